Background: an optimization exercise with open tools, aiming at small area. Do not read the settings as production practice.
At most, simulation tests tie the RTL to the original design; equivalence was not proved.
Order is by start time. A run may have started before the one above it ended, and the first run may already hold edits.
The series may have gaps, and a smaller design here may also do less where the tests do not look.
The RTL of runs 2 to 12, 25, 26 and 28 was laid out without a check of its function.

--- flow/design.v ---
module xor_module (
    input   x_share0,
    input   x_share1,
    input   y_share0,
    input   y_share1,
    output  z_share0,
    output  z_share1
);
    assign z_share0 = x_share0 ^ y_share0;
    assign z_share1 = x_share1 ^ y_share1;
endmodule
module reg_module (
    input   clk,
    input   input_share0,
    input   input_share1,
    output reg  output_share0,
    output reg  output_share1
);
    always @(posedge clk) begin
        output_share0 <= input_share0;
        output_share1 <= input_share1;
    end
endmodule
module reg_26bits (
    input clk,
    input  [25:0] input_share0,
    output [25:0] output_share0
);
    reg [25:0] reg_share0;
    always @(posedge clk) begin
        reg_share0 <= input_share0;
    end
    assign output_share0 = reg_share0;
endmodule
module hpc3_and_module (
    input   clk,
    input   x_share0,
    input   x_share1,
    input   y_share0,
    input   y_share1,
    input   randa,
    input   randb,
    output  z_share0,
    output  z_share1
);
    reg t0,t1,t2,t3,t4,t5,t6,t7;
    always @(posedge clk) begin
        t0 <= x_share0 & y_share0;
        t1 <= (~x_share0 & randa) ^ randb;
        t2 <= x_share0;
        t3 <= y_share1 ^ randa;
        t4 <= x_share1 & y_share1;
        t5 <= (~x_share1 & randa) ^ randb;
        t6 <= x_share1;
        t7 <= y_share0 ^ randa;
    end
    assign z_share0 = t0 ^ t1 ^ (t2 & t3);
    assign z_share1 = t4 ^ t5 ^ (t6 & t7);
endmodule
`timescale 1ns / 1ps
module aes_bp_graph_coloring (
  input           clk,
  input  [7:0] share0_in,
  input  [7:0] share1_in,
  input  [51:0] rand_bit_share0,
  input  [51:0] rand_bit_share1,
  output [7:0] o_share0,
  output [7:0] o_share1
);
  wire   [25:0] stage2a_share0, stage3a_share0, stage4a_share0;
  wire   [25:0] stage2b_share0, stage3b_share0, stage4b_share0;
  reg_26bits rand_stage1a (.clk(clk), .input_share0(rand_bit_share0[25:0]), .output_share0(stage2a_share0));
  reg_26bits rand_stage2a (.clk(clk), .input_share0(stage2a_share0), .output_share0(stage3a_share0));
  reg_26bits rand_stage3a (.clk(clk), .input_share0(stage3a_share0), .output_share0(stage4a_share0));
  reg_26bits rand_stage1b (.clk(clk), .input_share0(rand_bit_share0[51:26]), .output_share0(stage2b_share0));
  reg_26bits rand_stage2b (.clk(clk), .input_share0(stage2b_share0), .output_share0(stage3b_share0));
  reg_26bits rand_stage3b (.clk(clk), .input_share0(stage3b_share0), .output_share0(stage4b_share0));
  xor_module u_xor_t1_d0 (.x_share0(share0_in[7]), .x_share1(share1_in[7]), .y_share0(share0_in[4]), .y_share1(share1_in[4]), .z_share0(d0_t1_s0), .z_share1(d0_t1_s1));
  xor_module u_xor_t2_d0 (.x_share0(share0_in[7]), .x_share1(share1_in[7]), .y_share0(share0_in[2]), .y_share1(share1_in[2]), .z_share0(d0_t2_s0), .z_share1(d0_t2_s1));
  xor_module u_xor_t3_d0 (.x_share0(share0_in[7]), .x_share1(share1_in[7]), .y_share0(share0_in[1]), .y_share1(share1_in[1]), .z_share0(d0_t3_s0), .z_share1(d0_t3_s1));
  xor_module u_xor_t4_d0 (.x_share0(share0_in[4]), .x_share1(share1_in[4]), .y_share0(share0_in[2]), .y_share1(share1_in[2]), .z_share0(d0_t4_s0), .z_share1(d0_t4_s1));
  xor_module u_xor_t5_d0 (.x_share0(share0_in[3]), .x_share1(share1_in[3]), .y_share0(share0_in[1]), .y_share1(share1_in[1]), .z_share0(d0_t5_s0), .z_share1(d0_t5_s1));
  xor_module u_xor_t6_d0 (.x_share0(d0_t1_s0), .x_share1(d0_t1_s1), .y_share0(d0_t5_s0), .y_share1(d0_t5_s1), .z_share0(d0_t6_s0), .z_share1(d0_t6_s1));
  xor_module u_xor_t7_d0 (.x_share0(share0_in[6]), .x_share1(share1_in[6]), .y_share0(share0_in[5]), .y_share1(share1_in[5]), .z_share0(d0_t7_s0), .z_share1(d0_t7_s1));
  xor_module u_xor_t8_d0 (.x_share0(share0_in[0]), .x_share1(share1_in[0]), .y_share0(d0_t6_s0), .y_share1(d0_t6_s1), .z_share0(d0_t8_s0), .z_share1(d0_t8_s1));
  xor_module u_xor_t9_d0 (.x_share0(share0_in[0]), .x_share1(share1_in[0]), .y_share0(d0_t7_s0), .y_share1(d0_t7_s1), .z_share0(d0_t9_s0), .z_share1(d0_t9_s1));
  xor_module u_xor_t10_d0 (.x_share0(d0_t6_s0), .x_share1(d0_t6_s1), .y_share0(d0_t7_s0), .y_share1(d0_t7_s1), .z_share0(d0_t10_s0), .z_share1(d0_t10_s1));
  xor_module u_xor_t11_d0 (.x_share0(share0_in[6]), .x_share1(share1_in[6]), .y_share0(share0_in[2]), .y_share1(share1_in[2]), .z_share0(d0_t11_s0), .z_share1(d0_t11_s1));
  xor_module u_xor_t12_d0 (.x_share0(share0_in[5]), .x_share1(share1_in[5]), .y_share0(share0_in[2]), .y_share1(share1_in[2]), .z_share0(d0_t12_s0), .z_share1(d0_t12_s1));
  xor_module u_xor_t13_d0 (.x_share0(d0_t3_s0), .x_share1(d0_t3_s1), .y_share0(d0_t4_s0), .y_share1(d0_t4_s1), .z_share0(d0_t13_s0), .z_share1(d0_t13_s1));
  xor_module u_xor_t14_d0 (.x_share0(d0_t6_s0), .x_share1(d0_t6_s1), .y_share0(d0_t11_s0), .y_share1(d0_t11_s1), .z_share0(d0_t14_s0), .z_share1(d0_t14_s1));
  xor_module u_xor_t15_d0 (.x_share0(d0_t5_s0), .x_share1(d0_t5_s1), .y_share0(d0_t11_s0), .y_share1(d0_t11_s1), .z_share0(d0_t15_s0), .z_share1(d0_t15_s1));
  xor_module u_xor_t16_d0 (.x_share0(d0_t5_s0), .x_share1(d0_t5_s1), .y_share0(d0_t12_s0), .y_share1(d0_t12_s1), .z_share0(d0_t16_s0), .z_share1(d0_t16_s1));
  xor_module u_xor_t17_d0 (.x_share0(d0_t9_s0), .x_share1(d0_t9_s1), .y_share0(d0_t16_s0), .y_share1(d0_t16_s1), .z_share0(d0_t17_s0), .z_share1(d0_t17_s1));
  xor_module u_xor_t18_d0 (.x_share0(share0_in[4]), .x_share1(share1_in[4]), .y_share0(share0_in[0]), .y_share1(share1_in[0]), .z_share0(d0_t18_s0), .z_share1(d0_t18_s1));
  xor_module u_xor_t19_d0 (.x_share0(d0_t7_s0), .x_share1(d0_t7_s1), .y_share0(d0_t18_s0), .y_share1(d0_t18_s1), .z_share0(d0_t19_s0), .z_share1(d0_t19_s1));
  xor_module u_xor_t20_d0 (.x_share0(d0_t1_s0), .x_share1(d0_t1_s1), .y_share0(d0_t19_s0), .y_share1(d0_t19_s1), .z_share0(d0_t20_s0), .z_share1(d0_t20_s1));
  xor_module u_xor_t21_d0 (.x_share0(share0_in[1]), .x_share1(share1_in[1]), .y_share0(share0_in[0]), .y_share1(share1_in[0]), .z_share0(d0_t21_s0), .z_share1(d0_t21_s1));
  xor_module u_xor_t22_d0 (.x_share0(d0_t7_s0), .x_share1(d0_t7_s1), .y_share0(d0_t21_s0), .y_share1(d0_t21_s1), .z_share0(d0_t22_s0), .z_share1(d0_t22_s1));
  xor_module u_xor_t23_d0 (.x_share0(d0_t2_s0), .x_share1(d0_t2_s1), .y_share0(d0_t22_s0), .y_share1(d0_t22_s1), .z_share0(d0_t23_s0), .z_share1(d0_t23_s1));
  xor_module u_xor_t24_d0 (.x_share0(d0_t2_s0), .x_share1(d0_t2_s1), .y_share0(d0_t10_s0), .y_share1(d0_t10_s1), .z_share0(d0_t24_s0), .z_share1(d0_t24_s1));
  xor_module u_xor_t25_d0 (.x_share0(d0_t20_s0), .x_share1(d0_t20_s1), .y_share0(d0_t17_s0), .y_share1(d0_t17_s1), .z_share0(d0_t25_s0), .z_share1(d0_t25_s1));
  xor_module u_xor_t26_d0 (.x_share0(d0_t3_s0), .x_share1(d0_t3_s1), .y_share0(d0_t16_s0), .y_share1(d0_t16_s1), .z_share0(d0_t26_s0), .z_share1(d0_t26_s1));
  xor_module u_xor_t27_d0 (.x_share0(d0_t1_s0), .x_share1(d0_t1_s1), .y_share0(d0_t12_s0), .y_share1(d0_t12_s1), .z_share0(d0_t27_s0), .z_share1(d0_t27_s1));
  reg_module u_reg_t14_d1 (.clk(clk), .input_share0(d0_t14_s0), .input_share1(d0_t14_s1), .output_share0(d1_t14_s0), .output_share1(d1_t14_s1));
  reg_module u_reg_t26_d1 (.clk(clk), .input_share0(d0_t26_s0), .input_share1(d0_t26_s1), .output_share0(d1_t26_s0), .output_share1(d1_t26_s1));
  reg_module u_reg_t24_d1 (.clk(clk), .input_share0(d0_t24_s0), .input_share1(d0_t24_s1), .output_share0(d1_t24_s0), .output_share1(d1_t24_s1));
  reg_module u_reg_t25_d1 (.clk(clk), .input_share0(d0_t25_s0), .input_share1(d0_t25_s1), .output_share0(d1_t25_s0), .output_share1(d1_t25_s1));
  reg_module u_reg_t6_d1 (.clk(clk), .input_share0(d0_t6_s0), .input_share1(d0_t6_s1), .output_share0(d1_t6_s0), .output_share1(d1_t6_s1));
  reg_module u_reg_t8_d1 (.clk(clk), .input_share0(d0_t8_s0), .input_share1(d0_t8_s1), .output_share0(d1_t8_s0), .output_share1(d1_t8_s1));
  reg_module u_reg_i0_d1 (.clk(clk), .input_share0(share0_in[0]), .input_share1(share1_in[0]), .output_share0(d1_i0_s0), .output_share1(d1_i0_s1));
  reg_module u_reg_t16_d1 (.clk(clk), .input_share0(d0_t16_s0), .input_share1(d0_t16_s1), .output_share0(d1_t16_s0), .output_share1(d1_t16_s1));
  reg_module u_reg_t9_d1 (.clk(clk), .input_share0(d0_t9_s0), .input_share1(d0_t9_s1), .output_share0(d1_t9_s0), .output_share1(d1_t9_s1));
  reg_module u_reg_t17_d1 (.clk(clk), .input_share0(d0_t17_s0), .input_share1(d0_t17_s1), .output_share0(d1_t17_s0), .output_share1(d1_t17_s1));
  reg_module u_reg_t15_d1 (.clk(clk), .input_share0(d0_t15_s0), .input_share1(d0_t15_s1), .output_share0(d1_t15_s0), .output_share1(d1_t15_s1));
  reg_module u_reg_t27_d1 (.clk(clk), .input_share0(d0_t27_s0), .input_share1(d0_t27_s1), .output_share0(d1_t27_s0), .output_share1(d1_t27_s1));
  reg_module u_reg_t10_d1 (.clk(clk), .input_share0(d0_t10_s0), .input_share1(d0_t10_s1), .output_share0(d1_t10_s0), .output_share1(d1_t10_s1));
  reg_module u_reg_t13_d1 (.clk(clk), .input_share0(d0_t13_s0), .input_share1(d0_t13_s1), .output_share0(d1_t13_s0), .output_share1(d1_t13_s1));
  reg_module u_reg_t23_d1 (.clk(clk), .input_share0(d0_t23_s0), .input_share1(d0_t23_s1), .output_share0(d1_t23_s0), .output_share1(d1_t23_s1));
  reg_module u_reg_t19_d1 (.clk(clk), .input_share0(d0_t19_s0), .input_share1(d0_t19_s1), .output_share0(d1_t19_s0), .output_share1(d1_t19_s1));
  reg_module u_reg_t3_d1 (.clk(clk), .input_share0(d0_t3_s0), .input_share1(d0_t3_s1), .output_share0(d1_t3_s0), .output_share1(d1_t3_s1));
  reg_module u_reg_t22_d1 (.clk(clk), .input_share0(d0_t22_s0), .input_share1(d0_t22_s1), .output_share0(d1_t22_s0), .output_share1(d1_t22_s1));
  reg_module u_reg_t20_d1 (.clk(clk), .input_share0(d0_t20_s0), .input_share1(d0_t20_s1), .output_share0(d1_t20_s0), .output_share1(d1_t20_s1));
  reg_module u_reg_t1_d1 (.clk(clk), .input_share0(d0_t1_s0), .input_share1(d0_t1_s1), .output_share0(d1_t1_s0), .output_share1(d1_t1_s1));
  reg_module u_reg_t4_d1 (.clk(clk), .input_share0(d0_t4_s0), .input_share1(d0_t4_s1), .output_share0(d1_t4_s0), .output_share1(d1_t4_s1));
  reg_module u_reg_t2_d1 (.clk(clk), .input_share0(d0_t2_s0), .input_share1(d0_t2_s1), .output_share0(d1_t2_s0), .output_share1(d1_t2_s1));
  hpc3_and_module u_and_m1_d1 (.clk(clk), .x_share0(d0_t13_s0), .x_share1(d0_t13_s1), .y_share0(d0_t6_s0), .y_share1(d0_t6_s1),         .randa(ra_m1),  .randb(rb_m1), .z_share0(d1_m1_s0), .z_share1(d1_m1_s1));
  hpc3_and_module u_and_m2_d1 (.clk(clk), .x_share0(d0_t23_s0), .x_share1(d0_t23_s1), .y_share0(d0_t8_s0), .y_share1(d0_t8_s1),         .randa(ra_m2),  .randb(rb_m2), .z_share0(d1_m2_s0), .z_share1(d1_m2_s1));
  hpc3_and_module u_and_m4_d1 (.clk(clk), .x_share0(d0_t19_s0), .x_share1(d0_t19_s1), .y_share0(share0_in[0]), .y_share1(share1_in[0]), .randa(ra_m4),  .randb(rb_m4), .z_share0(d1_m4_s0), .z_share1(d1_m4_s1));
  hpc3_and_module u_and_m6_d1 (.clk(clk), .x_share0(d0_t3_s0), .x_share1(d0_t3_s1), .y_share0(d0_t16_s0), .y_share1(d0_t16_s1),         .randa(ra_m6),  .randb(rb_m6), .z_share0(d1_m6_s0), .z_share1(d1_m6_s1));
  hpc3_and_module u_and_m7_d1 (.clk(clk), .x_share0(d0_t22_s0), .x_share1(d0_t22_s1), .y_share0(d0_t9_s0), .y_share1(d0_t9_s1),         .randa(ra_m7),  .randb(rb_m7), .z_share0(d1_m7_s0), .z_share1(d1_m7_s1));
  hpc3_and_module u_and_m9_d1 (.clk(clk), .x_share0(d0_t20_s0), .x_share1(d0_t20_s1), .y_share0(d0_t17_s0), .y_share1(d0_t17_s1),       .randa(ra_m9),  .randb(rb_m9), .z_share0(d1_m9_s0), .z_share1(d1_m9_s1));
  hpc3_and_module u_and_m11_d1 (.clk(clk), .x_share0(d0_t1_s0), .x_share1(d0_t1_s1), .y_share0(d0_t15_s0), .y_share1(d0_t15_s1),        .randa(ra_m11), .randb(rb_m11), .z_share0(d1_m11_s0), .z_share1(d1_m11_s1));
  hpc3_and_module u_and_m12_d1 (.clk(clk), .x_share0(d0_t4_s0), .x_share1(d0_t4_s1), .y_share0(d0_t27_s0), .y_share1(d0_t27_s1),        .randa(ra_m12), .randb(rb_m12), .z_share0(d1_m12_s0), .z_share1(d1_m12_s1));
  hpc3_and_module u_and_m14_d1 (.clk(clk), .x_share0(d0_t2_s0), .x_share1(d0_t2_s1), .y_share0(d0_t10_s0), .y_share1(d0_t10_s1),        .randa(ra_m14), .randb(rb_m14), .z_share0(d1_m14_s0), .z_share1(d1_m14_s1));
  assign ra_m1 = rand_bit_share0[0];
  assign ra_m2 = rand_bit_share0[1];
  assign ra_m4 = rand_bit_share0[2];
  assign ra_m6 = rand_bit_share0[3];
  assign ra_m7 = rand_bit_share0[4];
  assign ra_m9 = rand_bit_share0[5];
  assign ra_m11 = rand_bit_share0[6];
  assign ra_m12 = rand_bit_share0[7];
  assign ra_m14 = rand_bit_share0[8];
  assign rb_m1 =  rand_bit_share0[26+0];
  assign rb_m2 =  rand_bit_share0[26+1];
  assign rb_m4 =  rand_bit_share0[26+2];
  assign rb_m6 =  rand_bit_share0[26+3];
  assign rb_m7 =  rand_bit_share0[26+4];
  assign rb_m9 =  rand_bit_share0[26+5];
  assign rb_m11 = rand_bit_share0[26+6];
  assign rb_m12 = rand_bit_share0[26+7];
  assign rb_m14 = rand_bit_share0[26+8];
  xor_module u_xor_m3_d1 (.x_share0(d1_t14_s0), .x_share1(d1_t14_s1), .y_share0(d1_m1_s0), .y_share1(d1_m1_s1), .z_share0(d1_m3_s0), .z_share1(d1_m3_s1));
  xor_module u_xor_m5_d1 (.x_share0(d1_m4_s0), .x_share1(d1_m4_s1), .y_share0(d1_m1_s0), .y_share1(d1_m1_s1), .z_share0(d1_m5_s0), .z_share1(d1_m5_s1));
  xor_module u_xor_m8_d1 (.x_share0(d1_t26_s0), .x_share1(d1_t26_s1), .y_share0(d1_m6_s0), .y_share1(d1_m6_s1), .z_share0(d1_m8_s0), .z_share1(d1_m8_s1));
  xor_module u_xor_m10_d1 (.x_share0(d1_m9_s0), .x_share1(d1_m9_s1), .y_share0(d1_m6_s0), .y_share1(d1_m6_s1), .z_share0(d1_m10_s0), .z_share1(d1_m10_s1));
  xor_module u_xor_m13_d1 (.x_share0(d1_m12_s0), .x_share1(d1_m12_s1), .y_share0(d1_m11_s0), .y_share1(d1_m11_s1), .z_share0(d1_m13_s0), .z_share1(d1_m13_s1));
  xor_module u_xor_m15_d1 (.x_share0(d1_m14_s0), .x_share1(d1_m14_s1), .y_share0(d1_m11_s0), .y_share1(d1_m11_s1), .z_share0(d1_m15_s0), .z_share1(d1_m15_s1));
  xor_module u_xor_m16_d1 (.x_share0(d1_m3_s0), .x_share1(d1_m3_s1), .y_share0(d1_m2_s0), .y_share1(d1_m2_s1), .z_share0(d1_m16_s0), .z_share1(d1_m16_s1));
  xor_module u_xor_m17_d1 (.x_share0(d1_m5_s0), .x_share1(d1_m5_s1), .y_share0(d1_t24_s0), .y_share1(d1_t24_s1), .z_share0(d1_m17_s0), .z_share1(d1_m17_s1));
  xor_module u_xor_m18_d1 (.x_share0(d1_m8_s0), .x_share1(d1_m8_s1), .y_share0(d1_m7_s0), .y_share1(d1_m7_s1), .z_share0(d1_m18_s0), .z_share1(d1_m18_s1));
  xor_module u_xor_m19_d1 (.x_share0(d1_m10_s0), .x_share1(d1_m10_s1), .y_share0(d1_m15_s0), .y_share1(d1_m15_s1), .z_share0(d1_m19_s0), .z_share1(d1_m19_s1));
  xor_module u_xor_m20_d1 (.x_share0(d1_m16_s0), .x_share1(d1_m16_s1), .y_share0(d1_m13_s0), .y_share1(d1_m13_s1), .z_share0(d1_m20_s0), .z_share1(d1_m20_s1));
  xor_module u_xor_m21_d1 (.x_share0(d1_m17_s0), .x_share1(d1_m17_s1), .y_share0(d1_m15_s0), .y_share1(d1_m15_s1), .z_share0(d1_m21_s0), .z_share1(d1_m21_s1));
  xor_module u_xor_m22_d1 (.x_share0(d1_m18_s0), .x_share1(d1_m18_s1), .y_share0(d1_m13_s0), .y_share1(d1_m13_s1), .z_share0(d1_m22_s0), .z_share1(d1_m22_s1));
  xor_module u_xor_m23_d1 (.x_share0(d1_m19_s0), .x_share1(d1_m19_s1), .y_share0(d1_t25_s0), .y_share1(d1_t25_s1), .z_share0(d1_m23_s0), .z_share1(d1_m23_s1));
  xor_module u_xor_m24_d1 (.x_share0(d1_m22_s0), .x_share1(d1_m22_s1), .y_share0(d1_m23_s0), .y_share1(d1_m23_s1), .z_share0(d1_m24_s0), .z_share1(d1_m24_s1));
  xor_module u_xor_m27_d1 (.x_share0(d1_m20_s0), .x_share1(d1_m20_s1), .y_share0(d1_m21_s0), .y_share1(d1_m21_s1), .z_share0(d1_m27_s0), .z_share1(d1_m27_s1));
  reg_module u_reg_m21_d2 (.clk(clk), .input_share0(d1_m21_s0), .input_share1(d1_m21_s1), .output_share0(d2_m21_s0), .output_share1(d2_m21_s1));
  reg_module u_reg_m23_d2 (.clk(clk), .input_share0(d1_m23_s0), .input_share1(d1_m23_s1), .output_share0(d2_m23_s0), .output_share1(d2_m23_s1));
  reg_module u_reg_m27_d2 (.clk(clk), .input_share0(d1_m27_s0), .input_share1(d1_m27_s1), .output_share0(d2_m27_s0), .output_share1(d2_m27_s1));
  reg_module u_reg_m24_d2 (.clk(clk), .input_share0(d1_m24_s0), .input_share1(d1_m24_s1), .output_share0(d2_m24_s0), .output_share1(d2_m24_s1));
  reg_module u_reg_t6_d2 (.clk(clk), .input_share0(d1_t6_s0), .input_share1(d1_t6_s1), .output_share0(d2_t6_s0), .output_share1(d2_t6_s1));
  reg_module u_reg_t8_d2 (.clk(clk), .input_share0(d1_t8_s0), .input_share1(d1_t8_s1), .output_share0(d2_t8_s0), .output_share1(d2_t8_s1));
  reg_module u_reg_i0_d2 (.clk(clk), .input_share0(d1_i0_s0), .input_share1(d1_i0_s1), .output_share0(d2_i0_s0), .output_share1(d2_i0_s1));
  reg_module u_reg_t16_d2 (.clk(clk), .input_share0(d1_t16_s0), .input_share1(d1_t16_s1), .output_share0(d2_t16_s0), .output_share1(d2_t16_s1));
  reg_module u_reg_t9_d2 (.clk(clk), .input_share0(d1_t9_s0), .input_share1(d1_t9_s1), .output_share0(d2_t9_s0), .output_share1(d2_t9_s1));
  reg_module u_reg_t17_d2 (.clk(clk), .input_share0(d1_t17_s0), .input_share1(d1_t17_s1), .output_share0(d2_t17_s0), .output_share1(d2_t17_s1));
  reg_module u_reg_t15_d2 (.clk(clk), .input_share0(d1_t15_s0), .input_share1(d1_t15_s1), .output_share0(d2_t15_s0), .output_share1(d2_t15_s1));
  reg_module u_reg_t27_d2 (.clk(clk), .input_share0(d1_t27_s0), .input_share1(d1_t27_s1), .output_share0(d2_t27_s0), .output_share1(d2_t27_s1));
  reg_module u_reg_t10_d2 (.clk(clk), .input_share0(d1_t10_s0), .input_share1(d1_t10_s1), .output_share0(d2_t10_s0), .output_share1(d2_t10_s1));
  reg_module u_reg_t13_d2 (.clk(clk), .input_share0(d1_t13_s0), .input_share1(d1_t13_s1), .output_share0(d2_t13_s0), .output_share1(d2_t13_s1));
  reg_module u_reg_t23_d2 (.clk(clk), .input_share0(d1_t23_s0), .input_share1(d1_t23_s1), .output_share0(d2_t23_s0), .output_share1(d2_t23_s1));
  reg_module u_reg_t19_d2 (.clk(clk), .input_share0(d1_t19_s0), .input_share1(d1_t19_s1), .output_share0(d2_t19_s0), .output_share1(d2_t19_s1));
  reg_module u_reg_t3_d2 (.clk(clk), .input_share0(d1_t3_s0), .input_share1(d1_t3_s1), .output_share0(d2_t3_s0), .output_share1(d2_t3_s1));
  reg_module u_reg_t22_d2 (.clk(clk), .input_share0(d1_t22_s0), .input_share1(d1_t22_s1), .output_share0(d2_t22_s0), .output_share1(d2_t22_s1));
  reg_module u_reg_t20_d2 (.clk(clk), .input_share0(d1_t20_s0), .input_share1(d1_t20_s1), .output_share0(d2_t20_s0), .output_share1(d2_t20_s1));
  reg_module u_reg_t1_d2 (.clk(clk), .input_share0(d1_t1_s0), .input_share1(d1_t1_s1), .output_share0(d2_t1_s0), .output_share1(d2_t1_s1));
  reg_module u_reg_t4_d2 (.clk(clk), .input_share0(d1_t4_s0), .input_share1(d1_t4_s1), .output_share0(d2_t4_s0), .output_share1(d2_t4_s1));
  reg_module u_reg_t2_d2 (.clk(clk), .input_share0(d1_t2_s0), .input_share1(d1_t2_s1), .output_share0(d2_t2_s0), .output_share1(d2_t2_s1));
  hpc3_and_module u_and_m25_d2 (.clk(clk), .x_share0(d1_m22_s0), .x_share1(d1_m22_s1), .y_share0(d1_m20_s0), .y_share1(d1_m20_s1), .randa(ra_m25), .randb(rb_m25), .z_share0(d2_m25_s0), .z_share1(d2_m25_s1));
  hpc3_and_module u_and_m31_d2 (.clk(clk), .x_share0(d1_m20_s0), .x_share1(d1_m20_s1), .y_share0(d1_m23_s0), .y_share1(d1_m23_s1), .randa(ra_m31), .randb(rb_m31), .z_share0(d2_m31_s0), .z_share1(d2_m31_s1));
  hpc3_and_module u_and_m34_d2 (.clk(clk), .x_share0(d1_m21_s0), .x_share1(d1_m21_s1), .y_share0(d1_m22_s0), .y_share1(d1_m22_s1), .randa(ra_m34), .randb(rb_m34), .z_share0(d2_m34_s0), .z_share1(d2_m34_s1));
  assign ra_m25 = stage2a_share0[9];
  assign ra_m31 = stage2a_share0[14];
  assign ra_m34 = stage2a_share0[17];
  assign rb_m25 = stage2b_share0[9];
  assign rb_m31 = stage2b_share0[14];
  assign rb_m34 = stage2b_share0[17];
  xor_module u_xor_m26_d2 (.x_share0(d2_m21_s0), .x_share1(d2_m21_s1), .y_share0(d2_m25_s0), .y_share1(d2_m25_s1), .z_share0(d2_m26_s0), .z_share1(d2_m26_s1));
  xor_module u_xor_m28_d2 (.x_share0(d2_m23_s0), .x_share1(d2_m23_s1), .y_share0(d2_m25_s0), .y_share1(d2_m25_s1), .z_share0(d2_m28_s0), .z_share1(d2_m28_s1));
  xor_module u_xor_m33_d2 (.x_share0(d2_m27_s0), .x_share1(d2_m27_s1), .y_share0(d2_m25_s0), .y_share1(d2_m25_s1), .z_share0(d2_m33_s0), .z_share1(d2_m33_s1));
  xor_module u_xor_m36_d2 (.x_share0(d2_m24_s0), .x_share1(d2_m24_s1), .y_share0(d2_m25_s0), .y_share1(d2_m25_s1), .z_share0(d2_m36_s0), .z_share1(d2_m36_s1));
  reg_module u_reg_m21_d3 (.clk(clk), .input_share0(d2_m21_s0), .input_share1(d2_m21_s1), .output_share0(d3_m21_s0), .output_share1(d3_m21_s1));
  reg_module u_reg_m33_d3 (.clk(clk), .input_share0(d2_m33_s0), .input_share1(d2_m33_s1), .output_share0(d3_m33_s0), .output_share1(d3_m33_s1));
  reg_module u_reg_m23_d3 (.clk(clk), .input_share0(d2_m23_s0), .input_share1(d2_m23_s1), .output_share0(d3_m23_s0), .output_share1(d3_m23_s1));
  reg_module u_reg_m36_d3 (.clk(clk), .input_share0(d2_m36_s0), .input_share1(d2_m36_s1), .output_share0(d3_m36_s0), .output_share1(d3_m36_s1));
  reg_module u_reg_t6_d3 (.clk(clk), .input_share0(d2_t6_s0), .input_share1(d2_t6_s1), .output_share0(d3_t6_s0), .output_share1(d3_t6_s1));
  reg_module u_reg_t8_d3 (.clk(clk), .input_share0(d2_t8_s0), .input_share1(d2_t8_s1), .output_share0(d3_t8_s0), .output_share1(d3_t8_s1));
  reg_module u_reg_i0_d3 (.clk(clk), .input_share0(d2_i0_s0), .input_share1(d2_i0_s1), .output_share0(d3_i0_s0), .output_share1(d3_i0_s1));
  reg_module u_reg_t16_d3 (.clk(clk), .input_share0(d2_t16_s0), .input_share1(d2_t16_s1), .output_share0(d3_t16_s0), .output_share1(d3_t16_s1));
  reg_module u_reg_t9_d3 (.clk(clk), .input_share0(d2_t9_s0), .input_share1(d2_t9_s1), .output_share0(d3_t9_s0), .output_share1(d3_t9_s1));
  reg_module u_reg_t17_d3 (.clk(clk), .input_share0(d2_t17_s0), .input_share1(d2_t17_s1), .output_share0(d3_t17_s0), .output_share1(d3_t17_s1));
  reg_module u_reg_t15_d3 (.clk(clk), .input_share0(d2_t15_s0), .input_share1(d2_t15_s1), .output_share0(d3_t15_s0), .output_share1(d3_t15_s1));
  reg_module u_reg_t27_d3 (.clk(clk), .input_share0(d2_t27_s0), .input_share1(d2_t27_s1), .output_share0(d3_t27_s0), .output_share1(d3_t27_s1));
  reg_module u_reg_t10_d3 (.clk(clk), .input_share0(d2_t10_s0), .input_share1(d2_t10_s1), .output_share0(d3_t10_s0), .output_share1(d3_t10_s1));
  reg_module u_reg_t13_d3 (.clk(clk), .input_share0(d2_t13_s0), .input_share1(d2_t13_s1), .output_share0(d3_t13_s0), .output_share1(d3_t13_s1));
  reg_module u_reg_t23_d3 (.clk(clk), .input_share0(d2_t23_s0), .input_share1(d2_t23_s1), .output_share0(d3_t23_s0), .output_share1(d3_t23_s1));
  reg_module u_reg_t19_d3 (.clk(clk), .input_share0(d2_t19_s0), .input_share1(d2_t19_s1), .output_share0(d3_t19_s0), .output_share1(d3_t19_s1));
  reg_module u_reg_t3_d3 (.clk(clk), .input_share0(d2_t3_s0), .input_share1(d2_t3_s1), .output_share0(d3_t3_s0), .output_share1(d3_t3_s1));
  reg_module u_reg_t22_d3 (.clk(clk), .input_share0(d2_t22_s0), .input_share1(d2_t22_s1), .output_share0(d3_t22_s0), .output_share1(d3_t22_s1));
  reg_module u_reg_t20_d3 (.clk(clk), .input_share0(d2_t20_s0), .input_share1(d2_t20_s1), .output_share0(d3_t20_s0), .output_share1(d3_t20_s1));
  reg_module u_reg_t1_d3 (.clk(clk), .input_share0(d2_t1_s0), .input_share1(d2_t1_s1), .output_share0(d3_t1_s0), .output_share1(d3_t1_s1));
  reg_module u_reg_t4_d3 (.clk(clk), .input_share0(d2_t4_s0), .input_share1(d2_t4_s1), .output_share0(d3_t4_s0), .output_share1(d3_t4_s1));
  reg_module u_reg_t2_d3 (.clk(clk), .input_share0(d2_t2_s0), .input_share1(d2_t2_s1), .output_share0(d3_t2_s0), .output_share1(d3_t2_s1));
  hpc3_and_module u_and_m29_d3 (.clk(clk), .x_share0(d2_m28_s0), .x_share1(d2_m28_s1), .y_share0(d2_m27_s0), .y_share1(d2_m27_s1), .randa(ra_m29), .randb(rb_m29), .z_share0(d3_m29_s0), .z_share1(d3_m29_s1));
  hpc3_and_module u_and_m30_d3 (.clk(clk), .x_share0(d2_m26_s0), .x_share1(d2_m26_s1), .y_share0(d2_m24_s0), .y_share1(d2_m24_s1), .randa(ra_m30), .randb(rb_m30), .z_share0(d3_m30_s0), .z_share1(d3_m30_s1));
  hpc3_and_module u_and_m32_d3 (.clk(clk), .x_share0(d2_m27_s0), .x_share1(d2_m27_s1), .y_share0(d2_m31_s0), .y_share1(d2_m31_s1), .randa(ra_m32), .randb(rb_m32), .z_share0(d3_m32_s0), .z_share1(d3_m32_s1));
  hpc3_and_module u_and_m35_d3 (.clk(clk), .x_share0(d2_m24_s0), .x_share1(d2_m24_s1), .y_share0(d2_m34_s0), .y_share1(d2_m34_s1), .randa(ra_m35), .randb(rb_m35), .z_share0(d3_m35_s0), .z_share1(d3_m35_s1));
  assign ra_m29 = stage3a_share0[10];
  assign ra_m30 = stage3a_share0[11];
  assign ra_m32 = stage3a_share0[12];
  assign ra_m35 = stage3a_share0[13];
  assign rb_m29 = stage3b_share0[10];
  assign rb_m30 = stage3b_share0[11];
  assign rb_m32 = stage3b_share0[12];
  assign rb_m35 = stage3b_share0[13];
  xor_module u_xor_m37_d3 (.x_share0(d3_m21_s0), .x_share1(d3_m21_s1), .y_share0(d3_m29_s0), .y_share1(d3_m29_s1), .z_share0(d3_m37_s0), .z_share1(d3_m37_s1));
  xor_module u_xor_m38_d3 (.x_share0(d3_m32_s0), .x_share1(d3_m32_s1), .y_share0(d3_m33_s0), .y_share1(d3_m33_s1), .z_share0(d3_m38_s0), .z_share1(d3_m38_s1));
  xor_module u_xor_m39_d3 (.x_share0(d3_m23_s0), .x_share1(d3_m23_s1), .y_share0(d3_m30_s0), .y_share1(d3_m30_s1), .z_share0(d3_m39_s0), .z_share1(d3_m39_s1));
  xor_module u_xor_m40_d3 (.x_share0(d3_m35_s0), .x_share1(d3_m35_s1), .y_share0(d3_m36_s0), .y_share1(d3_m36_s1), .z_share0(d3_m40_s0), .z_share1(d3_m40_s1));
  xor_module u_xor_m41_d3 (.x_share0(d3_m38_s0), .x_share1(d3_m38_s1), .y_share0(d3_m40_s0), .y_share1(d3_m40_s1), .z_share0(d3_m41_s0), .z_share1(d3_m41_s1));
  xor_module u_xor_m42_d3 (.x_share0(d3_m37_s0), .x_share1(d3_m37_s1), .y_share0(d3_m39_s0), .y_share1(d3_m39_s1), .z_share0(d3_m42_s0), .z_share1(d3_m42_s1));
  xor_module u_xor_m43_d3 (.x_share0(d3_m37_s0), .x_share1(d3_m37_s1), .y_share0(d3_m38_s0), .y_share1(d3_m38_s1), .z_share0(d3_m43_s0), .z_share1(d3_m43_s1));
  xor_module u_xor_m44_d3 (.x_share0(d3_m39_s0), .x_share1(d3_m39_s1), .y_share0(d3_m40_s0), .y_share1(d3_m40_s1), .z_share0(d3_m44_s0), .z_share1(d3_m44_s1));
  xor_module u_xor_m45_d3 (.x_share0(d3_m42_s0), .x_share1(d3_m42_s1), .y_share0(d3_m41_s0), .y_share1(d3_m41_s1), .z_share0(d3_m45_s0), .z_share1(d3_m45_s1));
  hpc3_and_module u_and_m46_d4 (.clk(clk), .x_share0(d3_m44_s0), .x_share1(d3_m44_s1), .y_share0(d3_t6_s0), .y_share1(d3_t6_s1),   .randa(ra_m46), .randb(rb_m46), .z_share0(d4_m46_s0), .z_share1(d4_m46_s1));
  hpc3_and_module u_and_m47_d4 (.clk(clk), .x_share0(d3_m40_s0), .x_share1(d3_m40_s1), .y_share0(d3_t8_s0), .y_share1(d3_t8_s1),   .randa(ra_m47), .randb(rb_m47), .z_share0(d4_m47_s0), .z_share1(d4_m47_s1));
  hpc3_and_module u_and_m48_d4 (.clk(clk), .x_share0(d3_m39_s0), .x_share1(d3_m39_s1), .y_share0(d3_i0_s0), .y_share1(d3_i0_s1),   .randa(ra_m48), .randb(rb_m48), .z_share0(d4_m48_s0), .z_share1(d4_m48_s1));
  hpc3_and_module u_and_m49_d4 (.clk(clk), .x_share0(d3_m43_s0), .x_share1(d3_m43_s1), .y_share0(d3_t16_s0), .y_share1(d3_t16_s1), .randa(ra_m49), .randb(rb_m49), .z_share0(d4_m49_s0), .z_share1(d4_m49_s1));
  hpc3_and_module u_and_m50_d4 (.clk(clk), .x_share0(d3_m38_s0), .x_share1(d3_m38_s1), .y_share0(d3_t9_s0), .y_share1(d3_t9_s1),   .randa(ra_m50), .randb(rb_m50), .z_share0(d4_m50_s0), .z_share1(d4_m50_s1));
  hpc3_and_module u_and_m51_d4 (.clk(clk), .x_share0(d3_m37_s0), .x_share1(d3_m37_s1), .y_share0(d3_t17_s0), .y_share1(d3_t17_s1), .randa(ra_m51), .randb(rb_m51), .z_share0(d4_m51_s0), .z_share1(d4_m51_s1));
  hpc3_and_module u_and_m52_d4 (.clk(clk), .x_share0(d3_m42_s0), .x_share1(d3_m42_s1), .y_share0(d3_t15_s0), .y_share1(d3_t15_s1), .randa(ra_m52), .randb(rb_m52), .z_share0(d4_m52_s0), .z_share1(d4_m52_s1));
  hpc3_and_module u_and_m53_d4 (.clk(clk), .x_share0(d3_m45_s0), .x_share1(d3_m45_s1), .y_share0(d3_t27_s0), .y_share1(d3_t27_s1), .randa(ra_m53), .randb(rb_m53), .z_share0(d4_m53_s0), .z_share1(d4_m53_s1));
  hpc3_and_module u_and_m54_d4 (.clk(clk), .x_share0(d3_m41_s0), .x_share1(d3_m41_s1), .y_share0(d3_t10_s0), .y_share1(d3_t10_s1), .randa(ra_m54), .randb(rb_m54), .z_share0(d4_m54_s0), .z_share1(d4_m54_s1));
  hpc3_and_module u_and_m55_d4 (.clk(clk), .x_share0(d3_m44_s0), .x_share1(d3_m44_s1), .y_share0(d3_t13_s0), .y_share1(d3_t13_s1), .randa(ra_m55), .randb(rb_m55), .z_share0(d4_m55_s0), .z_share1(d4_m55_s1));
  hpc3_and_module u_and_m56_d4 (.clk(clk), .x_share0(d3_m40_s0), .x_share1(d3_m40_s1), .y_share0(d3_t23_s0), .y_share1(d3_t23_s1), .randa(ra_m56), .randb(rb_m56), .z_share0(d4_m56_s0), .z_share1(d4_m56_s1));
  hpc3_and_module u_and_m57_d4 (.clk(clk), .x_share0(d3_m39_s0), .x_share1(d3_m39_s1), .y_share0(d3_t19_s0), .y_share1(d3_t19_s1), .randa(ra_m57), .randb(rb_m57), .z_share0(d4_m57_s0), .z_share1(d4_m57_s1));
  hpc3_and_module u_and_m58_d4 (.clk(clk), .x_share0(d3_m43_s0), .x_share1(d3_m43_s1), .y_share0(d3_t3_s0), .y_share1(d3_t3_s1),   .randa(ra_m58), .randb(rb_m58), .z_share0(d4_m58_s0), .z_share1(d4_m58_s1));
  hpc3_and_module u_and_m59_d4 (.clk(clk), .x_share0(d3_m38_s0), .x_share1(d3_m38_s1), .y_share0(d3_t22_s0), .y_share1(d3_t22_s1), .randa(ra_m59), .randb(rb_m59), .z_share0(d4_m59_s0), .z_share1(d4_m59_s1));
  hpc3_and_module u_and_m60_d4 (.clk(clk), .x_share0(d3_m37_s0), .x_share1(d3_m37_s1), .y_share0(d3_t20_s0), .y_share1(d3_t20_s1), .randa(ra_m60), .randb(rb_m60), .z_share0(d4_m60_s0), .z_share1(d4_m60_s1));
  hpc3_and_module u_and_m61_d4 (.clk(clk), .x_share0(d3_m42_s0), .x_share1(d3_m42_s1), .y_share0(d3_t1_s0), .y_share1(d3_t1_s1),   .randa(ra_m61), .randb(rb_m61), .z_share0(d4_m61_s0), .z_share1(d4_m61_s1));
  hpc3_and_module u_and_m62_d4 (.clk(clk), .x_share0(d3_m45_s0), .x_share1(d3_m45_s1), .y_share0(d3_t4_s0), .y_share1(d3_t4_s1),   .randa(ra_m62), .randb(rb_m62), .z_share0(d4_m62_s0), .z_share1(d4_m62_s1));
  hpc3_and_module u_and_m63_d4 (.clk(clk), .x_share0(d3_m41_s0), .x_share1(d3_m41_s1), .y_share0(d3_t2_s0), .y_share1(d3_t2_s1),   .randa(ra_m63), .randb(rb_m63), .z_share0(d4_m63_s0), .z_share1(d4_m63_s1));
  assign ra_m46 = stage4a_share0[14];
  assign ra_m47 = stage4a_share0[20];
  assign ra_m48 = stage4a_share0[17];
  assign ra_m49 = stage4a_share0[18];
  assign ra_m50 = stage4a_share0[19];
  assign ra_m51 = stage4a_share0[24];
  assign ra_m52 = stage4a_share0[24];
  assign ra_m53 = stage4a_share0[15];
  assign ra_m54 = stage4a_share0[20];
  assign ra_m55 = stage4a_share0[23];
  assign ra_m56 = stage4a_share0[22];
  assign ra_m57 = stage4a_share0[24];
  assign ra_m58 = stage4a_share0[23];
  assign ra_m59 = stage4a_share0[22];
  assign ra_m60 = stage4a_share0[25];
  assign ra_m61 = stage4a_share0[21];
  assign ra_m62 = stage4a_share0[16];
  assign ra_m63 = stage4a_share0[15];
  assign rb_m46 = stage4b_share0[14];
  assign rb_m47 = stage4b_share0[20];
  assign rb_m48 = stage4b_share0[17];
  assign rb_m49 = stage4b_share0[18];
  assign rb_m50 = stage4b_share0[19];
  assign rb_m51 = stage4b_share0[24];
  assign rb_m52 = stage4b_share0[24];
  assign rb_m53 = stage4b_share0[15];
  assign rb_m54 = stage4b_share0[20];
  assign rb_m55 = stage4b_share0[23];
  assign rb_m56 = stage4b_share0[22];
  assign rb_m57 = stage4b_share0[24];
  assign rb_m58 = stage4b_share0[23];
  assign rb_m59 = stage4b_share0[22];
  assign rb_m60 = stage4b_share0[25];
  assign rb_m61 = stage4b_share0[21];
  assign rb_m62 = stage4b_share0[16];
  assign rb_m63 = stage4b_share0[15];
  xor_module u_xor_l0_d4 (.x_share0(d4_m61_s0), .x_share1(d4_m61_s1), .y_share0(d4_m62_s0), .y_share1(d4_m62_s1), .z_share0(d4_l0_s0), .z_share1(d4_l0_s1));
  xor_module u_xor_l1_d4 (.x_share0(d4_m50_s0), .x_share1(d4_m50_s1), .y_share0(d4_m56_s0), .y_share1(d4_m56_s1), .z_share0(d4_l1_s0), .z_share1(d4_l1_s1));
  xor_module u_xor_l2_d4 (.x_share0(d4_m46_s0), .x_share1(d4_m46_s1), .y_share0(d4_m48_s0), .y_share1(d4_m48_s1), .z_share0(d4_l2_s0), .z_share1(d4_l2_s1));
  xor_module u_xor_l3_d4 (.x_share0(d4_m47_s0), .x_share1(d4_m47_s1), .y_share0(d4_m55_s0), .y_share1(d4_m55_s1), .z_share0(d4_l3_s0), .z_share1(d4_l3_s1));
  xor_module u_xor_l4_d4 (.x_share0(d4_m54_s0), .x_share1(d4_m54_s1), .y_share0(d4_m58_s0), .y_share1(d4_m58_s1), .z_share0(d4_l4_s0), .z_share1(d4_l4_s1));
  xor_module u_xor_l5_d4 (.x_share0(d4_m49_s0), .x_share1(d4_m49_s1), .y_share0(d4_m61_s0), .y_share1(d4_m61_s1), .z_share0(d4_l5_s0), .z_share1(d4_l5_s1));
  xor_module u_xor_l6_d4 (.x_share0(d4_m62_s0), .x_share1(d4_m62_s1), .y_share0(d4_l5_s0), .y_share1(d4_l5_s1), .z_share0(d4_l6_s0), .z_share1(d4_l6_s1));
  xor_module u_xor_l7_d4 (.x_share0(d4_m46_s0), .x_share1(d4_m46_s1), .y_share0(d4_l3_s0), .y_share1(d4_l3_s1), .z_share0(d4_l7_s0), .z_share1(d4_l7_s1));
  xor_module u_xor_l8_d4 (.x_share0(d4_m51_s0), .x_share1(d4_m51_s1), .y_share0(d4_m59_s0), .y_share1(d4_m59_s1), .z_share0(d4_l8_s0), .z_share1(d4_l8_s1));
  xor_module u_xor_l9_d4 (.x_share0(d4_m52_s0), .x_share1(d4_m52_s1), .y_share0(d4_m53_s0), .y_share1(d4_m53_s1), .z_share0(d4_l9_s0), .z_share1(d4_l9_s1));
  xor_module u_xor_l10_d4 (.x_share0(d4_m53_s0), .x_share1(d4_m53_s1), .y_share0(d4_l4_s0), .y_share1(d4_l4_s1), .z_share0(d4_l10_s0), .z_share1(d4_l10_s1));
  xor_module u_xor_l11_d4 (.x_share0(d4_m60_s0), .x_share1(d4_m60_s1), .y_share0(d4_l2_s0), .y_share1(d4_l2_s1), .z_share0(d4_l11_s0), .z_share1(d4_l11_s1));
  xor_module u_xor_l12_d4 (.x_share0(d4_m48_s0), .x_share1(d4_m48_s1), .y_share0(d4_m51_s0), .y_share1(d4_m51_s1), .z_share0(d4_l12_s0), .z_share1(d4_l12_s1));
  xor_module u_xor_l13_d4 (.x_share0(d4_m50_s0), .x_share1(d4_m50_s1), .y_share0(d4_l0_s0), .y_share1(d4_l0_s1), .z_share0(d4_l13_s0), .z_share1(d4_l13_s1));
  xor_module u_xor_l14_d4 (.x_share0(d4_m52_s0), .x_share1(d4_m52_s1), .y_share0(d4_m61_s0), .y_share1(d4_m61_s1), .z_share0(d4_l14_s0), .z_share1(d4_l14_s1));
  xor_module u_xor_l15_d4 (.x_share0(d4_m55_s0), .x_share1(d4_m55_s1), .y_share0(d4_l1_s0), .y_share1(d4_l1_s1), .z_share0(d4_l15_s0), .z_share1(d4_l15_s1));
  xor_module u_xor_l16_d4 (.x_share0(d4_m56_s0), .x_share1(d4_m56_s1), .y_share0(d4_l0_s0), .y_share1(d4_l0_s1), .z_share0(d4_l16_s0), .z_share1(d4_l16_s1));
  xor_module u_xor_l17_d4 (.x_share0(d4_m57_s0), .x_share1(d4_m57_s1), .y_share0(d4_l1_s0), .y_share1(d4_l1_s1), .z_share0(d4_l17_s0), .z_share1(d4_l17_s1));
  xor_module u_xor_l18_d4 (.x_share0(d4_m58_s0), .x_share1(d4_m58_s1), .y_share0(d4_l8_s0), .y_share1(d4_l8_s1), .z_share0(d4_l18_s0), .z_share1(d4_l18_s1));
  xor_module u_xor_l19_d4 (.x_share0(d4_m63_s0), .x_share1(d4_m63_s1), .y_share0(d4_l4_s0), .y_share1(d4_l4_s1), .z_share0(d4_l19_s0), .z_share1(d4_l19_s1));
  xor_module u_xor_l20_d4 (.x_share0(d4_l0_s0), .x_share1(d4_l0_s1), .y_share0(d4_l1_s0), .y_share1(d4_l1_s1), .z_share0(d4_l20_s0), .z_share1(d4_l20_s1));
  xor_module u_xor_l21_d4 (.x_share0(d4_l1_s0), .x_share1(d4_l1_s1), .y_share0(d4_l7_s0), .y_share1(d4_l7_s1), .z_share0(d4_l21_s0), .z_share1(d4_l21_s1));
  xor_module u_xor_l22_d4 (.x_share0(d4_l3_s0), .x_share1(d4_l3_s1), .y_share0(d4_l12_s0), .y_share1(d4_l12_s1), .z_share0(d4_l22_s0), .z_share1(d4_l22_s1));
  xor_module u_xor_l23_d4 (.x_share0(d4_l18_s0), .x_share1(d4_l18_s1), .y_share0(d4_l2_s0), .y_share1(d4_l2_s1), .z_share0(d4_l23_s0), .z_share1(d4_l23_s1));
  xor_module u_xor_l24_d4 (.x_share0(d4_l15_s0), .x_share1(d4_l15_s1), .y_share0(d4_l9_s0), .y_share1(d4_l9_s1), .z_share0(d4_l24_s0), .z_share1(d4_l24_s1));
  xor_module u_xor_l25_d4 (.x_share0(d4_l6_s0), .x_share1(d4_l6_s1), .y_share0(d4_l10_s0), .y_share1(d4_l10_s1), .z_share0(d4_l25_s0), .z_share1(d4_l25_s1));
  xor_module u_xor_l26_d4 (.x_share0(d4_l7_s0), .x_share1(d4_l7_s1), .y_share0(d4_l9_s0), .y_share1(d4_l9_s1), .z_share0(d4_l26_s0), .z_share1(d4_l26_s1));
  xor_module u_xor_l27_d4 (.x_share0(d4_l8_s0), .x_share1(d4_l8_s1), .y_share0(d4_l10_s0), .y_share1(d4_l10_s1), .z_share0(d4_l27_s0), .z_share1(d4_l27_s1));
  xor_module u_xor_l28_d4 (.x_share0(d4_l11_s0), .x_share1(d4_l11_s1), .y_share0(d4_l14_s0), .y_share1(d4_l14_s1), .z_share0(d4_l28_s0), .z_share1(d4_l28_s1));
  xor_module u_xor_l29_d4 (.x_share0(d4_l11_s0), .x_share1(d4_l11_s1), .y_share0(d4_l17_s0), .y_share1(d4_l17_s1), .z_share0(d4_l29_s0), .z_share1(d4_l29_s1));
  xor_module u_xor_o7_d4 (.x_share0(d4_l6_s0), .x_share1(d4_l6_s1), .y_share0(d4_l24_s0), .y_share1(d4_l24_s1), .z_share0(d4_o7_s0), .z_share1(d4_o7_s1));
  xor_module u_xor_o6_d4 (.x_share0(d4_l16_s0), .x_share1(d4_l16_s1), .y_share0(d4_l26_s0), .y_share1(d4_l26_s1), .z_share0(d4_o6_s0), .z_share1(d4_o6_s1));
  xor_module u_xor_o5_d4 (.x_share0(d4_l19_s0), .x_share1(d4_l19_s1), .y_share0(d4_l28_s0), .y_share1(d4_l28_s1), .z_share0(d4_o5_s0), .z_share1(d4_o5_s1));
  xor_module u_xor_o4_d4 (.x_share0(d4_l6_s0), .x_share1(d4_l6_s1), .y_share0(d4_l21_s0), .y_share1(d4_l21_s1), .z_share0(d4_o4_s0), .z_share1(d4_o4_s1));
  xor_module u_xor_o3_d4 (.x_share0(d4_l20_s0), .x_share1(d4_l20_s1), .y_share0(d4_l22_s0), .y_share1(d4_l22_s1), .z_share0(d4_o3_s0), .z_share1(d4_o3_s1));
  xor_module u_xor_o2_d4 (.x_share0(d4_l25_s0), .x_share1(d4_l25_s1), .y_share0(d4_l29_s0), .y_share1(d4_l29_s1), .z_share0(d4_o2_s0), .z_share1(d4_o2_s1));
  xor_module u_xor_o1_d4 (.x_share0(d4_l13_s0), .x_share1(d4_l13_s1), .y_share0(d4_l27_s0), .y_share1(d4_l27_s1), .z_share0(d4_o1_s0), .z_share1(d4_o1_s1));
  xor_module u_xor_o0_d4 (.x_share0(d4_l6_s0), .x_share1(d4_l6_s1), .y_share0(d4_l23_s0), .y_share1(d4_l23_s1), .z_share0(d4_o0_s0), .z_share1(d4_o0_s1));
  assign o_share0[0] = d4_o0_s0 ^ 1'b1;
  assign o_share1[0] = d4_o0_s1;
  assign o_share0[1] = d4_o1_s0 ^ 1'b1;
  assign o_share1[1] = d4_o1_s1;
  assign o_share0[2] = d4_o2_s0;
  assign o_share1[2] = d4_o2_s1;
  assign o_share0[3] = d4_o3_s0;
  assign o_share1[3] = d4_o3_s1;
  assign o_share0[4] = d4_o4_s0;
  assign o_share1[4] = d4_o4_s1;
  assign o_share0[5] = d4_o5_s0 ^ 1'b1;
  assign o_share1[5] = d4_o5_s1;
  assign o_share0[6] = d4_o6_s0 ^ 1'b1;
  assign o_share1[6] = d4_o6_s1;
  assign o_share0[7] = d4_o7_s0;
  assign o_share1[7] = d4_o7_s1;
endmodule
--- flow/run.sh ---
#!/bin/bash
# synth_recipe.tcl (not shown) runs the flow's synth.tcl, then flattens the netlist and writes it again
# the make line also repeats each setting of config.mk as NAME=value (left out here)
make -C /OpenROAD-flow-scripts/flow DESIGN_CONFIG=/design/flow/config.mk WORK_HOME=/design/flow/orfs CLKGATE_MAP_FILE= SYNTH_SCRIPT=/design/flow/synth_recipe.tcl finish
--- flow/config.mk ---
export PLATFORM = sky130hd
export DESIGN_NAME = aes_bp_graph_coloring
export DESIGN_NICKNAME = aes_bp_graph_coloring
export VERILOG_FILES = /design/flow/design.v
export SDC_FILE = /design/flow/constraint.sdc
export NUM_CORES = 4
export LEC_CHECK = 0
export CAP_MARGIN = 20
export CORE_MARGIN = 2
export CORE_UTILIZATION = 40
export SLEW_MARGIN = 20
--- flow/constraint.sdc ---
create_clock -name core_clock -period 5.0 [get_ports {clk}]
set_input_delay 1.0000 -clock core_clock [delete_from_list [all_inputs] [get_ports {clk}]]
set_output_delay 1.0000 -clock core_clock [all_outputs]
set_load 0.01 [all_outputs]
==> results of run 1 <==
==> through the flow <==
step	util, %	worst slack [ns]	std cells
after floorplan	-	2.08	1170
after detailed placement	44.3	1.46	1690
final	48.6	0.937	1773
after global routing	48.6	0.769	1773
after CTS	48.6	0.862	1773
after global placement	44.3	1.47	1690
==> cell usage in the layout (no fill, tap or decap), types with 2 or more instances in the layout <==
master,netlist,layout
dfxtp_1,456,456
xnor2_1,290,290
nand2_1,126,126
xor2_1,114,114
clkdlybuf4s50_1,0,84
inv_1,55,55
clkbuf_16,0,46
and2_1,44,44
nor2_1,22,22
xnor3_1,15,15
clkbuf_8,0,12
clkinv_2,0,10
xnor2_2,8,8
clkbuf_1,6,8
ha_1,6,6
nand2b_1,4,4
bufinv_16,0,3
nor2b_1,2,2
==> logic make-up (layout without fill, tap and decap cells) <==
group | Yosys count | after routing | synth area share [%]
XOR/XNOR | 429 | 429 | 28.0
buffers and inverters | 81 | 223 | 2.43
adder cells (fa/ha/maj) | 6 | 6 | 0.518
AND/OR/NAND/NOR | 198 | 198 | 6.00
flip-flops | 456 | 456 | 63.0
==> flip-flops by register name (all words and copies together) (netlist names), 12 cells and up <==
| name | count |
|---|---|
| rand_stage1a.reg_share0 | 17 |
| rand_stage1b.reg_share0 | 17 |
| rand_stage2a.reg_share0 | 16 |
| rand_stage2b.reg_share0 | 16 |
| rand_stage3a.reg_share0 | 12 |
| rand_stage3b.reg_share0 | 12 |
==> worst min-delay path by stage <==
stage / start / to / cells after the start
global route: u_reg_t16_d2.output_share0 / u_reg_t16_d3.output_share0 / 0
global placement: u_reg_t6_d2.output_share0 / u_reg_t6_d3.output_share0 / 0
floorplan: rand_stage1a.reg_share0[10] / rand_stage2a.reg_share0[10] / 0
detailed placement: rand_stage2a.reg_share0[22] / rand_stage3a.reg_share0[22] / 0
CTS: u_reg_t16_d2.output_share0 / u_reg_t16_d3.output_share0 / 0
finish: rand_stage2b.reg_share0[16] / rand_stage3b.reg_share0[16] / 0
==> layout make-up <==
| class | count | area share [%] |
|---|---|---|
| multi-input combinational | 633 | 28.9 |
| timing repair buffer | 85 | 4.90 |
| sequential | 456 | 52.8 |
| tap | 461 | 3.33 |
| clock inverter | 17 | 1.12 |
| clock buffer | 66 | 7.78 |
| inverter | 55 | 1.19 |
==> per-layer routing <==
metal	GRT usage (%)	share of wire, %	routed length, um
met2	21.4	45	11100
met5	0	0	0
met4	5.33	2.5	611
met1	17.5	49	12000
met3	2.49	3.7	920
==> critical path, delay by kind of cell (launching register included) <==
kind / cells / cell delay (ns)
xor gates and xnor gates: 6 / 1.66
buffers and inverters: 1 / 0.55
DFF: 1 / 0.31
==> results.sh, run 1 <==
export IMPL_cp_required_ns=4.00
export IMPL_worst_pin_slew_ns=0.766
export IMPL_area_growth_pct=19.5
export IMPL_synth_top_flop_cell="dfxtp_1"
export IMPL_yosys_warnings=459
export IMPL_h_tree_depth=2
export IMPL_crit_chain="xor2_1 > xnor2_1 > xnor2_2 > xnor3_2 > xnor2_4 > xnor2_1 > clkdlybuf4s50_1"
export IMPL_grt_usage_pct=13.2
export IMPL_drive_above_1_share_pct=6.55
export IMPL_dr_total_vias=7101
export IMPL_syn_nets=1297
export IMPL_min_period_ns=4.06
export IMPL_viasPerCell=4.01
export IMPL_slowest_stage="xnor3_2"
export IMPL_insertedDiodeCount=0
export IMPL_cp_max_fo=3
export IMPL_synth_seq_area_share_pct=63.0
export IMPL_clk_latency_ns=0.56
export IMPL_worstPathArrival_ns=3.06
export IMPL_start_util_pct=40.7
export IMPL_synth_top_area_share_pct=63.0
export IMPL_placed_area_um2=15800
export IMPL_cp_common_cell="xnor2_1"
export IMPL_dp_final_hpwl_um=18700
export IMPL_fp_dieW_um=194
export IMPL_synth_edf_count=0
export IMPL_critPathLaunch="u_and_m61_d4.t1"
export IMPL_endpoint="o_share0[2]"
export IMPL_dieArea_um2=37700
export IMPL_fill_cells=3311
export IMPL_fp_dieH_um=194
export IMPL_overflow=0
export IMPL_final_hold_viol_count=0
export IMPL_cts_buffers=45
export IMPL_status="finished clean"
export IMPL_wl_per_cell_um=13.9
export IMPL_skew_ns=0.0135
export IMPL_pin_count=137
export IMPL_finalCritPeriodShare_pct=81.3
export IMPL_rows=69
export IMPL_fin_nets=1403
export IMPL_core_um2=35600
export IMPL_async_reset_ff_share_pct=0
export IMPL_ys_ff_latch=456
export IMPL_drv_slew=0
export IMPL_slowest_delay_ns=0.55
export IMPL_synth_commonest_cells="dfxtp_1 (456), xnor2_1 (290), nand2_1 (126), xor2_1 (114), inv_1 (55)"
export IMPL_max_cap_viol_count=0
export IMPL_gp_congestion=0.801
export IMPL_syn_inst=1170
export IMPL_synth_distinct_cells=18
export IMPL_avgSynthCellArea_um2=12.4
export IMPL_setup_violations=0
export IMPL_clkSinkCount=456
export IMPL_clockBufferDepth=3
export IMPL_cts_resized=0
export IMPL_slew_headroom_pct=48.6
export IMPL_holdWs_ns=0.324
export IMPL_reg2reg_setup_slack_ns=2.87
export IMPL_synth_area_um2=14500
export IMPL_multi_input_area_um2=5000
export IMPL_dr_pass1_iters=4
export IMPL_antenna_found_initial=0
export IMPL_r2r_end="u_and_m25_d2.t5"
export IMPL_hold_path_class="reg2reg"
export IMPL_setup_tns_ns=0
export IMPL_yosysMostFrequentCell="dfxtp_1"
export IMPL_drcViolationCount=0
export IMPL_holdBufCountCts=0
export IMPL_cp_start_kind="flop"
export IMPL_end_kind="primary output"
export IMPL_grt_max_degree=15
export IMPL_critPathKind="reg2out"
export IMPL_rsz0062_at_grt="no"
export IMPL_grt_pass1_vias=7226
export IMPL_ys_top_cells_by_area="dfxtp_1 (63%), xnor2_1 (18%), xor2_1 (6.9%)"
export IMPL_yosysTopAreaCell="dfxtp_1"
export IMPL_ff_latch_area_um2=9130
export IMPL_max_freq_ghz=0.246
export IMPL_cts_root_buf="clkbuf_16"
export IMPL_io_buffer_count=84
export IMPL_crit_reg2reg_launch="u_and_m12_d1.t5"
export IMPL_ant_nets=0
export IMPL_drt_iter0_drc=165
export IMPL_grt_pass1_wl_um=38500
export IMPL_finalInstanceArea_um2=17300
export IMPL_cts_setup_buffers=0
export IMPL_r2r_cells=6
export IMPL_tritoncts="yes"
export IMPL_clk_pin_slew_ns=0.06
export IMPL_wl_um=24600
Power of run 1 is left out: the tool's default activity adds up to more than one toggle a clock period on the data nets, which glitch-free logic cannot reach.
==> inputs of run 2 (changes only) <==
==> flow/design.v (replaced) <==
module xor_module (
    input   x_share0,
    input   x_share1,
    input   y_share0,
    input   y_share1,
    output  z_share0,
    output  z_share1
);
    assign z_share0 = x_share0 ^ y_share0;
    assign z_share1 = x_share1 ^ y_share1;
endmodule
module reg_module (
    input   clk,
    input   input_share0,
    input   input_share1,
    output reg  output_share0,
    output reg  output_share1
);
    always @(posedge clk) begin
        output_share0 <= input_share0;
        output_share1 <= input_share1;
    end
endmodule
module reg_26bits (
    input clk,
    input  [25:0] input_share0,
    output [25:0] output_share0
);
    reg [25:0] reg_share0;
    always @(posedge clk) begin
        reg_share0 <= input_share0;
    end
    assign output_share0 = reg_share0;
endmodule
module hpc3_and_module (
    input   clk,
    input   x_share0,
    input   x_share1,
    input   y_share0,
    input   y_share1,
    input   randa,
    input   randb,
    output  z_share0,
    output  z_share1
);
    reg t0,t1,t2,t3,t4,t5,t6,t7;
    always @(posedge clk) begin
        t0 <= x_share0 & y_share0;
        t1 <= (~x_share0 & randa) ^ randb;
        t2 <= x_share0;
        t3 <= y_share1 ^ randa;
        t4 <= x_share1 & y_share1;
        t5 <= (~x_share1 & randa) ^ randb;
        t6 <= x_share1;
        t7 <= y_share0 ^ randa;
    end
    assign z_share0 = t0 ^ t1 ^ (t2 & t3);
    assign z_share1 = t4 ^ t5 ^ (t6 & t7);
endmodule
`timescale 1ns / 1ps
module aes_bp_graph_coloring (
  input           clk,
  input  [7:0] share0_in,
  input  [7:0] share1_in,
  input  [51:0] rand_bit_share0,
  input  [51:0] rand_bit_share1,
  output [7:0] o_share0,
  output [7:0] o_share1
);
  reg ra1_9;
  reg ra1_10;
  reg ra2_10;
  reg ra1_11;
  reg ra2_11;
  reg ra1_12;
  reg ra2_12;
  reg ra1_13;
  reg ra2_13;
  reg ra1_14;
  reg ra2_14;
  reg ra3_14;
  reg ra1_15;
  reg ra2_15;
  reg ra3_15;
  reg ra1_16;
  reg ra2_16;
  reg ra3_16;
  reg ra1_17;
  reg ra2_17;
  reg ra3_17;
  reg ra1_18;
  reg ra2_18;
  reg ra3_18;
  reg ra1_19;
  reg ra2_19;
  reg ra3_19;
  reg ra1_20;
  reg ra2_20;
  reg ra3_20;
  reg ra1_21;
  reg ra2_21;
  reg ra3_21;
  reg ra1_22;
  reg ra2_22;
  reg ra3_22;
  reg ra1_23;
  reg ra2_23;
  reg ra3_23;
  reg ra1_24;
  reg ra2_24;
  reg ra3_24;
  reg ra1_25;
  reg ra2_25;
  reg ra3_25;
  reg rb1_9;
  reg rb1_10;
  reg rb2_10;
  reg rb1_11;
  reg rb2_11;
  reg rb1_12;
  reg rb2_12;
  reg rb1_13;
  reg rb2_13;
  reg rb1_14;
  reg rb1_17;
  wire rc_0_0;
  reg rc_0_1;
  reg rc_0_2;
  reg rc_0_3;
  wire rc_1_0;
  reg rc_1_1;
  reg rc_1_2;
  reg rc_1_3;
  wire rc_2_0;
  reg rc_2_1;
  reg rc_2_2;
  reg rc_2_3;
  wire rc_3_0;
  reg rc_3_1;
  reg rc_3_2;
  reg rc_3_3;
  wire rc_4_0;
  reg rc_4_1;
  reg rc_4_2;
  reg rc_4_3;
  wire rc_5_0;
  reg rc_5_1;
  reg rc_5_2;
  reg rc_5_3;
  wire rc_6_0;
  reg rc_6_1;
  reg rc_6_2;
  reg rc_6_3;
  wire R_0;
  wire R_1;
  wire R_2;
  wire R_3;
  wire R_4;
  wire R_5;
  wire R_6;
  wire R_7;
  reg in1_0_0;
  reg in1_0_1;
  reg in1_0_2;
  reg in1_0_3;
  reg in1_0_4;
  reg in1_0_5;
  reg in1_0_6;
  reg in1_0_7;
  reg in2_0_0;
  reg in2_0_1;
  reg in2_0_2;
  reg in2_0_3;
  reg in2_0_4;
  reg in2_0_5;
  reg in2_0_6;
  reg in2_0_7;
  reg in3_0_0;
  reg in3_0_1;
  reg in3_0_2;
  reg in3_0_3;
  reg in3_0_4;
  reg in3_0_5;
  reg in3_0_6;
  reg in3_0_7;
  wire m1_x0_p;
  wire m1_mx0;
  reg m1_t3_0;
  wire m2_x0_p;
  wire m2_mx0;
  reg m2_t3_0;
  wire m4_x0_p;
  wire m4_mx0;
  reg m4_t3_0;
  wire m6_x0_p;
  wire m6_mx0;
  reg m6_t3_0;
  wire m7_x0_p;
  wire m7_mx0;
  reg m7_t3_0;
  wire m9_x0_p;
  wire m9_mx0;
  reg m9_t3_0;
  wire m11_x0_p;
  wire m11_mx0;
  reg m11_t3_0;
  wire m12_x0_p;
  wire m12_mx0;
  reg m12_t3_0;
  wire m14_x0_p;
  wire m14_mx0;
  reg m14_t3_0;
  reg Tm20_0;
  reg Tm21_0;
  reg Tm22_0;
  reg Tm23_0;
  wire m1_p0;
  wire m2_p0;
  wire m4_p0;
  wire m6_p0;
  wire m7_p0;
  wire m9_p0;
  wire m11_p0;
  wire m12_p0;
  wire m14_p0;
  wire m20_0;
  wire m21_0;
  wire m22_0;
  wire m23_0;
  wire m25_x0_p;
  wire m25_mx0;
  reg m25_t3_0;
  reg m25_t01_0;
  wire m31_x0_p;
  wire m31_mx0;
  reg m31_t3_0;
  reg m31_t01_0;
  wire m34_x0_p;
  wire m34_mx0;
  reg m34_t3_0;
  reg m34_t01_0;
  reg m20_r2_0;
  reg m21_r2_0;
  reg m22_r2_0;
  reg m23_r2_0;
  wire m25_0;
  wire m31_0;
  wire m34_0;
  wire m29_x0_p;
  wire m29_mx0;
  reg m29_t3_0;
  reg m29_xc_0;
  wire m30_x0_p;
  wire m30_mx0;
  reg m30_t3_0;
  reg m30_xc_0;
  wire m32_x0_p;
  wire m32_mx0;
  reg m32_t3_0;
  reg m32_xc_0;
  wire m35_x0_p;
  wire m35_mx0;
  reg m35_t3_0;
  reg m35_xc_0;
  reg Tm37_0;
  reg Tm38_0;
  reg Tm39_0;
  reg Tm40_0;
  wire m37_0;
  wire m38_0;
  wire m39_0;
  wire m40_0;
  wire m41_0;
  wire m42_0;
  wire m43_0;
  wire m44_0;
  wire m45_0;
  wire m46_mx0;
  reg m46_t3_0;
  wire m47_mx0;
  reg m47_t3_0;
  wire m48_mx0;
  reg m48_t3_0;
  wire m49_mx0;
  reg m49_t3_0;
  wire m50_mx0;
  reg m50_t3_0;
  wire m51_mx0;
  reg m51_t3_0;
  wire m52_mx0;
  reg m52_t3_0;
  wire m53_mx0;
  reg m53_t3_0;
  wire m54_mx0;
  reg m54_t3_0;
  wire m55_mx0;
  reg m55_t3_0;
  wire m56_mx0;
  reg m56_t3_0;
  wire m57_mx0;
  reg m57_t3_0;
  wire m58_mx0;
  reg m58_t3_0;
  wire m59_mx0;
  reg m59_t3_0;
  wire m60_mx0;
  reg m60_t3_0;
  wire m61_mx0;
  reg m61_t3_0;
  wire m62_mx0;
  reg m62_t3_0;
  wire m63_mx0;
  reg m63_t3_0;
  reg m37_r4_0;
  reg m38_r4_0;
  reg m39_r4_0;
  reg m40_r4_0;
  reg T0_0;
  reg T1_0;
  reg T2_0;
  reg T3_0;
  reg T4_0;
  reg T5_0;
  reg T6_0;
  reg T7_0;
  wire m37_q0;
  wire m38_q0;
  wire m39_q0;
  wire m40_q0;
  wire m41_q0;
  wire m42_q0;
  wire m43_q0;
  wire m44_q0;
  wire m45_q0;
  reg in1_1_0;
  reg in1_1_1;
  reg in1_1_2;
  reg in1_1_3;
  reg in1_1_4;
  reg in1_1_5;
  reg in1_1_6;
  reg in1_1_7;
  reg in2_1_0;
  reg in2_1_1;
  reg in2_1_2;
  reg in2_1_3;
  reg in2_1_4;
  reg in2_1_5;
  reg in2_1_6;
  reg in2_1_7;
  reg in3_1_0;
  reg in3_1_1;
  reg in3_1_2;
  reg in3_1_3;
  reg in3_1_4;
  reg in3_1_5;
  reg in3_1_6;
  reg in3_1_7;
  wire m1_x1_p;
  wire m1_mx1;
  reg m1_t3_1;
  wire m2_x1_p;
  wire m2_mx1;
  reg m2_t3_1;
  wire m4_x1_p;
  wire m4_mx1;
  reg m4_t3_1;
  wire m6_x1_p;
  wire m6_mx1;
  reg m6_t3_1;
  wire m7_x1_p;
  wire m7_mx1;
  reg m7_t3_1;
  wire m9_x1_p;
  wire m9_mx1;
  reg m9_t3_1;
  wire m11_x1_p;
  wire m11_mx1;
  reg m11_t3_1;
  wire m12_x1_p;
  wire m12_mx1;
  reg m12_t3_1;
  wire m14_x1_p;
  wire m14_mx1;
  reg m14_t3_1;
  reg Tm20_1;
  reg Tm21_1;
  reg Tm22_1;
  reg Tm23_1;
  wire m1_p1;
  wire m2_p1;
  wire m4_p1;
  wire m6_p1;
  wire m7_p1;
  wire m9_p1;
  wire m11_p1;
  wire m12_p1;
  wire m14_p1;
  wire m20_1;
  wire m21_1;
  wire m22_1;
  wire m23_1;
  wire m25_x1_p;
  wire m25_mx1;
  reg m25_t3_1;
  reg m25_t01_1;
  wire m31_x1_p;
  wire m31_mx1;
  reg m31_t3_1;
  reg m31_t01_1;
  wire m34_x1_p;
  wire m34_mx1;
  reg m34_t3_1;
  reg m34_t01_1;
  reg m20_r2_1;
  reg m21_r2_1;
  reg m22_r2_1;
  reg m23_r2_1;
  wire m25_1;
  wire m31_1;
  wire m34_1;
  wire m29_x1_p;
  wire m29_mx1;
  reg m29_t3_1;
  reg m29_xc_1;
  wire m30_x1_p;
  wire m30_mx1;
  reg m30_t3_1;
  reg m30_xc_1;
  wire m32_x1_p;
  wire m32_mx1;
  reg m32_t3_1;
  reg m32_xc_1;
  wire m35_x1_p;
  wire m35_mx1;
  reg m35_t3_1;
  reg m35_xc_1;
  reg Tm37_1;
  reg Tm38_1;
  reg Tm39_1;
  reg Tm40_1;
  wire m37_1;
  wire m38_1;
  wire m39_1;
  wire m40_1;
  wire m41_1;
  wire m42_1;
  wire m43_1;
  wire m44_1;
  wire m45_1;
  wire m46_mx1;
  reg m46_t3_1;
  wire m47_mx1;
  reg m47_t3_1;
  wire m48_mx1;
  reg m48_t3_1;
  wire m49_mx1;
  reg m49_t3_1;
  wire m50_mx1;
  reg m50_t3_1;
  wire m51_mx1;
  reg m51_t3_1;
  wire m52_mx1;
  reg m52_t3_1;
  wire m53_mx1;
  reg m53_t3_1;
  wire m54_mx1;
  reg m54_t3_1;
  wire m55_mx1;
  reg m55_t3_1;
  wire m56_mx1;
  reg m56_t3_1;
  wire m57_mx1;
  reg m57_t3_1;
  wire m58_mx1;
  reg m58_t3_1;
  wire m59_mx1;
  reg m59_t3_1;
  wire m60_mx1;
  reg m60_t3_1;
  wire m61_mx1;
  reg m61_t3_1;
  wire m62_mx1;
  reg m62_t3_1;
  wire m63_mx1;
  reg m63_t3_1;
  reg m37_r4_1;
  reg m38_r4_1;
  reg m39_r4_1;
  reg m40_r4_1;
  reg T0_1;
  reg T1_1;
  reg T2_1;
  reg T3_1;
  reg T4_1;
  reg T5_1;
  reg T6_1;
  reg T7_1;
  wire m37_q1;
  wire m38_q1;
  wire m39_q1;
  wire m40_q1;
  wire m41_q1;
  wire m42_q1;
  wire m43_q1;
  wire m44_q1;
  wire m45_q1;
  assign rc_0_0 = rand_bit_share0[40] ^ rand_bit_share0[42] ^ rand_bit_share0[43] ^ rand_bit_share0[44] ^ rand_bit_share0[47] ^ rand_bit_share0[48] ^ rand_bit_share0[49] ^ rand_bit_share0[50];
  assign rc_1_0 = rand_bit_share0[41] ^ rand_bit_share0[42] ^ rand_bit_share0[45] ^ rand_bit_share0[46] ^ rand_bit_share0[47] ^ rand_bit_share0[48] ^ rand_bit_share0[49] ^ rand_bit_share0[50];
  assign rc_2_0 = rand_bit_share0[40] ^ rand_bit_share0[41] ^ rand_bit_share0[42] ^ rand_bit_share0[43] ^ rand_bit_share0[44] ^ rand_bit_share0[45] ^ rand_bit_share0[46] ^ rand_bit_share0[47] ^ rand_bit_share0[48] ^ rand_bit_share0[49] ^ rand_bit_share0[50] ^ rand_bit_share0[51];
  assign rc_3_0 = rand_bit_share0[42] ^ rand_bit_share0[43] ^ rand_bit_share0[45] ^ rand_bit_share0[46] ^ rand_bit_share0[47] ^ rand_bit_share0[48] ^ rand_bit_share0[49] ^ rand_bit_share0[50];
  assign rc_4_0 = rand_bit_share0[40] ^ rand_bit_share0[42] ^ rand_bit_share0[44] ^ rand_bit_share0[45] ^ rand_bit_share0[46] ^ rand_bit_share0[47] ^ rand_bit_share0[48] ^ rand_bit_share0[49];
  assign rc_5_0 = rand_bit_share0[40] ^ rand_bit_share0[41] ^ rand_bit_share0[43] ^ rand_bit_share0[46] ^ rand_bit_share0[47] ^ rand_bit_share0[49] ^ rand_bit_share0[50] ^ rand_bit_share0[51];
  assign rc_6_0 = rand_bit_share0[40] ^ rand_bit_share0[41] ^ rand_bit_share0[42] ^ rand_bit_share0[46] ^ rand_bit_share0[47] ^ rand_bit_share0[48] ^ rand_bit_share0[49] ^ rand_bit_share0[50];
  assign R_0 = rc_0_3;
  assign R_1 = rc_1_3;
  assign R_2 = rc_2_3;
  assign R_3 = rc_3_3;
  assign R_4 = rc_4_3;
  assign R_5 = rc_5_3;
  assign R_6 = rc_6_3;
  assign R_7 = rc_0_3 ^ rc_3_3 ^ rc_6_3;
  assign m1_x0_p = share0_in[1] ^ share0_in[2] ^ share0_in[4] ^ share0_in[7];
  assign m1_mx0 = (m1_x0_p & (share0_in[1] ^ share0_in[3] ^ share0_in[4] ^ share0_in[7])) | (~m1_x0_p & rand_bit_share0[0]);
  assign m2_x0_p = share0_in[0] ^ share0_in[1] ^ share0_in[2] ^ share0_in[5] ^ share0_in[6] ^ share0_in[7];
  assign m2_mx0 = (m2_x0_p & (share0_in[0] ^ share0_in[1] ^ share0_in[3] ^ share0_in[4] ^ share0_in[7])) | (~m2_x0_p & rand_bit_share0[1]);
  assign m4_x0_p = share0_in[0] ^ share0_in[4] ^ share0_in[5] ^ share0_in[6];
  assign m4_mx0 = (m4_x0_p & (share0_in[0])) | (~m4_x0_p & rand_bit_share0[2]);
  assign m6_x0_p = share0_in[1] ^ share0_in[7];
  assign m6_mx0 = (m6_x0_p & (share0_in[1] ^ share0_in[2] ^ share0_in[3] ^ share0_in[5])) | (~m6_x0_p & rand_bit_share0[3]);
  assign m7_x0_p = share0_in[0] ^ share0_in[1] ^ share0_in[5] ^ share0_in[6];
  assign m7_mx0 = (m7_x0_p & (share0_in[0] ^ share0_in[5] ^ share0_in[6])) | (~m7_x0_p & rand_bit_share0[4]);
  assign m9_x0_p = share0_in[0] ^ share0_in[5] ^ share0_in[6] ^ share0_in[7];
  assign m9_mx0 = (m9_x0_p & (share0_in[0] ^ share0_in[1] ^ share0_in[2] ^ share0_in[3] ^ share0_in[6])) | (~m9_x0_p & rand_bit_share0[5]);
  assign m11_x0_p = share0_in[4] ^ share0_in[7];
  assign m11_mx0 = (m11_x0_p & (share0_in[1] ^ share0_in[2] ^ share0_in[3] ^ share0_in[6])) | (~m11_x0_p & rand_bit_share0[6]);
  assign m12_x0_p = share0_in[2] ^ share0_in[4];
  assign m12_mx0 = (m12_x0_p & (share0_in[2] ^ share0_in[4] ^ share0_in[5] ^ share0_in[7])) | (~m12_x0_p & rand_bit_share0[7]);
  assign m14_x0_p = share0_in[2] ^ share0_in[7];
  assign m14_mx0 = (m14_x0_p & (share0_in[1] ^ share0_in[3] ^ share0_in[4] ^ share0_in[5] ^ share0_in[6] ^ share0_in[7])) | (~m14_x0_p & rand_bit_share0[8]);
  assign m1_p0 = (in1_0_1 ^ in1_0_2 ^ in1_0_4 ^ in1_0_7) & m1_t3_0;
  assign m2_p0 = (in1_0_0 ^ in1_0_1 ^ in1_0_2 ^ in1_0_5 ^ in1_0_6 ^ in1_0_7) & m2_t3_0;
  assign m4_p0 = (in1_0_0 ^ in1_0_4 ^ in1_0_5 ^ in1_0_6) & m4_t3_0;
  assign m6_p0 = (in1_0_1 ^ in1_0_7) & m6_t3_0;
  assign m7_p0 = (in1_0_0 ^ in1_0_1 ^ in1_0_5 ^ in1_0_6) & m7_t3_0;
  assign m9_p0 = (in1_0_0 ^ in1_0_5 ^ in1_0_6 ^ in1_0_7) & m9_t3_0;
  assign m11_p0 = (in1_0_4 ^ in1_0_7) & m11_t3_0;
  assign m12_p0 = (in1_0_2 ^ in1_0_4) & m12_t3_0;
  assign m14_p0 = (in1_0_2 ^ in1_0_7) & m14_t3_0;
  assign m20_0 = Tm20_0 ^ m1_p0 ^ m2_p0 ^ m11_p0 ^ m12_p0;
  assign m21_0 = Tm21_0 ^ m1_p0 ^ m4_p0 ^ m11_p0 ^ m14_p0;
  assign m22_0 = Tm22_0 ^ m6_p0 ^ m7_p0 ^ m11_p0 ^ m12_p0;
  assign m23_0 = Tm23_0 ^ m6_p0 ^ m9_p0 ^ m11_p0 ^ m14_p0;
  assign m25_x0_p = m22_0;
  assign m25_mx0 = (m25_x0_p & (m20_0)) | (~m25_x0_p & ra1_9);
  assign m31_x0_p = m20_0;
  assign m31_mx0 = (m31_x0_p & (m23_0)) | (~m31_x0_p & ra1_14);
  assign m34_x0_p = m21_0;
  assign m34_mx0 = (m34_x0_p & (m22_0)) | (~m34_x0_p & ra1_17);
  assign m25_0 = m25_t01_0 ^ ((m22_r2_0) & m25_t3_0);
  assign m31_0 = m31_t01_0 ^ ((m20_r2_0) & m31_t3_0);
  assign m34_0 = m34_t01_0 ^ ((m21_r2_0) & m34_t3_0);
  assign m29_x0_p = m23_r2_0 ^ m25_0;
  assign m29_mx0 = (m29_x0_p & (m20_r2_0 ^ m21_r2_0)) | (~m29_x0_p & ra2_10);
  assign m30_x0_p = m21_r2_0 ^ m25_0;
  assign m30_mx0 = (m30_x0_p & (m22_r2_0 ^ m23_r2_0)) | (~m30_x0_p & ra2_11);
  assign m32_x0_p = m20_r2_0 ^ m21_r2_0;
  assign m32_mx0 = (m32_x0_p & (m31_0)) | (~m32_x0_p & ra2_12);
  assign m35_x0_p = m22_r2_0 ^ m23_r2_0;
  assign m35_mx0 = (m35_x0_p & (m34_0)) | (~m35_x0_p & ra2_13);
  assign m37_0 = Tm37_0 ^ (m29_xc_0 & m29_t3_0);
  assign m38_0 = Tm38_0 ^ (m32_xc_0 & m32_t3_0);
  assign m39_0 = Tm39_0 ^ (m30_xc_0 & m30_t3_0);
  assign m40_0 = Tm40_0 ^ (m35_xc_0 & m35_t3_0);
  assign m41_0 = m38_0 ^ m40_0;
  assign m42_0 = m37_0 ^ m39_0;
  assign m43_0 = m37_0 ^ m38_0;
  assign m44_0 = m39_0 ^ m40_0;
  assign m45_0 = m37_0 ^ m38_0 ^ m39_0 ^ m40_0;
  assign m46_mx0 = (m44_0 & (in3_0_1 ^ in3_0_3 ^ in3_0_4 ^ in3_0_7)) | (~m44_0 & ra3_14);
  assign m47_mx0 = (m40_0 & (in3_0_0 ^ in3_0_1 ^ in3_0_3 ^ in3_0_4 ^ in3_0_7)) | (~m40_0 & ra3_20);
  assign m48_mx0 = (m39_0 & (in3_0_0)) | (~m39_0 & ra3_17);
  assign m49_mx0 = (m43_0 & (in3_0_1 ^ in3_0_2 ^ in3_0_3 ^ in3_0_5)) | (~m43_0 & ra3_18);
  assign m50_mx0 = (m38_0 & (in3_0_0 ^ in3_0_5 ^ in3_0_6)) | (~m38_0 & ra3_19);
  assign m51_mx0 = (m37_0 & (in3_0_0 ^ in3_0_1 ^ in3_0_2 ^ in3_0_3 ^ in3_0_6)) | (~m37_0 & ra3_24);
  assign m52_mx0 = (m42_0 & (in3_0_1 ^ in3_0_2 ^ in3_0_3 ^ in3_0_6)) | (~m42_0 & ra3_24);
  assign m53_mx0 = (m45_0 & (in3_0_2 ^ in3_0_4 ^ in3_0_5 ^ in3_0_7)) | (~m45_0 & ra3_15);
  assign m54_mx0 = (m41_0 & (in3_0_1 ^ in3_0_3 ^ in3_0_4 ^ in3_0_5 ^ in3_0_6 ^ in3_0_7)) | (~m41_0 & ra3_20);
  assign m55_mx0 = (m44_0 & (in3_0_1 ^ in3_0_2 ^ in3_0_4 ^ in3_0_7)) | (~m44_0 & ra3_23);
  assign m56_mx0 = (m40_0 & (in3_0_0 ^ in3_0_1 ^ in3_0_2 ^ in3_0_5 ^ in3_0_6 ^ in3_0_7)) | (~m40_0 & ra3_22);
  assign m57_mx0 = (m39_0 & (in3_0_0 ^ in3_0_4 ^ in3_0_5 ^ in3_0_6)) | (~m39_0 & ra3_24);
  assign m58_mx0 = (m43_0 & (in3_0_1 ^ in3_0_7)) | (~m43_0 & ra3_23);
  assign m59_mx0 = (m38_0 & (in3_0_0 ^ in3_0_1 ^ in3_0_5 ^ in3_0_6)) | (~m38_0 & ra3_22);
  assign m60_mx0 = (m37_0 & (in3_0_0 ^ in3_0_5 ^ in3_0_6 ^ in3_0_7)) | (~m37_0 & ra3_25);
  assign m61_mx0 = (m42_0 & (in3_0_4 ^ in3_0_7)) | (~m42_0 & ra3_21);
  assign m62_mx0 = (m45_0 & (in3_0_2 ^ in3_0_4)) | (~m45_0 & ra3_16);
  assign m63_mx0 = (m41_0 & (in3_0_2 ^ in3_0_7)) | (~m41_0 & ra3_15);
  assign m37_q0 = m37_r4_0;
  assign m38_q0 = m38_r4_0;
  assign m39_q0 = m39_r4_0;
  assign m40_q0 = m40_r4_0;
  assign m41_q0 = m38_r4_0 ^ m40_r4_0;
  assign m42_q0 = m37_r4_0 ^ m39_r4_0;
  assign m43_q0 = m37_r4_0 ^ m38_r4_0;
  assign m44_q0 = m39_r4_0 ^ m40_r4_0;
  assign m45_q0 = m37_r4_0 ^ m38_r4_0 ^ m39_r4_0 ^ m40_r4_0;
  assign m1_x1_p = share1_in[1] ^ share1_in[2] ^ share1_in[4] ^ share1_in[7];
  assign m1_mx1 = (m1_x1_p & (share1_in[1] ^ share1_in[3] ^ share1_in[4] ^ share1_in[7])) | (~m1_x1_p & rand_bit_share0[0]);
  assign m2_x1_p = share1_in[0] ^ share1_in[1] ^ share1_in[2] ^ share1_in[5] ^ share1_in[6] ^ share1_in[7];
  assign m2_mx1 = (m2_x1_p & (share1_in[0] ^ share1_in[1] ^ share1_in[3] ^ share1_in[4] ^ share1_in[7])) | (~m2_x1_p & rand_bit_share0[1]);
  assign m4_x1_p = share1_in[0] ^ share1_in[4] ^ share1_in[5] ^ share1_in[6];
  assign m4_mx1 = (m4_x1_p & (share1_in[0])) | (~m4_x1_p & rand_bit_share0[2]);
  assign m6_x1_p = share1_in[1] ^ share1_in[7];
  assign m6_mx1 = (m6_x1_p & (share1_in[1] ^ share1_in[2] ^ share1_in[3] ^ share1_in[5])) | (~m6_x1_p & rand_bit_share0[3]);
  assign m7_x1_p = share1_in[0] ^ share1_in[1] ^ share1_in[5] ^ share1_in[6];
  assign m7_mx1 = (m7_x1_p & (share1_in[0] ^ share1_in[5] ^ share1_in[6])) | (~m7_x1_p & rand_bit_share0[4]);
  assign m9_x1_p = share1_in[0] ^ share1_in[5] ^ share1_in[6] ^ share1_in[7];
  assign m9_mx1 = (m9_x1_p & (share1_in[0] ^ share1_in[1] ^ share1_in[2] ^ share1_in[3] ^ share1_in[6])) | (~m9_x1_p & rand_bit_share0[5]);
  assign m11_x1_p = share1_in[4] ^ share1_in[7];
  assign m11_mx1 = (m11_x1_p & (share1_in[1] ^ share1_in[2] ^ share1_in[3] ^ share1_in[6])) | (~m11_x1_p & rand_bit_share0[6]);
  assign m12_x1_p = share1_in[2] ^ share1_in[4];
  assign m12_mx1 = (m12_x1_p & (share1_in[2] ^ share1_in[4] ^ share1_in[5] ^ share1_in[7])) | (~m12_x1_p & rand_bit_share0[7]);
  assign m14_x1_p = share1_in[2] ^ share1_in[7];
  assign m14_mx1 = (m14_x1_p & (share1_in[1] ^ share1_in[3] ^ share1_in[4] ^ share1_in[5] ^ share1_in[6] ^ share1_in[7])) | (~m14_x1_p & rand_bit_share0[8]);
  assign m1_p1 = (in1_1_1 ^ in1_1_2 ^ in1_1_4 ^ in1_1_7) & m1_t3_1;
  assign m2_p1 = (in1_1_0 ^ in1_1_1 ^ in1_1_2 ^ in1_1_5 ^ in1_1_6 ^ in1_1_7) & m2_t3_1;
  assign m4_p1 = (in1_1_0 ^ in1_1_4 ^ in1_1_5 ^ in1_1_6) & m4_t3_1;
  assign m6_p1 = (in1_1_1 ^ in1_1_7) & m6_t3_1;
  assign m7_p1 = (in1_1_0 ^ in1_1_1 ^ in1_1_5 ^ in1_1_6) & m7_t3_1;
  assign m9_p1 = (in1_1_0 ^ in1_1_5 ^ in1_1_6 ^ in1_1_7) & m9_t3_1;
  assign m11_p1 = (in1_1_4 ^ in1_1_7) & m11_t3_1;
  assign m12_p1 = (in1_1_2 ^ in1_1_4) & m12_t3_1;
  assign m14_p1 = (in1_1_2 ^ in1_1_7) & m14_t3_1;
  assign m20_1 = Tm20_1 ^ m1_p1 ^ m2_p1 ^ m11_p1 ^ m12_p1;
  assign m21_1 = Tm21_1 ^ m1_p1 ^ m4_p1 ^ m11_p1 ^ m14_p1;
  assign m22_1 = Tm22_1 ^ m6_p1 ^ m7_p1 ^ m11_p1 ^ m12_p1;
  assign m23_1 = Tm23_1 ^ m6_p1 ^ m9_p1 ^ m11_p1 ^ m14_p1;
  assign m25_x1_p = m22_1;
  assign m25_mx1 = (m25_x1_p & (m20_1)) | (~m25_x1_p & ra1_9);
  assign m31_x1_p = m20_1;
  assign m31_mx1 = (m31_x1_p & (m23_1)) | (~m31_x1_p & ra1_14);
  assign m34_x1_p = m21_1;
  assign m34_mx1 = (m34_x1_p & (m22_1)) | (~m34_x1_p & ra1_17);
  assign m25_1 = m25_t01_1 ^ ((m22_r2_1) & m25_t3_1);
  assign m31_1 = m31_t01_1 ^ ((m20_r2_1) & m31_t3_1);
  assign m34_1 = m34_t01_1 ^ ((m21_r2_1) & m34_t3_1);
  assign m29_x1_p = m23_r2_1 ^ m25_1;
  assign m29_mx1 = (m29_x1_p & (m20_r2_1 ^ m21_r2_1)) | (~m29_x1_p & ra2_10);
  assign m30_x1_p = m21_r2_1 ^ m25_1;
  assign m30_mx1 = (m30_x1_p & (m22_r2_1 ^ m23_r2_1)) | (~m30_x1_p & ra2_11);
  assign m32_x1_p = m20_r2_1 ^ m21_r2_1;
  assign m32_mx1 = (m32_x1_p & (m31_1)) | (~m32_x1_p & ra2_12);
  assign m35_x1_p = m22_r2_1 ^ m23_r2_1;
  assign m35_mx1 = (m35_x1_p & (m34_1)) | (~m35_x1_p & ra2_13);
  assign m37_1 = Tm37_1 ^ (m29_xc_1 & m29_t3_1);
  assign m38_1 = Tm38_1 ^ (m32_xc_1 & m32_t3_1);
  assign m39_1 = Tm39_1 ^ (m30_xc_1 & m30_t3_1);
  assign m40_1 = Tm40_1 ^ (m35_xc_1 & m35_t3_1);
  assign m41_1 = m38_1 ^ m40_1;
  assign m42_1 = m37_1 ^ m39_1;
  assign m43_1 = m37_1 ^ m38_1;
  assign m44_1 = m39_1 ^ m40_1;
  assign m45_1 = m37_1 ^ m38_1 ^ m39_1 ^ m40_1;
  assign m46_mx1 = (m44_1 & (in3_1_1 ^ in3_1_3 ^ in3_1_4 ^ in3_1_7)) | (~m44_1 & ra3_14);
  assign m47_mx1 = (m40_1 & (in3_1_0 ^ in3_1_1 ^ in3_1_3 ^ in3_1_4 ^ in3_1_7)) | (~m40_1 & ra3_20);
  assign m48_mx1 = (m39_1 & (in3_1_0)) | (~m39_1 & ra3_17);
  assign m49_mx1 = (m43_1 & (in3_1_1 ^ in3_1_2 ^ in3_1_3 ^ in3_1_5)) | (~m43_1 & ra3_18);
  assign m50_mx1 = (m38_1 & (in3_1_0 ^ in3_1_5 ^ in3_1_6)) | (~m38_1 & ra3_19);
  assign m51_mx1 = (m37_1 & (in3_1_0 ^ in3_1_1 ^ in3_1_2 ^ in3_1_3 ^ in3_1_6)) | (~m37_1 & ra3_24);
  assign m52_mx1 = (m42_1 & (in3_1_1 ^ in3_1_2 ^ in3_1_3 ^ in3_1_6)) | (~m42_1 & ra3_24);
  assign m53_mx1 = (m45_1 & (in3_1_2 ^ in3_1_4 ^ in3_1_5 ^ in3_1_7)) | (~m45_1 & ra3_15);
  assign m54_mx1 = (m41_1 & (in3_1_1 ^ in3_1_3 ^ in3_1_4 ^ in3_1_5 ^ in3_1_6 ^ in3_1_7)) | (~m41_1 & ra3_20);
  assign m55_mx1 = (m44_1 & (in3_1_1 ^ in3_1_2 ^ in3_1_4 ^ in3_1_7)) | (~m44_1 & ra3_23);
  assign m56_mx1 = (m40_1 & (in3_1_0 ^ in3_1_1 ^ in3_1_2 ^ in3_1_5 ^ in3_1_6 ^ in3_1_7)) | (~m40_1 & ra3_22);
  assign m57_mx1 = (m39_1 & (in3_1_0 ^ in3_1_4 ^ in3_1_5 ^ in3_1_6)) | (~m39_1 & ra3_24);
  assign m58_mx1 = (m43_1 & (in3_1_1 ^ in3_1_7)) | (~m43_1 & ra3_23);
  assign m59_mx1 = (m38_1 & (in3_1_0 ^ in3_1_1 ^ in3_1_5 ^ in3_1_6)) | (~m38_1 & ra3_22);
  assign m60_mx1 = (m37_1 & (in3_1_0 ^ in3_1_5 ^ in3_1_6 ^ in3_1_7)) | (~m37_1 & ra3_25);
  assign m61_mx1 = (m42_1 & (in3_1_4 ^ in3_1_7)) | (~m42_1 & ra3_21);
  assign m62_mx1 = (m45_1 & (in3_1_2 ^ in3_1_4)) | (~m45_1 & ra3_16);
  assign m63_mx1 = (m41_1 & (in3_1_2 ^ in3_1_7)) | (~m41_1 & ra3_15);
  assign m37_q1 = m37_r4_1;
  assign m38_q1 = m38_r4_1;
  assign m39_q1 = m39_r4_1;
  assign m40_q1 = m40_r4_1;
  assign m41_q1 = m38_r4_1 ^ m40_r4_1;
  assign m42_q1 = m37_r4_1 ^ m39_r4_1;
  assign m43_q1 = m37_r4_1 ^ m38_r4_1;
  assign m44_q1 = m39_r4_1 ^ m40_r4_1;
  assign m45_q1 = m37_r4_1 ^ m38_r4_1 ^ m39_r4_1 ^ m40_r4_1;
  assign o_share0[0] = T0_0 ^ (m44_q0 & (m46_t3_0)) ^ (m39_q0 & (m48_t3_0)) ^ (m43_q0 & (m49_t3_0 ^ m58_t3_0)) ^ (m37_q0 & (m51_t3_0)) ^ (m38_q0 & (m59_t3_0)) ^ (m42_q0 & (m61_t3_0)) ^ (m45_q0 & (m62_t3_0)) ^ 1'b1;
  assign o_share0[1] = T1_0 ^ (m38_q0 & (m50_t3_0 ^ m59_t3_0)) ^ (m37_q0 & (m51_t3_0)) ^ (m45_q0 & (m53_t3_0 ^ m62_t3_0)) ^ (m41_q0 & (m54_t3_0)) ^ (m43_q0 & (m58_t3_0)) ^ (m42_q0 & (m61_t3_0)) ^ 1'b1;
  assign o_share0[2] = T2_0 ^ (m44_q0 & (m46_t3_0)) ^ (m39_q0 & (m48_t3_0 ^ m57_t3_0)) ^ (m43_q0 & (m49_t3_0 ^ m58_t3_0)) ^ (m38_q0 & (m50_t3_0)) ^ (m45_q0 & (m53_t3_0 ^ m62_t3_0)) ^ (m41_q0 & (m54_t3_0)) ^ (m40_q0 & (m56_t3_0)) ^ (m37_q0 & (m60_t3_0)) ^ (m42_q0 & (m61_t3_0));
  assign o_share0[3] = T3_0 ^ (m40_q0 & (m47_t3_0 ^ m56_t3_0)) ^ (m39_q0 & (m48_t3_0)) ^ (m38_q0 & (m50_t3_0)) ^ (m37_q0 & (m51_t3_0)) ^ (m44_q0 & (m55_t3_0)) ^ (m42_q0 & (m61_t3_0)) ^ (m45_q0 & (m62_t3_0));
  assign o_share0[4] = T4_0 ^ (m44_q0 & (m46_t3_0 ^ m55_t3_0)) ^ (m40_q0 & (m47_t3_0 ^ m56_t3_0)) ^ (m43_q0 & (m49_t3_0)) ^ (m38_q0 & (m50_t3_0)) ^ (m42_q0 & (m61_t3_0)) ^ (m45_q0 & (m62_t3_0));
  assign o_share0[5] = T5_0 ^ (m44_q0 & (m46_t3_0)) ^ (m39_q0 & (m48_t3_0)) ^ (m42_q0 & (m52_t3_0 ^ m61_t3_0)) ^ (m41_q0 & (m54_t3_0 ^ m63_t3_0)) ^ (m43_q0 & (m58_t3_0)) ^ (m37_q0 & (m60_t3_0)) ^ 1'b1;
  assign o_share0[6] = T6_0 ^ (m44_q0 & (m46_t3_0 ^ m55_t3_0)) ^ (m40_q0 & (m47_t3_0 ^ m56_t3_0)) ^ (m42_q0 & (m52_t3_0 ^ m61_t3_0)) ^ (m45_q0 & (m53_t3_0 ^ m62_t3_0)) ^ 1'b1;
  assign o_share0[7] = T7_0 ^ (m43_q0 & (m49_t3_0)) ^ (m38_q0 & (m50_t3_0)) ^ (m42_q0 & (m52_t3_0 ^ m61_t3_0)) ^ (m45_q0 & (m53_t3_0 ^ m62_t3_0)) ^ (m44_q0 & (m55_t3_0)) ^ (m40_q0 & (m56_t3_0));
  assign o_share1[0] = T0_1 ^ (m44_q1 & (m46_t3_1)) ^ (m39_q1 & (m48_t3_1)) ^ (m43_q1 & (m49_t3_1 ^ m58_t3_1)) ^ (m37_q1 & (m51_t3_1)) ^ (m38_q1 & (m59_t3_1)) ^ (m42_q1 & (m61_t3_1)) ^ (m45_q1 & (m62_t3_1));
  assign o_share1[1] = T1_1 ^ (m38_q1 & (m50_t3_1 ^ m59_t3_1)) ^ (m37_q1 & (m51_t3_1)) ^ (m45_q1 & (m53_t3_1 ^ m62_t3_1)) ^ (m41_q1 & (m54_t3_1)) ^ (m43_q1 & (m58_t3_1)) ^ (m42_q1 & (m61_t3_1));
  assign o_share1[2] = T2_1 ^ (m44_q1 & (m46_t3_1)) ^ (m39_q1 & (m48_t3_1 ^ m57_t3_1)) ^ (m43_q1 & (m49_t3_1 ^ m58_t3_1)) ^ (m38_q1 & (m50_t3_1)) ^ (m45_q1 & (m53_t3_1 ^ m62_t3_1)) ^ (m41_q1 & (m54_t3_1)) ^ (m40_q1 & (m56_t3_1)) ^ (m37_q1 & (m60_t3_1)) ^ (m42_q1 & (m61_t3_1));
  assign o_share1[3] = T3_1 ^ (m40_q1 & (m47_t3_1 ^ m56_t3_1)) ^ (m39_q1 & (m48_t3_1)) ^ (m38_q1 & (m50_t3_1)) ^ (m37_q1 & (m51_t3_1)) ^ (m44_q1 & (m55_t3_1)) ^ (m42_q1 & (m61_t3_1)) ^ (m45_q1 & (m62_t3_1));
  assign o_share1[4] = T4_1 ^ (m44_q1 & (m46_t3_1 ^ m55_t3_1)) ^ (m40_q1 & (m47_t3_1 ^ m56_t3_1)) ^ (m43_q1 & (m49_t3_1)) ^ (m38_q1 & (m50_t3_1)) ^ (m42_q1 & (m61_t3_1)) ^ (m45_q1 & (m62_t3_1));
  assign o_share1[5] = T5_1 ^ (m44_q1 & (m46_t3_1)) ^ (m39_q1 & (m48_t3_1)) ^ (m42_q1 & (m52_t3_1 ^ m61_t3_1)) ^ (m41_q1 & (m54_t3_1 ^ m63_t3_1)) ^ (m43_q1 & (m58_t3_1)) ^ (m37_q1 & (m60_t3_1));
  assign o_share1[6] = T6_1 ^ (m44_q1 & (m46_t3_1 ^ m55_t3_1)) ^ (m40_q1 & (m47_t3_1 ^ m56_t3_1)) ^ (m42_q1 & (m52_t3_1 ^ m61_t3_1)) ^ (m45_q1 & (m53_t3_1 ^ m62_t3_1));
  assign o_share1[7] = T7_1 ^ (m43_q1 & (m49_t3_1)) ^ (m38_q1 & (m50_t3_1)) ^ (m42_q1 & (m52_t3_1 ^ m61_t3_1)) ^ (m45_q1 & (m53_t3_1 ^ m62_t3_1)) ^ (m44_q1 & (m55_t3_1)) ^ (m40_q1 & (m56_t3_1));
  always @(posedge clk) begin
    ra1_9 <= rand_bit_share0[9];
    ra1_10 <= rand_bit_share0[10];
    ra2_10 <= ra1_10;
    ra1_11 <= rand_bit_share0[11];
    ra2_11 <= ra1_11;
    ra1_12 <= rand_bit_share0[12];
    ra2_12 <= ra1_12;
    ra1_13 <= rand_bit_share0[13];
    ra2_13 <= ra1_13;
    ra1_14 <= rand_bit_share0[14];
    ra2_14 <= ra1_14;
    ra3_14 <= ra2_14;
    ra1_15 <= rand_bit_share0[15];
    ra2_15 <= ra1_15;
    ra3_15 <= ra2_15;
    ra1_16 <= rand_bit_share0[16];
    ra2_16 <= ra1_16;
    ra3_16 <= ra2_16;
    ra1_17 <= rand_bit_share0[17];
    ra2_17 <= ra1_17;
    ra3_17 <= ra2_17;
    ra1_18 <= rand_bit_share0[18];
    ra2_18 <= ra1_18;
    ra3_18 <= ra2_18;
    ra1_19 <= rand_bit_share0[19];
    ra2_19 <= ra1_19;
    ra3_19 <= ra2_19;
    ra1_20 <= rand_bit_share0[20];
    ra2_20 <= ra1_20;
    ra3_20 <= ra2_20;
    ra1_21 <= rand_bit_share0[21];
    ra2_21 <= ra1_21;
    ra3_21 <= ra2_21;
    ra1_22 <= rand_bit_share0[22];
    ra2_22 <= ra1_22;
    ra3_22 <= ra2_22;
    ra1_23 <= rand_bit_share0[23];
    ra2_23 <= ra1_23;
    ra3_23 <= ra2_23;
    ra1_24 <= rand_bit_share0[24];
    ra2_24 <= ra1_24;
    ra3_24 <= ra2_24;
    ra1_25 <= rand_bit_share0[25];
    ra2_25 <= ra1_25;
    ra3_25 <= ra2_25;
    rb1_9 <= rand_bit_share0[35];
    rb1_10 <= rand_bit_share0[36];
    rb2_10 <= rb1_10;
    rb1_11 <= rand_bit_share0[37];
    rb2_11 <= rb1_11;
    rb1_12 <= rand_bit_share0[38];
    rb2_12 <= rb1_12;
    rb1_13 <= rand_bit_share0[39];
    rb2_13 <= rb1_13;
    rb1_14 <= rand_bit_share0[40];
    rb1_17 <= rand_bit_share0[43];
    rc_0_1 <= rc_0_0;
    rc_0_2 <= rc_0_1;
    rc_0_3 <= rc_0_2;
    rc_1_1 <= rc_1_0;
    rc_1_2 <= rc_1_1;
    rc_1_3 <= rc_1_2;
    rc_2_1 <= rc_2_0;
    rc_2_2 <= rc_2_1;
    rc_2_3 <= rc_2_2;
    rc_3_1 <= rc_3_0;
    rc_3_2 <= rc_3_1;
    rc_3_3 <= rc_3_2;
    rc_4_1 <= rc_4_0;
    rc_4_2 <= rc_4_1;
    rc_4_3 <= rc_4_2;
    rc_5_1 <= rc_5_0;
    rc_5_2 <= rc_5_1;
    rc_5_3 <= rc_5_2;
    rc_6_1 <= rc_6_0;
    rc_6_2 <= rc_6_1;
    rc_6_3 <= rc_6_2;
    in1_0_0 <= share0_in[0];
    in1_0_1 <= share0_in[1];
    in1_0_2 <= share0_in[2];
    in1_0_3 <= share0_in[3];
    in1_0_4 <= share0_in[4];
    in1_0_5 <= share0_in[5];
    in1_0_6 <= share0_in[6];
    in1_0_7 <= share0_in[7];
    in2_0_0 <= in1_0_0;
    in2_0_1 <= in1_0_1;
    in2_0_2 <= in1_0_2;
    in2_0_3 <= in1_0_3;
    in2_0_4 <= in1_0_4;
    in2_0_5 <= in1_0_5;
    in2_0_6 <= in1_0_6;
    in2_0_7 <= in1_0_7;
    in3_0_0 <= in2_0_0;
    in3_0_1 <= in2_0_1;
    in3_0_2 <= in2_0_2;
    in3_0_3 <= in2_0_3;
    in3_0_4 <= in2_0_4;
    in3_0_5 <= in2_0_5;
    in3_0_6 <= in2_0_6;
    in3_0_7 <= in2_0_7;
    m1_t3_0 <= share1_in[1] ^ share1_in[3] ^ share1_in[4] ^ share1_in[7] ^ rand_bit_share0[0];
    m2_t3_0 <= share1_in[0] ^ share1_in[1] ^ share1_in[3] ^ share1_in[4] ^ share1_in[7] ^ rand_bit_share0[1];
    m4_t3_0 <= share1_in[0] ^ rand_bit_share0[2];
    m6_t3_0 <= share1_in[1] ^ share1_in[2] ^ share1_in[3] ^ share1_in[5] ^ rand_bit_share0[3];
    m7_t3_0 <= share1_in[0] ^ share1_in[5] ^ share1_in[6] ^ rand_bit_share0[4];
    m9_t3_0 <= share1_in[0] ^ share1_in[1] ^ share1_in[2] ^ share1_in[3] ^ share1_in[6] ^ rand_bit_share0[5];
    m11_t3_0 <= share1_in[1] ^ share1_in[2] ^ share1_in[3] ^ share1_in[6] ^ rand_bit_share0[6];
    m12_t3_0 <= share1_in[2] ^ share1_in[4] ^ share1_in[5] ^ share1_in[7] ^ rand_bit_share0[7];
    m14_t3_0 <= share1_in[1] ^ share1_in[3] ^ share1_in[4] ^ share1_in[5] ^ share1_in[6] ^ share1_in[7] ^ rand_bit_share0[8];
    Tm20_0 <= share0_in[1] ^ share0_in[2] ^ share0_in[3] ^ share0_in[4] ^ share0_in[6] ^ share0_in[7] ^ m1_mx0 ^ rand_bit_share0[26] ^ m2_mx0 ^ rand_bit_share0[27] ^ m11_mx0 ^ rand_bit_share0[32] ^ m12_mx0 ^ rand_bit_share0[33];
    Tm21_0 <= share0_in[1] ^ share0_in[2] ^ share0_in[3] ^ share0_in[4] ^ share0_in[5] ^ share0_in[6] ^ m1_mx0 ^ rand_bit_share0[26] ^ m4_mx0 ^ rand_bit_share0[28] ^ m11_mx0 ^ rand_bit_share0[32] ^ m14_mx0 ^ rand_bit_share0[34];
    Tm22_0 <= share0_in[2] ^ share0_in[3] ^ share0_in[5] ^ share0_in[7] ^ m6_mx0 ^ rand_bit_share0[29] ^ m7_mx0 ^ rand_bit_share0[30] ^ m11_mx0 ^ rand_bit_share0[32] ^ m12_mx0 ^ rand_bit_share0[33];
    Tm23_0 <= share0_in[1] ^ share0_in[2] ^ share0_in[3] ^ share0_in[5] ^ share0_in[7] ^ m6_mx0 ^ rand_bit_share0[29] ^ m9_mx0 ^ rand_bit_share0[31] ^ m11_mx0 ^ rand_bit_share0[32] ^ m14_mx0 ^ rand_bit_share0[34];
    m25_t3_0 <= m20_1 ^ ra1_9;
    m25_t01_0 <= m25_mx0 ^ rb1_9;
    m31_t3_0 <= m23_1 ^ ra1_14;
    m31_t01_0 <= m31_mx0 ^ rb1_14;
    m34_t3_0 <= m22_1 ^ ra1_17;
    m34_t01_0 <= m34_mx0 ^ rb1_17;
    m20_r2_0 <= m20_0;
    m21_r2_0 <= m21_0;
    m22_r2_0 <= m22_0;
    m23_r2_0 <= m23_0;
    m29_t3_0 <= m20_r2_1 ^ m21_r2_1 ^ ra2_10;
    m29_xc_0 <= m23_r2_0 ^ m25_0;
    m30_t3_0 <= m22_r2_1 ^ m23_r2_1 ^ ra2_11;
    m30_xc_0 <= m21_r2_0 ^ m25_0;
    m32_t3_0 <= m31_1 ^ ra2_12;
    m32_xc_0 <= m20_r2_0 ^ m21_r2_0;
    m35_t3_0 <= m34_1 ^ ra2_13;
    m35_xc_0 <= m22_r2_0 ^ m23_r2_0;
    Tm37_0 <= m21_r2_0 ^ m29_mx0 ^ rb2_10;
    Tm38_0 <= m20_r2_0 ^ m21_r2_0 ^ m25_0 ^ m32_mx0 ^ rb2_12;
    Tm39_0 <= m23_r2_0 ^ m30_mx0 ^ rb2_11;
    Tm40_0 <= m22_r2_0 ^ m23_r2_0 ^ m25_0 ^ m35_mx0 ^ rb2_13;
    m46_t3_0 <= in3_1_1 ^ in3_1_3 ^ in3_1_4 ^ in3_1_7 ^ ra3_14;
    m47_t3_0 <= in3_1_0 ^ in3_1_1 ^ in3_1_3 ^ in3_1_4 ^ in3_1_7 ^ ra3_20;
    m48_t3_0 <= in3_1_0 ^ ra3_17;
    m49_t3_0 <= in3_1_1 ^ in3_1_2 ^ in3_1_3 ^ in3_1_5 ^ ra3_18;
    m50_t3_0 <= in3_1_0 ^ in3_1_5 ^ in3_1_6 ^ ra3_19;
    m51_t3_0 <= in3_1_0 ^ in3_1_1 ^ in3_1_2 ^ in3_1_3 ^ in3_1_6 ^ ra3_24;
    m52_t3_0 <= in3_1_1 ^ in3_1_2 ^ in3_1_3 ^ in3_1_6 ^ ra3_24;
    m53_t3_0 <= in3_1_2 ^ in3_1_4 ^ in3_1_5 ^ in3_1_7 ^ ra3_15;
    m54_t3_0 <= in3_1_1 ^ in3_1_3 ^ in3_1_4 ^ in3_1_5 ^ in3_1_6 ^ in3_1_7 ^ ra3_20;
    m55_t3_0 <= in3_1_1 ^ in3_1_2 ^ in3_1_4 ^ in3_1_7 ^ ra3_23;
    m56_t3_0 <= in3_1_0 ^ in3_1_1 ^ in3_1_2 ^ in3_1_5 ^ in3_1_6 ^ in3_1_7 ^ ra3_22;
    m57_t3_0 <= in3_1_0 ^ in3_1_4 ^ in3_1_5 ^ in3_1_6 ^ ra3_24;
    m58_t3_0 <= in3_1_1 ^ in3_1_7 ^ ra3_23;
    m59_t3_0 <= in3_1_0 ^ in3_1_1 ^ in3_1_5 ^ in3_1_6 ^ ra3_22;
    m60_t3_0 <= in3_1_0 ^ in3_1_5 ^ in3_1_6 ^ in3_1_7 ^ ra3_25;
    m61_t3_0 <= in3_1_4 ^ in3_1_7 ^ ra3_21;
    m62_t3_0 <= in3_1_2 ^ in3_1_4 ^ ra3_16;
    m63_t3_0 <= in3_1_2 ^ in3_1_7 ^ ra3_15;
    m37_r4_0 <= m37_0;
    m38_r4_0 <= m38_0;
    m39_r4_0 <= m39_0;
    m40_r4_0 <= m40_0;
    T0_0 <= m46_mx0 ^ m48_mx0 ^ ((m43_0 & ((in3_0_1 ^ in3_0_2 ^ in3_0_3 ^ in3_0_5) ^ (in3_0_1 ^ in3_0_7))) | (~m43_0 & (ra3_18 ^ ra3_23))) ^ m51_mx0 ^ m59_mx0 ^ m61_mx0 ^ m62_mx0 ^ R_0;
    T1_0 <= ((m38_0 & ((in3_0_0 ^ in3_0_5 ^ in3_0_6) ^ (in3_0_0 ^ in3_0_1 ^ in3_0_5 ^ in3_0_6))) | (~m38_0 & (ra3_19 ^ ra3_22))) ^ m51_mx0 ^ ((m45_0 & ((in3_0_2 ^ in3_0_4 ^ in3_0_5 ^ in3_0_7) ^ (in3_0_2 ^ in3_0_4))) | (~m45_0 & (ra3_15 ^ ra3_16))) ^ m54_mx0 ^ m58_mx0 ^ m61_mx0 ^ R_1;
    T2_0 <= m46_mx0 ^ ((m39_0 & ((in3_0_0) ^ (in3_0_0 ^ in3_0_4 ^ in3_0_5 ^ in3_0_6))) | (~m39_0 & (ra3_17 ^ ra3_24))) ^ ((m43_0 & ((in3_0_1 ^ in3_0_2 ^ in3_0_3 ^ in3_0_5) ^ (in3_0_1 ^ in3_0_7))) | (~m43_0 & (ra3_18 ^ ra3_23))) ^ m50_mx0 ^ ((m45_0 & ((in3_0_2 ^ in3_0_4 ^ in3_0_5 ^ in3_0_7) ^ (in3_0_2 ^ in3_0_4))) | (~m45_0 & (ra3_15 ^ ra3_16))) ^ m54_mx0 ^ m56_mx0 ^ m60_mx0 ^ m61_mx0 ^ R_2;
    T3_0 <= ((m40_0 & ((in3_0_0 ^ in3_0_1 ^ in3_0_3 ^ in3_0_4 ^ in3_0_7) ^ (in3_0_0 ^ in3_0_1 ^ in3_0_2 ^ in3_0_5 ^ in3_0_6 ^ in3_0_7))) | (~m40_0 & (ra3_20 ^ ra3_22))) ^ m48_mx0 ^ m50_mx0 ^ m51_mx0 ^ m55_mx0 ^ m61_mx0 ^ m62_mx0 ^ R_3;
    T4_0 <= ((m44_0 & ((in3_0_1 ^ in3_0_3 ^ in3_0_4 ^ in3_0_7) ^ (in3_0_1 ^ in3_0_2 ^ in3_0_4 ^ in3_0_7))) | (~m44_0 & (ra3_14 ^ ra3_23))) ^ ((m40_0 & ((in3_0_0 ^ in3_0_1 ^ in3_0_3 ^ in3_0_4 ^ in3_0_7) ^ (in3_0_0 ^ in3_0_1 ^ in3_0_2 ^ in3_0_5 ^ in3_0_6 ^ in3_0_7))) | (~m40_0 & (ra3_20 ^ ra3_22))) ^ m49_mx0 ^ m50_mx0 ^ m61_mx0 ^ m62_mx0 ^ R_4;
    T5_0 <= m46_mx0 ^ m48_mx0 ^ ((m42_0 & ((in3_0_1 ^ in3_0_2 ^ in3_0_3 ^ in3_0_6) ^ (in3_0_4 ^ in3_0_7))) | (~m42_0 & (ra3_24 ^ ra3_21))) ^ ((m41_0 & ((in3_0_1 ^ in3_0_3 ^ in3_0_4 ^ in3_0_5 ^ in3_0_6 ^ in3_0_7) ^ (in3_0_2 ^ in3_0_7))) | (~m41_0 & (ra3_20 ^ ra3_15))) ^ m58_mx0 ^ m60_mx0 ^ R_5;
    T6_0 <= ((m44_0 & ((in3_0_1 ^ in3_0_3 ^ in3_0_4 ^ in3_0_7) ^ (in3_0_1 ^ in3_0_2 ^ in3_0_4 ^ in3_0_7))) | (~m44_0 & (ra3_14 ^ ra3_23))) ^ ((m40_0 & ((in3_0_0 ^ in3_0_1 ^ in3_0_3 ^ in3_0_4 ^ in3_0_7) ^ (in3_0_0 ^ in3_0_1 ^ in3_0_2 ^ in3_0_5 ^ in3_0_6 ^ in3_0_7))) | (~m40_0 & (ra3_20 ^ ra3_22))) ^ ((m42_0 & ((in3_0_1 ^ in3_0_2 ^ in3_0_3 ^ in3_0_6) ^ (in3_0_4 ^ in3_0_7))) | (~m42_0 & (ra3_24 ^ ra3_21))) ^ ((m45_0 & ((in3_0_2 ^ in3_0_4 ^ in3_0_5 ^ in3_0_7) ^ (in3_0_2 ^ in3_0_4))) | (~m45_0 & (ra3_15 ^ ra3_16))) ^ R_6;
    T7_0 <= m49_mx0 ^ m50_mx0 ^ ((m42_0 & ((in3_0_1 ^ in3_0_2 ^ in3_0_3 ^ in3_0_6) ^ (in3_0_4 ^ in3_0_7))) | (~m42_0 & (ra3_24 ^ ra3_21))) ^ ((m45_0 & ((in3_0_2 ^ in3_0_4 ^ in3_0_5 ^ in3_0_7) ^ (in3_0_2 ^ in3_0_4))) | (~m45_0 & (ra3_15 ^ ra3_16))) ^ m55_mx0 ^ m56_mx0 ^ R_7;
    in1_1_0 <= share1_in[0];
    in1_1_1 <= share1_in[1];
    in1_1_2 <= share1_in[2];
    in1_1_3 <= share1_in[3];
    in1_1_4 <= share1_in[4];
    in1_1_5 <= share1_in[5];
    in1_1_6 <= share1_in[6];
    in1_1_7 <= share1_in[7];
    in2_1_0 <= in1_1_0;
    in2_1_1 <= in1_1_1;
    in2_1_2 <= in1_1_2;
    in2_1_3 <= in1_1_3;
    in2_1_4 <= in1_1_4;
    in2_1_5 <= in1_1_5;
    in2_1_6 <= in1_1_6;
    in2_1_7 <= in1_1_7;
    in3_1_0 <= in2_1_0;
    in3_1_1 <= in2_1_1;
    in3_1_2 <= in2_1_2;
    in3_1_3 <= in2_1_3;
    in3_1_4 <= in2_1_4;
    in3_1_5 <= in2_1_5;
    in3_1_6 <= in2_1_6;
    in3_1_7 <= in2_1_7;
    m1_t3_1 <= share0_in[1] ^ share0_in[3] ^ share0_in[4] ^ share0_in[7] ^ rand_bit_share0[0];
    m2_t3_1 <= share0_in[0] ^ share0_in[1] ^ share0_in[3] ^ share0_in[4] ^ share0_in[7] ^ rand_bit_share0[1];
    m4_t3_1 <= share0_in[0] ^ rand_bit_share0[2];
    m6_t3_1 <= share0_in[1] ^ share0_in[2] ^ share0_in[3] ^ share0_in[5] ^ rand_bit_share0[3];
    m7_t3_1 <= share0_in[0] ^ share0_in[5] ^ share0_in[6] ^ rand_bit_share0[4];
    m9_t3_1 <= share0_in[0] ^ share0_in[1] ^ share0_in[2] ^ share0_in[3] ^ share0_in[6] ^ rand_bit_share0[5];
    m11_t3_1 <= share0_in[1] ^ share0_in[2] ^ share0_in[3] ^ share0_in[6] ^ rand_bit_share0[6];
    m12_t3_1 <= share0_in[2] ^ share0_in[4] ^ share0_in[5] ^ share0_in[7] ^ rand_bit_share0[7];
    m14_t3_1 <= share0_in[1] ^ share0_in[3] ^ share0_in[4] ^ share0_in[5] ^ share0_in[6] ^ share0_in[7] ^ rand_bit_share0[8];
    Tm20_1 <= share1_in[1] ^ share1_in[2] ^ share1_in[3] ^ share1_in[4] ^ share1_in[6] ^ share1_in[7] ^ m1_mx1 ^ rand_bit_share0[26] ^ m2_mx1 ^ rand_bit_share0[27] ^ m11_mx1 ^ rand_bit_share0[32] ^ m12_mx1 ^ rand_bit_share0[33];
    Tm21_1 <= share1_in[1] ^ share1_in[2] ^ share1_in[3] ^ share1_in[4] ^ share1_in[5] ^ share1_in[6] ^ m1_mx1 ^ rand_bit_share0[26] ^ m4_mx1 ^ rand_bit_share0[28] ^ m11_mx1 ^ rand_bit_share0[32] ^ m14_mx1 ^ rand_bit_share0[34];
    Tm22_1 <= share1_in[2] ^ share1_in[3] ^ share1_in[5] ^ share1_in[7] ^ m6_mx1 ^ rand_bit_share0[29] ^ m7_mx1 ^ rand_bit_share0[30] ^ m11_mx1 ^ rand_bit_share0[32] ^ m12_mx1 ^ rand_bit_share0[33];
    Tm23_1 <= share1_in[1] ^ share1_in[2] ^ share1_in[3] ^ share1_in[5] ^ share1_in[7] ^ m6_mx1 ^ rand_bit_share0[29] ^ m9_mx1 ^ rand_bit_share0[31] ^ m11_mx1 ^ rand_bit_share0[32] ^ m14_mx1 ^ rand_bit_share0[34];
    m25_t3_1 <= m20_0 ^ ra1_9;
    m25_t01_1 <= m25_mx1 ^ rb1_9;
    m31_t3_1 <= m23_0 ^ ra1_14;
    m31_t01_1 <= m31_mx1 ^ rb1_14;
    m34_t3_1 <= m22_0 ^ ra1_17;
    m34_t01_1 <= m34_mx1 ^ rb1_17;
    m20_r2_1 <= m20_1;
    m21_r2_1 <= m21_1;
    m22_r2_1 <= m22_1;
    m23_r2_1 <= m23_1;
    m29_t3_1 <= m20_r2_0 ^ m21_r2_0 ^ ra2_10;
    m29_xc_1 <= m23_r2_1 ^ m25_1;
    m30_t3_1 <= m22_r2_0 ^ m23_r2_0 ^ ra2_11;
    m30_xc_1 <= m21_r2_1 ^ m25_1;
    m32_t3_1 <= m31_0 ^ ra2_12;
    m32_xc_1 <= m20_r2_1 ^ m21_r2_1;
    m35_t3_1 <= m34_0 ^ ra2_13;
    m35_xc_1 <= m22_r2_1 ^ m23_r2_1;
    Tm37_1 <= m21_r2_1 ^ m29_mx1 ^ rb2_10;
    Tm38_1 <= m20_r2_1 ^ m21_r2_1 ^ m25_1 ^ m32_mx1 ^ rb2_12;
    Tm39_1 <= m23_r2_1 ^ m30_mx1 ^ rb2_11;
    Tm40_1 <= m22_r2_1 ^ m23_r2_1 ^ m25_1 ^ m35_mx1 ^ rb2_13;
    m46_t3_1 <= in3_0_1 ^ in3_0_3 ^ in3_0_4 ^ in3_0_7 ^ ra3_14;
    m47_t3_1 <= in3_0_0 ^ in3_0_1 ^ in3_0_3 ^ in3_0_4 ^ in3_0_7 ^ ra3_20;
    m48_t3_1 <= in3_0_0 ^ ra3_17;
    m49_t3_1 <= in3_0_1 ^ in3_0_2 ^ in3_0_3 ^ in3_0_5 ^ ra3_18;
    m50_t3_1 <= in3_0_0 ^ in3_0_5 ^ in3_0_6 ^ ra3_19;
    m51_t3_1 <= in3_0_0 ^ in3_0_1 ^ in3_0_2 ^ in3_0_3 ^ in3_0_6 ^ ra3_24;
    m52_t3_1 <= in3_0_1 ^ in3_0_2 ^ in3_0_3 ^ in3_0_6 ^ ra3_24;
    m53_t3_1 <= in3_0_2 ^ in3_0_4 ^ in3_0_5 ^ in3_0_7 ^ ra3_15;
    m54_t3_1 <= in3_0_1 ^ in3_0_3 ^ in3_0_4 ^ in3_0_5 ^ in3_0_6 ^ in3_0_7 ^ ra3_20;
    m55_t3_1 <= in3_0_1 ^ in3_0_2 ^ in3_0_4 ^ in3_0_7 ^ ra3_23;
    m56_t3_1 <= in3_0_0 ^ in3_0_1 ^ in3_0_2 ^ in3_0_5 ^ in3_0_6 ^ in3_0_7 ^ ra3_22;
    m57_t3_1 <= in3_0_0 ^ in3_0_4 ^ in3_0_5 ^ in3_0_6 ^ ra3_24;
    m58_t3_1 <= in3_0_1 ^ in3_0_7 ^ ra3_23;
    m59_t3_1 <= in3_0_0 ^ in3_0_1 ^ in3_0_5 ^ in3_0_6 ^ ra3_22;
    m60_t3_1 <= in3_0_0 ^ in3_0_5 ^ in3_0_6 ^ in3_0_7 ^ ra3_25;
    m61_t3_1 <= in3_0_4 ^ in3_0_7 ^ ra3_21;
    m62_t3_1 <= in3_0_2 ^ in3_0_4 ^ ra3_16;
    m63_t3_1 <= in3_0_2 ^ in3_0_7 ^ ra3_15;
    m37_r4_1 <= m37_1;
    m38_r4_1 <= m38_1;
    m39_r4_1 <= m39_1;
    m40_r4_1 <= m40_1;
    T0_1 <= m46_mx1 ^ m48_mx1 ^ ((m43_1 & ((in3_1_1 ^ in3_1_2 ^ in3_1_3 ^ in3_1_5) ^ (in3_1_1 ^ in3_1_7))) | (~m43_1 & (ra3_18 ^ ra3_23))) ^ m51_mx1 ^ m59_mx1 ^ m61_mx1 ^ m62_mx1 ^ R_0;
    T1_1 <= ((m38_1 & ((in3_1_0 ^ in3_1_5 ^ in3_1_6) ^ (in3_1_0 ^ in3_1_1 ^ in3_1_5 ^ in3_1_6))) | (~m38_1 & (ra3_19 ^ ra3_22))) ^ m51_mx1 ^ ((m45_1 & ((in3_1_2 ^ in3_1_4 ^ in3_1_5 ^ in3_1_7) ^ (in3_1_2 ^ in3_1_4))) | (~m45_1 & (ra3_15 ^ ra3_16))) ^ m54_mx1 ^ m58_mx1 ^ m61_mx1 ^ R_1;
    T2_1 <= m46_mx1 ^ ((m39_1 & ((in3_1_0) ^ (in3_1_0 ^ in3_1_4 ^ in3_1_5 ^ in3_1_6))) | (~m39_1 & (ra3_17 ^ ra3_24))) ^ ((m43_1 & ((in3_1_1 ^ in3_1_2 ^ in3_1_3 ^ in3_1_5) ^ (in3_1_1 ^ in3_1_7))) | (~m43_1 & (ra3_18 ^ ra3_23))) ^ m50_mx1 ^ ((m45_1 & ((in3_1_2 ^ in3_1_4 ^ in3_1_5 ^ in3_1_7) ^ (in3_1_2 ^ in3_1_4))) | (~m45_1 & (ra3_15 ^ ra3_16))) ^ m54_mx1 ^ m56_mx1 ^ m60_mx1 ^ m61_mx1 ^ R_2;
    T3_1 <= ((m40_1 & ((in3_1_0 ^ in3_1_1 ^ in3_1_3 ^ in3_1_4 ^ in3_1_7) ^ (in3_1_0 ^ in3_1_1 ^ in3_1_2 ^ in3_1_5 ^ in3_1_6 ^ in3_1_7))) | (~m40_1 & (ra3_20 ^ ra3_22))) ^ m48_mx1 ^ m50_mx1 ^ m51_mx1 ^ m55_mx1 ^ m61_mx1 ^ m62_mx1 ^ R_3;
    T4_1 <= ((m44_1 & ((in3_1_1 ^ in3_1_3 ^ in3_1_4 ^ in3_1_7) ^ (in3_1_1 ^ in3_1_2 ^ in3_1_4 ^ in3_1_7))) | (~m44_1 & (ra3_14 ^ ra3_23))) ^ ((m40_1 & ((in3_1_0 ^ in3_1_1 ^ in3_1_3 ^ in3_1_4 ^ in3_1_7) ^ (in3_1_0 ^ in3_1_1 ^ in3_1_2 ^ in3_1_5 ^ in3_1_6 ^ in3_1_7))) | (~m40_1 & (ra3_20 ^ ra3_22))) ^ m49_mx1 ^ m50_mx1 ^ m61_mx1 ^ m62_mx1 ^ R_4;
    T5_1 <= m46_mx1 ^ m48_mx1 ^ ((m42_1 & ((in3_1_1 ^ in3_1_2 ^ in3_1_3 ^ in3_1_6) ^ (in3_1_4 ^ in3_1_7))) | (~m42_1 & (ra3_24 ^ ra3_21))) ^ ((m41_1 & ((in3_1_1 ^ in3_1_3 ^ in3_1_4 ^ in3_1_5 ^ in3_1_6 ^ in3_1_7) ^ (in3_1_2 ^ in3_1_7))) | (~m41_1 & (ra3_20 ^ ra3_15))) ^ m58_mx1 ^ m60_mx1 ^ R_5;
    T6_1 <= ((m44_1 & ((in3_1_1 ^ in3_1_3 ^ in3_1_4 ^ in3_1_7) ^ (in3_1_1 ^ in3_1_2 ^ in3_1_4 ^ in3_1_7))) | (~m44_1 & (ra3_14 ^ ra3_23))) ^ ((m40_1 & ((in3_1_0 ^ in3_1_1 ^ in3_1_3 ^ in3_1_4 ^ in3_1_7) ^ (in3_1_0 ^ in3_1_1 ^ in3_1_2 ^ in3_1_5 ^ in3_1_6 ^ in3_1_7))) | (~m40_1 & (ra3_20 ^ ra3_22))) ^ ((m42_1 & ((in3_1_1 ^ in3_1_2 ^ in3_1_3 ^ in3_1_6) ^ (in3_1_4 ^ in3_1_7))) | (~m42_1 & (ra3_24 ^ ra3_21))) ^ ((m45_1 & ((in3_1_2 ^ in3_1_4 ^ in3_1_5 ^ in3_1_7) ^ (in3_1_2 ^ in3_1_4))) | (~m45_1 & (ra3_15 ^ ra3_16))) ^ R_6;
    T7_1 <= m49_mx1 ^ m50_mx1 ^ ((m42_1 & ((in3_1_1 ^ in3_1_2 ^ in3_1_3 ^ in3_1_6) ^ (in3_1_4 ^ in3_1_7))) | (~m42_1 & (ra3_24 ^ ra3_21))) ^ ((m45_1 & ((in3_1_2 ^ in3_1_4 ^ in3_1_5 ^ in3_1_7) ^ (in3_1_2 ^ in3_1_4))) | (~m45_1 & (ra3_15 ^ ra3_16))) ^ m55_mx1 ^ m56_mx1 ^ R_7;
  end
endmodule
==> results.sh, run 2 <==
export IMPL_status="finished clean"
export IMPL_avgSynthCellArea_um2=11.0
export IMPL_yosys_warnings=1
export IMPL_syn_inst=1120
export IMPL_cp_max_fo=14
export IMPL_worstPathArrival_ns=3.02
export IMPL_cp_required_ns=4.00
export IMPL_reg2reg_setup_slack_ns=2.10
export IMPL_syn_nets=1241
export IMPL_setup_slack_ns=0.982
export IMPL_cts_root_buf="clkbuf_16"
export IMPL_slew_headroom_pct=46.5
export IMPL_area_growth_pct=17.2
export IMPL_synth_top_area_share_pct=41.4
export IMPL_dr_pass1_iters=4
export IMPL_antenna_found_initial=0
export IMPL_max_freq_ghz=0.249
export IMPL_synth_seq_area_share_pct=41.4
export IMPL_dp_final_hpwl_um=20500
export IMPL_mostFrequentLayoutCell="xnor2_1"
export IMPL_grt_usage_pct=15.6
export IMPL_ys_ff_latch=255
export IMPL_yosysTopAreaCell="dfxtp_1"
export IMPL_hold_path_class="reg2reg"
export IMPL_cts_resized=0
export IMPL_grt_max_degree=16
export IMPL_final_hold_viol_count=0
export IMPL_clk_latency_ns=0.54
export IMPL_grt_pass1_wl_um=40000
export IMPL_worst_pin_slew_ns=0.799
export IMPL_io_buffer_count=84
export IMPL_max_cap_viol_count=0
export IMPL_critPathLaunch="m38_r4_1"
export IMPL_place_inst=1560
export IMPL_wl_per_cell_um=15.6
export IMPL_synth_area_um2=12300
export IMPL_drive_above_1_share_pct=7.91
export IMPL_fp_dieH_um=180
export IMPL_rsz0062_at_grt="no"
export IMPL_ant_nets=0
export IMPL_clk_pin_slew_ns=0.06
export IMPL_grt_pass1_vias=7310
export IMPL_setup_violations=0
export IMPL_pin_count=137
export IMPL_dr_total_vias=7071
export IMPL_yosysMostFrequentCell="xnor2_1"
export IMPL_pre_cts_slack_ns=1.25
export IMPL_end_kind="primary output"
export IMPL_min_period_ns=4.02
export IMPL_cp_common_cell="xnor2_1"
export IMPL_fin_nets=1314
export IMPL_layout_common_cells="xnor2_1 (324), dfxtp_1 (255), xor2_1 (159)"
export IMPL_drcViolationCount=0
export IMPL_synth_commonest_cells="xnor2_1 (324), dfxtp_1 (255), xor2_1 (159), nand2_1 (70), mux2i_1 (47)"
export IMPL_tritoncts="yes"
export IMPL_layout_cells_non_filler=1610
export IMPL_slowest_delay_ns=0.61
export IMPL_start_util_pct=40.5
export IMPL_wl_um=25200
export IMPL_rows=64
export IMPL_insertedDiodeCount=0
export IMPL_critical_path_top_delay_family="XOR/XNOR gates"
export IMPL_gp_congestion=0.906
export IMPL_holdBufCountCts=0
export IMPL_cp_start_kind="flop"
export IMPL_cts_setup_buffers=0
export IMPL_crit_reg2reg_launch="m29_t3_1"
export IMPL_drv_slew=0
export IMPL_ys_top_cells_by_area="dfxtp_1 (41%), xnor2_1 (23%), xor2_1 (11%)"
export IMPL_synth_top_flop_cell="dfxtp_1"
export IMPL_drt_iter0_drc=251
export IMPL_skew_ns=0.0236
export IMPL_overflow=0
export IMPL_core_um2=30400
export IMPL_crit_cells=7
export IMPL_setup_tns_ns=0
export IMPL_endpoint="o_share1[2]"
export IMPL_fp_dieW_um=180
export IMPL_r2r_end="T7_1"
export IMPL_synth_edf_count=0
export IMPL_path_buf_inv=1
export IMPL_slowest_stage="dfxtp_1"
export IMPL_synth_distinct_cells=48
export IMPL_finalCritPeriodShare_pct=80.4
export IMPL_holdWs_ns=0.311
export IMPL_dieArea_um2=32200
export IMPL_critPathKind="reg2out"
export IMPL_h_tree_depth=1
export IMPL_clockBufferDepth=3
export IMPL_clkSinkCount=255
export IMPL_viasPerCell=4.39
export IMPL_cts_buffers=27
export IMPL_r2r_cells=7
export IMPL_async_reset_ff_share_pct=0
export IMPL_crit_chain="xor2_1 > xnor2_1 > and2_1 > xor2_1 > xnor2_1 > xnor2_1 > clkdlybuf4s50_1"
run 2: changes by cell type after synthesis, moves of 34 or more:
| cell | delta |
|---|---|
| mux2i_1 | +47 |
| xor2_1 | +45 |
| xnor2_1 | +34 |
| dfxtp_1 | -201 |
| nand2_1 | -56 |
| and2_1 | -39 |
run 2: per-layer routing:
metal	global-route usage, %	vias to the layer above	wire length (um)	share of wire [%]
met2	28.5	125	12800	51
met4	3.71	0	462	1.8
met5	0	-	0	0
met1	19.4	3233	10900	43
met3	2.31	35	1000	4.0
li1	-	3678	-	-
run 2: cell type report:
| class | count | area, um2 |
|---|---|---|
| inverter | 28 | 105 |
| timing repair buffer | 84 | 841 |
| tap | 396 | 495 |
| multi-input combinational | 797 | 6920 |
| sequential | 255 | 5100 |
| fill | 2860 | 16000 |
| clock buffer | 31 | 721 |
| clock inverter | 19 | 255 |
run 2: per-stage QoR:
stage	area [um2]	util [%]
after floorplan	12300	-
after global placement	13500	44.3
after detailed placement	13500	44.3
after CTS	14400	47.5
after global routing	14400	47.5
final	14400	47.5
run 2: kinds of logic after synthesis:
| logic type | Yosys count | synth area share [%] |
|---|---|---|
| XOR/XNOR | 529 | 42.3 |
| AO/OA/AOI/OAI | 68 | 3.52 |
| adder cells (fa/ha/maj) | 1 | 0.0812 |
| AND/OR/NAND/NOR | 137 | 4.66 |
| multiplexers | 62 | 5.59 |
| buffers and inverters | 68 | 2.43 |
| flip-flops | 255 | 41.4 |
run 2: worst reg2reg max path: stages, from the launching register on:
cell     delay [ns]
dfxtp_1        0.31
nand2_1        0.06
xor2_1         0.64
xnor2_2        0.25
xnor2_2        0.29
mux2i_2        0.43
xor2_1         0.31
xnor3_1        0.47
run 2: worst min-delay path by stage:
stage / start / endpoint / slack, ns / cells after the start
detailed placement: in1_0_3 / in2_0_3 / 0.31 / 0
finish: in2_0_3 / in3_0_3 / 0.31 / 0
global placement: in2_1_7 / in3_1_7 / 0.31 / 0
global route: rc_3_2 / rc_3_3 / 0.33 / 0
CTS: in2_0_3 / in3_0_3 / 0.31 / 0
floorplan: in1_0_3 / in2_0_3 / 0.31 / 0
Power of run 2 is not shown: the default activity estimate is doubtful for this run.
==> run 3: too many edits to list; what changed since run 2 <==
flow/design.v: 964 -> 1842 lines; modules unchanged: 4
  aes_bp_graph_coloring: edited, 904 -> 1782 lines, shown in part
==> module aes_bp_graph_coloring as of run 3, first 118 of 1782 lines <==
module aes_bp_graph_coloring (
  input           clk,
  input  [7:0] share0_in,
  input  [7:0] share1_in,
  input  [51:0] rand_bit_share0,
  input  [51:0] rand_bit_share1,
  output [7:0] o_share0,
  output [7:0] o_share1
);
  reg ra9_d1;
  reg ra10_d1;
  reg ra10_d2;
  reg ra11_d1;
  reg ra11_d2;
  reg ra12_d1;
  reg ra12_d2;
  reg ra13_d1;
  reg ra13_d2;
  reg ra14_d1;
  reg ra14_d2;
  reg ra14_d3;
  reg ra15_d1;
  reg ra15_d2;
  reg ra15_d3;
  reg ra16_d1;
  reg ra16_d2;
  reg ra16_d3;
  reg ra17_d1;
  reg ra17_d2;
  reg ra17_d3;
  reg ra18_d1;
  reg ra18_d2;
  reg ra18_d3;
  reg ra19_d1;
  reg ra19_d2;
  reg ra19_d3;
  reg ra20_d1;
  reg ra20_d2;
  reg ra20_d3;
  reg ra21_d1;
  reg ra21_d2;
  reg ra21_d3;
  reg ra22_d1;
  reg ra22_d2;
  reg ra22_d3;
  reg ra23_d1;
  reg ra23_d2;
  reg ra23_d3;
  reg ra24_d1;
  reg ra24_d2;
  reg ra24_d3;
  reg ra25_d1;
  reg ra25_d2;
  reg ra25_d3;
  wire c0_9;
  reg c9_d1;
  wire c0_14;
  reg c14_d1;
  wire c0_17;
  reg c17_d1;
  wire c0_10;
  reg c10_d1;
  reg c10_d2;
  wire c0_11;
  reg c11_d1;
  reg c11_d2;
  wire c0_12;
  reg c12_d1;
  reg c12_d2;
  wire c0_13;
  reg c13_d1;
  reg c13_d2;
  wire c0_0;
  wire c0_1;
  wire c0_6;
  wire c0_7;
  wire rr1_m20;
  wire c0_2;
  wire c0_8;
  wire rr1_m21;
  wire c0_3;
  wire c0_4;
  wire rr1_m22;
  wire c0_5;
  wire rr1_m23;
  wire c0_16;
  wire c0_18;
  wire c0_21;
  wire c0_22;
  wire c0_23;
  wire c0_24;
  wire rc0_d0;
  reg rc0_d1;
  reg rc0_d2;
  reg rc0_d3;
  wire c0_15;
  wire c0_19;
  wire c0_20;
  wire rc1_d0;
  reg rc1_d1;
  reg rc1_d2;
  reg rc1_d3;
  wire c0_25;
  wire rc2_d0;
  reg rc2_d1;
  reg rc2_d2;
  reg rc2_d3;
  wire rc3_d0;
  reg rc3_d1;
  reg rc3_d2;
  reg rc3_d3;
  wire rc4_d0;
  reg rc4_d1;
  reg rc4_d2;
  reg rc4_d3;
  wire rc5_d0;
  reg rc5_d1;
  reg rc5_d2;
==> results.sh, run 3 <==
export IMPL_status="finished clean"
export IMPL_cp_required_ns=4.00
export IMPL_worstPathArrival_ns=3.36
export IMPL_holdBufCountCts=0
export IMPL_fin_nets=1375
export IMPL_place_inst=1622
export IMPL_hold_path_class="reg2reg"
export IMPL_final_hold_viol_count=0
export IMPL_max_cap_viol_count=0
export IMPL_cts_root_buf="clkbuf_16"
export IMPL_fp_dieW_um=181
export IMPL_cts_setup_buffers=0
export IMPL_clockBufferDepth=3
export IMPL_layout_cells_non_filler=1669
export IMPL_crit_chain="xnor2_1 > nor2_1 > o21bai_1 > a32o_1 > xor2_1 > xnor2_1 > xor2_1 > clkdlybuf4s50_1"
export IMPL_cp_max_fo=10
export IMPL_syn_inst=1173
export IMPL_syn_nets=1294
export IMPL_dieArea_um2=32700
export IMPL_dp_final_hpwl_um=21400
export IMPL_synth_distinct_cells=73
export IMPL_slew_headroom_pct=48.7
export IMPL_worst_pin_slew_ns=0.764
export IMPL_io_buffer_count=84
export IMPL_tritoncts="yes"
export IMPL_setup_tns_ns=0
export IMPL_fp_dieH_um=181
export IMPL_core_um2=30700
export IMPL_cts_resized=0
export IMPL_dr_total_vias=7719
export IMPL_ys_top_cells_by_area="dfxtp_1 (41%), xnor2_1 (19%), xor2_1 (8.9%)"
export IMPL_clk_latency_ns=0.52
export IMPL_wl_um=26200
export IMPL_skew_ns=0.00825
export IMPL_clkSinkCount=255
export IMPL_rsz0062_at_grt="no"
export IMPL_viasPerCell=4.62
export IMPL_ys_ff_latch=255
export IMPL_path_buf_inv=1
export IMPL_gp_congestion=0.874
export IMPL_yosys_warnings=1
export IMPL_avgSynthCellArea_um2=10.7
export IMPL_area_growth_pct=16.4
export IMPL_synth_commonest_cells="xnor2_1 (277), dfxtp_1 (255), xor2_1 (127), nand2_1 (96), nor2_1 (44)"
export IMPL_grt_pass1_vias=7500
export IMPL_drv_slew=0
export IMPL_slowest_delay_ns=0.55
export IMPL_synth_top_area_share_pct=40.8
export IMPL_yosysMostFrequentCell="xnor2_1"
export IMPL_grt_max_degree=16
export IMPL_h_tree_depth=1
export IMPL_drive_above_1_share_pct=5.73
export IMPL_setup_slack_ns=0.640
export IMPL_cts_buffers=26
export IMPL_overflow=0
export IMPL_ant_nets=0
export IMPL_max_freq_ghz=0.229
export IMPL_critPathKind="reg2out"
export IMPL_synth_edf_count=0
export IMPL_slowest_stage="clkdlybuf4s50_1"
export IMPL_pin_count=137
export IMPL_end_kind="primary output"
export IMPL_critical_path_top_delay_family="XOR/XNOR gates"
export IMPL_dr_pass1_iters=4
export IMPL_layout_common_cells="xnor2_1 (277), dfxtp_1 (255), xor2_1 (127)"
export IMPL_drcViolationCount=0
export IMPL_wl_per_cell_um=15.7
export IMPL_grt_usage_pct=15.9
export IMPL_clk_pin_slew_ns=0.07
export IMPL_async_reset_ff_share_pct=0
export IMPL_drt_iter0_drc=340
export IMPL_yosysTopAreaCell="dfxtp_1"
export IMPL_synth_top_flop_cell="dfxtp_1"
export IMPL_start_util_pct=40.8
export IMPL_rows=64
export IMPL_min_period_ns=4.36
export IMPL_antenna_found_initial=0
export IMPL_pre_cts_slack_ns=1.07
export IMPL_grt_pass1_wl_um=40800
export IMPL_synth_seq_area_share_pct=40.8
export IMPL_setup_violations=0
export IMPL_synth_area_um2=12500
export IMPL_mostFrequentLayoutCell="xnor2_1"
export IMPL_cp_start_kind="flop"
export IMPL_finalCritPeriodShare_pct=87.2
export IMPL_insertedDiodeCount=0
## run 3: routing by layer
| layer | vias up | GRT usage, % | part of all wire, % | wire length [um] |
|---|---|---|---|---|
| li1 | 3988 | - | - | - |
| met1 | 3572 | 19.4 | 44 | 11500 |
| met4 | 0 | 3.77 | 1.7 | 439 |
| met2 | 128 | 29.5 | 51 | 13500 |
| met5 | - | 0 | 0 | 0 |
| met3 | 31 | 2.10 | 3.0 | 794 |
## run 3: cells by family after synthesis
family	after synthesis	synth area share, %
AO/OA/AOI/OAI	134	7.39
multiplexers	16	1.30
buffers and inverters	76	2.58
adder cells (fa/ha/maj)	3	0.240
XOR/XNOR	464	39.2
AND/OR/NAND/NOR	225	8.49
flip-flops	255	40.8
## run 3: layout make-up
class | count | area (um2)
timing repair buffer | 85 | 848
multi-input combinational | 842 | 7070
inverter | 44 | 165
fill | 2828 | 16100
tap | 396 | 495
sequential | 255 | 5100
clock inverter | 14 | 136
clock buffer | 33 | 728
## run 3: metrics by stage
stage | cell area (um2) | hold WS (ns) | utilization, %
after floorplan | 12500 | 0.310 | -
after global placement | 13700 | 0.310 | 44.6
after detailed placement | 13700 | 0.312 | 44.6
after CTS | 14600 | 0.324 | 47.5
after global routing | 14600 | 0.329 | 47.5
final | 14600 | 0.324 | 47.5
## run 3: path summary, 6_finish.rpt
kind	slack, ns	startpoint	endpoint	cells past startpoint
worst min-delay path	0.32	in0_d2_4	in0_d3_4	0
worst min register to register	0.32	in0_d2_4	in0_d3_4	0
worst max-delay path	0.64	m40_r4_1	o_share1[2]	8
worst max register to register	1.74	m35_t3_0	T2_0	8
## run 3: worst register-to-register path, stage by stage, from the launching register on
cell,delay [ns]
dfxtp_1,0.31
a21boi_0,0.20
nor2_1,0.51
clkinv_1,0.41
xnor2_1,0.25
o21ai_0,0.31
xnor3_2,0.52
xnor3_1,0.40
xor3_1,0.21
Power of run 3 is not shown: the default activity estimate is doubtful for this run.
==> inputs of run 4 (changes only) <==
--- a/flow/config.mk
+++ b/flow/config.mk
@@ -9,3 +9,4 @@
 export CORE_MARGIN = 2
 export CORE_UTILIZATION = 40
+export CTS_BUF_LIST = sky130_fd_sc_hd__clkbuf_2
 export SLEW_MARGIN = 20
==> results.sh, run 4 <==
export IMPL_slowest_delay_ns=0.55
export IMPL_synth_area_um2=12500
export IMPL_wl_per_cell_um=15.2
export IMPL_top_usage_layer="met2"
export IMPL_yosysTopAreaCell="dfxtp_1"
export IMPL_synth_seq_area_share_pct=40.8
export IMPL_fp_dieH_um=181
export IMPL_overflow=0
export IMPL_r2r_cells=8
export IMPL_wl_um=26400
export IMPL_syn_nets=1294
export IMPL_pre_cts_slack_ns=1.07
export IMPL_clk_latency_ns=0.81
export IMPL_drive_above_1_share_pct=9.91
export IMPL_dr_pass1_iters=5
export IMPL_antenna_found_initial=1
export IMPL_viasPerCell=4.58
export IMPL_async_reset_ff_share_pct=0
export IMPL_mostFrequentLayoutCell="xnor2_1"
export IMPL_grt_pass1_vias=7878
export IMPL_holdBufCountCts=0
export IMPL_drt_iter0_drc=308
export IMPL_worstHoldStart="in0_d2_1"
export IMPL_skew_ns=0.0570
export IMPL_r2r_end="T2_0"
export IMPL_gp_congestion=0.874
export IMPL_grt_usage_pct=16.3
export IMPL_synth_edf_count=0
export IMPL_final_hold_viol_count=0
export IMPL_clk_pin_slew_ns=0.09
export IMPL_crit_chain="xnor2_1 > nor2_1 > o21bai_1 > a32o_1 > xor2_1 > xnor2_1 > xor2_1 > clkdlybuf4s50_1"
export IMPL_hold_end="in0_d3_1"
export IMPL_synth_top_area_share_pct=40.8
export IMPL_io_buffer_count=84
export IMPL_synth_top_flop_cell="dfxtp_1"
export IMPL_fp_dieW_um=181
export IMPL_yosysMostFrequentCell="xnor2_1"
export IMPL_clkSinkCount=255
export IMPL_avgSynthCellArea_um2=10.7
export IMPL_max_cap_viol_count=0
export IMPL_path_buf_inv=1
export IMPL_status="finished clean"
export IMPL_cp_max_fo=10
export IMPL_pin_count=137
export IMPL_setup_slack_ns=0.347
export IMPL_critPathKind="reg2out"
export IMPL_critical_path_top_delay_family="XOR/XNOR gates"
export IMPL_tritoncts="yes"
export IMPL_slew_headroom_pct=51.3
export IMPL_grt_use_met2_pct=29.2
export IMPL_end_kind="primary output"
export IMPL_rsz0062_at_grt="no"
export IMPL_start_util_pct=40.8
export IMPL_syn_inst=1173
export IMPL_gr_usage_met3_pct=3.18
export IMPL_cp_start_kind="flop"
export IMPL_drcViolationCount=0
export IMPL_cts_buffers=66
export IMPL_area_growth_pct=14.1
export IMPL_fin_nets=1415
export IMPL_cts_resized=0
export IMPL_synth_distinct_cells=73
export IMPL_ant_nets=0
export IMPL_synth_commonest_cells="xnor2_1 (277), dfxtp_1 (255), xor2_1 (127), nand2_1 (96), nor2_1 (44)"
export IMPL_crit_reg2reg_launch="m35_xc_0"
export IMPL_worst_pin_slew_ns=0.725
export IMPL_rows=64
export IMPL_finalCritPeriodShare_pct=93.1
export IMPL_cp_required_ns=4.00
export IMPL_reg2reg_setup_slack_ns=1.74
export IMPL_grt_max_degree=16
export IMPL_ys_ff_latch=255
export IMPL_h_tree_depth=3
export IMPL_cts_root_buf="clkbuf_2"
export IMPL_core_um2=30700
export IMPL_grt_use_met1_pct=19.0
export IMPL_max_freq_ghz=0.215
export IMPL_hold_path_class="reg2reg"
export IMPL_setup_violations=0
export IMPL_drv_slew=0
export IMPL_slowest_stage="clkdlybuf4s50_1"
export IMPL_setup_tns_ns=0
export IMPL_dieArea_um2=32700
export IMPL_grt_pass1_wl_um=41400
export IMPL_clockBufferDepth=3
export IMPL_layout_common_cells="xnor2_1 (277), dfxtp_1 (255), xor2_1 (127)"
export IMPL_min_period_ns=4.65
export IMPL_worstPathArrival_ns=3.65
export IMPL_cts_setup_buffers=0
export IMPL_dr_total_vias=7968
export IMPL_dp_final_hpwl_um=21400
export IMPL_worstHoldPathCells=0
export IMPL_ys_top_cells_by_area="dfxtp_1 (41%), xnor2_1 (19%), xor2_1 (8.9%)"
export IMPL_yosys_warnings=1
export IMPL_crit_cells=8
run 4: cell types whose count changed in the layout (fill, tap and decap cells not counted), sizes merged:
cell / before / now
clkinv: 12 / 19
inv: 42 / 43
clkbuf: 33 / 96
diode: 0 / 1
bufinv: 2 / 0
run 4: area by class of cell:
class                           count  area [um2]
Sequential cell                   255        5100
Timing Repair Buffer               85         848
Antenna cell                        1        2.50
Clock inverter                     20        87.6
Fill cell                        2904       16400
Inverter                           44         165
Multi-Input combinational cell    842        7070
Tap cell                          396         495
Clock buffer                       96         480
run 4: kinds of logic after synthesis:
kind of cell	share of synthesized area, %
xor gates and xnor gates	39.2
DFF	40.8
and+or+nand+nor	8.49
AOI/OAI and AO/OA	7.39
buffers and inverters	2.58
muxes	1.30
adders and majority gates	0.240
run 4: per-layer routing:
| metal | part of all wire, % | vias up | wire (um) |
|---|---|---|---|
| met5 | 0 | - | 0 |
| met4 | 2.3 | 0 | 599 |
| met3 | 4.4 | 36 | 1160 |
| met2 | 51 | 170 | 13500 |
| met1 | 42 | 3656 | 11200 |
| li1 | - | 4106 | - |
run 4: how the worst max path moves through the flow:
stage                 start           to
6_report           m40_r4_1  o_share1[2]
5_1_grt            m39_r4_1  o_share1[2]
4_1_cts            m40_r4_1  o_share1[2]
3_5_place_dp   share0_in[7]       Tm21_0
3_3_place_gp   share0_in[7]       Tm23_0
2_1_floorplan      m39_r4_1  o_share1[2]
run 4: worst reg2reg max path, delay by kind of cell, from the launching register on:
kind / cells / cell delay, ns
compound gates: 2 / 0.51
xor+xnor: 4 / 1.37
buf+inv: 1 / 0.40
flops: 1 / 0.33
simple gates: 1 / 0.50
run 4: metrics by stage:
step	instance area (um2)	hold WS (ns)	std cells	util [%]
after global placement	13700	0.310	1622	44.6
final	14300	0.319	1739	46.5
after floorplan	12500	0.310	1173	-
after detailed placement	13700	0.312	1622	44.6
after CTS	14300	0.322	1738	46.5
after global routing	14300	0.334	1739	46.5
Power of run 4 is not shown: the default activity estimate is doubtful for this run.
==> inputs of run 5 (changes only) <==
--- a/flow/config.mk
+++ b/flow/config.mk
@@ -8,5 +8,5 @@
 export CAP_MARGIN = 20
 export CORE_MARGIN = 2
-export CORE_UTILIZATION = 40
-export CTS_BUF_LIST = sky130_fd_sc_hd__clkbuf_2
+export CORE_UTILIZATION = 60
+export CTS_BUF_LIST = sky130_fd_sc_hd__clkbuf_1 sky130_fd_sc_hd__clkbuf_2 sky130_fd_sc_hd__clkbuf_4
 export SLEW_MARGIN = 20
==> results.sh, run 5 <==
export IMPL_critPathKind="reg2out"
export IMPL_clk_pin_slew_ns=0.07
export IMPL_grt_max_degree=19
export IMPL_end_kind="primary output"
export IMPL_drive_above_1_share_pct=7.50
export IMPL_finalCritPeriodShare_pct=89.4
export IMPL_final_hold_viol_count=0
export IMPL_dr_total_vias=7985
export IMPL_rows=52
export IMPL_core_um2=20400
export IMPL_drt_iter0_drc=439
export IMPL_clockBufferDepth=3
export IMPL_hold_path_class="reg2reg"
export IMPL_wl_per_cell_um=16.1
export IMPL_synth_distinct_cells=73
export IMPL_min_period_ns=4.47
export IMPL_yosysMostFrequentCell="xnor2_1"
export IMPL_slowest_delay_ns=0.55
export IMPL_wl_um=25800
export IMPL_pin_count=137
export IMPL_worstHoldStart="ra23_d2"
export IMPL_synth_edf_count=0
export IMPL_start_util_pct=61.4
export IMPL_grt_pass1_vias=8020
export IMPL_synth_seq_area_share_pct=40.8
export IMPL_layout_common_cells="xnor2_1 (277), dfxtp_1 (255), xor2_1 (127)"
export IMPL_io_buffer_count=84
export IMPL_dp_final_hpwl_um=20600
export IMPL_cp_start_kind="flop"
export IMPL_pre_cts_slack_ns=1.04
export IMPL_gr_usage_met3_pct=3.99
export IMPL_worstHoldPathCells=0
export IMPL_yosysTopAreaCell="dfxtp_1"
export IMPL_grt_use_met2_pct=45.5
export IMPL_setup_slack_ns=0.529
export IMPL_fin_nets=1411
export IMPL_fp_dieH_um=148
export IMPL_setup_tns_ns=0
export IMPL_avgSynthCellArea_um2=10.7
export IMPL_ys_top_cells_by_area="dfxtp_1 (41%), xnor2_1 (19%), xor2_1 (8.9%)"
export IMPL_cp_common_cell="xor2_1"
export IMPL_area_growth_pct=13.7
export IMPL_crit_chain="xor2_1 > nor2_1 > o21bai_1 > a32o_1 > xor2_1 > xnor2_1 > xor2_1 > clkdlybuf4s50_1"
export IMPL_synth_area_um2=12500
export IMPL_worst_pin_slew_ns=0.885
export IMPL_top_usage_layer="met2"
export IMPL_h_tree_depth=2
export IMPL_mostFrequentLayoutCell="xnor2_1"
export IMPL_holdBufCountCts=0
export IMPL_skew_ns=0.0601
export IMPL_max_cap_viol_count=0
export IMPL_slew_headroom_pct=40.6
export IMPL_clkSinkCount=255
export IMPL_synth_top_flop_cell="dfxtp_1"
export IMPL_cts_resized=0
export IMPL_dr_pass1_iters=5
export IMPL_ys_ff_latch=255
export IMPL_critical_path_top_delay_family="XOR/XNOR gates"
export IMPL_overflow=0
export IMPL_r2r_cells=8
export IMPL_fp_dieW_um=148
export IMPL_crit_reg2reg_launch="Tm40_0"
export IMPL_fill_cells=1613
export IMPL_rsz0062_at_grt="no"
export IMPL_yosys_warnings=1
export IMPL_hold_end="ra23_d3"
export IMPL_ff_latch_area_um2=5100
export IMPL_cp_required_ns=4.00
export IMPL_reg2reg_setup_slack_ns=1.88
export IMPL_cts_root_buf="clkbuf_4"
export IMPL_r2r_end="T2_0"
export IMPL_gp_congestion=0.934
export IMPL_clk_latency_ns=0.69
export IMPL_tritoncts="yes"
export IMPL_dieArea_um2=22000
export IMPL_cts_buffers=61
export IMPL_slowest_stage="dfxtp_1"
export IMPL_multi_input_area_um2=7070
export IMPL_cp_max_fo=9
export IMPL_viasPerCell=4.98
export IMPL_grt_usage_pct=24.3
export IMPL_synth_top_area_share_pct=40.8
export IMPL_syn_nets=1294
export IMPL_drcViolationCount=0
export IMPL_synth_commonest_cells="xnor2_1 (277), dfxtp_1 (255), xor2_1 (127), nand2_1 (96), nor2_1 (44)"
export IMPL_setup_violations=0
export IMPL_antenna_found_initial=2
export IMPL_grt_use_met1_pct=27.4
export IMPL_cts_setup_buffers=0
export IMPL_ant_nets=0
export IMPL_async_reset_ff_share_pct=0
export IMPL_drv_slew=0
export IMPL_grt_pass1_wl_um=41100
export IMPL_path_buf_inv=1
export IMPL_syn_inst=1173
export IMPL_status="finished clean"
export IMPL_worstPathArrival_ns=3.47
export IMPL_max_freq_ghz=0.224
run 5: how the worst max path moves through the flow:
stage | startpoint | endpoint | slack [ns] | cells past startpoint
finish | m39_r4_1 | o_share1[2] | 0.53 | 8
global route | m39_r4_1 | o_share1[2] | 0.26 | 8
CTS | m39_r4_1 | o_share1[2] | 0.45 | 8
detailed placement | share1_in[7] | Tm23_1 | 1.04 | 8
global placement | share0_in[7] | Tm23_0 | 1.10 | 8
floorplan | m39_r4_1 | o_share1[2] | 1.87 | 8
run 5: metrics by stage:
| stage | utilization (%) | hold WS [ns] | instances | instance area, um2 |
|---|---|---|---|---|
| finish | 69.8 | 0.282 | 1604 | 14200 |
| global route | 69.8 | 0.314 | 1604 | 14200 |
| CTS | 69.8 | 0.277 | 1603 | 14200 |
| detailed placement | 66.5 | 0.312 | 1497 | 13500 |
| global placement | 66.5 | 0.310 | 1497 | 13500 |
| floorplan | - | 0.310 | 1173 | 12500 |
run 5: final cells by class:
cell class                      instances  area share, %
Antenna cell                            1         0.0176
Clock buffer                           85           3.86
Clock inverter                         21          0.863
Inverter                               44           1.16
Multi-Input combinational cell        842           49.8
Sequential cell                       255           35.9
Tap cell                              270           2.38
Timing Repair Buffer                   86           6.02
run 5: worst reg2reg max path, cell delays in order (launching register included):
cell and delay [ns]:
dfxtp_1 0.31, a21boi_0 0.58, nor2_1 0.11, buf_4 0.20
or3_1 0.39, a31oi_2 0.32, xnor3_2 0.43, xnor3_1 0.38
xor3_1 0.23
run 5: metal layers:
layer	vias to the layer above	part of all wire (%)
li1	4120	-
met1	3644	41
met2	181	52
met3	40	3.6
met4	0	3.2
met5	-	0
run 5: cell families (layout without fill, tap and decap cells):
logic type      Yosys count  after routing  share of synthesized area, %
compound gates          134            134                          7.39
xor+xnor                464            464                          39.2
fa+ha+maj                 3              3                         0.240
buf+inv                  76            236                          2.58
flops                   255            255                          40.8
mux                      16             16                          1.30
other cells               0              1                             0
simple gates            225            225                          8.49
Power of run 5 is not shown: the default activity estimate is doubtful for this run.
==> run 6: too many edits to list; what changed since run 5 <==
flow/design.v: 1842 -> 1728 lines; modules unchanged: 4
  aes_bp_graph_coloring: edited, 1782 -> 1668 lines, shown in part
==> module aes_bp_graph_coloring, changes in run 6, first 114 of 1422 lines <==
@@ -73,116 +73,213 @@
   wire c0_0;
   wire c0_1;
-  wire c0_6;
-  wire c0_7;
-  wire rr1_m20;
   wire c0_2;
-  wire c0_8;
-  wire rr1_m21;
   wire c0_3;
   wire c0_4;
-  wire rr1_m22;
   wire c0_5;
-  wire rr1_m23;
+  wire c0_6;
+  wire c0_7;
+  wire c0_8;
+  wire rr1_x0;
+  wire rr1_x1;
+  wire rr1_x2;
+  wire rr1_x3;
+  wire rr1_x4;
+  wire rr1_x5;
+  wire rr1_x6;
+  wire rr1_x7;
+  wire rr1_x8;
+  wire rr1_x9;
+  wire c0_15;
   wire c0_16;
   wire c0_18;
+  wire c0_19;
+  wire c0_20;
   wire c0_21;
   wire c0_22;
   wire c0_23;
   wire c0_24;
-  wire rc0_d0;
+  wire c0_25;
+  wire rc_x0;
+  wire rc_x1;
+  wire rc_x2;
+  wire rc_x3;
+  wire rc_x4;
+  wire rc_x5;
+  wire rc_x6;
+  wire rc_x7;
+  wire rc_x8;
+  wire rc_x9;
+  wire rc_x10;
+  wire rc_x11;
+  wire rc_x12;
+  wire rc_x13;
+  wire rc_x14;
+  wire rc_x15;
+  wire rc_x16;
+  wire rc_x17;
+  wire rc_x18;
+  wire rc_x19;
+  wire rc_x20;
   reg rc0_d1;
   reg rc0_d2;
   reg rc0_d3;
-  wire c0_15;
-  wire c0_19;
-  wire c0_20;
-  wire rc1_d0;
   reg rc1_d1;
   reg rc1_d2;
   reg rc1_d3;
-  wire c0_25;
-  wire rc2_d0;
   reg rc2_d1;
   reg rc2_d2;
   reg rc2_d3;
-  wire rc3_d0;
   reg rc3_d1;
   reg rc3_d2;
   reg rc3_d3;
-  wire rc4_d0;
   reg rc4_d1;
   reg rc4_d2;
   reg rc4_d3;
-  wire rc5_d0;
   reg rc5_d1;
   reg rc5_d2;
   reg rc5_d3;
-  wire rc6_d0;
   reg rc6_d1;
   reg rc6_d2;
   reg rc6_d3;
-  wire r4_7;
-  reg in0_d1_0;
-  reg in0_d1_1;
-  reg in0_d1_2;
-  reg in0_d1_3;
-  reg in0_d1_4;
-  reg in0_d1_5;
-  reg in0_d1_6;
-  reg in0_d1_7;
-  reg in0_d2_0;
-  reg in0_d2_1;
-  reg in0_d2_2;
-  reg in0_d2_3;
-  reg in0_d2_4;
-  reg in0_d2_5;
-  reg in0_d2_6;
-  reg in0_d2_7;
-  reg in0_d3_0;
-  reg in0_d3_1;
-  reg in0_d3_2;
-  reg in0_d3_3;
-  reg in0_d3_4;
-  reg in0_d3_5;
-  reg in0_d3_6;
--- a/flow/config.mk
+++ b/flow/config.mk
@@ -8,5 +8,4 @@
 export CAP_MARGIN = 20
 export CORE_MARGIN = 2
-export CORE_UTILIZATION = 60
-export CTS_BUF_LIST = sky130_fd_sc_hd__clkbuf_1 sky130_fd_sc_hd__clkbuf_2 sky130_fd_sc_hd__clkbuf_4
+export CORE_UTILIZATION = 40
 export SLEW_MARGIN = 20
==> results.sh, run 6 <==
export IMPL_insertedDiodeCount=0
export IMPL_drv_slew=0
export IMPL_end_kind="primary output"
export IMPL_clockBufferDepth=3
export IMPL_start_util_pct=40.5
export IMPL_antenna_found_initial=0
export IMPL_drt_iter0_drc=282
export IMPL_rows=63
export IMPL_wl_um=25200
export IMPL_finalInstanceArea_um2=14000
export IMPL_ys_ff_latch=255
export IMPL_fp_dieW_um=177
export IMPL_grt_pass1_wl_um=39800
export IMPL_viasPerCell=4.60
export IMPL_mostFrequentLayoutCell="xnor2_1"
export IMPL_syn_nets=1298
export IMPL_critPathKind="reg2out"
export IMPL_setup_tns_ns=0
export IMPL_max_freq_ghz=0.231
export IMPL_synth_top_area_share_pct=42.7
export IMPL_ys_top_cells_by_area="dfxtp_1 (43%), xnor2_1 (21%), xor2_1 (11%)"
export IMPL_cp_required_ns=4.00
export IMPL_rsz0062_at_grt="no"
export IMPL_cts_root_buf="clkbuf_16"
export IMPL_layout_common_cells="xnor2_1 (292), dfxtp_1 (255), xor2_1 (144)"
export IMPL_placed_area_um2=13100
export IMPL_yosysTopAreaCell="dfxtp_1"
export IMPL_slew_headroom_pct=48.5
export IMPL_gp_congestion=0.872
export IMPL_grt_max_degree=17
export IMPL_grt_pass1_vias=7444
export IMPL_dieArea_um2=31300
export IMPL_cts_buffers=24
export IMPL_synth_top_flop_cell="dfxtp_1"
export IMPL_worstPathArrival_ns=3.32
export IMPL_yosys_warnings=1
export IMPL_cts_setup_buffers=0
export IMPL_cp_start_kind="flop"
export IMPL_h_tree_depth=1
export IMPL_skew_ns=0.0149
export IMPL_clk_latency_ns=0.51
export IMPL_max_cap_viol_count=0
export IMPL_yosysMostFrequentCell="xnor2_1"
export IMPL_worstHoldStart="ra18_d2"
export IMPL_core_um2=29600
export IMPL_finalCritPeriodShare_pct=86.4
export IMPL_syn_inst=1177
export IMPL_fill_cells=2790
export IMPL_worst_pin_slew_ns=0.767
export IMPL_dp_final_hpwl_um=20600
export IMPL_clkSinkCount=255
export IMPL_area_growth_pct=16.8
export IMPL_async_reset_ff_share_pct=0
export IMPL_overflow=0
export IMPL_hold_path_class="reg2reg"
export IMPL_tritoncts="yes"
export IMPL_synth_area_um2=12000
export IMPL_place_inst=1615
export IMPL_final_hold_viol_count=0
export IMPL_synth_commonest_cells="xnor2_1 (292), dfxtp_1 (255), xor2_1 (144), nand2_1 (108), inv_1 (47)"
export IMPL_synth_edf_count=0
export IMPL_holdBufCountCts=0
export IMPL_drive_above_1_share_pct=5.36
export IMPL_ff_latch_area_um2=5100
export IMPL_ant_nets=0
export IMPL_avgSynthCellArea_um2=10.2
export IMPL_dr_pass1_iters=4
export IMPL_layout_cells_non_filler=1659
export IMPL_grt_usage_pct=16.4
export IMPL_critPathLaunch="m39_r4_0"
export IMPL_wl_per_cell_um=15.2
export IMPL_fp_dieH_um=177
export IMPL_multi_input_area_um2=6480
export IMPL_setup_violations=0
export IMPL_drcViolationCount=0
export IMPL_min_period_ns=4.32
export IMPL_synth_seq_area_share_pct=42.7
export IMPL_dr_total_vias=7628
export IMPL_pin_count=137
export IMPL_fin_nets=1372
export IMPL_cp_max_fo=9
export IMPL_status="finished clean"
export IMPL_crit_reg2reg_launch="Tm38_1"
export IMPL_synth_distinct_cells=63
export IMPL_cts_resized=0
export IMPL_clk_pin_slew_ns=0.07
export IMPL_io_buffer_count=84
==> run 6: cell count changes in the layout (fill, tap and decap cells not counted), sizes merged, moves of 12 or more <==
cell / before / now
clkinv: 21 / 6
nand2: 96 / 108
xnor2: 279 / 299
xnor3: 46 / 14
xor2: 128 / 145
clkbuf: 85 / 33
==> run 6: area by class of cell <==
type | count | area share (%)
clock inverter | 11 | 1.31
sequential | 255 | 36.5
tap | 390 | 3.49
clock buffer | 33 | 4.84
timing repair buffer | 86 | 6.13
inverter | 48 | 1.29
multi-input combinational | 836 | 46.4
==> run 6: final timing paths <==
check / end / slack (ns) / depth (start not counted)
hold reg to reg: ra18_d3 / 0.32 / 0
setup / recovery: o_share0[4] / 0.68 / 8
setup reg to reg: T4_1 / 2.14 / 7
hold / removal: ra18_d3 / 0.32 / 0
==> run 6: metrics by stage <==
stage / hold WS (ns) / utilization, % / setup slack [ns]
floorplan: 0.310 / - / 1.94
global placement: 0.310 / 44.4 / 1.10
detailed placement: 0.312 / 44.4 / 1.07
CTS: 0.318 / 47.3 / 0.629
global route: 0.324 / 47.3 / 0.383
finish: 0.315 / 47.3 / 0.679
==> run 6: kinds of logic (layout without fill, tap and decap cells) <==
logic type / count (synthesis) / count (layout) / synth area share (%)
xor+xnor: 460 / 460 / 36.2
flops: 255 / 255 / 42.7
simple gates: 219 / 219 / 8.26
compound gates: 139 / 139 / 8.25
buf+inv: 86 / 178 / 3.10
mux: 17 / 17 / 1.45
fa+ha+maj: 1 / 1 / 0.0837
==> run 6: worst max-delay path: stages (launching register included) <==
cell	delay [ns]
dfxtp_1	0.54
xor2_1	0.39
nor2_1	0.11
o21bai_1	0.17
a32o_1	0.27
xor2_1	0.21
xnor2_1	0.39
xnor2_1	0.17
clkdlybuf4s50_1	0.55
==> run 6: per-layer routing <==
| layer | part of all wire, % | GRT usage, % | vias up |
|---|---|---|---|
| li1 | - | - | 3960 |
| met1 | 43 | 19.8 | 3482 |
| met2 | 51 | 30.3 | 150 |
| met3 | 3.5 | 2.13 | 36 |
| met4 | 2.1 | 4.34 | 0 |
| met5 | 0 | 0 | - |
Power of run 6 is not shown: the default activity estimate is doubtful for this run.
==> inputs of run 7 (changes only) <==
--- a/flow/config.mk
+++ b/flow/config.mk
@@ -9,3 +9,5 @@
 export CORE_MARGIN = 2
 export CORE_UTILIZATION = 40
+export CTS_BUF_LIST = sky130_fd_sc_hd__clkbuf_4
+export CTS_CLUSTER_SIZE = 12
 export SLEW_MARGIN = 20
==> results.sh, run 7 <==
export IMPL_status="finished clean"
export IMPL_yosysMostFrequentCell="xnor2_1"
export IMPL_syn_inst=1177
export IMPL_clockBufferDepth=3
export IMPL_min_period_ns=4.54
export IMPL_dp_final_hpwl_um=20600
export IMPL_ys_top_cells_by_area="dfxtp_1 (43%), xnor2_1 (21%), xor2_1 (11%)"
export IMPL_area_growth_pct=16.6
export IMPL_drv_slew=0
export IMPL_end_kind="primary output"
export IMPL_h_tree_depth=2
export IMPL_yosysTopAreaCell="dfxtp_1"
export IMPL_hold_path_class="reg2reg"
export IMPL_rsz0062_at_grt="no"
export IMPL_fp_dieH_um=177
export IMPL_critical_path_top_delay_family="XOR/XNOR gates"
export IMPL_syn_nets=1298
export IMPL_drive_above_1_share_pct=9.52
export IMPL_core_um2=29600
export IMPL_critPathKind="reg2out"
export IMPL_dieArea_um2=31300
export IMPL_ys_ff_latch=255
export IMPL_clk_pin_slew_ns=0.07
export IMPL_cp_start_kind="flop"
export IMPL_setup_tns_ns=0
export IMPL_mostFrequentLayoutCell="xnor2_1"
export IMPL_grt_usage_pct=16.6
export IMPL_cp_required_ns=4.00
export IMPL_synth_commonest_cells="xnor2_1 (292), dfxtp_1 (255), xor2_1 (144), nand2_1 (108), inv_1 (47)"
export IMPL_antenna_found_initial=1
export IMPL_synth_edf_count=0
export IMPL_overflow=0
export IMPL_wl_um=25300
export IMPL_grt_pass1_vias=7739
export IMPL_synth_area_um2=12000
export IMPL_clkSinkCount=255
export IMPL_cts_resized=0
export IMPL_max_freq_ghz=0.220
export IMPL_slew_headroom_pct=48.9
export IMPL_max_cap_viol_count=0
export IMPL_grt_max_degree=20
export IMPL_synth_top_area_share_pct=42.7
export IMPL_crit_chain="xor2_1 > nor2_1 > o21bai_1 > a32o_1 > xor2_1 > xnor2_1 > xnor2_1 > clkdlybuf4s50_1"
export IMPL_holdBufCountCts=0
export IMPL_dr_pass1_iters=5
export IMPL_viasPerCell=4.55
export IMPL_worstPathArrival_ns=3.54
export IMPL_skew_ns=0.0723
export IMPL_fin_nets=1407
export IMPL_wl_per_cell_um=14.7
export IMPL_finalCritPeriodShare_pct=90.7
export IMPL_pin_count=137
export IMPL_tritoncts="yes"
export IMPL_cts_setup_buffers=0
export IMPL_worst_pin_slew_ns=0.760
export IMPL_cts_buffers=59
export IMPL_io_buffer_count=84
export IMPL_rows=63
export IMPL_slowest_stage="clkdlybuf4s50_1"
export IMPL_yosys_warnings=1
export IMPL_drcViolationCount=0
export IMPL_cp_max_fo=9
export IMPL_drt_iter0_drc=322
export IMPL_fp_dieW_um=177
export IMPL_gp_congestion=0.872
export IMPL_layout_common_cells="xnor2_1 (292), dfxtp_1 (255), xor2_1 (144)"
export IMPL_dr_total_vias=7848
export IMPL_cts_root_buf="clkbuf_4"
export IMPL_synth_distinct_cells=63
export IMPL_ant_nets=0
export IMPL_synth_seq_area_share_pct=42.7
export IMPL_async_reset_ff_share_pct=0
export IMPL_start_util_pct=40.5
export IMPL_path_buf_inv=1
export IMPL_clk_latency_ns=0.73
export IMPL_avgSynthCellArea_um2=10.2
export IMPL_grt_pass1_wl_um=40100
export IMPL_fill_cells=2831
export IMPL_final_hold_viol_count=0
export IMPL_setup_violations=0
export IMPL_synth_top_flop_cell="dfxtp_1"
export IMPL_slowest_delay_ns=0.55
[run 7: cell counts after synthesis]
No cell type changed its count.
[run 7: cell type report]
cell class | count | area (um2) | share of cell area [%]
diodes | 1 | 2.50 | 0.0180
flip-flops and latches | 255 | 5100 | 36.6
repair buffers | 86 | 856 | 6.14
clock inverters | 19 | 149 | 1.07
multi-input cells | 836 | 6480 | 46.5
well taps | 390 | 488 | 3.50
clock buffers | 90 | 676 | 4.85
inverters | 48 | 180 | 1.29
[run 7: routing by layer]
metal	share of wire, %	track usage [%]	wire [um]	up-vias
li1	-	-	-	4080
met4	1.9	5.30	472	0
met2	51	30.4	13000	162
met5	0	0	0	-
met1	43	19.3	10800	3573
met3	4.1	3.29	1020	33
[run 7: worst paths after layout]
path	startpoint	to	slack [ns]	cells after the start
hold / removal	ra16_d2	ra16_d3	0.29	0
setup reg to reg	Tm38_1	T4_1	2.21	7
setup / recovery	m39_r4_0	o_share0[4]	0.46	8
hold reg to reg	ra16_d2	ra16_d3	0.29	0
[run 7: kinds of logic (layout without fill, tap and decap cells)]
family / after synthesis / in the layout / share of synthesized area (%)
muxes: 17 / 17 / 1.45
other: 0 / 1 / 0
and+or+nand+nor: 219 / 219 / 8.26
buffers and inverters: 86 / 243 / 3.10
xor gates and xnor gates: 460 / 460 / 36.2
DFF: 255 / 255 / 42.7
adders and majority gates: 1 / 1 / 0.0837
AOI/OAI and AO/OA: 139 / 139 / 8.25
[run 7: through the flow]
| stage | hold slack [ns] | utilization, % | area, um2 | std cells | setup slack (ns) |
|---|---|---|---|---|---|
| 2_1_floorplan | 0.310 | - | 12000 | 1177 | 1.94 |
| 3_5_place_dp | 0.312 | 44.4 | 13100 | 1615 | 1.07 |
| 5_1_grt | 0.321 | 47.2 | 13900 | 1725 | 0.149 |
| 4_1_cts | 0.307 | 47.1 | 13900 | 1724 | 0.418 |
| 3_3_place_gp | 0.310 | 44.4 | 13100 | 1615 | 1.10 |
| 6_report | 0.286 | 47.2 | 13900 | 1725 | 0.463 |
[run 7: worst reg2reg max path: stages (launching register included)]
cell and delay [ns]:
dfxtp_1 0.32, a21boi_0 0.54, o211ai_1 0.34, and2_0 0.36, o32ai_2 0.42, xnor2_1 0.25
xor2_1 0.33, xnor2_1 0.20
Power of run 7 is not shown: the default activity estimate is doubtful for this run.
==> inputs of run 8 (changes only) <==
--- a/flow/config.mk
+++ b/flow/config.mk
@@ -9,5 +9,5 @@
 export CORE_MARGIN = 2
 export CORE_UTILIZATION = 40
-export CTS_BUF_LIST = sky130_fd_sc_hd__clkbuf_4
-export CTS_CLUSTER_SIZE = 12
+export CTS_BUF_LIST = sky130_fd_sc_hd__clkbuf_8
+export CTS_CLUSTER_SIZE = 24
 export SLEW_MARGIN = 20
==> results.sh, run 8 <==
export IMPL_status="finished clean"
export IMPL_grt_pass1_vias=7596
export IMPL_async_reset_ff_share_pct=0
export IMPL_yosys_warnings=1
export IMPL_final_hold_viol_count=0
export IMPL_synthSimpleGateAreaFrac_pct=8.26
export IMPL_grt_pass1_wl_um=39800
export IMPL_setup_violations=0
export IMPL_io_buffer_count=84
export IMPL_dr_total_vias=7695
export IMPL_mostFrequentLayoutCell="xnor2_1"
export IMPL_core_um2=29600
export IMPL_h_tree_depth=2
export IMPL_synth_area_um2=12000
export IMPL_min_period_ns=4.35
export IMPL_gp_congestion=0.872
export IMPL_wl_per_cell_um=15.0
export IMPL_pin_count=137
export IMPL_setup_tns_ns=0
export IMPL_syn_nets=1298
export IMPL_tritoncts="yes"
export IMPL_clkSinkCount=255
export IMPL_worst_pin_slew_ns=0.766
export IMPL_yosysMostFrequentCell="xnor2_1"
export IMPL_wl_um=25300
export IMPL_clockBufferDepth=3
export IMPL_synth_seq_area_share_pct=42.7
export IMPL_skew_ns=0.0356
export IMPL_cts_buffers=38
export IMPL_fp_dieH_um=177
export IMPL_hold_path_class="reg2reg"
export IMPL_clk_latency_ns=0.54
export IMPL_synth_top_area_share_pct=42.7
export IMPL_rsz0062_at_grt="no"
export IMPL_slowest_stage="dfxtp_1"
export IMPL_drive_above_1_share_pct=6.52
export IMPL_cts_setup_buffers=0
export IMPL_drv_slew=0
export IMPL_cp_start_kind="flop"
export IMPL_finalCritPeriodShare_pct=87.0
export IMPL_max_cap_viol_count=0
export IMPL_ant_nets=0
export IMPL_slew_headroom_pct=48.6
export IMPL_synth_top_flop_cell="dfxtp_1"
export IMPL_synth_fa_ha_area_share_pct=0.0837
export IMPL_yosysTopAreaCell="dfxtp_1"
export IMPL_avgSynthCellArea_um2=10.2
export IMPL_end_kind="primary output"
export IMPL_max_freq_ghz=0.230
export IMPL_synth_edf_count=0
export IMPL_crit_chain="xor2_1 > nor2_1 > o21bai_1 > a32o_1 > xor2_1 > xnor2_1 > xnor2_1 > clkdlybuf4s50_1"
export IMPL_synth_distinct_cells=63
export IMPL_yosys_area_share_xor_xnor_pct=36.2
export IMPL_rows=63
export IMPL_holdBufCountCts=0
export IMPL_fin_nets=1386
export IMPL_muxShareOfSynthArea_pct=1.45
export IMPL_drt_iter0_drc=334
export IMPL_cts_root_buf="clkbuf_8"
export IMPL_syn_inst=1177
export IMPL_worstPathArrival_ns=3.35
export IMPL_layout_common_cells="xnor2_1 (292), dfxtp_1 (255), xor2_1 (144)"
export IMPL_critPathKind="reg2out"
export IMPL_insertedDiodeCount=0
export IMPL_drcViolationCount=0
export IMPL_ys_top_cells_by_area="dfxtp_1 (43%), xnor2_1 (21%), xor2_1 (11%)"
export IMPL_cp_max_fo=9
export IMPL_viasPerCell=4.58
export IMPL_antenna_found_initial=0
export IMPL_grt_usage_pct=16.5
export IMPL_area_growth_pct=16.3
export IMPL_slowest_delay_ns=0.55
export IMPL_holdWs_ns=0.312
export IMPL_synth_top_family_by_area="XOR/XNOR gates"
export IMPL_synth_compound_area_share_pct=8.25
export IMPL_clk_pin_slew_ns=0.07
export IMPL_ys_ff_latch=255
export IMPL_fp_dieW_um=177
export IMPL_start_util_pct=40.5
export IMPL_cp_required_ns=4.00
export IMPL_synth_commonest_cells="xnor2_1 (292), dfxtp_1 (255), xor2_1 (144), nand2_1 (108), inv_1 (47)"
export IMPL_dr_pass1_iters=4
export IMPL_cts_resized=0
export IMPL_grt_max_degree=17
export IMPL_overflow=0
export IMPL_dp_final_hpwl_um=20600
export IMPL_dieArea_um2=31300
## run 8: cell counts after synthesis
No cell type changed its count.
## run 8: worst paths after layout
| path | cells past startpoint | slack [ns] | startpoint | end |
|---|---|---|---|---|
| min reg2reg | 0 | 0.31 | rc0_d2 | rc0_d3 |
| max | 8 | 0.65 | m39_r4_0 | o_share0[4] |
| max reg2reg | 7 | 2.16 | Tm38_1 | T4_1 |
| min | 0 | 0.31 | rc0_d2 | rc0_d3 |
## run 8: cells by family after synthesis
kind of cell | after synthesis
AOI/OAI and AO/OA | 139
xor gates and xnor gates | 460
adders and majority gates | 1
buffers and inverters | 86
DFF | 255
muxes | 17
and+or+nand+nor | 219
## run 8: stage by stage
step / cell area [um2] / worst slack [ns] / utilization (%) / cells
after floorplan: 12000 / 1.94 / - / 1177
after global routing: 13900 / 0.362 / 47.1 / 1679
after global placement: 13100 / 1.10 / 44.4 / 1615
after detailed placement: 13100 / 1.07 / 44.4 / 1615
final: 13900 / 0.649 / 47.1 / 1679
after CTS: 13900 / 0.600 / 47.1 / 1679
## run 8: routing by layer
layer | wire, um | global-route usage [%]
met2 | 12800 | 30.2
met1 | 10600 | 19.4
met3 | 1080 | 2.58
met5 | 0 | 0
met4 | 698 | 6.13
## run 8: final cells by class
class | instances | area (um2)
multi-input cells | 836 | 6480
clock buffers | 49 | 674
fillers | 2800 | 15700
well taps | 390 | 488
inverters | 48 | 180
flip-flops and latches | 255 | 5100
clock inverters | 15 | 124
repair buffers | 86 | 856
## run 8: worst max-delay path, delay by kind of cell (launching register included)
kind | cells | cell delay [ns]
AND/OR/NAND/NOR | 1 | 0.11
flip-flops | 1 | 0.55
buffers and inverters | 1 | 0.55
XOR/XNOR | 4 | 1.16
AO/OA/AOI/OAI | 2 | 0.45
Power of run 8 is not shown: the default activity estimate is doubtful for this run.
==> inputs of run 9 (changes only) <==
==> flow/flow/run.sh (new file) <==
#!/bin/bash
set -euo pipefail
bash standard.sh "BUFFER_PORTS_ARGS=-buffer_cell sky130_fd_sc_hd__buf_1" finish > standard_flow.log 2>&1
==> flow/standard.sh (new file) <==
#!/bin/bash
# synth_recipe.tcl (not shown) runs the flow's synth.tcl, then flattens the netlist and writes it again
# the make line also repeats each setting of config.mk as NAME=value (left out here)
make -C /OpenROAD-flow-scripts/flow DESIGN_CONFIG=/design/flow/config.mk WORK_HOME=/design/flow/orfs CLKGATE_MAP_FILE= SYNTH_SCRIPT=/design/flow/synth_recipe.tcl "${@:-finish}"
--- a/flow/config.mk
+++ b/flow/config.mk
@@ -9,5 +9,3 @@
 export CORE_MARGIN = 2
 export CORE_UTILIZATION = 40
-export CTS_BUF_LIST = sky130_fd_sc_hd__clkbuf_8
-export CTS_CLUSTER_SIZE = 24
 export SLEW_MARGIN = 20
removed: flow/run.sh
==> results.sh, run 9 <==
export IMPL_overflow=0
export IMPL_finalCritPeriodShare_pct=78.3
export IMPL_max_cap_viol_count=0
export IMPL_cp_required_ns=4.00
export IMPL_fill_cells=2869
export IMPL_muxShareOfSynthArea_pct=1.45
export IMPL_h_tree_depth=1
export IMPL_fp_dieW_um=177
export IMPL_critPathKind="reg2out"
export IMPL_cts_buffers=23
export IMPL_drive_above_1_share_pct=5.38
export IMPL_fp_dieH_um=177
export IMPL_viasPerCell=4.56
export IMPL_dp_final_hpwl_um=20000
export IMPL_end_kind="primary output"
export IMPL_synthSimpleGateAreaFrac_pct=8.26
export IMPL_worst_pin_slew_ns=0.851
export IMPL_synth_distinct_cells=63
export IMPL_grt_max_degree=17
export IMPL_grt_pass1_wl_um=38700
export IMPL_start_util_pct=40.5
export IMPL_tritoncts="yes"
export IMPL_grt_pass1_vias=7361
export IMPL_dr_pass1_iters=4
export IMPL_synth_compound_area_share_pct=8.25
export IMPL_worstPathArrival_ns=2.92
export IMPL_maxUsedRoutingLayer="met4"
export IMPL_grt_usage_pct=15.8
export IMPL_ys_top_cells_by_area="dfxtp_1 (43%), xnor2_1 (21%), xor2_1 (11%)"
export IMPL_ys_ff_latch=255
export IMPL_insertedDiodeCount=0
export IMPL_status="finished clean"
export IMPL_rows=63
export IMPL_wl_per_cell_um=14.8
export IMPL_synth_top_area_share_pct=42.7
export IMPL_io_buffer_count=84
export IMPL_synth_edf_count=0
export IMPL_hold_path_class="reg2reg"
export IMPL_wl_um=24600
export IMPL_mostFrequentLayoutCell="xnor2_1"
export IMPL_cp_max_fo=9
export IMPL_async_reset_ff_share_pct=0
export IMPL_max_freq_ghz=0.255
export IMPL_yosysMostFrequentCell="xnor2_1"
export IMPL_yosys_area_share_xor_xnor_pct=36.2
export IMPL_drcViolationCount=0
export IMPL_dieArea_um2=31300
export IMPL_syn_nets=1298
export IMPL_area_growth_pct=11.6
export IMPL_core_um2=29600
export IMPL_holdBufCountCts=0
export IMPL_cp_start_kind="flop"
export IMPL_layout_common_cells="xnor2_1 (292), dfxtp_1 (255), xor2_1 (144)"
export IMPL_drv_slew=0
export IMPL_cts_root_buf="clkbuf_16"
export IMPL_setup_violations=0
export IMPL_synth_fa_ha_area_share_pct=0.0837
export IMPL_routed_wl_met2_um=12300
export IMPL_pin_count=137
export IMPL_setup_tns_ns=0
export IMPL_rsz0062_at_grt="no"
export IMPL_dr_total_vias=7555
export IMPL_cts_resized=0
export IMPL_clockBufferDepth=3
export IMPL_yosys_warnings=1
export IMPL_avgSynthCellArea_um2=10.2
export IMPL_antenna_found_initial=0
export IMPL_wl_met1_um=10900
export IMPL_skew_ns=0.0129
export IMPL_clk_latency_ns=0.51
export IMPL_synth_area_um2=12000
export IMPL_ant_nets=0
export IMPL_clk_pin_slew_ns=0.07
export IMPL_fin_nets=1371
export IMPL_cts_setup_buffers=0
export IMPL_clkSinkCount=255
export IMPL_min_period_ns=3.92
export IMPL_drt_iter0_drc=298
export IMPL_yosysTopAreaCell="dfxtp_1"
export IMPL_synth_top_flop_cell="dfxtp_1"
export IMPL_synth_seq_area_share_pct=42.7
export IMPL_syn_inst=1177
export IMPL_final_hold_viol_count=0
export IMPL_synth_commonest_cells="xnor2_1 (292), dfxtp_1 (255), xor2_1 (144), nand2_1 (108), inv_1 (47)"
export IMPL_gp_congestion=0.890
export IMPL_slew_headroom_pct=43.3
export IMPL_synth_top_family_by_area="XOR/XNOR gates"
export IMPL_wl_met3_um=845
==> run 9: changes by cell type in the layout (fill, tap and decap cells not counted), sizes merged <==
cell	delta
clkdlybuf4s50	-84
clkinv	+6
clkinvlp	-1
buf	+84
inv	-11
clkbuf	-18
==> run 9: metal layers <==
layer  up-vias  global-route usage, %
li1       3946                      -
met1      3446                   19.1
met2       131                   29.4
met3        32                   1.80
met4         0                   4.34
met5         -                      0
==> run 9: cell type report <==
| type | instances | area [um2] | area share [%] |
|---|---|---|---|
| Clock buffer | 31 | 666 | 4.99 |
| Sequential cell | 255 | 5100 | 38.2 |
| Inverter | 48 | 180 | 1.35 |
| Tap cell | 390 | 488 | 3.66 |
| Clock inverter | 9 | 97.6 | 0.731 |
| Timing Repair Buffer | 86 | 330 | 2.47 |
| Multi-Input combinational cell | 836 | 6480 | 48.6 |
==> run 9: cells by family after synthesis <==
logic type	Yosys count
xor gates and xnor gates	460
DFF	255
and+or+nand+nor	219
AOI/OAI and AO/OA	139
buffers and inverters	86
muxes	17
adders and majority gates	1
==> run 9: final timing paths <==
kind / from / end / slack (ns) / cells after the start
max: m39_r4_0 / o_share0[4] / 1.08 / 8
min: ra19_d2 / ra19_d3 / 0.32 / 0
max reg2reg: Tm38_1 / T4_1 / 2.19 / 7
min reg2reg: ra19_d2 / ra19_d3 / 0.32 / 0
==> run 9: worst max-delay path, cell delays in order, from the launching register on <==
cell	delay, ns
dfxtp_1	0.53
xor2_1	0.38
nor2_1	0.12
o21bai_1	0.18
a32o_1	0.27
xor2_1	0.21
xnor2_1	0.40
xnor2_1	0.16
buf_1	0.17
==> run 9: through the flow <==
| stage | setup slack [ns] | util [%] | hold slack, ns | instances | cell area (um2) |
|---|---|---|---|---|---|
| global route | 0.809 | 45.2 | 0.321 | 1655 | 13300 |
| global placement | 1.43 | 42.6 | 0.310 | 1615 | 12600 |
| floorplan | 1.94 | - | 0.310 | 1177 | 12000 |
| detailed placement | 1.40 | 42.6 | 0.312 | 1615 | 12600 |
| CTS | 1.03 | 45.2 | 0.314 | 1655 | 13300 |
| finish | 1.08 | 45.2 | 0.318 | 1655 | 13300 |
Power of run 9 is not shown: the default activity estimate is doubtful for this run.
==> inputs of run 10 (changes only) <==
==> flow/run.sh (new file) <==
#!/bin/bash
# synth_recipe.tcl (not shown) runs the flow's synth.tcl, then flattens the netlist and writes it again
# the make line also repeats each setting of config.mk as NAME=value (left out here)
make -C /OpenROAD-flow-scripts/flow DESIGN_CONFIG=/design/flow/config.mk WORK_HOME=/design/flow/orfs CLKGATE_MAP_FILE= SYNTH_SCRIPT=/design/flow/synth_recipe.tcl finish
--- a/flow/config.mk
+++ b/flow/config.mk
@@ -6,4 +6,5 @@
 export NUM_CORES = 4
 export LEC_CHECK = 0
+export ABC_AREA = 1
 export CAP_MARGIN = 20
 export CORE_MARGIN = 2
removed: flow/flow/run.sh
removed: flow/standard.sh
==> results.sh, run 10 <==
export IMPL_endpoint="o_share0[6]"
export IMPL_io_buffer_count=84
export IMPL_cts_buffers=27
export IMPL_critPathKind="reg2out"
export IMPL_layout_common_cells="nand2_1 (625), dfxtp_1 (255), inv_1 (209)"
export IMPL_fp_dieW_um=182
export IMPL_rsz0062_at_grt="no"
export IMPL_cp_common_cell="nand2_1"
export IMPL_drt_iter0_drc=608
export IMPL_dr_pass1_iters=5
export IMPL_tritoncts="yes"
export IMPL_cts_setup_buffers=0
export IMPL_ys_top_cells_by_area="dfxtp_1 (40%), nand2_1 (18%), xor2_1 (12%)"
export IMPL_drv_slew=0
export IMPL_slowest_delay_ns=0.56
export IMPL_crit_reg2reg_launch="ra23_d3"
export IMPL_clockBufferDepth=3
export IMPL_clkSinkCount=255
export IMPL_critPathLaunch="m38_r4_0"
export IMPL_path_buf_inv=3
export IMPL_insertedDiodeCount=0
export IMPL_grt_pass1_vias=9604
export IMPL_clk_latency_ns=0.54
export IMPL_skew_ns=0.0303
export IMPL_ant_nets=0
export IMPL_cp_max_fo=5
export IMPL_start_util_pct=40.4
export IMPL_fp_dieH_um=182
export IMPL_drcViolationCount=0
export IMPL_dp_final_hpwl_um=24600
export IMPL_grt_use_met1_pct=22.0
export IMPL_holdBufCountCts=0
export IMPL_min_period_ns=3.82
export IMPL_synth_commonest_cells="nand2_1 (625), dfxtp_1 (255), inv_1 (209), nand3_1 (171), xor2_1 (168)"
export IMPL_grt_max_degree=15
export IMPL_h_tree_depth=1
export IMPL_setup_tns_ns=0
export IMPL_synth_top_flop_cell="dfxtp_1"
export IMPL_rows=65
export IMPL_overflow=0
export IMPL_worst_pin_slew_ns=0.816
export IMPL_cp_required_ns=4.00
export IMPL_grt_use_met2_pct=31.7
export IMPL_yosysTopAreaCell="dfxtp_1"
export IMPL_critical_path_top_delay_family="XOR/XNOR gates"
export IMPL_yosysMostFrequentCell="nand2_1"
export IMPL_clk_pin_slew_ns=0.06
export IMPL_hold_path_class="reg2reg"
export IMPL_wl_um=29100
export IMPL_wl_per_cell_um=13.1
export IMPL_pin_count=137
export IMPL_synth_edf_count=0
export IMPL_mostFrequentLayoutCell="nand2_1"
export IMPL_area_growth_pct=17.6
export IMPL_fill_cells=3088
export IMPL_gr_usage_met3_pct=2.24
export IMPL_syn_inst=1691
export IMPL_max_freq_ghz=0.262
export IMPL_drive_above_1_share_pct=6.93
export IMPL_synth_top_area_share_pct=40.2
export IMPL_viasPerCell=4.54
export IMPL_cts_root_buf="clkbuf_16"
export IMPL_fin_nets=1922
export IMPL_antenna_found_initial=0
export IMPL_yosys_warnings=1
export IMPL_crit_chain="inv_1 > nand2_1 > nand2_1 > inv_1 > nand2_1 > nand2_1 > nand2_2 > xnor2_1 > xor2_1 > xor2_1 > clkdlybuf4s50_1"
export IMPL_syn_nets=1812
export IMPL_core_um2=31400
export IMPL_cts_resized=0
export IMPL_grt_usage_pct=17.8
export IMPL_synth_seq_area_share_pct=40.2
export IMPL_setup_violations=0
export IMPL_max_cap_viol_count=0
export IMPL_status="finished clean"
export IMPL_finalCritPeriodShare_pct=76.4
export IMPL_dieArea_um2=33200
export IMPL_reg2reg_setup_slack_ns=2.85
export IMPL_synth_distinct_cells=30
export IMPL_async_reset_ff_share_pct=0
export IMPL_final_hold_viol_count=0
export IMPL_top_usage_layer="met2"
export IMPL_cp_start_kind="flop"
export IMPL_synth_area_um2=12700
export IMPL_avgSynthCellArea_um2=7.51
export IMPL_r2r_end="T4_1"
export IMPL_slowest_stage="clkdlybuf4s50_1"
export IMPL_ys_ff_latch=255
export IMPL_gp_congestion=0.947
export IMPL_grt_pass1_wl_um=46800
export IMPL_slew_headroom_pct=45.4
export IMPL_dr_total_vias=10100
export IMPL_crit_cells=11
export IMPL_worstPathArrival_ns=2.82
export IMPL_end_kind="primary output"
export IMPL_r2r_cells=17
-- run 10: changes by cell type after synthesis, moves of 25 or more --
cell,before,now
a21oi_1,25,0
inv_1,47,209
nand2_1,108,625
nand2_2,0,31
nand3_1,13,171
xnor2_1,292,112
-- run 10: worst min-delay path by stage --
| stage | startpoint | slack, ns | cells past startpoint | end |
|---|---|---|---|---|
| 2_1_floorplan | b0_d1_i0 | 0.31 | 0 | b0_d2_i0 |
| 3_3_place_gp | ra19_d2 | 0.31 | 0 | ra19_d3 |
| 3_5_place_dp | ra16_d2 | 0.31 | 0 | ra16_d3 |
| 4_1_cts | rc3_d2 | 0.32 | 0 | rc3_d3 |
| 5_1_grt | b1_d2_t17 | 0.32 | 0 | b1_d3_t17 |
| 6_report | b0_d1_t17 | 0.32 | 0 | b0_d2_t17 |
-- run 10: cell families (layout without fill, tap and decap cells) --
| kind of cell | count (synthesis) | in the layout | share of synthesized area, % |
|---|---|---|---|
| compound gates | 8 | 8 | 0.394 |
| xor+xnor | 303 | 303 | 22.4 |
| buf+inv | 223 | 351 | 6.67 |
| flops | 255 | 255 | 40.2 |
| simple gates | 902 | 902 | 30.3 |
-- run 10: final cells by class --
type / instances / area, um2 / area share, %
inverters: 220 / 826 / 5.53
clock buffers: 33 / 738 / 4.95
flip-flops and latches: 255 / 5100 / 34.2
multi-input cells: 1213 / 6740 / 45.2
repair buffers: 84 / 841 / 5.63
clock inverters: 14 / 170 / 1.14
well taps: 402 / 503 / 3.37
-- run 10: stage by stage --
| step | setup slack (ns) | cell area [um2] | util (%) | hold WS, ns | instances |
|---|---|---|---|---|---|
| floorplan | 2.43 | 12700 | - | 0.310 | 1691 |
| global placement | 1.74 | 14000 | 44.6 | 0.310 | 2174 |
| detailed placement | 1.72 | 14000 | 44.6 | 0.312 | 2174 |
| CTS | 1.13 | 14900 | 47.5 | 0.321 | 2221 |
| global route | 0.908 | 14900 | 47.5 | 0.324 | 2221 |
| finish | 1.18 | 14900 | 47.5 | 0.320 | 2221 |
-- run 10: per-layer routing --
metal	vias up	wire [um]	part of all wire, %
li1	5341	-	-
met4	0	910	3.1
met2	253	13800	48
met3	57	1320	4.5
met1	4425	13000	45
met5	-	0	0
Power of run 10 is not shown: the default activity estimate is doubtful for this run.
==> inputs of run 11 (changes only) <==
--- a/flow/config.mk
+++ b/flow/config.mk
@@ -6,5 +6,5 @@
 export NUM_CORES = 4
 export LEC_CHECK = 0
-export ABC_AREA = 1
+export ABC_CLOCK_PERIOD_IN_PS = 20000
 export CAP_MARGIN = 20
 export CORE_MARGIN = 2
==> results.sh, run 11 <==
export IMPL_synth_top_area_share_pct=42.7
export IMPL_yosysTopAreaCell="dfxtp_1"
export IMPL_dieArea_um2=31300
export IMPL_avgSynthCellArea_um2=10.2
export IMPL_cts_resized=0
export IMPL_area_growth_pct=16.8
export IMPL_ys_top_cells_by_area="dfxtp_1 (43%), xnor2_1 (21%), xor2_1 (11%)"
export IMPL_slew_headroom_pct=48.5
export IMPL_fill_cells=2790
export IMPL_syn_nets=1298
export IMPL_drt_iter0_drc=282
export IMPL_cts_buffers=24
export IMPL_overflow=0
export IMPL_synth_commonest_cells="xnor2_1 (292), dfxtp_1 (255), xor2_1 (144), nand2_1 (108), inv_1 (47)"
export IMPL_max_cap_viol_count=0
export IMPL_wl_um=25200
export IMPL_start_util_pct=40.5
export IMPL_r2r_end="T4_1"
export IMPL_layout_common_cells="xnor2_1 (292), dfxtp_1 (255), xor2_1 (144)"
export IMPL_wl_per_cell_um=15.2
export IMPL_viasPerCell=4.60
export IMPL_synth_distinct_cells=63
export IMPL_drv_slew=0
export IMPL_yosys_warnings=1
export IMPL_synth_top_flop_cell="dfxtp_1"
export IMPL_grt_pass1_vias=7444
export IMPL_pin_count=137
export IMPL_synth_edf_count=0
export IMPL_synth_area_um2=12000
export IMPL_final_hold_viol_count=0
export IMPL_clk_latency_ns=0.51
export IMPL_mostFrequentLayoutCell="xnor2_1"
export IMPL_setup_slack_ns=0.679
export IMPL_clockBufferDepth=3
export IMPL_critPathKind="reg2out"
export IMPL_endpoint="o_share0[4]"
export IMPL_ant_nets=0
export IMPL_min_period_ns=4.32
export IMPL_gp_congestion=0.872
export IMPL_holdBufCountCts=0
export IMPL_status="finished clean"
export IMPL_worst_pin_slew_ns=0.767
export IMPL_pre_cts_slack_ns=1.07
export IMPL_grt_usage_pct=16.4
export IMPL_async_reset_ff_share_pct=0
export IMPL_max_freq_ghz=0.231
export IMPL_hold_path_class="reg2reg"
export IMPL_insertedDiodeCount=0
export IMPL_clk_pin_slew_ns=0.07
export IMPL_worstPathArrival_ns=3.32
export IMPL_h_tree_depth=1
export IMPL_rsz0062_at_grt="no"
export IMPL_dp_final_hpwl_um=20600
export IMPL_skew_ns=0.0149
export IMPL_post_route_util_pct=47.3
export IMPL_crit_reg2reg_launch="Tm38_1"
export IMPL_grt_pass1_wl_um=39800
export IMPL_tritoncts="yes"
export IMPL_drive_above_1_share_pct=5.36
export IMPL_core_um2=29600
export IMPL_antenna_found_initial=0
export IMPL_finalCritPeriodShare_pct=86.4
export IMPL_critPathLaunch="m39_r4_0"
export IMPL_fin_nets=1372
export IMPL_holdWs_ns=0.315
export IMPL_syn_inst=1177
export IMPL_cp_max_fo=9
export IMPL_yosysMostFrequentCell="xnor2_1"
export IMPL_dr_pass1_iters=4
export IMPL_clkSinkCount=255
export IMPL_cts_setup_buffers=0
export IMPL_cp_required_ns=4.00
export IMPL_drcViolationCount=0
export IMPL_io_buffer_count=84
export IMPL_synth_seq_area_share_pct=42.7
export IMPL_fp_dieH_um=177
export IMPL_rows=63
export IMPL_setup_violations=0
export IMPL_fp_dieW_um=177
export IMPL_r2r_cells=7
export IMPL_setup_tns_ns=0
export IMPL_dr_total_vias=7628
export IMPL_reg2reg_setup_slack_ns=2.14
export IMPL_worstHoldPathCells=0
export IMPL_cts_root_buf="clkbuf_16"
export IMPL_cp_start_kind="flop"
export IMPL_grt_max_degree=17
export IMPL_ys_ff_latch=255
export IMPL_end_kind="primary output"
## run 11: worst min path at each step
stage / slack [ns] / endpoint / startpoint
floorplan: 0.31 / b0_d2_i0 / b0_d1_i0
global placement: 0.31 / ra19_d3 / ra19_d2
detailed placement: 0.31 / b1_d3_i0 / b1_d2_i0
CTS: 0.32 / ra18_d3 / ra18_d2
global route: 0.32 / ra19_d3 / ra19_d2
finish: 0.32 / ra18_d3 / ra18_d2
## run 11: cells by family (layout without fill, tap and decap cells)
| family | after synthesis | count (layout) | synth area share (%) |
|---|---|---|---|
| xor+xnor | 460 | 460 | 36.2 |
| fa+ha+maj | 1 | 1 | 0.0837 |
| compound gates | 139 | 139 | 8.25 |
| simple gates | 219 | 219 | 8.26 |
| flops | 255 | 255 | 42.7 |
| mux | 17 | 17 | 1.45 |
| buf+inv | 86 | 178 | 3.10 |
## run 11: stage by stage
step	cell area, um2	instances
final	14000	1659
after global routing	14000	1659
after CTS	14000	1659
after detailed placement	13100	1615
after global placement	13100	1615
after floorplan	12000	1177
## run 11: worst max-delay path: stages (launching register included)
cell and delay, ns:
dfxtp_1 0.54, xor2_1 0.39, nor2_1 0.11, o21bai_1 0.17
a32o_1 0.27, xor2_1 0.21, xnor2_1 0.39, xnor2_1 0.17
clkdlybuf4s50_1 0.55
## run 11: cell type report
| class | count | area [um2] | share of cell area (%) |
|---|---|---|---|
| clock buffers | 33 | 676 | 4.84 |
| repair buffers | 86 | 856 | 6.13 |
| clock inverters | 11 | 183 | 1.31 |
| well taps | 390 | 488 | 3.49 |
| multi-input cells | 836 | 6480 | 46.4 |
| flip-flops and latches | 255 | 5100 | 36.5 |
| inverters | 48 | 180 | 1.29 |
## run 11: metal layers
layer | share of wire (%) | GRT usage, % | up-vias | wire length (um)
met5 | 0 | 0 | - | 0
met4 | 2.1 | 4.34 | 0 | 539
met3 | 3.5 | 2.13 | 36 | 881
met2 | 51 | 30.3 | 150 | 12800
met1 | 43 | 19.8 | 3482 | 10900
li1 | - | - | 3960 | -
Power of run 11 is not shown: the default activity estimate is doubtful for this run.
==> inputs of run 12 (changes only) <==
--- a/flow/config.mk
+++ b/flow/config.mk
@@ -6,4 +6,5 @@
 export NUM_CORES = 4
 export LEC_CHECK = 0
+export ABC_AREA = 1
 export ABC_CLOCK_PERIOD_IN_PS = 20000
 export CAP_MARGIN = 20
==> results.sh, run 12 <==
export IMPL_routed_wl_met2_um=13800
export IMPL_insertedDiodeCount=0
export IMPL_yosysMostFrequentCell="nand2_1"
export IMPL_fp_dieW_um=182
export IMPL_maxUsedRoutingLayer="met4"
export IMPL_min_period_ns=3.82
export IMPL_io_buffer_count=84
export IMPL_h_tree_depth=1
export IMPL_syn_nets=1812
export IMPL_synth_edf_count=0
export IMPL_syn_inst=1691
export IMPL_ant_nets=0
export IMPL_crit_chain="inv_1 > nand2_1 > nand2_1 > inv_1 > nand2_1 > nand2_1 > nand2_2 > xnor2_1 > xor2_1 > xor2_1 > clkdlybuf4s50_1"
export IMPL_slew_headroom_pct=45.4
export IMPL_synth_top_area_share_pct=40.2
export IMPL_setup_violations=0
export IMPL_grt_usage_pct=17.8
export IMPL_area_growth_pct=17.6
export IMPL_cp_common_cell="nand2_1"
export IMPL_rsz0062_at_grt="no"
export IMPL_dr_total_vias=10100
export IMPL_start_util_pct=40.4
export IMPL_holdBufCountCts=0
export IMPL_ys_ff_latch=255
export IMPL_drv_slew=0
export IMPL_yosysTopAreaCell="dfxtp_1"
export IMPL_core_um2=31400
export IMPL_clk_latency_ns=0.54
export IMPL_layout_common_cells="nand2_1 (625), dfxtp_1 (255), inv_1 (209)"
export IMPL_clk_pin_slew_ns=0.06
export IMPL_fp_dieH_um=182
export IMPL_fin_nets=1922
export IMPL_grt_max_degree=15
export IMPL_gp_congestion=0.947
export IMPL_critPathKind="reg2out"
export IMPL_overflow=0
export IMPL_final_hold_viol_count=0
export IMPL_slowest_stage="clkdlybuf4s50_1"
export IMPL_dp_final_hpwl_um=24600
export IMPL_rows=65
export IMPL_avgSynthCellArea_um2=7.51
export IMPL_async_reset_ff_share_pct=0
export IMPL_status="finished clean"
export IMPL_grt_pass1_wl_um=46800
export IMPL_clkSinkCount=255
export IMPL_path_buf_inv=3
export IMPL_mostFrequentLayoutCell="nand2_1"
export IMPL_dieArea_um2=33200
export IMPL_wl_per_cell_um=13.1
export IMPL_max_cap_viol_count=0
export IMPL_drcViolationCount=0
export IMPL_drt_iter0_drc=608
export IMPL_drive_above_1_share_pct=6.93
export IMPL_antenna_found_initial=0
export IMPL_dr_pass1_iters=5
export IMPL_cts_root_buf="clkbuf_16"
export IMPL_grt_pass1_vias=9604
export IMPL_worstPathArrival_ns=2.82
export IMPL_setup_tns_ns=0
export IMPL_wl_um=29100
export IMPL_max_freq_ghz=0.262
export IMPL_worst_pin_slew_ns=0.816
export IMPL_critical_path_top_delay_family="XOR/XNOR gates"
export IMPL_clockBufferDepth=3
export IMPL_cp_start_kind="flop"
export IMPL_wl_met3_um=1320
export IMPL_pin_count=137
export IMPL_synth_distinct_cells=30
export IMPL_cp_required_ns=4.00
export IMPL_synth_commonest_cells="nand2_1 (625), dfxtp_1 (255), inv_1 (209), nand3_1 (171), xor2_1 (168)"
export IMPL_fill_cells=3088
export IMPL_wl_met1_um=13000
export IMPL_end_kind="primary output"
export IMPL_yosys_warnings=1
export IMPL_cts_buffers=27
export IMPL_hold_path_class="reg2reg"
export IMPL_tritoncts="yes"
export IMPL_synth_top_flop_cell="dfxtp_1"
export IMPL_synth_seq_area_share_pct=40.2
export IMPL_finalCritPeriodShare_pct=76.4
export IMPL_ys_top_cells_by_area="dfxtp_1 (40%), nand2_1 (18%), xor2_1 (12%)"
export IMPL_cp_max_fo=5
export IMPL_cts_resized=0
export IMPL_skew_ns=0.0303
export IMPL_viasPerCell=4.54
export IMPL_cts_setup_buffers=0
export IMPL_synth_area_um2=12700
export IMPL_slowest_delay_ns=0.56
[run 12: changes by cell type in the layout (fill, tap and decap cells not counted), moves of 25 or more]
cell / previous run / this run
a21oi_1: 25 / 0
inv_1: 47 / 209
nand2_1: 108 / 625
nand2_2: 0 / 31
nand3_1: 13 / 171
xnor2_1: 292 / 112
[run 12: kinds of logic after synthesis]
kind of cell           count (synthesis)  synth area share, %
XOR/XNOR                             303                 22.4
flip-flops                           255                 40.2
AO/OA/AOI/OAI                          8                0.394
AND/OR/NAND/NOR                      902                 30.3
buffers and inverters                223                 6.67
[run 12: worst paths after layout]
path	start	to	slack, ns	cells past startpoint
worst min register to register	b0_d1_t17	b0_d2_t17	0.32	0
worst min-delay path	b0_d1_t17	b0_d2_t17	0.32	0
worst max register to register	ra23_d3	T4_1	2.85	17
worst max-delay path	m38_r4_0	o_share0[6]	1.18	11
[run 12: through the flow]
| step | util (%) | setup slack [ns] | hold slack (ns) | instances | instance area (um2) |
|---|---|---|---|---|---|
| 6_report | 47.5 | 1.18 | 0.320 | 2221 | 14900 |
| 2_1_floorplan | - | 2.43 | 0.310 | 1691 | 12700 |
| 3_5_place_dp | 44.6 | 1.72 | 0.312 | 2174 | 14000 |
| 4_1_cts | 47.5 | 1.13 | 0.321 | 2221 | 14900 |
| 3_3_place_gp | 44.6 | 1.74 | 0.310 | 2174 | 14000 |
| 5_1_grt | 47.5 | 0.908 | 0.324 | 2221 | 14900 |
[run 12: area by class of cell]
class	instances	area (um2)	share of cell area, %
Inverter	220	826	5.53
Clock inverter	14	170	1.14
Multi-Input combinational cell	1213	6740	45.2
Clock buffer	33	738	4.95
Sequential cell	255	5100	34.2
Timing Repair Buffer	84	841	5.63
Tap cell	402	503	3.37
[run 12: metal layers]
metal  up-vias  global-route usage [%]
met5         -                       0
met4         0                    6.55
met3        57                    2.24
met2       253                    31.7
met1      4425                    22.0
li1       5341                       -
Power of run 12 is not shown: the default activity estimate is doubtful for this run.
## Run 13: large edit since run 12, in outline
flow/design.v: 1728 -> 1846 lines; modules unchanged: 4
  aes_bp_graph_coloring: edited, 1668 -> 1780 lines, shown in part
  gxor2: new, 1 line
  gxnor2: new, 1 line
  gand2: new, 1 line
  gandx: new, 1 line
  ginv: new, 1 line
  gbuf_: new, 1 line
==> module aes_bp_graph_coloring as of run 13, first 117 of 1780 lines <==
module aes_bp_graph_coloring (
  input           clk,
  input  [7:0] share0_in,
  input  [7:0] share1_in,
  input  [51:0] rand_bit_share0,
  input  [51:0] rand_bit_share1,
  output [7:0] o_share0,
  output [7:0] o_share1
);
  reg ra9_d1;
  reg ra10_d1;
  reg ra10_d2;
  reg ra11_d1;
  reg ra11_d2;
  reg ra12_d1;
  reg ra12_d2;
  reg ra13_d1;
  reg ra13_d2;
  reg ra14_d1;
  reg ra14_d2;
  reg ra14_d3;
  reg ra15_d1;
  reg ra15_d2;
  reg ra15_d3;
  reg ra16_d1;
  reg ra16_d2;
  reg ra16_d3;
  reg ra17_d1;
  reg ra17_d2;
  reg ra17_d3;
  reg ra18_d1;
  reg ra18_d2;
  reg ra18_d3;
  reg ra19_d1;
  reg ra19_d2;
  reg ra19_d3;
  reg ra20_d1;
  reg ra20_d2;
  reg ra20_d3;
  reg ra21_d1;
  reg ra21_d2;
  reg ra21_d3;
  reg ra22_d1;
  reg ra22_d2;
  reg ra22_d3;
  reg ra23_d1;
  reg ra23_d2;
  reg ra23_d3;
  reg ra24_d1;
  reg ra24_d2;
  reg ra24_d3;
  reg ra25_d1;
  reg ra25_d2;
  reg ra25_d3;
  wire c0_9;
  reg c9_d1;
  wire c0_14;
  reg c14_d1;
  wire c0_17;
  reg c17_d1;
  wire c0_10;
  reg c10_d1;
  reg c10_d2;
  wire c0_11;
  reg c11_d1;
  reg c11_d2;
  wire c0_12;
  reg c12_d1;
  reg c12_d2;
  wire c0_13;
  reg c13_d1;
  reg c13_d2;
  wire c0_0;
  wire c0_1;
  wire c0_2;
  wire c0_3;
  wire c0_4;
  wire c0_5;
  wire c0_6;
  wire c0_7;
  wire c0_8;
  wire rr1_x0;
  wire rr1_x1;
  wire rr1_x2;
  wire rr1_x3;
  wire rr1_x4;
  wire rr1_x5;
  wire rr1_x6;
  wire rr1_x7;
  wire rr1_x8;
  wire rr1_x9;
  wire c0_15;
  wire c0_16;
  wire c0_18;
  wire c0_19;
  wire c0_20;
  wire c0_21;
  wire c0_22;
  wire c0_23;
  wire c0_24;
  wire c0_25;
  wire rc_x0;
  wire rc_x1;
  wire rc_x2;
  wire rc_x3;
  wire rc_x4;
  wire rc_x5;
  wire rc_x6;
  wire rc_x7;
  wire rc_x8;
  wire rc_x9;
  wire rc_x10;
  wire rc_x11;
  wire rc_x12;
  wire rc_x13;
  wire rc_x14;
  wire rc_x15;
==> module gxor2 as of run 13 <==
module gxor2 (input a, input b, output z); assign z = a ^ b; endmodule
==> module gxnor2 as of run 13 <==
module gxnor2 (input a, input b, output z); assign z = ~(a ^ b); endmodule
==> module gand2 as of run 13 <==
module gand2 (input a, input b, output z); assign z = a & b; endmodule
==> module gandx as of run 13 <==
module gandx (input a, input b, input c, output z); assign z = (a & b) ^ c; endmodule
==> module ginv as of run 13 <==
module ginv (input a, output z); assign z = ~a; endmodule
==> module gbuf_ as of run 13 <==
module gbuf_ (input a, output z); assign z = a; endmodule
--- a/flow/config.mk
+++ b/flow/config.mk
@@ -6,8 +6,7 @@
 export NUM_CORES = 4
 export LEC_CHECK = 0
-export ABC_AREA = 1
-export ABC_CLOCK_PERIOD_IN_PS = 20000
 export CAP_MARGIN = 20
 export CORE_MARGIN = 2
 export CORE_UTILIZATION = 40
 export SLEW_MARGIN = 20
+export SYNTH_HIERARCHICAL = 1
==> results.sh, run 13 <==
export IMPL_area_growth_pct=21.2
export IMPL_cts_resized=0
export IMPL_hold_path_class="reg2reg"
export IMPL_placed_area_um2=11800
export IMPL_end_kind="primary output"
export IMPL_avgSynthCellArea_um2=11.4
export IMPL_yosys_warnings=7
export IMPL_clk_pin_slew_ns=0.06
export IMPL_overflow=0
export IMPL_dp_final_hpwl_um=16800
export IMPL_ant_nets=0
export IMPL_wl_per_cell_um=14.5
export IMPL_rsz0062_at_grt="no"
export IMPL_drive_above_1_share_pct=4.28
export IMPL_dieArea_um2=27600
export IMPL_dr_total_vias=5654
export IMPL_worst_pin_slew_ns=0.742
export IMPL_cp_required_ns=4.00
export IMPL_finalInstanceArea_um2=12700
export IMPL_clockBufferDepth=3
export IMPL_fin_nets=1154
export IMPL_critPathKind="reg2out"
export IMPL_min_period_ns=4.33
export IMPL_synth_top_flop_cell="dfxtp_1"
export IMPL_status="finished clean"
export IMPL_antenna_found_initial=0
export IMPL_drcViolationCount=0
export IMPL_skew_ns=0.0206
export IMPL_async_reset_ff_share_pct=0
export IMPL_synth_commonest_cells="xor2_1 (495), dfxtp_1 (255), and2_1 (108), xnor2_1 (32), nand2_1 (28)"
export IMPL_mostFrequentLayoutCell="xor2_1"
export IMPL_setup_violations=0
export IMPL_grt_max_degree=15
export IMPL_cp_max_fo=4
export IMPL_slew_headroom_pct=50.4
export IMPL_fp_dieH_um=166
export IMPL_drv_slew=0
export IMPL_h_tree_depth=1
export IMPL_fill_cells=2372
export IMPL_gp_congestion=0.855
export IMPL_tritoncts="yes"
export IMPL_io_buffer_count=84
export IMPL_max_freq_ghz=0.231
export IMPL_clkSinkCount=255
export IMPL_drt_iter0_drc=163
export IMPL_grt_pass1_wl_um=31600
export IMPL_syn_inst=918
export IMPL_ys_ff_latch=255
export IMPL_synth_edf_count=0
export IMPL_start_util_pct=40.5
export IMPL_cts_buffers=26
export IMPL_holdBufCountCts=0
export IMPL_layout_common_cells="xor2_1 (495), dfxtp_1 (255), and2_1 (108)"
export IMPL_synth_distinct_cells=5
export IMPL_yosysTopAreaCell="dfxtp_1"
export IMPL_clk_latency_ns=0.52
export IMPL_finalCritPeriodShare_pct=86.6
export IMPL_cts_root_buf="clkbuf_16"
export IMPL_final_hold_viol_count=0
export IMPL_syn_nets=1039
export IMPL_setup_tns_ns=0
export IMPL_synth_seq_area_share_pct=48.6
export IMPL_wl_um=20100
export IMPL_grt_usage_pct=14.6
export IMPL_core_um2=25900
export IMPL_synth_top_area_share_pct=48.6
export IMPL_max_cap_viol_count=0
export IMPL_yosysMostFrequentCell="xor2_1"
export IMPL_ys_top_cells_by_area="dfxtp_1 (49%), xor2_1 (41%), and2_1 (6.4%)"
export IMPL_dr_pass1_iters=4
export IMPL_rows=59
export IMPL_insertedDiodeCount=0
export IMPL_viasPerCell=4.08
export IMPL_grt_pass1_vias=5907
export IMPL_synth_area_um2=10500
export IMPL_fp_dieW_um=166
export IMPL_cp_start_kind="flop"
export IMPL_worstPathArrival_ns=3.33
export IMPL_cts_setup_buffers=0
export IMPL_pin_count=137
[run 13: cell types whose count changed in the layout (fill, tap and decap cells not counted), sizes merged, moves of 5 or more]
cell    delta
nand3    -174
nand2    -630
nand3b    -11
inv      -221
xor2     +310
clkinv     -5
xnor2     -86
and2     +105
nand4     -16
or2        -6
nor2      -32
[run 13: metrics by stage]
| stage | setup slack [ns] | cells | hold WS [ns] | util (%) |
|---|---|---|---|---|
| final | 0.672 | 1387 | 0.305 | 49.1 |
| after global routing | 0.452 | 1387 | 0.310 | 49.1 |
| after CTS | 0.664 | 1387 | 0.309 | 49.1 |
| after detailed placement | 0.708 | 1340 | 0.312 | 45.5 |
| after global placement | 0.747 | 1340 | 0.310 | 45.5 |
| after floorplan | 1.83 | 918 | 0.310 | - |
[run 13: area by class of cell]
type | count | area [um2] | area share (%)
multi-input cells | 663 | 5400 | 42.4
well taps | 335 | 419 | 3.29
clock inverters | 10 | 181 | 1.43
clock buffers | 37 | 763 | 6.00
repair buffers | 87 | 863 | 6.78
flip-flops and latches | 255 | 5100 | 40.1
[run 13: final timing paths]
kind / cells past startpoint / startpoint / end / slack (ns)
worst max register to register: 9 / m30_xc_1 / T2_1 / 2.16
worst max-delay path: 8 / m39_r4_0 / o_share0[2] / 0.67
worst min-delay path: 0 / b0_d2_t1 / b0_d3_t1 / 0.31
worst min register to register: 0 / b0_d2_t1 / b0_d3_t1 / 0.31
[run 13: layer usage]
layer	track usage, %	share of wire [%]	vias up
met1	17.3	43	2492
met2	26.8	51	100
met5	0	0	-
met3	2.26	3.7	33
li1	-	-	3029
met4	5.33	2.8	0
[run 13: logic make-up after synthesis]
kind of cell | synth area share, %
DFF | 48.6
and+or+nand+nor | 7.43
xor gates and xnor gates | 44.0
[run 13: critical path, stage by stage (launching register included)]
cell and delay, ns:
dfxtp_1 0.41, xor2_1 0.29, and2_1 0.26, xor2_1 0.18, xor2_1 0.53, xor2_1 0.22
xor2_1 0.19, xor2_1 0.17, clkdlybuf4s50_1 0.55
[run 13: modules after synthesis (local to each module, per instance)]
module                 cell area [um2]  flip-flops and latches
aes_bp_graph_coloring             5100                     255
gxnor2                            8.76                       0
gand2                             6.26                       0
gandx                             12.5                       0
gxor2                             8.76                       0
Power of run 13 is not shown: default switching activity piles up to over one toggle a cycle in this logic, so the estimate is an artifact.
==> inputs of run 14 (changes only) <==
==> flow/flow/run.sh (new file) <==
#!/bin/bash
set -euo pipefail
bash standard.sh "BUFFER_PORTS_ARGS=-buffer_cell sky130_fd_sc_hd__buf_1" finish > standard_flow.log 2>&1
==> flow/standard.sh (new file) <==
#!/bin/bash
# synth_recipe.tcl (not shown) runs the flow's synth.tcl, then flattens the netlist and writes it again
# the make line also repeats each setting of config.mk as NAME=value (left out here)
make -C /OpenROAD-flow-scripts/flow DESIGN_CONFIG=/design/flow/config.mk WORK_HOME=/design/flow/orfs CLKGATE_MAP_FILE= SYNTH_SCRIPT=/design/flow/synth_recipe.tcl "${@:-finish}"
removed: flow/run.sh
==> results.sh, run 14 <==
export IMPL_slowest_stage="xor2_1"
export IMPL_cp_required_ns=4.00
export IMPL_gp_congestion=0.821
export IMPL_final_hold_viol_count=0
export IMPL_cts_setup_buffers=0
export IMPL_ys_top_cells_by_area="dfxtp_1 (49%), xor2_1 (41%), and2_1 (6.4%)"
export IMPL_status="finished clean"
export IMPL_synth_commonest_cells="xor2_1 (495), dfxtp_1 (255), and2_1 (108), xnor2_1 (32), nand2_1 (28)"
export IMPL_setup_tns_ns=0
export IMPL_ys_ff_latch=255
export IMPL_min_period_ns=3.92
export IMPL_insertedDiodeCount=0
export IMPL_async_reset_ff_share_pct=0
export IMPL_fill_cells=2432
export IMPL_muxShareOfSynthArea_pct=0
export IMPL_synth_compound_area_share_pct=0
export IMPL_layout_common_cells="xor2_1 (495), dfxtp_1 (255), and2_1 (108)"
export IMPL_viasPerCell=4.05
export IMPL_dieArea_um2=27600
export IMPL_grt_pass1_wl_um=30800
export IMPL_rsz0062_at_grt="no"
export IMPL_clockBufferDepth=3
export IMPL_critical_path_top_delay_family="XOR/XNOR gates"
export IMPL_post_route_util_pct=46.7
export IMPL_place_inst=1340
export IMPL_routed_wl_met2_um=9560
export IMPL_mostFrequentLayoutCell="xor2_1"
export IMPL_skew_ns=0.0280
export IMPL_cts_resized=0
export IMPL_yosysTopAreaCell="dfxtp_1"
export IMPL_cp_common_cell="xor2_1"
export IMPL_overflow=0
export IMPL_fp_dieH_um=166
export IMPL_avgSynthCellArea_um2=11.4
export IMPL_syn_inst=918
export IMPL_cp_max_fo=4
export IMPL_fp_dieW_um=166
export IMPL_slowest_delay_ns=0.50
export IMPL_clk_pin_slew_ns=0.06
export IMPL_tritoncts="yes"
export IMPL_area_growth_pct=15.2
export IMPL_yosysMostFrequentCell="xor2_1"
export IMPL_drv_slew=0
export IMPL_finalCritPeriodShare_pct=78.3
export IMPL_wl_per_cell_um=14.0
export IMPL_ant_nets=0
export IMPL_fin_nets=1153
export IMPL_layout_cells_non_filler=1386
export IMPL_drcViolationCount=0
export IMPL_dp_final_hpwl_um=16100
export IMPL_synth_distinct_cells=5
export IMPL_h_tree_depth=1
export IMPL_setup_slack_ns=1.08
export IMPL_cts_buffers=25
export IMPL_synth_top_family_by_area="XOR/XNOR gates"
export IMPL_cts_root_buf="clkbuf_16"
export IMPL_dr_total_vias=5617
export IMPL_maxUsedRoutingLayer="met4"
export IMPL_pin_count=137
export IMPL_rows=59
export IMPL_start_util_pct=40.5
export IMPL_max_freq_ghz=0.255
export IMPL_dr_pass1_iters=4
export IMPL_synth_top_flop_cell="dfxtp_1"
export IMPL_synth_seq_area_share_pct=48.6
export IMPL_synthSimpleGateAreaFrac_pct=7.43
export IMPL_grt_pass1_vias=5837
export IMPL_syn_nets=1039
export IMPL_io_buffer_count=84
export IMPL_end_kind="primary output"
export IMPL_setup_violations=0
export IMPL_drive_above_1_share_pct=4.00
export IMPL_hold_path_class="reg2reg"
export IMPL_worstPathArrival_ns=2.92
export IMPL_reg2reg_setup_slack_ns=2.10
export IMPL_synth_area_um2=10500
export IMPL_holdBufCountCts=0
export IMPL_core_um2=25900
export IMPL_path_buf_inv=1
export IMPL_cp_start_kind="flop"
export IMPL_crit_chain="xor2_1 > and2_1 > xor2_1 > xor2_1 > xor2_1 > xor2_1 > xor2_1 > buf_1"
export IMPL_clk_latency_ns=0.52
export IMPL_worst_pin_slew_ns=0.755
export IMPL_drt_iter0_drc=150
export IMPL_grt_max_degree=15
export IMPL_wl_met1_um=8570
export IMPL_yosys_area_share_xor_xnor_pct=44.0
export IMPL_synth_top_area_share_pct=48.6
export IMPL_clkSinkCount=255
export IMPL_synth_fa_ha_area_share_pct=0
export IMPL_max_cap_viol_count=0
export IMPL_pre_cts_slack_ns=1.08
export IMPL_antenna_found_initial=0
export IMPL_synth_edf_count=0
export IMPL_wl_um=19400
export IMPL_yosys_warnings=7
export IMPL_slew_headroom_pct=49.3
export IMPL_grt_usage_pct=14.2
export IMPL_critPathKind="reg2out"
export IMPL_wl_met3_um=632
-- run 14: final timing paths --
kind                            cells past startpoint  startpoint           to
worst min-delay path                                0    b1_d1_i0     b1_d2_i0
worst max-delay path                                8    m39_r4_0  o_share0[2]
worst min register to register                      0    b1_d1_i0     b1_d2_i0
worst max register to register                      9    m35_t3_1         T2_1
-- run 14: cell type report --
cell class | count | area, um2 | share of cell area (%)
clock buffer | 39 | 748 | 6.18
sequential | 255 | 5100 | 42.2
tap | 335 | 419 | 3.46
timing repair buffer | 87 | 338 | 2.79
multi-input combinational | 663 | 5400 | 44.6
clock inverter | 7 | 91.3 | 0.755
-- run 14: kinds of logic (layout without fill, tap and decap cells) --
| group | count (synthesis) | count (layout) |
|---|---|---|
| xor gates and xnor gates | 527 | 527 |
| and+or+nand+nor | 136 | 136 |
| buffers and inverters | 0 | 133 |
| DFF | 255 | 255 |
-- run 14: per-module statistics from Yosys (local to each module, per instance) --
| module | cell area (um2) | flops+latches | copies in the design | cells inside |
|---|---|---|---|---|
| gxor2 | 8.76 | 0 | 495 | 1 |
| gand2 | 6.26 | 0 | 108 | 1 |
| aes_bp_graph_coloring | 5100 | 255 | 1 | 255 |
| gandx | 12.5 | 0 | 28 | 2 |
| gxnor2 | 8.76 | 0 | 4 | 1 |
-- run 14: per-layer routing --
layer	track usage, %	up-vias
met2	25.1	95
met1	17.7	2460
li1	-	3029
met4	5.10	0
met5	0	-
met3	2.05	33
-- run 14: through the flow --
step | cell area [um2] | hold WS (ns)
floorplan | 10500 | 0.310
global placement | 11300 | 0.310
finish | 12100 | 0.316
global route | 12100 | 0.318
CTS | 12100 | 0.310
detailed placement | 11300 | 0.312
Power of run 14 is left out for the same reason.
--- run 15: outline of the changes from run 14 ---
flow/design.v: 1846 -> 1881 lines; modules unchanged: 8
  aes_bp_graph_coloring: edited, 1780 -> 1816 lines, shown in part
  gnand2: new, 1 line
  removed: gandx, gbuf_
==> module aes_bp_graph_coloring, changes in run 15, first 103 of 1810 lines <==
@@ -171,4 +171,13 @@
   wire a0d0_x25;
   wire a0d0_x26;
+  wire a0d0_x27;
+  wire a0d0_x28;
+  wire a0d0_x29;
+  wire a0d0_x30;
+  wire a0d0_x31;
+  wire a0d0_x32;
+  wire a0d0_x33;
+  wire a0d0_x34;
+  wire a0d0_x35;
   reg b0_d1_t9;
   reg b0_d1_t17;
@@ -210,4 +219,18 @@
   wire a0d3_x8;
   wire a0d3_x9;
+  wire a0d3_x10;
+  wire a0d3_x11;
+  wire a0d3_x12;
+  wire a0d3_x13;
+  wire a0d3_x14;
+  wire a0d3_x15;
+  wire a0d3_x16;
+  wire a0d3_x17;
+  wire a0d3_x18;
+  wire a0d3_x19;
+  wire a0d3_x20;
+  wire a0d3_x21;
+  wire a0d3_x22;
+  wire a0d3_x23;
   wire a1d0_x0;
   wire a1d0_x1;
@@ -237,4 +260,13 @@
   wire a1d0_x25;
   wire a1d0_x26;
+  wire a1d0_x27;
+  wire a1d0_x28;
+  wire a1d0_x29;
+  wire a1d0_x30;
+  wire a1d0_x31;
+  wire a1d0_x32;
+  wire a1d0_x33;
+  wire a1d0_x34;
+  wire a1d0_x35;
   reg b1_d1_t9;
   reg b1_d1_t17;
@@ -276,39 +308,35 @@
   wire a1d3_x8;
   wire a1d3_x9;
-  wire m1_w0;
+  wire a1d3_x10;
+  wire a1d3_x11;
+  wire a1d3_x12;
+  wire a1d3_x13;
+  wire a1d3_x14;
+  wire a1d3_x15;
+  wire a1d3_x16;
+  wire a1d3_x17;
+  wire a1d3_x18;
+  wire a1d3_x19;
+  wire a1d3_x20;
+  wire a1d3_x21;
+  wire a1d3_x22;
+  wire a1d3_x23;
   reg m1_t3_0;
-  wire m1_w1;
   reg m1_t3_1;
-  wire m2_w0;
   reg m2_t3_0;
-  wire m2_w1;
   reg m2_t3_1;
-  wire m4_w0;
   reg m4_t3_0;
-  wire m4_w1;
   reg m4_t3_1;
-  wire m6_w0;
   reg m6_t3_0;
-  wire m6_w1;
   reg m6_t3_1;
-  wire m7_w0;
   reg m7_t3_0;
-  wire m7_w1;
   reg m7_t3_1;
-  wire m9_w0;
   reg m9_t3_0;
-  wire m9_w1;
   reg m9_t3_1;
-  wire m11_w0;
   reg m11_t3_0;
-  wire m11_w1;
   reg m11_t3_1;
-  wire m12_w0;
   reg m12_t3_0;
-  wire m12_w1;
   reg m12_t3_1;
-  wire m14_w0;
   reg m14_t3_0;
-  wire m14_w1;
   reg m14_t3_1;
   wire m1_p0;
@@ -498,75 +526,39 @@
   wire x3_1_m41;
==> module gnand2 as of run 15 <==
module gnand2 (input a, input b, output z); assign z = ~(a & b); endmodule
==> flow/flow/run.sh (replaced) <==
#!/bin/bash
set -euo pipefail
bash standard.sh "BUFFER_PORTS_ARGS=-buffer_cell sky130_fd_sc_hd__buf_1" "CTS_ARGS=-sink_clustering_enable -repair_clock_nets -dont_use_dummy_load -buf_list sky130_fd_sc_hd__clkbuf_8 -sink_clustering_size 20 -sink_clustering_max_diameter 80" finish > standard_flow.log 2>&1
==> results.sh, run 15 <==
export IMPL_status="finished clean"
export IMPL_drt_iter0_drc=174
export IMPL_async_reset_ff_share_pct=0
export IMPL_clkSinkCount=255
export IMPL_grt_usage_pct=14.4
export IMPL_cp_common_cell="xor2_1"
export IMPL_yosys_warnings=7
export IMPL_avgSynthCellArea_um2=11.2
export IMPL_wl_um=18700
export IMPL_yosysTopAreaCell="dfxtp_1"
export IMPL_drcViolationCount=0
export IMPL_ys_top_cells_by_area="dfxtp_1 (50%), xor2_1 (42%), nand2_1 (5.0%)"
export IMPL_cts_resized=0
export IMPL_min_period_ns=3.87
export IMPL_post_route_util_pct=44.4
export IMPL_h_tree_depth=1
export IMPL_slowest_stage="xor2_1"
export IMPL_mostFrequentLayoutCell="xor2_1"
export IMPL_reg2reg_setup_slack_ns=2.17
export IMPL_insertedDiodeCount=0
export IMPL_area_growth_pct=9.41
export IMPL_skew_ns=0.0468
export IMPL_drv_slew=0
export IMPL_cp_start_kind="flop"
export IMPL_ant_nets=0
export IMPL_hold_path_class="reg2reg"
export IMPL_cp_max_fo=4
export IMPL_crit_reg2reg_launch="m30_xc_0"
export IMPL_wl_per_cell_um=13.9
export IMPL_cts_setup_buffers=0
export IMPL_clockBufferDepth=3
export IMPL_slowest_delay_ns=0.47
export IMPL_rsz0062_at_grt="no"
export IMPL_core_um2=25000
export IMPL_final_hold_viol_count=0
export IMPL_fin_nets=1134
export IMPL_dr_pass1_iters=4
export IMPL_holdWs_ns=0.310
export IMPL_ys_ff_latch=255
export IMPL_setup_tns_ns=0
export IMPL_synth_edf_count=0
export IMPL_clk_latency_ns=0.51
export IMPL_slew_headroom_pct=45.5
export IMPL_synth_top_flop_cell="dfxtp_1"
export IMPL_max_cap_viol_count=0
export IMPL_r2r_end="T2_0"
export IMPL_layout_common_cells="xor2_1 (489), dfxtp_1 (255), nand2_1 (136)"
export IMPL_cts_root_buf="clkbuf_8"
export IMPL_r2r_cells=9
export IMPL_fp_dieW_um=163
export IMPL_synth_area_um2=10200
export IMPL_synth_commonest_cells="xor2_1 (489), dfxtp_1 (255), nand2_1 (136), xnor2_1 (30)"
export IMPL_holdBufCountCts=0
export IMPL_pin_count=137
export IMPL_viasPerCell=4.05
export IMPL_cts_buffers=16
export IMPL_grt_max_degree=21
export IMPL_antenna_found_initial=0
export IMPL_setup_violations=0
export IMPL_grt_pass1_wl_um=29500
export IMPL_rows=58
export IMPL_synth_seq_area_share_pct=50.2
export IMPL_dieArea_um2=26700
export IMPL_syn_inst=910
export IMPL_synth_distinct_cells=4
export IMPL_worst_pin_slew_ns=0.815
export IMPL_hold_end="ra22_d3"
export IMPL_drive_above_1_share_pct=1.68
export IMPL_synth_top_area_share_pct=50.2
export IMPL_yosysMostFrequentCell="xor2_1"
export IMPL_clk_pin_slew_ns=0.12
export IMPL_max_freq_ghz=0.259
export IMPL_start_util_pct=40.6
export IMPL_cp_required_ns=4.00
export IMPL_syn_nets=1031
export IMPL_finalCritPeriodShare_pct=77.3
export IMPL_tritoncts="yes"
export IMPL_worstHoldStart="ra22_d2"
export IMPL_dp_final_hpwl_um=15600
export IMPL_critPathKind="reg2out"
export IMPL_overflow=0
export IMPL_fp_dieH_um=163
export IMPL_crit_chain="xor2_1 > nand2_1 > xor2_1 > xor2_1 > xor2_1 > xor2_1 > xor2_1 > buf_1"
export IMPL_io_buffer_count=84
export IMPL_gp_congestion=0.838
export IMPL_worstPathArrival_ns=2.87
export IMPL_dr_total_vias=5433
export IMPL_worstHoldPathCells=0
export IMPL_end_kind="primary output"
export IMPL_grt_pass1_vias=5550
run 15: changes by cell type after synthesis:
cell	before	now
and2_1	108	0
xor2_1	495	489
xnor2_1	32	30
nand2_1	28	136
run 15: routing by layer:
metal	up-vias	global-route usage (%)	routed length, um
met2	91	25.0	9110
met4	0	4.02	412
met3	22	1.75	655
met1	2373	18.9	8510
li1	2947	-	-
met5	-	0	0
run 15: how the worst max path moves through the flow:
stage / slack [ns] / endpoint / start / cells after the start
floorplan: 1.86 / Tm21_0 / share0_in[3] / 10
global placement: 1.11 / Tm22_0 / share0_in[1] / 11
detailed placement: 1.03 / Tm22_0 / share0_in[1] / 11
CTS: 1.04 / o_share1[2] / m39_r4_1 / 8
global route: 0.80 / o_share1[2] / m39_r4_1 / 8
finish: 1.13 / o_share1[2] / m39_r4_1 / 8
run 15: kinds of logic (layout without fill, tap and decap cells):
kind of cell	after synthesis	in the layout	synth area share, %
buffers and inverters	0	101	0
flip-flops	255	255	50.2
AND/OR/NAND/NOR	136	136	5.02
XOR/XNOR	519	519	44.7
run 15: stage by stage:
step | setup slack (ns) | std cells | instance area (um2)
after global routing | 0.802 | 1341 | 11100
after CTS | 1.04 | 1341 | 11100
final | 1.13 | 1341 | 11100
after global placement | 1.11 | 1325 | 10900
after floorplan | 1.86 | 910 | 10200
after detailed placement | 1.03 | 1325 | 10900
run 15: worst max-delay path, delay by kind of cell (launching register included):
| family | cells | cell delay (ns) |
|---|---|---|
| flip-flops | 1 | 0.46 |
| AND/OR/NAND/NOR | 1 | 0.18 |
| XOR/XNOR | 6 | 1.55 |
| buffers and inverters | 1 | 0.17 |
run 15: area by class of cell:
| type | count | area (um2) |
|---|---|---|
| fillers | 2448 | 13900 |
| flip-flops and latches | 255 | 5100 |
| multi-input cells | 655 | 5060 |
| well taps | 330 | 413 |
| repair buffers | 85 | 323 |
| clock buffers | 16 | 220 |
run 15: modules after synthesis (local to each module, per instance):
| module | cells inside | flops+latches | copies in the design |
|---|---|---|---|
| aes_bp_graph_coloring | 255 | 255 | 1 |
| gxor2 | 1 | 0 | 489 |
| gxnor2 | 1 | 0 | 30 |
| gnand2 | 1 | 0 | 136 |
Power of run 15 is left out for the same reason.
==> inputs of run 16 (changes only) <==
==> flow/flow/run.sh (replaced) <==
#!/bin/bash
set -euo pipefail
bash standard.sh "BUFFER_PORTS_ARGS=-buffer_cell sky130_fd_sc_hd__buf_1" "CTS_ARGS=-sink_clustering_enable -repair_clock_nets -dont_use_dummy_load" finish > standard_flow.log 2>&1
==> results.sh, run 16 <==
export IMPL_wl_um=18800
export IMPL_wl_per_cell_um=13.9
export IMPL_hold_path_class="reg2reg"
export IMPL_crit_chain="xor2_1 > nand2_1 > xor2_1 > xor2_1 > xor2_1 > xor2_1 > xor2_1 > buf_1"
export IMPL_synth_edf_count=0
export IMPL_final_hold_viol_count=0
export IMPL_cp_common_cell="xor2_1"
export IMPL_post_route_util_pct=46.0
export IMPL_ys_top_cells_by_area="dfxtp_1 (50%), xor2_1 (42%), nand2_1 (5.0%)"
export IMPL_slew_headroom_pct=46.5
export IMPL_fp_dieH_um=163
export IMPL_gp_congestion=0.838
export IMPL_start_util_pct=40.6
export IMPL_cp_start_kind="flop"
export IMPL_cts_resized=0
export IMPL_dieArea_um2=26700
export IMPL_dr_total_vias=5504
export IMPL_overflow=0
export IMPL_rsz0062_at_grt="no"
export IMPL_setup_violations=0
export IMPL_max_freq_ghz=0.262
export IMPL_synth_area_um2=10200
export IMPL_h_tree_depth=1
export IMPL_holdWs_ns=0.306
export IMPL_syn_inst=910
export IMPL_cts_buffers=25
export IMPL_max_cap_viol_count=0
export IMPL_synth_seq_area_share_pct=50.2
export IMPL_viasPerCell=4.08
export IMPL_cts_root_buf="clkbuf_16"
export IMPL_slowest_stage="xor2_1"
export IMPL_worstPathArrival_ns=2.82
export IMPL_end_kind="primary output"
export IMPL_mostFrequentLayoutCell="xor2_1"
export IMPL_cts_setup_buffers=0
export IMPL_pin_count=137
export IMPL_ant_nets=0
export IMPL_grt_usage_pct=14.5
export IMPL_drcViolationCount=0
export IMPL_insertedDiodeCount=0
export IMPL_placed_area_um2=10900
export IMPL_dp_final_hpwl_um=15600
export IMPL_clk_latency_ns=0.51
export IMPL_grt_pass1_wl_um=29800
export IMPL_drt_iter0_drc=203
export IMPL_synth_distinct_cells=4
export IMPL_cp_max_fo=4
export IMPL_grt_max_degree=16
export IMPL_io_buffer_count=84
export IMPL_yosys_warnings=7
export IMPL_cp_required_ns=4.00
export IMPL_fp_dieW_um=163
export IMPL_layout_common_cells="xor2_1 (489), dfxtp_1 (255), nand2_1 (136)"
export IMPL_synth_top_area_share_pct=50.2
export IMPL_clockBufferDepth=3
export IMPL_slowest_delay_ns=0.47
export IMPL_fin_nets=1143
export IMPL_syn_nets=1031
export IMPL_async_reset_ff_share_pct=0
export IMPL_synth_top_flop_cell="dfxtp_1"
export IMPL_min_period_ns=3.82
export IMPL_yosysMostFrequentCell="xor2_1"
export IMPL_ys_ff_latch=255
export IMPL_avgSynthCellArea_um2=11.2
export IMPL_holdBufCountCts=0
export IMPL_antenna_found_initial=0
export IMPL_setup_tns_ns=0
export IMPL_finalCritPeriodShare_pct=76.5
export IMPL_worst_pin_slew_ns=0.800
export IMPL_core_um2=25000
export IMPL_rows=58
export IMPL_status="finished clean"
export IMPL_area_growth_pct=13.4
export IMPL_drive_above_1_share_pct=2.55
export IMPL_dr_pass1_iters=4
export IMPL_grt_pass1_vias=5650
export IMPL_critPathKind="reg2out"
export IMPL_finalInstanceArea_um2=11500
export IMPL_synth_commonest_cells="xor2_1 (489), dfxtp_1 (255), nand2_1 (136), xnor2_1 (30)"
export IMPL_skew_ns=0.0178
export IMPL_yosysTopAreaCell="dfxtp_1"
export IMPL_drv_slew=0
export IMPL_clk_pin_slew_ns=0.06
export IMPL_tritoncts="yes"
export IMPL_clkSinkCount=255
==> run 16: worst paths after layout <==
check,from,end,slack (ns),cells after the start
max,m39_r4_1,o_share1[2],1.18,8
min,ra22_d2,ra22_d3,0.31,0
max reg2reg,m32_t3_0,T2_0,2.16,9
min reg2reg,ra22_d2,ra22_d3,0.31,0
==> run 16: modules after synthesis, one instance, submodules excluded <==
module / times used / flip-flops and latches
gnand2: 136 / 0
aes_bp_graph_coloring: 1 / 255
gxor2: 489 / 0
gxnor2: 30 / 0
==> run 16: per-stage QoR <==
stage               instances  setup slack (ns)
finish                   1350              1.18
global placement         1325              1.11
global route             1350             0.871
CTS                      1350              1.10
floorplan                 910              1.86
detailed placement       1325              1.03
==> run 16: routing by layer <==
layer	GRT usage (%)	share of wire, %	vias up
li1	-	-	2972
met1	18.8	45	2418
met2	25.2	49	91
met3	2.16	3.9	23
met4	4.02	2.1	0
met5	0	0	-
==> run 16: critical path: cells and delay by family, from the launching register on <==
family / cells / cell delay (ns)
XOR/XNOR: 6 / 1.55
buffers and inverters: 1 / 0.17
flip-flops: 1 / 0.43
AND/OR/NAND/NOR: 1 / 0.18
==> run 16: area by class of cell <==
class / instances / area [um2]
fillers: 2398 / 13500
flip-flops and latches: 255 / 5100
multi-input cells: 655 / 5060
clock buffers: 25 / 626
well taps: 330 / 413
repair buffers: 85 / 323
==> run 16: logic make-up after synthesis <==
logic type       after synthesis  share of synthesized area, %
AND/OR/NAND/NOR              136                          5.02
XOR/XNOR                     519                          44.7
flip-flops                   255                          50.2
Power of run 16 is left out for the same reason.
==> inputs of run 17 (changes only) <==
==> flow/flow/run.sh (replaced) <==
#!/bin/bash
set -euo pipefail
bash standard.sh "BUFFER_PORTS_ARGS=-buffer_cell sky130_fd_sc_hd__buf_1" "CTS_ARGS=-sink_clustering_enable -repair_clock_nets -dont_use_dummy_load -buf_list {sky130_fd_sc_hd__clkbuf_2 sky130_fd_sc_hd__clkbuf_4}" finish > standard_flow.log 2>&1
==> results.sh, run 17 <==
export IMPL_cts_setup_buffers=0
export IMPL_path_buf_inv=1
export IMPL_grt_pass1_vias=5887
export IMPL_synth_seq_area_share_pct=50.2
export IMPL_pin_count=137
export IMPL_mostFrequentLayoutCell="xor2_1"
export IMPL_cp_common_cell="xor2_1"
export IMPL_worst_pin_slew_ns=0.791
export IMPL_syn_inst=910
export IMPL_dr_pass1_iters=4
export IMPL_cp_required_ns=4.00
export IMPL_end_kind="primary output"
export IMPL_clkSinkCount=255
export IMPL_synth_edf_count=0
export IMPL_start_util_pct=40.6
export IMPL_skew_ns=0.0509
export IMPL_dieArea_um2=26700
export IMPL_dr_total_vias=5642
export IMPL_post_route_util_pct=45.2
export IMPL_ant_nets=0
export IMPL_fp_dieH_um=163
export IMPL_synth_distinct_cells=4
export IMPL_clk_latency_ns=0.64
export IMPL_slowest_stage="xor2_1"
export IMPL_avgSynthCellArea_um2=11.2
export IMPL_drcViolationCount=0
export IMPL_ys_top_cells_by_area="dfxtp_1 (50%), xor2_1 (42%), nand2_1 (5.0%)"
export IMPL_reg2reg_setup_slack_ns=2.13
export IMPL_syn_nets=1031
export IMPL_fp_dieW_um=163
export IMPL_overflow=0
export IMPL_fill_cells=2441
export IMPL_wl_um=19000
export IMPL_hold_path_class="reg2reg"
export IMPL_slew_headroom_pct=47.1
export IMPL_yosys_warnings=7
export IMPL_async_reset_ff_share_pct=0
export IMPL_area_growth_pct=11.5
export IMPL_crit_chain="xor2_1 > nand2_1 > xor2_1 > xor2_1 > xor2_1 > xor2_1 > xor2_1 > buf_1"
export IMPL_critical_path_top_delay_family="XOR/XNOR gates"
export IMPL_cp_max_fo=4
export IMPL_worstPathArrival_ns=2.98
export IMPL_yosysTopAreaCell="dfxtp_1"
export IMPL_drive_above_1_share_pct=5.51
export IMPL_wl_per_cell_um=13.7
export IMPL_cp_start_kind="flop"
export IMPL_io_buffer_count=84
export IMPL_holdWs_ns=0.302
export IMPL_h_tree_depth=2
export IMPL_clk_pin_slew_ns=0.07
export IMPL_antenna_found_initial=1
export IMPL_cts_resized=0
export IMPL_yosysMostFrequentCell="xor2_1"
export IMPL_gp_congestion=0.838
export IMPL_critPathKind="reg2out"
export IMPL_viasPerCell=4.08
export IMPL_cts_buffers=57
export IMPL_setup_tns_ns=0
export IMPL_finalCritPeriodShare_pct=79.6
export IMPL_tritoncts="yes"
export IMPL_holdBufCountCts=0
export IMPL_rows=58
export IMPL_dp_final_hpwl_um=15600
export IMPL_final_hold_viol_count=0
export IMPL_synth_area_um2=10200
export IMPL_grt_usage_pct=14.9
export IMPL_finalInstanceArea_um2=11300
export IMPL_synth_commonest_cells="xor2_1 (489), dfxtp_1 (255), nand2_1 (136), xnor2_1 (30)"
export IMPL_clockBufferDepth=3
export IMPL_grt_max_degree=16
export IMPL_synth_top_area_share_pct=50.2
export IMPL_drv_slew=0
export IMPL_ys_ff_latch=255
export IMPL_max_cap_viol_count=0
export IMPL_slowest_delay_ns=0.47
export IMPL_core_um2=25000
export IMPL_grt_pass1_wl_um=30300
export IMPL_min_period_ns=3.98
export IMPL_max_freq_ghz=0.251
export IMPL_drt_iter0_drc=180
export IMPL_cts_root_buf="clkbuf_4"
export IMPL_synth_top_flop_cell="dfxtp_1"
export IMPL_setup_violations=0
export IMPL_layout_common_cells="xor2_1 (489), dfxtp_1 (255), nand2_1 (136)"
export IMPL_rsz0062_at_grt="no"
export IMPL_fin_nets=1175
export IMPL_placed_area_um2=10900
export IMPL_status="finished clean"
==> run 17: cell count changes in the layout (fill, tap and decap cells not counted) <==
cell / delta
clkbuf_16: -25
clkbuf_4: +57
diode_2: +1
==> run 17: logic make-up after synthesis <==
group / synth area share [%]
flip-flops: 50.2
AND/OR/NAND/NOR: 5.02
XOR/XNOR: 44.7
==> run 17: per-module statistics from Yosys, one instance, submodules excluded <==
module | flops+latches | times used
gxnor2 | 0 | 30
gxor2 | 0 | 489
aes_bp_graph_coloring | 255 | 1
gnand2 | 0 | 136
==> run 17: metrics by stage <==
step | worst slack (ns) | instances
6_report | 1.02 | 1383
5_1_grt | 0.688 | 1383
4_1_cts | 0.923 | 1382
3_5_place_dp | 1.03 | 1325
3_3_place_gp | 1.11 | 1325
2_1_floorplan | 1.86 | 910
==> run 17: final timing paths <==
| kind | from | endpoint | cells after the start |
|---|---|---|---|
| worst max-delay path | m39_r4_1 | o_share1[2] | 8 |
| worst min register to register | ra16_d1 | ra16_d2 | 0 |
| worst min-delay path | ra16_d1 | ra16_d2 | 0 |
| worst max register to register | m32_t3_0 | T2_0 | 9 |
==> run 17: routing by layer <==
layer	GRT usage [%]	routed length, um	up-vias
met5	0	0	-
met4	5.31	398	0
met3	3.22	798	24
met2	25.2	9280	113
met1	18.6	8480	2453
li1	-	-	3052
==> run 17: area by class of cell <==
class                           count  area, um2  share of cell area (%)
Antenna cell                        1       2.50                  0.0221
Clock buffer                       57        428                    3.78
Multi-Input combinational cell    655       5060                    44.6
Sequential cell                   255       5100                    45.1
Tap cell                          330        413                    3.65
Timing Repair Buffer               85        323                    2.85
Power of run 17 is left out for the same reason.
==> inputs of run 18 (changes only) <==
==> flow/flow/run.sh (replaced) <==
#!/bin/bash
set -euo pipefail
bash standard.sh "BUFFER_PORTS_ARGS=-buffer_cell sky130_fd_sc_hd__buf_1" "CTS_ARGS=-sink_clustering_enable -repair_clock_nets -dont_use_dummy_load -buf_list sky130_fd_sc_hd__clkbuf_4 -sink_clustering_size 10 -sink_clustering_max_diameter 50" finish > standard_flow.log 2>&1
==> results.sh, run 18 <==
export IMPL_area_growth_pct=9.41
export IMPL_yosysTopAreaCell="dfxtp_1"
export IMPL_crit_reg2reg_launch="m32_t3_0"
export IMPL_synth_top_area_share_pct=50.2
export IMPL_cp_max_fo=4
export IMPL_mostFrequentLayoutCell="xor2_1"
export IMPL_io_buffer_count=84
export IMPL_grt_max_degree=14
export IMPL_grt_pass1_wl_um=29900
export IMPL_drive_above_1_share_pct=2.93
export IMPL_grt_usage_pct=14.6
export IMPL_cts_setup_buffers=0
export IMPL_layout_common_cells="xor2_1 (489), dfxtp_1 (255), nand2_1 (136)"
export IMPL_yosys_warnings=7
export IMPL_finalCritPeriodShare_pct=80.1
export IMPL_cts_resized=0
export IMPL_synth_top_flop_cell="dfxtp_1"
export IMPL_core_um2=25000
export IMPL_dr_total_vias=5527
export IMPL_cp_start_kind="flop"
export IMPL_status="finished clean"
export IMPL_yosys_area_share_xor_xnor_pct=44.7
export IMPL_slowest_stage="xor2_1"
export IMPL_yosysMostFrequentCell="xor2_1"
export IMPL_fp_dieH_um=163
export IMPL_synth_compound_area_share_pct=0
export IMPL_overflow=0
export IMPL_avgSynthCellArea_um2=11.2
export IMPL_synth_area_um2=10200
export IMPL_slew_headroom_pct=46.5
export IMPL_finalInstanceArea_um2=11100
export IMPL_drv_slew=0
export IMPL_clockBufferDepth=3
export IMPL_min_period_ns=4.01
export IMPL_synth_seq_area_share_pct=50.2
export IMPL_hold_path_class="reg2reg"
export IMPL_placed_area_um2=10900
export IMPL_muxShareOfSynthArea_pct=0
export IMPL_setup_tns_ns=0
export IMPL_synth_distinct_cells=4
export IMPL_gp_congestion=0.838
export IMPL_synthSimpleGateAreaFrac_pct=5.02
export IMPL_max_cap_viol_count=0
export IMPL_cts_root_buf="clkbuf_4"
export IMPL_cp_required_ns=4.00
export IMPL_rows=58
export IMPL_cp_common_cell="xor2_1"
export IMPL_async_reset_ff_share_pct=0
export IMPL_synth_top_family_by_area="XOR/XNOR gates"
export IMPL_start_util_pct=40.6
export IMPL_syn_inst=910
export IMPL_crit_chain="xor2_1 > nand2_1 > xor2_1 > xor2_1 > xor2_1 > xor2_1 > xor2_1 > buf_1"
export IMPL_clk_pin_slew_ns=0.11
export IMPL_critical_path_top_delay_family="XOR/XNOR gates"
export IMPL_pin_count=137
export IMPL_holdBufCountCts=0
export IMPL_synth_edf_count=0
export IMPL_critPathKind="reg2out"
export IMPL_h_tree_depth=1
export IMPL_drcViolationCount=0
export IMPL_clkSinkCount=255
export IMPL_dp_final_hpwl_um=15600
export IMPL_critPathLaunch="m39_r4_1"
export IMPL_fin_nets=1147
export IMPL_path_buf_inv=1
export IMPL_worst_pin_slew_ns=0.799
export IMPL_final_hold_viol_count=0
export IMPL_wl_per_cell_um=13.9
export IMPL_antenna_found_initial=1
export IMPL_worstHoldStart="b1_d2_i0"
export IMPL_dieArea_um2=26700
export IMPL_synth_commonest_cells="xor2_1 (489), dfxtp_1 (255), nand2_1 (136), xnor2_1 (30)"
export IMPL_worstPathArrival_ns=3.01
export IMPL_dr_pass1_iters=4
export IMPL_fill_cells=2447
export IMPL_clk_latency_ns=0.64
export IMPL_setup_violations=0
export IMPL_ys_ff_latch=255
export IMPL_max_freq_ghz=0.250
export IMPL_skew_ns=0.0339
export IMPL_wl_um=18800
export IMPL_rsz0062_at_grt="no"
export IMPL_fp_dieW_um=163
export IMPL_slowest_delay_ns=0.48
export IMPL_syn_nets=1031
export IMPL_end_kind="primary output"
export IMPL_viasPerCell=4.08
export IMPL_ys_top_cells_by_area="dfxtp_1 (50%), xor2_1 (42%), nand2_1 (5.0%)"
export IMPL_tritoncts="yes"
export IMPL_cts_buffers=29
export IMPL_ant_nets=0
export IMPL_synth_fa_ha_area_share_pct=0
export IMPL_grt_pass1_vias=5650
export IMPL_drt_iter0_drc=172
## run 18: changes by cell type in the layout (fill, tap and decap cells not counted)
| cell | delta |
|---|---|
| clkbuf_4 | -28 |
## run 18: area by class of cell
cell class | instances | area (um2) | share of cell area (%)
timing repair buffer | 85 | 323 | 2.90
clock buffer | 29 | 218 | 1.96
multi-input combinational | 655 | 5060 | 45.5
sequential | 255 | 5100 | 45.9
tap | 330 | 413 | 3.71
antenna | 1 | 2.50 | 0.0225
## run 18: per-module statistics from Yosys (local to each module, per instance)
module / cells / flip-flops and latches / area, um2
aes_bp_graph_coloring: 255 / 255 / 5100
gxnor2: 1 / 0 / 8.76
gxor2: 1 / 0 / 8.76
gnand2: 1 / 0 / 3.75
## run 18: final timing paths
kind              slack [ns]  cells after the start          end
setup reg to reg        2.15                      9         T2_0
hold reg to reg         0.32                      0     b1_d3_i0
setup / recovery        0.99                      8  o_share1[2]
hold / removal          0.32                      0     b1_d3_i0
## run 18: kinds of logic after synthesis
kind of cell and count (synthesis):
XOR/XNOR 519, flip-flops 255, AND/OR/NAND/NOR 136
## run 18: through the flow
step	worst slack [ns]	hold WS [ns]	cells	utilization [%]
floorplan	1.86	0.310	910	-
global placement	1.11	0.310	1325	43.5
detailed placement	1.03	0.312	1325	43.5
CTS	0.873	0.308	1354	44.4
global route	0.647	0.336	1355	44.4
finish	0.994	0.322	1355	44.4
## run 18: per-layer routing
layer / wire, um / GRT usage [%] / up-vias
li1: - / - / 2981
met1: 8530 / 19.0 / 2415
met2: 9140 / 25.1 / 107
met3: 764 / 2.13 / 24
met4: 394 / 4.10 / 0
met5: 0 / 0 / -
Power of run 18 is left out for the same reason.
==> inputs of run 19 (changes only) <==
==> flow/flow/run.sh (replaced) <==
#!/bin/bash
set -euo pipefail
bash standard.sh "BUFFER_PORTS_ARGS=-buffer_cell sky130_fd_sc_hd__buf_1" "CTS_ARGS=-sink_clustering_enable -repair_clock_nets -dont_use_dummy_load -buf_list sky130_fd_sc_hd__clkbuf_4 -sink_clustering_size 8 -sink_clustering_max_diameter 40" finish > standard_flow.log 2>&1
==> results.sh, run 19 <==
export IMPL_crit_reg2reg_launch="m32_xc_0"
export IMPL_critPathKind="reg2out"
export IMPL_synth_top_flop_cell="dfxtp_1"
export IMPL_antenna_found_initial=1
export IMPL_synth_top_area_share_pct=50.2
export IMPL_slew_headroom_pct=46.4
export IMPL_ant_nets=0
export IMPL_synth_area_um2=10200
export IMPL_r2r_end="T2_0"
export IMPL_reg2reg_setup_slack_ns=2.14
export IMPL_skew_ns=0.0558
export IMPL_cts_resized=0
export IMPL_dp_final_hpwl_um=15600
export IMPL_gp_congestion=0.838
export IMPL_tritoncts="yes"
export IMPL_grt_max_degree=11
export IMPL_synth_seq_area_share_pct=50.2
export IMPL_async_reset_ff_share_pct=0
export IMPL_wl_um=18900
export IMPL_setup_tns_ns=0
export IMPL_dr_pass1_iters=4
export IMPL_cp_max_fo=4
export IMPL_h_tree_depth=2
export IMPL_overflow=0
export IMPL_io_buffer_count=84
export IMPL_rows=58
export IMPL_hold_end="ra22_d3"
export IMPL_synth_distinct_cells=4
export IMPL_synth_edf_count=0
export IMPL_cp_common_cell="xor2_1"
export IMPL_holdBufCountCts=0
export IMPL_yosys_warnings=7
export IMPL_clk_latency_ns=0.62
export IMPL_path_buf_inv=1
export IMPL_slowest_stage="xor2_1"
export IMPL_synth_commonest_cells="xor2_1 (489), dfxtp_1 (255), nand2_1 (136), xnor2_1 (30)"
export IMPL_rsz0062_at_grt="no"
export IMPL_critical_path_top_delay_family="XOR/XNOR gates"
export IMPL_min_period_ns=3.92
export IMPL_clockBufferDepth=3
export IMPL_drt_iter0_drc=233
export IMPL_cts_buffers=40
export IMPL_syn_inst=910
export IMPL_viasPerCell=4.10
export IMPL_final_hold_viol_count=0
export IMPL_grt_usage_pct=14.8
export IMPL_pin_count=137
export IMPL_dieArea_um2=26700
export IMPL_fin_nets=1158
export IMPL_yosysMostFrequentCell="xor2_1"
export IMPL_cts_setup_buffers=0
export IMPL_ys_ff_latch=255
export IMPL_cp_required_ns=4.00
export IMPL_cp_start_kind="flop"
export IMPL_cts_root_buf="clkbuf_4"
export IMPL_holdWs_ns=0.293
export IMPL_hold_path_class="reg2reg"
export IMPL_clkSinkCount=255
export IMPL_crit_chain="xor2_1 > nand2_1 > xor2_1 > xor2_1 > xor2_1 > xor2_1 > xor2_1 > buf_1"
export IMPL_max_freq_ghz=0.255
export IMPL_core_um2=25000
export IMPL_ys_top_cells_by_area="dfxtp_1 (50%), xor2_1 (42%), nand2_1 (5.0%)"
export IMPL_wl_per_cell_um=13.8
export IMPL_grt_pass1_vias=5771
export IMPL_yosysTopAreaCell="dfxtp_1"
export IMPL_status="finished clean"
export IMPL_fp_dieW_um=163
export IMPL_end_kind="primary output"
export IMPL_setup_violations=0
export IMPL_finalCritPeriodShare_pct=78.3
export IMPL_worstPathArrival_ns=2.92
export IMPL_syn_nets=1031
export IMPL_area_growth_pct=10.2
export IMPL_drive_above_1_share_pct=3.96
export IMPL_layout_common_cells="xor2_1 (489), dfxtp_1 (255), nand2_1 (136)"
export IMPL_avgSynthCellArea_um2=11.2
export IMPL_drcViolationCount=0
export IMPL_worstHoldPathCells=0
export IMPL_dr_total_vias=5600
export IMPL_fp_dieH_um=163
export IMPL_worstHoldStart="ra22_d2"
export IMPL_grt_pass1_wl_um=30100
export IMPL_clk_pin_slew_ns=0.07
export IMPL_worst_pin_slew_ns=0.801
export IMPL_critPathLaunch="m39_r4_1"
export IMPL_start_util_pct=40.6
export IMPL_drv_slew=0
export IMPL_r2r_cells=9
export IMPL_max_cap_viol_count=0
export IMPL_mostFrequentLayoutCell="xor2_1"
export IMPL_slowest_delay_ns=0.47
==> run 19: Yosys stat by module, one instance, submodules excluded <==
| module | flops+latches | cell area, um2 | copies in the design |
|---|---|---|---|
| gnand2 | 0 | 3.75 | 136 |
| gxnor2 | 0 | 8.76 | 30 |
| aes_bp_graph_coloring | 255 | 5100 | 1 |
| gxor2 | 0 | 8.76 | 489 |
==> run 19: logic make-up after synthesis <==
family | count (synthesis) | synth area share (%)
XOR/XNOR | 519 | 44.7
flip-flops | 255 | 50.2
AND/OR/NAND/NOR | 136 | 5.02
==> run 19: worst max-delay path by stage <==
| stage | to | slack (ns) | cells after the start |
|---|---|---|---|
| 6_report | o_share1[2] | 1.08 | 8 |
| 2_1_floorplan | Tm21_0 | 1.86 | 10 |
| 3_3_place_gp | Tm22_0 | 1.11 | 11 |
| 5_1_grt | o_share1[2] | 0.75 | 8 |
| 3_5_place_dp | Tm22_0 | 1.03 | 11 |
| 4_1_cts | o_share1[2] | 0.99 | 8 |
==> run 19: final cells by class <==
| type | instances | area (um2) |
|---|---|---|
| diodes | 1 | 2.50 |
| clock buffers | 40 | 300 |
| fillers | 2458 | 13800 |
| multi-input cells | 655 | 5060 |
| flip-flops and latches | 255 | 5100 |
| well taps | 330 | 413 |
| repair buffers | 85 | 323 |
==> run 19: per-stage QoR <==
step	cells	utilization [%]	setup WS (ns)	cell area, um2
final	1366	44.7	1.08	11200
after detailed placement	1325	43.5	1.03	10900
after CTS	1365	44.7	0.992	11200
after global placement	1325	43.5	1.11	10900
after global routing	1366	44.7	0.754	11200
after floorplan	910	-	1.86	10200
==> run 19: worst register-to-register path, stage by stage (launching register included) <==
cell	delay, ns
dfxtp_1	0.31
nand2_1	0.06
xnor2_1	0.59
xor2_1	0.34
xor2_1	0.21
nand2_1	0.13
xor2_1	0.48
xor2_1	0.23
xor2_1	0.19
xor2_1	0.21
==> run 19: layer usage <==
layer | up-vias | GRT usage (%) | part of all wire, %
met5 | - | 0 | 0
met3 | 30 | 2.92 | 3.9
met4 | 0 | 4.99 | 2.2
met1 | 2454 | 18.6 | 45
met2 | 107 | 25.3 | 49
li1 | 3009 | - | -
Power of run 19 is left out for the same reason.
==> inputs of run 20 (changes only) <==
==> flow/flow/run.sh (replaced) <==
#!/bin/bash
set -euo pipefail
bash standard.sh "BUFFER_PORTS_ARGS=-buffer_cell sky130_fd_sc_hd__buf_1" "CTS_ARGS=-sink_clustering_enable -repair_clock_nets -dont_use_dummy_load -buf_list sky130_fd_sc_hd__clkbuf_2 -sink_clustering_size 6 -sink_clustering_max_diameter 30" finish > standard_flow.log 2>&1
==> results.sh, run 20 <==
export IMPL_status="finished clean"
export IMPL_wl_per_cell_um=13.7
export IMPL_cp_start_kind="flop"
export IMPL_dieArea_um2=26700
export IMPL_rows=58
export IMPL_skew_ns=0.141
export IMPL_dr_total_vias=5625
export IMPL_fill_cells=2443
export IMPL_yosys_warnings=7
export IMPL_ys_ff_latch=255
export IMPL_synth_commonest_cells="xor2_1 (489), dfxtp_1 (255), nand2_1 (136), xnor2_1 (30)"
export IMPL_synth_top_family_by_area="XOR/XNOR gates"
export IMPL_dp_final_hpwl_um=15600
export IMPL_place_inst=1325
export IMPL_grt_pass1_wl_um=30100
export IMPL_area_growth_pct=9.83
export IMPL_drv_slew=0
export IMPL_synth_distinct_cells=4
export IMPL_synth_top_area_share_pct=50.2
export IMPL_gp_congestion=0.838
export IMPL_grt_usage_pct=14.8
export IMPL_finalCritPeriodShare_pct=81.3
export IMPL_synth_compound_area_share_pct=0
export IMPL_yosysMostFrequentCell="xor2_1"
export IMPL_muxShareOfSynthArea_pct=0
export IMPL_max_cap_viol_count=0
export IMPL_end_kind="primary output"
export IMPL_fin_nets=1170
export IMPL_cp_max_fo=4
export IMPL_syn_inst=910
export IMPL_dr_pass1_iters=4
export IMPL_slew_headroom_pct=46.0
export IMPL_synth_edf_count=0
export IMPL_worstHoldStart="ra22_d2"
export IMPL_tritoncts="yes"
export IMPL_synth_top_flop_cell="dfxtp_1"
export IMPL_core_um2=25000
export IMPL_clockBufferDepth=3
export IMPL_h_tree_depth=2
export IMPL_cts_setup_buffers=0
export IMPL_synth_seq_area_share_pct=50.2
export IMPL_clkSinkCount=255
export IMPL_yosys_area_share_xor_xnor_pct=44.7
export IMPL_cp_required_ns=4.00
export IMPL_grt_max_degree=15
export IMPL_drive_above_1_share_pct=5.06
export IMPL_fp_dieH_um=163
export IMPL_drcViolationCount=0
export IMPL_io_buffer_count=84
export IMPL_avgSynthCellArea_um2=11.2
export IMPL_yosysTopAreaCell="dfxtp_1"
export IMPL_syn_nets=1031
export IMPL_layout_cells_non_filler=1378
export IMPL_worst_pin_slew_ns=0.807
export IMPL_clk_latency_ns=0.79
export IMPL_async_reset_ff_share_pct=0
export IMPL_critPathKind="reg2out"
export IMPL_wl_um=18900
export IMPL_holdBufCountCts=0
export IMPL_critPathLaunch="m37_r4_1"
export IMPL_synth_fa_ha_area_share_pct=0
export IMPL_viasPerCell=4.08
export IMPL_layout_common_cells="xor2_1 (489), dfxtp_1 (255), nand2_1 (136)"
export IMPL_setup_violations=0
export IMPL_grt_pass1_vias=5842
export IMPL_clk_pin_slew_ns=0.10
export IMPL_crit_reg2reg_launch="m32_t3_0"
export IMPL_max_freq_ghz=0.246
export IMPL_pin_count=137
export IMPL_setup_tns_ns=0
export IMPL_final_hold_viol_count=0
export IMPL_ys_top_cells_by_area="dfxtp_1 (50%), xor2_1 (42%), nand2_1 (5.0%)"
export IMPL_ant_nets=0
export IMPL_ff_latch_area_um2=5100
export IMPL_synthSimpleGateAreaFrac_pct=5.02
export IMPL_cts_resized=0
export IMPL_synth_area_um2=10200
export IMPL_worstPathArrival_ns=3.07
export IMPL_drt_iter0_drc=206
export IMPL_mostFrequentLayoutCell="xor2_1"
export IMPL_fp_dieW_um=163
export IMPL_cts_root_buf="clkbuf_2"
export IMPL_min_period_ns=4.07
export IMPL_antenna_found_initial=1
export IMPL_overflow=0
export IMPL_hold_path_class="reg2reg"
export IMPL_cts_buffers=52
export IMPL_rsz0062_at_grt="no"
export IMPL_start_util_pct=40.6
export IMPL_multi_input_area_um2=5060
run 20: cell types whose count changed in the layout (fill, tap and decap cells not counted):
cell	change
clkbuf_2	+52
clkbuf_4	-40
run 20: worst max-delay path, stage by stage (launching register included):
cell and delay, ns:
dfxtp_1 0.43, xor2_1 0.28, nand2_1 0.18, xor2_1 0.22, xor2_1 0.48, xor2_1 0.21, xor2_1 0.20, xor2_1 0.17
buf_1 0.17
run 20: modules after synthesis (local to each module, per instance):
| module | area, um2 | cells | flip-flops and latches |
|---|---|---|---|
| aes_bp_graph_coloring | 5100 | 255 | 255 |
| gnand2 | 3.75 | 1 | 0 |
| gxor2 | 8.76 | 1 | 0 |
| gxnor2 | 8.76 | 1 | 0 |
run 20: worst paths after layout:
check	to	slack, ns	depth (start not counted)
setup / recovery	o_share1[2]	0.93	8
hold / removal	ra22_d3	0.30	0
setup reg to reg	T2_0	2.05	9
hold reg to reg	ra22_d3	0.30	0
run 20: cell families after synthesis:
family and count (synthesis):
flip-flops 255, AND/OR/NAND/NOR 136, XOR/XNOR 519
run 20: layer usage:
layer / vias up / GRT usage [%] / wire, um
li1: 3040 / - / -
met1: 2451 / 18.7 / 8370
met2: 116 / 25.0 / 9280
met3: 18 / 3.22 / 903
met4: 0 / 4.95 / 357
met5: - / 0 / 0
run 20: final cells by class:
| cell class | instances | area share, % |
|---|---|---|
| repair buffers | 85 | 2.89 |
| clock buffers | 52 | 2.33 |
| well taps | 330 | 3.70 |
| flip-flops and latches | 255 | 45.7 |
| diodes | 1 | 0.0224 |
| multi-input cells | 655 | 45.3 |
run 20: per-stage QoR:
step / hold slack (ns) / utilization (%) / area [um2] / setup WS, ns
final: 0.298 / 44.6 / 11200 / 0.935
after global routing: 0.237 / 44.6 / 11200 / 0.574
after CTS: 0.245 / 44.6 / 11200 / 0.806
after detailed placement: 0.312 / 43.5 / 10900 / 1.03
after global placement: 0.310 / 43.5 / 10900 / 1.11
after floorplan: 0.310 / - / 10200 / 1.86
Power of run 20 is left out for the same reason.
--- run 21: outline of the changes from run 20 ---
flow/design.v: 1881 -> 1799 lines; modules unchanged: 9
  aes_bp_graph_coloring: edited, 1816 -> 1734 lines, shown in part
==> module aes_bp_graph_coloring, changes in run 21, first 96 of 1917 lines <==
@@ -120,5 +120,4 @@
   wire rc_x18;
   wire rc_x19;
-  wire rc_x20;
   reg rc0_d1;
   reg rc0_d2;
@@ -176,8 +175,4 @@
   wire a0d0_x30;
   wire a0d0_x31;
-  wire a0d0_x32;
-  wire a0d0_x33;
-  wire a0d0_x34;
-  wire a0d0_x35;
   reg b0_d1_t9;
   reg b0_d1_t17;
@@ -265,8 +260,4 @@
   wire a1d0_x30;
   wire a1d0_x31;
-  wire a1d0_x32;
-  wire a1d0_x33;
-  wire a1d0_x34;
-  wire a1d0_x35;
   reg b1_d1_t9;
   reg b1_d1_t17;
@@ -580,49 +571,41 @@
   wire m62_p0;
   wire m63_p0;
-  wire pre4_0_l5;
-  wire pre4_0_l6;
-  wire pre4_0_l8;
-  wire pre4_0_l18;
-  wire pre4_0_l2;
-  wire pre4_0_l23;
-  wire pre4_0_o0;
+  wire pre4_0_x0;
+  wire pre4_0_x1;
+  wire pre4_0_x2;
+  wire pre4_0_x3;
+  wire pre4_0_x4;
+  wire pre4_0_x5;
+  wire pre4_0_x6;
+  wire pre4_0_x7;
+  wire pre4_0_x8;
+  wire pre4_0_x9;
+  wire pre4_0_x10;
+  wire pre4_0_x11;
+  wire pre4_0_x12;
+  wire pre4_0_x13;
+  wire pre4_0_x14;
+  wire pre4_0_x15;
+  wire pre4_0_x16;
+  wire pre4_0_x17;
+  wire pre4_0_x18;
+  wire pre4_0_x19;
+  wire pre4_0_x20;
+  wire pre4_0_x21;
+  wire pre4_0_x22;
+  wire pre4_0_x23;
+  wire pre4_0_x24;
+  wire pre4_0_x25;
+  wire pre4_0_x26;
+  wire pre4_0_x27;
+  wire pre4_0_x28;
+  wire pre4_0_x29;
   reg T0_0;
-  wire pre4_0_l0;
-  wire pre4_0_l13;
-  wire pre4_0_l4;
-  wire pre4_0_l10;
-  wire pre4_0_l27;
-  wire pre4_0_o1;
   reg T1_0;
-  wire pre4_0_l25;
-  wire pre4_0_l11;
-  wire pre4_0_l1;
-  wire pre4_0_l17;
-  wire pre4_0_l29;
-  wire pre4_0_o2;
   reg T2_0;
-  wire pre4_0_l20;
-  wire pre4_0_l3;
-  wire pre4_0_l12;
-  wire pre4_0_l22;
-  wire pre4_0_o3;
   reg T3_0;
-  wire pre4_0_l7;
-  wire pre4_0_l21;
-  wire pre4_0_o4;
   reg T4_0;
-  wire pre4_0_l19;
-  wire pre4_0_l14;
-  wire pre4_0_l28;
-  wire pre4_0_o5;
   reg T5_0;
-  wire pre4_0_l16;
-  wire pre4_0_l9;
==> flow/flow/run.sh (replaced) <==
#!/bin/bash
set -euo pipefail
bash standard.sh "BUFFER_PORTS_ARGS=-buffer_cell sky130_fd_sc_hd__buf_1" "CTS_ARGS=-sink_clustering_enable -repair_clock_nets -dont_use_dummy_load -buf_list sky130_fd_sc_hd__clkbuf_4 -sink_clustering_size 10 -sink_clustering_max_diameter 50" finish > standard_flow.log 2>&1
==> results.sh, run 21 <==
export IMPL_async_reset_ff_share_pct=0
export IMPL_slowest_stage="dfxtp_2"
export IMPL_worstHoldPathCells=0
export IMPL_pin_count=137
export IMPL_area_growth_pct=11.9
export IMPL_holdBufCountCts=0
export IMPL_wl_per_cell_um=13.5
export IMPL_drt_iter0_drc=207
export IMPL_status="finished clean"
export IMPL_mostFrequentLayoutCell="xor2_1"
export IMPL_hold_path_class="reg2reg"
export IMPL_setup_tns_ns=0
export IMPL_cp_max_fo=4
export IMPL_max_cap_viol_count=0
export IMPL_drv_slew=0
export IMPL_yosys_warnings=7
export IMPL_hold_end="b1_d3_t20"
export IMPL_syn_nets=986
export IMPL_grt_usage_pct=14.2
export IMPL_worstPathArrival_ns=3.71
export IMPL_syn_inst=865
export IMPL_start_util_pct=40.4
export IMPL_cp_common_cell="xor2_1"
export IMPL_final_hold_viol_count=0
export IMPL_clkSinkCount=255
export IMPL_grt_max_degree=15
export IMPL_dp_final_hpwl_um=14700
export IMPL_layout_cells_non_filler=1321
export IMPL_cts_buffers=30
export IMPL_place_inst=1280
export IMPL_synth_edf_count=0
export IMPL_worst_pin_slew_ns=0.733
export IMPL_tritoncts="yes"
export IMPL_critPathKind="reg2out"
export IMPL_min_period_ns=4.71
export IMPL_dr_total_vias=5407
export IMPL_slowest_delay_ns=0.41
export IMPL_yosysMostFrequentCell="xor2_1"
export IMPL_synth_seq_area_share_pct=52.3
export IMPL_crit_reg2reg_launch="m32_t3_1"
export IMPL_grt_pass1_wl_um=28600
export IMPL_slew_headroom_pct=51.0
export IMPL_synth_top_flop_cell="dfxtp_1"
export IMPL_dr_pass1_iters=4
export IMPL_h_tree_depth=1
export IMPL_cts_root_buf="clkbuf_4"
export IMPL_worstHoldStart="b1_d2_t20"
export IMPL_clk_latency_ns=0.67
export IMPL_dieArea_um2=25700
export IMPL_layout_common_cells="xor2_1 (434), dfxtp_1 (247), nand2_1 (136)"
export IMPL_max_freq_ghz=0.212
export IMPL_reg2reg_setup_slack_ns=0.99
export IMPL_grt_pass1_vias=5654
export IMPL_avgSynthCellArea_um2=11.3
export IMPL_clockBufferDepth=3
export IMPL_fp_dieW_um=160
export IMPL_synth_distinct_cells=4
export IMPL_placed_area_um2=10500
export IMPL_skew_ns=0.0475
export IMPL_io_buffer_count=84
export IMPL_viasPerCell=4.09
export IMPL_ys_ff_latch=255
export IMPL_gp_congestion=0.844
export IMPL_synth_top_area_share_pct=52.3
export IMPL_ant_nets=0
export IMPL_rows=57
export IMPL_ys_top_cells_by_area="dfxtp_1 (52%), xor2_1 (40%), nand2_1 (5.2%)"
export IMPL_wl_um=17800
export IMPL_synth_area_um2=9770
export IMPL_overflow=0
export IMPL_finalInstanceArea_um2=10900
export IMPL_drcViolationCount=0
export IMPL_r2r_end="T6_1"
export IMPL_finalCritPeriodShare_pct=94.2
export IMPL_r2r_cells=14
export IMPL_fin_nets=1119
export IMPL_end_kind="primary output"
export IMPL_antenna_found_initial=1
export IMPL_core_um2=24200
export IMPL_crit_chain="xor2_2 > xor2_1 > nand2_1 > xor2_2 > xor2_2 > xor2_2 > xor2_1 > xor2_1 > xor2_1 > xor2_1 > xor2_1 > xnor2_1 > buf_1"
export IMPL_fp_dieH_um=160
export IMPL_drive_above_1_share_pct=6.53
export IMPL_clk_pin_slew_ns=0.10
export IMPL_yosysTopAreaCell="dfxtp_1"
export IMPL_synth_commonest_cells="xor2_1 (444), dfxtp_1 (255), nand2_1 (136), xnor2_1 (30)"
export IMPL_setup_violations=0
export IMPL_cp_required_ns=4.00
export IMPL_cp_start_kind="flop"
## run 21: cell type report
| cell class | instances | area, um2 |
|---|---|---|
| Antenna cell | 1 | 2.50 |
| Clock buffer | 30 | 225 |
| Fill cell | 2317 | 13200 |
| Multi-Input combinational cell | 610 | 4740 |
| Sequential cell | 255 | 5110 |
| Tap cell | 324 | 405 |
| Timing Repair Buffer | 101 | 443 |
## run 21: timing repair
item	4_1_cts	5_1_grt
hold endpoints to repair	0	0
setup endpoints to repair	5	6
setup buffers	4	6
pin swaps	7	5
resized for setup	8	10
## run 21: routing by layer
| metal | wire (um) | part of all wire (%) | global-route usage [%] |
|---|---|---|---|
| met5 | 0 | 0 | 0 |
| met4 | 426 | 2.4 | 4.59 |
| met3 | 621 | 3.5 | 2.29 |
| met2 | 8830 | 50 | 25.5 |
| met1 | 7910 | 44 | 17.3 |
## run 21: modules after synthesis (local to each module, per instance)
| module | flops+latches | cell area [um2] |
|---|---|---|
| gxnor2 | 0 | 8.76 |
| aes_bp_graph_coloring | 255 | 5100 |
| gxor2 | 0 | 8.76 |
| gnand2 | 0 | 3.75 |
## run 21: worst max-delay path by stage
stage	startpoint	cells past startpoint	slack, ns	to
after detailed placement	share0_in[7]	14	0.41	Tm22_0
after floorplan	m38_r4_1	12	1.10	o_share1[6]
after global routing	m40_r4_0	13	-0.04	o_share0[6]
after global placement	share0_in[7]	14	0.46	Tm22_0
after CTS	m40_r4_1	13	0.01	o_share1[6]
final	m40_r4_0	13	0.29	o_share0[6]
## run 21: cell families (layout without fill, tap and decap cells)
logic type / count (synthesis) / in the layout / synth area share, %
buffers and inverters: 0 / 131 / 0
other: 0 / 1 / 0
xor gates and xnor gates: 474 / 474 / 42.5
and+or+nand+nor: 136 / 136 / 5.23
DFF: 255 / 255 / 52.3
## run 21: through the flow
stage	utilization, %	hold WS, ns	setup slack [ns]
floorplan	-	0.310	1.10
global placement	43.6	0.311	0.464
detailed placement	43.6	0.312	0.414
CTS	44.9	0.318	0.0103
global route	45.2	0.330	-0.0446
finish	45.2	0.318	0.288
## run 21: critical path: cells and delay by family, from the launching register on
kind	cells	cell delay, ns
flops	1	0.41
xor+xnor	11	2.36
buf+inv	1	0.16
simple gates	1	0.11
Power of run 21 is left out for the same reason.
==> inputs of run 22 (changes only) <==
--- a/flow/design.v
+++ b/flow/design.v
@@ -786,4 +786,5 @@
   wire post4_0_x28;
   wire post4_0_x29;
+  wire post4_0_x30;
   wire x4_1_m44;
   wire m46_q1;
@@ -839,4 +840,5 @@
   wire post4_1_x28;
   wire post4_1_x29;
+  wire post4_1_x30;
   wire _g271;
   wire _g274;
@@ -853,57 +855,56 @@
   wire _g332;
   wire _g335;
-  wire _g561;
-  wire _g562;
-  wire _g565;
-  wire _g566;
-  wire _g569;
-  wire _g570;
-  wire _g573;
-  wire _g574;
-  wire _g577;
-  wire _g578;
-  wire _g581;
-  wire _g582;
-  wire _g585;
-  wire _g586;
-  wire _g589;
-  wire _g590;
-  wire _g593;
-  wire _g594;
-  wire _g597;
-  wire _g598;
-  wire _g601;
-  wire _g602;
-  wire _g605;
-  wire _g606;
-  wire _g609;
-  wire _g610;
-  wire _g613;
-  wire _g614;
-  wire _g617;
-  wire _g618;
+  wire _g563;
+  wire _g564;
+  wire _g567;
+  wire _g568;
+  wire _g571;
+  wire _g572;
+  wire _g575;
+  wire _g576;
+  wire _g579;
+  wire _g580;
+  wire _g583;
+  wire _g584;
+  wire _g587;
+  wire _g588;
+  wire _g591;
+  wire _g592;
+  wire _g595;
+  wire _g596;
+  wire _g599;
+  wire _g600;
+  wire _g603;
+  wire _g604;
+  wire _g607;
+  wire _g608;
+  wire _g611;
+  wire _g612;
+  wire _g615;
+  wire _g616;
+  wire _g619;
   wire _g620;
-  wire _g623;
-  wire _g624;
+  wire _g622;
+  wire _g625;
   wire _g626;
-  wire _g629;
-  wire _g630;
+  wire _g628;
+  wire _g631;
   wire _g632;
-  wire _g635;
-  wire _g636;
+  wire _g634;
+  wire _g637;
   wire _g638;
-  wire _g641;
-  wire _g642;
+  wire _g640;
+  wire _g643;
   wire _g644;
-  wire _g647;
-  wire _g648;
+  wire _g646;
+  wire _g649;
   wire _g650;
-  wire _g653;
-  wire _g654;
+  wire _g652;
+  wire _g655;
   wire _g656;
-  wire _g659;
-  wire _g660;
+  wire _g658;
+  wire _g661;
   wire _g662;
-  wire _g665;
+  wire _g664;
   wire _g667;
   wire _g669;
@@ -921,4 +922,5 @@
   wire _g693;
   wire _g695;
+  wire _g697;
   gxor2 u1 (.a(rand_bit_share0[9]), .b(rand_bit_share0[35]), .z(c0_9));
   gxor2 u2 (.a(rand_bit_share0[14]), .b(rand_bit_share0[40]), .z(c0_14));
@@ -937,14 +939,14 @@
   gxor2 u15 (.a(rand_bit_share0[7]), .b(rand_bit_share0[33]), .z(c0_7));
   gxor2 u16 (.a(rand_bit_share0[8]), .b(rand_bit_share0[34]), .z(c0_8));
-  gxor2 u17 (.a(c0_3), .b(c0_6), .z(rr1_x0));
-  gxor2 u18 (.a(c0_0), .b(c0_6), .z(rr1_x1));
-  gxor2 u19 (.a(c0_2), .b(rr1_x1), .z(rr1_x2));
-  gxor2 u20 (.a(c0_4), .b(rr1_x0), .z(rr1_x3));
-  gxor2 u21 (.a(c0_8), .b(rr1_x2), .z(rr1_x4));
-  gxor2 u22 (.a(c0_7), .b(rr1_x1), .z(rr1_x5));
-  gxor2 u23 (.a(c0_8), .b(rr1_x0), .z(rr1_x6));
-  gxor2 u24 (.a(c0_7), .b(rr1_x3), .z(rr1_x7));
-  gxor2 u25 (.a(c0_1), .b(rr1_x5), .z(rr1_x8));
-  gxor2 u26 (.a(c0_5), .b(rr1_x6), .z(rr1_x9));
+  gxor2 u17 (.a(c0_6), .b(c0_7), .z(rr1_x0));
+  gxor2 u18 (.a(c0_6), .b(c0_8), .z(rr1_x1));
+  gxor2 u19 (.a(c0_0), .b(c0_1), .z(rr1_x2));
+  gxor2 u20 (.a(c0_0), .b(c0_2), .z(rr1_x3));
+  gxor2 u21 (.a(rr1_x1), .b(rr1_x3), .z(rr1_x4));
+  gxor2 u22 (.a(c0_3), .b(c0_5), .z(rr1_x5));
+  gxor2 u23 (.a(c0_3), .b(c0_4), .z(rr1_x6));
+  gxor2 u24 (.a(rr1_x1), .b(rr1_x5), .z(rr1_x7));
+  gxor2 u25 (.a(rr1_x0), .b(rr1_x6), .z(rr1_x8));
+  gxor2 u26 (.a(rr1_x0), .b(rr1_x2), .z(rr1_x9));
   gxor2 u27 (.a(rand_bit_share0[15]), .b(rand_bit_share0[41]), .z(c0_15));
   gxor2 u28 (.a(rand_bit_share0[16]), .b(rand_bit_share0[42]), .z(c0_16));
@@ -958,23 +960,23 @@
   gxor2 u36 (.a(rand_bit_share0[25]), .b(rand_bit_share0[51]), .z(c0_25));
   gxor2 u37 (.a(c0_21), .b(c0_23), .z(rc_x0));
-  gxor2 u38 (.a(c0_20), .b(rc_x0), .z(rc_x1));
-  gxor2 u39 (.a(c0_16), .b(c0_22), .z(rc_x2));
-  gxor2 u40 (.a(c0_24), .b(rc_x1), .z(rc_x3));
-  gxor2 u41 (.a(c0_14), .b(rc_x2), .z(rc_x4));
+  gxor2 u38 (.a(c0_16), .b(c0_22), .z(rc_x1));
+  gxor2 u39 (.a(c0_20), .b(rc_x0), .z(rc_x2));
+  gxor2 u40 (.a(c0_24), .b(rc_x2), .z(rc_x3));
+  gxor2 u41 (.a(c0_14), .b(rc_x1), .z(rc_x4));
   gxor2 u42 (.a(c0_15), .b(rc_x3), .z(rc_x5));
   gxor2 u43 (.a(c0_18), .b(rc_x4), .z(rc_x6));
-  gxor2 u44 (.a(c0_25), .b(rc_x5), .z(rc_x7));
-  gxor2 u45 (.a(rc_x4), .b(rc_x5), .z(rc_x8));
-  gxor2 u46 (.a(c0_19), .b(rc_x6), .z(rc_x9));
-  gxor2 u47 (.a(rc_x1), .b(rc_x9), .z(rc_x10));
-  gxor2 u48 (.a(c0_17), .b(rc_x7), .z(rc_x11));
-  gxor2 u49 (.a(c0_14), .b(rc_x11), .z(rc_x12));
-  gxor2 u50 (.a(rc_x9), .b(rc_x11), .z(rc_x13));
-  gxor2 u51 (.a(c0_19), .b(rc_x2), .z(rc_x14));
-  gxor2 u52 (.a(rc_x5), .b(rc_x14), .z(rc_x15));
-  gxor2 u53 (.a(c0_17), .b(rc_x3), .z(rc_x16));
-  gxor2 u54 (.a(rc_x14), .b(rc_x16), .z(rc_x17));
-  gxor2 u55 (.a(c0_20), .b(rc_x6), .z(rc_x18));
-  gxor2 u56 (.a(rc_x16), .b(rc_x18), .z(rc_x19));
+  gxor2 u44 (.a(rc_x4), .b(rc_x5), .z(rc_x7));
+  gxor2 u45 (.a(c0_19), .b(rc_x1), .z(rc_x8));
+  gxor2 u46 (.a(rc_x5), .b(rc_x8), .z(rc_x9));
+  gxor2 u47 (.a(c0_17), .b(rc_x3), .z(rc_x10));
+  gxor2 u48 (.a(rc_x8), .b(rc_x10), .z(rc_x11));
+  gxor2 u49 (.a(rc_x6), .b(rc_x10), .z(rc_x12));
+  gxor2 u50 (.a(c0_20), .b(rc_x12), .z(rc_x13));
+  gxor2 u51 (.a(c0_15), .b(c0_25), .z(rc_x14));
+  gxor2 u52 (.a(c0_19), .b(rc_x6), .z(rc_x15));
+  gxor2 u53 (.a(rc_x2), .b(rc_x15), .z(rc_x16));
+  gxor2 u54 (.a(rc_x10), .b(rc_x14), .z(rc_x17));
+  gxor2 u55 (.a(c0_14), .b(rc_x17), .z(rc_x18));
+  gxor2 u56 (.a(rc_x15), .b(rc_x17), .z(rc_x19));
   gxor2 u57 (.a(rc3_d3), .b(rc6_d3), .z(r4_x0));
   gxor2 u58 (.a(rc0_d3), .b(r4_x0), .z(r4_x1));
@@ -1110,14 +1112,14 @@
   gnand2 u188 (.a(a0d0_x2), .b(a0d0_x31), .z(m12_p0));
   gnand2 u189 (.a(a0d0_x3), .b(a0d0_x24), .z(m14_p0));
-  gxor2 u190 (.a(m6_p0), .b(m11_p0), .z(pre1_0_x0));
-  gxor2 u191 (.a(m1_p0), .b(m11_p0), .z(pre1_0_x1));
-  gxor2 u192 (.a(m4_p0), .b(pre1_0_x1), .z(pre1_0_x2));
-  gxor2 u193 (.a(m7_p0), .b(pre1_0_x0), .z(pre1_0_x3));
-  gxor2 u194 (.a(m14_p0), .b(pre1_0_x2), .z(pre1_0_x4));
-  gxor2 u195 (.a(m12_p0), .b(pre1_0_x1), .z(pre1_0_x5));
-  gxor2 u196 (.a(m14_p0), .b(pre1_0_x0), .z(pre1_0_x6));
-  gxor2 u197 (.a(m12_p0), .b(pre1_0_x3), .z(pre1_0_x7));
-  gxor2 u198 (.a(m2_p0), .b(pre1_0_x5), .z(pre1_0_x8));
-  gxor2 u199 (.a(m9_p0), .b(pre1_0_x6), .z(pre1_0_x9));
+  gxor2 u190 (.a(m11_p0), .b(m12_p0), .z(pre1_0_x0));
+  gxor2 u191 (.a(m11_p0), .b(m14_p0), .z(pre1_0_x1));
+  gxor2 u192 (.a(m1_p0), .b(m2_p0), .z(pre1_0_x2));
+  gxor2 u193 (.a(m1_p0), .b(m4_p0), .z(pre1_0_x3));
+  gxor2 u194 (.a(pre1_0_x1), .b(pre1_0_x3), .z(pre1_0_x4));
+  gxor2 u195 (.a(m6_p0), .b(m9_p0), .z(pre1_0_x5));
+  gxor2 u196 (.a(m6_p0), .b(m7_p0), .z(pre1_0_x6));
+  gxor2 u197 (.a(pre1_0_x1), .b(pre1_0_x5), .z(pre1_0_x7));
+  gxor2 u198 (.a(pre1_0_x0), .b(pre1_0_x6), .z(pre1_0_x8));
+  gxor2 u199 (.a(pre1_0_x0), .b(pre1_0_x2), .z(pre1_0_x9));
   gnand2 u200 (.a(a1d0_x5), .b(a1d0_x9), .z(m1_p1));
   gnand2 u201 (.a(a1d0_x16), .b(a1d0_x27), .z(m2_p1));
@@ -1129,14 +1131,14 @@
   gnand2 u207 (.a(a1d0_x2), .b(a1d0_x31), .z(m12_p1));
   gnand2 u208 (.a(a1d0_x3), .b(a1d0_x24), .z(m14_p1));
-  gxor2 u209 (.a(m6_p1), .b(m11_p1), .z(pre1_1_x0));
-  gxor2 u210 (.a(m1_p1), .b(m11_p1), .z(pre1_1_x1));
-  gxor2 u211 (.a(m4_p1), .b(pre1_1_x1), .z(pre1_1_x2));
-  gxor2 u212 (.a(m7_p1), .b(pre1_1_x0), .z(pre1_1_x3));
-  gxor2 u213 (.a(m14_p1), .b(pre1_1_x2), .z(pre1_1_x4));
-  gxor2 u214 (.a(m12_p1), .b(pre1_1_x1), .z(pre1_1_x5));
-  gxor2 u215 (.a(m14_p1), .b(pre1_1_x0), .z(pre1_1_x6));
-  gxor2 u216 (.a(m12_p1), .b(pre1_1_x3), .z(pre1_1_x7));
-  gxor2 u217 (.a(m2_p1), .b(pre1_1_x5), .z(pre1_1_x8));
-  gxor2 u218 (.a(m9_p1), .b(pre1_1_x6), .z(pre1_1_x9));
+  gxor2 u209 (.a(m11_p1), .b(m12_p1), .z(pre1_1_x0));
+  gxor2 u210 (.a(m11_p1), .b(m14_p1), .z(pre1_1_x1));
+  gxor2 u211 (.a(m1_p1), .b(m2_p1), .z(pre1_1_x2));
+  gxor2 u212 (.a(m1_p1), .b(m4_p1), .z(pre1_1_x3));
+  gxor2 u213 (.a(pre1_1_x1), .b(pre1_1_x3), .z(pre1_1_x4));
+  gxor2 u214 (.a(m6_p1), .b(m9_p1), .z(pre1_1_x5));
+  gxor2 u215 (.a(m6_p1), .b(m7_p1), .z(pre1_1_x6));
+  gxor2 u216 (.a(pre1_1_x1), .b(pre1_1_x5), .z(pre1_1_x7));
+  gxor2 u217 (.a(pre1_1_x0), .b(pre1_1_x6), .z(pre1_1_x8));
+  gxor2 u218 (.a(pre1_1_x0), .b(pre1_1_x2), .z(pre1_1_x9));
   gnand2 u219 (.a(a0d1_x4), .b(m1_t3_0), .z(m1_q0));
   gnand2 u220 (.a(a0d1_x3), .b(m2_t3_0), .z(m2_q0));
@@ -1148,18 +1150,18 @@
   gnand2 u226 (.a(b0_d1_t4), .b(m12_t3_0), .z(m12_q0));
   gnand2 u227 (.a(a0d1_x1), .b(m14_t3_0), .z(m14_q0));
-  gxor2 u228 (.a(m6_q0), .b(m11_q0), .z(post1_0_x0));
-  gxor2 u229 (.a(m1_q0), .b(m11_q0), .z(post1_0_x1));
-  gxor2 u230 (.a(m4_q0), .b(post1_0_x1), .z(post1_0_x2));
-  gxor2 u231 (.a(m7_q0), .b(post1_0_x0), .z(post1_0_x3));
-  gxor2 u232 (.a(m14_q0), .b(post1_0_x2), .z(post1_0_x4));
-  gxor2 u233 (.a(m12_q0), .b(post1_0_x1), .z(post1_0_x5));
-  gxor2 u234 (.a(m14_q0), .b(post1_0_x0), .z(post1_0_x6));
-  gxor2 u235 (.a(m12_q0), .b(post1_0_x3), .z(post1_0_x7));
-  gxor2 u236 (.a(m2_q0), .b(post1_0_x5), .z(post1_0_x8));
-  gxor2 u237 (.a(m9_q0), .b(post1_0_x6), .z(post1_0_x9));
-  gxor2 u238 (.a(Tm20_0), .b(post1_0_x8), .z(m20_v0));
+  gxor2 u228 (.a(m11_q0), .b(m12_q0), .z(post1_0_x0));
+  gxor2 u229 (.a(m11_q0), .b(m14_q0), .z(post1_0_x1));
+  gxor2 u230 (.a(m1_q0), .b(m2_q0), .z(post1_0_x2));
+  gxor2 u231 (.a(m1_q0), .b(m4_q0), .z(post1_0_x3));
+  gxor2 u232 (.a(post1_0_x1), .b(post1_0_x3), .z(post1_0_x4));
+  gxor2 u233 (.a(m6_q0), .b(m9_q0), .z(post1_0_x5));
+  gxor2 u234 (.a(m6_q0), .b(m7_q0), .z(post1_0_x6));
+  gxor2 u235 (.a(post1_0_x1), .b(post1_0_x5), .z(post1_0_x7));
+  gxor2 u236 (.a(post1_0_x0), .b(post1_0_x6), .z(post1_0_x8));
+  gxor2 u237 (.a(post1_0_x0), .b(post1_0_x2), .z(post1_0_x9));
+  gxor2 u238 (.a(Tm20_0), .b(post1_0_x9), .z(m20_v0));
   gxor2 u239 (.a(Tm21_0), .b(post1_0_x4), .z(m21_v0));
-  gxor2 u240 (.a(Tm22_0), .b(post1_0_x7), .z(m22_v0));
-  gxor2 u241 (.a(Tm23_0), .b(post1_0_x9), .z(m23_v0));
+  gxor2 u240 (.a(Tm22_0), .b(post1_0_x8), .z(m22_v0));
+  gxor2 u241 (.a(Tm23_0), .b(post1_0_x7), .z(m23_v0));
   gnand2 u242 (.a(a1d1_x4), .b(m1_t3_1), .z(m1_q1));
   gnand2 u243 (.a(a1d1_x3), .b(m2_t3_1), .z(m2_q1));
@@ -1171,18 +1173,18 @@
   gnand2 u249 (.a(b1_d1_t4), .b(m12_t3_1), .z(m12_q1));
   gnand2 u250 (.a(a1d1_x1), .b(m14_t3_1), .z(m14_q1));
-  gxor2 u251 (.a(m6_q1), .b(m11_q1), .z(post1_1_x0));
-  gxor2 u252 (.a(m1_q1), .b(m11_q1), .z(post1_1_x1));
-  gxor2 u253 (.a(m4_q1), .b(post1_1_x1), .z(post1_1_x2));
-  gxor2 u254 (.a(m7_q1), .b(post1_1_x0), .z(post1_1_x3));
-  gxor2 u255 (.a(m14_q1), .b(post1_1_x2), .z(post1_1_x4));
-  gxor2 u256 (.a(m12_q1), .b(post1_1_x1), .z(post1_1_x5));
-  gxor2 u257 (.a(m14_q1), .b(post1_1_x0), .z(post1_1_x6));
-  gxor2 u258 (.a(m12_q1), .b(post1_1_x3), .z(post1_1_x7));
-  gxor2 u259 (.a(m2_q1), .b(post1_1_x5), .z(post1_1_x8));
-  gxor2 u260 (.a(m9_q1), .b(post1_1_x6), .z(post1_1_x9));
-  gxor2 u261 (.a(Tm20_1), .b(post1_1_x8), .z(m20_v1));
+  gxor2 u251 (.a(m11_q1), .b(m12_q1), .z(post1_1_x0));
+  gxor2 u252 (.a(m11_q1), .b(m14_q1), .z(post1_1_x1));
+  gxor2 u253 (.a(m1_q1), .b(m2_q1), .z(post1_1_x2));
+  gxor2 u254 (.a(m1_q1), .b(m4_q1), .z(post1_1_x3));
+  gxor2 u255 (.a(post1_1_x1), .b(post1_1_x3), .z(post1_1_x4));
+  gxor2 u256 (.a(m6_q1), .b(m9_q1), .z(post1_1_x5));
+  gxor2 u257 (.a(m6_q1), .b(m7_q1), .z(post1_1_x6));
+  gxor2 u258 (.a(post1_1_x1), .b(post1_1_x5), .z(post1_1_x7));
+  gxor2 u259 (.a(post1_1_x0), .b(post1_1_x6), .z(post1_1_x8));
+  gxor2 u260 (.a(post1_1_x0), .b(post1_1_x2), .z(post1_1_x9));
+  gxor2 u261 (.a(Tm20_1), .b(post1_1_x9), .z(m20_v1));
   gxor2 u262 (.a(Tm21_1), .b(post1_1_x4), .z(m21_v1));
-  gxor2 u263 (.a(Tm22_1), .b(post1_1_x7), .z(m22_v1));
-  gxor2 u264 (.a(Tm23_1), .b(post1_1_x9), .z(m23_v1));
+  gxor2 u263 (.a(Tm22_1), .b(post1_1_x8), .z(m22_v1));
+  gxor2 u264 (.a(Tm23_1), .b(post1_1_x7), .z(m23_v1));
   gxor2 u265 (.a(m20_v1), .b(ra9_d1), .z(m25_w0));
   gxor2 u266 (.a(m20_v0), .b(ra9_d1), .z(m25_w1));
@@ -1370,169 +1372,171 @@
   gxor2 u462 (.a(m61_q0), .b(m62_q0), .z(post4_0_x0));
   gxor2 u463 (.a(m56_q0), .b(post4_0_x0), .z(post4_0_x1));
-  gxor2 u464 (.a(m55_q0), .b(post4_0_x1), .z(post4_0_x2));
-  gxor2 u465 (.a(m46_q0), .b(m48_q0), .z(post4_0_x3));
-  gxor2 u466 (.a(m50_q0), .b(m53_q0), .z(post4_0_x4));
+  gxor2 u464 (.a(m50_q0), .b(post4_0_x1), .z(post4_0_x2));
+  gxor2 u465 (.a(m46_q0), .b(m49_q0), .z(post4_0_x3));
+  gxor2 u466 (.a(m47_q0), .b(m55_q0), .z(post4_0_x4));
   gxor2 u467 (.a(m54_q0), .b(m58_q0), .z(post4_0_x5));
-  gxor2 u468 (.a(m47_q0), .b(post4_0_x2), .z(post4_0_x6));
-  gxor2 u469 (.a(post4_0_x4), .b(post4_0_x5), .z(post4_0_x7));
-  gxor2 u470 (.a(m50_q0), .b(post4_0_x6), .z(post4_0_x8));
-  gxor2 u471 (.a(m51_q0), .b(m59_q0), .z(post4_0_x9));
-  gxor2 u472 (.a(m49_q0), .b(post4_0_x3), .z(post4_0_x10));
-  gxor2 u473 (.a(post4_0_x0), .b(post4_0_x9), .z(post4_0_x11));
-  gxor2 u474 (.a(m52_q0), .b(m60_q0), .z(post4_0_x12));
-  gxor2 u475 (.a(post4_0_x7), .b(post4_0_x11), .z(post4_0_x13));
-  gxor2 u476 (.a(m48_q0), .b(post4_0_x8), .z(post4_0_x14));
-  gxor2 u477 (.a(m51_q0), .b(post4_0_x14), .z(post4_0_x15));
-  gxor2 u478 (.a(post4_0_x10), .b(post4_0_x14), .z(post4_0_x16));
-  gxor2 u479 (.a(m52_q0), .b(post4_0_x4), .z(post4_0_x17));
-  gxor2 u480 (.a(m49_q0), .b(post4_0_x17), .z(post4_0_x18));
-  gxor2 u481 (.a(post4_0_x2), .b(post4_0_x18), .z(post4_0_x19));
-  gxor2 u482 (.a(post4_0_x16), .b(post4_0_x18), .z(post4_0_x20));
-  gxor2 u483 (.a(m58_q0), .b(post4_0_x10), .z(post4_0_x21));
-  gxor2 u484 (.a(post4_0_x11), .b(post4_0_x21), .z(post4_0_x22));
-  gxor2 u485 (.a(m57_q0), .b(post4_0_x1), .z(post4_0_x23));
-  gxor2 u486 (.a(m60_q0), .b(post4_0_x10), .z(post4_0_x24));
-  gxor2 u487 (.a(post4_0_x7), .b(post4_0_x24), .z(post4_0_x25));
-  gxor2 u488 (.a(post4_0_x23), .b(post4_0_x25), .z(post4_0_x26));
-  gxor2 u489 (.a(m61_q0), .b(post4_0_x18), .z(post4_0_x27));
-  gxor2 u490 (.a(m63_q0), .b(post4_0_x27), .z(post4_0_x28));
-  gxor2 u491 (.a(post4_0_x25), .b(post4_0_x28), .z(post4_0_x29));
-  gxnor2 u492 (.a(T0_0), .b(post4_0_x22), .z(o_share0[0]));
-  gxnor2 u493 (.a(T1_0), .b(post4_0_x13), .z(o_share0[1]));
-  gxor2 u494 (.a(T2_0), .b(post4_0_x26), .z(o_share0[2]));
-  gxor2 u495 (.a(T3_0), .b(post4_0_x15), .z(o_share0[3]));
-  gxor2 u496 (.a(T4_0), .b(post4_0_x16), .z(o_share0[4]));
-  gxnor2 u497 (.a(T5_0), .b(post4_0_x29), .z(o_share0[5]));
-  gxnor2 u498 (.a(T6_0), .b(post4_0_x20), .z(o_share0[6]));
-  gxor2 u499 (.a(T7_0), .b(post4_0_x19), .z(o_share0[7]));
-  gxor2 u500 (.a(m39_r4_1), .b(m40_r4_1), .z(x4_1_m44));
-  gnand2 u501 (.a(x4_1_m44), .b(m46_t3_1), .z(m46_q1));
-  gnand2 u502 (.a(m40_r4_1), .b(m47_t3_1), .z(m47_q1));
-  gnand2 u503 (.a(m39_r4_1), .b(m48_t3_1), .z(m48_q1));
-  gxor2 u504 (.a(m37_r4_1), .b(m38_r4_1), .z(x4_1_m43));
-  gnand2 u505 (.a(x4_1_m43), .b(m49_t3_1), .z(m49_q1));
-  gnand2 u506 (.a(m38_r4_1), .b(m50_t3_1), .z(m50_q1));
-  gnand2 u507 (.a(m37_r4_1), .b(m51_t3_1), .z(m51_q1));
-  gxor2 u508 (.a(m37_r4_1), .b(m39_r4_1), .z(x4_1_m42));
-  gnand2 u509 (.a(x4_1_m42), .b(m52_t3_1), .z(m52_q1));
-  gxor2 u510 (.a(m38_r4_1), .b(m40_r4_1), .z(x4_1_m41));
-  gxor2 u511 (.a(x4_1_m42), .b(x4_1_m41), .z(x4_1_m45));
-  gnand2 u512 (.a(x4_1_m45), .b(m53_t3_1), .z(m53_q1));
-  gnand2 u513 (.a(x4_1_m41), .b(m54_t3_1), .z(m54_q1));
-  gnand2 u514 (.a(x4_1_m44), .b(m55_t3_1), .z(m55_q1));
-  gnand2 u515 (.a(m40_r4_1), .b(m56_t3_1), .z(m56_q1));
-  gnand2 u516 (.a(m39_r4_1), .b(m57_t3_1), .z(m57_q1));
-  gnand2 u517 (.a(x4_1_m43), .b(m58_t3_1), .z(m58_q1));
-  gnand2 u518 (.a(m38_r4_1), .b(m59_t3_1), .z(m59_q1));
-  gnand2 u519 (.a(m37_r4_1), .b(m60_t3_1), .z(m60_q1));
-  gnand2 u520 (.a(x4_1_m42), .b(m61_t3_1), .z(m61_q1));
-  gnand2 u521 (.a(x4_1_m45), .b(m62_t3_1), .z(m62_q1));
-  gnand2 u522 (.a(x4_1_m41), .b(m63_t3_1), .z(m63_q1));
-  gxor2 u523 (.a(m61_q1), .b(m62_q1), .z(post4_1_x0));
-  gxor2 u524 (.a(m56_q1), .b(post4_1_x0), .z(post4_1_x1));
-  gxor2 u525 (.a(m55_q1), .b(post4_1_x1), .z(post4_1_x2));
-  gxor2 u526 (.a(m46_q1), .b(m48_q1), .z(post4_1_x3));
-  gxor2 u527 (.a(m50_q1), .b(m53_q1), .z(post4_1_x4));
-  gxor2 u528 (.a(m54_q1), .b(m58_q1), .z(post4_1_x5));
-  gxor2 u529 (.a(m47_q1), .b(post4_1_x2), .z(post4_1_x6));
-  gxor2 u530 (.a(post4_1_x4), .b(post4_1_x5), .z(post4_1_x7));
-  gxor2 u531 (.a(m50_q1), .b(post4_1_x6), .z(post4_1_x8));
-  gxor2 u532 (.a(m51_q1), .b(m59_q1), .z(post4_1_x9));
-  gxor2 u533 (.a(m49_q1), .b(post4_1_x3), .z(post4_1_x10));
-  gxor2 u534 (.a(post4_1_x0), .b(post4_1_x9), .z(post4_1_x11));
-  gxor2 u535 (.a(m52_q1), .b(m60_q1), .z(post4_1_x12));
-  gxor2 u536 (.a(post4_1_x7), .b(post4_1_x11), .z(post4_1_x13));
-  gxor2 u537 (.a(m48_q1), .b(post4_1_x8), .z(post4_1_x14));
-  gxor2 u538 (.a(m51_q1), .b(post4_1_x14), .z(post4_1_x15));
-  gxor2 u539 (.a(post4_1_x10), .b(post4_1_x14), .z(post4_1_x16));
-  gxor2 u540 (.a(m52_q1), .b(post4_1_x4), .z(post4_1_x17));
-  gxor2 u541 (.a(m49_q1), .b(post4_1_x17), .z(post4_1_x18));
-  gxor2 u542 (.a(post4_1_x2), .b(post4_1_x18), .z(post4_1_x19));
-  gxor2 u543 (.a(post4_1_x16), .b(post4_1_x18), .z(post4_1_x20));
-  gxor2 u544 (.a(m58_q1), .b(post4_1_x10), .z(post4_1_x21));
-  gxor2 u545 (.a(post4_1_x11), .b(post4_1_x21), .z(post4_1_x22));
-  gxor2 u546 (.a(m57_q1), .b(post4_1_x1), .z(post4_1_x23));
-  gxor2 u547 (.a(m60_q1), .b(post4_1_x10), .z(post4_1_x24));
-  gxor2 u548 (.a(post4_1_x7), .b(post4_1_x24), .z(post4_1_x25));
-  gxor2 u549 (.a(post4_1_x23), .b(post4_1_x25), .z(post4_1_x26));
-  gxor2 u550 (.a(m61_q1), .b(post4_1_x18), .z(post4_1_x27));
-  gxor2 u551 (.a(m63_q1), .b(post4_1_x27), .z(post4_1_x28));
-  gxor2 u552 (.a(post4_1_x25), .b(post4_1_x28), .z(post4_1_x29));
-  gxor2 u553 (.a(T0_1), .b(post4_1_x22), .z(o_share1[0]));
-  gxor2 u554 (.a(T1_1), .b(post4_1_x13), .z(o_share1[1]));
-  gxor2 u555 (.a(T2_1), .b(post4_1_x26), .z(o_share1[2]));
-  gxor2 u556 (.a(T3_1), .b(post4_1_x15), .z(o_share1[3]));
-  gxor2 u557 (.a(T4_1), .b(post4_1_x16), .z(o_share1[4]));
-  gxor2 u558 (.a(T5_1), .b(post4_1_x29), .z(o_share1[5]));
-  gxor2 u559 (.a(T6_1), .b(post4_1_x20), .z(o_share1[6]));
-  gxor2 u560 (.a(T7_1), .b(post4_1_x19), .z(o_share1[7]));
-  gxor2 u563 (.a(a0d0_x8), .b(pre1_0_x8), .z(_g562));
-  gxor2 u564 (.a(_g562), .b(rr1_x8), .z(_g561));
-  gxor2 u567 (.a(a0d0_x25), .b(pre1_0_x4), .z(_g566));
-  gxor2 u568 (.a(_g566), .b(rr1_x4), .z(_g565));
-  gxor2 u571 (.a(a0d0_x22), .b(pre1_0_x7), .z(_g570));
-  gxor2 u572 (.a(_g570), .b(rr1_x7), .z(_g569));
-  gxor2 u575 (.a(a0d0_x21), .b(pre1_0_x9), .z(_g574));
-  gxor2 u576 (.a(_g574), .b(rr1_x9), .z(_g573));
-  gxor2 u579 (.a(a1d0_x8), .b(pre1_1_x8), .z(_g578));
-  gxor2 u580 (.a(_g578), .b(rr1_x8), .z(_g577));
-  gxor2 u583 (.a(a1d0_x25), .b(pre1_1_x4), .z(_g582));
-  gxor2 u584 (.a(_g582), .b(rr1_x4), .z(_g581));
-  gxor2 u587 (.a(a1d0_x22), .b(pre1_1_x7), .z(_g586));
-  gxor2 u588 (.a(_g586), .b(rr1_x7), .z(_g585));
-  gxor2 u591 (.a(a1d0_x21), .b(pre1_1_x9), .z(_g590));
-  gxor2 u592 (.a(_g590), .b(rr1_x9), .z(_g589));
-  gnand2 u595 (.a(m22_v0), .b(m25_w1), .z(_g594));
-  gxnor2 u596 (.a(_g594), .b(c9_d1), .z(_g593));
-  gnand2 u599 (.a(m20_v0), .b(m31_w1), .z(_g598));
-  gxnor2 u600 (.a(_g598), .b(c14_d1), .z(_g597));
-  gnand2 u603 (.a(m21_v0), .b(m34_w1), .z(_g602));
-  gxnor2 u604 (.a(_g602), .b(c17_d1), .z(_g601));
-  gnand2 u607 (.a(m22_v1), .b(m25_w0), .z(_g606));
-  gxnor2 u608 (.a(_g606), .b(c9_d1), .z(_g605));
-  gnand2 u611 (.a(m20_v1), .b(m31_w0), .z(_g610));
-  gxnor2 u612 (.a(_g610), .b(c14_d1), .z(_g609));
-  gnand2 u615 (.a(m21_v1), .b(m34_w0), .z(_g614));
-  gxnor2 u616 (.a(_g614), .b(c17_d1), .z(_g613));
-  gnand2 u619 (.a(post2_0_m28), .b(m29_w1), .z(_g618));
-  gxor2 u621 (.a(m21_r2_0), .b(_g618), .z(_g620));
-  gxnor2 u622 (.a(_g620), .b(c10_d2), .z(_g617));
-  gnand2 u625 (.a(post2_0_m27), .b(m32_w1), .z(_g624));
-  gxor2 u627 (.a(post2_0_m33), .b(_g624), .z(_g626));
-  gxor2 u628 (.a(_g626), .b(c12_d2), .z(_g623));
-  gnand2 u631 (.a(post2_0_m26), .b(m30_w1), .z(_g630));
-  gxor2 u633 (.a(m23_r2_0), .b(_g630), .z(_g632));
-  gxnor2 u634 (.a(_g632), .b(c11_d2), .z(_g629));
-  gnand2 u637 (.a(post2_0_m24), .b(m35_w1), .z(_g636));
-  gxor2 u639 (.a(post2_0_m36), .b(_g636), .z(_g638));
-  gxor2 u640 (.a(_g638), .b(c13_d2), .z(_g635));
-  gnand2 u643 (.a(post2_1_m28), .b(m29_w0), .z(_g642));
-  gxor2 u645 (.a(m21_r2_1), .b(_g642), .z(_g644));
-  gxnor2 u646 (.a(_g644), .b(c10_d2), .z(_g641));
-  gnand2 u649 (.a(post2_1_m27), .b(m32_w0), .z(_g648));
-  gxor2 u651 (.a(post2_1_m33), .b(_g648), .z(_g650));
-  gxor2 u652 (.a(_g650), .b(c12_d2), .z(_g647));
-  gnand2 u655 (.a(post2_1_m26), .b(m30_w0), .z(_g654));
-  gxor2 u657 (.a(m23_r2_1), .b(_g654), .z(_g656));
-  gxnor2 u658 (.a(_g656), .b(c11_d2), .z(_g653));
-  gnand2 u661 (.a(post2_1_m24), .b(m35_w0), .z(_g660));
-  gxor2 u663 (.a(post2_1_m36), .b(_g660), .z(_g662));
-  gxor2 u664 (.a(_g662), .b(c13_d2), .z(_g659));
-  gxor2 u666 (.a(pre4_0_x22), .b(rc0_d3), .z(_g665));
-  gxor2 u668 (.a(pre4_0_x13), .b(rc1_d3), .z(_g667));
-  gxor2 u670 (.a(pre4_0_x26), .b(rc2_d3), .z(_g669));
-  gxor2 u672 (.a(pre4_0_x15), .b(rc3_d3), .z(_g671));
-  gxor2 u674 (.a(pre4_0_x16), .b(rc4_d3), .z(_g673));
-  gxor2 u676 (.a(pre4_0_x29), .b(rc5_d3), .z(_g675));
-  gxor2 u678 (.a(pre4_0_x20), .b(rc6_d3), .z(_g677));
-  gxor2 u680 (.a(pre4_0_x19), .b(r4_x1), .z(_g679));
-  gxor2 u682 (.a(pre4_1_x22), .b(rc0_d3), .z(_g681));
-  gxor2 u684 (.a(pre4_1_x13), .b(rc1_d3), .z(_g683));
-  gxor2 u686 (.a(pre4_1_x26), .b(rc2_d3), .z(_g685));
-  gxor2 u688 (.a(pre4_1_x15), .b(rc3_d3), .z(_g687));
-  gxor2 u690 (.a(pre4_1_x16), .b(rc4_d3), .z(_g689));
-  gxor2 u692 (.a(pre4_1_x29), .b(rc5_d3), .z(_g691));
-  gxor2 u694 (.a(pre4_1_x20), .b(rc6_d3), .z(_g693));
-  gxor2 u696 (.a(pre4_1_x19), .b(r4_x1), .z(_g695));
+  gxor2 u468 (.a(m53_q0), .b(post4_0_x5), .z(post4_0_x6));
+  gxor2 u469 (.a(m48_q0), .b(m51_q0), .z(post4_0_x7));
+  gxor2 u470 (.a(m46_q0), .b(m52_q0), .z(post4_0_x8));
+  gxor2 u471 (.a(m48_q0), .b(m60_q0), .z(post4_0_x9));
+  gxor2 u472 (.a(post4_0_x2), .b(post4_0_x3), .z(post4_0_x10));
+  gxor2 u473 (.a(post4_0_x4), .b(post4_0_x10), .z(post4_0_x11));
+  gxor2 u474 (.a(post4_0_x3), .b(post4_0_x7), .z(post4_0_x12));
+  gxor2 u475 (.a(post4_0_x11), .b(post4_0_x12), .z(post4_0_x13));
+  gxor2 u476 (.a(m53_q0), .b(post4_0_x8), .z(post4_0_x14));
+  gxor2 u477 (.a(m59_q0), .b(post4_0_x0), .z(post4_0_x15));
+  gxor2 u478 (.a(post4_0_x6), .b(post4_0_x9), .z(post4_0_x16));
+  gxor2 u479 (.a(m57_q0), .b(post4_0_x10), .z(post4_0_x17));
+  gxor2 u480 (.a(post4_0_x16), .b(post4_0_x17), .z(post4_0_x18));
+  gxor2 u481 (.a(m58_q0), .b(post4_0_x12), .z(post4_0_x19));
+  gxor2 u482 (.a(post4_0_x15), .b(post4_0_x19), .z(post4_0_x20));
+  gxor2 u483 (.a(post4_0_x1), .b(post4_0_x4), .z(post4_0_x21));
+  gxor2 u484 (.a(post4_0_x14), .b(post4_0_x21), .z(post4_0_x22));
+  gxor2 u485 (.a(post4_0_x10), .b(post4_0_x14), .z(post4_0_x23));
+  gxor2 u486 (.a(m55_q0), .b(post4_0_x23), .z(post4_0_x24));
+  gxor2 u487 (.a(post4_0_x14), .b(post4_0_x16), .z(post4_0_x25));
+  gxor2 u488 (.a(m61_q0), .b(post4_0_x25), .z(post4_0_x26));
+  gxor2 u489 (.a(m63_q0), .b(post4_0_x26), .z(post4_0_x27));
+  gxor2 u490 (.a(m50_q0), .b(m51_q0), .z(post4_0_x28));
+  gxor2 u491 (.a(post4_0_x15), .b(post4_0_x28), .z(post4_0_x29));
+  gxor2 u492 (.a(post4_0_x6), .b(post4_0_x29), .z(post4_0_x30));
+  gxnor2 u493 (.a(T0_0), .b(post4_0_x20), .z(o_share0[0]));
+  gxnor2 u494 (.a(T1_0), .b(post4_0_x30), .z(o_share0[1]));
+  gxor2 u495 (.a(T2_0), .b(post4_0_x18), .z(o_share0[2]));
+  gxor2 u496 (.a(T3_0), .b(post4_0_x13), .z(o_share0[3]));
+  gxor2 u497 (.a(T4_0), .b(post4_0_x11), .z(o_share0[4]));
+  gxnor2 u498 (.a(T5_0), .b(post4_0_x27), .z(o_share0[5]));
+  gxnor2 u499 (.a(T6_0), .b(post4_0_x22), .z(o_share0[6]));
+  gxor2 u500 (.a(T7_0), .b(post4_0_x24), .z(o_share0[7]));
+  gxor2 u501 (.a(m39_r4_1), .b(m40_r4_1), .z(x4_1_m44));
+  gnand2 u502 (.a(x4_1_m44), .b(m46_t3_1), .z(m46_q1));
+  gnand2 u503 (.a(m40_r4_1), .b(m47_t3_1), .z(m47_q1));
+  gnand2 u504 (.a(m39_r4_1), .b(m48_t3_1), .z(m48_q1));
+  gxor2 u505 (.a(m37_r4_1), .b(m38_r4_1), .z(x4_1_m43));
+  gnand2 u506 (.a(x4_1_m43), .b(m49_t3_1), .z(m49_q1));
+  gnand2 u507 (.a(m38_r4_1), .b(m50_t3_1), .z(m50_q1));
+  gnand2 u508 (.a(m37_r4_1), .b(m51_t3_1), .z(m51_q1));
+  gxor2 u509 (.a(m37_r4_1), .b(m39_r4_1), .z(x4_1_m42));
+  gnand2 u510 (.a(x4_1_m42), .b(m52_t3_1), .z(m52_q1));
+  gxor2 u511 (.a(m38_r4_1), .b(m40_r4_1), .z(x4_1_m41));
+  gxor2 u512 (.a(x4_1_m42), .b(x4_1_m41), .z(x4_1_m45));
+  gnand2 u513 (.a(x4_1_m45), .b(m53_t3_1), .z(m53_q1));
+  gnand2 u514 (.a(x4_1_m41), .b(m54_t3_1), .z(m54_q1));
+  gnand2 u515 (.a(x4_1_m44), .b(m55_t3_1), .z(m55_q1));
+  gnand2 u516 (.a(m40_r4_1), .b(m56_t3_1), .z(m56_q1));
+  gnand2 u517 (.a(m39_r4_1), .b(m57_t3_1), .z(m57_q1));
+  gnand2 u518 (.a(x4_1_m43), .b(m58_t3_1), .z(m58_q1));
+  gnand2 u519 (.a(m38_r4_1), .b(m59_t3_1), .z(m59_q1));
+  gnand2 u520 (.a(m37_r4_1), .b(m60_t3_1), .z(m60_q1));
+  gnand2 u521 (.a(x4_1_m42), .b(m61_t3_1), .z(m61_q1));
+  gnand2 u522 (.a(x4_1_m45), .b(m62_t3_1), .z(m62_q1));
+  gnand2 u523 (.a(x4_1_m41), .b(m63_t3_1), .z(m63_q1));
+  gxor2 u524 (.a(m61_q1), .b(m62_q1), .z(post4_1_x0));
+  gxor2 u525 (.a(m56_q1), .b(post4_1_x0), .z(post4_1_x1));
+  gxor2 u526 (.a(m50_q1), .b(post4_1_x1), .z(post4_1_x2));
+  gxor2 u527 (.a(m46_q1), .b(m49_q1), .z(post4_1_x3));
+  gxor2 u528 (.a(m47_q1), .b(m55_q1), .z(post4_1_x4));
+  gxor2 u529 (.a(m54_q1), .b(m58_q1), .z(post4_1_x5));
+  gxor2 u530 (.a(m53_q1), .b(post4_1_x5), .z(post4_1_x6));
+  gxor2 u531 (.a(m48_q1), .b(m51_q1), .z(post4_1_x7));
+  gxor2 u532 (.a(m46_q1), .b(m52_q1), .z(post4_1_x8));
+  gxor2 u533 (.a(m48_q1), .b(m60_q1), .z(post4_1_x9));
+  gxor2 u534 (.a(post4_1_x2), .b(post4_1_x3), .z(post4_1_x10));
+  gxor2 u535 (.a(post4_1_x4), .b(post4_1_x10), .z(post4_1_x11));
+  gxor2 u536 (.a(post4_1_x3), .b(post4_1_x7), .z(post4_1_x12));
+  gxor2 u537 (.a(post4_1_x11), .b(post4_1_x12), .z(post4_1_x13));
+  gxor2 u538 (.a(m53_q1), .b(post4_1_x8), .z(post4_1_x14));
+  gxor2 u539 (.a(m59_q1), .b(post4_1_x0), .z(post4_1_x15));
+  gxor2 u540 (.a(post4_1_x6), .b(post4_1_x9), .z(post4_1_x16));
+  gxor2 u541 (.a(m57_q1), .b(post4_1_x10), .z(post4_1_x17));
+  gxor2 u542 (.a(post4_1_x16), .b(post4_1_x17), .z(post4_1_x18));
+  gxor2 u543 (.a(m58_q1), .b(post4_1_x12), .z(post4_1_x19));
+  gxor2 u544 (.a(post4_1_x15), .b(post4_1_x19), .z(post4_1_x20));
+  gxor2 u545 (.a(post4_1_x1), .b(post4_1_x4), .z(post4_1_x21));
+  gxor2 u546 (.a(post4_1_x14), .b(post4_1_x21), .z(post4_1_x22));
+  gxor2 u547 (.a(post4_1_x10), .b(post4_1_x14), .z(post4_1_x23));
+  gxor2 u548 (.a(m55_q1), .b(post4_1_x23), .z(post4_1_x24));
+  gxor2 u549 (.a(post4_1_x14), .b(post4_1_x16), .z(post4_1_x25));
+  gxor2 u550 (.a(m61_q1), .b(post4_1_x25), .z(post4_1_x26));
+  gxor2 u551 (.a(m63_q1), .b(post4_1_x26), .z(post4_1_x27));
+  gxor2 u552 (.a(m50_q1), .b(m51_q1), .z(post4_1_x28));
+  gxor2 u553 (.a(post4_1_x15), .b(post4_1_x28), .z(post4_1_x29));
+  gxor2 u554 (.a(post4_1_x6), .b(post4_1_x29), .z(post4_1_x30));
+  gxor2 u555 (.a(T0_1), .b(post4_1_x20), .z(o_share1[0]));
+  gxor2 u556 (.a(T1_1), .b(post4_1_x30), .z(o_share1[1]));
+  gxor2 u557 (.a(T2_1), .b(post4_1_x18), .z(o_share1[2]));
+  gxor2 u558 (.a(T3_1), .b(post4_1_x13), .z(o_share1[3]));
+  gxor2 u559 (.a(T4_1), .b(post4_1_x11), .z(o_share1[4]));
+  gxor2 u560 (.a(T5_1), .b(post4_1_x27), .z(o_share1[5]));
+  gxor2 u561 (.a(T6_1), .b(post4_1_x22), .z(o_share1[6]));
+  gxor2 u562 (.a(T7_1), .b(post4_1_x24), .z(o_share1[7]));
+  gxor2 u565 (.a(a0d0_x8), .b(pre1_0_x9), .z(_g564));
+  gxor2 u566 (.a(_g564), .b(rr1_x9), .z(_g563));
+  gxor2 u569 (.a(a0d0_x25), .b(pre1_0_x4), .z(_g568));
+  gxor2 u570 (.a(_g568), .b(rr1_x4), .z(_g567));
+  gxor2 u573 (.a(a0d0_x22), .b(pre1_0_x8), .z(_g572));
+  gxor2 u574 (.a(_g572), .b(rr1_x8), .z(_g571));
+  gxor2 u577 (.a(a0d0_x21), .b(pre1_0_x7), .z(_g576));
+  gxor2 u578 (.a(_g576), .b(rr1_x7), .z(_g575));
+  gxor2 u581 (.a(a1d0_x8), .b(pre1_1_x9), .z(_g580));
+  gxor2 u582 (.a(_g580), .b(rr1_x9), .z(_g579));
+  gxor2 u585 (.a(a1d0_x25), .b(pre1_1_x4), .z(_g584));
+  gxor2 u586 (.a(_g584), .b(rr1_x4), .z(_g583));
+  gxor2 u589 (.a(a1d0_x22), .b(pre1_1_x8), .z(_g588));
+  gxor2 u590 (.a(_g588), .b(rr1_x8), .z(_g587));
+  gxor2 u593 (.a(a1d0_x21), .b(pre1_1_x7), .z(_g592));
+  gxor2 u594 (.a(_g592), .b(rr1_x7), .z(_g591));
+  gnand2 u597 (.a(m22_v0), .b(m25_w1), .z(_g596));
+  gxnor2 u598 (.a(_g596), .b(c9_d1), .z(_g595));
+  gnand2 u601 (.a(m20_v0), .b(m31_w1), .z(_g600));
+  gxnor2 u602 (.a(_g600), .b(c14_d1), .z(_g599));
+  gnand2 u605 (.a(m21_v0), .b(m34_w1), .z(_g604));
+  gxnor2 u606 (.a(_g604), .b(c17_d1), .z(_g603));
+  gnand2 u609 (.a(m22_v1), .b(m25_w0), .z(_g608));
+  gxnor2 u610 (.a(_g608), .b(c9_d1), .z(_g607));
+  gnand2 u613 (.a(m20_v1), .b(m31_w0), .z(_g612));
+  gxnor2 u614 (.a(_g612), .b(c14_d1), .z(_g611));
+  gnand2 u617 (.a(m21_v1), .b(m34_w0), .z(_g616));
+  gxnor2 u618 (.a(_g616), .b(c17_d1), .z(_g615));
+  gnand2 u621 (.a(post2_0_m28), .b(m29_w1), .z(_g620));
+  gxor2 u623 (.a(m21_r2_0), .b(_g620), .z(_g622));
+  gxnor2 u624 (.a(_g622), .b(c10_d2), .z(_g619));
+  gnand2 u627 (.a(post2_0_m27), .b(m32_w1), .z(_g626));
+  gxor2 u629 (.a(post2_0_m33), .b(_g626), .z(_g628));
+  gxor2 u630 (.a(_g628), .b(c12_d2), .z(_g625));
+  gnand2 u633 (.a(post2_0_m26), .b(m30_w1), .z(_g632));
+  gxor2 u635 (.a(m23_r2_0), .b(_g632), .z(_g634));
+  gxnor2 u636 (.a(_g634), .b(c11_d2), .z(_g631));
+  gnand2 u639 (.a(post2_0_m24), .b(m35_w1), .z(_g638));
+  gxor2 u641 (.a(post2_0_m36), .b(_g638), .z(_g640));
+  gxor2 u642 (.a(_g640), .b(c13_d2), .z(_g637));
+  gnand2 u645 (.a(post2_1_m28), .b(m29_w0), .z(_g644));
+  gxor2 u647 (.a(m21_r2_1), .b(_g644), .z(_g646));
+  gxnor2 u648 (.a(_g646), .b(c10_d2), .z(_g643));
+  gnand2 u651 (.a(post2_1_m27), .b(m32_w0), .z(_g650));
+  gxor2 u653 (.a(post2_1_m33), .b(_g650), .z(_g652));
+  gxor2 u654 (.a(_g652), .b(c12_d2), .z(_g649));
+  gnand2 u657 (.a(post2_1_m26), .b(m30_w0), .z(_g656));
+  gxor2 u659 (.a(m23_r2_1), .b(_g656), .z(_g658));
+  gxnor2 u660 (.a(_g658), .b(c11_d2), .z(_g655));
+  gnand2 u663 (.a(post2_1_m24), .b(m35_w0), .z(_g662));
+  gxor2 u665 (.a(post2_1_m36), .b(_g662), .z(_g664));
+  gxor2 u666 (.a(_g664), .b(c13_d2), .z(_g661));
+  gxor2 u668 (.a(pre4_0_x22), .b(rc0_d3), .z(_g667));
+  gxor2 u670 (.a(pre4_0_x13), .b(rc1_d3), .z(_g669));
+  gxor2 u672 (.a(pre4_0_x26), .b(rc2_d3), .z(_g671));
+  gxor2 u674 (.a(pre4_0_x15), .b(rc3_d3), .z(_g673));
+  gxor2 u676 (.a(pre4_0_x16), .b(rc4_d3), .z(_g675));
+  gxor2 u678 (.a(pre4_0_x29), .b(rc5_d3), .z(_g677));
+  gxor2 u680 (.a(pre4_0_x20), .b(rc6_d3), .z(_g679));
+  gxor2 u682 (.a(pre4_0_x19), .b(r4_x1), .z(_g681));
+  gxor2 u684 (.a(pre4_1_x22), .b(rc0_d3), .z(_g683));
+  gxor2 u686 (.a(pre4_1_x13), .b(rc1_d3), .z(_g685));
+  gxor2 u688 (.a(pre4_1_x26), .b(rc2_d3), .z(_g687));
+  gxor2 u690 (.a(pre4_1_x15), .b(rc3_d3), .z(_g689));
+  gxor2 u692 (.a(pre4_1_x16), .b(rc4_d3), .z(_g691));
+  gxor2 u694 (.a(pre4_1_x29), .b(rc5_d3), .z(_g693));
+  gxor2 u696 (.a(pre4_1_x20), .b(rc6_d3), .z(_g695));
+  gxor2 u698 (.a(pre4_1_x19), .b(r4_x1), .z(_g697));
   always @(posedge clk) begin
     ra9_d1 <= rand_bit_share0[9];
@@ -1592,23 +1596,23 @@
     c13_d1 <= c0_13;
     c13_d2 <= c13_d1;
-    rc0_d1 <= rc_x19;
+    rc0_d1 <= rc_x13;
     rc0_d2 <= rc0_d1;
     rc0_d3 <= rc0_d2;
-    rc1_d1 <= rc_x15;
+    rc1_d1 <= rc_x9;
     rc1_d2 <= rc1_d1;
     rc1_d3 <= rc1_d2;
-    rc2_d1 <= rc_x13;
+    rc2_d1 <= rc_x19;
     rc2_d2 <= rc2_d1;
     rc2_d3 <= rc2_d2;
-    rc3_d1 <= rc_x17;
+    rc3_d1 <= rc_x11;
     rc3_d2 <= rc3_d1;
     rc3_d3 <= rc3_d2;
-    rc4_d1 <= rc_x10;
+    rc4_d1 <= rc_x16;
     rc4_d2 <= rc4_d1;
     rc4_d3 <= rc4_d2;
-    rc5_d1 <= rc_x12;
+    rc5_d1 <= rc_x18;
     rc5_d2 <= rc5_d1;
     rc5_d3 <= rc5_d2;
-    rc6_d1 <= rc_x8;
+    rc6_d1 <= rc_x7;
     rc6_d2 <= rc6_d1;
     rc6_d3 <= rc6_d2;
@@ -1679,12 +1683,12 @@
     m14_t3_0 <= a1d0_x24;
     m14_t3_1 <= a0d0_x24;
-    Tm20_0 <= _g561;
-    Tm21_0 <= _g565;
-    Tm22_0 <= _g569;
-    Tm23_0 <= _g573;
-    Tm20_1 <= _g577;
-    Tm21_1 <= _g581;
-    Tm22_1 <= _g585;
-    Tm23_1 <= _g589;
+    Tm20_0 <= _g563;
+    Tm21_0 <= _g567;
+    Tm22_0 <= _g571;
+    Tm23_0 <= _g575;
+    Tm20_1 <= _g579;
+    Tm21_1 <= _g583;
+    Tm22_1 <= _g587;
+    Tm23_1 <= _g591;
     m25_t3_0 <= m25_w0;
     m25_t3_1 <= m25_w1;
@@ -1693,14 +1697,14 @@
     m34_t3_0 <= m34_w0;
     m34_t3_1 <= m34_w1;
-    m25_t01_0 <= _g593;
-    m31_t01_0 <= _g597;
-    m34_t01_0 <= _g601;
+    m25_t01_0 <= _g595;
+    m31_t01_0 <= _g599;
+    m34_t01_0 <= _g603;
     m20_r2_0 <= m20_v0;
     m21_r2_0 <= m21_v0;
     m22_r2_0 <= m22_v0;
     m23_r2_0 <= m23_v0;
-    m25_t01_1 <= _g605;
-    m31_t01_1 <= _g609;
-    m34_t01_1 <= _g613;
+    m25_t01_1 <= _g607;
+    m31_t01_1 <= _g611;
+    m34_t01_1 <= _g615;
     m20_r2_1 <= m20_v1;
     m21_r2_1 <= m21_v1;
@@ -1719,16 +1723,16 @@
     m32_xc_0 <= post2_0_m27;
     m35_xc_0 <= post2_0_m24;
-    Tm37_0 <= _g617;
-    Tm38_0 <= _g623;
-    Tm39_0 <= _g629;
-    Tm40_0 <= _g635;
+    Tm37_0 <= _g619;
+    Tm38_0 <= _g625;
+    Tm39_0 <= _g631;
+    Tm40_0 <= _g637;
     m29_xc_1 <= post2_1_m28;
     m30_xc_1 <= post2_1_m26;
     m32_xc_1 <= post2_1_m27;
     m35_xc_1 <= post2_1_m24;
-    Tm37_1 <= _g641;
-    Tm38_1 <= _g647;
-    Tm39_1 <= _g653;
-    Tm40_1 <= _g659;
+    Tm37_1 <= _g643;
+    Tm38_1 <= _g649;
+    Tm39_1 <= _g655;
+    Tm40_1 <= _g661;
     m46_t3_0 <= a1d3_x14;
     m46_t3_1 <= a0d3_x14;
@@ -1767,24 +1771,24 @@
     m63_t3_0 <= a1d3_x8;
     m63_t3_1 <= a0d3_x8;
-    T0_0 <= _g665;
-    T1_0 <= _g667;
-    T2_0 <= _g669;
-    T3_0 <= _g671;
-    T4_0 <= _g673;
-    T5_0 <= _g675;
-    T6_0 <= _g677;
-    T7_0 <= _g679;
+    T0_0 <= _g667;
+    T1_0 <= _g669;
+    T2_0 <= _g671;
+    T3_0 <= _g673;
+    T4_0 <= _g675;
+    T5_0 <= _g677;
+    T6_0 <= _g679;
+    T7_0 <= _g681;
     m37_r4_0 <= m37_v0;
     m38_r4_0 <= m38_v0;
     m39_r4_0 <= m39_v0;
     m40_r4_0 <= m40_v0;
-    T0_1 <= _g681;
-    T1_1 <= _g683;
-    T2_1 <= _g685;
-    T3_1 <= _g687;
-    T4_1 <= _g689;
-    T5_1 <= _g691;
-    T6_1 <= _g693;
-    T7_1 <= _g695;
+    T0_1 <= _g683;
+    T1_1 <= _g685;
+    T2_1 <= _g687;
+    T3_1 <= _g689;
+    T4_1 <= _g691;
+    T5_1 <= _g693;
+    T6_1 <= _g695;
+    T7_1 <= _g697;
     m37_r4_1 <= m37_v1;
     m38_r4_1 <= m38_v1;
==> results.sh, run 22 <==
export IMPL_skew_ns=0.0789
export IMPL_place_inst=1284
export IMPL_drive_above_1_share_pct=3.74
export IMPL_path_buf_inv=1
export IMPL_cp_max_fo=4
export IMPL_worst_pin_slew_ns=0.713
export IMPL_mostFrequentLayoutCell="xor2_1"
export IMPL_post_route_util_pct=44.7
export IMPL_yosys_area_share_xor_xnor_pct=42.7
export IMPL_ys_top_cells_by_area="dfxtp_1 (52%), xor2_1 (40%), nand2_1 (5.2%)"
export IMPL_muxShareOfSynthArea_pct=0
export IMPL_fill_cells=2292
export IMPL_layout_cells_non_filler=1315
export IMPL_cts_root_buf="clkbuf_4"
export IMPL_cp_start_kind="flop"
export IMPL_synth_commonest_cells="xor2_1 (448), dfxtp_1 (255), nand2_1 (136), xnor2_1 (30)"
export IMPL_pin_count=137
export IMPL_synth_top_flop_cell="dfxtp_1"
export IMPL_crit_reg2reg_launch="m30_xc_1"
export IMPL_synth_top_family_by_area="XOR/XNOR gates"
export IMPL_worstHoldPathCells=0
export IMPL_worstHoldStart="b0_d2_t6"
export IMPL_synth_distinct_cells=4
export IMPL_core_um2=24200
export IMPL_critical_path_top_delay_family="XOR/XNOR gates"
export IMPL_slew_headroom_pct=52.3
export IMPL_max_cap_viol_count=0
export IMPL_dp_final_hpwl_um=15000
export IMPL_cts_setup_buffers=0
export IMPL_syn_nets=990
export IMPL_synthSimpleGateAreaFrac_pct=5.21
export IMPL_cp_common_cell="xor2_1"
export IMPL_viasPerCell=4.12
export IMPL_cts_buffers=30
export IMPL_multi_input_area_um2=4700
export IMPL_yosysMostFrequentCell="xor2_1"
export IMPL_ys_ff_latch=255
export IMPL_cp_required_ns=4.00
export IMPL_hold_path_class="reg2reg"
export IMPL_crit_chain="xor2_1 > xor2_1 > nand2_1 > xor2_1 > xor2_1 > xor2_1 > xor2_1 > xor2_1 > xor2_1 > xor2_1 > buf_1"
export IMPL_tritoncts="yes"
export IMPL_gp_congestion=0.810
export IMPL_slowest_delay_ns=0.42
export IMPL_finalCritPeriodShare_pct=91.9
export IMPL_wl_per_cell_um=13.9
export IMPL_dr_total_vias=5424
export IMPL_antenna_found_initial=1
export IMPL_rows=57
export IMPL_drt_iter0_drc=191
export IMPL_clockBufferDepth=3
export IMPL_slowest_stage="dfxtp_1"
export IMPL_grt_max_degree=15
export IMPL_clk_latency_ns=0.66
export IMPL_area_growth_pct=10.2
export IMPL_critPathKind="reg2out"
export IMPL_holdBufCountCts=0
export IMPL_end_kind="primary output"
export IMPL_setup_tns_ns=0
export IMPL_fp_dieW_um=161
export IMPL_drcViolationCount=0
export IMPL_synth_seq_area_share_pct=52.1
export IMPL_grt_pass1_wl_um=29300
export IMPL_synth_fa_ha_area_share_pct=0
export IMPL_r2r_end="T6_1"
export IMPL_yosysTopAreaCell="dfxtp_1"
export IMPL_max_freq_ghz=0.218
export IMPL_setup_violations=0
export IMPL_fin_nets=1113
export IMPL_worstPathArrival_ns=3.60
export IMPL_grt_pass1_vias=5689
export IMPL_final_hold_viol_count=0
export IMPL_wl_um=18200
export IMPL_cts_resized=0
export IMPL_start_util_pct=40.5
export IMPL_r2r_cells=14
export IMPL_status="finished clean"
export IMPL_dr_pass1_iters=4
export IMPL_avgSynthCellArea_um2=11.3
export IMPL_layout_common_cells="xor2_1 (448), dfxtp_1 (255), nand2_1 (136)"
export IMPL_hold_end="b0_d3_t6"
export IMPL_yosys_warnings=7
export IMPL_clk_pin_slew_ns=0.11
export IMPL_pre_cts_slack_ns=0.562
export IMPL_ff_latch_area_um2=5100
export IMPL_reg2reg_setup_slack_ns=0.93
export IMPL_synth_edf_count=0
export IMPL_synth_area_um2=9800
export IMPL_io_buffer_count=84
export IMPL_async_reset_ff_share_pct=0
export IMPL_grt_usage_pct=14.5
export IMPL_min_period_ns=4.60
export IMPL_synth_top_area_share_pct=52.1
export IMPL_setup_slack_ns=0.403
export IMPL_ant_nets=0
export IMPL_overflow=0
export IMPL_dieArea_um2=25800
export IMPL_h_tree_depth=1
export IMPL_syn_inst=869
export IMPL_rsz0062_at_grt="no"
export IMPL_clkSinkCount=255
export IMPL_drv_slew=0
export IMPL_fp_dieH_um=161
export IMPL_synth_compound_area_share_pct=0
## run 22: worst max-delay path by stage
stage | depth (start not counted) | from | to | slack (ns)
floorplan | 12 | share0_in[7] | Tm23_0 | 1.38
global placement | 13 | share0_in[7] | Tm22_0 | 0.61
detailed placement | 13 | share0_in[7] | Tm22_0 | 0.56
CTS | 11 | m39_r4_1 | o_share1[3] | 0.33
global route | 11 | m39_r4_1 | o_share1[3] | 0.05
finish | 11 | m39_r4_1 | o_share1[3] | 0.40
## run 22: Yosys stat by module, one instance, submodules excluded
module	times used	cells
gxor2	448	1
gxnor2	30	1
aes_bp_graph_coloring	1	255
gnand2	136	1
## run 22: stage by stage
step | hold slack [ns] | instance area, um2
5_1_grt | 0.332 | 10800
6_report | 0.321 | 10800
2_1_floorplan | 0.310 | 9800
3_3_place_gp | 0.310 | 10600
4_1_cts | 0.305 | 10800
3_5_place_dp | 0.312 | 10600
## run 22: cell families after synthesis
kind of cell	count (synthesis)
simple gates	136
flops	255
xor+xnor	478
## run 22: layer usage
| metal | part of all wire (%) | wire (um) | GRT usage [%] |
|---|---|---|---|
| met1 | 44 | 8090 | 18.2 |
| met2 | 49 | 8900 | 25.5 |
| met3 | 4.5 | 819 | 2.27 |
| met4 | 2.3 | 422 | 4.79 |
| met5 | 0 | 0 | 0 |
## run 22: area by class of cell
| class | instances | area share (%) |
|---|---|---|
| Timing Repair Buffer | 91 | 3.41 |
| Sequential cell | 255 | 47.3 |
| Tap cell | 324 | 3.75 |
| Multi-Input combinational cell | 614 | 43.5 |
| Clock buffer | 30 | 2.08 |
| Antenna cell | 1 | 0.0232 |
Power of run 22 is left out for the same reason.
==> inputs of run 23 (changes only) <==
--- a/flow/config.mk
+++ b/flow/config.mk
@@ -6,7 +6,7 @@
 export NUM_CORES = 4
 export LEC_CHECK = 0
-export CAP_MARGIN = 20
+export CAP_MARGIN = 0
 export CORE_MARGIN = 2
 export CORE_UTILIZATION = 40
-export SLEW_MARGIN = 20
+export SLEW_MARGIN = 0
 export SYNTH_HIERARCHICAL = 1
==> results.sh, run 23 <==
export IMPL_status="finished clean"
export IMPL_yosysMostFrequentCell="xor2_1"
export IMPL_dr_total_vias=5424
export IMPL_finalInstanceArea_um2=10800
export IMPL_cp_start_kind="flop"
export IMPL_worst_pin_slew_ns=0.713
export IMPL_grt_usage_pct=14.5
export IMPL_area_growth_pct=10.2
export IMPL_min_period_ns=4.60
export IMPL_post_route_util_pct=44.7
export IMPL_cts_buffers=30
export IMPL_slew_headroom_pct=52.3
export IMPL_worstPathArrival_ns=3.60
export IMPL_synth_seq_area_share_pct=52.1
export IMPL_avgSynthCellArea_um2=11.3
export IMPL_final_hold_viol_count=0
export IMPL_synth_edf_count=0
export IMPL_wl_per_cell_um=13.9
export IMPL_gp_congestion=0.810
export IMPL_async_reset_ff_share_pct=0
export IMPL_clk_pin_slew_ns=0.11
export IMPL_syn_nets=990
export IMPL_finalCritPeriodShare_pct=91.9
export IMPL_grt_pass1_vias=5689
export IMPL_core_um2=24200
export IMPL_yosysTopAreaCell="dfxtp_1"
export IMPL_dr_pass1_iters=4
export IMPL_cp_max_fo=4
export IMPL_max_freq_ghz=0.218
export IMPL_clockBufferDepth=3
export IMPL_drv_slew=0
export IMPL_dp_final_hpwl_um=15000
export IMPL_ant_nets=0
export IMPL_hold_path_class="reg2reg"
export IMPL_grt_pass1_wl_um=29300
export IMPL_holdBufCountCts=0
export IMPL_ys_ff_latch=255
export IMPL_synth_top_flop_cell="dfxtp_1"
export IMPL_placed_area_um2=10600
export IMPL_wl_um=18200
export IMPL_clk_latency_ns=0.66
export IMPL_cts_resized=0
export IMPL_synth_commonest_cells="xor2_1 (448), dfxtp_1 (255), nand2_1 (136), xnor2_1 (30)"
export IMPL_synth_area_um2=9800
export IMPL_yosys_warnings=7
export IMPL_syn_inst=869
export IMPL_mostFrequentLayoutCell="xor2_1"
export IMPL_drcViolationCount=0
export IMPL_cts_setup_buffers=0
export IMPL_io_buffer_count=84
export IMPL_antenna_found_initial=1
export IMPL_drive_above_1_share_pct=3.74
export IMPL_drt_iter0_drc=191
export IMPL_holdWs_ns=0.321
export IMPL_ys_top_cells_by_area="dfxtp_1 (52%), xor2_1 (40%), nand2_1 (5.2%)"
export IMPL_skew_ns=0.0789
export IMPL_clkSinkCount=255
export IMPL_grt_max_degree=15
export IMPL_layout_common_cells="xor2_1 (448), dfxtp_1 (255), nand2_1 (136)"
export IMPL_max_cap_viol_count=0
export IMPL_fin_nets=1113
export IMPL_h_tree_depth=1
export IMPL_cts_root_buf="clkbuf_4"
export IMPL_rows=57
export IMPL_synth_top_area_share_pct=52.1
export IMPL_setup_tns_ns=0
export IMPL_rsz0062_at_grt="no"
export IMPL_critPathKind="reg2out"
export IMPL_setup_violations=0
export IMPL_overflow=0
export IMPL_fp_dieH_um=161
export IMPL_synth_distinct_cells=4
export IMPL_cp_required_ns=4.00
export IMPL_dieArea_um2=25800
export IMPL_end_kind="primary output"
export IMPL_pin_count=137
export IMPL_tritoncts="yes"
export IMPL_fp_dieW_um=161
export IMPL_start_util_pct=40.5
export IMPL_viasPerCell=4.12
[run 23: cell counts after synthesis]
Identical to the previous run, type by type.
[run 23: worst max-delay path: stages (launching register included)]
cell and delay (ns):
dfxtp_1 0.42, xor2_1 0.32, xor2_1 0.22, nand2_1 0.09, xor2_1 0.26, xor2_1 0.30, xor2_1 0.20, xor2_1 0.33
xor2_1 0.28, xor2_1 0.19, xor2_1 0.15, buf_1 0.16
[run 23: worst paths after layout]
path         startpoint  slack, ns  depth (start not counted)           to
max            m39_r4_1       0.40                         11  o_share1[3]
min            b0_d2_t6       0.32                          0     b0_d3_t6
max reg2reg    m30_xc_1       0.93                         14         T6_1
min reg2reg    b0_d2_t6       0.32                          0     b0_d3_t6
[run 23: cells by family (layout without fill, tap and decap cells)]
| group | count (synthesis) | in the layout | share of synthesized area, % |
|---|---|---|---|
| buffers and inverters | 0 | 121 | 0 |
| DFF | 255 | 255 | 52.1 |
| other | 0 | 1 | 0 |
| xor gates and xnor gates | 478 | 478 | 42.7 |
| and+or+nand+nor | 136 | 136 | 5.21 |
[run 23: area by class of cell]
type	instances	area [um2]
fill	2292	13400
multi-input combinational	614	4700
tap	324	405
timing repair buffer	91	368
sequential	255	5100
antenna	1	2.50
clock buffer	30	225
[run 23: per-stage QoR]
step                      instances  worst slack, ns
after global routing           1315           0.0480
after global placement         1284            0.612
after detailed placement       1284            0.562
after floorplan                 869             1.38
after CTS                      1314            0.329
final                          1315            0.403
[run 23: modules after synthesis (local to each module, per instance)]
module | flip-flops and latches | times used | cells | cell area, um2
gxor2 | 0 | 448 | 1 | 8.76
gxnor2 | 0 | 30 | 1 | 8.76
gnand2 | 0 | 136 | 1 | 3.75
aes_bp_graph_coloring | 255 | 1 | 255 | 5100
[run 23: per-layer routing]
metal,track usage (%),part of all wire [%]
met5,0,0
met4,4.79,2.3
met3,2.27,4.5
met2,25.5,49
met1,18.2,44
Power of run 23 is left out for the same reason.
==> inputs of run 24 (changes only) <==
--- a/flow/config.mk
+++ b/flow/config.mk
@@ -6,7 +6,8 @@
 export NUM_CORES = 4
 export LEC_CHECK = 0
-export CAP_MARGIN = 0
+export CAP_MARGIN = 20
 export CORE_MARGIN = 2
 export CORE_UTILIZATION = 40
-export SLEW_MARGIN = 0
+export GPL_TIMING_DRIVEN = 0
+export SLEW_MARGIN = 20
 export SYNTH_HIERARCHICAL = 1
==> results.sh, run 24 <==
export IMPL_rsz0062_at_grt="no"
export IMPL_pre_cts_slack_ns=0.551
export IMPL_end_kind="primary output"
export IMPL_cts_root_buf="clkbuf_4"
export IMPL_synth_area_um2=9800
export IMPL_fin_nets=1106
export IMPL_viasPerCell=4.11
export IMPL_holdBufCountCts=0
export IMPL_cp_common_cell="xor2_1"
export IMPL_hold_path_class="reg2reg"
export IMPL_worstPathArrival_ns=3.62
export IMPL_yosys_warnings=7
export IMPL_drt_iter0_drc=204
export IMPL_pin_count=137
export IMPL_gp_congestion=0.842
export IMPL_fp_dieW_um=161
export IMPL_slowest_delay_ns=0.42
export IMPL_slew_headroom_pct=47.9
export IMPL_finalCritPeriodShare_pct=92.5
export IMPL_synth_top_flop_cell="dfxtp_1"
export IMPL_start_util_pct=40.5
export IMPL_synth_edf_count=0
export IMPL_max_cap_viol_count=0
export IMPL_final_hold_viol_count=0
export IMPL_wl_um=18200
export IMPL_setup_slack_ns=0.377
export IMPL_worst_pin_slew_ns=0.779
export IMPL_setup_violations=0
export IMPL_status="finished clean"
export IMPL_cp_max_fo=4
export IMPL_core_um2=24200
export IMPL_area_growth_pct=9.68
export IMPL_dieArea_um2=25800
export IMPL_min_period_ns=4.62
export IMPL_synth_distinct_cells=4
export IMPL_cts_setup_buffers=0
export IMPL_clockBufferDepth=3
export IMPL_cp_start_kind="flop"
export IMPL_clk_latency_ns=0.67
export IMPL_cts_resized=0
export IMPL_wl_per_cell_um=13.9
export IMPL_syn_nets=990
export IMPL_mostFrequentLayoutCell="xor2_1"
export IMPL_dr_total_vias=5378
export IMPL_grt_pass1_vias=5659
export IMPL_setup_tns_ns=0
export IMPL_rows=57
export IMPL_avgSynthCellArea_um2=11.3
export IMPL_clkSinkCount=255
export IMPL_synth_top_area_share_pct=52.1
export IMPL_grt_usage_pct=14.5
export IMPL_io_buffer_count=84
export IMPL_fp_dieH_um=161
export IMPL_critical_path_top_delay_family="XOR/XNOR gates"
export IMPL_syn_inst=869
export IMPL_ys_ff_latch=255
export IMPL_ant_nets=0
export IMPL_skew_ns=0.0821
export IMPL_cp_required_ns=4.00
export IMPL_ys_top_cells_by_area="dfxtp_1 (52%), xor2_1 (40%), nand2_1 (5.2%)"
export IMPL_slowest_stage="dfxtp_1"
export IMPL_grt_pass1_wl_um=29400
export IMPL_tritoncts="yes"
export IMPL_dr_pass1_iters=4
export IMPL_h_tree_depth=1
export IMPL_yosysMostFrequentCell="xor2_1"
export IMPL_cts_buffers=30
export IMPL_path_buf_inv=1
export IMPL_crit_chain="xor2_1 > xor2_1 > nand2_1 > xor2_1 > xor2_1 > xor2_1 > xor2_1 > xor2_1 > xor2_1 > xor2_1 > buf_1"
export IMPL_grt_max_degree=16
export IMPL_max_freq_ghz=0.216
export IMPL_async_reset_ff_share_pct=0
export IMPL_synth_seq_area_share_pct=52.1
export IMPL_layout_common_cells="xor2_1 (448), dfxtp_1 (255), nand2_1 (136)"
export IMPL_drv_slew=0
export IMPL_holdWs_ns=0.258
export IMPL_overflow=0
export IMPL_yosysTopAreaCell="dfxtp_1"
export IMPL_drcViolationCount=0
export IMPL_antenna_found_initial=1
export IMPL_critPathKind="reg2out"
export IMPL_synth_commonest_cells="xor2_1 (448), dfxtp_1 (255), nand2_1 (136), xnor2_1 (30)"
export IMPL_drive_above_1_share_pct=3.05
export IMPL_clk_pin_slew_ns=0.10
export IMPL_dp_final_hpwl_um=15000
==> run 24: cell count changes in the layout (fill, tap and decap cells not counted) <==
cell	delta
buf_4	-7
==> run 24: cells by family after synthesis <==
kind of cell	count (synthesis)	synth area share [%]
xor gates and xnor gates	478	42.7
DFF	255	52.1
and+or+nand+nor	136	5.21
==> run 24: routing by layer <==
| layer | part of all wire, % | vias up | GRT usage (%) |
|---|---|---|---|
| met5 | 0 | - | 0 |
| li1 | - | 2867 | - |
| met1 | 45 | 2375 | 18.2 |
| met2 | 48 | 107 | 25.4 |
| met4 | 2.7 | 0 | 5.12 |
| met3 | 3.8 | 29 | 2.32 |
==> run 24: metrics by stage <==
step                      util (%)  instances  area, um2
final                         44.5       1308      10800
after global routing          44.5       1308      10800
after detailed placement      43.5       1277      10500
after global placement        43.5       1277      10500
after CTS                     44.5       1307      10700
after floorplan                  -        869       9800
==> run 24: worst reg2reg max path, delay by kind of cell, from the launching register on <==
kind             cells  cell delay [ns]
flip-flops           1             0.32
XOR/XNOR            12             3.60
AND/OR/NAND/NOR      2             0.16
==> run 24: final timing paths <==
check | from | end | slack, ns | depth (start not counted)
min | b1_d2_t17 | b1_d3_t17 | 0.26 | 0
max reg2reg | m30_xc_1 | T6_1 | 0.94 | 14
min reg2reg | b1_d2_t17 | b1_d3_t17 | 0.26 | 0
max | m39_r4_1 | o_share1[3] | 0.38 | 11
==> run 24: final cells by class <==
type | count | area (um2)
clock buffer | 30 | 225
fill | 2314 | 13400
sequential | 255 | 5100
antenna | 1 | 2.50
multi-input combinational | 614 | 4700
tap | 324 | 405
timing repair buffer | 84 | 315
==> run 24: modules after synthesis (local to each module, per instance) <==
module / cell area, um2 / cells / flops+latches
aes_bp_graph_coloring: 5100 / 255 / 255
gxnor2: 8.76 / 1 / 0
gxor2: 8.76 / 1 / 0
gnand2: 3.75 / 1 / 0
Power of run 24 is left out for the same reason.
==> inputs of run 25 (changes only) <==
--- a/flow/design.v
+++ b/flow/design.v
@@ -786,5 +786,4 @@
   wire post4_0_x28;
   wire post4_0_x29;
-  wire post4_0_x30;
   wire x4_1_m44;
   wire m46_q1;
@@ -840,5 +839,4 @@
   wire post4_1_x28;
   wire post4_1_x29;
-  wire post4_1_x30;
   wire _g271;
   wire _g274;
@@ -855,56 +853,57 @@
   wire _g332;
   wire _g335;
-  wire _g563;
-  wire _g564;
-  wire _g567;
-  wire _g568;
-  wire _g571;
-  wire _g572;
-  wire _g575;
-  wire _g576;
-  wire _g579;
-  wire _g580;
-  wire _g583;
-  wire _g584;
-  wire _g587;
-  wire _g588;
-  wire _g591;
-  wire _g592;
-  wire _g595;
-  wire _g596;
-  wire _g599;
-  wire _g600;
-  wire _g603;
-  wire _g604;
-  wire _g607;
-  wire _g608;
-  wire _g611;
-  wire _g612;
-  wire _g615;
-  wire _g616;
-  wire _g619;
+  wire _g561;
+  wire _g562;
+  wire _g565;
+  wire _g566;
+  wire _g569;
+  wire _g570;
+  wire _g573;
+  wire _g574;
+  wire _g577;
+  wire _g578;
+  wire _g581;
+  wire _g582;
+  wire _g585;
+  wire _g586;
+  wire _g589;
+  wire _g590;
+  wire _g593;
+  wire _g594;
+  wire _g597;
+  wire _g598;
+  wire _g601;
+  wire _g602;
+  wire _g605;
+  wire _g606;
+  wire _g609;
+  wire _g610;
+  wire _g613;
+  wire _g614;
+  wire _g617;
+  wire _g618;
   wire _g620;
-  wire _g622;
-  wire _g625;
+  wire _g623;
+  wire _g624;
   wire _g626;
-  wire _g628;
-  wire _g631;
+  wire _g629;
+  wire _g630;
   wire _g632;
-  wire _g634;
-  wire _g637;
+  wire _g635;
+  wire _g636;
   wire _g638;
-  wire _g640;
-  wire _g643;
+  wire _g641;
+  wire _g642;
   wire _g644;
-  wire _g646;
-  wire _g649;
+  wire _g647;
+  wire _g648;
   wire _g650;
-  wire _g652;
-  wire _g655;
+  wire _g653;
+  wire _g654;
   wire _g656;
-  wire _g658;
-  wire _g661;
+  wire _g659;
+  wire _g660;
   wire _g662;
-  wire _g664;
+  wire _g665;
   wire _g667;
   wire _g669;
@@ -922,5 +921,4 @@
   wire _g693;
   wire _g695;
-  wire _g697;
   gxor2 u1 (.a(rand_bit_share0[9]), .b(rand_bit_share0[35]), .z(c0_9));
   gxor2 u2 (.a(rand_bit_share0[14]), .b(rand_bit_share0[40]), .z(c0_14));
@@ -1272,31 +1270,31 @@
   gxor2 u362 (.a(m56_p0), .b(pre4_0_x0), .z(pre4_0_x1));
   gxor2 u363 (.a(m55_p0), .b(pre4_0_x1), .z(pre4_0_x2));
-  gxor2 u364 (.a(m46_p0), .b(m48_p0), .z(pre4_0_x3));
-  gxor2 u365 (.a(m50_p0), .b(m53_p0), .z(pre4_0_x4));
-  gxor2 u366 (.a(m54_p0), .b(m58_p0), .z(pre4_0_x5));
+  gxor2 u364 (.a(m48_p0), .b(m58_p0), .z(pre4_0_x3));
+  gxor2 u365 (.a(m49_p0), .b(m50_p0), .z(pre4_0_x4));
+  gxor2 u366 (.a(m46_p0), .b(pre4_0_x3), .z(pre4_0_x5));
   gxor2 u367 (.a(m47_p0), .b(pre4_0_x2), .z(pre4_0_x6));
-  gxor2 u368 (.a(pre4_0_x4), .b(pre4_0_x5), .z(pre4_0_x7));
-  gxor2 u369 (.a(m50_p0), .b(pre4_0_x6), .z(pre4_0_x8));
-  gxor2 u370 (.a(m51_p0), .b(m59_p0), .z(pre4_0_x9));
-  gxor2 u371 (.a(m49_p0), .b(pre4_0_x3), .z(pre4_0_x10));
-  gxor2 u372 (.a(pre4_0_x0), .b(pre4_0_x9), .z(pre4_0_x11));
-  gxor2 u373 (.a(m52_p0), .b(m60_p0), .z(pre4_0_x12));
-  gxor2 u374 (.a(pre4_0_x7), .b(pre4_0_x11), .z(pre4_0_x13));
-  gxor2 u375 (.a(m48_p0), .b(pre4_0_x8), .z(pre4_0_x14));
-  gxor2 u376 (.a(m51_p0), .b(pre4_0_x14), .z(pre4_0_x15));
-  gxor2 u377 (.a(pre4_0_x10), .b(pre4_0_x14), .z(pre4_0_x16));
-  gxor2 u378 (.a(m52_p0), .b(pre4_0_x4), .z(pre4_0_x17));
-  gxor2 u379 (.a(m49_p0), .b(pre4_0_x17), .z(pre4_0_x18));
-  gxor2 u380 (.a(pre4_0_x2), .b(pre4_0_x18), .z(pre4_0_x19));
-  gxor2 u381 (.a(pre4_0_x16), .b(pre4_0_x18), .z(pre4_0_x20));
-  gxor2 u382 (.a(m58_p0), .b(pre4_0_x10), .z(pre4_0_x21));
-  gxor2 u383 (.a(pre4_0_x11), .b(pre4_0_x21), .z(pre4_0_x22));
-  gxor2 u384 (.a(m57_p0), .b(pre4_0_x1), .z(pre4_0_x23));
-  gxor2 u385 (.a(m60_p0), .b(pre4_0_x10), .z(pre4_0_x24));
-  gxor2 u386 (.a(pre4_0_x7), .b(pre4_0_x24), .z(pre4_0_x25));
-  gxor2 u387 (.a(pre4_0_x23), .b(pre4_0_x25), .z(pre4_0_x26));
-  gxor2 u388 (.a(m61_p0), .b(pre4_0_x18), .z(pre4_0_x27));
-  gxor2 u389 (.a(m63_p0), .b(pre4_0_x27), .z(pre4_0_x28));
-  gxor2 u390 (.a(pre4_0_x25), .b(pre4_0_x28), .z(pre4_0_x29));
+  gxor2 u368 (.a(m51_p0), .b(m59_p0), .z(pre4_0_x7));
+  gxor2 u369 (.a(m53_p0), .b(pre4_0_x4), .z(pre4_0_x8));
+  gxor2 u370 (.a(m60_p0), .b(pre4_0_x5), .z(pre4_0_x9));
+  gxor2 u371 (.a(pre4_0_x0), .b(pre4_0_x7), .z(pre4_0_x10));
+  gxor2 u372 (.a(m46_p0), .b(pre4_0_x6), .z(pre4_0_x11));
+  gxor2 u373 (.a(pre4_0_x4), .b(pre4_0_x11), .z(pre4_0_x12));
+  gxor2 u374 (.a(m52_p0), .b(pre4_0_x8), .z(pre4_0_x13));
+  gxor2 u375 (.a(pre4_0_x2), .b(pre4_0_x13), .z(pre4_0_x14));
+  gxor2 u376 (.a(pre4_0_x12), .b(pre4_0_x13), .z(pre4_0_x15));
+  gxor2 u377 (.a(m49_p0), .b(pre4_0_x10), .z(pre4_0_x16));
+  gxor2 u378 (.a(pre4_0_x5), .b(pre4_0_x16), .z(pre4_0_x17));
+  gxor2 u379 (.a(m54_p0), .b(pre4_0_x8), .z(pre4_0_x18));
+  gxor2 u380 (.a(pre4_0_x9), .b(pre4_0_x18), .z(pre4_0_x19));
+  gxor2 u381 (.a(m57_p0), .b(pre4_0_x19), .z(pre4_0_x20));
+  gxor2 u382 (.a(pre4_0_x1), .b(pre4_0_x20), .z(pre4_0_x21));
+  gxor2 u383 (.a(m58_p0), .b(pre4_0_x18), .z(pre4_0_x22));
+  gxor2 u384 (.a(pre4_0_x16), .b(pre4_0_x22), .z(pre4_0_x23));
+  gxor2 u385 (.a(m51_p0), .b(pre4_0_x6), .z(pre4_0_x24));
+  gxor2 u386 (.a(m48_p0), .b(m50_p0), .z(pre4_0_x25));
+  gxor2 u387 (.a(pre4_0_x24), .b(pre4_0_x25), .z(pre4_0_x26));
+  gxor2 u388 (.a(m61_p0), .b(m63_p0), .z(pre4_0_x27));
+  gxor2 u389 (.a(pre4_0_x19), .b(pre4_0_x27), .z(pre4_0_x28));
+  gxor2 u390 (.a(pre4_0_x13), .b(pre4_0_x28), .z(pre4_0_x29));
   gnand2 u391 (.a(x3_1_m44), .b(a1d3_x14), .z(m46_p1));
   gnand2 u392 (.a(m40_v1), .b(a1d3_x3), .z(m47_p1));
@@ -1320,31 +1318,31 @@
   gxor2 u410 (.a(m56_p1), .b(pre4_1_x0), .z(pre4_1_x1));
   gxor2 u411 (.a(m55_p1), .b(pre4_1_x1), .z(pre4_1_x2));
-  gxor2 u412 (.a(m46_p1), .b(m48_p1), .z(pre4_1_x3));
-  gxor2 u413 (.a(m50_p1), .b(m53_p1), .z(pre4_1_x4));
-  gxor2 u414 (.a(m54_p1), .b(m58_p1), .z(pre4_1_x5));
+  gxor2 u412 (.a(m48_p1), .b(m58_p1), .z(pre4_1_x3));
+  gxor2 u413 (.a(m49_p1), .b(m50_p1), .z(pre4_1_x4));
+  gxor2 u414 (.a(m46_p1), .b(pre4_1_x3), .z(pre4_1_x5));
   gxor2 u415 (.a(m47_p1), .b(pre4_1_x2), .z(pre4_1_x6));
-  gxor2 u416 (.a(pre4_1_x4), .b(pre4_1_x5), .z(pre4_1_x7));
-  gxor2 u417 (.a(m50_p1), .b(pre4_1_x6), .z(pre4_1_x8));
-  gxor2 u418 (.a(m51_p1), .b(m59_p1), .z(pre4_1_x9));
-  gxor2 u419 (.a(m49_p1), .b(pre4_1_x3), .z(pre4_1_x10));
-  gxor2 u420 (.a(pre4_1_x0), .b(pre4_1_x9), .z(pre4_1_x11));
-  gxor2 u421 (.a(m52_p1), .b(m60_p1), .z(pre4_1_x12));
-  gxor2 u422 (.a(pre4_1_x7), .b(pre4_1_x11), .z(pre4_1_x13));
-  gxor2 u423 (.a(m48_p1), .b(pre4_1_x8), .z(pre4_1_x14));
-  gxor2 u424 (.a(m51_p1), .b(pre4_1_x14), .z(pre4_1_x15));
-  gxor2 u425 (.a(pre4_1_x10), .b(pre4_1_x14), .z(pre4_1_x16));
-  gxor2 u426 (.a(m52_p1), .b(pre4_1_x4), .z(pre4_1_x17));
-  gxor2 u427 (.a(m49_p1), .b(pre4_1_x17), .z(pre4_1_x18));
-  gxor2 u428 (.a(pre4_1_x2), .b(pre4_1_x18), .z(pre4_1_x19));
-  gxor2 u429 (.a(pre4_1_x16), .b(pre4_1_x18), .z(pre4_1_x20));
-  gxor2 u430 (.a(m58_p1), .b(pre4_1_x10), .z(pre4_1_x21));
-  gxor2 u431 (.a(pre4_1_x11), .b(pre4_1_x21), .z(pre4_1_x22));
-  gxor2 u432 (.a(m57_p1), .b(pre4_1_x1), .z(pre4_1_x23));
-  gxor2 u433 (.a(m60_p1), .b(pre4_1_x10), .z(pre4_1_x24));
-  gxor2 u434 (.a(pre4_1_x7), .b(pre4_1_x24), .z(pre4_1_x25));
-  gxor2 u435 (.a(pre4_1_x23), .b(pre4_1_x25), .z(pre4_1_x26));
-  gxor2 u436 (.a(m61_p1), .b(pre4_1_x18), .z(pre4_1_x27));
-  gxor2 u437 (.a(m63_p1), .b(pre4_1_x27), .z(pre4_1_x28));
-  gxor2 u438 (.a(pre4_1_x25), .b(pre4_1_x28), .z(pre4_1_x29));
+  gxor2 u416 (.a(m51_p1), .b(m59_p1), .z(pre4_1_x7));
+  gxor2 u417 (.a(m53_p1), .b(pre4_1_x4), .z(pre4_1_x8));
+  gxor2 u418 (.a(m60_p1), .b(pre4_1_x5), .z(pre4_1_x9));
+  gxor2 u419 (.a(pre4_1_x0), .b(pre4_1_x7), .z(pre4_1_x10));
+  gxor2 u420 (.a(m46_p1), .b(pre4_1_x6), .z(pre4_1_x11));
+  gxor2 u421 (.a(pre4_1_x4), .b(pre4_1_x11), .z(pre4_1_x12));
+  gxor2 u422 (.a(m52_p1), .b(pre4_1_x8), .z(pre4_1_x13));
+  gxor2 u423 (.a(pre4_1_x2), .b(pre4_1_x13), .z(pre4_1_x14));
+  gxor2 u424 (.a(pre4_1_x12), .b(pre4_1_x13), .z(pre4_1_x15));
+  gxor2 u425 (.a(m49_p1), .b(pre4_1_x10), .z(pre4_1_x16));
+  gxor2 u426 (.a(pre4_1_x5), .b(pre4_1_x16), .z(pre4_1_x17));
+  gxor2 u427 (.a(m54_p1), .b(pre4_1_x8), .z(pre4_1_x18));
+  gxor2 u428 (.a(pre4_1_x9), .b(pre4_1_x18), .z(pre4_1_x19));
+  gxor2 u429 (.a(m57_p1), .b(pre4_1_x19), .z(pre4_1_x20));
+  gxor2 u430 (.a(pre4_1_x1), .b(pre4_1_x20), .z(pre4_1_x21));
+  gxor2 u431 (.a(m58_p1), .b(pre4_1_x18), .z(pre4_1_x22));
+  gxor2 u432 (.a(pre4_1_x16), .b(pre4_1_x22), .z(pre4_1_x23));
+  gxor2 u433 (.a(m51_p1), .b(pre4_1_x6), .z(pre4_1_x24));
+  gxor2 u434 (.a(m48_p1), .b(m50_p1), .z(pre4_1_x25));
+  gxor2 u435 (.a(pre4_1_x24), .b(pre4_1_x25), .z(pre4_1_x26));
+  gxor2 u436 (.a(m61_p1), .b(m63_p1), .z(pre4_1_x27));
+  gxor2 u437 (.a(pre4_1_x19), .b(pre4_1_x27), .z(pre4_1_x28));
+  gxor2 u438 (.a(pre4_1_x13), .b(pre4_1_x28), .z(pre4_1_x29));
   gxor2 u439 (.a(m39_r4_0), .b(m40_r4_0), .z(x4_0_m44));
   gnand2 u440 (.a(x4_0_m44), .b(m46_t3_0), .z(m46_q0));
@@ -1372,171 +1370,169 @@
   gxor2 u462 (.a(m61_q0), .b(m62_q0), .z(post4_0_x0));
   gxor2 u463 (.a(m56_q0), .b(post4_0_x0), .z(post4_0_x1));
-  gxor2 u464 (.a(m50_q0), .b(post4_0_x1), .z(post4_0_x2));
-  gxor2 u465 (.a(m46_q0), .b(m49_q0), .z(post4_0_x3));
-  gxor2 u466 (.a(m47_q0), .b(m55_q0), .z(post4_0_x4));
-  gxor2 u467 (.a(m54_q0), .b(m58_q0), .z(post4_0_x5));
-  gxor2 u468 (.a(m53_q0), .b(post4_0_x5), .z(post4_0_x6));
-  gxor2 u469 (.a(m48_q0), .b(m51_q0), .z(post4_0_x7));
-  gxor2 u470 (.a(m46_q0), .b(m52_q0), .z(post4_0_x8));
-  gxor2 u471 (.a(m48_q0), .b(m60_q0), .z(post4_0_x9));
-  gxor2 u472 (.a(post4_0_x2), .b(post4_0_x3), .z(post4_0_x10));
-  gxor2 u473 (.a(post4_0_x4), .b(post4_0_x10), .z(post4_0_x11));
-  gxor2 u474 (.a(post4_0_x3), .b(post4_0_x7), .z(post4_0_x12));
-  gxor2 u475 (.a(post4_0_x11), .b(post4_0_x12), .z(post4_0_x13));
-  gxor2 u476 (.a(m53_q0), .b(post4_0_x8), .z(post4_0_x14));
-  gxor2 u477 (.a(m59_q0), .b(post4_0_x0), .z(post4_0_x15));
-  gxor2 u478 (.a(post4_0_x6), .b(post4_0_x9), .z(post4_0_x16));
-  gxor2 u479 (.a(m57_q0), .b(post4_0_x10), .z(post4_0_x17));
-  gxor2 u480 (.a(post4_0_x16), .b(post4_0_x17), .z(post4_0_x18));
-  gxor2 u481 (.a(m58_q0), .b(post4_0_x12), .z(post4_0_x19));
-  gxor2 u482 (.a(post4_0_x15), .b(post4_0_x19), .z(post4_0_x20));
-  gxor2 u483 (.a(post4_0_x1), .b(post4_0_x4), .z(post4_0_x21));
-  gxor2 u484 (.a(post4_0_x14), .b(post4_0_x21), .z(post4_0_x22));
-  gxor2 u485 (.a(post4_0_x10), .b(post4_0_x14), .z(post4_0_x23));
-  gxor2 u486 (.a(m55_q0), .b(post4_0_x23), .z(post4_0_x24));
-  gxor2 u487 (.a(post4_0_x14), .b(post4_0_x16), .z(post4_0_x25));
-  gxor2 u488 (.a(m61_q0), .b(post4_0_x25), .z(post4_0_x26));
-  gxor2 u489 (.a(m63_q0), .b(post4_0_x26), .z(post4_0_x27));
-  gxor2 u490 (.a(m50_q0), .b(m51_q0), .z(post4_0_x28));
-  gxor2 u491 (.a(post4_0_x15), .b(post4_0_x28), .z(post4_0_x29));
-  gxor2 u492 (.a(post4_0_x6), .b(post4_0_x29), .z(post4_0_x30));
-  gxnor2 u493 (.a(T0_0), .b(post4_0_x20), .z(o_share0[0]));
-  gxnor2 u494 (.a(T1_0), .b(post4_0_x30), .z(o_share0[1]));
-  gxor2 u495 (.a(T2_0), .b(post4_0_x18), .z(o_share0[2]));
-  gxor2 u496 (.a(T3_0), .b(post4_0_x13), .z(o_share0[3]));
-  gxor2 u497 (.a(T4_0), .b(post4_0_x11), .z(o_share0[4]));
-  gxnor2 u498 (.a(T5_0), .b(post4_0_x27), .z(o_share0[5]));
-  gxnor2 u499 (.a(T6_0), .b(post4_0_x22), .z(o_share0[6]));
-  gxor2 u500 (.a(T7_0), .b(post4_0_x24), .z(o_share0[7]));
-  gxor2 u501 (.a(m39_r4_1), .b(m40_r4_1), .z(x4_1_m44));
-  gnand2 u502 (.a(x4_1_m44), .b(m46_t3_1), .z(m46_q1));
-  gnand2 u503 (.a(m40_r4_1), .b(m47_t3_1), .z(m47_q1));
-  gnand2 u504 (.a(m39_r4_1), .b(m48_t3_1), .z(m48_q1));
-  gxor2 u505 (.a(m37_r4_1), .b(m38_r4_1), .z(x4_1_m43));
-  gnand2 u506 (.a(x4_1_m43), .b(m49_t3_1), .z(m49_q1));
-  gnand2 u507 (.a(m38_r4_1), .b(m50_t3_1), .z(m50_q1));
-  gnand2 u508 (.a(m37_r4_1), .b(m51_t3_1), .z(m51_q1));
-  gxor2 u509 (.a(m37_r4_1), .b(m39_r4_1), .z(x4_1_m42));
-  gnand2 u510 (.a(x4_1_m42), .b(m52_t3_1), .z(m52_q1));
-  gxor2 u511 (.a(m38_r4_1), .b(m40_r4_1), .z(x4_1_m41));
-  gxor2 u512 (.a(x4_1_m42), .b(x4_1_m41), .z(x4_1_m45));
-  gnand2 u513 (.a(x4_1_m45), .b(m53_t3_1), .z(m53_q1));
-  gnand2 u514 (.a(x4_1_m41), .b(m54_t3_1), .z(m54_q1));
-  gnand2 u515 (.a(x4_1_m44), .b(m55_t3_1), .z(m55_q1));
-  gnand2 u516 (.a(m40_r4_1), .b(m56_t3_1), .z(m56_q1));
-  gnand2 u517 (.a(m39_r4_1), .b(m57_t3_1), .z(m57_q1));
-  gnand2 u518 (.a(x4_1_m43), .b(m58_t3_1), .z(m58_q1));
-  gnand2 u519 (.a(m38_r4_1), .b(m59_t3_1), .z(m59_q1));
-  gnand2 u520 (.a(m37_r4_1), .b(m60_t3_1), .z(m60_q1));
-  gnand2 u521 (.a(x4_1_m42), .b(m61_t3_1), .z(m61_q1));
-  gnand2 u522 (.a(x4_1_m45), .b(m62_t3_1), .z(m62_q1));
-  gnand2 u523 (.a(x4_1_m41), .b(m63_t3_1), .z(m63_q1));
-  gxor2 u524 (.a(m61_q1), .b(m62_q1), .z(post4_1_x0));
-  gxor2 u525 (.a(m56_q1), .b(post4_1_x0), .z(post4_1_x1));
-  gxor2 u526 (.a(m50_q1), .b(post4_1_x1), .z(post4_1_x2));
-  gxor2 u527 (.a(m46_q1), .b(m49_q1), .z(post4_1_x3));
-  gxor2 u528 (.a(m47_q1), .b(m55_q1), .z(post4_1_x4));
-  gxor2 u529 (.a(m54_q1), .b(m58_q1), .z(post4_1_x5));
-  gxor2 u530 (.a(m53_q1), .b(post4_1_x5), .z(post4_1_x6));
-  gxor2 u531 (.a(m48_q1), .b(m51_q1), .z(post4_1_x7));
-  gxor2 u532 (.a(m46_q1), .b(m52_q1), .z(post4_1_x8));
-  gxor2 u533 (.a(m48_q1), .b(m60_q1), .z(post4_1_x9));
-  gxor2 u534 (.a(post4_1_x2), .b(post4_1_x3), .z(post4_1_x10));
-  gxor2 u535 (.a(post4_1_x4), .b(post4_1_x10), .z(post4_1_x11));
-  gxor2 u536 (.a(post4_1_x3), .b(post4_1_x7), .z(post4_1_x12));
-  gxor2 u537 (.a(post4_1_x11), .b(post4_1_x12), .z(post4_1_x13));
-  gxor2 u538 (.a(m53_q1), .b(post4_1_x8), .z(post4_1_x14));
-  gxor2 u539 (.a(m59_q1), .b(post4_1_x0), .z(post4_1_x15));
-  gxor2 u540 (.a(post4_1_x6), .b(post4_1_x9), .z(post4_1_x16));
-  gxor2 u541 (.a(m57_q1), .b(post4_1_x10), .z(post4_1_x17));
-  gxor2 u542 (.a(post4_1_x16), .b(post4_1_x17), .z(post4_1_x18));
-  gxor2 u543 (.a(m58_q1), .b(post4_1_x12), .z(post4_1_x19));
-  gxor2 u544 (.a(post4_1_x15), .b(post4_1_x19), .z(post4_1_x20));
-  gxor2 u545 (.a(post4_1_x1), .b(post4_1_x4), .z(post4_1_x21));
-  gxor2 u546 (.a(post4_1_x14), .b(post4_1_x21), .z(post4_1_x22));
-  gxor2 u547 (.a(post4_1_x10), .b(post4_1_x14), .z(post4_1_x23));
-  gxor2 u548 (.a(m55_q1), .b(post4_1_x23), .z(post4_1_x24));
-  gxor2 u549 (.a(post4_1_x14), .b(post4_1_x16), .z(post4_1_x25));
-  gxor2 u550 (.a(m61_q1), .b(post4_1_x25), .z(post4_1_x26));
-  gxor2 u551 (.a(m63_q1), .b(post4_1_x26), .z(post4_1_x27));
-  gxor2 u552 (.a(m50_q1), .b(m51_q1), .z(post4_1_x28));
-  gxor2 u553 (.a(post4_1_x15), .b(post4_1_x28), .z(post4_1_x29));
-  gxor2 u554 (.a(post4_1_x6), .b(post4_1_x29), .z(post4_1_x30));
-  gxor2 u555 (.a(T0_1), .b(post4_1_x20), .z(o_share1[0]));
-  gxor2 u556 (.a(T1_1), .b(post4_1_x30), .z(o_share1[1]));
-  gxor2 u557 (.a(T2_1), .b(post4_1_x18), .z(o_share1[2]));
-  gxor2 u558 (.a(T3_1), .b(post4_1_x13), .z(o_share1[3]));
-  gxor2 u559 (.a(T4_1), .b(post4_1_x11), .z(o_share1[4]));
-  gxor2 u560 (.a(T5_1), .b(post4_1_x27), .z(o_share1[5]));
-  gxor2 u561 (.a(T6_1), .b(post4_1_x22), .z(o_share1[6]));
-  gxor2 u562 (.a(T7_1), .b(post4_1_x24), .z(o_share1[7]));
-  gxor2 u565 (.a(a0d0_x8), .b(pre1_0_x9), .z(_g564));
-  gxor2 u566 (.a(_g564), .b(rr1_x9), .z(_g563));
-  gxor2 u569 (.a(a0d0_x25), .b(pre1_0_x4), .z(_g568));
-  gxor2 u570 (.a(_g568), .b(rr1_x4), .z(_g567));
-  gxor2 u573 (.a(a0d0_x22), .b(pre1_0_x8), .z(_g572));
-  gxor2 u574 (.a(_g572), .b(rr1_x8), .z(_g571));
-  gxor2 u577 (.a(a0d0_x21), .b(pre1_0_x7), .z(_g576));
-  gxor2 u578 (.a(_g576), .b(rr1_x7), .z(_g575));
-  gxor2 u581 (.a(a1d0_x8), .b(pre1_1_x9), .z(_g580));
-  gxor2 u582 (.a(_g580), .b(rr1_x9), .z(_g579));
-  gxor2 u585 (.a(a1d0_x25), .b(pre1_1_x4), .z(_g584));
-  gxor2 u586 (.a(_g584), .b(rr1_x4), .z(_g583));
-  gxor2 u589 (.a(a1d0_x22), .b(pre1_1_x8), .z(_g588));
-  gxor2 u590 (.a(_g588), .b(rr1_x8), .z(_g587));
-  gxor2 u593 (.a(a1d0_x21), .b(pre1_1_x7), .z(_g592));
-  gxor2 u594 (.a(_g592), .b(rr1_x7), .z(_g591));
-  gnand2 u597 (.a(m22_v0), .b(m25_w1), .z(_g596));
-  gxnor2 u598 (.a(_g596), .b(c9_d1), .z(_g595));
-  gnand2 u601 (.a(m20_v0), .b(m31_w1), .z(_g600));
-  gxnor2 u602 (.a(_g600), .b(c14_d1), .z(_g599));
-  gnand2 u605 (.a(m21_v0), .b(m34_w1), .z(_g604));
-  gxnor2 u606 (.a(_g604), .b(c17_d1), .z(_g603));
-  gnand2 u609 (.a(m22_v1), .b(m25_w0), .z(_g608));
-  gxnor2 u610 (.a(_g608), .b(c9_d1), .z(_g607));
-  gnand2 u613 (.a(m20_v1), .b(m31_w0), .z(_g612));
-  gxnor2 u614 (.a(_g612), .b(c14_d1), .z(_g611));
-  gnand2 u617 (.a(m21_v1), .b(m34_w0), .z(_g616));
-  gxnor2 u618 (.a(_g616), .b(c17_d1), .z(_g615));
-  gnand2 u621 (.a(post2_0_m28), .b(m29_w1), .z(_g620));
-  gxor2 u623 (.a(m21_r2_0), .b(_g620), .z(_g622));
-  gxnor2 u624 (.a(_g622), .b(c10_d2), .z(_g619));
-  gnand2 u627 (.a(post2_0_m27), .b(m32_w1), .z(_g626));
-  gxor2 u629 (.a(post2_0_m33), .b(_g626), .z(_g628));
-  gxor2 u630 (.a(_g628), .b(c12_d2), .z(_g625));
-  gnand2 u633 (.a(post2_0_m26), .b(m30_w1), .z(_g632));
-  gxor2 u635 (.a(m23_r2_0), .b(_g632), .z(_g634));
-  gxnor2 u636 (.a(_g634), .b(c11_d2), .z(_g631));
-  gnand2 u639 (.a(post2_0_m24), .b(m35_w1), .z(_g638));
-  gxor2 u641 (.a(post2_0_m36), .b(_g638), .z(_g640));
-  gxor2 u642 (.a(_g640), .b(c13_d2), .z(_g637));
-  gnand2 u645 (.a(post2_1_m28), .b(m29_w0), .z(_g644));
-  gxor2 u647 (.a(m21_r2_1), .b(_g644), .z(_g646));
-  gxnor2 u648 (.a(_g646), .b(c10_d2), .z(_g643));
-  gnand2 u651 (.a(post2_1_m27), .b(m32_w0), .z(_g650));
-  gxor2 u653 (.a(post2_1_m33), .b(_g650), .z(_g652));
-  gxor2 u654 (.a(_g652), .b(c12_d2), .z(_g649));
-  gnand2 u657 (.a(post2_1_m26), .b(m30_w0), .z(_g656));
-  gxor2 u659 (.a(m23_r2_1), .b(_g656), .z(_g658));
-  gxnor2 u660 (.a(_g658), .b(c11_d2), .z(_g655));
-  gnand2 u663 (.a(post2_1_m24), .b(m35_w0), .z(_g662));
-  gxor2 u665 (.a(post2_1_m36), .b(_g662), .z(_g664));
-  gxor2 u666 (.a(_g664), .b(c13_d2), .z(_g661));
-  gxor2 u668 (.a(pre4_0_x22), .b(rc0_d3), .z(_g667));
-  gxor2 u670 (.a(pre4_0_x13), .b(rc1_d3), .z(_g669));
-  gxor2 u672 (.a(pre4_0_x26), .b(rc2_d3), .z(_g671));
-  gxor2 u674 (.a(pre4_0_x15), .b(rc3_d3), .z(_g673));
-  gxor2 u676 (.a(pre4_0_x16), .b(rc4_d3), .z(_g675));
-  gxor2 u678 (.a(pre4_0_x29), .b(rc5_d3), .z(_g677));
-  gxor2 u680 (.a(pre4_0_x20), .b(rc6_d3), .z(_g679));
-  gxor2 u682 (.a(pre4_0_x19), .b(r4_x1), .z(_g681));
-  gxor2 u684 (.a(pre4_1_x22), .b(rc0_d3), .z(_g683));
-  gxor2 u686 (.a(pre4_1_x13), .b(rc1_d3), .z(_g685));
-  gxor2 u688 (.a(pre4_1_x26), .b(rc2_d3), .z(_g687));
-  gxor2 u690 (.a(pre4_1_x15), .b(rc3_d3), .z(_g689));
-  gxor2 u692 (.a(pre4_1_x16), .b(rc4_d3), .z(_g691));
-  gxor2 u694 (.a(pre4_1_x29), .b(rc5_d3), .z(_g693));
-  gxor2 u696 (.a(pre4_1_x20), .b(rc6_d3), .z(_g695));
-  gxor2 u698 (.a(pre4_1_x19), .b(r4_x1), .z(_g697));
+  gxor2 u464 (.a(m55_q0), .b(post4_0_x1), .z(post4_0_x2));
+  gxor2 u465 (.a(m48_q0), .b(m58_q0), .z(post4_0_x3));
+  gxor2 u466 (.a(m49_q0), .b(m50_q0), .z(post4_0_x4));
+  gxor2 u467 (.a(m46_q0), .b(post4_0_x3), .z(post4_0_x5));
+  gxor2 u468 (.a(m47_q0), .b(post4_0_x2), .z(post4_0_x6));
+  gxor2 u469 (.a(m51_q0), .b(m59_q0), .z(post4_0_x7));
+  gxor2 u470 (.a(m53_q0), .b(post4_0_x4), .z(post4_0_x8));
+  gxor2 u471 (.a(m60_q0), .b(post4_0_x5), .z(post4_0_x9));
+  gxor2 u472 (.a(post4_0_x0), .b(post4_0_x7), .z(post4_0_x10));
+  gxor2 u473 (.a(m46_q0), .b(post4_0_x6), .z(post4_0_x11));
+  gxor2 u474 (.a(post4_0_x4), .b(post4_0_x11), .z(post4_0_x12));
+  gxor2 u475 (.a(m52_q0), .b(post4_0_x8), .z(post4_0_x13));
+  gxor2 u476 (.a(post4_0_x2), .b(post4_0_x13), .z(post4_0_x14));
+  gxor2 u477 (.a(post4_0_x12), .b(post4_0_x13), .z(post4_0_x15));
+  gxor2 u478 (.a(m49_q0), .b(post4_0_x10), .z(post4_0_x16));
+  gxor2 u479 (.a(post4_0_x5), .b(post4_0_x16), .z(post4_0_x17));
+  gxor2 u480 (.a(m54_q0), .b(post4_0_x8), .z(post4_0_x18));
+  gxor2 u481 (.a(post4_0_x9), .b(post4_0_x18), .z(post4_0_x19));
+  gxor2 u482 (.a(m57_q0), .b(post4_0_x19), .z(post4_0_x20));
+  gxor2 u483 (.a(post4_0_x1), .b(post4_0_x20), .z(post4_0_x21));
+  gxor2 u484 (.a(m58_q0), .b(post4_0_x18), .z(post4_0_x22));
+  gxor2 u485 (.a(post4_0_x16), .b(post4_0_x22), .z(post4_0_x23));
+  gxor2 u486 (.a(m51_q0), .b(post4_0_x6), .z(post4_0_x24));
+  gxor2 u487 (.a(m48_q0), .b(m50_q0), .z(post4_0_x25));
+  gxor2 u488 (.a(post4_0_x24), .b(post4_0_x25), .z(post4_0_x26));
+  gxor2 u489 (.a(m61_q0), .b(m63_q0), .z(post4_0_x27));
+  gxor2 u490 (.a(post4_0_x19), .b(post4_0_x27), .z(post4_0_x28));
+  gxor2 u491 (.a(post4_0_x13), .b(post4_0_x28), .z(post4_0_x29));
+  gxnor2 u492 (.a(T0_0), .b(post4_0_x17), .z(o_share0[0]));
+  gxnor2 u493 (.a(T1_0), .b(post4_0_x23), .z(o_share0[1]));
+  gxor2 u494 (.a(T2_0), .b(post4_0_x21), .z(o_share0[2]));
+  gxor2 u495 (.a(T3_0), .b(post4_0_x26), .z(o_share0[3]));
+  gxor2 u496 (.a(T4_0), .b(post4_0_x12), .z(o_share0[4]));
+  gxnor2 u497 (.a(T5_0), .b(post4_0_x29), .z(o_share0[5]));
+  gxnor2 u498 (.a(T6_0), .b(post4_0_x15), .z(o_share0[6]));
+  gxor2 u499 (.a(T7_0), .b(post4_0_x14), .z(o_share0[7]));
+  gxor2 u500 (.a(m39_r4_1), .b(m40_r4_1), .z(x4_1_m44));
+  gnand2 u501 (.a(x4_1_m44), .b(m46_t3_1), .z(m46_q1));
+  gnand2 u502 (.a(m40_r4_1), .b(m47_t3_1), .z(m47_q1));
+  gnand2 u503 (.a(m39_r4_1), .b(m48_t3_1), .z(m48_q1));
+  gxor2 u504 (.a(m37_r4_1), .b(m38_r4_1), .z(x4_1_m43));
+  gnand2 u505 (.a(x4_1_m43), .b(m49_t3_1), .z(m49_q1));
+  gnand2 u506 (.a(m38_r4_1), .b(m50_t3_1), .z(m50_q1));
+  gnand2 u507 (.a(m37_r4_1), .b(m51_t3_1), .z(m51_q1));
+  gxor2 u508 (.a(m37_r4_1), .b(m39_r4_1), .z(x4_1_m42));
+  gnand2 u509 (.a(x4_1_m42), .b(m52_t3_1), .z(m52_q1));
+  gxor2 u510 (.a(m38_r4_1), .b(m40_r4_1), .z(x4_1_m41));
+  gxor2 u511 (.a(x4_1_m42), .b(x4_1_m41), .z(x4_1_m45));
+  gnand2 u512 (.a(x4_1_m45), .b(m53_t3_1), .z(m53_q1));
+  gnand2 u513 (.a(x4_1_m41), .b(m54_t3_1), .z(m54_q1));
+  gnand2 u514 (.a(x4_1_m44), .b(m55_t3_1), .z(m55_q1));
+  gnand2 u515 (.a(m40_r4_1), .b(m56_t3_1), .z(m56_q1));
+  gnand2 u516 (.a(m39_r4_1), .b(m57_t3_1), .z(m57_q1));
+  gnand2 u517 (.a(x4_1_m43), .b(m58_t3_1), .z(m58_q1));
+  gnand2 u518 (.a(m38_r4_1), .b(m59_t3_1), .z(m59_q1));
+  gnand2 u519 (.a(m37_r4_1), .b(m60_t3_1), .z(m60_q1));
+  gnand2 u520 (.a(x4_1_m42), .b(m61_t3_1), .z(m61_q1));
+  gnand2 u521 (.a(x4_1_m45), .b(m62_t3_1), .z(m62_q1));
+  gnand2 u522 (.a(x4_1_m41), .b(m63_t3_1), .z(m63_q1));
+  gxor2 u523 (.a(m61_q1), .b(m62_q1), .z(post4_1_x0));
+  gxor2 u524 (.a(m56_q1), .b(post4_1_x0), .z(post4_1_x1));
+  gxor2 u525 (.a(m55_q1), .b(post4_1_x1), .z(post4_1_x2));
+  gxor2 u526 (.a(m48_q1), .b(m58_q1), .z(post4_1_x3));
+  gxor2 u527 (.a(m49_q1), .b(m50_q1), .z(post4_1_x4));
+  gxor2 u528 (.a(m46_q1), .b(post4_1_x3), .z(post4_1_x5));
+  gxor2 u529 (.a(m47_q1), .b(post4_1_x2), .z(post4_1_x6));
+  gxor2 u530 (.a(m51_q1), .b(m59_q1), .z(post4_1_x7));
+  gxor2 u531 (.a(m53_q1), .b(post4_1_x4), .z(post4_1_x8));
+  gxor2 u532 (.a(m60_q1), .b(post4_1_x5), .z(post4_1_x9));
+  gxor2 u533 (.a(post4_1_x0), .b(post4_1_x7), .z(post4_1_x10));
+  gxor2 u534 (.a(m46_q1), .b(post4_1_x6), .z(post4_1_x11));
+  gxor2 u535 (.a(post4_1_x4), .b(post4_1_x11), .z(post4_1_x12));
+  gxor2 u536 (.a(m52_q1), .b(post4_1_x8), .z(post4_1_x13));
+  gxor2 u537 (.a(post4_1_x2), .b(post4_1_x13), .z(post4_1_x14));
+  gxor2 u538 (.a(post4_1_x12), .b(post4_1_x13), .z(post4_1_x15));
+  gxor2 u539 (.a(m49_q1), .b(post4_1_x10), .z(post4_1_x16));
+  gxor2 u540 (.a(post4_1_x5), .b(post4_1_x16), .z(post4_1_x17));
+  gxor2 u541 (.a(m54_q1), .b(post4_1_x8), .z(post4_1_x18));
+  gxor2 u542 (.a(post4_1_x9), .b(post4_1_x18), .z(post4_1_x19));
+  gxor2 u543 (.a(m57_q1), .b(post4_1_x19), .z(post4_1_x20));
+  gxor2 u544 (.a(post4_1_x1), .b(post4_1_x20), .z(post4_1_x21));
+  gxor2 u545 (.a(m58_q1), .b(post4_1_x18), .z(post4_1_x22));
+  gxor2 u546 (.a(post4_1_x16), .b(post4_1_x22), .z(post4_1_x23));
+  gxor2 u547 (.a(m51_q1), .b(post4_1_x6), .z(post4_1_x24));
+  gxor2 u548 (.a(m48_q1), .b(m50_q1), .z(post4_1_x25));
+  gxor2 u549 (.a(post4_1_x24), .b(post4_1_x25), .z(post4_1_x26));
+  gxor2 u550 (.a(m61_q1), .b(m63_q1), .z(post4_1_x27));
+  gxor2 u551 (.a(post4_1_x19), .b(post4_1_x27), .z(post4_1_x28));
+  gxor2 u552 (.a(post4_1_x13), .b(post4_1_x28), .z(post4_1_x29));
+  gxor2 u553 (.a(T0_1), .b(post4_1_x17), .z(o_share1[0]));
+  gxor2 u554 (.a(T1_1), .b(post4_1_x23), .z(o_share1[1]));
+  gxor2 u555 (.a(T2_1), .b(post4_1_x21), .z(o_share1[2]));
+  gxor2 u556 (.a(T3_1), .b(post4_1_x26), .z(o_share1[3]));
+  gxor2 u557 (.a(T4_1), .b(post4_1_x12), .z(o_share1[4]));
+  gxor2 u558 (.a(T5_1), .b(post4_1_x29), .z(o_share1[5]));
+  gxor2 u559 (.a(T6_1), .b(post4_1_x15), .z(o_share1[6]));
+  gxor2 u560 (.a(T7_1), .b(post4_1_x14), .z(o_share1[7]));
+  gxor2 u563 (.a(a0d0_x8), .b(pre1_0_x9), .z(_g562));
+  gxor2 u564 (.a(_g562), .b(rr1_x9), .z(_g561));
+  gxor2 u567 (.a(a0d0_x25), .b(pre1_0_x4), .z(_g566));
+  gxor2 u568 (.a(_g566), .b(rr1_x4), .z(_g565));
+  gxor2 u571 (.a(a0d0_x22), .b(pre1_0_x8), .z(_g570));
+  gxor2 u572 (.a(_g570), .b(rr1_x8), .z(_g569));
+  gxor2 u575 (.a(a0d0_x21), .b(pre1_0_x7), .z(_g574));
+  gxor2 u576 (.a(_g574), .b(rr1_x7), .z(_g573));
+  gxor2 u579 (.a(a1d0_x8), .b(pre1_1_x9), .z(_g578));
+  gxor2 u580 (.a(_g578), .b(rr1_x9), .z(_g577));
+  gxor2 u583 (.a(a1d0_x25), .b(pre1_1_x4), .z(_g582));
+  gxor2 u584 (.a(_g582), .b(rr1_x4), .z(_g581));
+  gxor2 u587 (.a(a1d0_x22), .b(pre1_1_x8), .z(_g586));
+  gxor2 u588 (.a(_g586), .b(rr1_x8), .z(_g585));
+  gxor2 u591 (.a(a1d0_x21), .b(pre1_1_x7), .z(_g590));
+  gxor2 u592 (.a(_g590), .b(rr1_x7), .z(_g589));
+  gnand2 u595 (.a(m22_v0), .b(m25_w1), .z(_g594));
+  gxnor2 u596 (.a(_g594), .b(c9_d1), .z(_g593));
+  gnand2 u599 (.a(m20_v0), .b(m31_w1), .z(_g598));
+  gxnor2 u600 (.a(_g598), .b(c14_d1), .z(_g597));
+  gnand2 u603 (.a(m21_v0), .b(m34_w1), .z(_g602));
+  gxnor2 u604 (.a(_g602), .b(c17_d1), .z(_g601));
+  gnand2 u607 (.a(m22_v1), .b(m25_w0), .z(_g606));
+  gxnor2 u608 (.a(_g606), .b(c9_d1), .z(_g605));
+  gnand2 u611 (.a(m20_v1), .b(m31_w0), .z(_g610));
+  gxnor2 u612 (.a(_g610), .b(c14_d1), .z(_g609));
+  gnand2 u615 (.a(m21_v1), .b(m34_w0), .z(_g614));
+  gxnor2 u616 (.a(_g614), .b(c17_d1), .z(_g613));
+  gnand2 u619 (.a(post2_0_m28), .b(m29_w1), .z(_g618));
+  gxor2 u621 (.a(m21_r2_0), .b(_g618), .z(_g620));
+  gxnor2 u622 (.a(_g620), .b(c10_d2), .z(_g617));
+  gnand2 u625 (.a(post2_0_m27), .b(m32_w1), .z(_g624));
+  gxor2 u627 (.a(post2_0_m33), .b(_g624), .z(_g626));
+  gxor2 u628 (.a(_g626), .b(c12_d2), .z(_g623));
+  gnand2 u631 (.a(post2_0_m26), .b(m30_w1), .z(_g630));
+  gxor2 u633 (.a(m23_r2_0), .b(_g630), .z(_g632));
+  gxnor2 u634 (.a(_g632), .b(c11_d2), .z(_g629));
+  gnand2 u637 (.a(post2_0_m24), .b(m35_w1), .z(_g636));
+  gxor2 u639 (.a(post2_0_m36), .b(_g636), .z(_g638));
+  gxor2 u640 (.a(_g638), .b(c13_d2), .z(_g635));
+  gnand2 u643 (.a(post2_1_m28), .b(m29_w0), .z(_g642));
+  gxor2 u645 (.a(m21_r2_1), .b(_g642), .z(_g644));
+  gxnor2 u646 (.a(_g644), .b(c10_d2), .z(_g641));
+  gnand2 u649 (.a(post2_1_m27), .b(m32_w0), .z(_g648));
+  gxor2 u651 (.a(post2_1_m33), .b(_g648), .z(_g650));
+  gxor2 u652 (.a(_g650), .b(c12_d2), .z(_g647));
+  gnand2 u655 (.a(post2_1_m26), .b(m30_w0), .z(_g654));
+  gxor2 u657 (.a(m23_r2_1), .b(_g654), .z(_g656));
+  gxnor2 u658 (.a(_g656), .b(c11_d2), .z(_g653));
+  gnand2 u661 (.a(post2_1_m24), .b(m35_w0), .z(_g660));
+  gxor2 u663 (.a(post2_1_m36), .b(_g660), .z(_g662));
+  gxor2 u664 (.a(_g662), .b(c13_d2), .z(_g659));
+  gxor2 u666 (.a(pre4_0_x17), .b(rc0_d3), .z(_g665));
+  gxor2 u668 (.a(pre4_0_x23), .b(rc1_d3), .z(_g667));
+  gxor2 u670 (.a(pre4_0_x21), .b(rc2_d3), .z(_g669));
+  gxor2 u672 (.a(pre4_0_x26), .b(rc3_d3), .z(_g671));
+  gxor2 u674 (.a(pre4_0_x12), .b(rc4_d3), .z(_g673));
+  gxor2 u676 (.a(pre4_0_x29), .b(rc5_d3), .z(_g675));
+  gxor2 u678 (.a(pre4_0_x15), .b(rc6_d3), .z(_g677));
+  gxor2 u680 (.a(pre4_0_x14), .b(r4_x1), .z(_g679));
+  gxor2 u682 (.a(pre4_1_x17), .b(rc0_d3), .z(_g681));
+  gxor2 u684 (.a(pre4_1_x23), .b(rc1_d3), .z(_g683));
+  gxor2 u686 (.a(pre4_1_x21), .b(rc2_d3), .z(_g685));
+  gxor2 u688 (.a(pre4_1_x26), .b(rc3_d3), .z(_g687));
+  gxor2 u690 (.a(pre4_1_x12), .b(rc4_d3), .z(_g689));
+  gxor2 u692 (.a(pre4_1_x29), .b(rc5_d3), .z(_g691));
+  gxor2 u694 (.a(pre4_1_x15), .b(rc6_d3), .z(_g693));
+  gxor2 u696 (.a(pre4_1_x14), .b(r4_x1), .z(_g695));
   always @(posedge clk) begin
     ra9_d1 <= rand_bit_share0[9];
@@ -1683,12 +1679,12 @@
     m14_t3_0 <= a1d0_x24;
     m14_t3_1 <= a0d0_x24;
-    Tm20_0 <= _g563;
-    Tm21_0 <= _g567;
-    Tm22_0 <= _g571;
-    Tm23_0 <= _g575;
-    Tm20_1 <= _g579;
-    Tm21_1 <= _g583;
-    Tm22_1 <= _g587;
-    Tm23_1 <= _g591;
+    Tm20_0 <= _g561;
+    Tm21_0 <= _g565;
+    Tm22_0 <= _g569;
+    Tm23_0 <= _g573;
+    Tm20_1 <= _g577;
+    Tm21_1 <= _g581;
+    Tm22_1 <= _g585;
+    Tm23_1 <= _g589;
     m25_t3_0 <= m25_w0;
     m25_t3_1 <= m25_w1;
@@ -1697,14 +1693,14 @@
     m34_t3_0 <= m34_w0;
     m34_t3_1 <= m34_w1;
-    m25_t01_0 <= _g595;
-    m31_t01_0 <= _g599;
-    m34_t01_0 <= _g603;
+    m25_t01_0 <= _g593;
+    m31_t01_0 <= _g597;
+    m34_t01_0 <= _g601;
     m20_r2_0 <= m20_v0;
     m21_r2_0 <= m21_v0;
     m22_r2_0 <= m22_v0;
     m23_r2_0 <= m23_v0;
-    m25_t01_1 <= _g607;
-    m31_t01_1 <= _g611;
-    m34_t01_1 <= _g615;
+    m25_t01_1 <= _g605;
+    m31_t01_1 <= _g609;
+    m34_t01_1 <= _g613;
     m20_r2_1 <= m20_v1;
     m21_r2_1 <= m21_v1;
@@ -1723,16 +1719,16 @@
     m32_xc_0 <= post2_0_m27;
     m35_xc_0 <= post2_0_m24;
-    Tm37_0 <= _g619;
-    Tm38_0 <= _g625;
-    Tm39_0 <= _g631;
-    Tm40_0 <= _g637;
+    Tm37_0 <= _g617;
+    Tm38_0 <= _g623;
+    Tm39_0 <= _g629;
+    Tm40_0 <= _g635;
     m29_xc_1 <= post2_1_m28;
     m30_xc_1 <= post2_1_m26;
     m32_xc_1 <= post2_1_m27;
     m35_xc_1 <= post2_1_m24;
-    Tm37_1 <= _g643;
-    Tm38_1 <= _g649;
-    Tm39_1 <= _g655;
-    Tm40_1 <= _g661;
+    Tm37_1 <= _g641;
+    Tm38_1 <= _g647;
+    Tm39_1 <= _g653;
+    Tm40_1 <= _g659;
     m46_t3_0 <= a1d3_x14;
     m46_t3_1 <= a0d3_x14;
@@ -1771,24 +1767,24 @@
     m63_t3_0 <= a1d3_x8;
     m63_t3_1 <= a0d3_x8;
-    T0_0 <= _g667;
-    T1_0 <= _g669;
-    T2_0 <= _g671;
-    T3_0 <= _g673;
-    T4_0 <= _g675;
-    T5_0 <= _g677;
-    T6_0 <= _g679;
-    T7_0 <= _g681;
+    T0_0 <= _g665;
+    T1_0 <= _g667;
+    T2_0 <= _g669;
+    T3_0 <= _g671;
+    T4_0 <= _g673;
+    T5_0 <= _g675;
+    T6_0 <= _g677;
+    T7_0 <= _g679;
     m37_r4_0 <= m37_v0;
     m38_r4_0 <= m38_v0;
     m39_r4_0 <= m39_v0;
     m40_r4_0 <= m40_v0;
-    T0_1 <= _g683;
-    T1_1 <= _g685;
-    T2_1 <= _g687;
-    T3_1 <= _g689;
-    T4_1 <= _g691;
-    T5_1 <= _g693;
-    T6_1 <= _g695;
-    T7_1 <= _g697;
+    T0_1 <= _g681;
+    T1_1 <= _g683;
+    T2_1 <= _g685;
+    T3_1 <= _g687;
+    T4_1 <= _g689;
+    T5_1 <= _g691;
+    T6_1 <= _g693;
+    T7_1 <= _g695;
     m37_r4_1 <= m37_v1;
     m38_r4_1 <= m38_v1;
==> results.sh, run 25 <==
export IMPL_synth_top_flop_cell="dfxtp_1"
export IMPL_max_cap_viol_count=0
export IMPL_clkSinkCount=255
export IMPL_hold_path_class="reg2reg"
export IMPL_mostFrequentLayoutCell="xor2_1"
export IMPL_synth_seq_area_share_pct=52.1
export IMPL_gp_congestion=0.825
export IMPL_cp_required_ns=4.00
export IMPL_synthSimpleGateAreaFrac_pct=5.21
export IMPL_slowest_delay_ns=0.46
export IMPL_grt_pass1_vias=5313
export IMPL_dieArea_um2=25800
export IMPL_avgSynthCellArea_um2=11.3
export IMPL_grt_max_degree=15
export IMPL_synth_area_um2=9800
export IMPL_clk_pin_slew_ns=0.10
export IMPL_ys_top_cells_by_area="dfxtp_1 (52%), xor2_1 (40%), nand2_1 (5.2%)"
export IMPL_cp_max_fo=4
export IMPL_drive_above_1_share_pct=4.17
export IMPL_post_route_util_pct=44.7
export IMPL_pin_count=137
export IMPL_setup_violations=0
export IMPL_yosys_warnings=7
export IMPL_ys_ff_latch=255
export IMPL_synth_distinct_cells=4
export IMPL_tritoncts="yes"
export IMPL_start_util_pct=40.5
export IMPL_crit_chain="xor2_2 > xor2_1 > nand2_1 > xor2_1 > xor2_1 > xor2_1 > xor2_1 > xor2_1 > xor2_1 > xor2_1 > xnor2_1 > buf_1"
export IMPL_synth_top_area_share_pct=52.1
export IMPL_finalCritPeriodShare_pct=93.9
export IMPL_status="finished clean"
export IMPL_synth_top_family_by_area="XOR/XNOR gates"
export IMPL_muxShareOfSynthArea_pct=0
export IMPL_critPathKind="reg2out"
export IMPL_drv_slew=0
export IMPL_cp_start_kind="flop"
export IMPL_synth_commonest_cells="xor2_1 (448), dfxtp_1 (255), nand2_1 (136), xnor2_1 (30)"
export IMPL_final_hold_viol_count=0
export IMPL_grt_usage_pct=14.1
export IMPL_yosysTopAreaCell="dfxtp_1"
export IMPL_yosys_area_share_xor_xnor_pct=42.7
export IMPL_io_buffer_count=84
export IMPL_clk_latency_ns=0.65
export IMPL_slowest_stage="dfxtp_1"
export IMPL_skew_ns=0.0568
export IMPL_core_um2=24200
export IMPL_end_kind="primary output"
export IMPL_area_growth_pct=10.1
export IMPL_fp_dieW_um=161
export IMPL_viasPerCell=4.08
export IMPL_clockBufferDepth=3
export IMPL_antenna_found_initial=1
export IMPL_min_period_ns=4.70
export IMPL_wl_per_cell_um=13.8
export IMPL_grt_pass1_wl_um=28300
export IMPL_ant_nets=0
export IMPL_fin_nets=1107
export IMPL_cts_buffers=29
export IMPL_rows=57
export IMPL_synth_fa_ha_area_share_pct=0
export IMPL_worstPathArrival_ns=3.70
export IMPL_drcViolationCount=0
export IMPL_wl_um=18100
export IMPL_syn_inst=869
export IMPL_overflow=0
export IMPL_dr_pass1_iters=4
export IMPL_worst_pin_slew_ns=0.796
export IMPL_max_freq_ghz=0.213
export IMPL_cts_root_buf="clkbuf_4"
export IMPL_yosysMostFrequentCell="xor2_1"
export IMPL_dp_final_hpwl_um=14800
export IMPL_cp_common_cell="xor2_1"
export IMPL_h_tree_depth=1
export IMPL_async_reset_ff_share_pct=0
export IMPL_dr_total_vias=5338
export IMPL_synth_compound_area_share_pct=0
export IMPL_synth_edf_count=0
export IMPL_fp_dieH_um=161
export IMPL_drt_iter0_drc=166
export IMPL_syn_nets=990
export IMPL_slew_headroom_pct=46.7
export IMPL_layout_common_cells="xor2_1 (444), dfxtp_1 (249), nand2_1 (136)"
run 25: cell counts after synthesis:
Identical to the previous run, type by type.
run 25: layout make-up:
type / count / area [um2]
fillers: 2286 / 13400
flip-flops and latches: 255 / 5110
multi-input cells: 614 / 4730
well taps: 324 / 405
repair buffers: 86 / 330
clock buffers: 29 / 218
diodes: 1 / 2.50
run 25: worst paths after layout:
| kind | startpoint | endpoint | slack [ns] | cells after the start |
|---|---|---|---|---|
| worst max register to register | m30_xc_1 | T6_1 | 1.25 | 13 |
| worst min-delay path | ra17_d2 | ra17_d3 | 0.29 | 0 |
| worst max-delay path | m39_r4_0 | o_share0[6] | 0.30 | 12 |
| worst min register to register | ra17_d2 | ra17_d3 | 0.29 | 0 |
run 25: worst max-delay path: cells and delay by family, from the launching register on:
kind | cells | cell delay, ns
buffers and inverters | 1 | 0.16
DFF | 1 | 0.46
xor gates and xnor gates | 10 | 2.37
and+or+nand+nor | 1 | 0.09
run 25: cell families (layout without fill, tap and decap cells):
logic type,Yosys count,after routing
AND/OR/NAND/NOR,136,136
buffers and inverters,0,115
other,0,1
XOR/XNOR,478,478
flip-flops,255,255
run 25: per-module statistics from Yosys (local to each module, per instance):
module	times used	area (um2)
aes_bp_graph_coloring	1	5100
gnand2	136	3.75
gxnor2	30	8.76
gxor2	448	8.76
run 25: metal layers:
metal  up-vias  part of all wire, %  GRT usage [%]
li1       2862                    -              -
met1      2333                   46           17.8
met2       109                   49           24.9
met3        34                  3.6           2.12
met4         0                  2.1           4.30
met5         -                    0              0
run 25: timing repair:
item	CTS	global route
resized for setup	0	10
setup endpoints to repair	0	3
hold buffers	0	0
buffers inserted	0	2
run 25: through the flow:
stage	cell area [um2]	setup WS [ns]	hold slack, ns	cells	TNS, ns
2_1_floorplan	9800	1.28	0.310	869	0
3_3_place_gp	10500	0.565	0.311	1277	0
3_5_place_dp	10500	0.528	0.312	1277	0
4_1_cts	10700	0.0479	0.296	1306	0
5_1_grt	10800	-0.0128	0.300	1309	-0.0128
6_report	10800	0.304	0.291	1309	0
Power of run 25 is left out for the same reason.
==> inputs of run 26 (changes only) <==
==> flow/flow/run.sh (replaced) <==
#!/bin/bash
set -euo pipefail
bash standard.sh "BUFFER_PORTS_ARGS=-buffer_cell sky130_fd_sc_hd__buf_1" "CTS_ARGS=-sink_clustering_enable -repair_clock_nets -dont_use_dummy_load -buf_list sky130_fd_sc_hd__clkbuf_4 -sink_clustering_size 12 -sink_clustering_max_diameter 60" finish > standard_flow.log 2>&1
==> results.sh, run 26 <==
export IMPL_grt_usage_pct=14.1
export IMPL_dr_total_vias=5296
export IMPL_pin_count=137
export IMPL_holdBufCountCts=0
export IMPL_clk_pin_slew_ns=0.12
export IMPL_rsz0062_at_grt="no"
export IMPL_setup_slack_ns=0.345
export IMPL_hold_path_class="reg2reg"
export IMPL_ys_top_cells_by_area="dfxtp_1 (52%), xor2_1 (40%), nand2_1 (5.2%)"
export IMPL_drt_iter0_drc=175
export IMPL_fill_cells=2309
export IMPL_syn_nets=990
export IMPL_rows=57
export IMPL_skew_ns=0.0432
export IMPL_multi_input_area_um2=4730
export IMPL_worstHoldStart="b0_d2_t17"
export IMPL_synth_distinct_cells=4
export IMPL_dp_final_hpwl_um=14800
export IMPL_synth_area_um2=9800
export IMPL_fp_dieH_um=161
export IMPL_max_cap_viol_count=0
export IMPL_hold_end="b0_d3_t17"
export IMPL_ant_nets=0
export IMPL_slew_headroom_pct=46.8
export IMPL_crit_chain="xor2_2 > xor2_1 > nand2_1 > xor2_1 > xor2_1 > xor2_1 > xor2_1 > xor2_1 > xor2_1 > xor2_1 > xnor2_1 > buf_1"
export IMPL_r2r_end="T6_1"
export IMPL_clockBufferDepth=3
export IMPL_synth_commonest_cells="xor2_1 (448), dfxtp_1 (255), nand2_1 (136), xnor2_1 (30)"
export IMPL_cp_start_kind="flop"
export IMPL_ys_ff_latch=255
export IMPL_wl_um=18000
export IMPL_drcViolationCount=0
export IMPL_finalCritPeriodShare_pct=93.1
export IMPL_mostFrequentLayoutCell="xor2_1"
export IMPL_r2r_cells=13
export IMPL_synth_top_area_share_pct=52.1
export IMPL_dr_pass1_iters=4
export IMPL_status="finished clean"
export IMPL_h_tree_depth=1
export IMPL_syn_inst=869
export IMPL_start_util_pct=40.5
export IMPL_worstPathArrival_ns=3.65
export IMPL_cp_max_fo=4
export IMPL_crit_reg2reg_launch="m30_xc_1"
export IMPL_yosysTopAreaCell="dfxtp_1"
export IMPL_synth_seq_area_share_pct=52.1
export IMPL_pre_cts_slack_ns=0.528
export IMPL_max_freq_ghz=0.215
export IMPL_viasPerCell=4.06
export IMPL_synth_top_flop_cell="dfxtp_1"
export IMPL_antenna_found_initial=1
export IMPL_dieArea_um2=25800
export IMPL_worstHoldPathCells=0
export IMPL_synth_edf_count=0
export IMPL_yosys_warnings=7
export IMPL_fin_nets=1104
export IMPL_setup_violations=0
export IMPL_clkSinkCount=255
export IMPL_worst_pin_slew_ns=0.796
export IMPL_layout_common_cells="xor2_1 (444), dfxtp_1 (249), nand2_1 (136)"
export IMPL_avgSynthCellArea_um2=11.3
export IMPL_cts_buffers=25
export IMPL_drv_slew=0
export IMPL_cp_required_ns=4.00
export IMPL_reg2reg_setup_slack_ns=1.24
export IMPL_setup_tns_ns=0
export IMPL_cts_root_buf="clkbuf_4"
export IMPL_grt_max_degree=13
export IMPL_ff_latch_area_um2=5110
export IMPL_fp_dieW_um=161
export IMPL_cp_common_cell="xor2_1"
export IMPL_area_growth_pct=9.91
export IMPL_async_reset_ff_share_pct=0
export IMPL_gp_congestion=0.825
export IMPL_min_period_ns=4.65
export IMPL_tritoncts="yes"
export IMPL_drive_above_1_share_pct=3.87
export IMPL_wl_per_cell_um=13.8
export IMPL_final_hold_viol_count=0
export IMPL_overflow=0
export IMPL_io_buffer_count=84
export IMPL_core_um2=24200
export IMPL_critPathKind="reg2out"
export IMPL_clk_latency_ns=0.63
export IMPL_grt_pass1_wl_um=28100
export IMPL_yosysMostFrequentCell="xor2_1"
export IMPL_end_kind="primary output"
export IMPL_slowest_stage="dfxtp_1"
export IMPL_slowest_delay_ns=0.46
export IMPL_grt_pass1_vias=5271
run 26: cell families (layout without fill, tap and decap cells):
logic type / count (synthesis) / after routing / share of synthesized area [%]
XOR/XNOR: 478 / 478 / 42.7
buffers and inverters: 0 / 112 / 0
flip-flops: 255 / 255 / 52.1
other: 0 / 1 / 0
AND/OR/NAND/NOR: 136 / 136 / 5.21
run 26: worst max path at each step:
| stage | start | end | slack [ns] |
|---|---|---|---|
| finish | m39_r4_0 | o_share0[6] | 0.35 |
| global route | m40_r4_1 | o_share1[6] | 0.03 |
| CTS | m40_r4_1 | o_share1[6] | 0.02 |
| detailed placement | share0_in[7] | Tm22_0 | 0.53 |
| global placement | share0_in[7] | Tm22_0 | 0.56 |
| floorplan | m38_r4_1 | o_share1[6] | 1.28 |
run 26: through the flow:
step           utilization, %  area (um2)  hold WS (ns)  std cells
2_1_floorplan               -        9800         0.310        869
3_3_place_gp             43.5       10500         0.311       1277
3_5_place_dp             43.5       10500         0.312       1277
4_1_cts                  44.3       10700         0.291       1302
5_1_grt                  44.6       10800         0.293       1306
6_report                 44.6       10800         0.291       1306
run 26: cell type report:
class / count / area share [%]
multi-input combinational: 614 / 43.9
clock buffer: 25 / 1.74
sequential: 255 / 47.5
tap: 324 / 3.76
antenna: 1 / 0.0232
timing repair buffer: 87 / 3.14
run 26: per-module statistics from Yosys (local to each module, per instance):
| module | cells | flops+latches | copies in the design |
|---|---|---|---|
| aes_bp_graph_coloring | 255 | 255 | 1 |
| gnand2 | 1 | 0 | 136 |
| gxnor2 | 1 | 0 | 30 |
| gxor2 | 1 | 0 | 448 |
run 26: critical path, delay by kind of cell, from the launching register on:
| kind | cells | cell delay [ns] |
|---|---|---|
| buffers and inverters | 1 | 0.16 |
| XOR/XNOR | 10 | 2.31 |
| AND/OR/NAND/NOR | 1 | 0.09 |
| flip-flops | 1 | 0.46 |
run 26: layer usage:
metal | GRT usage, % | vias to the layer above | wire length (um)
met5 | 0 | - | 0
met1 | 17.7 | 2323 | 8210
li1 | - | 2852 | -
met4 | 4.46 | 0 | 342
met3 | 2.20 | 26 | 572
met2 | 24.8 | 95 | 8840
run 26: what timing repair did:
item,CTS,global route
resized for setup,0,10
setup endpoints to repair,0,3
endpoints found under the hold margin,0,0
buffers inserted,0,3
Power of run 26 is left out for the same reason.
## Run 27: large edit since run 26, in outline
flow/design.v: 1799 -> 1793 lines; modules unchanged: 9
  aes_bp_graph_coloring: edited, 1734 -> 1728 lines, shown in part
==> module aes_bp_graph_coloring, changes in run 27, first 116 of 1443 lines <==
@@ -119,5 +119,4 @@
   wire rc_x17;
   wire rc_x18;
-  wire rc_x19;
   reg rc0_d1;
   reg rc0_d2;
@@ -600,5 +599,4 @@
   wire pre4_0_x27;
   wire pre4_0_x28;
-  wire pre4_0_x29;
   reg T0_0;
   reg T1_0;
@@ -660,5 +658,4 @@
   wire pre4_1_x27;
   wire pre4_1_x28;
-  wire pre4_1_x29;
   reg T0_1;
   reg T1_1;
@@ -779,86 +776,86 @@
   wire post4_1_x28;
   wire post4_1_x29;
-  wire _g271;
-  wire _g274;
-  wire _g277;
-  wire _g286;
-  wire _g289;
-  wire _g292;
-  wire _g309;
-  wire _g312;
-  wire _g315;
-  wire _g318;
-  wire _g326;
-  wire _g329;
-  wire _g332;
-  wire _g335;
-  wire _g561;
+  wire _g270;
+  wire _g273;
+  wire _g276;
+  wire _g285;
+  wire _g288;
+  wire _g291;
+  wire _g308;
+  wire _g311;
+  wire _g314;
+  wire _g317;
+  wire _g325;
+  wire _g328;
+  wire _g331;
+  wire _g334;
+  wire _g558;
+  wire _g559;
   wire _g562;
-  wire _g565;
+  wire _g563;
   wire _g566;
-  wire _g569;
+  wire _g567;
   wire _g570;
-  wire _g573;
+  wire _g571;
   wire _g574;
-  wire _g577;
+  wire _g575;
   wire _g578;
-  wire _g581;
+  wire _g579;
   wire _g582;
-  wire _g585;
+  wire _g583;
   wire _g586;
-  wire _g589;
+  wire _g587;
   wire _g590;
-  wire _g593;
+  wire _g591;
   wire _g594;
-  wire _g597;
+  wire _g595;
   wire _g598;
-  wire _g601;
+  wire _g599;
   wire _g602;
-  wire _g605;
+  wire _g603;
   wire _g606;
-  wire _g609;
+  wire _g607;
   wire _g610;
-  wire _g613;
+  wire _g611;
   wire _g614;
+  wire _g615;
   wire _g617;
-  wire _g618;
   wire _g620;
+  wire _g621;
   wire _g623;
-  wire _g624;
   wire _g626;
+  wire _g627;
   wire _g629;
-  wire _g630;
   wire _g632;
+  wire _g633;
   wire _g635;
-  wire _g636;
   wire _g638;
+  wire _g639;
   wire _g641;
-  wire _g642;
   wire _g644;
+  wire _g645;
   wire _g647;
-  wire _g648;
   wire _g650;
==> flow/flow/run.sh (replaced) <==
#!/bin/bash
set -euo pipefail
bash standard.sh "BUFFER_PORTS_ARGS=-buffer_cell sky130_fd_sc_hd__buf_1" "CTS_ARGS=-sink_clustering_enable -repair_clock_nets -dont_use_dummy_load -buf_list sky130_fd_sc_hd__clkbuf_4 -sink_clustering_size 10 -sink_clustering_max_diameter 50" finish > standard_flow.log 2>&1
==> results.sh, run 27 <==
export IMPL_status="finished clean"
export IMPL_dr_pass1_iters=6
export IMPL_fin_nets=1104
export IMPL_cts_root_buf="clkbuf_4"
export IMPL_dp_final_hpwl_um=14700
export IMPL_hold_end="b0_d3_t17"
export IMPL_cts_buffers=31
export IMPL_h_tree_depth=1
export IMPL_clkSinkCount=255
export IMPL_async_reset_ff_share_pct=0
export IMPL_viasPerCell=4.09
export IMPL_drv_slew=0
export IMPL_crit_reg2reg_launch="m30_xc_0"
export IMPL_max_cap_viol_count=0
export IMPL_max_freq_ghz=0.221
export IMPL_skew_ns=0.0599
export IMPL_synth_compound_area_share_pct=0
export IMPL_layout_common_cells="xor2_1 (445), dfxtp_1 (255), nand2_1 (136)"
export IMPL_critPathKind="reg2out"
export IMPL_yosys_warnings=7
export IMPL_synth_top_flop_cell="dfxtp_1"
export IMPL_drt_iter0_drc=166
export IMPL_synthSimpleGateAreaFrac_pct=5.22
export IMPL_fp_dieW_um=160
export IMPL_ant_nets=0
export IMPL_dr_total_vias=5338
export IMPL_worstHoldPathCells=0
export IMPL_synth_edf_count=0
export IMPL_cp_required_ns=4.00
export IMPL_grt_pass1_vias=5369
export IMPL_fp_dieH_um=160
export IMPL_slew_headroom_pct=47.7
export IMPL_clk_latency_ns=0.65
export IMPL_worst_pin_slew_ns=0.782
export IMPL_synth_distinct_cells=4
export IMPL_clk_pin_slew_ns=0.09
export IMPL_ys_top_cells_by_area="dfxtp_1 (52%), xor2_1 (40%), nand2_1 (5.2%)"
export IMPL_setup_violations=0
export IMPL_min_period_ns=4.52
export IMPL_wl_um=17700
export IMPL_synth_top_family_by_area="XOR/XNOR gates"
export IMPL_tritoncts="yes"
export IMPL_clockBufferDepth=3
export IMPL_synth_top_area_share_pct=52.2
export IMPL_reg2reg_setup_slack_ns=0.80
export IMPL_r2r_end="T3_0"
export IMPL_final_hold_viol_count=0
export IMPL_worstHoldStart="b0_d2_t17"
export IMPL_synth_commonest_cells="xor2_1 (445), dfxtp_1 (255), nand2_1 (136), xnor2_1 (30)"
export IMPL_cp_max_fo=4
export IMPL_yosys_area_share_xor_xnor_pct=42.6
export IMPL_finalCritPeriodShare_pct=90.4
export IMPL_overflow=0
export IMPL_yosysMostFrequentCell="xor2_1"
export IMPL_grt_max_degree=16
export IMPL_yosysTopAreaCell="dfxtp_1"
export IMPL_drcViolationCount=0
export IMPL_holdBufCountCts=0
export IMPL_end_kind="primary output"
export IMPL_synth_seq_area_share_pct=52.2
export IMPL_rows=57
export IMPL_wl_per_cell_um=13.6
export IMPL_pin_count=137
export IMPL_cts_setup_buffers=0
export IMPL_worstPathArrival_ns=3.52
export IMPL_setup_tns_ns=0
export IMPL_io_buffer_count=84
export IMPL_rsz0062_at_grt="no"
export IMPL_core_um2=24200
export IMPL_start_util_pct=40.4
export IMPL_dieArea_um2=25700
export IMPL_avgSynthCellArea_um2=11.3
export IMPL_antenna_found_initial=1
export IMPL_hold_path_class="reg2reg"
export IMPL_muxShareOfSynthArea_pct=0
export IMPL_cts_resized=0
export IMPL_r2r_cells=14
export IMPL_syn_nets=987
export IMPL_synth_area_um2=9780
export IMPL_grt_usage_pct=14.0
export IMPL_ys_ff_latch=255
export IMPL_cp_start_kind="flop"
export IMPL_synth_fa_ha_area_share_pct=0
export IMPL_area_growth_pct=9.78
export IMPL_drive_above_1_share_pct=3.16
export IMPL_grt_pass1_wl_um=28000
export IMPL_mostFrequentLayoutCell="xor2_1"
export IMPL_syn_inst=866
export IMPL_gp_congestion=0.818
## run 27: stage by stage
stage	setup WS, ns	hold WS (ns)	instances	cell area (um2)	util [%]
6_report	0.478	0.316	1306	10700	44.4
3_3_place_gp	0.484	0.311	1274	10500	43.4
5_1_grt	0.103	0.320	1306	10700	44.4
4_1_cts	0.415	0.319	1305	10700	44.4
3_5_place_dp	0.499	0.312	1274	10500	43.4
2_1_floorplan	1.38	0.310	866	9780	-
## run 27: Yosys stat by module, one instance, submodules excluded
module,cells inside,copies in the design,area [um2],flip-flops and latches
gxor2,1,445,8.76,0
aes_bp_graph_coloring,255,1,5100,255
gnand2,1,136,3.75,0
gxnor2,1,30,8.76,0
## run 27: kinds of logic (layout without fill, tap and decap cells)
kind of cell | count (synthesis) | in the layout
buffers and inverters | 0 | 115
AND/OR/NAND/NOR | 136 | 136
XOR/XNOR | 475 | 475
other | 0 | 1
flip-flops | 255 | 255
## run 27: metal layers
layer | part of all wire, % | wire [um] | track usage [%] | vias up
met1 | 46 | 8080 | 17.7 | 2336
met2 | 48 | 8510 | 24.6 | 119
met5 | 0 | 0 | 0 | -
met3 | 4.0 | 703 | 1.99 | 32
met4 | 2.5 | 447 | 4.42 | 0
li1 | - | - | - | 2851
## run 27: how the worst max path moves through the flow
stage,startpoint,end,cells past startpoint
3_3_place_gp,share0_in[7],Tm20_0,13
6_report,m37_r4_1,o_share1[3],11
4_1_cts,m37_r4_1,o_share1[3],11
5_1_grt,m40_r4_0,o_share0[4],11
3_5_place_dp,share0_in[7],Tm22_0,13
2_1_floorplan,share0_in[7],Tm23_0,12
## run 27: critical path, cell delays in order, from the launching register on
cell     delay, ns
dfxtp_1       0.42
xor2_1        0.31
xor2_1        0.21
nand2_1       0.09
xor2_1        0.26
xor2_1        0.20
xor2_1        0.29
xor2_1        0.21
xor2_1        0.36
xor2_1        0.23
xor2_1        0.15
buf_1         0.16
## run 27: final cells by class
class                   count  area, um2
diodes                      1       2.50
clock buffers              31        233
fillers                  2310      13400
multi-input cells         611       4670
flip-flops and latches    255       5100
well taps                 324        405
repair buffers             84        315
Power of run 27 is left out for the same reason.
## Run 28: large edit since run 27, in outline
flow/design.v: 1793 -> 1807 lines; modules unchanged: 9
  aes_bp_graph_coloring: edited, 1728 -> 1742 lines, shown in part
==> module aes_bp_graph_coloring, changes in run 28, first 108 of 1603 lines <==
@@ -13,8 +13,4 @@
   reg ra11_d1;
   reg ra11_d2;
-  reg ra12_d1;
-  reg ra12_d2;
-  reg ra13_d1;
-  reg ra13_d2;
   reg ra14_d1;
   reg ra14_d2;
@@ -56,6 +52,8 @@
   reg c9_d1;
   wire c0_14;
+  wire c0p_14;
   reg c14_d1;
   wire c0_17;
+  wire c0p_17;
   reg c17_d1;
   wire c0_10;
@@ -119,4 +117,5 @@
   wire rc_x17;
   wire rc_x18;
+  wire rc_x19;
   reg rc0_d1;
   reg rc0_d2;
@@ -474,11 +473,7 @@
   wire m30_w1;
   reg m30_t3_1;
-  wire m32_w0;
   reg m32_t3_0;
-  wire m32_w1;
   reg m32_t3_1;
-  wire m35_w0;
   reg m35_t3_0;
-  wire m35_w1;
   reg m35_t3_1;
   reg m29_xc_0;
@@ -599,4 +594,7 @@
   wire pre4_0_x27;
   wire pre4_0_x28;
+  wire pre4_0_x29;
+  wire pre4_0_x30;
+  wire pre4_0_x31;
   reg T0_0;
   reg T1_0;
@@ -658,4 +656,7 @@
   wire pre4_1_x27;
   wire pre4_1_x28;
+  wire pre4_1_x29;
+  wire pre4_1_x30;
+  wire pre4_1_x31;
   reg T0_1;
   reg T1_1;
@@ -723,4 +724,7 @@
   wire post4_0_x28;
   wire post4_0_x29;
+  wire post4_0_x30;
+  wire post4_0_x31;
+  wire post4_0_x32;
   wire x4_1_m44;
   wire m46_q1;
@@ -776,697 +780,711 @@
   wire post4_1_x28;
   wire post4_1_x29;
-  wire _g270;
+  wire post4_1_x30;
+  wire post4_1_x31;
+  wire post4_1_x32;
   wire _g273;
   wire _g276;
-  wire _g285;
+  wire _g279;
   wire _g288;
   wire _g291;
-  wire _g308;
-  wire _g311;
-  wire _g314;
-  wire _g317;
-  wire _g325;
-  wire _g328;
-  wire _g331;
-  wire _g334;
-  wire _g558;
-  wire _g559;
-  wire _g562;
-  wire _g563;
-  wire _g566;
-  wire _g567;
+  wire _g294;
+  wire _g307;
+  wire _g310;
+  wire _g313;
+  wire _g316;
+  wire _g324;
+  wire _g327;
+  wire _g330;
+  wire _g333;
+  wire _g569;
   wire _g570;
-  wire _g571;
+  wire _g573;
   wire _g574;
-  wire _g575;
+  wire _g577;
   wire _g578;
-  wire _g579;
+  wire _g581;
   wire _g582;
-  wire _g583;
==> results.sh, run 28 <==
export IMPL_path_buf_inv=1
export IMPL_slowest_stage="dfxtp_1"
export IMPL_synth_commonest_cells="xor2_1 (456), dfxtp_1 (251), nand2_1 (136), xnor2_1 (30)"
export IMPL_cp_common_cell="xor2_1"
export IMPL_dieArea_um2=25700
export IMPL_grt_pass1_vias=5454
export IMPL_yosysMostFrequentCell="xor2_1"
export IMPL_end_kind="primary output"
export IMPL_synth_area_um2=9790
export IMPL_cp_required_ns=4.00
export IMPL_finalInstanceArea_um2=10700
export IMPL_worst_pin_slew_ns=0.777
export IMPL_tritoncts="yes"
export IMPL_synth_seq_area_share_pct=51.3
export IMPL_cp_max_fo=4
export IMPL_yosysTopAreaCell="dfxtp_1"
export IMPL_grt_pass1_wl_um=28900
export IMPL_wl_per_cell_um=13.8
export IMPL_worstPathArrival_ns=3.64
export IMPL_grt_usage_pct=14.3
export IMPL_hold_path_class="reg2reg"
export IMPL_max_freq_ghz=0.216
export IMPL_final_hold_viol_count=0
export IMPL_setup_violations=0
export IMPL_async_reset_ff_share_pct=0
export IMPL_drive_above_1_share_pct=3.14
export IMPL_drcViolationCount=0
export IMPL_cts_root_buf="clkbuf_4"
export IMPL_r2r_end="T2_0"
export IMPL_synth_edf_count=0
export IMPL_clockBufferDepth=3
export IMPL_finalCritPeriodShare_pct=92.7
export IMPL_fp_dieW_um=160
export IMPL_synth_distinct_cells=4
export IMPL_avgSynthCellArea_um2=11.2
export IMPL_crit_chain="xor2_1 > xor2_1 > nand2_1 > xor2_1 > xor2_1 > xor2_1 > xor2_2 > xor2_1 > xor2_1 > xor2_1 > buf_1"
export IMPL_antenna_found_initial=1
export IMPL_ys_ff_latch=251
export IMPL_setup_tns_ns=0
export IMPL_max_cap_viol_count=0
export IMPL_overflow=0
export IMPL_wl_um=18100
export IMPL_dr_total_vias=5365
export IMPL_drv_slew=0
export IMPL_endpoint="o_share0[7]"
export IMPL_area_growth_pct=9.76
export IMPL_io_buffer_count=84
export IMPL_synth_top_flop_cell="dfxtp_1"
export IMPL_status="finished clean"
export IMPL_viasPerCell=4.09
export IMPL_slowest_delay_ns=0.44
export IMPL_critical_path_top_delay_family="XOR/XNOR gates"
export IMPL_dr_pass1_iters=4
export IMPL_grt_max_degree=15
export IMPL_critPathKind="reg2out"
export IMPL_slew_headroom_pct=48.0
export IMPL_syn_nets=994
export IMPL_layout_common_cells="xor2_1 (455), dfxtp_1 (251), nand2_1 (136)"
export IMPL_critPathLaunch="m40_r4_0"
export IMPL_clk_pin_slew_ns=0.10
export IMPL_fin_nets=1110
export IMPL_ys_top_cells_by_area="dfxtp_1 (51%), xor2_1 (41%), nand2_1 (5.2%)"
export IMPL_fill_cells=2324
export IMPL_h_tree_depth=1
export IMPL_r2r_cells=13
export IMPL_cts_buffers=30
export IMPL_pin_count=137
export IMPL_min_period_ns=4.64
export IMPL_rows=57
export IMPL_fp_dieH_um=160
export IMPL_dp_final_hpwl_um=14900
export IMPL_reg2reg_setup_slack_ns=1.03
export IMPL_clkSinkCount=251
export IMPL_core_um2=24200
export IMPL_skew_ns=0.0678
export IMPL_synth_top_area_share_pct=51.3
export IMPL_mostFrequentLayoutCell="xor2_1"
export IMPL_rsz0062_at_grt="no"
export IMPL_ant_nets=0
export IMPL_crit_reg2reg_launch="m30_xc_0"
export IMPL_cp_start_kind="flop"
export IMPL_clk_latency_ns=0.67
export IMPL_yosys_warnings=7
export IMPL_crit_cells=11
export IMPL_placed_area_um2=10500
export IMPL_gp_congestion=0.842
export IMPL_syn_inst=873
export IMPL_start_util_pct=40.5
export IMPL_drt_iter0_drc=198
-- run 28: cell count changes in the layout (fill, tap and decap cells not counted) --
cell,previous run,this run
clkbuf_4,31,30
dfxtp_1,255,251
xor2_1,445,455
xor2_2,0,1
-- run 28: modules after synthesis (local to each module, per instance) --
| module | copies in the design | flip-flops and latches |
|---|---|---|
| aes_bp_graph_coloring | 1 | 251 |
| gxor2 | 456 | 0 |
| gnand2 | 136 | 0 |
| gxnor2 | 30 | 0 |
-- run 28: cell families (layout without fill, tap and decap cells) --
| family | count (synthesis) | count (layout) | synth area share (%) |
|---|---|---|---|
| flip-flops | 251 | 251 | 51.3 |
| XOR/XNOR | 486 | 486 | 43.5 |
| buffers and inverters | 0 | 114 | 0 |
| AND/OR/NAND/NOR | 136 | 136 | 5.21 |
| other | 0 | 1 | 0 |
-- run 28: final cells by class --
| cell class | count | area (um2) | area share [%] |
|---|---|---|---|
| diodes | 1 | 2.50 | 0.0233 |
| clock buffers | 30 | 225 | 2.10 |
| multi-input cells | 622 | 4770 | 44.4 |
| flip-flops and latches | 251 | 5020 | 46.8 |
| well taps | 324 | 405 | 3.77 |
| repair buffers | 84 | 315 | 2.93 |
-- run 28: what timing repair did --
item,in CTS,in global routing
hold buffers,0,0
hold endpoints to repair,0,0
buffers inserted,0,0
resized for setup,0,1
endpoints found under the setup margin,0,1
-- run 28: metal layers --
layer / routed length, um / global-route usage, % / part of all wire, % / up-vias
met5: 0 / 0 / 0 / -
li1: - / - / - / 2866
met4: 374 / 4.10 / 2.1 / 0
met1: 8250 / 18.1 / 46 / 2368
met3: 724 / 2.48 / 4.0 / 28
met2: 8780 / 24.9 / 48 / 103
-- run 28: through the flow --
stage	hold WS [ns]	std cells	worst slack, ns	utilization [%]
final	0.324	1312	0.363	44.5
after global placement	0.311	1281	0.500	43.5
after floorplan	0.310	873	1.38	-
after detailed placement	0.312	1281	0.540	43.5
after CTS	0.316	1311	0.262	44.4
after global routing	0.333	1312	0.0129	44.5
-- run 28: how the worst min path moves through the flow --
stage | from | end | slack [ns] | cells after the start
finish | ra20_d1 | ra20_d2 | 0.32 | 0
global route | b0_d2_i0 | b0_d3_i0 | 0.33 | 0
CTS | rc4_d1 | rc4_d2 | 0.32 | 0
detailed placement | b0_d2_t9 | b0_d3_t9 | 0.31 | 0
global placement | b0_d2_t1 | b0_d3_t1 | 0.31 | 0
floorplan | b0_d1_i0 | b0_d2_i0 | 0.31 | 0
Power of run 28 is left out for the same reason.
--- run 29: outline of the changes from run 28 ---
flow/design.v: 1807 -> 1781 lines; modules unchanged: 9
  aes_bp_graph_coloring: edited, 1742 -> 1716 lines, shown in part
==> module aes_bp_graph_coloring, changes in run 29, first 110 of 1473 lines <==
@@ -117,5 +117,4 @@
   wire rc_x17;
   wire rc_x18;
-  wire rc_x19;
   reg rc0_d1;
   reg rc0_d2;
@@ -594,7 +593,4 @@
   wire pre4_0_x27;
   wire pre4_0_x28;
-  wire pre4_0_x29;
-  wire pre4_0_x30;
-  wire pre4_0_x31;
   reg T0_0;
   reg T1_0;
@@ -656,7 +652,4 @@
   wire pre4_1_x27;
   wire pre4_1_x28;
-  wire pre4_1_x29;
-  wire pre4_1_x30;
-  wire pre4_1_x31;
   reg T0_1;
   reg T1_1;
@@ -724,7 +717,4 @@
   wire post4_0_x28;
   wire post4_0_x29;
-  wire post4_0_x30;
-  wire post4_0_x31;
-  wire post4_0_x32;
   wire x4_1_m44;
   wire m46_q1;
@@ -780,89 +770,86 @@
   wire post4_1_x28;
   wire post4_1_x29;
-  wire post4_1_x30;
-  wire post4_1_x31;
-  wire post4_1_x32;
-  wire _g273;
-  wire _g276;
-  wire _g279;
-  wire _g288;
-  wire _g291;
-  wire _g294;
-  wire _g307;
-  wire _g310;
-  wire _g313;
-  wire _g316;
-  wire _g324;
-  wire _g327;
-  wire _g330;
-  wire _g333;
+  wire _g272;
+  wire _g275;
+  wire _g278;
+  wire _g287;
+  wire _g290;
+  wire _g293;
+  wire _g306;
+  wire _g309;
+  wire _g312;
+  wire _g315;
+  wire _g323;
+  wire _g326;
+  wire _g329;
+  wire _g332;
+  wire _g556;
+  wire _g557;
+  wire _g560;
+  wire _g561;
+  wire _g564;
+  wire _g565;
+  wire _g568;
   wire _g569;
-  wire _g570;
+  wire _g572;
   wire _g573;
-  wire _g574;
+  wire _g576;
   wire _g577;
-  wire _g578;
+  wire _g580;
   wire _g581;
-  wire _g582;
+  wire _g584;
   wire _g585;
-  wire _g586;
+  wire _g588;
   wire _g589;
-  wire _g590;
+  wire _g592;
   wire _g593;
-  wire _g594;
+  wire _g596;
   wire _g597;
-  wire _g598;
+  wire _g600;
   wire _g601;
-  wire _g602;
+  wire _g604;
   wire _g605;
-  wire _g606;
+  wire _g608;
   wire _g609;
-  wire _g610;
+  wire _g612;
   wire _g613;
-  wire _g614;
-  wire _g617;
+  wire _g615;
   wire _g618;
+  wire _g619;
==> results.sh, run 29 <==
export IMPL_drcViolationCount=0
export IMPL_ys_ff_latch=251
export IMPL_synth_commonest_cells="xor2_1 (443), dfxtp_1 (251), nand2_1 (136), xnor2_1 (30)"
export IMPL_post_route_util_pct=44.9
export IMPL_ant_nets=0
export IMPL_grt_pass1_vias=5391
export IMPL_cp_start_kind="flop"
export IMPL_drv_slew=0
export IMPL_start_util_pct=41.0
export IMPL_holdBufCountCts=0
export IMPL_skew_ns=0.0344
export IMPL_clockBufferDepth=3
export IMPL_core_um2=23600
export IMPL_dieArea_um2=25500
export IMPL_setup_tns_ns=0
export IMPL_h_tree_depth=1
export IMPL_end_kind="primary output"
export IMPL_min_period_ns=4.59
export IMPL_synth_edf_count=0
export IMPL_holdWs_ns=0.300
export IMPL_finalInstanceArea_um2=10600
export IMPL_status="finished clean"
export IMPL_yosys_warnings=7
export IMPL_dr_total_vias=5323
export IMPL_viasPerCell=4.12
export IMPL_fin_nets=1096
export IMPL_tritoncts="yes"
export IMPL_gp_congestion=0.831
export IMPL_wl_per_cell_um=13.8
export IMPL_io_buffer_count=84
export IMPL_worst_pin_slew_ns=0.750
export IMPL_cts_root_buf="clkbuf_4"
export IMPL_mostFrequentLayoutCell="xor2_1"
export IMPL_setup_violations=0
export IMPL_final_hold_viol_count=0
export IMPL_slew_headroom_pct=49.6
export IMPL_layout_common_cells="xor2_1 (443), dfxtp_1 (251), nand2_1 (136)"
export IMPL_grt_usage_pct=14.1
export IMPL_wl_um=17800
export IMPL_cts_setup_buffers=0
export IMPL_hold_path_class="reg2reg"
export IMPL_clk_latency_ns=0.65
export IMPL_clkSinkCount=251
export IMPL_finalCritPeriodShare_pct=91.8
export IMPL_syn_nets=981
export IMPL_area_growth_pct=9.66
export IMPL_pin_count=137
export IMPL_cp_required_ns=4.00
export IMPL_placed_area_um2=10400
export IMPL_ys_top_cells_by_area="dfxtp_1 (52%), xor2_1 (40%), nand2_1 (5.3%)"
export IMPL_dp_final_hpwl_um=14600
export IMPL_drt_iter0_drc=195
export IMPL_yosysMostFrequentCell="xor2_1"
export IMPL_synth_top_flop_cell="dfxtp_1"
export IMPL_async_reset_ff_share_pct=0
export IMPL_max_freq_ghz=0.218
export IMPL_synth_top_area_share_pct=51.9
export IMPL_drive_above_1_share_pct=2.98
export IMPL_fp_dieH_um=160
export IMPL_grt_max_degree=15
export IMPL_fp_dieW_um=160
export IMPL_worstPathArrival_ns=3.59
export IMPL_rows=56
export IMPL_synth_area_um2=9680
export IMPL_clk_pin_slew_ns=0.09
export IMPL_cts_buffers=29
export IMPL_syn_inst=860
export IMPL_grt_pass1_wl_um=28300
export IMPL_critPathKind="reg2out"
export IMPL_antenna_found_initial=1
export IMPL_yosysTopAreaCell="dfxtp_1"
export IMPL_avgSynthCellArea_um2=11.3
export IMPL_cts_resized=0
export IMPL_rsz0062_at_grt="no"
export IMPL_synth_distinct_cells=4
export IMPL_overflow=0
export IMPL_max_cap_viol_count=0
export IMPL_synth_seq_area_share_pct=51.9
export IMPL_dr_pass1_iters=4
export IMPL_cp_max_fo=4
run 29: changes by cell type after synthesis, sizes merged:
cell,change
xor2,-13
run 29: logic make-up (layout without fill, tap and decap cells):
| kind of cell | after synthesis | after routing | synth area share, % |
|---|---|---|---|
| simple gates | 136 | 136 | 5.27 |
| other cells | 0 | 1 | 0 |
| flops | 251 | 251 | 51.9 |
| xor+xnor | 473 | 473 | 42.8 |
| buf+inv | 0 | 113 | 0 |
run 29: area by class of cell:
class | count | area [um2]
Antenna cell | 1 | 2.50
Clock buffer | 29 | 218
Fill cell | 2297 | 13000
Multi-Input combinational cell | 609 | 4650
Sequential cell | 251 | 5020
Tap cell | 319 | 399
Timing Repair Buffer | 84 | 315
run 29: critical path: stages (launching register included):
cell     delay [ns]
dfxtp_1        0.44
xor2_1         0.30
xor2_1         0.22
nand2_1        0.09
xor2_1         0.25
xor2_1         0.20
xor2_1         0.28
xor2_1         0.20
xor2_1         0.39
xor2_1         0.22
xor2_1         0.17
buf_1          0.17
run 29: path summary, 6_finish.rpt:
path / start / end / slack [ns] / cells after the start
worst min-delay path: b1_d2_t17 / b1_d3_t17 / 0.30 / 0
worst max-delay path: m37_r4_1 / o_share1[3] / 0.41 / 11
worst min register to register: b1_d2_t17 / b1_d3_t17 / 0.30 / 0
worst max register to register: m30_t3_0 / T3_0 / 0.91 / 14
run 29: stage by stage:
step	worst slack, ns	cells
after global placement	0.509	1263
after floorplan	1.38	860
final	0.412	1293
after global routing	0.00785	1293
after CTS	0.339	1292
after detailed placement	0.480	1263
run 29: per-module statistics from Yosys, one instance, submodules excluded:
module	area [um2]	copies in the design
aes_bp_graph_coloring	5020	1
gxnor2	8.76	30
gxor2	8.76	443
gnand2	3.75	136
run 29: per-layer routing:
metal  share of wire [%]  vias to the layer above  track usage [%]
met5                   0                        -                0
met4                 2.3                        0             4.34
met3                 4.2                       31             2.60
met2                  49                      115             24.6
met1                  45                     2350             17.7
li1                    -                     2827                -
Power of run 29 is left out for the same reason.
==> inputs of run 30 (changes only) <==
==> flow/flow/run.sh (replaced) <==
#!/bin/bash
set -euo pipefail
bash standard.sh "BUFFER_PORTS_ARGS=-buffer_cell sky130_fd_sc_hd__buf_1" "CTS_ARGS=-sink_clustering_enable -repair_clock_nets -dont_use_dummy_load -buf_list sky130_fd_sc_hd__clkbuf_4 -sink_clustering_size 11 -sink_clustering_max_diameter 50" finish > standard_flow.log 2>&1
==> results.sh, run 30 <==
export IMPL_status="finished clean"
export IMPL_cts_resized=0
export IMPL_drcViolationCount=0
export IMPL_ys_top_cells_by_area="dfxtp_1 (52%), xor2_1 (40%), nand2_1 (5.3%)"
export IMPL_setup_violations=0
export IMPL_rows=56
export IMPL_dieArea_um2=25500
export IMPL_hold_path_class="reg2reg"
export IMPL_path_buf_inv=1
export IMPL_grt_pass1_wl_um=28200
export IMPL_synth_edf_count=0
export IMPL_drv_slew=0
export IMPL_r2r_cells=14
export IMPL_fin_nets=1094
export IMPL_clkSinkCount=251
export IMPL_yosysTopAreaCell="dfxtp_1"
export IMPL_dp_final_hpwl_um=14600
export IMPL_cts_root_buf="clkbuf_4"
export IMPL_worstHoldStart="ra22_d2"
export IMPL_layout_common_cells="xor2_1 (443), dfxtp_1 (251), nand2_1 (136)"
export IMPL_drt_iter0_drc=198
export IMPL_wl_um=17800
export IMPL_async_reset_ff_share_pct=0
export IMPL_dr_total_vias=5323
export IMPL_start_util_pct=41.0
export IMPL_grt_max_degree=13
export IMPL_end_kind="primary output"
export IMPL_worstPathArrival_ns=3.62
export IMPL_yosys_warnings=7
export IMPL_gp_congestion=0.831
export IMPL_slowest_stage="dfxtp_1"
export IMPL_grt_usage_pct=14.1
export IMPL_io_buffer_count=84
export IMPL_max_cap_viol_count=0
export IMPL_critPathKind="reg2out"
export IMPL_clk_pin_slew_ns=0.12
export IMPL_setup_tns_ns=0
export IMPL_dr_pass1_iters=5
export IMPL_antenna_found_initial=1
export IMPL_slew_headroom_pct=50.3
export IMPL_h_tree_depth=1
export IMPL_worst_pin_slew_ns=0.740
export IMPL_crit_cells=11
export IMPL_final_hold_viol_count=0
export IMPL_cts_setup_buffers=0
export IMPL_critical_path_top_delay_family="XOR/XNOR gates"
export IMPL_r2r_end="T3_1"
export IMPL_drive_above_1_share_pct=2.78
export IMPL_area_growth_pct=9.50
export IMPL_finalCritPeriodShare_pct=92.3
export IMPL_fp_dieH_um=160
export IMPL_post_route_util_pct=44.9
export IMPL_endpoint="o_share1[3]"
export IMPL_clockBufferDepth=3
export IMPL_synth_seq_area_share_pct=51.9
export IMPL_max_freq_ghz=0.217
export IMPL_ys_ff_latch=251
export IMPL_grt_pass1_vias=5384
export IMPL_cp_common_cell="xor2_1"
export IMPL_crit_chain="xor2_1 > xor2_1 > nand2_1 > xor2_1 > xor2_1 > xor2_1 > xor2_1 > xor2_1 > xor2_1 > xor2_1 > buf_1"
export IMPL_yosysMostFrequentCell="xor2_1"
export IMPL_synth_distinct_cells=4
export IMPL_core_um2=23600
export IMPL_tritoncts="yes"
export IMPL_cp_required_ns=4.00
export IMPL_synth_area_um2=9680
export IMPL_avgSynthCellArea_um2=11.3
export IMPL_critPathLaunch="m37_r4_1"
export IMPL_mostFrequentLayoutCell="xor2_1"
export IMPL_holdBufCountCts=0
export IMPL_fp_dieW_um=160
export IMPL_cts_buffers=27
export IMPL_syn_nets=981
export IMPL_slowest_delay_ns=0.45
export IMPL_cp_start_kind="flop"
export IMPL_rsz0062_at_grt="no"
export IMPL_cp_max_fo=4
export IMPL_ant_nets=0
export IMPL_crit_reg2reg_launch="m35_t3_1"
export IMPL_wl_per_cell_um=13.8
export IMPL_synth_top_area_share_pct=51.9
export IMPL_min_period_ns=4.62
export IMPL_synth_commonest_cells="xor2_1 (443), dfxtp_1 (251), nand2_1 (136), xnor2_1 (30)"
export IMPL_skew_ns=0.0314
export IMPL_clk_latency_ns=0.65
export IMPL_pin_count=137
export IMPL_placed_area_um2=10400
export IMPL_finalInstanceArea_um2=10600
export IMPL_reg2reg_setup_slack_ns=0.90
export IMPL_overflow=0
export IMPL_syn_inst=860
export IMPL_viasPerCell=4.12
export IMPL_synth_top_flop_cell="dfxtp_1"
run 30: cell counts after synthesis:
No cell type changed its count.
run 30: per-layer routing:
metal / wire length, um / track usage [%] / vias up
met3: 695 / 2.37 / 34
li1: - / - / 2831
met1: 8070 / 17.7 / 2342
met2: 8590 / 24.4 / 116
met5: 0 / 0 / -
met4: 477 / 4.96 / 0
run 30: layout make-up:
cell class / instances / area [um2]
clock buffers: 27 / 203
repair buffers: 84 / 315
well taps: 319 / 399
diodes: 1 / 2.50
flip-flops and latches: 251 / 5020
multi-input cells: 609 / 4650
fillers: 2309 / 13000
run 30: logic make-up (layout without fill, tap and decap cells):
kind of cell	count (synthesis)	count (layout)	synth area share, %
XOR/XNOR	473	473	42.8
buffers and inverters	0	111	0
AND/OR/NAND/NOR	136	136	5.27
other	0	1	0
flip-flops	251	251	51.9
run 30: stage by stage:
step | hold WS [ns] | setup slack [ns] | cells
after CTS | 0.325 | 0.332 | 1290
after detailed placement | 0.312 | 0.480 | 1263
after floorplan | 0.310 | 1.38 | 860
final | 0.327 | 0.384 | 1291
after global routing | 0.335 | 0.0112 | 1291
after global placement | 0.311 | 0.509 | 1263
run 30: how the worst min path moves through the flow:
stage | endpoint | slack, ns | depth (start not counted)
2_1_floorplan | b0_d2_i0 | 0.31 | 0
4_1_cts | b0_d3_t9 | 0.33 | 0
6_report | ra22_d3 | 0.33 | 0
5_1_grt | ra22_d3 | 0.33 | 0
3_3_place_gp | b0_d3_t17 | 0.31 | 0
3_5_place_dp | b0_d2_t17 | 0.31 | 0
run 30: modules after synthesis, one instance, submodules excluded:
module / flops+latches / area [um2] / times used / cells
gxnor2: 0 / 8.76 / 30 / 1
gxor2: 0 / 8.76 / 443 / 1
gnand2: 0 / 3.75 / 136 / 1
aes_bp_graph_coloring: 251 / 5020 / 1 / 251
Power of run 30 is left out for the same reason.

==> what the ideal ports hide <==
The flow's constraints put no driver on any port. The routed layouts listed below were extracted and timed again, unchanged, in two steps. Step 1: set_driving_cell puts a clkbuf_16 on clk and a buf_2 on each other input, an assumption about the parent block. Step 2 moves the port delays by t, midway between the first and last clock arrival at a register: inputs arrive t later, outputs are due t later. That takes back most of the time a late clock gives input paths. Slacks: ideal / step 1 / step 2; pairs: ideal / step 1.
run | shift t [ns] | setup WS [ns] | worst data-port slew with drivers (ns)
run 1 | 0.599 | 0.937 / 0.887 / 1.486 | 0.05
run 2 | 0.571 | 0.982 / 0.935 / 1.295 | 0.04
run 3 | 0.568 | 0.640 / 0.587 / 1.051 | 0.04
run 4 | 0.822 | 0.347 / 0.307 / 1.049 | 0.04
run 5 | 0.703 | 0.529 / 0.489 / 1.017 | 0.04
run 6 | 0.558 | 0.679 / 0.628 / 1.061 | 0.04
run 7 | 0.738 | 0.463 / 0.419 / 1.044 | 0.04
run 8 | 0.570 | 0.649 / 0.603 / 1.079 | 0.04
run 9 | 0.551 | 1.083 / 1.032 / 1.392 | 0.03
run 10 | 0.582 | 1.178 / 1.124 / 1.706 | 0.04
run 11 | 0.558 | 0.679 / 0.628 / 1.061 | 0.04
run 12 | 0.582 | 1.178 / 1.124 / 1.706 | 0.04
run 13 | 0.560 | 0.672 / 0.622 / 0.746 | 0.04
run 14 | 0.556 | 1.085 / 1.036 / 1.089 | 0.04
run 15 | 0.531 | 1.133 / 1.091 / 1.083 | 0.04
run 16 | 0.541 | 1.176 / 1.133 / 1.060 | 0.04
run 17 | 0.662 | 1.022 / 0.983 / 1.080 | 0.04
run 18 | 0.665 | 0.994 / 0.954 / 1.065 | 0.04
run 19 | 0.631 | 1.085 / 1.045 / 1.064 | 0.04
run 20 | 0.760 | 0.935 / 0.897 / 1.134 | 0.04
run 21 | 0.680 | 0.288 / 0.250 / 0.513 | 0.03
run 22 | 0.667 | 0.403 / 0.360 / 0.642 | 0.03
run 23 | 0.667 | 0.403 / 0.360 / 0.642 | 0.03
run 24 | 0.670 | 0.377 / 0.335 / 0.542 | 0.04
run 25 | 0.668 | 0.304 / 0.265 / 0.517 | 0.03
run 26 | 0.651 | 0.345 / 0.305 / 0.550 | 0.03
run 27 | 0.656 | 0.478 / 0.441 / 0.598 | 0.03
run 28 | 0.673 | 0.363 / 0.324 / 0.593 | 0.04
run 29 | 0.673 | 0.412 / 0.373 / 0.590 | 0.03
run 30 | 0.671 | 0.384 / 0.344 / 0.593 | 0.03
After both steps setup and hold are still met in every run listed. The setup slack of run 16, which loses most, moves by -0.043 ns with the drivers and by -0.116 ns with both steps.
